This is an optimization exercise on Yosys and OpenROAD, whose aim is small area, a short achievable clock period and few clock cycles, not a production implementation.
Where RTL was checked, it was by simulation tests only, not by an equivalence proof against the original.
Runs are listed by start time; runs that overlapped did not see each other's results, and the first one shown may already differ from the original design.
The series may have gaps, and a smaller design here may also do less where the tests do not look.
No functional check of the RTL was part of runs 1 to 7, 17 to 19, 24, 25, 30, 32, 43 and 44.
Power and IR drop assume default switching activity.

==> flow/design.v <==
`timescale 1ns / 1ps
module Data_selector(
	input clk,
	input rst,
	input data_collect_finish,
	input [7:0] data_in,
	output reg [7:0] data_out,
	output reg [13:0] read_select,
	output reg [13:0] write_out_se,
	output reg data_process_finish,
	output reg wr_enable
    );
	 parameter w1 = 1, w2 = 2, w3 = 1, w4 = 2, w5 = 4, w6 = 2, w7 = 1, w8 = 2, w9 = 1;  
	 reg [6:0] row, column;  
	 wire [13:0] scanpixel;  
	 reg [7:0] MEM [0:8];   
	 reg [3:0] mem_select;  
	 reg running;           
	 reg issue_done;        
	 wire edge_pixel;
	 reg cap_valid;
	 reg [3:0] cap_slot;    
	 reg cap_shift;         
	 reg cap_last;          
	 reg [13:0] cap_addr;   
	 reg [11:0] temp_out;
	 reg [3:0] slot;
	 reg [13:0] addr;
	 reg last_read;
	 assign scanpixel = row*100 + column;  
	 assign edge_pixel = (row == 0 || row == 99 || column == 0 || column == 99);
	 always @(*) begin
		slot = 4'd9;
		addr = scanpixel;
		last_read = 1'b1;
		if (!edge_pixel) begin
			if (column == 1) begin  
				last_read = (mem_select == 8);
				slot = mem_select;
				case (mem_select)
					0: addr = scanpixel - 101;  
					1: addr = scanpixel - 100;
					2: addr = scanpixel - 99;   
					3: addr = scanpixel - 1;
					4: addr = scanpixel;
					5: addr = scanpixel + 1;
					6: addr = scanpixel + 99;
					7: addr = scanpixel + 100;
					default: addr = scanpixel + 101;
				endcase
			end
			else begin   
				last_read = (mem_select == 2);
				case (mem_select)
					0: begin slot = 4'd2; addr = scanpixel - 99; end
					1: begin slot = 4'd5; addr = scanpixel + 1; end
					default: begin slot = 4'd8; addr = scanpixel + 101; end
				endcase
			end
		end
	 end
	 always @(*) begin
		temp_out = MEM[0] * w1 + MEM[1] * w2 + MEM[2] * w3 + MEM[3] * w4 + MEM[4] * w5
		         + MEM[5] * w6 + MEM[6] * w7 + MEM[7] * w8 + data_in * w9;
	 end
	 always @(posedge clk or posedge rst) begin
		if (rst) begin
			row <= 7'd0;
			column <= 7'd0;
			mem_select <= 0;
			read_select <= 0;
			running <= 1'b0;
			issue_done <= 1'b0;
			cap_valid <= 1'b0;
			cap_slot <= 0;
			cap_shift <= 1'b0;
			cap_last <= 1'b0;
			cap_addr <= 0;
			data_process_finish <= 1'b0;
		end
		else begin
			cap_valid <= 1'b0;
			if (running && !issue_done) begin
				read_select <= addr;
				cap_valid <= 1'b1;
				cap_slot <= slot;
				cap_shift <= (!edge_pixel && column != 1 && mem_select == 0);
				cap_last <= last_read;
				cap_addr <= scanpixel;
				if (last_read) begin
					mem_select <= 0;
					if (column == 99) begin  
						column <= 0;
						if (row == 99) issue_done <= 1'b1;
						else row <= row + 1;
					end
					else column <= column + 1;
				end
				else mem_select <= mem_select + 1;
			end
			else if (running && issue_done && !cap_valid) begin  
				running <= 1'b0;
				data_process_finish <= 1'b1;
			end
			else if (!running && data_process_finish && !data_collect_finish) begin
				data_process_finish <= 1'b0;
			end
			else if (!running && !data_process_finish && data_collect_finish) begin
				running <= 1'b1;
				issue_done <= 1'b0;
				row <= 7'd0;
				column <= 7'd0;
				mem_select <= 0;
			end
		end
	 end
	 always @(posedge clk or posedge rst) begin
		if (rst) begin
			wr_enable <= 1'b0;
			write_out_se <= 0;
		end
		else begin
			wr_enable <= 1'b0;
			if (cap_valid && cap_last) begin
				wr_enable <= 1'b1;
				write_out_se <= cap_addr;
			end
		end
	 end
	 always @(posedge clk) begin
		if (cap_valid) begin
			if (cap_slot == 9)
				data_out <= data_in;
			else begin
				if (cap_shift) begin
					MEM[0] <= MEM[1];
					MEM[1] <= MEM[2];
					MEM[3] <= MEM[4];
					MEM[4] <= MEM[5];
					MEM[6] <= MEM[7];
					MEM[7] <= MEM[8];
				end
				MEM[cap_slot] <= data_in;
				if (cap_last) data_out <= temp_out / 16;
			end
		end
	 end
endmodule
==> flow/run.sh <==
#!/bin/bash
# synth_recipe.tcl (not shown) runs the flow's synth.tcl, then flattens the netlist and writes it again
# the make line also repeats each setting of config.mk as NAME=value (left out here)
make -C /OpenROAD-flow-scripts/flow DESIGN_CONFIG=/design/flow/config.mk WORK_HOME=/design/flow/orfs CLKGATE_MAP_FILE= SYNTH_SCRIPT=/design/flow/synth_recipe.tcl finish
==> flow/config.mk <==
export PLATFORM = sky130hd
export DESIGN_NAME = Data_selector
export DESIGN_NICKNAME = Data_selector
export VERILOG_FILES = /design/flow/design.v
export SDC_FILE = /design/flow/constraint.sdc
export NUM_CORES = 4
export LEC_CHECK = 0
export CAP_MARGIN = 20
export CORE_MARGIN = 2
export CORE_UTILIZATION = 40
export SLEW_MARGIN = 20
==> flow/constraint.sdc <==
create_clock -name core_clock -period 5.5 [get_ports {clk}]
set_input_delay 1.1000 -clock core_clock [delete_from_list [all_inputs] [get_ports {clk}]]
set_output_delay 1.1000 -clock core_clock [all_outputs]
set_load 0.01 [all_outputs]
==> summary.txt, run 1 <==
Mean Syn Cell Area 10.2 sq um; RSZ-0062 raised after global routing false; CP Depth 15; Avg WL per Cell just over 20 microns; Cell Area, Synth between 10,000 and 15,000 sq um; number of setup buffers added after CTS 0; antenna-violating nets left 0; Multi-input gate area about 6900 sq um; Vias/cell about 5.8; biggest cell delay along the critical path 0.53 ns; status finished clean; Clock Sinks about 150; Synth area leader edfxtp_1; Overall Global Routing Usage between 20% and 30%; row cnt approximately 60; 1st-iter DRT viols about 780; f_max just under 0.2 GHz; clk root buf clkbuf_16; Longest Clk Path Bufs 2; final hold violations 0; die area 29,900 sq um; Num CTS Buffers 17; critical path buffer and inverter count 1; Synthesized Nets approximately 1,300; Area contributors post-synth edfxtp_1 21%, dfrtp_1 16%, fa_1 9.8%; nets@finish approximately 1,300; initial antenna violation count 0; CP arrival around 5.4 ns; most numerous cell in the Yosys netlist nand2_1; P&R area growth vs syn 14.0%; GP Congestion 0.973; Reg area between 4000 and 5000 sq um; Max Cap Viol 0; vias in the first global route around 8,800; Yosys reg bits 151; R2R depth 19; Top cell by count, worst path fa_1; Worst slew margin around 28%; Die Span Y 173 microns; Tightest Pin Transition between 1 and 1.5 ns; EDFF count, synth 80; core area between 20,000 and 30,000 sq um; DP Wirelength about 23,000 microns; share of cells above drive strength 1 a little over an eighth; Worst-Skew Late Latency around 0.45 ns; CTS tree built; Post-Route Skew slightly below 0.02 ns; Via Count slightly above 9,000; Setup WS pre-CTS -0.0414 ns; Worst Path Max Fanout 2; Die X 173 microns; Hold Path Depth 2; Post-Synthesis Cells between 1,000 and 1,500; Final Setup Violations 0; Setup Crit Path Kind in -> reg; initial core utilization between 40% and 50%; H-tree depth 4; Setup WS post-layout 0.326 ns; Worst path slowest cell fa_1; # fillers between 2,000 and 3,000; synth unique cells 85; Tmin final a little over 5 ns; Congestion Overflow GR 0; total wire length 31,800 microns; Reg clk slew, reported paths ~0.070 ns; Final Max Slew Viols 0; first-pass GRT wire length between 50,000 and 60,000 microns; Post-CTS Hold Buffers 0; HP Class reg -> reg; critical-path cell list clkdlybuf4s50_1 > fa_1 > fa_1 > fa_1 > fa_1 > ha_1 > nor2b_1 > o21ai_0 > a21oi_1 > o21ai_0 > nand2b_1 > a21o_1 > a21oi_1 > xor2_1 > o21ai_0; FFs w/ async S/R, synth between 40% and 50%; top cell type's share of synthesized area between 20% and 30%; YS warnings 1; largest net degree at the start of global routing 53; diode count 0; post_cts resized 0; Critical Path Start Type input pin; Port Buffers 48; register area share after synthesis between 30 and 40%; DRC 0; first drt pass iteration count 5; Top delay family on crit path adder cells; I/O pin total between 40 and 50; top cells by count, synth 104 x nand2_1, 81 x o21ai_0, 80 x edfxtp_1; post-route clock period utilization 94.1%; critical path required time 5.68 ns; crit path capture type register; Most used DFF post-synth edfxtp_1
[sequential cells by signal, summed over array words and instances (netlist names)]
| register | flops |
|---|---|
| mem_select | 4 |
| issue_done | 1 |
| row | 7 |
| cap_valid | 1 |
| cap_shift | 1 |
| MEM | 72 |
| data_process_finish | 1 |
| read_select | 14 |
| cap_slot | 4 |
| data_out | 8 |
| cap_addr | 14 |
| column | 7 |
| running | 1 |
| write_out_se | 14 |
| cap_last | 1 |
| wr_enable | 1 |
[placed cells by master (no fill, tap or decap), types with 17 or more instances in the layout]
| cell type | synthesis | final |
|---|---|---|
| nand2_1 | 104 | 104 |
| edfxtp_1 | 80 | 80 |
| o21ai_0 | 81 | 79 |
| nor2_1 | 78 | 77 |
| ha_1 | 77 | 77 |
| a21oi_1 | 73 | 73 |
| dfrtp_1 | 71 | 71 |
| mux2_2 | 62 | 62 |
| fa_1 | 56 | 56 |
| clkdlybuf4s50_1 | 0 | 48 |
| inv_1 | 48 | 47 |
| xnor2_1 | 39 | 39 |
| buf_4 | 1 | 36 |
| nand3_1 | 30 | 30 |
| nor3_1 | 30 | 30 |
| xor2_1 | 23 | 23 |
| clkbuf_16 | 0 | 17 |
[tightest hold or removal path: cells and delay by family (launching register included)]
kind | cells | cell delay, ns
flip-flops | 1 | 0.34
AND/OR/NAND/NOR | 2 | 0.10
[layout make-up]
cell class                 count  area share (%)
clock inverter                14           0.874
tap                          378            3.63
multi-input combinational    873            52.8
clock buffer                  18            3.29
sequential                   151            32.1
inverter                      50            1.44
timing repair buffer          85            5.85
[metal layers]
layer  vias to the layer above  GRT usage (%)  wire length (microns)
li1                       4227              -                      -
met1                      4476           31.6                  14700
met2                       357           32.7                  14100
met3                        43           4.02                   2350
met4                         0           6.46                    648
met5                         -              0                      0
[kinds of logic (layout without fill, tap and decap cells)]
kind of cell               after synthesis  count (layout)  share of synthesized area, %
AOI/OAI and AO/OA                      283             283                          16.1
xor gates and xnor gates                65              65                          5.32
adders and majority gates              133             133                          18.2
buffers and inverters                  101             167                          3.55
DFF                                    151             151                          36.6
muxes                                   63              63                          6.20
and+or+nand+nor                        329             329                          14.0
[final timing paths]
check / start / to / slack, ns
worst max-delay path: data_in[5] / data_out[7] / 0.33
worst min-delay path: cap_addr[7] / cap_addr[7] / 0.47
worst max register to register: row[2] / read_select[13] / 0.34
worst min register to register: cap_addr[7] / cap_addr[7] / 0.47
max in group asynchronous: rst / cap_shift / 3.33
min in group asynchronous: rst / write_out_se[7] / 1.18
[stage by stage]
stage,TNS [ns],util [%],cells,hold WS [ns],area [sq um]
3_5_place_dp,-0.0763,44.7,1537,0.463,12500
2_1_floorplan,0,-,1125,0.442,11400
6_report,0,46.6,1569,0.474,13000
3_3_place_gp,-0.0657,44.6,1536,0.458,12500
5_1_grt,0,46.6,1569,0.508,13000
4_1_cts,0,46.6,1569,0.479,13000
Power of run 1 is not shown: default switching activity piles up to over one toggle a cycle in this logic, so the estimate is an artifact.
==> run 2: changes to the inputs <==
==> flow/design.v (replaced) <==
`timescale 1ns / 1ps
module Data_selector(
	input clk,
	input rst,
	input data_collect_finish,
	input [7:0] data_in,
	output reg [7:0] data_out,
	output reg [13:0] read_select,
	output reg [13:0] write_out_se,
	output reg data_process_finish,
	output reg wr_enable
    );
	localparam integer H   = 7;                     
	localparam integer K   = H - 2;                 
	localparam integer NB  = (98 + K - 1) / K;      
	localparam integer R0L = 100 - H;               
	localparam integer R0P = (NB - 2) * K;          
	localparam integer DN  = 100;                               
	localparam integer DC  = 1 - 100 * (H - 1);                 
	localparam integer DB  = -199;                              
	localparam integer DBL = (R0L - R0P - H + 1) * 100 - 99;    
	localparam integer DF  = -100 * (H - 1);                    
	localparam [13:0] A1  = -201;
	localparam [13:0] A2  = 100 * (H - 1) - 102;
	localparam [13:0] A3  = 98;
	localparam [13:0] A4  = -101 - DBL;
	localparam [13:0] A5  = -101 - DF;
	localparam [13:0] A6  = -100 * K - 101;
	localparam [13:0] A7  = -100 * (R0L - R0P) - 101;
	localparam [13:0] A8  = -100 * (R0L - R0P) - 2 + 100 * (H - 1);
	localparam [13:0] A9  = -200;
	localparam [13:0] A10 = 9899;
	localparam [13:0] A11 = 100 * (H - 2) - 1;
	localparam [13:0] A12 = 100 * (H - 2);
	localparam [1:0] S_NONE = 2'd0, S_BLUR = 2'd1, S_COLC = 2'd2, S_ROWC = 2'd3;
	reg running;
	reg p1, p2;                  
	reg [2:0] j;                 
	reg [6:0] c;                 
	reg [4:0] b;                 
	reg [7:0] D [1:2*H];         
	reg [9:0] h1, h2, h3;        
	reg [1:0] src, src1;         
	reg [3:0] acode, acode1;     
	reg [13:0] delta;            
	reg zero;                    
	wire go = running | (data_collect_finish & ~data_process_finish & ~p1 & ~p2);
	wire jl = (j == H - 1);
	wire c0 = (c == 0);
	wire c1 = (c == 1);
	wire c99 = (c == 99);
	wire cf = (c == 100);
	wire bf = (b == 0);
	wire bl = (b == NB - 1);
	wire bp = (b == NB - 2);
	wire [9:0] h0 = ({2'b0, D[2*H]} + {1'b0, D[H], 1'b0}) + {2'b0, data_in};
	wire [11:0] sum = ({2'b0, h3} + {1'b0, h2, 1'b0}) + {2'b0, h1};
	always @(*) begin
		zero = 1'b0;
		if (!jl) delta = DN;
		else if (cf) begin delta = 0; zero = 1'b1; end
		else if (!c99) delta = DC;
		else if (bl) delta = DF;
		else if (bp) delta = DBL;
		else delta = DB;
		src = S_NONE;
		acode = 4'd0;
		if (j >= 2) begin
			if (c0) begin
				if (!bf) begin
					src = S_COLC;
					if (bl) acode = jl ? 4'd8 : 4'd7;
					else acode = jl ? 4'd3 : 4'd6;
				end
			end
			else if (cf) begin
				src = S_COLC;
				acode = jl ? 4'd10 : 4'd9;
			end
			else begin
				src = c1 ? S_COLC : S_BLUR;
				if (!jl) acode = 4'd1;
				else if (!c99) acode = 4'd2;
				else if (bl) acode = 4'd5;
				else if (bp) acode = 4'd4;
				else acode = 4'd3;
			end
		end
		else if (j == 1) begin
			if (bf && !cf) begin src = S_ROWC; acode = 4'd9; end
		end
		else begin
			if (cf) begin src = S_ROWC; acode = 4'd12; end
			else if (bl && !c0) begin src = S_ROWC; acode = 4'd11; end
		end
	end
	reg [13:0] aoff;
	always @(*) begin
		case (acode1)
			4'd1: aoff = A1;
			4'd2: aoff = A2;
			4'd3: aoff = A3;
			4'd4: aoff = A4;
			4'd5: aoff = A5;
			4'd6: aoff = A6;
			4'd7: aoff = A7;
			4'd8: aoff = A8;
			4'd9: aoff = A9;
			4'd10: aoff = A10;
			4'd11: aoff = A11;
			default: aoff = A12;
		endcase
	end
	always @(posedge clk or posedge rst) begin
		if (rst) begin
			running <= 1'b0;
			p1 <= 1'b0;
			p2 <= 1'b0;
			j <= 0;
			c <= 0;
			b <= 0;
			read_select <= 0;
			src1 <= S_NONE;
			acode1 <= 0;
			wr_enable <= 1'b0;
			data_process_finish <= 1'b0;
		end
		else begin
			p2 <= p1;
			p1 <= 1'b0;
			src1 <= S_NONE;
			if (go) begin
				src1 <= src;
				acode1 <= acode;
				running <= 1'b1;
				read_select <= zero ? 14'd0 : read_select + delta;
				if (!jl) j <= j + 1;
				else begin
					j <= 0;
					if (cf) begin
						c <= 0;
						b <= 0;
						running <= 1'b0;
						p1 <= 1'b1;
					end
					else if (c99) begin
						if (bl) c <= 100;
						else begin c <= 0; b <= b + 1; end
					end
					else c <= c + 1;
				end
			end
			wr_enable <= (src1 != S_NONE);
			if (p2) data_process_finish <= 1'b1;
			else if (!data_collect_finish) data_process_finish <= 1'b0;
		end
	end
	integer k;
	always @(posedge clk) begin
		D[1] <= data_in;
		for (k = 2; k <= 2 * H; k = k + 1) D[k] <= D[k-1];
		h1 <= h0;
		h2 <= h1;
		h3 <= h2;
		write_out_se <= read_select + aoff;
		case (src1)
			S_BLUR: data_out <= sum[11:4];
			S_COLC: data_out <= D[H+2];
			default: data_out <= D[2];
		endcase
	end
endmodule
==> summary.txt, run 2 <==
status finished clean; FFs w/ async S/R, synth 19.6% (-27 points); top cells by count, synth 164 x dfxtp_1, 62 x ha_1, 40 x dfrtp_1; Yosys reg bits 204 (+35%); CTS tree built; core area 19,300 sq um (-31%); commonest non-fill, non-tap cell in the layout dfxtp_1; Util after Layout 48.4% (+1.8 points); row cnt 51 (-16%); R2R depth 14 (-5); Most used DFF post-synth dfxtp_1; initial core utilization 40.5% (-0.43 points); Via Count 5,043 (-45%); Vias/cell 4.96 (-15%); Num CTS Buffers 22 (+5); register area share after synthesis 54.9% (+18 points); synth unique cells 67 (-21%); Fin Setup TNS 0 ns (unchanged); Port Buffers 48 (unchanged); Synthesized Nets 770 (-39%); most flop-heavy register D; Post-Route Skew 0.0124 ns (-0.00679 ns); Hold Path Depth 0 (-2); Post-CTS Hold Buffers 0 (unchanged); Top delay family on crit path simple AND/OR/NAND/NOR gates; die area 20,600 sq um (-31%); reg2reg end read_select[13]; critical path buffer and inverter count 3 (+2); Setup Crit Path Kind reg -> reg; number of setup buffers added after CTS 0 (unchanged); top cell type's share of synthesized area 42.1% (+21 points); Die X 144 microns (-17%); I/O pin total 49 (unchanged); clk root buf clkbuf_16; share of cells above drive strength 1 6.78% (-6.4 points); biggest cell delay along the critical path 0.43 ns (-0.10 ns); post_cts resized 0 (unchanged); Worst path slowest cell dfrtp_1; Longest Clk Path Bufs 3 (+1); Clock Sinks 204 (+35%); Overall Global Routing Usage 15.1% (-6.6 points); Critical Path Start Type register; Setup WS pre-CTS 1.85 ns (+1.89 ns); Regs by FF count D (112), read_select (14), write_out_se (14); Synth area leader dfxtp_1; placed cells 980 (-36%); YS warnings 2 (+1); Avg WL per Cell 15.1 microns (-26%); final cell count without fillers 1,017 (-35%); H-tree depth 1 (-3); vias in the first global route 5,119 (-42%); antenna-violating nets left 0 (unchanged); Setup WS post-layout 2.10 ns (+1.77 ns); EDFF count, synth 0 (-100%); Worst Path Max Fanout 12 (+10); CP arrival 3.79 ns (-1.56 ns); Die Span Y 144 microns (-17%); f_max 0.294 GHz (+52%); most frequent cells in the layout 164 x dfxtp_1, 62 x ha_1, 48 x clkdlybuf4s50_1, 40 x dfrtp_1, 39 x nand2_1; DP Wirelength 10,800 microns (-54%); first-pass GRT wire length 25,000 microns (-51%); initial antenna violation count 0 (unchanged); Worst-Skew Late Latency 0.50 ns (+0.05 ns); RSZ-0062 raised after global routing false; Worst slew margin 38.2% (+11 points); Post-Synthesis Cells 679 (-40%); GP Congestion 0.849 (-13%); nets@finish 830 (-37%); max reg flops 112 (+56%); final hold violations 0 (unchanged); post-route clock period utilization 61.9% (-32 points); Tightest Pin Transition 0.923 ns (-0.160 ns); Hold Startpoint D[11][2]; Final Setup Violations 0 (unchanged); HP Class reg -> reg; critical path required time 5.89 ns (+0.21 ns); Reg clk slew, reported paths 0.06 ns (about the same); Area contributors post-synth dfxtp_1 42%, dfrtp_1 13%, ha_1 9.9%; Congestion Overflow GR 0 (unchanged); crit path capture type register; P&R area growth vs syn 19.6%; Cell Area, Synth 7800 sq um (-32%); Mean Syn Cell Area 11.5 sq um (+13%); r2r startpoint c[0]; WHS Endpoint D[12][2]; total wire length 15,300 microns (-52%); reg2reg setup slack 2.10 ns (+1.76 ns); Tmin final 3.40 ns (-1.77 ns); DRC 0 (unchanged); 1st-iter DRT viols 244 (-69%); critical-path cell list inv_1 > ha_1 > and4_1 > nand2_1 > nand2_2 > inv_2 > nand2_1 > inv_1 > ha_1 > nand3_1 > o21ai_2 > a31oi_2 > mux2i_1 > a22o_1; most numerous cell in the Yosys netlist dfxtp_1; largest net degree at the start of global routing 41 (-23%); Final Max Slew Viols 0 (unchanged); diode count 0 (unchanged); Max Cap Viol 0 (unchanged); first drt pass iteration count 4 (-1)
## run 2: cell types whose count changed after synthesis, moves of 38 or more
cell / before / now
mux2_2: 62 / 0
dfxtp_1: 0 / 164
fa_1: 56 / 18
o21ai_0: 81 / 30
nand2_1: 104 / 39
edfxtp_1: 80 / 0
nor2_1: 78 / 35
a21oi_1: 73 / 34
## run 2: worst max-delay path by stage
stage                     slack [ns]         endpoint  depth (start not counted)                 from
after floorplan                 2.46            h1[8]                          8           data_in[2]
after global placement          1.90   read_select[5]                          6  data_collect_finish
after detailed placement        1.85            h1[8]                          9           data_in[2]
after CTS                       2.13  read_select[13]                         13                 c[0]
after global routing            1.81  read_select[11]                         13                 c[0]
final                           2.10  read_select[13]                         14                 c[0]
## run 2: metal layers
layer	wire length [microns]	global-route usage, %
met3	588	2.80
met2	7340	25.7
met1	7060	19.2
met4	321	5.26
met5	0	0
## run 2: final cells by class
| cell class | count | area [sq um] |
|---|---|---|
| Clock buffer | 33 | 686 |
| Timing Repair Buffer | 50 | 495 |
| Fill cell | 1742 | 9940 |
| Sequential cell | 204 | 4280 |
| Inverter | 38 | 143 |
| Clock inverter | 4 | 71.3 |
| Tap cell | 265 | 332 |
| Multi-Input combinational cell | 423 | 3320 |
## run 2: logic make-up after synthesis
kind of cell / after synthesis / share of synthesized area, %
buf+inv: 52 / 2.58
fa+ha+maj: 80 / 14.6
mux: 5 / 0.642
simple gates: 142 / 9.11
compound gates: 164 / 14.6
flops: 204 / 54.9
xor+xnor: 32 / 3.59
## run 2: metrics by stage
stage          instance area [sq um]  hold WS, ns
6_report                        9330        0.323
3_3_place_gp                    8570        0.310
5_1_grt                         9330        0.325
4_1_cts                         9330        0.325
2_1_floorplan                   7800        0.310
3_5_place_dp                    8570        0.312
Power of run 2 is not shown: the default activity estimate is doubtful for this run.
==> run 3: changes to the inputs <==
--- a/flow/design.v
+++ b/flow/design.v
@@ -17,2 +17,4 @@
 	localparam integer R0P = (NB - 2) * K;          
+	localparam integer JW  = $clog2(H);
+	localparam integer BW  = $clog2(NB);
 	localparam integer DN  = 100;                               
@@ -37,5 +39,8 @@
 	reg p1, p2;                  
-	reg [2:0] j;                 
+	reg [JW-1:0] j;              
 	reg [6:0] c;                 
-	reg [4:0] b;                 
+	reg [BW-1:0] b;              
+	reg jl, j2, j1;              
+	reg c0, c1, c99, cf;         
+	reg bf, bl, bp;              
 	reg [7:0] D [1:2*H];         
@@ -47,11 +52,4 @@
 	wire go = running | (data_collect_finish & ~data_process_finish & ~p1 & ~p2);
-	wire jl = (j == H - 1);
-	wire c0 = (c == 0);
-	wire c1 = (c == 1);
-	wire c99 = (c == 99);
-	wire cf = (c == 100);
-	wire bf = (b == 0);
-	wire bl = (b == NB - 1);
-	wire bp = (b == NB - 2);
-	wire [9:0] h0 = ({2'b0, D[2*H]} + {1'b0, D[H], 1'b0}) + {2'b0, data_in};
+	wire [9:0] hp = {2'b0, D[2*H]} + {1'b0, D[H], 1'b0};
+	wire [9:0] h0 = hp + {2'b0, data_in};
 	wire [11:0] sum = ({2'b0, h3} + {1'b0, h2, 1'b0}) + {2'b0, h1};
@@ -67,3 +65,3 @@
 		acode = 4'd0;
-		if (j >= 2) begin
+		if (j2) begin
 			if (c0) begin
@@ -88,3 +86,3 @@
 		end
-		else if (j == 1) begin
+		else if (j1) begin
 			if (bf && !cf) begin src = S_ROWC; acode = 4'd9; end
@@ -121,5 +119,14 @@
 			b <= 0;
+			jl <= 1'b0;
+			j2 <= 1'b0;
+			j1 <= 1'b0;
+			c0 <= 1'b1;
+			c1 <= 1'b0;
+			c99 <= 1'b0;
+			cf <= 1'b0;
+			bf <= 1'b1;
+			bl <= 1'b0;
+			bp <= (NB == 2);
 			read_select <= 0;
 			src1 <= S_NONE;
-			acode1 <= 0;
 			wr_enable <= 1'b0;
@@ -133,8 +140,15 @@
 				src1 <= src;
-				acode1 <= acode;
 				running <= 1'b1;
 				read_select <= zero ? 14'd0 : read_select + delta;
-				if (!jl) j <= j + 1;
+				if (!jl) begin
+					j <= j + 1'b1;
+					jl <= (j == H - 2);
+					j2 <= (j >= 1);
+					j1 <= (j == 0);
+				end
 				else begin
 					j <= 0;
+					jl <= 1'b0;
+					j2 <= 1'b0;
+					j1 <= 1'b0;
 					if (cf) begin
@@ -142,2 +156,7 @@
 						b <= 0;
+						c0 <= 1'b1;
+						cf <= 1'b0;
+						bf <= 1'b1;
+						bl <= 1'b0;
+						bp <= (NB == 2);
 						running <= 1'b0;
@@ -146,6 +165,22 @@
 					else if (c99) begin
-						if (bl) c <= 100;
-						else begin c <= 0; b <= b + 1; end
+						c99 <= 1'b0;
+						if (bl) begin
+							c <= 100;
+							cf <= 1'b1;
+						end
+						else begin
+							c <= 0;
+							c0 <= 1'b1;
+							b <= b + 1'b1;
+							bf <= 1'b0;
+							bl <= (b == NB - 2);
+							bp <= (b == NB - 3);
+						end
 					end
-					else c <= c + 1;
+					else begin
+						c <= c + 1'b1;
+						c0 <= 1'b0;
+						c1 <= c0;
+						c99 <= (c == 98);
+					end
 				end
@@ -159,2 +194,3 @@
 	always @(posedge clk) begin
+		acode1 <= acode;
 		D[1] <= data_in;
--- a/flow/config.mk
+++ b/flow/config.mk
@@ -10,2 +10,3 @@
 export CORE_UTILIZATION = 40
+export SETUP_SLACK_MARGIN = 3.0
 export SLEW_MARGIN = 20
==> summary.txt, run 3 <==
Longest Clk Path Bufs 3 (unchanged); Post-CTS Hold Buffers 0 (unchanged); Critical Path Start Type register; Regs by FF count D (112), read_select (14), write_out_se (14); Final Cell Area 10,800 sq um (+16%); largest net degree at the start of global routing 47 (+15%); first-pass GRT wire length 27,400 microns (+9.9%); Multi-input gate area 3810 sq um (+15%); critical-path cell list inv_2 > fa_1 > inv_1 > ha_1 > a41o_1 > or4_4 > a31o_1 > a21o_1 > a21oi_2 > o221ai_2; crit path capture type register; Die Span Y 149 microns (+3.7%); Compound-Gate Fraction of Synth Area 13.3% (-1.3 points); met2 WL 7980 microns (+8.8%); Post-Route Skew 0.0107 ns (-0.00169 ns); final hold violations 0 (unchanged); status finished clean; CP arrival 3.13 ns (-0.66 ns); Worst slew margin 55.7% (+17 points); Avg WL per Cell 14.9 microns (-1.3%); biggest cell delay along the critical path 0.52 ns (+0.09 ns); Area contributors post-synth dfxtp_1 42%, dfrtp_1 13%, ha_1 10%; vias in the first global route 5,499 (+7.4%); WL met3 633 microns (+7.7%); Yosys reg bits 221 (+8.3%); reg2reg setup slack 2.72 ns (+0.63 ns); Adder-Cell Fraction of Synth Area 14.4% (-0.15 points); critical path buffer and inverter count 2 (-1); I/O pin total 49 (unchanged); Worst Path Max Fanout 3 (-9); Top delay family on crit path compound AO/OA/AOI/OAI gates; f_max 0.360 GHz (+23%); DRC 0 (unchanged); Congestion Overflow GR 0 (unchanged); RSZ-0062 raised after global routing true; Num CTS Buffers 24 (+9.1%); Post-Synthesis Cells 741 (+9.1%); core area 20,800 sq um (+8.1%); largest family of logic cells by synthesized area adder cells; Reg area 4670 sq um (+9.1%); Worst path slowest cell fa_1; max reg flops 112 (unchanged); Synth Area in Simple Gates 9.35% (+0.24 points); synth unique cells 66 (-1.5%); Post-Synth XOR/XNOR Area 3.75% (+0.16 points); Reg clk slew, reported paths 0.06 ns (about the same); P&R area growth vs syn 28.4%; Die X 149 microns (+3.7%); Critical Path Source h1[2]; 1st-iter DRT viols 243 (-0.41%); top cell type's share of synthesized area 41.7% (-0.39 points); commonest non-fill, non-tap cell in the layout dfxtp_1; CTS tree built; register area share after synthesis 55.4% (+0.51 points); routed metal-1 wirelength 8030 microns (+14%); clk root buf clkbuf_16; Tmin final 2.78 ns (-0.629 ns); dpl cell area 9200 sq um (+7.3%); row cnt 53 (+3.9%); Fin Setup TNS 0 ns (unchanged); Setup Crit Path Kind reg -> reg; initial core utilization 40.3% (-0.13 points); Most used DFF post-synth dfxtp_1; most flop-heavy register D; hold_ws 0.323 ns (-0.0000540 ns); nets@finish 946 (+14%); Final Setup Violations 0 (unchanged); Final Max Slew Viols 0 (unchanged); most frequent cells in the layout 174 x dfxtp_1, 59 x ha_1, 49 x buf_4, 43 x inv_1, 40 x nor2_1; Synth area leader dfxtp_1; CP Depth 10 (-4); Worst-Skew Late Latency 0.50 ns (about the same); FFs w/ async S/R, synth 20.8% (+1.2 points); final cell count without fillers 1,141 (+12%); r2r startpoint h1[2]; DP Wirelength 11,000 microns (+1.8%); YS warnings 2 (unchanged); worst setup path end data_out[7]; diode count 0 (unchanged); Port Buffers 48 (unchanged); total wire length 16,900 microns (+11%); top cells by count, synth 175 x dfxtp_1, 68 x ha_1, 48 x inv_1; Overall Global Routing Usage 15.3% (+0.19 points); placed cells 1,052 (+7.3%); GP Congestion 0.828 (-2.5%); Cell Area, Synth 8400 sq um (+7.7%); die area 22,200 sq um (+7.5%); Synthesized Nets 838 (+8.8%); HP Class reg -> reg; Clock Sinks 221 (+8.3%); Max Cap Viol 0 (unchanged); EDFF count, synth 0 (unchanged); antenna-violating nets left 0 (unchanged); Via Count 5,561 (+10%); first drt pass iteration count 4 (unchanged); critical path required time 5.86 ns (-0.03 ns); initial antenna violation count 0 (unchanged); reg2reg end data_out[7]; mux cell area share after synthesis 0.745% (+0.10 points); R2R depth 10 (-4); Vias/cell 4.87 (-1.7%); H-tree depth 1 (unchanged); Mean Syn Cell Area 11.3 sq um (-1.3%); Tightest Pin Transition 0.664 ns (-0.259 ns); DR top layer met4; share of cells above drive strength 1 19.5% (+13 points); most numerous cell in the Yosys netlist dfxtp_1; # fillers 1,844 (+5.9%); post-route clock period utilization 50.5% (-11 points)
==> run 3: what timing repair did <==
| action | 4_1_cts | 5_1_grt |
|---|---|---|
| gates resized for setup | 70 | 44 |
| pin swaps | 20 | 26 |
| endpoints found under the setup margin | 62 | 35 |
| endpoints found under the hold margin | 0 | 0 |
| buffers inserted | 22 | 24 |
==> run 3: cell type report <==
type / count / share of cell area (%)
sequential: 221 / 43.3
multi-input combinational: 455 / 35.4
timing repair buffer: 98 / 7.76
clock buffer: 30 / 6.46
tap: 275 / 3.19
clock inverter: 13 / 2.15
inverter: 49 / 1.79
==> run 3: worst min path at each step <==
stage / endpoint / cells past startpoint / from
2_1_floorplan: D[11][0] / 0 / D[10][0]
3_3_place_gp: D[5][3] / 0 / D[4][3]
3_5_place_dp: D[6][1] / 0 / D[5][1]
4_1_cts: D[13][5] / 0 / D[12][5]
5_1_grt: D[13][3] / 0 / D[12][3]
6_report: D[4][1] / 0 / D[3][1]
==> run 3: metal layers <==
| metal | vias to the layer above | global-route usage [%] |
|---|---|---|
| met2 | 90 | 25.2 |
| met1 | 2651 | 20.6 |
| met4 | 0 | 4.76 |
| met3 | 28 | 2.45 |
| li1 | 2792 | - |
| met5 | - | 0 |
==> run 3: logic make-up (layout without fill, tap and decap cells) <==
| family | Yosys count | in the layout |
|---|---|---|
| multiplexers | 6 | 6 |
| buffers and inverters | 65 | 190 |
| AND/OR/NAND/NOR | 160 | 160 |
| adder cells (fa/ha/maj) | 86 | 86 |
| XOR/XNOR | 36 | 36 |
| flip-flops | 221 | 221 |
| AO/OA/AOI/OAI | 167 | 167 |
==> run 3: through the flow <==
stage                     util, %  worst slack, ns
after floorplan                 -             2.58
final                        51.8             2.72
after CTS                    50.0             2.71
after global placement       44.2             2.05
after detailed placement     44.2             2.01
after global routing         51.8             2.61
Power of run 3 is not shown: the default activity estimate is doubtful for this run.
==> run 4: changes to the inputs <==
--- a/flow/config.mk
+++ b/flow/config.mk
@@ -10,3 +10,2 @@
 export CORE_UTILIZATION = 40
-export SETUP_SLACK_MARGIN = 3.0
 export SLEW_MARGIN = 20
==> summary.txt, run 4 <==
status finished clean; Critical Path Source jl; Regs by FF count D (112), read_select (14), write_out_se (14); Post-CTS Hold Buffers 0 (unchanged); final hold violations 0 (unchanged); clk root buf clkbuf_16; largest net degree at the start of global routing 47 (unchanged); row cnt 53 (unchanged); Synthesized Nets 838 (unchanged); number of setup buffers added after CTS 0 (-100%); Yosys reg bits 221 (unchanged); EDFF count, synth 0 (unchanged); Multi-input gate area 3490 sq um (-8.5%); f_max 0.323 GHz (-10%); Worst slew margin 40.4% (-15 points); FFs w/ async S/R, synth 20.8% (unchanged); initial antenna violation count 0 (unchanged); CP arrival 3.53 ns (+0.40 ns); register area share after synthesis 55.4% (unchanged); critical-path cell list clkinv_1 > nor2_1 > inv_1 > ha_1 > o221ai_2 > o2111ai_2 > a21oi_1 > a311o_1 > o21ai_1; synth unique cells 66 (unchanged); most frequent cells in the layout 175 x dfxtp_1, 68 x ha_1, 48 x clkdlybuf4s50_1, 47 x inv_1, 45 x nor2_1; Longest Clk Path Bufs 3 (unchanged); Reg area 4660 sq um (-0.32%); top cell type's share of synthesized area 41.7% (unchanged); Fin Setup TNS 0 ns (unchanged); initial core utilization 40.3% (unchanged); H-tree depth 1 (unchanged); Critical Path Start Type register; DP Wirelength 10,800 microns (-1.5%); hold_ws 0.315 ns (-0.00776 ns); CP Depth 9 (-1); Tmin final 3.10 ns (+0.321 ns); largest family of logic cells by synthesized area adder cells; Final Max Slew Viols 0 (unchanged); 1st-iter DRT viols 208 (-14%); Max Cap Viol 0 (unchanged); vias in the first global route 5,163 (-6.1%); most numerous cell in the Yosys netlist dfxtp_1; r2r startpoint jl; Final Setup Violations 0 (unchanged); Worst path slowest cell dfrtp_1; Num CTS Buffers 23 (-4.2%); RSZ-0062 raised after global routing false; commonest non-fill, non-tap cell in the layout dfxtp_1; core area 20,800 sq um (unchanged); Setup WS post-layout 2.40 ns (-0.321 ns); YS warnings 2 (unchanged); CTS tree built; WHS Endpoint D[7][2]; die area 22,200 sq um (unchanged); Die Span Y 149 microns (unchanged); critical path buffer and inverter count 2 (unchanged); first drt pass iteration count 4 (unchanged); R2R depth 9 (-1); Clock Sinks 221 (unchanged); Avg WL per Cell 14.2 microns (-4.4%); # fillers 1,903 (+3.2%); Post-Synthesis Cells 741 (unchanged); GP Congestion 0.822 (-0.80%); nets@finish 897 (-5.2%); Synth area leader dfxtp_1; Area contributors post-synth dfxtp_1 42%, dfrtp_1 13%, ha_1 10%; post_cts resized 0 (-100%); max reg flops 112 (unchanged); Hold Startpoint D[6][2]; diode count 0 (unchanged); crit path capture type register; Cell Area, Synth 8400 sq um (unchanged); HP Class reg -> reg; Setup Crit Path Kind reg -> reg; Post-Route Skew 0.0174 ns (+0.00663 ns); Worst-Skew Late Latency 0.52 ns (+0.02 ns); reg2reg setup slack 2.40 ns (-0.32 ns); Via Count 5,354 (-3.7%); Tightest Pin Transition 0.894 ns (+0.230 ns); share of cells above drive strength 1 6.98% (-13 points); first-pass GRT wire length 25,900 microns (-5.7%); Post-Synth XOR/XNOR Area 3.75% (unchanged); final cell count without fillers 1,092 (-4.3%); Top delay family on crit path compound AO/OA/AOI/OAI gates; reg2reg end read_select[13]; top cells by count, synth 175 x dfxtp_1, 68 x ha_1, 48 x inv_1; I/O pin total 49 (unchanged); post-route clock period utilization 56.3% (+5.8 points); Mean Syn Cell Area 11.3 sq um (unchanged); Hold Path Depth 0 (unchanged); total wire length 15,500 microns (-8.5%); Setup WS pre-CTS 1.87 ns (-0.138 ns); most flop-heavy register D; Vias/cell 4.90 (+0.60%); DRC 0 (unchanged); Worst Path Max Fanout 11 (+8); placed cells 1,050 (-0.19%); Overall Global Routing Usage 14.4% (-0.89 points); Die X 149 microns (unchanged); Compound-Gate Fraction of Synth Area 13.3% (unchanged); critical path required time 5.94 ns (+0.08 ns); Adder-Cell Fraction of Synth Area 14.4% (unchanged); Reg clk slew, reported paths 0.06 ns (about the same); Most used DFF post-synth dfxtp_1; antenna-violating nets left 0 (unchanged); Synth Area in Simple Gates 9.35% (unchanged); mux cell area share after synthesis 0.745% (unchanged); Port Buffers 48 (unchanged); biggest cell delay along the critical path 0.56 ns (+0.04 ns); P&R area growth vs syn 18.7%; Congestion Overflow GR 0 (unchanged)
==> run 4: cell counts after synthesis <==
No cell type changed its count.
==> run 4: kinds of logic (layout without fill, tap and decap cells) <==
| logic type | after synthesis | count (layout) |
|---|---|---|
| AND/OR/NAND/NOR | 160 | 160 |
| multiplexers | 6 | 6 |
| AO/OA/AOI/OAI | 167 | 167 |
| adder cells (fa/ha/maj) | 86 | 86 |
| flip-flops | 221 | 221 |
| buffers and inverters | 65 | 141 |
| XOR/XNOR | 36 | 36 |
==> run 4: layout make-up <==
| class | count | share of cell area [%] |
|---|---|---|
| clock buffer | 32 | 6.82 |
| timing repair buffer | 50 | 4.97 |
| tap | 275 | 3.45 |
| clock inverter | 10 | 1.22 |
| sequential | 221 | 46.7 |
| inverter | 49 | 1.86 |
| multi-input combinational | 455 | 35.0 |
==> run 4: worst max path at each step <==
stage	to	slack [ns]
after floorplan	h1[8]	2.46
after global placement	h1[8]	1.91
after detailed placement	h1[8]	1.87
after CTS	h1[8]	2.42
after global routing	read_select[10]	2.14
final	read_select[13]	2.40
==> run 4: layer usage <==
metal,share of wire (%),global-route usage (%),up-vias
li1,-,-,2701
met1,49,20.0,2534
met2,44,22.6,86
met3,4.1,2.78,33
met4,2.8,4.57,0
met5,0,0,-
==> run 4: worst register-to-register path: stages (launching register included) <==
cell and delay, ns:
dfrtp_1 0.56, clkinv_1 0.39, nor2_1 0.45, inv_1 0.21, ha_1 0.42, o221ai_2 0.17
o2111ai_2 0.28, a21oi_1 0.10, a311o_1 0.32, o21ai_1 0.12
==> run 4: metrics by stage <==
step           area [sq um]  utilization (%)
2_1_floorplan          8400                -
3_3_place_gp           9170             44.0
3_5_place_dp           9170             44.0
4_1_cts                9970             47.9
5_1_grt                9970             47.9
6_report               9970             47.9
Power of run 4 is not shown: the default activity estimate is doubtful for this run.
==> run 5: changes to the inputs <==
--- a/flow/design.v
+++ b/flow/design.v
@@ -46,3 +46,4 @@
 	reg [7:0] D [1:2*H];         
-	reg [9:0] h1, h2, h3;        
+	reg [9:0] h1, h2;            
+	reg [11:0] q;                
 	reg [1:0] src, src1;         
@@ -54,3 +55,3 @@
 	wire [9:0] h0 = hp + {2'b0, data_in};
-	wire [11:0] sum = ({2'b0, h3} + {1'b0, h2, 1'b0}) + {2'b0, h1};
+	wire [11:0] sum = q + {2'b0, h1};
 	always @(*) begin
@@ -94,19 +95,14 @@
 	end
-	reg [13:0] aoff;
-	always @(*) begin
-		case (acode1)
-			4'd1: aoff = A1;
-			4'd2: aoff = A2;
-			4'd3: aoff = A3;
-			4'd4: aoff = A4;
-			4'd5: aoff = A5;
-			4'd6: aoff = A6;
-			4'd7: aoff = A7;
-			4'd8: aoff = A8;
-			4'd9: aoff = A9;
-			4'd10: aoff = A10;
-			4'd11: aoff = A11;
-			default: aoff = A12;
-		endcase
-	end
+	wire [13:0] aoff =
+		(acode1 == 4'd1)  ? A1  :
+		(acode1 == 4'd2)  ? A2  :
+		(acode1 == 4'd3)  ? A3  :
+		(acode1 == 4'd4)  ? A4  :
+		(acode1 == 4'd5)  ? A5  :
+		(acode1 == 4'd6)  ? A6  :
+		(acode1 == 4'd7)  ? A7  :
+		(acode1 == 4'd8)  ? A8  :
+		(acode1 == 4'd9)  ? A9  :
+		(acode1 == 4'd10) ? A10 :
+		(acode1 == 4'd11) ? A11 : A12;
 	always @(posedge clk or posedge rst) begin
@@ -199,3 +195,3 @@
 		h2 <= h1;
-		h3 <= h2;
+		q <= {2'b0, h2} + {1'b0, h1, 1'b0};
 		write_out_se <= read_select + aoff;
--- a/flow/config.mk
+++ b/flow/config.mk
@@ -10,2 +10,3 @@
 export CORE_UTILIZATION = 40
+export SETUP_SLACK_MARGIN = 3.2
 export SLEW_MARGIN = 20
==> summary.txt, run 5 <==
status finished clean; vias in the first global route 6,053 (+17%); Synthesized Nets 835 (-0.36%); first-pass GRT wire length 29,800 microns (+15%); largest net degree at the start of global routing 47 (unchanged); CP arrival 3.04 ns (-0.49 ns); Yosys reg bits 216 (-2.3%); Avg WL per Cell 15.6 microns (+10%); r2r startpoint c99; synth unique cells 54 (-18%); peak supply drop 0.359 mV; # fillers 1,694 (-11%); f_max 0.376 GHz (+16%); Final Max Slew Viols 0 (unchanged); Setup WS post-layout 2.84 ns (+0.438 ns); most numerous cell in the Yosys netlist dfxtp_1; placed cells 1,050 (unchanged); FFs w/ async S/R, synth 21.3% (+0.48 points); Post-Route Skew 0.0181 ns (+0.000746 ns); CTS tree built; initial antenna violation count 0 (unchanged); Tightest Pin Transition 0.626 ns (-0.268 ns); Num CTS Buffers 24 (+4.3%); combinational power share 48.7%; Port Buffers 48 (unchanged); nets@finish 985 (+9.8%); Hold Startpoint D[11][2]; Mean Syn Cell Area 11.0 sq um (-3.2%); Reg clk slew, reported paths 0.07 ns (about the same); share of cells above drive strength 1 28.4% (+21 points); 1st-iter DRT viols 204 (-1.9%); crit path capture type register; final cell count without fillers 1,185 (+8.5%); Worst-Skew Late Latency 0.51 ns (about the same); Synth area leader dfxtp_1; Hold Path Depth 0 (unchanged); internal power between 4 and 5 mW; initial core utilization 40.6% (+0.30 points); leakage power around 4.9 nW; Regs by FF count D (112), read_select (14), write_out_se (14); Overall Global Routing Usage 16.8% (+2.4 points); R2R depth 11 (+2); Cell Area, Synth 8200 sq um (-2.4%); Clk pwr share approximately 22%; Setup WS pre-CTS 1.92 ns (+0.0428 ns); most frequent cells in the layout 164 x dfxtp_1, 77 x buf_4, 54 x nand2_1, 48 x ha_1, 40 x o21ai_0; Most used DFF post-synth dfxtp_1; final hold violations 0 (unchanged); Final Setup Violations 0 (unchanged); top cell type's share of synthesized area 41.5% (-0.19 points); H-tree depth 1 (unchanged); Clock Sinks 216 (-2.3%); Die Span Y 147 microns (-1.2%); YS warnings 2 (unchanged); max reg flops 112 (unchanged); RSZ-0062 raised after global routing true; Setup Crit Path Kind reg -> reg; Reg area 4600 sq um (-1.2%); Die X 147 microns (-1.2%); DRC 0 (unchanged); Pwr Density about 660 nW/um^2; switching pwr 2.61 mW; Max Cap Viol 0 (unchanged); Tmin final 2.66 ns (-0.438 ns); register area share after synthesis 55.6% (+0.15 points); clk root buf clkbuf_16; WHS Endpoint D[12][2]; Fin Setup TNS 0 ns (unchanged); Final Cell Area 11,100 sq um (+11%); DP Wirelength 11,600 microns (+6.8%); antenna-violating nets left 0 (unchanged); Reg power frac between 20 and 30%; Worst Path Max Fanout 5 (-6); Vias/cell 5.04 (+2.8%); Area contributors post-synth dfxtp_1 42%, dfrtp_1 13%, ha_1 10%; Longest Clk Path Bufs 3 (unchanged); I/O pin total 49 (unchanged); most flop-heavy register D; Multi-input gate area 4010 sq um (+15%); commonest non-fill, non-tap cell in the layout dfxtp_1; P&R area growth vs syn 35.5%; Worst slew margin 58.3% (+18 points); Critical Path Start Type register; GP Congestion 0.910 (+11%); Congestion Overflow GR 0 (unchanged); first drt pass iteration count 4 (unchanged); Post-Synthesis Cells 747 (+0.81%); Net Sw Frac 35.8%; total wire length 18,500 microns (+19%); Critical Path Source c99; core area 20,200 sq um (-3.1%); row cnt 52 (-1.9%); Via Count 5,971 (+12%); diode count 0 (unchanged); dpl cell area 9150 sq um (-0.25%); HP Class reg -> reg; die area 21,700 sq um (-2.3%); reg2reg end read_select[13]; top cells by count, synth 170 x dfxtp_1, 67 x ha_1, 58 x nand2_1; EDFF count, synth 0 (unchanged); Post-CTS Hold Buffers 0 (unchanged); critical path required time 5.88 ns (-0.06 ns); reg2reg setup slack 2.84 ns (+0.44 ns); post-route clock period utilization 48.3% (-8.0 points)
[run 5: cell types whose count changed after synthesis, moves of 6 or more]
cell / previous run / this run
inv_1: 48 / 34
a21oi_1: 38 / 44
nand2_1: 37 / 58
clkbuf_1: 8 / 17
fa_1: 18 / 10
o21ai_0: 36 / 50
buf_2: 7 / 0
[run 5: final cells by class]
cell class              instances  share of cell area, %
flip-flops and latches        216                   41.4
repair buffers                140                   10.9
well taps                     270                   3.04
multi-input cells             480                   36.1
clock inverters                18                   1.52
inverters                      35                   1.36
clock buffers                  26                   5.67
[run 5: metal layers]
layer,part of all wire (%),global-route usage (%)
met2,50,29.0
met5,0,0
met4,2.6,6.25
met1,43,21.2
met3,4.8,2.70
[run 5: worst max path at each step]
stage,depth (start not counted),endpoint,slack (ns)
2_1_floorplan,10,h1[7],2.59
3_3_place_gp,10,h1[9],1.95
3_5_place_dp,12,h1[9],1.92
4_1_cts,12,h1[9],2.83
5_1_grt,13,read_select[12],2.75
6_report,11,read_select[13],2.84
[run 5: kinds of logic (layout without fill, tap and decap cells)]
kind of cell             count (synthesis)  count (layout)  synth area share (%)
adder cells (fa/ha/maj)                 77              77                  12.7
AND/OR/NAND/NOR                        172             172                  9.77
buffers and inverters                   52             219                  2.38
flip-flops                             216             216                  55.6
AO/OA/AOI/OAI                          181             182                  14.2
XOR/XNOR                                43              43                  4.59
multiplexers                             6               6                 0.794
[run 5: what timing repair did]
action	in CTS	in global routing
cloned	0	1
gates resized for setup	135	56
buffers inserted	69	21
setup endpoints to repair	88	44
pin swaps	47	63
[run 5: power groups by stage]
stage | logic (mW) | clock network [mW] | registers (mW)
after floorplan | 1.95 | 0 | 2.21
after global routing | 3.90 | 1.69 | 2.21
after detailed placement | 2.67 | 0 | 2.26
after global placement | 2.59 | 0 | 2.25
final | 3.56 | 1.58 | 2.17
after CTS | 3.20 | 1.62 | 2.16
[run 5: through the flow]
| stage | power (mW) | util, % | hold slack, ns |
|---|---|---|---|
| floorplan | 4.15 | - | 0.310 |
| detailed placement | 4.93 | 45.4 | 0.312 |
| global placement | 4.84 | 45.4 | 0.311 |
| finish | 7.31 | 55.1 | 0.323 |
| global route | 7.80 | 55.1 | 0.329 |
| CTS | 6.98 | 52.9 | 0.323 |
[run 5: critical path, stage by stage (launching register included)]
cell and delay, ns:
dfrtp_2 0.45, nor2b_4 0.15, buf_12 0.12, a21oi_2 0.24, ha_4 0.26, a21oi_2 0.21, a21oi_2 0.09, o22a_1 0.22
a211o_1 0.24, a21oi_2 0.19, mux2i_1 0.23, o221ai_2 0.11
==> run 6: changes to the inputs <==
--- a/flow/design.v
+++ b/flow/design.v
@@ -12,3 +12,3 @@
     );
-	localparam integer H   = 7;                     
+	localparam integer H   = 9;                     
 	localparam integer K   = H - 2;                 
@@ -45,3 +45,4 @@
 	reg bf, bl, bp;              
-	reg [7:0] D [1:2*H];         
+	reg [7:0] D [1:2*H-1];       
+	reg [9:0] hp;                
 	reg [9:0] h1, h2;            
@@ -49,7 +50,4 @@
 	reg [1:0] src, src1;         
-	reg [3:0] acode, acode1;     
-	reg [13:0] delta;            
-	reg zero;                    
+	reg [3:0] acode;             
 	wire go = running | (data_collect_finish & ~data_process_finish & ~p1 & ~p2);
-	wire [9:0] hp = {2'b0, D[2*H]} + {1'b0, D[H], 1'b0};
 	wire [9:0] h0 = hp + {2'b0, data_in};
@@ -57,9 +55,2 @@
 	always @(*) begin
-		zero = 1'b0;
-		if (!jl) delta = DN;
-		else if (cf) begin delta = 0; zero = 1'b1; end
-		else if (!c99) delta = DC;
-		else if (bl) delta = DF;
-		else if (bp) delta = DBL;
-		else delta = DB;
 		src = S_NONE;
@@ -96,13 +87,17 @@
 	wire [13:0] aoff =
-		(acode1 == 4'd1)  ? A1  :
-		(acode1 == 4'd2)  ? A2  :
-		(acode1 == 4'd3)  ? A3  :
-		(acode1 == 4'd4)  ? A4  :
-		(acode1 == 4'd5)  ? A5  :
-		(acode1 == 4'd6)  ? A6  :
-		(acode1 == 4'd7)  ? A7  :
-		(acode1 == 4'd8)  ? A8  :
-		(acode1 == 4'd9)  ? A9  :
-		(acode1 == 4'd10) ? A10 :
-		(acode1 == 4'd11) ? A11 : A12;
+		(acode == 4'd1)  ? A1  :
+		(acode == 4'd2)  ? A2  :
+		(acode == 4'd3)  ? A3  :
+		(acode == 4'd4)  ? A4  :
+		(acode == 4'd5)  ? A5  :
+		(acode == 4'd6)  ? A6  :
+		(acode == 4'd7)  ? A7  :
+		(acode == 4'd8)  ? A8  :
+		(acode == 4'd9)  ? A9  :
+		(acode == 4'd10) ? A10 :
+		(acode == 4'd11) ? A11 : A12;
+	reg [13:0] aoff1;
+	wire [13:0] dsw = !c99 ? DC[13:0] : bl ? DF[13:0] : bp ? DBL[13:0] : DB[13:0];
+	wire [13:0] a_row = read_select + 14'd100;
+	wire [13:0] a_sw = read_select + dsw;
 	always @(posedge clk or posedge rst) begin
@@ -137,3 +132,3 @@
 				running <= 1'b1;
-				read_select <= zero ? 14'd0 : read_select + delta;
+				read_select <= !jl ? a_row : cf ? 14'd0 : a_sw;
 				if (!jl) begin
@@ -190,5 +185,6 @@
 	always @(posedge clk) begin
-		acode1 <= acode;
+		aoff1 <= aoff;
 		D[1] <= data_in;
-		for (k = 2; k <= 2 * H; k = k + 1) D[k] <= D[k-1];
+		for (k = 2; k <= 2 * H - 1; k = k + 1) D[k] <= D[k-1];
+		hp <= {2'b0, D[2*H-1]} + {1'b0, D[H-1], 1'b0};
 		h1 <= h0;
@@ -196,3 +192,3 @@
 		q <= {2'b0, h2} + {1'b0, h1, 1'b0};
-		write_out_se <= read_select + aoff;
+		write_out_se <= read_select + aoff1;
 		case (src1)
==> summary.txt, run 6 <==
Post-CTS Hold Buffers 0 (unchanged); die area 25,200 sq um (+16%); row cnt 56 (+7.7%); register area share after synthesis 56.3% (+0.72 points); Yosys reg bits 258 (+19%); biggest cell delay along the critical path 0.41 ns (-0.04 ns); Tightest Pin Transition 0.853 ns (+0.227 ns); diode count 0 (unchanged); first-pass GRT wire length 33,500 microns (+12%); most numerous cell in the Yosys netlist dfxtp_1; Post-Synthesis Cells 888 (+19%); Post-Route Skew 0.0116 ns (-0.00653 ns); Final Max Slew Viols 0 (unchanged); Die X 159 microns (+7.9%); Congestion Overflow GR 0 (unchanged); Die Span Y 159 microns (+7.9%); Tmin final 2.31 ns (-0.354 ns); I/O pin total 49 (unchanged); core area 23,500 sq um (+16%); nets@finish 1,079 (+9.5%); initial core utilization 40.8% (+0.19 points); Via Count 6,667 (+12%); Worst path slowest cell dfrtp_2; HP Class reg -> reg; Regs by FF count D (136), read_select (14), write_out_se (14); Fin Setup TNS 0 ns (unchanged); CTS tree built; crit path capture type output port; largest net degree at the start of global routing 47 (unchanged); max reg flops 136 (+21%); share of cells above drive strength 1 20.0% (-8.4 points); YS warnings 2 (unchanged); most flop-heavy register D; initial antenna violation count 0 (unchanged); peak supply drop 0.294 mV (-18%); # fillers 2,088 (+23%); Num CTS Buffers 26 (+8.3%); GP Congestion 0.794 (-13%); Worst Path Max Fanout 2 (-3); Critical Path Start Type register; Final Setup Violations 0 (unchanged); RSZ-0062 raised after global routing true; status finished clean; Setup Crit Path Kind reg -> out; Longest Clk Path Bufs 3 (unchanged); critical-path cell list buf_4 > buf_6; leakage power 5.11 nW (+3.6%); most frequent cells in the layout 211 x dfxtp_1, 61 x nand2_1, 58 x nor2_1, 56 x ha_1, 45 x buf_4; Worst slew margin 43.2% (-15 points); critical path buffer and inverter count 2 (+1); Cell Area, Synth 9580 sq um (+17%); first drt pass iteration count 5 (+1); Clock Sinks 258 (+19%); Top delay family on crit path flip-flops; Synth area leader dfxtp_1; Port Buffers 48 (unchanged); overall power 7.67 mW (+4.9%); critical path required time 4.40 ns (-1.48 ns); CP arrival 1.20 ns (-1.84 ns); Max Cap Viol 0 (unchanged); top cell type's share of synthesized area 44.3% (+2.8 points); final hold violations 0 (unchanged); Util after Layout 51.2% (-3.9 points); Overall Global Routing Usage 16.1% (-0.67 points); f_max 0.434 GHz (+15%); 1st-iter DRT viols 252 (+24%); post-route clock period utilization 41.9% (-6.4 points); vias in the first global route 6,624 (+9.4%); top cells by count, synth 212 x dfxtp_1, 69 x ha_1, 63 x nand2_1; FFs w/ async S/R, synth 17.8% (-3.5 points); Pwr Density 638 nW/um^2 (-3.1%); P&R area growth vs syn 25.3%; antenna-violating nets left 0 (unchanged); DRC 0 (unchanged); Worst-Skew Late Latency 0.53 ns (+0.02 ns); synth unique cells 73 (+35%); Vias/cell 5.00 (-0.82%); Synthesized Nets 972 (+16%); Most used DFF post-synth dfxtp_1; commonest non-fill, non-tap cell in the layout dfxtp_1; Mean Syn Cell Area 10.8 sq um (-1.6%); DP Wirelength 13,100 microns (+13%); total wire length 20,400 microns (+10%); EDFF count, synth 0 (unchanged); H-tree depth 1 (unchanged); Avg WL per Cell 15.3 microns (-2.3%); Area contributors post-synth dfxtp_1 44%, dfrtp_1 11%, ha_1 9.0%; Reg clk slew, reported paths 0.07 ns (about the same); clk root buf clkbuf_16
run 6: metal layers:
metal / wire, microns / track usage [%] / vias to the layer above / share of wire [%]
li1: - / - / 3344 / -
met4: 566 / 4.71 / 0 / 2.8
met3: 791 / 2.61 / 48 / 3.9
met5: 0 / 0 / - / 0
met1: 9520 / 21.4 / 3156 / 47
met2: 9500 / 27.1 / 119 / 47
run 6: worst paths after layout:
check	startpoint	to	slack (ns)	cells after the start
max	read_select[1]	read_select[1]	3.20	2
min	D[1][3]	D[2][3]	0.32	0
max reg2reg	read_select[1]	write_out_se[13]	3.23	8
min reg2reg	D[1][3]	D[2][3]	0.32	0
max in group asynchronous	rst	jl	3.81	2
min in group asynchronous	rst	wr_enable	1.10	2
run 6: kinds of logic (layout without fill, tap and decap cells):
logic type,count (synthesis),in the layout,share of synthesized area (%)
flops,258,258,56.3
simple gates,234,235,12.3
compound gates,204,204,14.1
fa+ha+maj,73,73,9.84
buf+inv,68,194,2.69
xor+xnor,43,43,3.93
mux,8,8,0.849
run 6: layout make-up:
cell class / instances / area, sq um / area share, %
clock buffers: 28 / 678 / 5.65
inverters: 48 / 190 / 1.58
well taps: 319 / 399 / 3.32
clock inverters: 20 / 246 / 2.05
multi-input cells: 563 / 4270 / 35.5
flip-flops and latches: 258 / 5420 / 45.2
repair buffers: 98 / 806 / 6.71
run 6: where the power goes:
part	leakage, nW	total (mW)	internal [mW]	switching [mW]
Clock	0.441	1.86	1.10	0.763
Sequential	2.34	2.55	2.32	0.232
Combinational	2.33	3.26	1.54	1.72
Total	5.11	7.67	4.95	2.72
run 6: what timing repair did:
item / CTS / global route
pin swaps: 18 / 19
setup buffers: 40 / 8
resized for setup: 138 / 34
setup endpoints to repair: 83 / 27
gates cloned: 1 / 0
run 6: stage by stage:
stage,setup slack (ns),hold slack (ns),std cells,area (sq um)
4_1_cts,3.16,0.319,1326,11900
3_5_place_dp,2.14,0.312,1237,10500
6_report,3.20,0.316,1334,12000
3_3_place_gp,2.15,0.310,1237,10500
2_1_floorplan,2.98,0.310,888,9640
5_1_grt,3.13,0.322,1334,12000
==> run 7: changes to the inputs <==
--- a/flow/config.mk
+++ b/flow/config.mk
@@ -10,2 +10,5 @@
 export CORE_UTILIZATION = 40
+export CTS_BUF_LIST = sky130_fd_sc_hd__clkbuf_8
+export CTS_CLUSTER_DIAMETER = 60
+export CTS_CLUSTER_SIZE = 20
 export SETUP_SLACK_MARGIN = 3.2
==> summary.txt, run 7 <==
status finished clean; CTS tree built; core area 23,500 sq um (unchanged); WL met3 689 microns (-13%); Num CTS Buffers 22 (-15%); Final Max Slew Viols 0 (unchanged); Yosys reg bits 258 (unchanged); Longest Clk Path Bufs 3 (unchanged); largest net degree at the start of global routing 47 (unchanged); Regs by FF count D (136), read_select (14), write_out_se (14); total wire length 20,100 microns (-1.3%); peak supply drop 0.226 mV (-23%); I/O pin total 49 (unchanged); Post-CTS Hold Buffers 0 (unchanged); Cell Area, Synth 9580 sq um (unchanged); Clock Sinks 258 (unchanged); max reg flops 136 (unchanged); register area share after synthesis 56.3% (unchanged); Vias/cell 4.94 (-1.1%); dpl cell area 10,500 sq um (unchanged); Port Buffers 48 (unchanged); hold_ws 0.319 ns (+0.00372 ns); Worst Path Max Fanout 2 (unchanged); top cell type's share of synthesized area 44.3% (unchanged); critical path required time 4.40 ns (about the same); first drt pass iteration count 4 (-1); # fillers 2,127 (+1.9%); Setup WS pre-CTS 2.14 ns (unchanged); commonest non-fill, non-tap cell in the layout dfxtp_1; H-tree depth 1 (unchanged); Post-Synthesis Cells 888 (unchanged); initial core utilization 40.8% (unchanged); synth unique cells 73 (unchanged); Area contributors post-synth dfxtp_1 44%, dfrtp_1 11%, ha_1 9.0%; diode count 0 (unchanged); die area 25,200 sq um (unchanged); most frequent cells in the layout 211 x dfxtp_1, 61 x nand2_1, 58 x nor2_1, 55 x ha_1; leakage power 4.92 nW (-3.6%); Worst slew margin 42.4% (-0.71 points); Synthesized Nets 972 (unchanged); placed cells 1,237 (unchanged); Util after Layout 49.5% (-1.7 points); top cells by count, synth 212 x dfxtp_1, 69 x ha_1, 63 x nand2_1; final hold violations 0 (unchanged); Most used DFF post-synth dfxtp_1; Die X 159 microns (unchanged); routed metal-1 wirelength 9590 microns (+0.79%); Setup WS post-layout 3.10 ns (-0.0981 ns); Worst path slowest cell dfrtp_2; clk root buf clkbuf_8; share of cells above drive strength 1 19.4% (-0.56 points); CP arrival 1.30 ns (+0.10 ns); initial antenna violation count 0 (unchanged); Pwr Density 600 nW/um^2 (-6.0%); met2 WL 9390 microns (-1.1%); f_max 0.416 GHz (-4.1%); vias in the first global route 6,449 (-2.6%); Multi-input gate area 4290 sq um (+0.50%); Max Cap Viol 0 (unchanged); most flop-heavy register D; Avg WL per Cell 15.2 microns (-0.77%); GP Congestion 0.794 (unchanged); nets@finish 1,079 (unchanged); P&R area growth vs syn 21.1%; post-route clock period utilization 43.7% (+1.8 points); Mean Syn Cell Area 10.8 sq um (unchanged); FFs w/ async S/R, synth 17.8% (unchanged); critical path buffer and inverter count 3 (+1); HP Class reg -> reg; most numerous cell in the Yosys netlist dfxtp_1; antenna-violating nets left 0 (unchanged); Congestion Overflow GR 0 (unchanged); Fin Setup TNS 0 ns (unchanged); Final Cell Area 11,600 sq um (-3.3%); Top delay family on crit path flip-flops; row cnt 56 (unchanged); Die Span Y 159 microns (unchanged); Tmin final 2.40 ns (+0.0981 ns); Reg area 5420 sq um (unchanged); Setup Crit Path Kind reg -> out; Via Count 6,560 (-1.6%); biggest cell delay along the critical path 0.43 ns (+0.02 ns); final cell count without fillers 1,327 (-0.52%); Overall Global Routing Usage 15.9% (-0.20 points); Final Setup Violations 0 (unchanged); Tightest Pin Transition 0.863 ns (+0.0106 ns); Post-Route Skew 0.0259 ns (+0.0143 ns); YS warnings 2 (unchanged); 1st-iter DRT viols 317 (+26%); first-pass GRT wire length 32,900 microns (-1.9%); RSZ-0062 raised after global routing true; DR top layer met4; DP Wirelength 13,100 microns (unchanged); Top cell by count, worst path buf_6; Synth area leader dfxtp_1; EDFF count, synth 0 (unchanged); critical-path cell list buf_6 > buf_6 > buf_6; DRC 0 (unchanged); overall power 6.96 mW (-9.2%); crit path capture type output port; Reg clk slew, reported paths 0.11 ns (+0.04 ns); Critical Path Start Type register; Worst-Skew Late Latency 0.55 ns (+0.02 ns)
## run 7: path summary, 6_finish.rpt
| path | end | start | cells past startpoint | slack, ns |
|---|---|---|---|---|
| setup / recovery | read_select[1] | read_select[1] | 3 | 3.10 |
| hold / removal | D[16][0] | D[15][0] | 0 | 0.32 |
| setup reg to reg | write_out_se[13] | read_select[1] | 8 | 3.22 |
| hold reg to reg | D[16][0] | D[15][0] | 0 | 0.32 |
| max in group asynchronous | jl | rst | 2 | 3.83 |
| min in group asynchronous | wr_enable | rst | 2 | 1.07 |
## run 7: power by group
part / switching, mW / internal [mW] / total (mW)
clock: 0.699 / 0.440 / 1.14
combinational: 1.73 / 1.55 / 3.27
sequential: 0.238 / 2.31 / 2.55
total: 2.67 / 4.30 / 6.96
## run 7: final cells by class
type	instances	share of cell area, %
clock buffers	23	2.73
clock inverters	14	1.36
inverters	48	1.62
multi-input cells	563	36.9
flip-flops and latches	258	46.7
well taps	319	3.44
repair buffers	102	7.20
## run 7: cell families (layout without fill, tap and decap cells)
family / after synthesis / after routing / synth area share, %
flip-flops: 258 / 258 / 56.3
multiplexers: 8 / 8 / 0.849
AND/OR/NAND/NOR: 234 / 235 / 12.3
AO/OA/AOI/OAI: 204 / 204 / 14.1
XOR/XNOR: 43 / 43 / 3.93
buffers and inverters: 68 / 187 / 2.69
adder cells (fa/ha/maj): 73 / 73 / 9.84
## run 7: repair_timing
action / CTS / global route
pin swaps: 15 / 21
cloned: 1 / 0
setup buffers: 41 / 11
gates resized for setup: 147 / 48
endpoints found under the hold margin: 0 / 0
endpoints found under the setup margin: 82 / 34
## run 7: layer usage
layer / vias up / GRT usage [%]
met5: - / 0
met4: 0 / 4.09
met3: 31 / 2.40
met2: 89 / 26.9
met1: 3106 / 21.3
li1: 3334 / -
==> run 8: changes to the inputs <==
--- a/flow/design.v
+++ b/flow/design.v
@@ -17,4 +17,4 @@
 	localparam integer R0P = (NB - 2) * K;          
-	localparam integer JW  = $clog2(H);
-	localparam integer BW  = $clog2(NB);
+	localparam integer JW  = 4;                     
+	localparam integer BW  = 4;                     
 	localparam integer DN  = 100;                               
--- a/flow/config.mk
+++ b/flow/config.mk
@@ -10,5 +10,2 @@
 export CORE_UTILIZATION = 40
-export CTS_BUF_LIST = sky130_fd_sc_hd__clkbuf_8
-export CTS_CLUSTER_DIAMETER = 60
-export CTS_CLUSTER_SIZE = 20
 export SETUP_SLACK_MARGIN = 3.2
==> summary.txt, run 8 <==
status finished clean; diode count 0 (unchanged); 1st-iter DRT viols 252 (-21%); DRC 0 (unchanged); I/O pin total 49 (unchanged); final cell count without fillers 1,334 (+0.53%); crit path capture type output port; Synthesized Nets 972 (unchanged); most frequent cells in the layout 211 x dfxtp_1, 61 x nand2_1, 58 x nor2_1, 56 x ha_1, 45 x buf_4; Clock Sinks 258 (unchanged); f_max 0.434 GHz (+4.3%); EDFF count, synth 0 (unchanged); row cnt 56 (unchanged); final hold violations 0 (unchanged); vias in the first global route 6,624 (+2.7%); Congestion Overflow GR 0 (unchanged); nets@finish 1,079 (unchanged); commonest non-fill, non-tap cell in the layout dfxtp_1; Vias/cell 5.00 (+1.1%); Setup WS pre-CTS 2.14 ns (unchanged); CTS tree built; P&R area growth vs syn 25.3%; most numerous cell in the Yosys netlist dfxtp_1; reg2reg end write_out_se[13]; Tightest Pin Transition 0.853 ns (-0.0106 ns); Post-Synthesis Cells 888 (unchanged); Num CTS Buffers 26 (+18%); Overall Global Routing Usage 16.1% (+0.20 points); first drt pass iteration count 5 (+1); Tmin final 2.31 ns (-0.0981 ns); DP Wirelength 13,100 microns (unchanged); R2R depth 8 (unchanged); Synth area leader dfxtp_1; CP arrival 1.20 ns (-0.10 ns); GP Congestion 0.794 (unchanged); Yosys reg bits 258 (unchanged); Max Cap Viol 0 (unchanged); r2r startpoint read_select[1]; Most used DFF post-synth dfxtp_1; WHS Endpoint D[2][3]; Pwr Density 638 nW/um^2 (+6.4%); reg2reg setup slack 3.23 ns (about the same); synth unique cells 73 (unchanged); Via Count 6,667 (+1.6%); post-route clock period utilization 41.9% (-1.8 points); total wire length 20,400 microns (+1.3%); Hold Path Depth 0 (unchanged); Regs by FF count D (136), read_select (14), write_out_se (14); Final Setup Violations 0 (unchanged); Hold Startpoint D[1][3]; most flop-heavy register D; Die X 159 microns (unchanged); Critical Path Start Type register; top cell type's share of synthesized area 44.3% (unchanged); H-tree depth 1 (unchanged); die area 25,200 sq um (unchanged); Worst Path Max Fanout 2 (unchanged); HP Class reg -> reg; Avg WL per Cell 15.3 microns (+0.78%); peak supply drop 0.294 mV (+30%); clk root buf clkbuf_16; first-pass GRT wire length 33,500 microns (+1.9%); FFs w/ async S/R, synth 17.8% (unchanged); Worst-Skew Late Latency 0.53 ns (-0.02 ns); initial core utilization 40.8% (unchanged); share of cells above drive strength 1 20.0% (+0.56 points); antenna-violating nets left 0 (unchanged); initial antenna violation count 0 (unchanged); Post-Route Skew 0.0116 ns (-0.0143 ns); Die Span Y 159 microns (unchanged); core area 23,500 sq um (unchanged); Cell Area, Synth 9580 sq um (unchanged); Setup WS post-layout 3.20 ns (+0.0981 ns); Worst slew margin 43.2% (+0.71 points); RSZ-0062 raised after global routing true; Setup Crit Path Kind reg -> out; Longest Clk Path Bufs 3 (unchanged); top cells by count, synth 212 x dfxtp_1, 69 x ha_1, 63 x nand2_1; Port Buffers 48 (unchanged); register area share after synthesis 56.3% (unchanged); Util after Layout 51.2% (+1.7 points); critical path required time 4.40 ns (about the same); leakage power 5.11 nW (+3.7%); Mean Syn Cell Area 10.8 sq um (unchanged); max reg flops 136 (unchanged); largest net degree at the start of global routing 47 (unchanged); Area contributors post-synth dfxtp_1 44%, dfrtp_1 11%, ha_1 9.0%; Fin Setup TNS 0 ns (unchanged); Reg clk slew, reported paths 0.07 ns (-0.04 ns); Final Max Slew Viols 0 (unchanged); placed cells 1,237 (unchanged); YS warnings 2 (unchanged)
==> run 8: cell counts after synthesis <==
Identical to the previous run, type by type.
==> run 8: final cells by class <==
type | count | area, sq um
inverter | 48 | 190
timing repair buffer | 98 | 806
tap | 319 | 399
clock buffer | 28 | 678
sequential | 258 | 5420
multi-input combinational | 563 | 4270
fill | 2088 | 11500
clock inverter | 20 | 246
==> run 8: worst max path at each step <==
stage | from | to | slack, ns
finish | read_select[1] | read_select[1] | 3.20
global route | read_select[1] | write_out_se[13] | 3.13
floorplan | data_in[2] | h1[8] | 2.98
detailed placement | data_collect_finish | read_select[13] | 2.14
CTS | jl | aoff1[6] | 3.16
global placement | data_collect_finish | read_select[10] | 2.15
==> run 8: timing repair <==
item,4_1_cts,5_1_grt
setup endpoints to repair,83,27
cloned,1,0
gates resized for setup,138,34
setup buffers,40,8
endpoints found under the hold margin,0,0
pin swaps,18,19
hold buffers,0,0
==> run 8: power breakdown <==
part           switching [mW]  total, mW  leakage [nW]  internal, mW
Clock                   0.763       1.86         0.441          1.10
Sequential              0.232       2.55          2.34          2.32
Combinational            1.72       3.26          2.33          1.54
==> run 8: critical path, stage by stage (launching register included) <==
cell and delay (ns):
dfrtp_2 0.41, buf_4 0.15, buf_6 0.11
==> run 8: kinds of logic (layout without fill, tap and decap cells) <==
group | count (synthesis) | in the layout | synth area share (%)
mux | 8 | 8 | 0.849
fa+ha+maj | 73 | 73 | 9.84
compound gates | 204 | 204 | 14.1
flops | 258 | 258 | 56.3
xor+xnor | 43 | 43 | 3.93
simple gates | 234 | 235 | 12.3
buf+inv | 68 | 194 | 2.69
==> run 8: metrics by stage <==
step	cell area, sq um	power (mW)	hold slack (ns)
6_report	12000	7.67	0.316
5_1_grt	12000	8.21	0.322
4_1_cts	11900	7.56	0.319
3_5_place_dp	10500	5.42	0.312
3_3_place_gp	10500	5.40	0.310
2_1_floorplan	9640	4.60	0.310
==> run 8: per-layer routing <==
metal | wire, microns | track usage [%] | vias up
li1 | - | - | 3344
met1 | 9520 | 21.4 | 3156
met2 | 9500 | 27.1 | 119
met3 | 791 | 2.61 | 48
met4 | 566 | 4.71 | 0
met5 | 0 | 0 | -
Testbench counts for the RTL of run 8, summed over its fixed seeds: cycles 302,736.
==> run 9: changes to the inputs <==
--- a/flow/config.mk
+++ b/flow/config.mk
@@ -10,3 +10,3 @@
 export CORE_UTILIZATION = 40
-export SETUP_SLACK_MARGIN = 3.2
+export SETUP_SLACK_MARGIN = 3.5
 export SLEW_MARGIN = 20
==> summary.txt, run 9 <==
post-route clock period utilization 41.6% (-0.28 points); Final Setup Violations 0 (unchanged); top cells by count, synth 212 x dfxtp_1, 69 x ha_1, 63 x nand2_1; Worst Path Max Fanout 2 (unchanged); Yosys reg bits 258 (unchanged); I/O pin total 49 (unchanged); Overall Global Routing Usage 16.5% (+0.41 points); diode count 0 (unchanged); CTS tree built; total wire length 21,000 microns (+3.3%); Synthesized Nets 972 (unchanged); vias in the first global route 6,580 (-0.66%); Post-Route Skew 0.0105 ns (-0.00107 ns); nets@finish 1,110 (+2.9%); Port Buffers 48 (unchanged); Synth area leader dfxtp_1; Die Span Y 159 microns (unchanged); peak supply drop 0.327 mV (+12%); DRC 0 (unchanged); Area contributors post-synth dfxtp_1 44%, dfrtp_1 11%, ha_1 9.0%; max reg flops 136 (unchanged); Reg area 5450 sq um (+0.39%); GP Congestion 0.794 (about the same); Max Cap Viol 0 (unchanged); Num CTS Buffers 27 (+3.8%); HP Class reg -> reg; Hold Path Depth 0 (unchanged); Congestion Overflow GR 0 (unchanged); most numerous cell in the Yosys netlist dfxtp_1; r2r startpoint read_select[1]; first-pass GRT wire length 34,000 microns (+1.5%); Reg power frac 32.0% (-1.2 points); Tmin final 2.29 ns (-0.0154 ns); combinational power share 46.2% (+3.7 points); largest net degree at the start of global routing 47 (unchanged); met3 track demand over resource 3.03% (+0.42 points); Vias/cell 4.99 (-0.16%); Cell Area, Synth 9580 sq um (unchanged); most frequent cells in the layout 198 x dfxtp_1, 59 x nand2_1, 59 x buf_4, 56 x nor2_1, 45 x ha_1; CP arrival 1.19 ns (about the same); EDFF count, synth 0 (unchanged); initial antenna violation count 0 (unchanged); hold_ws 0.320 ns (+0.00459 ns); final hold violations 0 (unchanged); critical-path cell list buf_4 > buf_6; Mean Syn Cell Area 10.8 sq um (unchanged); internal power 5.21 mW (+5.2%); R2R depth 8 (unchanged); reg2reg end write_out_se[13]; Setup Crit Path Kind reg -> out; RSZ-0062 raised after global routing true; crit path capture type output port; core area 23,500 sq um (unchanged); Longest Clk Path Bufs 3 (unchanged); biggest cell delay along the critical path 0.41 ns (about the same); Avg WL per Cell 15.4 microns (+0.91%); Pwr Density 637 nW/um^2 (-0.27%); # fillers 1,983 (-5.0%); Worst path slowest cell dfrtp_2; share of cells above drive strength 1 32.2% (+12 points); H-tree depth 1 (unchanged); Final Max Slew Viols 0 (unchanged); critical path required time 4.40 ns (about the same); Clk pwr share 21.9% (-2.4 points); synth unique cells 73 (unchanged); Reg clk slew, reported paths 0.07 ns (about the same); Via Count 6,811 (+2.2%); Regs by FF count D (136), read_select (14), write_out_se (14); reg2reg setup slack 3.26 ns (+0.03 ns); Clock Sinks 258 (unchanged); layer with the highest usage met2; FFs w/ async S/R, synth 17.8% (unchanged); Hold Startpoint D[10][3]; initial core utilization 40.8% (unchanged); DP Wirelength 13,400 microns (+2.0%); Fin Setup TNS 0 ns (unchanged); die area 25,200 sq um (unchanged); met2 Use GR 26.3% (-0.73 points); clk root buf clkbuf_16; 1st-iter DRT viols 417 (+65%); Multi-input gate area 4690 sq um (+9.8%); Net Sw Frac 35.9% (+0.45 points); status finished clean; met1 Use GR 22.8% (+1.4 points); first drt pass iteration count 5 (unchanged); Most used DFF post-synth dfxtp_1; Die X 159 microns (unchanged); antenna-violating nets left 0 (unchanged); row cnt 56 (unchanged); switching pwr 2.91 mW (+7.3%); Tightest Pin Transition 0.581 ns (-0.272 ns); WHS Endpoint D[11][3]; most flop-heavy register D; Critical Path Start Type register; register area share after synthesis 56.3% (unchanged); YS warnings 2 (unchanged); Worst-Skew Late Latency 0.52 ns (about the same); top cell type's share of synthesized area 44.3% (unchanged); leakage power 5.35 nW (+4.8%); f_max 0.437 GHz (+0.67%); P&R area growth vs syn 33.1%; Worst slew margin 61.3% (+18 points); commonest non-fill, non-tap cell in the layout dfxtp_1; Post-Synthesis Cells 888 (unchanged)
==> run 9: cell count changes in the layout (fill, tap and decap cells not counted), sizes merged, moves of 3 or more <==
cell	before	now
bufinv	4	1
clkinvlp	6	3
clkdlybuf4s15	7	0
inv	49	52
dlygate4sd2	25	0
clkbuf	29	35
buf	61	124
==> run 9: per-stage QoR <==
stage / instances / instance area [sq um] / util [%] / power [mW] / setup slack, ns
3_3_place_gp: 1237 / 10700 / 45.7 / 5.56 / 2.32
4_1_cts: 1339 / 12300 / 52.3 / 7.79 / 3.20
5_1_grt: 1365 / 12800 / 54.3 / 8.70 / 3.14
2_1_floorplan: 888 / 9950 / - / 4.76 / 3.01
3_5_place_dp: 1237 / 10700 / 45.7 / 5.60 / 2.30
6_report: 1365 / 12800 / 54.3 / 8.12 / 3.21
==> run 9: worst max path at each step <==
stage / endpoint / slack [ns] / start
final: read_select[1] / 3.21 / read_select[1]
after global placement: read_select[9] / 2.32 / data_collect_finish
after detailed placement: read_select[9] / 2.30 / data_collect_finish
after global routing: write_out_se[13] / 3.14 / read_select[1]
after floorplan: h1[8] / 3.01 / data_in[0]
after CTS: read_select[10] / 3.20 / read_select[10]
==> run 9: layer usage <==
metal	routed length (microns)	part of all wire, %
met5	0	0
met4	505	2.4
met3	752	3.6
met2	9610	46
met1	10200	48
==> run 9: cell families (layout without fill, tap and decap cells) <==
| kind of cell | count (synthesis) | count (layout) | share of synthesized area (%) |
|---|---|---|---|
| buffers and inverters | 68 | 226 | 2.69 |
| adder cells (fa/ha/maj) | 73 | 73 | 9.84 |
| flip-flops | 258 | 258 | 56.3 |
| XOR/XNOR | 43 | 43 | 3.93 |
| AND/OR/NAND/NOR | 234 | 234 | 12.3 |
| multiplexers | 8 | 8 | 0.849 |
| AO/OA/AOI/OAI | 204 | 204 | 14.1 |
==> run 9: repair_timing <==
action / 4_1_cts / 5_1_grt
buffers inserted: 53 / 25
hold buffers: 0 / 0
endpoints found under the setup margin: 105 / 81
gates resized for setup: 278 / 76
gates cloned: 0 / 0
pin swaps: 55 / 52
==> run 9: area by class of cell <==
| type | instances | share of cell area (%) |
|---|---|---|
| Sequential cell | 258 | 42.7 |
| Clock buffer | 33 | 5.88 |
| Timing Repair Buffer | 129 | 8.98 |
| Tap cell | 319 | 3.13 |
| Inverter | 48 | 1.53 |
| Multi-Input combinational cell | 562 | 36.7 |
| Clock inverter | 16 | 1.05 |
==> run 9: power groups by stage <==
stage | Clock (mW) | Combinational (mW) | Sequential, mW
6_report | 1.78 | 3.75 | 2.59
5_1_grt | 1.91 | 4.15 | 2.64
4_1_cts | 1.83 | 3.38 | 2.59
3_5_place_dp | 0 | 2.89 | 2.70
3_3_place_gp | 0 | 2.86 | 2.70
2_1_floorplan | 0 | 2.12 | 2.64
==> run 9: critical path: cells and delay by family (launching register included) <==
family / cells / cell delay (ns)
buf+inv: 2 / 0.25
flops: 1 / 0.41
==> run 10: changes to the inputs <==
==> flow/flow/run.sh (new file) <==
#!/bin/bash
# Standard ORFS layout (standard.sh), with two changes:
#  - port buffers are the smallest buffer (buf_1) instead of clkdlybuf4s50_1;
#  - clock tree built from clkbuf_8 in clusters of up to 20 sinks, without dummy loads.
set -euo pipefail
bash standard.sh \
  "BUFFER_PORTS_ARGS=-buffer_cell sky130_fd_sc_hd__buf_1" \
  "CTS_ARGS=-sink_clustering_enable -repair_clock_nets -dont_use_dummy_load -buf_list sky130_fd_sc_hd__clkbuf_8 -sink_clustering_size 20 -sink_clustering_max_diameter 60" \
  finish > standard_flow.log 2>&1
==> flow/standard.sh (new file) <==
#!/bin/bash
# synth_recipe.tcl (not shown) runs the flow's synth.tcl, then flattens the netlist and writes it again
# the make line also repeats each setting of config.mk as NAME=value (left out here)
make -C /OpenROAD-flow-scripts/flow DESIGN_CONFIG=/design/flow/config.mk WORK_HOME=/design/flow/orfs CLKGATE_MAP_FILE= SYNTH_SCRIPT=/design/flow/synth_recipe.tcl "${@:-finish}"
--- a/flow/config.mk
+++ b/flow/config.mk
@@ -10,3 +10,3 @@
 export CORE_UTILIZATION = 40
-export SETUP_SLACK_MARGIN = 3.5
+export SETUP_SLACK_MARGIN = 3.2
 export SLEW_MARGIN = 20
removed: flow/run.sh
==> summary.txt, run 10 <==
status finished clean; Clock Sinks 258 (unchanged); WHS Endpoint D[5][2]; Cell Area, Synth 9580 sq um (unchanged); vias in the first global route 6,183 (-6.0%); antenna-violating nets left 0 (unchanged); leakage power 4.59 nW (-14%); top cells by count, synth 212 x dfxtp_1, 69 x ha_1, 63 x nand2_1; initial core utilization 40.8% (unchanged); share of cells above drive strength 1 15.2% (-17 points); initial antenna violation count 0 (unchanged); final cell count without fillers 1,301 (-4.7%); Longest Clk Path Bufs 3 (unchanged); most frequent cells in the layout 211 x dfxtp_1, 61 x nand2_1, 61 x ha_1, 58 x nor2_1, 46 x buf_1; Num CTS Buffers 23 (-15%); Die X 159 microns (unchanged); crit path capture type register; most flop-heavy register D; f_max 0.426 GHz (-2.5%); Mean Syn Cell Area 10.8 sq um (unchanged); Max Cap Viol 0 (unchanged); Area contributors post-synth dfxtp_1 44%, dfrtp_1 11%, ha_1 9.0%; Via Count 6,447 (-5.3%); Final Setup Violations 0 (unchanged); largest net degree at the start of global routing 47 (unchanged); top cell type's share of synthesized area 44.3% (unchanged); Tmin final 2.35 ns (+0.0598 ns); placed cells 1,238 (+0.081%); clk root buf clkbuf_8; most numerous cell in the Yosys netlist dfxtp_1; peak supply drop 0.206 mV (-37%); row cnt 56 (unchanged); first drt pass iteration count 4 (-1); r2r startpoint read_select[1]; Synth area leader dfxtp_1; Post-Synthesis Cells 888 (unchanged); Fin Setup TNS 0 ns (unchanged); H-tree depth 1 (unchanged); nets@finish 1,068 (-3.8%); Avg WL per Cell 14.6 microns (-5.5%); first-pass GRT wire length 30,800 microns (-9.4%); I/O pin total 49 (unchanged); critical path required time 5.86 ns (+1.46 ns); total wire length 19,000 microns (-9.9%); commonest non-fill, non-tap cell in the layout dfxtp_1; Worst-Skew Late Latency 0.55 ns (+0.03 ns); Final Max Slew Viols 0 (unchanged); diode count 0 (unchanged); Overall Global Routing Usage 14.8% (-1.7 points); Die Span Y 159 microns (unchanged); Hold Path Depth 0 (unchanged); core area 23,500 sq um (unchanged); die area 25,200 sq um (unchanged); Worst slew margin 44.9% (-16 points); Hold Startpoint D[4][2]; register area share after synthesis 56.3% (unchanged); Yosys reg bits 258 (unchanged); Critical Path Start Type register; EDFF count, synth 0 (unchanged); CTS tree built; reg2reg end write_out_se[13]; Setup Crit Path Kind reg -> reg; Post-CTS Hold Buffers 0 (unchanged); Vias/cell 4.96 (-0.69%); CP arrival 2.70 ns (+1.51 ns); Most used DFF post-synth dfxtp_1; final hold violations 0 (unchanged); Congestion Overflow GR 0 (unchanged); Pwr Density 591 nW/um^2 (-7.2%); Worst Path Max Fanout 4 (+2); RSZ-0062 raised after global routing true; max reg flops 136 (unchanged); HP Class reg -> reg; DP Wirelength 12,600 microns (-5.6%); P&R area growth vs syn 15.5%; Post-Route Skew 0.0906 ns (+0.0800 ns); 1st-iter DRT viols 365 (-12%); YS warnings 2 (unchanged); Regs by FF count D (136), read_select (14), write_out_se (14); DRC 0 (unchanged); synth unique cells 73 (unchanged); Reg clk slew, reported paths 0.10 ns (+0.03 ns); Tightest Pin Transition 0.820 ns (+0.240 ns); Port Buffers 48 (unchanged); GP Congestion 0.796 (+0.23%); reg2reg setup slack 3.15 ns (-0.11 ns); FFs w/ async S/R, synth 17.8% (unchanged); post-route clock period utilization 42.7% (+1.1 points); R2R depth 8 (unchanged); Synthesized Nets 972 (unchanged)
## run 10: changes by cell type in the layout (fill, tap and decap cells not counted), moves of 17 or more
cell       change
clkbuf_8      +20
o21ai_0       +26
clkbuf_16     -28
o21ai_1       -19
buf_2         -17
buf_4         -22
buf_1         +46
buf_6         -36
## run 10: kinds of logic (layout without fill, tap and decap cells)
| logic type | count (synthesis) | count (layout) | synth area share [%] |
|---|---|---|---|
| adder cells (fa/ha/maj) | 73 | 73 | 9.84 |
| XOR/XNOR | 43 | 43 | 3.93 |
| AND/OR/NAND/NOR | 234 | 234 | 12.3 |
| AO/OA/AOI/OAI | 204 | 204 | 14.1 |
| flip-flops | 258 | 258 | 56.3 |
| buffers and inverters | 68 | 162 | 2.69 |
| multiplexers | 8 | 8 | 0.849 |
## run 10: cell type report
| cell class | instances | area [sq um] |
|---|---|---|
| inverter | 48 | 188 |
| fill | 2201 | 12400 |
| timing repair buffer | 91 | 541 |
| tap | 319 | 399 |
| multi-input combinational | 562 | 4210 |
| sequential | 258 | 5430 |
| clock buffer | 23 | 317 |
## run 10: critical path, cell delays in order (launching register included)
cell       delay (ns)
dfrtp_2          0.45
buf_6            0.13
ha_4             0.24
a21oi_4          0.16
o211ai_1         0.12
or4_4            0.44
a31o_4           0.27
mux2i_1          0.12
a2111oi_0        0.27
## run 10: worst max-delay path by stage
stage               depth (start not counted)               end                start
floorplan                                   7             h1[8]           data_in[2]
global placement                            8          aoff1[6]                   jl
detailed placement                          8   read_select[13]  data_collect_finish
CTS                                         2    read_select[1]       read_select[1]
global route                                8  write_out_se[13]       read_select[1]
finish                                      8  write_out_se[13]       read_select[1]
## run 10: where the power goes
part           leakage, nW  switching (mW)  internal (mW)
logic                 2.09            1.62           1.39
registers             2.34           0.281           2.32
clock network        0.165           0.561          0.373
## run 10: timing repair
item,4_1_cts,5_1_grt
pin swaps,11,14
gates resized for setup,43,31
endpoints found under the setup margin,38,27
endpoints found under the hold margin,0,0
buffers inserted,23,17
## run 10: stage by stage
stage	util [%]	setup slack [ns]	cell area [sq um]	power (mW)	hold slack, ns
2_1_floorplan	-	2.98	9640	4.60	0.310
3_3_place_gp	43.3	2.66	10200	5.22	0.310
3_5_place_dp	43.3	2.60	10200	5.23	0.312
4_1_cts	46.1	3.14	10800	6.39	0.271
5_1_grt	47.2	3.07	11100	7.07	0.269
6_report	47.2	3.15	11100	6.54	0.267
## run 10: layer usage
layer	global-route usage, %	routed length [microns]	up-vias
met2	24.3	8800	91
met1	19.9	8980	3037
met5	0	0	-
met3	2.19	622	33
met4	4.92	554	0
li1	-	-	3286
==> run 11: changes to the inputs <==
--- a/flow/config.mk
+++ b/flow/config.mk
@@ -7,2 +7,3 @@
 export LEC_CHECK = 0
+export ABC_CLOCK_PERIOD_IN_PS = 1800
 export CAP_MARGIN = 20
==> summary.txt, run 11 <==
antenna-violating nets left 0 (unchanged); 1st-iter DRT viols 365 (unchanged); nets@finish 1,068 (unchanged); RSZ-0062 raised after global routing true; Tightest Pin Transition 0.820 ns (unchanged); Cell Area, Synth 9580 sq um (unchanged); Final Max Slew Viols 0 (unchanged); Tmin final 2.35 ns (unchanged); most flop-heavy register D; diode count 0 (unchanged); vias in the first global route 6,183 (unchanged); Net Sw Frac 37.6% (unchanged); Via Count 6,447 (unchanged); YS warnings 2 (unchanged); leakage power 4.59 nW (unchanged); Clk pwr share 14.3% (about the same); CP arrival 2.70 ns (about the same); Longest Clk Path Bufs 3 (unchanged); Reg power frac 39.7% (about the same); post-route clock period utilization 42.7% (unchanged); Reg clk slew, reported paths 0.10 ns (about the same); peak supply drop 0.206 mV (unchanged); Num CTS Buffers 23 (unchanged); top cells by count, synth 212 x dfxtp_1, 69 x ha_1, 63 x nand2_1; Mean Syn Cell Area 10.8 sq um (unchanged); Yosys reg bits 258 (unchanged); most numerous cell in the Yosys netlist dfxtp_1; EDFF count, synth 0 (unchanged); share of cells above drive strength 1 15.2% (unchanged); DP Wirelength 12,600 microns (unchanged); Final Setup Violations 0 (unchanged); initial core utilization 40.8% (unchanged); total wire length 19,000 microns (unchanged); switching pwr 2.46 mW (unchanged); Die X 159 microns (unchanged); Critical Path Source read_select[1]; R2R depth 8 (unchanged); final cell count without fillers 1,301 (unchanged); Clock Sinks 258 (unchanged); final hold violations 0 (unchanged); overall power 6.54 mW (unchanged); Setup Crit Path Kind reg -> reg; row cnt 56 (unchanged); largest net degree at the start of global routing 47 (unchanged); CTS tree built; worst setup path end write_out_se[13]; DRC 0 (unchanged); critical path required time 5.86 ns (about the same); P&R area growth vs syn 15.5% (unchanged); first drt pass iteration count 4 (unchanged); internal power 4.08 mW (unchanged); H-tree depth 1 (unchanged); Post-Route Skew 0.0906 ns (unchanged); f_max 0.426 GHz (unchanged); Critical Path Start Type register; Pwr Density 591 nW/um^2 (unchanged); synth unique cells 73 (unchanged); register area share after synthesis 56.3% (unchanged); Max Cap Viol 0 (unchanged); reg2reg end write_out_se[13]; top cell type's share of synthesized area 44.3% (unchanged); commonest non-fill, non-tap cell in the layout dfxtp_1; Post-CTS Hold Buffers 0 (unchanged); I/O pin total 49 (unchanged); Avg WL per Cell 14.6 microns (unchanged); Worst Path Max Fanout 4 (unchanged); Synthesized Nets 972 (unchanged); die area 25,200 sq um (unchanged); FFs w/ async S/R, synth 17.8% (unchanged); Area contributors post-synth dfxtp_1 44%, dfrtp_1 11%, ha_1 9.0%; Worst slew margin 44.9% (unchanged); core area 23,500 sq um (unchanged); Synth area leader dfxtp_1; most frequent cells in the layout 211 x dfxtp_1, 61 x nand2_1, 61 x ha_1, 58 x nor2_1, 46 x buf_1; Most used DFF post-synth dfxtp_1; r2r startpoint read_select[1]; Post-Synthesis Cells 888 (unchanged); initial antenna violation count 0 (unchanged); reg2reg setup slack 3.15 ns (about the same); Worst-Skew Late Latency 0.55 ns (about the same); crit path capture type register; HP Class reg -> reg; status finished clean; placed cells 1,238 (unchanged); Port Buffers 48 (unchanged); clk root buf clkbuf_8; Regs by FF count D (136), read_select (14), write_out_se (14); hold_ws 0.267 ns (unchanged); GP Congestion 0.796 (unchanged); first-pass GRT wire length 30,800 microns (unchanged); Fin Setup TNS 0 ns (unchanged); combinational power share 46.0% (about the same); Die Span Y 159 microns (unchanged); Vias/cell 4.96 (unchanged); max reg flops 136 (unchanged); Overall Global Routing Usage 14.8% (unchanged); Congestion Overflow GR 0 (unchanged)
-- run 11: cell counts in the layout (fill, tap and decap cells not counted) --
Identical to the previous run, type by type.
-- run 11: cell type report --
type	instances	area [sq um]
multi-input combinational	562	4210
fill	2201	12400
timing repair buffer	91	541
inverter	48	188
tap	319	399
clock buffer	23	317
sequential	258	5430
-- run 11: how the worst min path moves through the flow --
stage	endpoint	cells past startpoint	from	slack, ns
floorplan	D[10][0]	0	D[9][0]	0.31
global placement	D[15][2]	0	D[14][2]	0.31
detailed placement	D[4][0]	0	D[3][0]	0.31
CTS	D[5][2]	0	D[4][2]	0.27
global route	D[5][2]	0	D[4][2]	0.27
finish	D[5][2]	0	D[4][2]	0.27
-- run 11: metrics by stage --
stage	util [%]	setup WS [ns]	instance area, sq um
global placement	43.3	2.66	10200
detailed placement	43.3	2.60	10200
global route	47.2	3.07	11100
CTS	46.1	3.14	10800
floorplan	-	2.98	9640
finish	47.2	3.15	11100
-- run 11: repair_timing --
| action | in CTS | in global routing |
|---|---|---|
| buffers inserted | 23 | 17 |
| gates resized for setup | 43 | 31 |
| pin swaps | 11 | 14 |
| cloned | 0 | 0 |
| endpoints found under the setup margin | 38 | 27 |
| endpoints found under the hold margin | 0 | 0 |
-- run 11: power by group through the flow --
stage / clock network (mW) / logic, mW / registers (mW)
2_1_floorplan: 0 / 1.99 / 2.61
3_3_place_gp: 0 / 2.54 / 2.68
3_5_place_dp: 0 / 2.55 / 2.68
4_1_cts: 0.983 / 2.80 / 2.61
5_1_grt: 1.04 / 3.38 / 2.64
6_report: 0.934 / 3.01 / 2.60
-- run 11: layer usage --
metal	up-vias	share of wire [%]	global-route usage, %
met5	-	0	0
met4	0	2.9	4.92
met3	33	3.3	2.19
met2	91	46	24.3
met1	3037	47	19.9
li1	3286	-	-
-- run 11: critical path: stages, from the launching register on --
cell and delay, ns:
dfrtp_2 0.45, buf_6 0.13, ha_4 0.24, a21oi_4 0.16
o211ai_1 0.12, or4_4 0.44, a31o_4 0.27, mux2i_1 0.12
a2111oi_0 0.27
-- run 11: cells by family after synthesis --
kind of cell | after synthesis | share of synthesized area, %
DFF | 258 | 56.3
and+or+nand+nor | 234 | 12.3
AOI/OAI and AO/OA | 204 | 14.1
adders and majority gates | 73 | 9.84
buffers and inverters | 68 | 2.69
xor gates and xnor gates | 43 | 3.93
muxes | 8 | 0.849
==> run 12: changes to the inputs <==
--- a/flow/config.mk
+++ b/flow/config.mk
@@ -11,3 +11,3 @@
 export CORE_UTILIZATION = 40
-export SETUP_SLACK_MARGIN = 3.2
+export SETUP_SLACK_MARGIN = 3.4
 export SLEW_MARGIN = 20
==> summary.txt, run 12 <==
crit path capture type register; Synth area leader dfxtp_1; most numerous cell in the Yosys netlist dfxtp_1; Post-CTS Hold Buffers 0 (unchanged); Worst slew margin 59.6% (+15 points); Fin Setup TNS 0 ns (unchanged); Tightest Pin Transition 0.606 ns (-0.215 ns); overall power 6.94 mW (+6.0%); Avg WL per Cell 15.0 microns (+3.2%); Final Cell Area 11,700 sq um (+5.8%); 1st-iter DRT viols 340 (-6.8%); Worst Path Max Fanout 8 (+4); RSZ-0062 raised after global routing true; Pwr Density 592 nW/um^2 (+0.24%); f_max 0.446 GHz (+4.7%); peak supply drop 0.245 mV (+19%); Post-Synthesis Cells 888 (unchanged); Reg area 5430 sq um (+0.16%); Final Setup Violations 0 (unchanged); Via Count 6,624 (+2.7%); CP arrival 2.63 ns (-0.07 ns); Post-Route Skew 0.0621 ns (-0.0285 ns); critical path required time 5.88 ns (+0.02 ns); I/O pin total 49 (unchanged); clk root buf clkbuf_8; most frequent cells in the layout 205 x dfxtp_1, 60 x nand2_1, 58 x nor2_1, 50 x buf_4, 49 x ha_1; H-tree depth 1 (unchanged); register area share after synthesis 56.3% (unchanged); R2R depth 10 (+2); Synthesized Nets 972 (unchanged); Most used DFF post-synth dfxtp_1; Tmin final 2.24 ns (-0.106 ns); Reg clk slew, reported paths 0.11 ns (about the same); Final Max Slew Viols 0 (unchanged); EDFF count, synth 0 (unchanged); core area 23,500 sq um (unchanged); synth unique cells 73 (unchanged); Multi-input gate area 4520 sq um (+7.5%); Clock Sinks 258 (unchanged); initial core utilization 40.8% (unchanged); Mean Syn Cell Area 10.8 sq um (unchanged); DP Wirelength 13,100 microns (+3.6%); Setup Crit Path Kind in -> reg; Area contributors post-synth dfxtp_1 44%, dfrtp_1 11%, ha_1 9.0%; CP Depth 7 (-1); Critical Path Source data_collect_finish; commonest non-fill, non-tap cell in the layout dfxtp_1; Die Span Y 159 microns (unchanged); reg2reg setup slack 3.31 ns (+0.16 ns); Cell Area, Synth 9580 sq um (unchanged); GP Congestion 0.842 (+5.8%); hold_ws 0.254 ns (-0.0135 ns); Max Cap Viol 0 (unchanged); nets@finish 1,086 (+1.7%); top cells by count, synth 212 x dfxtp_1, 69 x ha_1, 63 x nand2_1; Critical Path Start Type input pin; P&R area growth vs syn 22.2%; top cell type's share of synthesized area 44.3% (unchanged); Util after Layout 49.9% (+2.7 points); r2r startpoint bl; Worst path slowest cell o21ai_2; YS warnings 2 (unchanged); biggest cell delay along the critical path 0.45 ns (about the same); Port Buffers 48 (unchanged); Regs by FF count D (136), read_select (14), write_out_se (14); Top delay family on crit path compound AO/OA/AOI/OAI gates; HP Class reg -> reg; status finished clean; reg2reg end read_select[10]; die area 25,200 sq um (unchanged); Worst-Skew Late Latency 0.56 ns (about the same); Overall Global Routing Usage 15.4% (+0.65 points); share of cells above drive strength 1 24.7% (+9.5 points); dpl cell area 10,400 sq um (+2.1%); DRC 0 (unchanged); Vias/cell 5.02 (+1.3%); diode count 0 (unchanged); final hold violations 0 (unchanged); largest net degree at the start of global routing 47 (unchanged); first drt pass iteration count 4 (unchanged); Yosys reg bits 258 (unchanged); leakage power 4.90 nW (+6.6%); Hold Startpoint D[13][2]; antenna-violating nets left 0 (unchanged); initial antenna violation count 0 (unchanged); # fillers 2,078 (-5.6%); max reg flops 136 (unchanged); Die X 159 microns (unchanged); row cnt 56 (unchanged); total wire length 19,800 microns (+4.7%); FFs w/ async S/R, synth 17.8% (unchanged); Num CTS Buffers 25 (+8.7%); CTS tree built; Longest Clk Path Bufs 3 (unchanged); vias in the first global route 6,355 (+2.8%); first-pass GRT wire length 32,100 microns (+4.3%); most flop-heavy register D; Congestion Overflow GR 0 (unchanged); critical path buffer and inverter count 2 (+1); critical-path cell list buf_6 > nor4b_4 > buf_4 > o21ai_2 > nor3_2 > mux2_4 > a211o_1; worst setup path end read_select[10]; post-route clock period utilization 40.8% (-1.9 points)
run 12: routing by layer:
| metal | global-route usage, % | share of wire (%) | vias to the layer above |
|---|---|---|---|
| li1 | - | - | 3330 |
| met1 | 21.9 | 50 | 3151 |
| met2 | 24.3 | 45 | 106 |
| met3 | 2.27 | 3.4 | 37 |
| met4 | 4.59 | 2.1 | 0 |
| met5 | 0 | 0 | - |
run 12: cells by family after synthesis:
| group | share of synthesized area (%) |
|---|---|
| buffers and inverters | 2.69 |
| XOR/XNOR | 3.93 |
| AO/OA/AOI/OAI | 14.1 |
| AND/OR/NAND/NOR | 12.3 |
| adder cells (fa/ha/maj) | 9.84 |
| flip-flops | 56.3 |
| multiplexers | 0.849 |
run 12: how the worst min path moves through the flow:
| stage | end | depth (start not counted) |
|---|---|---|
| after CTS | D[4][1] | 0 |
| after detailed placement | D[11][1] | 0 |
| after global placement | D[14][2] | 0 |
| after floorplan | D[10][0] | 0 |
| final | D[14][2] | 0 |
| after global routing | D[14][2] | 0 |
run 12: report_power, final:
| part | switching, mW | total [mW] | internal, mW | leakage (nW) |
|---|---|---|---|---|
| clock | 0.578 | 0.981 | 0.403 | 0.180 |
| sequential | 0.276 | 2.60 | 2.32 | 2.34 |
| combinational | 1.75 | 3.36 | 1.61 | 2.38 |
| total | 2.61 | 6.94 | 4.33 | 4.90 |
run 12: per-stage QoR:
step | cells | setup WS, ns
6_report | 1319 | 3.26
5_1_grt | 1319 | 3.21
4_1_cts | 1300 | 3.24
3_5_place_dp | 1236 | 2.63
3_3_place_gp | 1236 | 2.67
2_1_floorplan | 888 | 3.01
run 12: area by class of cell:
| type | instances | share of cell area (%) |
|---|---|---|
| clock buffer | 25 | 2.94 |
| inverter | 48 | 1.62 |
| multi-input combinational | 562 | 38.6 |
| sequential | 258 | 46.4 |
| tap | 319 | 3.41 |
| timing repair buffer | 107 | 7.02 |
run 12: timing repair:
item                                    in CTS  in global routing
endpoints found under the setup margin      71                 67
pin swaps                                   14                 33
gates resized for setup                     81                 76
gates cloned                                 1                  0
buffers inserted                            38                 18
==> run 13: changes to the inputs <==
--- a/flow/config.mk
+++ b/flow/config.mk
@@ -7,3 +7,2 @@
 export LEC_CHECK = 0
-export ABC_CLOCK_PERIOD_IN_PS = 1800
 export CAP_MARGIN = 20
@@ -11,3 +10,3 @@
 export CORE_UTILIZATION = 40
-export SETUP_SLACK_MARGIN = 3.4
+export SETUP_SLACK_MARGIN = 3.0
 export SLEW_MARGIN = 20
==> summary.txt, run 13 <==
Max Cap Viol 0 (unchanged); hold_ws 0.298 ns (+0.0444 ns); Die X 159 microns (unchanged); Synth Area in Simple Gates 12.3% (unchanged); Post-Synthesis Cells 888 (unchanged); Post-Synth XOR/XNOR Area 3.93% (unchanged); HP Class reg -> reg; largest family of logic cells by synthesized area compound AO/OA/AOI/OAI gates; CTS tree built; WL met3 751 microns (+11%); GP Congestion 0.811 (-3.7%); Clock Sinks 258 (unchanged); diode count 0 (unchanged); Pwr Density 586 nW/um^2 (-0.99%); Yosys reg bits 258 (unchanged); mux cell area share after synthesis 0.849% (unchanged); most frequent cells in the layout 212 x dfxtp_1, 68 x ha_1, 61 x nand2_1, 58 x nor2_1, 48 x buf_1; Top delay family on crit path simple AND/OR/NAND/NOR gates; leakage power 4.42 nW (-9.7%); H-tree depth 1 (unchanged); Num CTS Buffers 22 (-12%); most numerous cell in the Yosys netlist dfxtp_1; crit path capture type register; initial core utilization 40.8% (unchanged); row cnt 56 (unchanged); Worst-Skew Late Latency 0.55 ns (about the same); Worst Path Max Fanout 29 (+21); critical path buffer and inverter count 2 (unchanged); f_max 0.408 GHz (-8.5%); Post-Route Skew 0.0581 ns (-0.00405 ns); Reg clk slew, reported paths 0.10 ns (about the same); Final Setup Violations 0 (unchanged); status finished clean; most flop-heavy register D; EDFF count, synth 0 (unchanged); Congestion Overflow GR 0 (unchanged); nets@finish 1,037 (-4.5%); share of cells above drive strength 1 8.31% (-16 points); initial antenna violation count 0 (unchanged); Critical Path Start Type input pin; I/O pin total 49 (unchanged); Setup Crit Path Kind in -> reg; Avg WL per Cell 14.3 microns (-4.9%); Worst slew margin 44.3% (-15 points); critical path required time 5.93 ns (+0.05 ns); met2 WL 8330 microns (-5.7%); Compound-Gate Fraction of Synth Area 14.1% (unchanged); overall power 6.20 mW (-11%); critical-path cell list buf_1 > nor4b_4 > nor2_2 > buf_4 > or4b_4 > nor3_1 > a311oi_1 > a31oi_1; Adder-Cell Fraction of Synth Area 9.84% (unchanged); first drt pass iteration count 4 (unchanged); DP Wirelength 12,800 microns (-2.4%); clk root buf clkbuf_8; 1st-iter DRT viols 310 (-8.8%); FFs w/ async S/R, synth 17.8% (unchanged); total wire length 18,200 microns (-8.4%); YS warnings 2 (unchanged); Worst path slowest cell or4b_4; Synth area leader dfxtp_1; Via Count 6,350 (-4.1%); first-pass GRT wire length 30,200 microns (-5.9%); Tightest Pin Transition 0.835 ns (+0.229 ns); final hold violations 0 (unchanged); register area share after synthesis 56.3% (unchanged); Die Span Y 159 microns (unchanged); biggest cell delay along the critical path 0.59 ns (+0.14 ns); DRC 0 (unchanged); Cell Area, Synth 9580 sq um (unchanged); Final Max Slew Viols 0 (unchanged); Mean Syn Cell Area 10.8 sq um (unchanged); Most used DFF post-synth dfxtp_1; antenna-violating nets left 0 (unchanged); top cells by count, synth 212 x dfxtp_1, 69 x ha_1, 63 x nand2_1; die area 25,200 sq um (unchanged); Vias/cell 5.00 (-0.44%); P&R area growth vs syn 10.2%; commonest non-fill, non-tap cell in the layout dfxtp_1; post-route clock period utilization 44.6% (+3.8 points); largest net degree at the start of global routing 47 (unchanged); core area 23,500 sq um (unchanged); Overall Global Routing Usage 14.4% (-1.0 points); max reg flops 136 (unchanged); Regs by FF count D (136), read_select (14), write_out_se (14); DR top layer met4; CP arrival 2.88 ns (+0.25 ns); synth unique cells 73 (unchanged); top cell type's share of synthesized area 44.3% (unchanged); Area contributors post-synth dfxtp_1 44%, dfrtp_1 11%, ha_1 9.0%; Fin Setup TNS 0 ns (unchanged); RSZ-0062 raised after global routing false; peak supply drop 0.177 mV (-28%); Synthesized Nets 972 (unchanged); vias in the first global route 6,159 (-3.1%); Port Buffers 48 (unchanged); Tmin final 2.45 ns (+0.210 ns); Longest Clk Path Bufs 3 (unchanged); routed metal-1 wirelength 8710 microns (-12%)
## run 13: cell counts after synthesis
Identical to the previous run, type by type.
## run 13: repair_timing
action / CTS / global route
gates resized for setup: 14 / 12
buffers inserted: 8 / 3
hold buffers: 0 / 0
setup endpoints to repair: 21 / 18
gates cloned: 0 / 0
endpoints found under the hold margin: 0 / 0
pin swaps: 1 / 5
## run 13: logic make-up after synthesis
| logic type | after synthesis |
|---|---|
| fa+ha+maj | 73 |
| buf+inv | 68 |
| mux | 8 |
| compound gates | 204 |
| flops | 258 |
| xor+xnor | 43 |
| simple gates | 234 |
## run 13: where the power goes
part / internal, mW / switching, mW
sequential: 2.31 / 0.304
combinational: 1.19 / 1.48
clock: 0.358 / 0.555
## run 13: worst paths after layout
kind,startpoint,endpoint,slack (ns),depth (start not counted)
max,data_collect_finish,read_select[13],3.05,8
min,D[4][3],D[5][3],0.30,0
max reg2reg,bl,read_select[10],3.07,10
max in group asynchronous,rst,jl,4.19,2
min reg2reg,D[4][3],D[5][3],0.30,0
min in group asynchronous,rst,read_select[4],0.70,2
## run 13: layer usage
metal | track usage, % | up-vias
met1 | 19.4 | 2996
met3 | 2.51 | 27
met4 | 3.84 | 0
met2 | 23.8 | 104
met5 | 0 | -
li1 | - | 3223
## run 13: metrics by stage
step	instance area (sq um)	instances	worst slack (ns)	util, %
after global placement	10100	1237	2.50	43.0
after floorplan	9580	888	2.95	-
after global routing	10600	1270	2.98	45.0
final	10600	1270	3.05	45.0
after detailed placement	10100	1237	2.47	43.0
after CTS	10500	1267	2.96	44.7
## run 13: area by class of cell
type	count	area, sq um
flip-flops and latches	258	5410
multi-input cells	562	3990
clock buffers	22	303
well taps	319	399
repair buffers	61	278
fillers	2197	12900
inverters	48	181
==> run 14: changes to the inputs <==
==> flow/design.v (replaced) <==
`timescale 1ns / 1ps
module Data_selector(
	input clk,
	input rst,
	input data_collect_finish,
	input [7:0] data_in,
	output reg [7:0] data_out,
	output reg [13:0] read_select,
	output reg [13:0] write_out_se,
	output reg data_process_finish,
	output reg wr_enable
    );
	localparam integer H   = 9;                     
	localparam integer K   = H - 2;                 
	localparam integer R0L = 100 - H;               
	localparam [13:0] DN  = 100;                    
	localparam [13:0] DC  = 1 - 100 * (H - 1);      
	localparam [13:0] DB  = -199;                   
	localparam [13:0] DF  = -100 * (H - 1);         
	localparam [13:0] ALAST = (R0L - K + H - 1) * 100 + 99;
	localparam [13:0] A1  = -201;                   
	localparam [13:0] A2  = 100 * (H - 1) - 102;    
	localparam [13:0] A3  = 98;                     
	localparam [13:0] A5  = 100 * (H - 1) - 101;    
	localparam [13:0] A6  = -100 * K - 101;         
	localparam [13:0] A9  = -200;                   
	localparam [13:0] A10 = 9899;                   
	localparam [13:0] A11 = 100 * (H - 2) - 1;      
	localparam [13:0] A12 = 100 * (H - 2);          
	localparam [6:0] C98 = 7'd46;                   
	localparam [3:0] J7  = 4'd10;                   
	localparam [1:0] S_NONE = 2'd0, S_BLUR = 2'd1, S_COLC = 2'd2, S_ROWC = 2'd3;
	reg running;
	reg p1, p2;                  
	reg [3:0] j;                 
	reg [6:0] c;                 
	reg jl, j2, j1;              
	reg c0, c1, c99, cf;         
	reg bf, bl;                  
	reg [7:0] D [1:2*H-1];       
	reg [9:0] hp;                
	reg [9:0] h1, h2;            
	reg [11:0] q;                
	reg [1:0] src, src1;         
	reg [13:0] aoff, aoff1;      
	wire go = running | (data_collect_finish & ~data_process_finish & ~p1 & ~p2);
	wire [9:0] h0 = hp + {2'b0, data_in};
	wire [11:0] sum = q + {2'b0, h1};
	always @(*) begin
		src = S_NONE;
		aoff = A1;
		if (j2) begin
			if (c0) begin
				if (!bf) begin
					src = S_COLC;
					aoff = jl ? A3 : A6;
				end
			end
			else if (cf) begin
				src = S_COLC;
				aoff = jl ? A10 : A9;
			end
			else begin
				src = c1 ? S_COLC : S_BLUR;
				if (!jl) aoff = A1;
				else if (!c99) aoff = A2;
				else if (bl) aoff = A5;
				else aoff = A3;
			end
		end
		else if (j1) begin
			if (bf && !cf) begin src = S_ROWC; aoff = A9; end
		end
		else begin
			if (cf) begin src = S_ROWC; aoff = A12; end
			else if (bl && !c0) begin src = S_ROWC; aoff = A11; end
		end
	end
	wire [13:0] dsw = !c99 ? DC : bl ? DF : DB;
	wire [13:0] a_row = read_select + DN;
	wire [13:0] a_sw = read_select + dsw;
	always @(posedge clk or posedge rst) begin
		if (rst) begin
			running <= 1'b0;
			p1 <= 1'b0;
			p2 <= 1'b0;
			j <= 4'd1;
			c <= 7'd1;
			jl <= 1'b0;
			j2 <= 1'b0;
			j1 <= 1'b0;
			c0 <= 1'b1;
			c1 <= 1'b0;
			c99 <= 1'b0;
			cf <= 1'b0;
			bf <= 1'b1;
			bl <= 1'b0;
			read_select <= 0;
			src1 <= S_NONE;
			wr_enable <= 1'b0;
			data_process_finish <= 1'b0;
		end
		else begin
			p2 <= p1;
			p1 <= 1'b0;
			src1 <= S_NONE;
			if (go) begin
				src1 <= src;
				running <= 1'b1;
				read_select <= !jl ? a_row : cf ? 14'd0 : a_sw;
				if (!jl) begin
					j <= {j[2:0], j[3] ^ j[2]};
					jl <= (j == J7);
					j2 <= (j != 4'd1);
					j1 <= (j == 4'd1);
				end
				else begin
					j <= 4'd1;
					jl <= 1'b0;
					j2 <= 1'b0;
					j1 <= 1'b0;
					if (cf) begin
						c <= 7'd1;
						c0 <= 1'b1;
						cf <= 1'b0;
						bf <= 1'b1;
						bl <= 1'b0;
						running <= 1'b0;
						p1 <= 1'b1;
					end
					else if (c99) begin
						c99 <= 1'b0;
						if (bl) cf <= 1'b1;
						else begin
							c <= 7'd1;
							c0 <= 1'b1;
							bf <= 1'b0;
							bl <= (read_select == ALAST);
						end
					end
					else begin
						c <= {c[5:0], c[6] ^ c[5]};
						c0 <= 1'b0;
						c1 <= c0;
						c99 <= (c == C98);
					end
				end
			end
			wr_enable <= (src1 != S_NONE);
			if (p2) data_process_finish <= 1'b1;
			else if (!data_collect_finish) data_process_finish <= 1'b0;
		end
	end
	integer k;
	always @(posedge clk) begin
		aoff1 <= aoff;
		D[1] <= data_in;
		for (k = 2; k <= 2 * H - 1; k = k + 1) D[k] <= D[k-1];
		hp <= {2'b0, D[2*H-1]} + {1'b0, D[H-1], 1'b0};
		h1 <= h0;
		h2 <= h1;
		q <= {2'b0, h2} + {1'b0, h1, 1'b0};
		write_out_se <= read_select + aoff1;
		case (src1)
			S_BLUR: data_out <= sum[11:4];
			S_COLC: data_out <= D[H+2];
			default: data_out <= D[2];
		endcase
	end
endmodule
==> flow/flow/run.sh (replaced) <==
#!/bin/bash
# Standard ORFS layout (standard.sh), with two changes:
#  - port buffers are the smallest buffer (buf_1) instead of clkdlybuf4s50_1;
#  - clock tree built from clkbuf_8 in clusters of up to 16 sinks, without dummy loads.
set -euo pipefail
bash standard.sh \
  "BUFFER_PORTS_ARGS=-buffer_cell sky130_fd_sc_hd__buf_1" \
  "CTS_ARGS=-sink_clustering_enable -repair_clock_nets -dont_use_dummy_load -buf_list sky130_fd_sc_hd__clkbuf_8 -sink_clustering_size 16 -sink_clustering_max_diameter 50" \
  finish > standard_flow.log 2>&1
--- a/flow/config.mk
+++ b/flow/config.mk
@@ -7,2 +7,3 @@
 export LEC_CHECK = 0
+export ABC_AREA = 1
 export CAP_MARGIN = 20
@@ -10,3 +11,3 @@
 export CORE_UTILIZATION = 40
-export SETUP_SLACK_MARGIN = 3.0
+export SETUP_SLACK_MARGIN = 3.4
 export SLEW_MARGIN = 20
==> summary.txt, run 14 <==
Critical Path Start Type register; P&R area growth vs syn 15.6%; Tightest Pin Transition 0.906 ns (+0.0710 ns); row cnt 55 (-1.8%); Final Max Slew Viols 0 (unchanged); I/O pin total 49 (unchanged); max reg flops 136 (unchanged); FFs w/ async S/R, synth 16.2% (-1.6 points); Num CTS Buffers 28 (+27%); peak supply drop 0.239 mV (+35%); first drt pass iteration count 4 (unchanged); Die X 156 microns (-2.0%); Synth area leader dfxtp_1; internal power 4.03 mW (+4.6%); register area share after synthesis 57.4% (+1.1 points); hold_ws 0.273 ns (-0.0252 ns); Final Setup Violations 0 (unchanged); die area 24,200 sq um (-4.0%); Port Buffers 48 (unchanged); Clk pwr share 15.4% (+0.7 points); initial antenna violation count 0 (unchanged); Tmin final 2.19 ns (-0.262 ns); Fin Setup TNS 0 ns (unchanged); initial core utilization 40.7% (-0.11 points); Setup Crit Path Kind reg -> out; placed cells 1,265 (+2.3%); critical path required time 4.40 ns (-1.53 ns); Max Cap Viol 0 (unchanged); core area 22,600 sq um (-3.8%); top cells by count, synth 212 x dfxtp_1, 147 x nand2_1, 92 x inv_1; clk root buf clkbuf_8; biggest cell delay along the critical path 0.45 ns (-0.14 ns); crit path capture type output port; CP arrival 1.09 ns (-1.79 ns); Net Sw Frac 39.6% (+1.8 points); status finished clean; most numerous cell in the Yosys netlist dfxtp_1; Cell Area, Synth 9190 sq um (-4.1%); diode count 0 (unchanged); Avg WL per Cell 15.1 microns (+5.4%); largest net degree at the start of global routing 42 (-11%); critical-path cell list buf_6; f_max 0.457 GHz (+12%); Synthesized Nets 1,019 (+4.8%); most flop-heavy register D; most frequent cells in the layout 198 x dfxtp_1, 142 x nand2_1, 88 x inv_1, 82 x a21oi_1, 65 x nor2_1; Yosys reg bits 253 (-1.9%); DRC 0 (unchanged); Overall Global Routing Usage 16.5% (+2.2 points); overall power 6.68 mW (+7.8%); vias in the first global route 6,402 (+3.9%); Reg clk slew, reported paths 0.09 ns (about the same); Die Span Y 156 microns (-2.0%); Congestion Overflow GR 0 (unchanged); antenna-violating nets left 0 (unchanged); synth unique cells 51 (-30%); CTS tree built; Clock Sinks 253 (-1.9%); H-tree depth 1 (unchanged); final cell count without fillers 1,315 (+3.5%); Pwr Density 628 nW/um^2 (+7.1%); Reg power frac 39.1% (-3.1 points); Top delay family on crit path flip-flops; commonest non-fill, non-tap cell in the layout dfxtp_1; HP Class reg -> reg; Via Count 6,523 (+2.7%); leakage power 4.85 nW (+9.6%); critical path buffer and inverter count 1 (-1); Worst-Skew Late Latency 0.57 ns (+0.02 ns); Most used DFF post-synth dfxtp_1; share of cells above drive strength 1 16.6% (+8.3 points); GP Congestion 0.857 (+5.6%); RSZ-0062 raised after global routing true; Longest Clk Path Bufs 3 (unchanged); first-pass GRT wire length 32,000 microns (+5.9%); Final Cell Area 10,600 sq um (+0.58%); switching pwr 2.64 mW (+13%); final hold violations 0 (unchanged); nets@finish 1,105 (+6.6%); post-route clock period utilization 39.8% (-4.8 points); combinational power share 45.6% (+2.5 points); Worst Path Max Fanout 2 (-93%); DP Wirelength 13,800 microns (+8.1%); total wire length 19,800 microns (+9.2%); Worst path slowest cell dfrtp_2; Post-Route Skew 0.0788 ns (+0.0207 ns); 1st-iter DRT viols 352 (+14%); Area contributors post-synth dfxtp_1 46%, dfrtp_1 10%, ha_1 7.9%; Mean Syn Cell Area 9.72 sq um (-10%); YS warnings 2 (unchanged); Regs by FF count D (136), read_select (14), write_out_se (14); Post-Synthesis Cells 946 (+6.5%); dpl cell area 9730 sq um (-3.7%); Vias/cell 4.96 (-0.79%); Post-CTS Hold Buffers 0 (unchanged); top cell type's share of synthesized area 46.2% (+1.9 points); Worst slew margin 39.5% (-4.8 points); EDFF count, synth 0 (unchanged)
run 14: power groups by stage:
stage               Clock, mW  Sequential, mW  Combinational [mW]
CTS                      1.06            2.60                2.90
finish                   1.03            2.61                3.04
detailed placement          0            2.71                2.58
floorplan                   0            2.62                1.97
global placement            0            2.70                2.55
global route             1.14            2.65                3.46
run 14: what timing repair did:
item	4_1_cts	5_1_grt
setup endpoints to repair	60	57
resized for setup	70	55
pin swaps	3	5
buffers inserted	18	4
hold endpoints to repair	0	0
run 14: per-layer routing:
| metal | vias to the layer above | global-route usage, % | routed length (microns) | part of all wire [%] |
|---|---|---|---|---|
| li1 | 3289 | - | - | - |
| met1 | 3063 | 21.9 | 9170 | 46 |
| met2 | 129 | 27.5 | 9340 | 47 |
| met3 | 42 | 3.14 | 819 | 4.1 |
| met4 | 0 | 5.07 | 504 | 2.5 |
| met5 | - | 0 | 0 | 0 |
run 14: cell type report:
class                      count  area, sq um
fill                        2124        11900
clock buffer                  28          385
multi-input combinational    584         3670
inverter                      95          362
sequential                   253         5310
timing repair buffer          70          537
tap                          285          357
run 14: cells by family after synthesis:
| family | count (synthesis) | synth area share, % |
|---|---|---|
| and+or+nand+nor | 310 | 14.6 |
| DFF | 253 | 57.4 |
| AOI/OAI and AO/OA | 169 | 10.4 |
| buffers and inverters | 109 | 4.74 |
| adders and majority gates | 62 | 8.77 |
| xor gates and xnor gates | 43 | 4.10 |
run 14: through the flow:
step	util, %	setup WS, ns
2_1_floorplan	-	3.24
3_3_place_gp	43.1	2.77
3_5_place_dp	43.1	2.74
4_1_cts	46.2	3.28
5_1_grt	47.1	3.27
6_report	47.1	3.31
run 14: final timing paths:
kind,from,endpoint,slack [ns],cells past startpoint
worst min-delay path,D[1][0],D[2][0],0.27,0
max in group asynchronous,rst,read_select[4],4.10,2
worst max register to register,read_select[0],read_select[10],3.47,13
worst max-delay path,read_select[6],read_select[6],3.31,1
min in group asynchronous,rst,wr_enable,0.72,2
worst min register to register,D[1][0],D[2][0],0.27,0
Testbench counts for the RTL of run 14, summed over its fixed seeds: cycles 302,736.
==> run 15: changes to the inputs <==
--- a/flow/config.mk
+++ b/flow/config.mk
@@ -11,3 +11,3 @@
 export CORE_UTILIZATION = 40
-export SETUP_SLACK_MARGIN = 3.4
+export SETUP_SLACK_MARGIN = 3.2
 export SLEW_MARGIN = 20
==> summary.txt, run 15 <==
status finished clean; Top delay family on crit path flip-flops; switching pwr 2.53 mW (-4.4%); HP Class reg -> reg; Final Max Slew Viols 0 (unchanged); I/O pin total 49 (unchanged); YS warnings 2 (unchanged); diode count 0 (unchanged); Tightest Pin Transition 0.541 ns (-0.365 ns); Via Count 6,403 (-1.8%); Worst path slowest cell dfrtp_2; Overall Global Routing Usage 15.6% (-0.90 points); Synth area leader dfxtp_1; Area contributors post-synth dfxtp_1 46%, dfrtp_1 10%, ha_1 7.9%; Yosys reg bits 253 (unchanged); GP Congestion 0.855 (-0.22%); Die X 156 microns (unchanged); post-route clock period utilization 40.8% (+0.97 points); initial core utilization 40.7% (unchanged); DP Wirelength 13,600 microns (-1.7%); Adder-Cell Fraction of Synth Area 8.77% (unchanged); Clk pwr share 15.7% (+0.3 points); Post-Route Skew 0.0774 ns (-0.00141 ns); largest net degree at the start of global routing 42 (unchanged); RSZ-0062 raised after global routing false; Cell Area, Synth 9190 sq um (unchanged); most numerous cell in the Yosys netlist dfxtp_1; Post-Synth XOR/XNOR Area 4.10% (unchanged); Fin Setup TNS 0 ns (unchanged); Regs by FF count D (136), read_select (14), write_out_se (14); commonest non-fill, non-tap cell in the layout dfxtp_1; leakage power 4.67 nW (-3.7%); Final Setup Violations 0 (unchanged); final hold violations 0 (unchanged); register area share after synthesis 57.4% (unchanged); peak supply drop 0.255 mV (+6.5%); vias in the first global route 6,168 (-3.7%); internal power 3.81 mW (-5.6%); 1st-iter DRT viols 343 (-2.6%); Most used DFF post-synth dfxtp_1; DRC 0 (unchanged); share of cells above drive strength 1 8.28% (-8.3 points); Synthesized Nets 1,019 (unchanged); critical path required time 4.40 ns (about the same); f_max 0.446 GHz (-2.4%); Longest Clk Path Bufs 3 (unchanged); biggest cell delay along the critical path 0.46 ns (about the same); largest family of logic cells by synthesized area simple AND/OR/NAND/NOR gates; Compound-Gate Fraction of Synth Area 10.4% (unchanged); CTS tree built; combinational power share 42.9% (-2.7 points); top cells by count, synth 212 x dfxtp_1, 147 x nand2_1, 92 x inv_1; Tmin final 2.24 ns (+0.0536 ns); CP arrival 1.14 ns (+0.05 ns); antenna-violating nets left 0 (unchanged); clk root buf clkbuf_8; top cell type's share of synthesized area 46.2% (unchanged); most frequent cells in the layout 212 x dfxtp_1, 147 x nand2_1, 91 x inv_1, 87 x a21oi_1, 66 x nor2_1; most flop-heavy register D; core area 22,600 sq um (unchanged); Clock Sinks 253 (unchanged); Worst-Skew Late Latency 0.57 ns (about the same); first drt pass iteration count 5 (+1); Vias/cell 4.88 (-1.5%); # fillers 2,193 (+3.2%); crit path capture type output port; critical path buffer and inverter count 1 (unchanged); hold_ws 0.272 ns (-0.000346 ns); Congestion Overflow GR 0 (unchanged); Port Buffers 48 (unchanged); Synth Area in Simple Gates 14.6% (unchanged); Worst slew margin 64.0% (+24 points); Reg clk slew, reported paths 0.09 ns (about the same); Net Sw Frac 39.9% (+0.30 points); nets@finish 1,101 (-0.36%); Post-Synthesis Cells 946 (unchanged); Critical Path Start Type register; first-pass GRT wire length 30,600 microns (-4.3%); max reg flops 136 (unchanged); Setup Crit Path Kind reg -> out; row cnt 55 (unchanged); Pwr Density 620 nW/um^2 (-1.4%); mux cell area share after synthesis 0% (unchanged); total wire length 18,600 microns (-6.2%); P&R area growth vs syn 11.2%; Reg power frac 41.4% (+2.3 points); Die Span Y 156 microns (unchanged); Num CTS Buffers 27 (-3.6%); Max Cap Viol 0 (unchanged); Avg WL per Cell 14.2 microns (-5.9%); critical-path cell list buf_1; synth unique cells 51 (unchanged); Worst Path Max Fanout 7 (+5); H-tree depth 1 (unchanged); Post-CTS Hold Buffers 0 (unchanged); Mean Syn Cell Area 9.72 sq um (unchanged); die area 24,200 sq um (unchanged); FFs w/ async S/R, synth 16.2% (unchanged); initial antenna violation count 0 (unchanged); EDFF count, synth 0 (unchanged)
## run 15: cell count changes in the layout (fill, tap and decap cells not counted), sizes merged
cell    before  now
clkinv       1    2
inv         94   93
clkbuf      36   27
buf         62   67
## run 15: final cells by class
| type | count | area, sq um | area share, % |
|---|---|---|---|
| timing repair buffer | 67 | 335 | 3.28 |
| multi-input combinational | 584 | 3500 | 34.3 |
| inverter | 95 | 362 | 3.54 |
| sequential | 253 | 5290 | 51.8 |
| tap | 285 | 357 | 3.49 |
| clock buffer | 27 | 372 | 3.63 |
## run 15: what timing repair did
item | CTS | global route
buffers inserted | 1 | 17
resized for setup | 19 | 2
endpoints found under the setup margin | 45 | 31
pin swaps | 0 | 1
## run 15: cell families after synthesis
group	Yosys count
AO/OA/AOI/OAI	169
XOR/XNOR	43
adder cells (fa/ha/maj)	62
buffers and inverters	109
flip-flops	253
AND/OR/NAND/NOR	310
## run 15: final timing paths
| check | start | end | slack, ns | cells after the start |
|---|---|---|---|---|
| min in group asynchronous | rst | j2 | 0.67 | 3 |
| min | D[16][0] | D[17][0] | 0.27 | 0 |
| min reg2reg | D[16][0] | D[17][0] | 0.27 | 0 |
| max reg2reg | bl | read_select[10] | 3.37 | 11 |
| max in group asynchronous | rst | read_select[11] | 4.40 | 3 |
| max | read_select[6] | read_select[6] | 3.26 | 1 |
## run 15: routing by layer
metal | part of all wire [%] | global-route usage (%)
met5 | 0 | 0
met4 | 2.8 | 5.07
met3 | 4.2 | 2.94
met2 | 46 | 25.7
met1 | 47 | 20.8
## run 15: metrics by stage
| step | utilization [%] | power (mW) | worst slack (ns) | instance area, sq um | instances |
|---|---|---|---|---|---|
| floorplan | - | 4.57 | 3.22 | 9190 | 946 |
| global route | 45.3 | 6.89 | 3.20 | 10200 | 1311 |
| global placement | 42.8 | 5.23 | 2.13 | 9660 | 1266 |
| finish | 45.3 | 6.34 | 3.26 | 10200 | 1311 |
| CTS | 44.6 | 6.31 | 3.16 | 10100 | 1294 |
| detailed placement | 42.8 | 5.26 | 2.11 | 9660 | 1266 |
## run 15: power by group through the flow
stage	Combinational (mW)	Clock, mW	Sequential (mW)
floorplan	1.95	0	2.62
global placement	2.53	0	2.70
detailed placement	2.56	0	2.70
CTS	2.60	1.04	2.67
global route	3.12	1.10	2.68
finish	2.72	0.996	2.62
==> run 16: changes to the inputs <==
--- a/flow/config.mk
+++ b/flow/config.mk
@@ -10,3 +10,3 @@
 export CORE_MARGIN = 2
-export CORE_UTILIZATION = 40
+export CORE_UTILIZATION = 55
 export SETUP_SLACK_MARGIN = 3.2
==> summary.txt, run 16 <==
reg2reg end read_select[12]; diode count 0 (unchanged); initial core utilization 55.8% (+15 points); commonest non-fill, non-tap cell in the layout dfxtp_1; Synth area leader dfxtp_1; Tightest Pin Transition 0.534 ns (-0.00628 ns); Max Cap Viol 0 (unchanged); Worst slew margin 64.4% (+0.42 points); Vias/cell 5.29 (+8.4%); Top delay family on crit path flip-flops; Clock Sinks 253 (unchanged); Final Setup Violations 0 (unchanged); Critical Path Start Type register; biggest cell delay along the critical path 0.48 ns (+0.02 ns); 1st-iter DRT viols 386 (+13%); first-pass GRT wire length 32,000 microns (+4.6%); r2r startpoint bl; P&R area growth vs syn 9.15%; CP Depth 1 (unchanged); vias in the first global route 6,473 (+4.9%); f_max 0.444 GHz (-0.31%); Congestion Overflow GR 0 (unchanged); synth unique cells 51 (unchanged); I/O pin total 49 (unchanged); Regs by FF count D (136), read_select (14), write_out_se (14); most flop-heavy register D; crit path capture type output port; reg2reg setup slack 3.35 ns (-0.02 ns); Hold Path Depth 0 (unchanged); Port Buffers 48 (unchanged); Post-Route Skew 0.0625 ns (-0.0149 ns); Reg clk slew, reported paths 0.09 ns (about the same); FFs w/ async S/R, synth 16.2% (unchanged); Avg WL per Cell 15.9 microns (+12%); row cnt 47 (-15%); Worst-Skew Late Latency 0.55 ns (-0.02 ns); Die Span Y 133 microns (-14%); critical-path cell list buf_1; WHS Endpoint D[6][3]; first drt pass iteration count 5 (unchanged); Fin Setup TNS 0 ns (unchanged); post-route clock period utilization 40.9% (+0.13 points); HP Class reg -> reg; EDFF count, synth 0 (unchanged); total wire length 19,600 microns (+5.2%); Yosys reg bits 253 (unchanged); Setup Crit Path Kind reg -> out; Cell Area, Synth 9190 sq um (unchanged); top cells by count, synth 212 x dfxtp_1, 147 x nand2_1, 92 x inv_1; Via Count 6,534 (+2.0%); largest net degree at the start of global routing 42 (unchanged); DP Wirelength 14,500 microns (+6.7%); Longest Clk Path Bufs 3 (unchanged); Hold Startpoint D[5][3]; most numerous cell in the Yosys netlist dfxtp_1; core area 16,500 sq um (-27%); Most used DFF post-synth dfxtp_1; CTS tree built; Worst path slowest cell dfrtp_2; most frequent cells in the layout 212 x dfxtp_1, 147 x nand2_1, 92 x inv_1, 86 x a21oi_1, 66 x nor2_1; Post-Synthesis Cells 946 (unchanged); initial antenna violation count 0 (unchanged); Tmin final 2.25 ns (+0.00704 ns); dpl cell area 9580 sq um (-0.84%); status finished clean; register area share after synthesis 57.4% (unchanged); RSZ-0062 raised after global routing false; clk root buf clkbuf_8; nets@finish 1,089 (-1.1%); DRC 0 (unchanged); Num CTS Buffers 24 (-11%); Overall Global Routing Usage 22.4% (+6.8 points); Final Cell Area 10,000 sq um (-1.9%); die area 17,800 sq um (-27%); YS warnings 2 (unchanged); critical path required time 4.40 ns (about the same); top cell type's share of synthesized area 46.2% (unchanged); max reg flops 136 (unchanged); H-tree depth 1 (unchanged); antenna-violating nets left 0 (unchanged); CP arrival 1.15 ns (about the same); Die X 133 microns (-14%); share of cells above drive strength 1 7.50% (-0.79 points); Worst Path Max Fanout 9 (+2); Mean Syn Cell Area 9.72 sq um (unchanged); R2R depth 11 (unchanged); Final Max Slew Viols 0 (unchanged); Synthesized Nets 1,019 (unchanged); critical path buffer and inverter count 1 (unchanged); final hold violations 0 (unchanged); GP Congestion 0.903 (+5.6%); Area contributors post-synth dfxtp_1 46%, dfrtp_1 10%, ha_1 7.9%
[run 16: cell counts after synthesis]
No cell type changed its count.
[run 16: worst max path at each step]
stage,from,slack (ns),end
5_1_grt,read_select[5],3.21,read_select[5]
3_3_place_gp,data_collect_finish,2.23,read_select[2]
6_report,read_select[5],3.25,read_select[5]
2_1_floorplan,data_in[0],3.22,h1[6]
3_5_place_dp,data_collect_finish,2.11,read_select[2]
4_1_cts,data_collect_finish,3.19,read_select[2]
[run 16: cell type report]
| type | instances | area, sq um |
|---|---|---|
| Clock buffer | 24 | 330 |
| Fill cell | 1406 | 6430 |
| Inverter | 95 | 362 |
| Multi-Input combinational cell | 584 | 3520 |
| Sequential cell | 253 | 5290 |
| Tap cell | 220 | 275 |
| Timing Repair Buffer | 58 | 256 |
[run 16: metrics by stage]
stage / util [%] / std cells / hold slack (ns) / setup WS (ns)
floorplan: - / 946 / 0.310 / 3.22
global placement: 58.2 / 1201 / 0.310 / 2.23
detailed placement: 58.2 / 1201 / 0.312 / 2.11
CTS: 60.4 / 1225 / 0.270 / 3.19
global route: 60.9 / 1234 / 0.279 / 3.21
finish: 60.9 / 1234 / 0.271 / 3.25
[run 16: repair_timing]
action	CTS	global route
resized for setup	18	6
hold buffers	0	0
gates cloned	0	0
setup buffers	0	9
setup endpoints to repair	43	34
pin swaps	0	1
[run 16: metal layers]
layer | vias up | part of all wire, % | GRT usage [%]
li1 | 3251 | - | -
met1 | 3081 | 42 | 26.7
met2 | 154 | 51 | 41.1
met3 | 48 | 3.4 | 3.08
met4 | 0 | 3.8 | 8.69
met5 | - | 0 | 0
[run 16: cells by family (layout without fill, tap and decap cells)]
logic type | Yosys count | in the layout | synth area share [%]
compound gates | 169 | 169 | 10.4
xor+xnor | 43 | 43 | 4.10
fa+ha+maj | 62 | 62 | 8.77
buf+inv | 109 | 177 | 4.74
flops | 253 | 253 | 57.4
simple gates | 310 | 310 | 14.6
[run 16: worst reg2reg max path, cell delays in order (launching register included)]
cell and delay [ns]:
dfrtp_1 0.45, inv_2 0.18, nand2_4 0.11, ha_2 0.42
nand2_1 0.09, nor2_1 0.10, nand3_1 0.13, nand3_2 0.13
nand3_2 0.11, nand3_1 0.09, nand3_1 0.13, a21oi_1 0.15
Power of run 16 is not shown: the default activity estimate is doubtful for this run.
==> run 17: changes to the inputs <==
--- a/flow/design.v
+++ b/flow/design.v
@@ -148,2 +148,16 @@
 			end
+			else begin
+				read_select <= 0;
+				j <= 4'd1;
+				c <= 7'd1;
+				jl <= 1'b0;
+				j2 <= 1'b0;
+				j1 <= 1'b0;
+				c0 <= 1'b1;
+				c1 <= 1'b0;
+				c99 <= 1'b0;
+				cf <= 1'b0;
+				bf <= 1'b1;
+				bl <= 1'b0;
+			end
 			wr_enable <= (src1 != S_NONE);
==> summary.txt, run 17 <==
status finished clean; Num CTS Buffers 25 (+4.2%); reg2reg end q[9]; initial antenna violation count 0 (unchanged); overall power roughly 6.2 mW; Synthesized Nets 1,046 (+2.6%); Tmin final 2.26 ns (+0.00401 ns); Synth area leader dfxtp_1; Overall Global Routing Usage 21.2% (-1.2 points); critical path required time 4.40 ns (about the same); 1st-iter DRT viols 252 (-35%); H-tree depth 1 (unchanged); Mean Syn Cell Area 9.62 sq um (-0.96%); Congestion Overflow GR 0 (unchanged); dpl cell area 9760 sq um (+1.9%); most frequent cells in the layout 212 x dfxtp_1, 158 x nand2_1, 107 x inv_1, 74 x a21oi_1, 63 x nand3_1; Worst Path Max Fanout 8 (-1); nets@finish 1,122 (+3.0%); RSZ-0062 raised after global routing false; Pwr Density a little over 600 nW/um^2; top cell type's share of synthesized area 45.3% (-0.85 points); Regs by FF count D (136), read_select (14), write_out_se (14); FFs w/ async S/R, synth 16.2% (unchanged); most numerous cell in the Yosys netlist dfxtp_1; met1 Use GR 27.7% (+1.0 points); Fin Setup TNS 0 ns (unchanged); P&R area growth vs syn 9.03%; total wire length 18,800 microns (-4.1%); final hold violations 0 (unchanged); Port Buffers 48 (unchanged); synth unique cells 51 (unchanged); Via Count 6,385 (-2.3%); YS warnings 2 (unchanged); DRC 0 (unchanged); CTS tree built; Cell Area, Synth 9360 sq um (+1.9%); Hold Startpoint D[7][5]; met3 track demand over resource 3.04% (-0.042 points); Longest Clk Path Bufs 3 (unchanged); register area share after synthesis 56.3% (-1.1 points); I/O pin total 49 (unchanged); max reg flops 136 (unchanged); largest net degree at the start of global routing 42 (unchanged); EDFF count, synth 0 (unchanged); Vias/cell 5.04 (-4.8%); f_max 0.443 GHz (-0.18%); Reg clk slew, reported paths 0.09 ns (about the same); share of cells above drive strength 1 9.17% (+1.7 points); Setup Crit Path Kind reg -> out; Most used DFF post-synth dfxtp_1; Die X 134 microns (+0.90%); Final Setup Violations 0 (unchanged); biggest cell delay along the critical path 0.46 ns (-0.02 ns); HP Class reg -> reg; antenna-violating nets left 0 (unchanged); die area 18,100 sq um (+1.8%); leakage power 4.69 nW; critical-path cell list buf_1; Max Cap Viol 0 (unchanged); Post-CTS Hold Buffers 0 (unchanged); core area 16,600 sq um (+0.71%); reg2reg setup slack 3.39 ns (+0.04 ns); Clock Sinks 253 (unchanged); Post-Synthesis Cells 973 (+2.9%); Final Max Slew Viols 0 (unchanged); initial core utilization 56.5% (+0.64 points); crit path capture type output port; top cells by count, synth 212 x dfxtp_1, 158 x nand2_1, 108 x inv_1; critical path buffer and inverter count 1 (unchanged); Critical Path Start Type register; Avg WL per Cell 14.8 microns (-6.6%); peak supply drop around 0.26 mV; Area contributors post-synth dfxtp_1 45%, dfrtp_1 9.9%, ha_1 7.8%; WHS Endpoint D[8][5]; CP arrival 1.16 ns (about the same); Worst-Skew Late Latency 0.54 ns (about the same); Yosys reg bits 253 (unchanged); r2r startpoint h1[0]; most flop-heavy register D; commonest non-fill, non-tap cell in the layout dfxtp_1; Hold Path Depth 0 (unchanged); post-route clock period utilization 41.0% (+0.073 points); first-pass GRT wire length 30,600 microns (-4.5%); Die Span Y 134 microns (+0.90%); DP Wirelength 14,000 microns (-3.5%); GP Congestion 0.941 (+4.2%); first drt pass iteration count 5 (unchanged); Final Cell Area 10,200 sq um (+1.8%); row cnt 47 (unchanged); diode count 0 (unchanged); Post-Route Skew 0.0545 ns (-0.00801 ns); Tightest Pin Transition 0.533 ns (-0.00137 ns); clk root buf clkbuf_8; R2R depth 7 (-4); vias in the first global route 6,132 (-5.3%); layer with the highest usage met2; Top delay family on crit path flip-flops; met2 Use GR 37.0% (-4.1 points); Worst slew margin 64.5% (+0.091 points); Worst path slowest cell dfrtp_2
-- run 17: metrics by stage --
step / worst slack, ns / hold WS (ns) / instances / utilization (%)
2_1_floorplan: 3.20 / 0.310 / 973 / -
5_1_grt: 3.20 / 0.297 / 1267 / 61.6
3_5_place_dp: 2.97 / 0.312 / 1231 / 58.9
4_1_cts: 3.20 / 0.274 / 1260 / 61.2
3_3_place_gp: 3.00 / 0.310 / 1231 / 58.9
6_report: 3.24 / 0.277 / 1267 / 61.6
-- run 17: cell families after synthesis --
group	count (synthesis)	share of synthesized area, %
fa+ha+maj	62	8.61
flops	253	56.3
buf+inv	129	5.51
xor+xnor	37	3.46
compound gates	149	9.21
simple gates	343	16.9
-- run 17: layer usage --
layer,vias to the layer above,wire (microns)
met4,0,362
li1,3327,-
met2,121,9050
met3,28,769
met5,-,0
met1,2909,8590
-- run 17: power by group --
| part | switching (mW) | internal, mW | leakage, nW |
|---|---|---|---|
| combinational | 1.68 | 1.03 | 2.23 |
| sequential | 0.264 | 2.28 | 2.28 |
| clock | 0.549 | 0.404 | 0.180 |
| total | 2.49 | 3.71 | 4.69 |
-- run 17: worst max-delay path by stage --
stage               startpoint               to  slack, ns  cells past startpoint
3_5_place_dp        data_in[0]            h1[6]       2.97                      8
3_3_place_gp        data_in[0]            h1[6]       3.00                      8
5_1_grt        read_select[11]  read_select[11]       3.20                      1
6_report       read_select[12]  read_select[12]       3.24                      1
2_1_floorplan       data_in[0]            h1[6]       3.20                      7
4_1_cts         read_select[9]   read_select[9]       3.20                      1
-- run 17: final cells by class --
cell class              count  area [sq um]
clock buffers              25           344
fillers                  1495          6370
inverters                 118           450
multi-input cells         591          3580
flip-flops and latches    253          5290
well taps                 220           275
repair buffers             60           270
-- run 17: what timing repair did --
action	CTS	global route
endpoints found under the setup margin	10	12
gates cloned	0	0
pin swaps	0	0
buffers inserted	4	7
resized for setup	10	4
==> run 18: changes to the inputs <==
--- a/flow/config.mk
+++ b/flow/config.mk
@@ -7,3 +7,2 @@
 export LEC_CHECK = 0
-export ABC_AREA = 1
 export CAP_MARGIN = 20
==> summary.txt, run 18 <==
peak supply drop 0.330 mV (+27%); Setup Crit Path Kind reg -> reg; Adder-Cell Fraction of Synth Area 9.51% (+0.90 points); post-route clock period utilization 42.9% (+1.9 points); max reg flops 136 (unchanged); Tmin final 2.36 ns (+0.103 ns); Cell Area, Synth 8710 sq um (-7.0%); initial core utilization 55.6% (-0.82 points); Reg clk slew, reported paths 0.09 ns (about the same); Clk pwr share 15.0% (-0.4 points); I/O pin total 49 (unchanged); Setup WS post-layout 3.14 ns (-0.103 ns); first drt pass iteration count 4 (-1); Yosys reg bits 253 (unchanged); f_max 0.424 GHz (-4.4%); Area contributors post-synth dfxtp_1 49%, dfrtp_1 11%, ha_1 8.3%; Worst slew margin 44.0% (-20 points); Congestion Overflow GR 0 (unchanged); Final Cell Area 9830 sq um (-3.7%); YS warnings 2 (unchanged); total wire length 16,000 microns (-15%); RSZ-0062 raised after global routing true; Post-Synth XOR/XNOR Area 5.03% (+1.6 points); initial antenna violation count 0 (unchanged); met2 WL 7920 microns (-12%); Pwr Density 616 nW/um^2 (+1.3%); internal power 3.84 mW (+3.5%); DR top layer met4; critical path required time 5.85 ns (+1.45 ns); Net Sw Frac 36.6% (-3.6 points); Overall Global Routing Usage 19.7% (-1.5 points); diode count 0 (unchanged); HP Class reg -> reg; Port Buffers 48 (unchanged); Synthesized Nets 830 (-21%); Worst Path Max Fanout 5 (-3); register area share after synthesis 60.6% (+4.2 points); Avg WL per Cell 15.2 microns (+2.6%); Compound-Gate Fraction of Synth Area 13.0% (+3.8 points); combinational power share 42.3% (-1.3 points); Max Cap Viol 0 (unchanged); most flop-heavy register D; Final Setup Violations 0 (unchanged); reg2reg setup slack 3.14 ns (-0.25 ns); P&R area growth vs syn 12.9%; clk root buf clkbuf_8; Fin Setup TNS 0 ns (unchanged); Final Max Slew Viols 0 (unchanged); EDFF count, synth 0 (unchanged); CP arrival 2.71 ns (+1.55 ns); FFs w/ async S/R, synth 16.2% (unchanged); WL met3 568 microns (-26%); Die Span Y 130 microns (-3.4%); most numerous cell in the Yosys netlist dfxtp_1; Post-Synthesis Cells 757 (-22%); share of cells above drive strength 1 14.5% (+5.4 points); row cnt 46 (-2.1%); vias in the first global route 5,587 (-8.9%); Die X 130 microns (-3.4%); die area 16,900 sq um (-6.8%); crit path capture type register; commonest non-fill, non-tap cell in the layout dfxtp_1; synth unique cells 66 (+29%); dpl cell area 9180 sq um (-6.0%); # fillers 1,295 (-13%); top cell type's share of synthesized area 48.7% (+3.4 points); most frequent cells in the layout 210 x dfxtp_1, 50 x nor2_1, 50 x ha_1, 47 x buf_1, 41 x a21oi_1; H-tree depth 1 (unchanged); largest family of logic cells by synthesized area compound AO/OA/AOI/OAI gates; switching pwr 2.22 mW (-11%); 1st-iter DRT viols 204 (-19%); Via Count 5,530 (-13%); Worst-Skew Late Latency 0.53 ns (about the same); Tightest Pin Transition 0.833 ns (+0.300 ns); GP Congestion 0.796 (-15%); Regs by FF count D (136), read_select (14), write_out_se (14); final hold violations 0 (unchanged); routed metal-1 wirelength 7160 microns (-17%); Longest Clk Path Bufs 3 (unchanged); largest net degree at the start of global routing 42 (unchanged); top cells by count, synth 212 x dfxtp_1, 58 x ha_1, 51 x nor2_1; CTS tree built; DP Wirelength 11,400 microns (-19%); first-pass GRT wire length 26,600 microns (-13%); Vias/cell 5.24 (+4.0%); Most used DFF post-synth dfxtp_1; mux cell area share after synthesis 0.129% (+0.13 points); Synth area leader dfxtp_1; Synth Area in Simple Gates 9.12% (-7.8 points); Post-Route Skew 0.0575 ns (+0.00301 ns); DRC 0 (unchanged); nets@finish 914 (-19%); Setup WS pre-CTS 2.77 ns (-0.204 ns); Clock Sinks 253 (unchanged); antenna-violating nets left 0 (unchanged); Critical Path Start Type register; status finished clean; leakage power 4.16 nW (-11%); core area 15,700 sq um (-5.6%); Num CTS Buffers 23 (-8.0%); Reg power frac 42.6% (+1.6 points); Mean Syn Cell Area 11.5 sq um (+20%)
[run 18: cell count changes after synthesis, moves of 10 or more]
cell,change
a21oi_1,-26
clkbuf_1,+11
inv_1,-69
nand2_1,-118
nand2b_1,+10
nand3_1,-51
nand4_1,-17
nor2_1,-10
nor2b_1,+13
xnor2_1,+26
xor2_1,-13
[run 18: critical path, stage by stage, from the launching register on]
cell,delay (ns)
dfrtp_2,0.42
nor2b_4,0.19
inv_4,0.06
ha_4,0.22
a21o_1,0.16
a21oi_2,0.14
o31ai_2,0.08
maj3_2,0.35
a2111oi_4,0.31
xnor2_1,0.15
o22ai_1,0.08
[run 18: logic make-up after synthesis]
group | after synthesis
buffers and inverters | 58
and+or+nand+nor | 164
xor gates and xnor gates | 50
muxes | 1
adders and majority gates | 64
AOI/OAI and AO/OA | 167
DFF | 253
[run 18: stage by stage]
stage / power [mW] / std cells / hold WS (ns) / util [%]
after global placement: 4.83 / 1006 / 0.310 / 58.6
after floorplan: 4.29 / 757 / 0.310 / -
after detailed placement: 4.91 / 1006 / 0.312 / 58.6
after CTS: 5.96 / 1041 / 0.299 / 61.7
final: 6.06 / 1055 / 0.301 / 62.8
after global routing: 6.54 / 1055 / 0.300 / 62.8
[run 18: final cells by class]
class	instances	area [sq um]	area share [%]
Clock buffer	23	317	3.22
Multi-Input combinational cell	446	3400	34.6
Timing Repair Buffer	76	398	4.05
Tap cell	216	270	2.75
Inverter	41	156	1.59
Sequential cell	253	5300	53.8
[run 18: per-layer routing]
layer  vias to the layer above  track usage (%)
met5                         -                0
met4                         0             6.39
met3                        34             3.12
met2                        92             35.3
met1                      2640             24.4
li1                       2764                -
[run 18: timing repair]
action                     4_1_cts  5_1_grt
hold buffers                     0        0
setup endpoints to repair       26       21
pin swaps                        4       13
buffers inserted                12       14
resized for setup               30       22
[run 18: worst paths after layout]
kind,from,endpoint,depth (start not counted)
hold / removal,D[12][0],D[13][0],0
setup reg to reg,c99,read_select[13],10
hold reg to reg,D[12][0],D[13][0],0
setup / recovery,c99,read_select[13],10
max in group asynchronous,rst,read_select[10],3
min in group asynchronous,rst,wr_enable,3
[run 18: power by group through the flow]
stage          logic [mW]  clock network [mW]  registers [mW]
2_1_floorplan        1.73                   0            2.57
3_3_place_gp         2.19                   0            2.64
3_5_place_dp         2.26                   0            2.65
4_1_cts              2.42               0.951            2.58
5_1_grt              2.88                1.02            2.64
6_report             2.56               0.911            2.58
==> run 19: changes to the inputs <==
--- a/flow/design.v
+++ b/flow/design.v
@@ -79,4 +79,3 @@
 	wire [13:0] dsw = !c99 ? DC : bl ? DF : DB;
-	wire [13:0] a_row = read_select + DN;
-	wire [13:0] a_sw = read_select + dsw;
+	wire [13:0] a_next = read_select + (jl ? dsw : DN);
 	always @(posedge clk or posedge rst) begin
@@ -109,3 +108,3 @@
 				running <= 1'b1;
-				read_select <= !jl ? a_row : cf ? 14'd0 : a_sw;
+				read_select <= (jl && cf) ? 14'd0 : a_next;
 				if (!jl) begin
@@ -148,16 +147,2 @@
 			end
-			else begin
-				read_select <= 0;
-				j <= 4'd1;
-				c <= 7'd1;
-				jl <= 1'b0;
-				j2 <= 1'b0;
-				j1 <= 1'b0;
-				c0 <= 1'b1;
-				c1 <= 1'b0;
-				c99 <= 1'b0;
-				cf <= 1'b0;
-				bf <= 1'b1;
-				bl <= 1'b0;
-			end
 			wr_enable <= (src1 != S_NONE);
--- a/flow/config.mk
+++ b/flow/config.mk
@@ -7,2 +7,3 @@
 export LEC_CHECK = 0
+export ABC_AREA = 1
 export CAP_MARGIN = 20
==> summary.txt, run 19 <==
Final Setup Violations 0 (unchanged); Worst-Skew Late Latency 0.55 ns (+0.02 ns); I/O pin total 49 (unchanged); GP Congestion 0.888 (+12%); vias in the first global route 6,478 (+16%); first-pass GRT wire length 31,500 microns (+18%); diode count 0 (unchanged); commonest non-fill, non-tap cell in the layout dfxtp_1; clk root buf clkbuf_8; Most used DFF post-synth dfxtp_1; 1st-iter DRT viols 296 (+45%); initial core utilization 55.9% (+0.22 points); final hold violations 0 (unchanged); register area share after synthesis 57.4% (-3.2 points); CTS tree built; HP Class reg -> reg; Num CTS Buffers 25 (+8.7%); core area 16,500 sq um (+5.2%); Post-CTS Hold Buffers 0 (unchanged); row cnt 47 (+2.2%); WL met3 658 microns (+16%); RSZ-0062 raised after global routing true; Final Max Slew Viols 0 (unchanged); Max Cap Viol 0 (unchanged); DR top layer met4; Tmin final 2.24 ns (-0.119 ns); DRC 0 (unchanged); Post-Route Skew 0.0669 ns (+0.00937 ns); synth unique cells 48 (-27%); critical path required time 4.40 ns (-1.45 ns); DP Wirelength 14,200 microns (+25%); top cell type's share of synthesized area 46.1% (-2.6 points); Port Buffers 48 (unchanged); Congestion Overflow GR 0 (unchanged); Synthesized Nets 1,010 (+22%); Post-Synthesis Cells 935 (+24%); critical-path cell list buf_1; critical path buffer and inverter count 1 (unchanged); Critical Path Start Type register; Worst path slowest cell dfrtp_2; Clock Sinks 253 (unchanged); f_max 0.447 GHz (+5.3%); Setup Crit Path Kind reg -> out; Regs by FF count D (136), read_select (14), write_out_se (14); Vias/cell 5.26 (+0.27%); Die X 133 microns (+2.7%); most frequent cells in the layout 212 x dfxtp_1, 165 x nand2_1, 91 x inv_1, 67 x a21oi_1, 64 x nand3_1; EDFF count, synth 0 (unchanged); crit path capture type output port; first drt pass iteration count 5 (+1); most flop-heavy register D; share of cells above drive strength 1 9.41% (-5.1 points); initial antenna violation count 0 (unchanged); largest net degree at the start of global routing 42 (unchanged); YS warnings 2 (unchanged); Fin Setup TNS 0 ns (unchanged); P&R area growth vs syn 9.89%; Yosys reg bits 253 (unchanged); Synth area leader dfxtp_1; status finished clean; Via Count 6,465 (+17%); routed metal-1 wirelength 8210 microns (+15%); antenna-violating nets left 0 (unchanged); # fillers 1,409 (+8.8%); Reg area 5300 sq um (about the same); Cell Area, Synth 9200 sq um (+5.6%); Top delay family on crit path flip-flops; Mean Syn Cell Area 9.84 sq um (-15%); nets@finish 1,087 (+19%); Longest Clk Path Bufs 3 (unchanged); H-tree depth 1 (unchanged); most numerous cell in the Yosys netlist dfxtp_1; total wire length 19,100 microns (+19%); Worst slew margin 63.7% (+20 points); Worst Path Max Fanout 6 (+1); post-route clock period utilization 40.7% (-2.2 points); CP arrival 1.14 ns (-1.57 ns); Reg clk slew, reported paths 0.09 ns (about the same); Area contributors post-synth dfxtp_1 46%, dfrtp_1 10%, ha_1 8.2%; die area 17,800 sq um (+5.4%); Tightest Pin Transition 0.542 ns (-0.291 ns); FFs w/ async S/R, synth 16.2% (unchanged); biggest cell delay along the critical path 0.47 ns (+0.05 ns); Avg WL per Cell 15.5 microns (+2.3%); Overall Global Routing Usage 22.0% (+2.3 points); Die Span Y 133 microns (+2.7%); max reg flops 136 (unchanged); met2 WL 9520 microns (+20%); Multi-input gate area 3520 sq um (+3.7%); top cells by count, synth 212 x dfxtp_1, 165 x nand2_1, 91 x inv_1
[run 19: cell count changes after synthesis, moves of 11 or more]
cell     previous run  this run
nand3_1            12        64
xor2_1             14        25
nand2_1            40       165
xnor2_1            36         9
nor2b_1            13         0
inv_1              39        91
a21oi_1            48        67
nand4_1             2        15
[run 19: repair_timing]
item,CTS,global route
setup buffers,1,11
pin swaps,0,0
setup endpoints to repair,28,14
gates resized for setup,12,11
endpoints found under the hold margin,0,0
[run 19: path summary, 6_finish.rpt]
check	endpoint	slack, ns	from	cells after the start
min in group asynchronous	data_process_finish	0.68	rst	3
max in group asynchronous	jl	4.36	rst	3
worst min register to register	D[8][1]	0.26	D[7][1]	0
worst max-delay path	read_select[9]	3.26	read_select[9]	1
worst max register to register	read_select[12]	3.35	c99	15
worst min-delay path	D[8][1]	0.26	D[7][1]	0
[run 19: kinds of logic after synthesis]
group | count (synthesis) | share of synthesized area (%)
buffers and inverters | 107 | 4.67
adder cells (fa/ha/maj) | 64 | 9.03
XOR/XNOR | 34 | 3.24
AND/OR/NAND/NOR | 336 | 16.9
flip-flops | 253 | 57.4
AO/OA/AOI/OAI | 141 | 8.83
[run 19: layout make-up]
type | count | share of cell area, %
multi-input cells | 575 | 34.9
well taps | 220 | 2.72
inverters | 96 | 3.61
repair buffers | 61 | 3.00
clock buffers | 25 | 3.40
flip-flops and latches | 253 | 52.4
[run 19: metrics by stage]
step	std cells	util (%)	hold slack (ns)	setup WS (ns)	area, sq um
3_3_place_gp	1193	58.3	0.310	2.63	9600
6_report	1230	61.4	0.258	3.26	10100
2_1_floorplan	935	-	0.310	3.23	9200
4_1_cts	1219	60.6	0.267	3.21	9970
3_5_place_dp	1193	58.3	0.312	2.55	9600
5_1_grt	1230	61.4	0.278	3.16	10100
[run 19: metal layers]
metal  vias to the layer above  GRT usage (%)
met1                      3049           26.0
met2                       138           40.1
met4                         0           8.81
li1                       3227              -
met3                        51           3.50
met5                         -              0
Power of run 19 is not shown: the default activity estimate is doubtful for this run.
==> run 20: changes to the inputs <==
--- a/flow/design.v
+++ b/flow/design.v
@@ -147,2 +147,16 @@
 			end
+			else begin
+				read_select <= 0;
+				j <= 4'd1;
+				c <= 7'd1;
+				jl <= 1'b0;
+				j2 <= 1'b0;
+				j1 <= 1'b0;
+				c0 <= 1'b1;
+				c1 <= 1'b0;
+				c99 <= 1'b0;
+				cf <= 1'b0;
+				bf <= 1'b1;
+				bl <= 1'b0;
+			end
 			wr_enable <= (src1 != S_NONE);
==> summary.txt, run 20 <==
die area 17,500 sq um (-1.5%); Final Setup Violations 0 (unchanged); Cell Area, Synth 9050 sq um (-1.6%); GP Congestion 0.883 (-0.56%); critical path required time 4.40 ns (about the same); Worst path slowest cell dfrtp_1; max reg flops 136 (unchanged); # fillers 1,393 (-1.1%); Critical Path Start Type register; register area share after synthesis 58.3% (+0.92 points); Die Span Y 132 microns (-0.77%); DP Wirelength 13,500 microns (-5.2%); H-tree depth 1 (unchanged); EDFF count, synth 0 (unchanged); Port Buffers 48 (unchanged); diode count 0 (unchanged); Tmin final 2.25 ns (+0.00875 ns); core area 16,000 sq um (-2.8%); Area contributors post-synth dfxtp_1 47%, dfrtp_1 10%, ha_1 8.3%; f_max 0.445 GHz (-0.39%); Top delay family on crit path flip-flops; final hold violations 0 (unchanged); vias in the first global route 6,207 (-4.2%); initial antenna violation count 0 (unchanged); CTS tree built; row cnt 46 (-2.1%); Longest Clk Path Bufs 3 (unchanged); Avg WL per Cell 15.0 microns (-3.3%); Fin Setup TNS 0 ns (unchanged); largest net degree at the start of global routing 42 (unchanged); Congestion Overflow GR 0 (unchanged); synth unique cells 47 (-2.1%); first drt pass iteration count 5 (unchanged); Post-Route Skew 0.0528 ns (-0.0141 ns); P&R area growth vs syn 9.09%; Worst slew margin 64.1% (+0.38 points); Regs by FF count D (136), read_select (14), write_out_se (14); 1st-iter DRT viols 396 (+34%); Synth area leader dfxtp_1; clk root buf clkbuf_8; Die X 132 microns (-0.77%); top cells by count, synth 212 x dfxtp_1, 128 x nand2_1, 104 x inv_1; Vias/cell 5.21 (-0.80%); Synthesized Nets 988 (-2.2%); Most used DFF post-synth dfxtp_1; Num CTS Buffers 25 (unchanged); initial core utilization 56.6% (+0.72 points); DRC 0 (unchanged); commonest non-fill, non-tap cell in the layout dfxtp_1; FFs w/ async S/R, synth 16.2% (unchanged); Setup Crit Path Kind reg -> out; critical-path cell list buf_1; most flop-heavy register D; placed cells 1,171 (-1.8%); first-pass GRT wire length 29,600 microns (-6.3%); status finished clean; antenna-violating nets left 0 (unchanged); Mean Syn Cell Area 9.92 sq um (+0.79%); Tightest Pin Transition 0.538 ns (-0.00376 ns); I/O pin total 49 (unchanged); Worst-Skew Late Latency 0.54 ns (about the same); most frequent cells in the layout 212 x dfxtp_1, 127 x nand2_1, 104 x inv_1, 79 x a21oi_1, 74 x nor2_1; RSZ-0062 raised after global routing false; Util after Layout 61.7% (+0.34 points); post-route clock period utilization 40.9% (+0.16 points); nets@finish 1,061 (-2.4%); Max Cap Viol 0 (unchanged); share of cells above drive strength 1 8.13% (-1.3 points); crit path capture type output port; Yosys reg bits 253 (unchanged); biggest cell delay along the critical path 0.45 ns (-0.02 ns); critical path buffer and inverter count 1 (unchanged); Via Count 6,257 (-3.2%); top cell type's share of synthesized area 46.9% (+0.74 points); Worst Path Max Fanout 4 (-2); Clock Sinks 253 (unchanged); Post-Synthesis Cells 913 (-2.4%); Overall Global Routing Usage 20.6% (-1.5 points); Reg clk slew, reported paths 0.09 ns (about the same); total wire length 18,000 microns (-5.7%); HP Class reg -> reg; Final Max Slew Viols 0 (unchanged); YS warnings 2 (unchanged); most numerous cell in the Yosys netlist dfxtp_1; CP arrival 1.15 ns (about the same); final cell count without fillers 1,200 (-2.4%)
## run 20: cell types whose count changed in the layout (fill, tap and decap cells not counted), moves of 3 or more
cell | previous run | this run
nand2_1 | 165 | 127
dfrtp_2 | 14 | 11
inv_1 | 91 | 104
nand2_2 | 6 | 12
nor2_2 | 4 | 1
a21oi_1 | 67 | 79
buf_4 | 11 | 5
nand3_1 | 64 | 42
o21ai_0 | 37 | 29
o21ai_1 | 1 | 4
nand3_2 | 4 | 1
nor2_1 | 55 | 74
dfrtp_1 | 22 | 25
## run 20: cell families (layout without fill, tap and decap cells)
logic type	Yosys count	count (layout)	share of synthesized area (%)
AOI/OAI and AO/OA	143	143	8.72
adders and majority gates	64	64	9.18
buffers and inverters	116	187	5.02
DFF	253	253	58.3
xor gates and xnor gates	38	38	3.68
and+or+nand+nor	299	299	15.1
## run 20: area by class of cell
class	count	area [sq um]	area share, %
inverter	109	412	4.17
clock buffer	25	344	3.48
multi-input combinational	544	3340	33.8
sequential	253	5290	53.6
timing repair buffer	53	218	2.20
tap	216	270	2.74
## run 20: routing by layer
layer,GRT usage (%),vias up,share of wire (%)
li1,-,3118,-
met1,25.5,2970,44
met2,37.0,133,50
met3,3.81,36,4.2
met4,4.96,0,2.3
met5,0,-,0
## run 20: metrics by stage
stage          area [sq um]  setup WS, ns  hold slack, ns
2_1_floorplan          9060          3.24           0.310
3_3_place_gp           9470          2.82           0.311
3_5_place_dp           9470          2.72           0.312
4_1_cts                9830          3.20           0.287
5_1_grt                9880          3.20           0.293
6_report               9880          3.25           0.288
## run 20: worst paths after layout
| check | startpoint | endpoint | slack [ns] | cells after the start |
|---|---|---|---|---|
| max | read_select[6] | read_select[6] | 3.25 | 1 |
| min | D[13][5] | D[14][5] | 0.29 | 0 |
| max reg2reg | c99 | read_select[12] | 3.35 | 10 |
| min reg2reg | D[13][5] | D[14][5] | 0.29 | 0 |
| max in group asynchronous | rst | read_select[5] | 4.38 | 3 |
| min in group asynchronous | rst | c[3] | 0.66 | 3 |
## run 20: what timing repair did
action	4_1_cts	5_1_grt
endpoints found under the setup margin	17	14
hold buffers	0	0
buffers inserted	0	4
gates resized for setup	9	9
pin swaps	0	1
Testbench counts for the RTL of run 20, summed over its fixed seeds: cycles 302,736.
Power of run 20 is not shown: the default activity estimate is doubtful for this run.
==> run 21: changes to the inputs <==
--- a/flow/config.mk
+++ b/flow/config.mk
@@ -11,3 +11,3 @@
 export CORE_UTILIZATION = 55
-export SETUP_SLACK_MARGIN = 3.2
+export SETUP_SLACK_MARGIN = 3.1
 export SLEW_MARGIN = 20
==> summary.txt, run 21 <==
FFs w/ async S/R, synth 16.2% (unchanged); Setup WS post-layout 3.17 ns (-0.0823 ns); CTS tree built; DP Wirelength 13,600 microns (+0.67%); Final Max Slew Viols 0 (unchanged); H-tree depth 1 (unchanged); WHS Endpoint D[4][2]; Top delay family on crit path flip-flops; Final Setup Violations 0 (unchanged); GP Congestion 0.912 (+3.3%); top cell type's share of synthesized area 46.9% (unchanged); Yosys reg bits 253 (unchanged); total wire length 17,700 microns (-1.8%); layer with the highest usage met2; YS warnings 2 (unchanged); vias in the first global route 5,873 (-5.4%); core area 16,000 sq um (unchanged); Setup WS pre-CTS 2.74 ns (+0.0158 ns); Area contributors post-synth dfxtp_1 47%, dfrtp_1 10%, ha_1 8.3%; reg2reg end read_select[10]; Fin Setup TNS 0 ns (unchanged); CP arrival 1.23 ns (+0.08 ns); Worst slew margin 63.8% (-0.29 points); share of cells above drive strength 1 6.43% (-1.7 points); register area share after synthesis 58.3% (unchanged); top cells by count, synth 212 x dfxtp_1, 128 x nand2_1, 104 x inv_1; status finished clean; Die Span Y 132 microns (unchanged); Worst path slowest cell dfrtp_1; f_max 0.429 GHz (-3.5%); I/O pin total 49 (unchanged); Regs by FF count D (136), read_select (14), write_out_se (14); biggest cell delay along the critical path 0.53 ns (+0.08 ns); initial core utilization 56.6% (unchanged); Worst-Skew Late Latency 0.52 ns (-0.02 ns); Longest Clk Path Bufs 3 (unchanged); first-pass GRT wire length 29,100 microns (-1.6%); EDFF count, synth 0 (unchanged); RSZ-0062 raised after global routing false; Num CTS Buffers 23 (-8.0%); crit path capture type output port; met3 track demand over resource 3.23% (-0.58 points); met1 Use GR 25.9% (+0.35 points); Avg WL per Cell 14.8 microns (-1.5%); critical path buffer and inverter count 1 (unchanged); most numerous cell in the Yosys netlist dfxtp_1; Congestion Overflow GR 0 (unchanged); Clock Sinks 253 (unchanged); nets@finish 1,057 (-0.38%); Setup Crit Path Kind reg -> out; Cell Area, Synth 9050 sq um (unchanged); post-route clock period utilization 42.4% (+1.5 points); P&R area growth vs syn 8.32%; Reg clk slew, reported paths 0.09 ns (about the same); most flop-heavy register D; initial antenna violation count 0 (unchanged); HP Class reg -> reg; met2 Use GR 35.6% (-1.5 points); Hold Path Depth 0 (unchanged); Mean Syn Cell Area 9.92 sq um (unchanged); row cnt 46 (unchanged); Overall Global Routing Usage 20.4% (-0.17 points); Port Buffers 48 (unchanged); 1st-iter DRT viols 274 (-31%); Most used DFF post-synth dfxtp_1; Synth area leader dfxtp_1; diode count 0 (unchanged); Critical Path Start Type register; reg2reg setup slack 3.33 ns (-0.02 ns); Vias/cell 5.11 (-2.1%); largest net degree at the start of global routing 42 (unchanged); Post-Route Skew 0.0298 ns (-0.0230 ns); # fillers 1,425 (+2.3%); clk root buf clkbuf_8; synth unique cells 47 (unchanged); Die X 132 microns (unchanged); die area 17,500 sq um (unchanged); R2R depth 11 (+1); Via Count 6,107 (-2.4%); Tightest Pin Transition 0.542 ns (+0.00380 ns); first drt pass iteration count 5 (unchanged); critical path required time 4.40 ns (about the same); most frequent cells in the layout 212 x dfxtp_1, 128 x nand2_1, 104 x inv_1, 79 x a21oi_1, 75 x nor2_1; Synthesized Nets 988 (unchanged); Tmin final 2.33 ns (+0.0823 ns); antenna-violating nets left 0 (unchanged); Max Cap Viol 0 (unchanged); commonest non-fill, non-tap cell in the layout dfxtp_1; final hold violations 0 (unchanged); Worst Path Max Fanout 9 (+5); critical-path cell list buf_1; DRC 0 (unchanged); Post-Synthesis Cells 913 (unchanged); max reg flops 136 (unchanged); r2r startpoint bl; Hold Startpoint D[3][2]
==> run 21: cell counts after synthesis <==
Identical to the previous run, type by type.
==> run 21: layout make-up <==
cell class	count	area, sq um	area share (%)
Inverter	109	412	4.20
Timing Repair Buffer	51	203	2.07
Sequential cell	253	5280	53.9
Multi-Input combinational cell	544	3320	33.9
Clock buffer	23	317	3.23
Tap cell	216	270	2.76
==> run 21: kinds of logic after synthesis <==
kind of cell	after synthesis	share of synthesized area [%]
flops	253	58.3
compound gates	143	8.72
fa+ha+maj	64	9.18
simple gates	299	15.1
xor+xnor	38	3.68
buf+inv	116	5.02
==> run 21: routing by layer <==
| metal | up-vias | part of all wire (%) | wire length (microns) |
|---|---|---|---|
| met5 | - | 0 | 0 |
| met2 | 136 | 48 | 8570 |
| met1 | 2818 | 45 | 7910 |
| met4 | 0 | 3.0 | 528 |
| li1 | 3117 | - | - |
| met3 | 36 | 4.0 | 707 |
==> run 21: stage by stage <==
stage	instance area [sq um]	util (%)	hold slack (ns)	instances
floorplan	9050	-	0.310	913
global placement	9470	59.2	0.310	1171
detailed placement	9470	59.2	0.312	1171
CTS	9790	61.2	0.304	1194
global route	9810	61.3	0.300	1196
finish	9810	61.3	0.304	1196
==> run 21: how the worst max path moves through the flow <==
stage / end / depth (start not counted) / start
global route: read_select[5] / 1 / read_select[5]
finish: read_select[5] / 1 / read_select[5]
detailed placement: c[0] / 9 / data_collect_finish
global placement: c[0] / 9 / data_collect_finish
floorplan: h1[6] / 8 / data_in[0]
CTS: read_select[3] / 1 / read_select[3]
==> run 21: what timing repair did <==
action | in CTS | in global routing
cloned | 0 | 0
gates resized for setup | 2 | 3
endpoints found under the hold margin | 0 | 0
hold buffers | 0 | 0
endpoints found under the setup margin | 8 | 7
setup buffers | 0 | 2
Power of run 21 is not shown: the default activity estimate is doubtful for this run.
==> run 22: changes to the inputs <==
==> flow/flow/run.sh (replaced) <==
#!/bin/bash
# Standard ORFS layout (standard.sh), with two changes:
#  - port buffers are the smallest buffer (buf_1) instead of clkdlybuf4s50_1;
#  - clock tree built from clkbuf_16 in clusters of up to 30 sinks, without dummy loads.
set -euo pipefail
bash standard.sh \
  "BUFFER_PORTS_ARGS=-buffer_cell sky130_fd_sc_hd__buf_1" \
  "CTS_ARGS=-sink_clustering_enable -repair_clock_nets -dont_use_dummy_load -buf_list sky130_fd_sc_hd__clkbuf_16 -sink_clustering_size 30 -sink_clustering_max_diameter 100" \
  finish > standard_flow.log 2>&1
--- a/flow/config.mk
+++ b/flow/config.mk
@@ -11,3 +11,3 @@
 export CORE_UTILIZATION = 55
-export SETUP_SLACK_MARGIN = 3.1
+export SETUP_SLACK_MARGIN = 3.2
 export SLEW_MARGIN = 20
==> summary.txt, run 22 <==
Yosys reg bits 253 (unchanged); Die Span Y 132 microns (unchanged); f_max 0.448 GHz (+4.3%); H-tree depth 1 (unchanged); R2R depth 10 (-1); Worst Path Max Fanout 5 (-4); Fin Setup TNS 0 ns (unchanged); synth unique cells 47 (unchanged); YS warnings 2 (unchanged); top cells by count, synth 212 x dfxtp_1, 128 x nand2_1, 104 x inv_1; FFs w/ async S/R, synth 16.2% (unchanged); GP Congestion 0.883 (-3.2%); I/O pin total 49 (unchanged); top cell type's share of synthesized area 46.9% (unchanged); Longest Clk Path Bufs 3 (unchanged); Critical Path Start Type register; share of cells above drive strength 1 6.48% (+0.053 points); RSZ-0062 raised after global routing false; Num CTS Buffers 12 (-48%); diode count 0 (unchanged); Tmin final 2.23 ns (-0.0971 ns); WHS Endpoint D[14][6]; initial antenna violation count 0 (unchanged); vias in the first global route 6,089 (+3.7%); reg2reg setup slack 3.36 ns (+0.03 ns); first-pass GRT wire length 29,200 microns (+0.43%); DRC 0 (unchanged); Max Cap Viol 0 (unchanged); Tightest Pin Transition 0.537 ns (-0.00461 ns); commonest non-fill, non-tap cell in the layout dfxtp_1; Vias/cell 5.17 (+1.2%); clk root buf clkbuf_16; Final Max Slew Viols 0 (unchanged); HP Class reg -> reg; largest net degree at the start of global routing 42 (unchanged); post-route clock period utilization 40.6% (-1.8 points); 1st-iter DRT viols 338 (+23%); critical path required time 4.40 ns (about the same); Post-Synthesis Cells 913 (unchanged); Clock Sinks 253 (unchanged); r2r startpoint c99; row cnt 46 (unchanged); DP Wirelength 13,500 microns (-0.66%); register area share after synthesis 58.3% (unchanged); CTS tree built; met1 Use GR 26.0% (+0.067 points); reg2reg end read_select[12]; status finished clean; EDFF count, synth 0 (unchanged); Synth area leader dfxtp_1; Area contributors post-synth dfxtp_1 47%, dfrtp_1 10%, ha_1 8.3%; Congestion Overflow GR 0 (unchanged); core area 16,000 sq um (unchanged); initial core utilization 56.6% (unchanged); met3 track demand over resource 3.34% (+0.12 points); most frequent cells in the layout 212 x dfxtp_1, 127 x nand2_1, 104 x inv_1, 79 x a21oi_1, 74 x nor2_1; CP arrival 1.13 ns (-0.10 ns); P&R area growth vs syn 8.62%; Avg WL per Cell 14.9 microns (+0.58%); Cell Area, Synth 9050 sq um (unchanged); Worst path slowest cell dfrtp_1; Port Buffers 48 (unchanged); Reg clk slew, reported paths 0.11 ns (+0.02 ns); max reg flops 136 (unchanged); Most used DFF post-synth dfxtp_1; Via Count 6,141 (+0.56%); layer with the highest usage met2; most numerous cell in the Yosys netlist dfxtp_1; Worst-Skew Late Latency 0.47 ns (-0.05 ns); Post-Route Skew 0.0274 ns (-0.00243 ns); Setup Crit Path Kind reg -> out; critical-path cell list buf_1; met2 Use GR 36.2% (+0.67 points); critical path buffer and inverter count 1 (unchanged); first drt pass iteration count 5 (unchanged); Final Setup Violations 0 (unchanged); Die X 132 microns (unchanged); CP Depth 1 (unchanged); Regs by FF count D (136), read_select (14), write_out_se (14); antenna-violating nets left 0 (unchanged); biggest cell delay along the critical path 0.49 ns (-0.04 ns); Worst slew margin 64.2% (+0.35 points); Overall Global Routing Usage 20.5% (+0.091 points); final hold violations 0 (unchanged); Hold Startpoint D[13][6]; Hold Path Depth 0 (unchanged); total wire length 17,700 microns (about the same); most flop-heavy register D; Top delay family on crit path flip-flops; nets@finish 1,049 (-0.76%); die area 17,500 sq um (unchanged); Synthesized Nets 988 (unchanged); crit path capture type output port; Mean Syn Cell Area 9.92 sq um (unchanged)
-- run 22: cell counts after synthesis --
Identical to the previous run, type by type.
-- run 22: timing repair --
action                     in CTS  in global routing
hold buffers                    0                  0
gates resized for setup         4                  9
setup buffers                   0                  5
pin swaps                       0                  1
setup endpoints to repair      12                 18
-- run 22: worst max-delay path by stage --
| stage | startpoint | end | slack [ns] |
|---|---|---|---|
| finish | read_select[8] | read_select[8] | 3.27 |
| global placement | data_collect_finish | c[0] | 2.82 |
| global route | h1[0] | q[11] | 3.20 |
| CTS | jl | read_select[12] | 3.20 |
| detailed placement | data_collect_finish | c[0] | 2.72 |
| floorplan | data_in[0] | h1[6] | 3.24 |
-- run 22: cell families (layout without fill, tap and decap cells) --
kind of cell	Yosys count	in the layout	share of synthesized area, %
DFF	253	253	58.3
xor gates and xnor gates	38	38	3.68
buffers and inverters	116	175	5.02
AOI/OAI and AO/OA	143	143	8.72
adders and majority gates	64	64	9.18
and+or+nand+nor	299	299	15.1
-- run 22: area by class of cell --
type / count / area (sq um)
clock buffers: 12 / 300
fillers: 1396 / 6170
inverters: 109 / 412
multi-input cells: 544 / 3340
flip-flops and latches: 253 / 5290
well taps: 216 / 270
repair buffers: 54 / 225
-- run 22: per-layer routing --
| metal | routed length, microns | part of all wire [%] | up-vias |
|---|---|---|---|
| met1 | 7840 | 44 | 2897 |
| met2 | 8740 | 49 | 122 |
| met5 | 0 | 0 | - |
| met4 | 380 | 2.1 | 0 |
| li1 | - | - | 3092 |
| met3 | 736 | 4.2 | 30 |
-- run 22: stage by stage --
stage               util (%)  setup WS, ns  hold WS [ns]  cells  area [sq um]
finish                  61.5          3.27         0.328   1188          9830
global route            61.5          3.20         0.333   1188          9830
CTS                     61.1          3.20         0.329   1183          9780
detailed placement      59.2          2.72         0.312   1171          9470
global placement        59.2          2.82         0.311   1171          9470
floorplan                  -          3.24         0.310    913          9060
Power of run 22 is not shown: the default activity estimate is doubtful for this run.
==> run 23: changes to the inputs <==
==> flow/flow/run.sh (replaced) <==
#!/bin/bash
# Standard ORFS layout (standard.sh), with two changes:
#  - port buffers are the smallest buffer (buf_1) instead of clkdlybuf4s50_1;
#  - clock tree built from clkbuf_8 in clusters of up to 16 sinks, without dummy loads.
set -euo pipefail
bash standard.sh \
  "BUFFER_PORTS_ARGS=-buffer_cell sky130_fd_sc_hd__buf_1" \
  "CTS_ARGS=-sink_clustering_enable -repair_clock_nets -dont_use_dummy_load -buf_list sky130_fd_sc_hd__clkbuf_8 -sink_clustering_size 16 -sink_clustering_max_diameter 50" \
  finish > standard_flow.log 2>&1
--- a/flow/config.mk
+++ b/flow/config.mk
@@ -10,3 +10,3 @@
 export CORE_MARGIN = 2
-export CORE_UTILIZATION = 55
+export CORE_UTILIZATION = 65
 export SETUP_SLACK_MARGIN = 3.2
==> summary.txt, run 23 <==
Max Cap Viol 0 (unchanged); Most used DFF post-synth dfxtp_1; CTS tree built; Top delay family on crit path flip-flops; Area contributors post-synth dfxtp_1 47%, dfrtp_1 10%, ha_1 8.3%; diode count 0 (unchanged); crit path capture type output port; most numerous cell in the Yosys netlist dfxtp_1; Die X 122 microns (-7.8%); critical path buffer and inverter count 1 (unchanged); CP arrival 1.13 ns (about the same); synth unique cells 47 (unchanged); Reg clk slew, reported paths 0.10 ns (about the same); reg2reg setup slack 3.38 ns (+0.02 ns); Worst-Skew Late Latency 0.52 ns (+0.05 ns); Setup Crit Path Kind reg -> out; EDFF count, synth 0 (unchanged); r2r startpoint jl; top cells by count, synth 212 x dfxtp_1, 128 x nand2_1, 104 x inv_1; nets@finish 1,056 (+0.67%); 1st-iter DRT viols 426 (+26%); WHS Endpoint D[5][2]; Critical Path Start Type register; P&R area growth vs syn 7.86%; commonest non-fill, non-tap cell in the layout dfxtp_1; status finished clean; I/O pin total 49 (unchanged); Final Setup Violations 0 (unchanged); total wire length 18,400 microns (+3.8%); Cell Area, Synth 9050 sq um (unchanged); register area share after synthesis 58.3% (unchanged); GP Congestion 0.924 (+4.6%); CP Depth 1 (unchanged); Tmin final 2.23 ns (+0.00100 ns); critical-path cell list buf_1; Final Max Slew Viols 0 (unchanged); initial antenna violation count 0 (unchanged); Synthesized Nets 988 (unchanged); biggest cell delay along the critical path 0.45 ns (-0.04 ns); R2R depth 12 (+2); most flop-heavy register D; Avg WL per Cell 15.9 microns (+6.4%); top cell type's share of synthesized area 46.9% (unchanged); Num CTS Buffers 22 (+10); most frequent cells in the layout 212 x dfxtp_1, 128 x nand2_1, 104 x inv_1, 79 x a21oi_1, 75 x nor2_1; Worst Path Max Fanout 4 (-1); vias in the first global route 6,040 (-0.80%); antenna-violating nets left 0 (unchanged); Vias/cell 5.43 (+5.0%); Yosys reg bits 253 (unchanged); core area 13,700 sq um (-14%); Die Span Y 122 microns (-7.8%); RSZ-0062 raised after global routing true; YS warnings 2 (unchanged); H-tree depth 1 (unchanged); Worst path slowest cell dfrtp_1; Post-Synthesis Cells 913 (unchanged); largest net degree at the start of global routing 42 (unchanged); Regs by FF count D (136), read_select (14), write_out_se (14); Post-CTS Hold Buffers 0 (unchanged); Post-Route Skew 0.0534 ns (+0.0261 ns); Hold Path Depth 0 (unchanged); post-route clock period utilization 40.6% (about the same); Overall Global Routing Usage 24.7% (+4.2 points); die area 14,900 sq um (-15%); Port Buffers 48 (unchanged); critical path required time 4.40 ns (about the same); initial core utilization 66.0% (+9.4 points); Synth area leader dfxtp_1; Via Count 6,293 (+2.5%); FFs w/ async S/R, synth 16.2% (unchanged); first drt pass iteration count 5 (unchanged); Mean Syn Cell Area 9.92 sq um (unchanged); Tightest Pin Transition 0.537 ns (-0.000721 ns); DP Wirelength 13,600 microns (+0.79%); final hold violations 0 (unchanged); Fin Setup TNS 0 ns (unchanged); Clock Sinks 253 (unchanged); Hold Startpoint D[4][2]; reg2reg end read_select[11]; first-pass GRT wire length 28,900 microns (-0.97%); DRC 0 (unchanged); row cnt 43 (-6.5%); Longest Clk Path Bufs 3 (unchanged); share of cells above drive strength 1 7.05% (+0.57 points); f_max 0.448 GHz (about the same); Worst slew margin 64.2% (about the same); Congestion Overflow GR 0 (unchanged); clk root buf clkbuf_8; HP Class reg -> reg; max reg flops 136 (unchanged)
run 23: worst max-delay path by stage:
stage | to | startpoint
global route | read_select[12] | jl
CTS | read_select[1] | read_select[1]
detailed placement | c[0] | data_collect_finish
floorplan | h1[6] | data_in[0]
finish | read_select[2] | read_select[2]
global placement | c[0] | data_collect_finish
run 23: cell type report:
class | instances | area [sq um]
Clock buffer | 22 | 303
Tap cell | 180 | 225
Inverter | 109 | 412
Fill cell | 986 | 3960
Sequential cell | 253 | 5290
Multi-Input combinational cell | 544 | 3330
Timing Repair Buffer | 51 | 203
run 23: cell families (layout without fill, tap and decap cells):
family,after synthesis,after routing,synth area share [%]
AOI/OAI and AO/OA,143,143,8.72
xor gates and xnor gates,38,38,3.68
adders and majority gates,64,64,9.18
buffers and inverters,116,182,5.02
DFF,253,253,58.3
and+or+nand+nor,299,299,15.1
run 23: worst reg2reg max path: stages (launching register included):
cell and delay, ns:
dfrtp_4 0.48, buf_4 0.15, nand3_4 0.13, ha_1 0.35, inv_1 0.07, nor2_1 0.24
inv_1 0.10, nor2_1 0.12, nand3_1 0.11, nand3_1 0.09, nand2_1 0.05, nand2_1 0.06
nor2_1 0.03
run 23: through the flow:
step | setup WS (ns) | utilization [%] | std cells | area, sq um | hold slack (ns)
after floorplan | 3.24 | - | 913 | 9060 | 0.310
after global placement | 2.88 | 68.7 | 1135 | 9430 | 0.310
after detailed placement | 2.76 | 68.7 | 1135 | 9430 | 0.312
after CTS | 3.20 | 71.0 | 1157 | 9740 | 0.307
after global routing | 3.19 | 71.2 | 1159 | 9760 | 0.315
final | 3.27 | 71.2 | 1159 | 9760 | 0.307
run 23: timing repair:
| item | CTS | global route |
|---|---|---|
| buffers inserted | 0 | 2 |
| resized for setup | 4 | 8 |
| endpoints found under the setup margin | 12 | 16 |
| gates cloned | 0 | 0 |
run 23: routing by layer:
metal	share of wire, %	vias to the layer above	global-route usage [%]
met2	50	197	43.0
met1	43	2936	31.2
met3	4.3	42	3.70
met5	0	-	0
met4	2.9	0	9.12
li1	-	3118	-
Power of run 23 is not shown: the default activity estimate is doubtful for this run.
==> run 24: changes to the inputs <==
--- a/flow/design.v
+++ b/flow/design.v
@@ -20,11 +20,7 @@
 	localparam [13:0] ALAST = (R0L - K + H - 1) * 100 + 99;
-	localparam [13:0] A1  = -201;                   
-	localparam [13:0] A2  = 100 * (H - 1) - 102;    
-	localparam [13:0] A3  = 98;                     
-	localparam [13:0] A5  = 100 * (H - 1) - 101;    
-	localparam [13:0] A6  = -100 * K - 101;         
-	localparam [13:0] A9  = -200;                   
-	localparam [13:0] A10 = 9899;                   
-	localparam [13:0] A11 = 100 * (H - 2) - 1;      
-	localparam [13:0] A12 = 100 * (H - 2);          
+	localparam [13:0] WB  = -101;                   
+	localparam [13:0] WC  = -100 * K - 1;           
+	localparam [13:0] WU  = -100;                   
+	localparam [13:0] WL  = 100 * (H - 1) - 1;      
+	localparam [13:0] WF  = 100 * (H - 1);          
 	localparam [6:0] C98 = 7'd46;                   
@@ -44,3 +40,4 @@
 	reg [1:0] src, src1;         
-	reg [13:0] aoff, aoff1;      
+	reg [13:0] aoff;             
+	reg [13:0] wa1;              
 	wire go = running | (data_collect_finish & ~data_process_finish & ~p1 & ~p2);
@@ -50,3 +47,3 @@
 		src = S_NONE;
-		aoff = A1;
+		aoff = WB;
 		if (j2) begin
@@ -55,3 +52,3 @@
 					src = S_COLC;
-					aoff = jl ? A3 : A6;
+					aoff = WC;
 				end
@@ -60,3 +57,3 @@
 				src = S_COLC;
-				aoff = jl ? A10 : A9;
+				aoff = WU;
 			end
@@ -64,6 +61,2 @@
 				src = c1 ? S_COLC : S_BLUR;
-				if (!jl) aoff = A1;
-				else if (!c99) aoff = A2;
-				else if (bl) aoff = A5;
-				else aoff = A3;
 			end
@@ -71,7 +64,7 @@
 		else if (j1) begin
-			if (bf && !cf) begin src = S_ROWC; aoff = A9; end
+			if (bf && !cf) begin src = S_ROWC; aoff = WU; end
 		end
 		else begin
-			if (cf) begin src = S_ROWC; aoff = A12; end
-			else if (bl && !c0) begin src = S_ROWC; aoff = A11; end
+			if (cf) begin src = S_ROWC; aoff = WF; end
+			else if (bl && !c0) begin src = S_ROWC; aoff = WL; end
 		end
@@ -168,3 +161,3 @@
 	always @(posedge clk) begin
-		aoff1 <= aoff;
+		wa1 <= read_select + aoff;
 		D[1] <= data_in;
@@ -175,3 +168,3 @@
 		q <= {2'b0, h2} + {1'b0, h1, 1'b0};
-		write_out_se <= read_select + aoff1;
+		write_out_se <= wa1;
 		case (src1)
==> flow/flow/run.sh (replaced) <==
#!/bin/bash
# Standard ORFS layout (standard.sh), with two changes:
#  - port buffers are the smallest buffer (buf_1) instead of clkdlybuf4s50_1;
#  - clock tree built from clkbuf_16 in clusters of up to 30 sinks, without dummy loads.
set -euo pipefail
bash standard.sh \
  "BUFFER_PORTS_ARGS=-buffer_cell sky130_fd_sc_hd__buf_1" \
  "CTS_ARGS=-sink_clustering_enable -repair_clock_nets -dont_use_dummy_load -buf_list sky130_fd_sc_hd__clkbuf_16 -sink_clustering_size 30 -sink_clustering_max_diameter 100" \
  finish > standard_flow.log 2>&1
--- a/flow/config.mk
+++ b/flow/config.mk
@@ -11,3 +11,3 @@
 export CORE_UTILIZATION = 65
-export SETUP_SLACK_MARGIN = 3.2
+export SETUP_SLACK_MARGIN = 3.4
 export SLEW_MARGIN = 20
==> summary.txt, run 24 <==
status finished clean; Clock Sinks 255 (+0.79%); register area share after synthesis 59.3% (+1.0 points); Final Setup Violations 0 (unchanged); Longest Clk Path Bufs 3 (unchanged); Worst slew margin 62.3% (-1.9 points); Setup WS pre-CTS 2.95 ns (+0.187 ns); DR top layer met4; critical-path cell list buf_4 > nor2_4 > buf_4 > ha_2 > nand2_2 > nor2_1 > nand2_1 > nand3b_1 > nand2_2 > o21ai_2 > xor2_1; share of cells above drive strength 1 15.2% (+8.2 points); EDFF count, synth 0 (unchanged); Pwr Density between 600 and 700 nW/um^2; total wire length 20,100 microns (+9.4%); Max Cap Viol 0 (unchanged); critical path buffer and inverter count 2 (+1); initial core utilization 67.1% (+1.1 points); Mean Syn Cell Area 9.90 sq um (-0.15%); Post-CTS Hold Buffers 0 (unchanged); Most used DFF post-synth dfxtp_1; Die X 121 microns (-0.50%); vias in the first global route 6,492 (+7.5%); I/O pin total 49 (unchanged); Final Max Slew Viols 0 (unchanged); Congestion Overflow GR 0 (unchanged); Synth area leader dfxtp_1; Tightest Pin Transition 0.565 ns (+0.0287 ns); Reg clk slew, reported paths 0.11 ns (about the same); Avg WL per Cell 17.1 microns (+8.0%); Port Buffers 48 (unchanged); antenna-violating nets left 0 (unchanged); Util after Layout 77.4% (+6.2 points); largest family of logic cells by synthesized area simple AND/OR/NAND/NOR gates; DP Wirelength 13,600 microns (about the same); synth unique cells 45 (-4.3%); most flop-heavy register D; Tmin final 2.23 ns (-0.00346 ns); Yosys reg bits 255 (+0.79%); HP Class reg -> reg; clk root buf clkbuf_16; Fin Setup TNS 0 ns (unchanged); WL met3 789 microns (-0.13%); Overall Global Routing Usage 26.8% (+2.1 points); commonest non-fill, non-tap cell in the layout dfxtp_1; CP arrival 2.63 ns (+1.50 ns); Num CTS Buffers 12 (-45%); initial antenna violation count 0 (unchanged); Die Span Y 121 microns (-0.50%); first-pass GRT wire length 31,300 microns (+8.1%); routed metal-1 wirelength 8000 microns (+1.1%); critical path required time 5.90 ns (+1.50 ns); top cell type's share of synthesized area 47.8% (+0.93 points); Compound-Gate Fraction of Synth Area 8.14% (-0.58 points); final hold violations 0 (unchanged); top cells by count, synth 214 x dfxtp_1, 142 x nand2_1, 104 x inv_1; Post-Route Skew 0.0312 ns (-0.0222 ns); largest net degree at the start of global routing 42 (unchanged); 1st-iter DRT viols 442 (+3.8%); Worst-Skew Late Latency 0.47 ns (-0.05 ns); Top delay family on crit path simple AND/OR/NAND/NOR gates; P&R area growth vs syn 15.3%; leakage power around 4.8 nW; Synth Area in Simple Gates 14.5% (-0.64 points); post-route clock period utilization 40.6% (-0.063 points); crit path capture type register; f_max 0.448 GHz (+0.16%); final cell count without fillers 1,175 (+1.4%); H-tree depth 1 (unchanged); Adder-Cell Fraction of Synth Area 9.13% (-0.045 points); core area 13,300 sq um (-2.7%); GP Congestion 0.925 (+0.19%); Synthesized Nets 979 (-0.91%); Area contributors post-synth dfxtp_1 48%, dfrtp_1 10%, ha_1 8.2%; row cnt 42 (-2.3%); biggest cell delay along the critical path 0.57 ns (+0.12 ns); diode count 0 (unchanged); Setup Crit Path Kind reg -> reg; overall power around 6.5 mW; Worst path slowest cell dfstp_2; FFs w/ async S/R, synth 16.1% (-0.13 points); Vias/cell 5.54 (+1.9%); Post-Synthesis Cells 905 (-0.88%); CTS tree built; Via Count 6,504 (+3.4%); nets@finish 1,075 (+1.8%); most numerous cell in the Yosys netlist dfxtp_1; peak supply drop roughly 0.35 mV; Setup WS post-layout 3.27 ns (+0.00346 ns); met2 WL 10,600 microns (+16%); die area 14,700 sq um (-0.99%); Cell Area, Synth 8960 sq um (-1.0%); placed cells 1,123 (-1.1%); DRC 0 (unchanged); Critical Path Start Type register; max reg flops 136 (unchanged); first drt pass iteration count 5 (unchanged); Post-Synth XOR/XNOR Area 3.91% (+0.23 points); Worst Path Max Fanout 5 (+1); RSZ-0062 raised after global routing true; YS warnings 2 (unchanged); most frequent cells in the layout 213 x dfxtp_1, 132 x nand2_1, 95 x inv_1, 78 x nor2_1, 65 x a21oi_1; mux cell area share after synthesis 0% (unchanged)
==> run 24: changes by cell type in the layout (fill, tap and decap cells not counted), sizes merged, moves of 2 or more <==
cell    change
nand2       +3
dfxtp       +2
inv         -4
a21boi      -3
or2         -2
nand3       -5
nor2        +4
o21ai       -8
nand3b      +3
o221ai      +2
a21oi       -7
clkinv      +2
o21bai      +2
buf        +28
==> run 24: final cells by class <==
type	instances	area, sq um
clock buffer	12	300
multi-input combinational	536	3530
sequential	255	5330
inverter	107	409
fill	854	3020
tap	176	220
timing repair buffer	89	538
==> run 24: stage by stage <==
stage               hold WS, ns  cell area (sq um)
floorplan                 0.310               9070
global placement          0.310               9430
detailed placement        0.312               9430
CTS                       0.329              10000
global route              0.334              10300
finish                    0.319              10300
==> run 24: worst register-to-register path, delay by kind of cell (launching register included) <==
kind	cells	cell delay (ns)
AND/OR/NAND/NOR	6	0.65
flip-flops	1	0.57
adder cells (fa/ha/maj)	1	0.39
buffers and inverters	2	0.29
XOR/XNOR	1	0.15
AO/OA/AOI/OAI	1	0.13
==> run 24: routing by layer <==
layer / track usage, % / up-vias
li1: - / 3132
met1: 31.6 / 3099
met2: 50.2 / 224
met3: 3.10 / 49
met4: 9.05 / 0
met5: 0 / -
==> run 24: what timing repair did <==
action	4_1_cts	5_1_grt
gates resized for setup	29	61
buffers inserted	25	15
pin swaps	3	13
setup endpoints to repair	32	38
==> run 24: final timing paths <==
path                          from  endpoint  slack, ns  cells past startpoint
max in group asynchronous      rst        j2       4.38                      3
min in group asynchronous      rst      j[3]       0.73                      3
max                             bf   wa1[12]       3.27                     11
max reg2reg                     bf   wa1[12]       3.27                     11
min                        D[5][2]   D[6][2]       0.32                      0
min reg2reg                D[5][2]   D[6][2]       0.32                      0
==> run 24: report_power, final <==
part	internal, mW	total (mW)	switching [mW]
Combinational	1.20	3.03	1.83
Sequential	2.32	2.53	0.213
Clock	0.396	0.930	0.535
Total	3.91	6.49	2.58
==> run 24: cell families (layout without fill, tap and decap cells) <==
family                     Yosys count  count (layout)
AOI/OAI and AO/OA                  130             130
and+or+nand+nor                    303             303
buffers and inverters              114             208
xor gates and xnor gates            40              40
adders and majority gates           63              63
DFF                                255             255
==> run 25: changes to the inputs <==
--- a/flow/config.mk
+++ b/flow/config.mk
@@ -11,3 +11,3 @@
 export CORE_UTILIZATION = 65
-export SETUP_SLACK_MARGIN = 3.4
+export SETUP_SLACK_MARGIN = 3.3
 export SLEW_MARGIN = 20
==> summary.txt, run 25 <==
commonest non-fill, non-tap cell in the layout dfxtp_1; Congestion Overflow GR 0 (unchanged); antenna-violating nets left 0 (unchanged); Most used DFF post-synth dfxtp_1; most numerous cell in the Yosys netlist dfxtp_1; GP Congestion 0.910 (-1.7%); final hold violations 0 (unchanged); crit path capture type register; DP Wirelength 14,000 microns (+2.8%); EDFF count, synth 0 (unchanged); 1st-iter DRT viols 564 (+28%); Cell Area, Synth 8960 sq um (unchanged); Max Cap Viol 0 (unchanged); most frequent cells in the layout 214 x dfxtp_1, 133 x nand2_1, 97 x inv_1, 77 x nor2_1, 67 x a21oi_1; I/O pin total 49 (unchanged); Post-Route Skew 0.0464 ns (+0.0151 ns); biggest cell delay along the critical path 0.61 ns (+0.04 ns); Final Setup Violations 0 (unchanged); Worst path slowest cell dfstp_2; register area share after synthesis 59.3% (unchanged); FFs w/ async S/R, synth 16.1% (unchanged); Port Buffers 48 (unchanged); met2 WL 11,100 microns (+4.9%); Vias/cell 5.63 (+1.8%); Yosys reg bits 255 (unchanged); Tightest Pin Transition 0.532 ns (-0.0327 ns); Synth area leader dfxtp_1; routed metal-1 wirelength 8000 microns (about the same); post-route clock period utilization 41.4% (+0.87 points); die area 14,700 sq um (unchanged); f_max 0.439 GHz (-2.1%); DRC 0 (unchanged); critical path required time 5.87 ns (-0.03 ns); Top cell by count, worst path a21oi_1; first drt pass iteration count 6 (+1); Avg WL per Cell 17.8 microns (+4.0%); critical-path cell list nand2_2 > nor2_4 > buf_4 > ha_1 > a21oi_1 > o21ai_0 > a21oi_1 > nand2_1 > xnor2_1; initial antenna violation count 0 (unchanged); DR top layer met4; Worst-Skew Late Latency 0.47 ns (about the same); r2r startpoint c0; RSZ-0062 raised after global routing true; CTS tree built; Longest Clk Path Bufs 3 (unchanged); Synthesized Nets 979 (unchanged); H-tree depth 1 (unchanged); P&R area growth vs syn 13.9%; Die X 121 microns (unchanged); Setup Crit Path Kind reg -> reg; Hold Startpoint D[1][5]; Clock Sinks 255 (unchanged); most flop-heavy register D; Post-Synthesis Cells 905 (unchanged); Via Count 6,604 (+1.5%); Final Max Slew Viols 0 (unchanged); share of cells above drive strength 1 12.1% (-3.1 points); Post-CTS Hold Buffers 0 (unchanged); Top delay family on crit path compound AO/OA/AOI/OAI gates; Die Span Y 121 microns (unchanged); YS warnings 2 (unchanged); nets@finish 1,072 (-0.28%); max reg flops 136 (unchanged); Tmin final 2.28 ns (+0.0477 ns); top cells by count, synth 214 x dfxtp_1, 142 x nand2_1, 104 x inv_1; row cnt 42 (unchanged); top cell type's share of synthesized area 47.8% (unchanged); status finished clean; Critical Path Source c0; synth unique cells 45 (unchanged); Worst slew margin 64.5% (+2.2 points); Area contributors post-synth dfxtp_1 48%, dfrtp_1 10%, ha_1 8.2%; total wire length 20,900 microns (+3.7%); Mean Syn Cell Area 9.90 sq um (unchanged); Reg clk slew, reported paths 0.11 ns (about the same); Critical Path Start Type register; critical path buffer and inverter count 1 (-1); Fin Setup TNS 0 ns (unchanged); vias in the first global route 6,412 (-1.2%); Worst Path Max Fanout 5 (unchanged); CP arrival 2.64 ns (about the same); HP Class reg -> reg; diode count 0 (unchanged); Num CTS Buffers 12 (unchanged); core area 13,300 sq um (unchanged); clk root buf clkbuf_16; WL met3 937 microns (+19%); Overall Global Routing Usage 27.1% (+0.30 points); first-pass GRT wire length 31,100 microns (-0.73%); initial core utilization 67.1% (unchanged); largest net degree at the start of global routing 42 (unchanged)
## run 25: layer usage
| layer | track usage, % | vias to the layer above |
|---|---|---|
| li1 | - | 3125 |
| met1 | 30.6 | 3137 |
| met2 | 52.1 | 276 |
| met3 | 2.96 | 66 |
| met4 | 9.84 | 0 |
| met5 | 0 | - |
## run 25: cell families after synthesis
kind of cell	after synthesis	synth area share [%]
AO/OA/AOI/OAI	130	8.14
buffers and inverters	114	5.00
adder cells (fa/ha/maj)	63	9.13
XOR/XNOR	40	3.91
AND/OR/NAND/NOR	303	14.5
flip-flops	255	59.3
## run 25: final timing paths
path	to	slack, ns	cells past startpoint
worst max-delay path	wa1[13]	3.22	9
worst min-delay path	D[2][5]	0.33	0
worst max register to register	wa1[13]	3.22	9
worst min register to register	D[2][5]	0.33	0
max in group asynchronous	jl	4.31	3
min in group asynchronous	c[5]	0.74	3
## run 25: layout make-up
class / instances / area, sq um
well taps: 176 / 220
inverters: 107 / 409
flip-flops and latches: 255 / 5330
multi-input cells: 536 / 3470
repair buffers: 86 / 469
clock buffers: 12 / 300
fillers: 847 / 3150
## run 25: stage by stage
stage	cell area (sq um)	instances	util, %	hold slack [ns]	setup slack (ns)
global route	10200	1172	76.4	0.337	3.08
floorplan	9000	905	-	0.310	3.27
detailed placement	9360	1123	70.1	0.312	2.90
global placement	9360	1123	70.1	0.310	2.99
CTS	9870	1148	73.9	0.331	3.24
finish	10200	1172	76.4	0.334	3.22
## run 25: repair_timing
action	CTS	global route
buffers inserted	13	24
resized for setup	27	44
endpoints found under the hold margin	0	0
cloned	0	0
setup endpoints to repair	25	24
pin swaps	5	22
Power of run 25 is not shown: the default activity estimate is doubtful for this run.
==> run 26: changes to the inputs <==
--- a/flow/design.v
+++ b/flow/design.v
@@ -20,7 +20,11 @@
 	localparam [13:0] ALAST = (R0L - K + H - 1) * 100 + 99;
-	localparam [13:0] WB  = -101;                   
-	localparam [13:0] WC  = -100 * K - 1;           
-	localparam [13:0] WU  = -100;                   
-	localparam [13:0] WL  = 100 * (H - 1) - 1;      
-	localparam [13:0] WF  = 100 * (H - 1);          
+	localparam [13:0] A1  = -201;                   
+	localparam [13:0] A2  = 100 * (H - 1) - 102;    
+	localparam [13:0] A3  = 98;                     
+	localparam [13:0] A5  = 100 * (H - 1) - 101;    
+	localparam [13:0] A6  = -100 * K - 101;         
+	localparam [13:0] A9  = -200;                   
+	localparam [13:0] A10 = 9899;                   
+	localparam [13:0] A11 = 100 * (H - 2) - 1;      
+	localparam [13:0] A12 = 100 * (H - 2);          
 	localparam [6:0] C98 = 7'd46;                   
@@ -40,4 +44,3 @@
 	reg [1:0] src, src1;         
-	reg [13:0] aoff;             
-	reg [13:0] wa1;              
+	reg [13:0] aoff, aoff1;      
 	wire go = running | (data_collect_finish & ~data_process_finish & ~p1 & ~p2);
@@ -47,3 +50,3 @@
 		src = S_NONE;
-		aoff = WB;
+		aoff = A1;
 		if (j2) begin
@@ -52,3 +55,3 @@
 					src = S_COLC;
-					aoff = WC;
+					aoff = jl ? A3 : A6;
 				end
@@ -57,3 +60,3 @@
 				src = S_COLC;
-				aoff = WU;
+				aoff = jl ? A10 : A9;
 			end
@@ -61,2 +64,6 @@
 				src = c1 ? S_COLC : S_BLUR;
+				if (!jl) aoff = A1;
+				else if (!c99) aoff = A2;
+				else if (bl) aoff = A5;
+				else aoff = A3;
 			end
@@ -64,7 +71,7 @@
 		else if (j1) begin
-			if (bf && !cf) begin src = S_ROWC; aoff = WU; end
+			if (bf && !cf) begin src = S_ROWC; aoff = A9; end
 		end
 		else begin
-			if (cf) begin src = S_ROWC; aoff = WF; end
-			else if (bl && !c0) begin src = S_ROWC; aoff = WL; end
+			if (cf) begin src = S_ROWC; aoff = A12; end
+			else if (bl && !c0) begin src = S_ROWC; aoff = A11; end
 		end
@@ -161,3 +168,3 @@
 	always @(posedge clk) begin
-		wa1 <= read_select + aoff;
+		aoff1 <= aoff;
 		D[1] <= data_in;
@@ -168,3 +175,3 @@
 		q <= {2'b0, h2} + {1'b0, h1, 1'b0};
-		write_out_se <= wa1;
+		write_out_se <= read_select + aoff1;
 		case (src1)
==> flow/flow/run.sh (replaced) <==
#!/bin/bash
# Standard ORFS layout (standard.sh), with two changes:
#  - port buffers are the smallest buffer (buf_1) instead of clkdlybuf4s50_1;
#  - clock tree built from clkbuf_8 in clusters of up to 16 sinks, without dummy loads.
set -euo pipefail
bash standard.sh \
  "BUFFER_PORTS_ARGS=-buffer_cell sky130_fd_sc_hd__buf_1" \
  "CTS_ARGS=-sink_clustering_enable -repair_clock_nets -dont_use_dummy_load -buf_list sky130_fd_sc_hd__clkbuf_8 -sink_clustering_size 16 -sink_clustering_max_diameter 50" \
  finish > standard_flow.log 2>&1
--- a/flow/config.mk
+++ b/flow/config.mk
@@ -10,3 +10,3 @@
 export CORE_MARGIN = 2
-export CORE_UTILIZATION = 65
+export CORE_UTILIZATION = 55
 export SETUP_SLACK_MARGIN = 3.3
==> summary.txt, run 26 <==
share of cells above drive strength 1 10.4% (-1.7 points); critical path buffer and inverter count 1 (unchanged); first-pass GRT wire length 30,000 microns (-3.2%); most numerous cell in the Yosys netlist dfxtp_1; 1st-iter DRT viols 266 (-53%); Longest Clk Path Bufs 3 (unchanged); first drt pass iteration count 5 (-1); row cnt 46 (+9.5%); Worst slew margin 64.7% (+0.16 points); Reg clk slew, reported paths 0.09 ns (-0.02 ns); Via Count 6,249 (-5.4%); status finished clean; RSZ-0062 raised after global routing true; largest net degree at the start of global routing 41 (-2.4%); CTS tree built; critical path required time 4.40 ns (-1.47 ns); CP arrival 1.06 ns (-1.58 ns); Synthesized Nets 988 (+0.92%); Num CTS Buffers 24 (+12); total wire length 18,200 microns (-13%); Util after Layout 62.7% (-14 points); Die X 132 microns (+9.0%); commonest non-fill, non-tap cell in the layout dfxtp_1; Port Buffers 48 (unchanged); clk root buf clkbuf_8; Top delay family on crit path flip-flops; diode count 0 (unchanged); Congestion Overflow GR 0 (unchanged); Tmin final 2.16 ns (-0.119 ns); Area contributors post-synth dfxtp_1 47%, dfrtp_1 10%, ha_1 8.3%; top cells by count, synth 212 x dfxtp_1, 128 x nand2_1, 104 x inv_1; Reg area 5290 sq um (-0.73%); Most used DFF post-synth dfxtp_1; Final Max Slew Viols 0 (unchanged); Overall Global Routing Usage 21.0% (-6.0 points); I/O pin total 49 (unchanged); Avg WL per Cell 14.9 microns (-16%); Post-CTS Hold Buffers 0 (unchanged); Tightest Pin Transition 0.530 ns (-0.00238 ns); # fillers 1,362 (+61%); top cell type's share of synthesized area 46.9% (-0.93 points); core area 16,000 sq um (+20%); post-route clock period utilization 39.3% (-2.2 points); f_max 0.463 GHz (+5.5%); max reg flops 136 (unchanged); Post-Route Skew 0.0455 ns (-0.000873 ns); Clock Sinks 253 (-0.78%); nets@finish 1,076 (+0.37%); Fin Setup TNS 0 ns (unchanged); initial core utilization 56.6% (-11 points); Mean Syn Cell Area 9.92 sq um (+0.15%); Max Cap Viol 0 (unchanged); Worst Path Max Fanout 4 (-1); initial antenna violation count 0 (unchanged); Synth area leader dfxtp_1; Regs by FF count D (136), read_select (14), write_out_se (14); Cell Area, Synth 9050 sq um (+1.0%); critical-path cell list buf_1; HP Class reg -> reg; Worst-Skew Late Latency 0.53 ns (+0.06 ns); synth unique cells 47 (+4.4%); Vias/cell 5.14 (-8.7%); Die Span Y 132 microns (+9.0%); vias in the first global route 6,298 (-1.8%); Worst path slowest cell dfrtp_2; DRC 0 (unchanged); EDFF count, synth 0 (unchanged); GP Congestion 0.913 (+0.38%); YS warnings 2 (unchanged); Setup Crit Path Kind reg -> out; Yosys reg bits 253 (-0.78%); die area 17,500 sq um (+19%); most flop-heavy register D; FFs w/ async S/R, synth 16.2% (+0.13 points); H-tree depth 1 (unchanged); Final Setup Violations 0 (unchanged); Critical Path Start Type register; biggest cell delay along the critical path 0.43 ns (-0.18 ns); P&R area growth vs syn 10.8%; antenna-violating nets left 0 (unchanged); crit path capture type output port; Multi-input gate area 3390 sq um (-2.3%); Post-Synthesis Cells 913 (+0.88%); most frequent cells in the layout 212 x dfxtp_1, 128 x nand2_1, 103 x inv_1, 77 x a21oi_1, 74 x nor2_1; final hold violations 0 (unchanged); register area share after synthesis 58.3% (-1.0 points); DP Wirelength 13,400 microns (-4.2%)
run 26: cell count changes in the layout (fill, tap and decap cells not counted), moves of 8 or more:
cell       before  now
clkbuf_16      12    0
clkbuf_8        0   24
buf_4          37   21
o21ai_0        20   28
a21oi_1        67   77
run 26: timing repair:
| action | in CTS | in global routing |
|---|---|---|
| endpoints found under the setup margin | 27 | 11 |
| setup buffers | 18 | 2 |
| resized for setup | 16 | 10 |
| pin swaps | 0 | 2 |
run 26: per-stage QoR:
stage	cell area, sq um	setup WS (ns)	hold WS [ns]	std cells
2_1_floorplan	9080	3.28	0.310	913
3_3_place_gp	9500	2.82	0.310	1171
3_5_place_dp	9500	2.70	0.312	1171
4_1_cts	9990	3.30	0.274	1213
5_1_grt	10000	3.28	0.276	1215
6_report	10000	3.34	0.278	1215
run 26: cell type report:
cell class | count | share of cell area [%]
clock buffers | 24 | 3.29
inverters | 109 | 4.10
multi-input cells | 544 | 33.8
flip-flops and latches | 253 | 52.8
well taps | 216 | 2.69
repair buffers | 69 | 3.37
run 26: cell families (layout without fill, tap and decap cells):
logic type,count (synthesis),after routing,synth area share [%]
compound gates,143,143,8.72
fa+ha+maj,64,64,9.18
simple gates,299,299,15.1
flops,253,253,58.3
xor+xnor,38,38,3.68
buf+inv,116,202,5.02
run 26: layer usage:
metal / part of all wire, % / track usage [%] / vias up
met1: 42 / 25.0 / 2922
met3: 3.7 / 3.50 / 53
met2: 50 / 37.9 / 135
li1: - / - / 3139
met4: 3.7 / 8.42 / 0
met5: 0 / 0 / -
run 26: final timing paths:
check	slack (ns)	startpoint	depth (start not counted)	to
setup reg to reg	3.41	jl	12	read_select[12]
min in group asynchronous	0.40	rst	2	wr_enable
setup / recovery	3.34	read_select[0]	1	read_select[0]
hold reg to reg	0.28	D[1][6]	0	D[2][6]
hold / removal	0.28	D[1][6]	0	D[2][6]
max in group asynchronous	4.37	rst	3	jl
Testbench counts for the RTL of run 26, summed over its fixed seeds: cycles 302,736.
Power of run 26 is not shown: the default activity estimate is doubtful for this run.
==> run 27: changes to the inputs <==
--- a/flow/config.mk
+++ b/flow/config.mk
@@ -10,3 +10,3 @@
 export CORE_MARGIN = 2
-export CORE_UTILIZATION = 55
+export CORE_UTILIZATION = 65
 export SETUP_SLACK_MARGIN = 3.3
==> summary.txt, run 27 <==
reg2reg end read_select[10]; Port Buffers 48 (unchanged); critical-path cell list buf_1; Worst Path Max Fanout 3 (-1); share of cells above drive strength 1 10.5% (+0.13 points); r2r startpoint jl; Via Count 6,405 (+2.5%); Die Span Y 122 microns (-7.8%); Area contributors post-synth dfxtp_1 47%, dfrtp_1 10%, ha_1 8.3%; Reg clk slew, reported paths 0.10 ns (about the same); f_max 0.461 GHz (-0.52%); met1 Use GR 33.5% (+8.4 points); synth unique cells 47 (unchanged); Max Cap Viol 0 (unchanged); CTS tree built; Final Setup Violations 0 (unchanged); critical path buffer and inverter count 1 (unchanged); max reg flops 136 (unchanged); register area share after synthesis 58.3% (unchanged); Avg WL per Cell 16.1 microns (+7.9%); Post-Synthesis Cells 913 (unchanged); Vias/cell 5.40 (+5.0%); total wire length 19,100 microns (+5.3%); most frequent cells in the layout 212 x dfxtp_1, 128 x nand2_1, 103 x inv_1, 78 x a21oi_1, 74 x nor2_1; Worst slew margin 65.1% (+0.48 points); DRC 0 (unchanged); FFs w/ async S/R, synth 16.2% (unchanged); EDFF count, synth 0 (unchanged); first-pass GRT wire length 31,600 microns (+5.1%); nets@finish 1,083 (+0.65%); HP Class reg -> reg; WHS Endpoint D[2][3]; antenna-violating nets left 0 (unchanged); status finished clean; final hold violations 0 (unchanged); R2R depth 13 (+1); most flop-heavy register D; commonest non-fill, non-tap cell in the layout dfxtp_1; Longest Clk Path Bufs 3 (unchanged); GP Congestion 0.937 (+2.6%); die area 14,900 sq um (-15%); row cnt 43 (-6.5%); H-tree depth 1 (unchanged); met2 Use GR 47.1% (+9.2 points); Num CTS Buffers 22 (-8.3%); biggest cell delay along the critical path 0.44 ns (about the same); Cell Area, Synth 9050 sq um (unchanged); Synth area leader dfxtp_1; Most used DFF post-synth dfxtp_1; RSZ-0062 raised after global routing true; P&R area growth vs syn 10.5%; Die X 122 microns (-7.8%); Hold Startpoint D[1][3]; critical path required time 4.40 ns (about the same); reg2reg setup slack 3.39 ns (-0.02 ns); Tightest Pin Transition 0.523 ns (-0.00727 ns); top cells by count, synth 212 x dfxtp_1, 128 x nand2_1, 104 x inv_1; Top delay family on crit path flip-flops; largest net degree at the start of global routing 42 (+2.4%); Synthesized Nets 988 (unchanged); Hold Path Depth 0 (unchanged); initial core utilization 66.0% (+9.4 points); Yosys reg bits 253 (unchanged); I/O pin total 49 (unchanged); Worst path slowest cell dfrtp_2; crit path capture type output port; layer with the highest usage met2; met3 track demand over resource 3.79% (+0.29 points); core area 13,700 sq um (-14%); top cell type's share of synthesized area 46.9% (unchanged); Congestion Overflow GR 0 (unchanged); Post-Route Skew 0.0534 ns (+0.00787 ns); Regs by FF count D (136), read_select (14), write_out_se (14); Worst-Skew Late Latency 0.53 ns (about the same); DP Wirelength 14,000 microns (+4.5%); Fin Setup TNS 0 ns (unchanged); 1st-iter DRT viols 352 (+32%); Critical Path Start Type register; Tmin final 2.17 ns (+0.0114 ns); CP arrival 1.07 ns (about the same); initial antenna violation count 0 (unchanged); Mean Syn Cell Area 9.92 sq um (unchanged); first drt pass iteration count 5 (unchanged); vias in the first global route 6,607 (+4.9%); most numerous cell in the Yosys netlist dfxtp_1; YS warnings 2 (unchanged); Setup Crit Path Kind reg -> out; Overall Global Routing Usage 26.9% (+5.9 points); clk root buf clkbuf_8; Clock Sinks 253 (unchanged); post-route clock period utilization 39.5% (+0.21 points); diode count 0 (unchanged); Final Max Slew Viols 0 (unchanged)
## run 27: routing by layer
layer,wire (microns),up-vias,part of all wire [%]
li1,-,3160,-
met1,8160,3004,43
met2,9380,177,49
met3,868,64,4.5
met4,716,0,3.7
met5,0,-,0
## run 27: stage by stage
stage,hold WS [ns],cells,utilization [%],worst slack [ns],area [sq um]
after floorplan,0.310,913,-,3.28,9080
after global placement,0.311,1135,68.9,2.86,9450
after detailed placement,0.312,1135,68.9,2.77,9450
after CTS,0.290,1177,72.4,3.30,9930
after global routing,0.305,1186,72.9,3.29,10000
final,0.309,1186,72.9,3.33,10000
## run 27: cells by family (layout without fill, tap and decap cells)
group | after synthesis | after routing | share of synthesized area [%]
buffers and inverters | 116 | 209 | 5.02
adders and majority gates | 64 | 64 | 9.18
DFF | 253 | 253 | 58.3
and+or+nand+nor | 299 | 299 | 15.1
xor gates and xnor gates | 38 | 38 | 3.68
AOI/OAI and AO/OA | 143 | 143 | 8.72
## run 27: layout make-up
type / count / area [sq um]
inverter: 109 / 412
sequential: 253 / 5290
clock buffer: 22 / 303
fill: 972 / 3710
tap: 180 / 225
timing repair buffer: 78 / 407
multi-input combinational: 544 / 3370
## run 27: worst reg2reg max path, delay by kind of cell, from the launching register on
family / cells / cell delay, ns
simple gates: 9 / 0.76
buf+inv: 2 / 0.33
compound gates: 1 / 0.24
flops: 1 / 0.49
fa+ha+maj: 1 / 0.19
## run 27: how the worst max path moves through the flow
| stage | startpoint | endpoint | slack (ns) | cells past startpoint |
|---|---|---|---|---|
| after floorplan | data_in[0] | h1[6] | 3.28 | 8 |
| after global placement | data_collect_finish | c[0] | 2.86 | 9 |
| after detailed placement | data_collect_finish | c[0] | 2.77 | 9 |
| after CTS | read_select[6] | read_select[6] | 3.30 | 1 |
| after global routing | read_select[0] | write_out_se[10] | 3.29 | 11 |
| final | read_select[0] | read_select[0] | 3.33 | 1 |
## run 27: timing repair
item,CTS,global route
setup endpoints to repair,26,14
buffers inserted,20,9
resized for setup,14,6
pin swaps,0,2
hold buffers,0,0
Power of run 27 is not shown: the default activity estimate is doubtful for this run.
==> run 28: changes to the inputs <==
==> flow/flow/run.sh (replaced) <==
#!/bin/bash
# Standard ORFS layout (standard.sh), with two changes:
#  - port buffers are the smallest buffer (buf_1) instead of clkdlybuf4s50_1;
#  - clock tree built from clkbuf_16 in clusters of up to 30 sinks, without dummy loads.
set -euo pipefail
bash standard.sh \
  "BUFFER_PORTS_ARGS=-buffer_cell sky130_fd_sc_hd__buf_1" \
  "CTS_ARGS=-sink_clustering_enable -repair_clock_nets -dont_use_dummy_load -buf_list sky130_fd_sc_hd__clkbuf_16 -sink_clustering_size 30 -sink_clustering_max_diameter 100" \
  finish > standard_flow.log 2>&1
--- a/flow/config.mk
+++ b/flow/config.mk
@@ -10,3 +10,3 @@
 export CORE_MARGIN = 2
-export CORE_UTILIZATION = 65
+export CORE_UTILIZATION = 55
 export SETUP_SLACK_MARGIN = 3.3
==> summary.txt, run 28 <==
initial antenna violation count 0 (unchanged); Final Max Slew Viols 0 (unchanged); Multi-input gate area 3410 sq um (+1.4%); CP arrival 1.14 ns (+0.07 ns); Max Cap Viol 0 (unchanged); share of cells above drive strength 1 9.92% (-0.62 points); final hold violations 0 (unchanged); r2r startpoint jl; Area contributors post-synth dfxtp_1 47%, dfrtp_1 10%, ha_1 8.3%; first-pass GRT wire length 29,800 microns (-5.8%); critical-path cell list buf_6 > buf_6; Synth Area in Simple Gates 15.1% (unchanged); max reg flops 136 (unchanged); DP Wirelength 13,400 microns (-4.3%); antenna-violating nets left 0 (unchanged); clk root buf clkbuf_16; f_max 0.447 GHz (-3.0%); Adder-Cell Fraction of Synth Area 9.18% (unchanged); initial core utilization 56.6% (-9.4 points); YS warnings 2 (unchanged); Vias/cell 5.14 (-4.8%); register area share after synthesis 58.3% (unchanged); Setup Crit Path Kind reg -> out; diode count 0 (unchanged); Top cell by count, worst path buf_6; top cell type's share of synthesized area 46.9% (unchanged); Via Count 6,193 (-3.3%); Most used DFF post-synth dfxtp_1; Post-Synthesis Cells 913 (unchanged); Yosys reg bits 253 (unchanged); Fin Setup TNS 0 ns (unchanged); crit path capture type output port; EDFF count, synth 0 (unchanged); Cell Area, Synth 9050 sq um (unchanged); Mean Syn Cell Area 9.92 sq um (unchanged); vias in the first global route 6,151 (-6.9%); Post-Route Skew 0.0629 ns (+0.00947 ns); top cells by count, synth 212 x dfxtp_1, 128 x nand2_1, 104 x inv_1; Synth area leader dfxtp_1; most flop-heavy register D; core area 16,000 sq um (+17%); Worst Path Max Fanout 3 (unchanged); placed cells 1,171 (+3.2%); Reg area 5290 sq um (unchanged); first drt pass iteration count 5 (unchanged); Longest Clk Path Bufs 3 (unchanged); DRC 0 (unchanged); commonest non-fill, non-tap cell in the layout dfxtp_1; HP Class reg -> reg; Die Span Y 132 microns (+8.4%); most numerous cell in the Yosys netlist dfxtp_1; reg2reg setup slack 3.38 ns (about the same); Tmin final 2.24 ns (+0.0682 ns); synth unique cells 47 (unchanged); Die X 132 microns (+8.4%); biggest cell delay along the critical path 0.44 ns (about the same); H-tree depth 1 (unchanged); Congestion Overflow GR 0 (unchanged); largest family of logic cells by synthesized area simple AND/OR/NAND/NOR gates; Critical Path Source read_select[0]; 1st-iter DRT viols 305 (-13%); Avg WL per Cell 15.0 microns (-6.7%); largest net degree at the start of global routing 41 (-2.4%); Worst-Skew Late Latency 0.47 ns (-0.06 ns); FFs w/ async S/R, synth 16.2% (unchanged); Worst path slowest cell dfrtp_2; Overall Global Routing Usage 20.7% (-6.2 points); most frequent cells in the layout 212 x dfxtp_1, 128 x nand2_1, 101 x inv_1, 77 x a21oi_1, 73 x nor2_1; Port Buffers 48 (unchanged); status finished clean; nets@finish 1,065 (-1.7%); Num CTS Buffers 13 (-41%); # fillers 1,351 (+39%); Clock Sinks 253 (unchanged); CTS tree built; Hold Startpoint D[9][0]; P&R area growth vs syn 11.3%; Final Setup Violations 0 (unchanged); RSZ-0062 raised after global routing true; total wire length 18,100 microns (-5.3%); Compound-Gate Fraction of Synth Area 8.72% (unchanged); Synthesized Nets 988 (unchanged); Tightest Pin Transition 0.531 ns (+0.00808 ns); Regs by FF count D (136), read_select (14), write_out_se (14); Critical Path Start Type register; final cell count without fillers 1,204 (+1.5%); Worst slew margin 64.6% (-0.54 points); post-route clock period utilization 40.7% (+1.2 points); Reg clk slew, reported paths 0.11 ns (about the same); I/O pin total 49 (unchanged); Post-Synth XOR/XNOR Area 3.68% (unchanged); critical path required time 4.40 ns (about the same); die area 17,500 sq um (+18%); mux cell area share after synthesis 0% (unchanged); row cnt 46 (+7.0%); GP Congestion 0.913 (-2.6%)
## run 28: cell counts after synthesis
Identical to the previous run, type by type.
## run 28: final timing paths
kind | end | cells past startpoint
min in group asynchronous | wr_enable | 2
min reg2reg | D[10][0] | 0
max reg2reg | read_select[12] | 12
max | read_select[0] | 2
min | D[10][0] | 0
max in group asynchronous | j[0] | 3
## run 28: critical path: cells and delay by family (launching register included)
kind,cells,cell delay (ns)
flip-flops,1,0.44
buffers and inverters,2,0.24
## run 28: cell families (layout without fill, tap and decap cells)
kind of cell / count (synthesis) / count (layout)
adder cells (fa/ha/maj): 64 / 64
buffers and inverters: 116 / 191
AO/OA/AOI/OAI: 143 / 143
flip-flops: 253 / 253
XOR/XNOR: 38 / 38
AND/OR/NAND/NOR: 299 / 299
## run 28: what timing repair did
item                       CTS  global route
gates cloned                 0             0
hold buffers                 0             0
setup buffers                4            16
gates resized for setup     13            23
setup endpoints to repair   22            20
pin swaps                    0             2
## run 28: area by class of cell
cell class,instances,share of cell area [%]
clock buffer,13,3.23
inverter,109,4.12
multi-input combinational,544,33.9
sequential,253,52.5
tap,216,2.68
timing repair buffer,69,3.54
## run 28: routing by layer
| metal | GRT usage, % | vias to the layer above | share of wire [%] | wire length [microns] |
|---|---|---|---|---|
| met4 | 5.14 | 0 | 2.0 | 365 |
| li1 | - | 3124 | - | - |
| met2 | 38.6 | 101 | 52 | 9400 |
| met5 | 0 | - | 0 | 0 |
| met3 | 2.73 | 28 | 2.6 | 467 |
| met1 | 25.4 | 2940 | 43 | 7870 |
## run 28: metrics by stage
stage               cell area (sq um)  utilization (%)  hold WS [ns]  worst slack (ns)
floorplan                        9080                -         0.310              3.28
global placement                 9500             59.4         0.310              2.82
detailed placement               9500             59.4         0.312              2.70
CTS                              9870             61.7         0.317              3.31
global route                    10100             63.0         0.317              3.22
finish                          10100             63.0         0.316              3.26
Power of run 28 is not shown: the default activity estimate is doubtful for this run.
==> run 29: changes to the inputs <==
--- a/flow/design.v
+++ b/flow/design.v
@@ -41,4 +41,3 @@
 	reg [9:0] hp;                
-	reg [9:0] h1, h2;            
-	reg [11:0] q;                
+	reg [9:0] h1, h2, h3;        
 	reg [1:0] src, src1;         
@@ -47,3 +46,3 @@
 	wire [9:0] h0 = hp + {2'b0, data_in};
-	wire [11:0] sum = q + {2'b0, h1};
+	wire [11:0] sum = {2'b0, h3} + {1'b0, h2, 1'b0} + {2'b0, h1};
 	always @(*) begin
@@ -174,3 +173,3 @@
 		h2 <= h1;
-		q <= {2'b0, h2} + {1'b0, h1, 1'b0};
+		h3 <= h2;
 		write_out_se <= read_select + aoff1;
==> flow/flow/run.sh (replaced) <==
#!/bin/bash
# Standard ORFS layout (standard.sh), with two changes:
#  - port buffers are the smallest buffer (buf_1) instead of clkdlybuf4s50_1;
#  - clock tree built from clkbuf_8 in clusters of up to 16 sinks, without dummy loads.
set -euo pipefail
bash standard.sh \
  "BUFFER_PORTS_ARGS=-buffer_cell sky130_fd_sc_hd__buf_1" \
  "CTS_ARGS=-sink_clustering_enable -repair_clock_nets -dont_use_dummy_load -buf_list sky130_fd_sc_hd__clkbuf_8 -sink_clustering_size 16 -sink_clustering_max_diameter 50" \
  finish > standard_flow.log 2>&1
==> summary.txt, run 29 <==
FFs w/ async S/R, synth 16.3% (+0.13 points); clk root buf clkbuf_8; top cells by count, synth 210 x dfxtp_1, 113 x nand2_1, 89 x inv_1; critical path required time 4.40 ns (about the same); initial core utilization 55.6% (-0.93 points); # fillers 1,360 (+0.67%); CP Depth 1 (-1); Critical Path Start Type register; CP arrival 1.08 ns (-0.06 ns); EDFF count, synth 0 (unchanged); Fin Setup TNS 0 ns (unchanged); DP Wirelength 12,000 microns (-10%); DRC 0 (unchanged); Synthesized Nets 918 (-7.1%); Final Max Slew Viols 0 (unchanged); Reg clk slew, reported paths 0.09 ns (-0.02 ns); vias in the first global route 5,529 (-10%); first-pass GRT wire length 26,500 microns (-11%); Top delay family on crit path flip-flops; Worst path slowest cell dfrtp_2; total wire length 16,500 microns (-8.9%); Worst Path Max Fanout 3 (unchanged); Clock Sinks 251 (-0.79%); diode count 0 (unchanged); nets@finish 1,004 (-5.7%); Die Span Y 130 microns (-1.7%); Most used DFF post-synth dfxtp_1; die area 16,900 sq um (-3.3%); Mean Syn Cell Area 10.4 sq um (+4.9%); R2R depth 12 (unchanged); Yosys reg bits 251 (-0.79%); Avg WL per Cell 14.5 microns (-3.9%); H-tree depth 1 (unchanged); Setup Crit Path Kind reg -> out; critical path buffer and inverter count 1 (-1); GP Congestion 0.906 (-0.76%); core area 15,700 sq um (-1.8%); max reg flops 136 (unchanged); register area share after synthesis 59.9% (+1.6 points); Congestion Overflow GR 0 (unchanged); Synth area leader dfxtp_1; Reg area 5250 sq um (-0.85%); post-route clock period utilization 39.7% (-1.0 points); row cnt 46 (unchanged); Vias/cell 4.99 (-3.0%); critical-path cell list buf_6; Num CTS Buffers 23 (+10); largest family of logic cells by synthesized area simple AND/OR/NAND/NOR gates; Cell Area, Synth 8740 sq um (-3.4%); initial antenna violation count 0 (unchanged); HP Class reg -> reg; reg2reg setup slack 3.37 ns (about the same); reg2reg end data_out[1]; crit path capture type output port; status finished clean; Post-Route Skew 0.0631 ns (+0.000254 ns); Overall Global Routing Usage 19.8% (-0.94 points); Area contributors post-synth dfxtp_1 48%, dfrtp_1 11%, ha_1 7.7%; Longest Clk Path Bufs 3 (unchanged); RSZ-0062 raised after global routing true; YS warnings 2 (unchanged); 1st-iter DRT viols 241 (-21%); most flop-heavy register D; Worst-Skew Late Latency 0.52 ns (+0.05 ns); WHS Endpoint D[8][7]; first drt pass iteration count 6 (+1); Via Count 5,691 (-8.1%); antenna-violating nets left 0 (unchanged); Final Setup Violations 0 (unchanged); Multi-input gate area 3280 sq um (-3.9%); share of cells above drive strength 1 14.8% (+4.9 points); CTS tree built; Adder-Cell Fraction of Synth Area 10.5% (+1.3 points); Tmin final 2.18 ns (-0.0568 ns); Post-Synthesis Cells 841 (-7.9%); most numerous cell in the Yosys netlist dfxtp_1; mux cell area share after synthesis 0% (unchanged); Max Cap Viol 0 (unchanged); final hold violations 0 (unchanged); Post-Synth XOR/XNOR Area 3.41% (-0.27 points); top cell type's share of synthesized area 48.1% (+1.2 points); Regs by FF count D (136), read_select (14), write_out_se (14); Tightest Pin Transition 0.524 ns (-0.00714 ns); I/O pin total 49 (unchanged); Die X 130 microns (-1.7%); Port Buffers 48 (unchanged); Compound-Gate Fraction of Synth Area 8.33% (-0.39 points); Worst slew margin 65.1% (+0.48 points); Synth Area in Simple Gates 13.1% (-2.0 points); most frequent cells in the layout 207 x dfxtp_1, 106 x nand2_1, 84 x inv_1, 70 x nor2_1, 58 x a21oi_1; Hold Startpoint D[7][7]; biggest cell delay along the critical path 0.44 ns (about the same); Hold Path Depth 0 (unchanged); r2r startpoint h3[3]; commonest non-fill, non-tap cell in the layout dfxtp_1; P&R area growth vs syn 12.6%; largest net degree at the start of global routing 42 (+2.4%); synth unique cells 48 (+2.1%); f_max 0.458 GHz (+2.6%)
-- run 29: cell count changes after synthesis, moves of 6 or more --
cell and delta:
ha_1 -6, o21ai_1 +8, fa_1 +8, nand4_1 -7
inv_1 -15, nand3_1 -9, o21ai_0 -16, nand2_1 -15
a21oi_1 -14
-- run 29: cell families (layout without fill, tap and decap cells) --
group / after synthesis / after routing
AOI/OAI and AO/OA: 124 / 124
xor gates and xnor gates: 34 / 34
adders and majority gates: 66 / 66
buffers and inverters: 108 / 192
DFF: 251 / 251
and+or+nand+nor: 258 / 258
-- run 29: layout make-up --
| class | instances | area share, % |
|---|---|---|
| Sequential cell | 251 | 53.3 |
| Multi-Input combinational cell | 482 | 33.3 |
| Inverter | 100 | 3.86 |
| Timing Repair Buffer | 69 | 3.53 |
| Clock buffer | 23 | 3.22 |
| Tap cell | 216 | 2.75 |
-- run 29: how the worst max path moves through the flow --
stage,start,end
2_1_floorplan,data_in[0],h1[6]
3_3_place_gp,data_in[0],h1[6]
3_5_place_dp,data_in[0],h1[8]
4_1_cts,read_select[0],read_select[0]
5_1_grt,read_select[0],read_select[0]
6_report,read_select[0],read_select[0]
-- run 29: routing by layer --
metal	track usage [%]	part of all wire [%]
met4	6.89	3.1
met1	25.6	45
met2	33.8	49
met5	0	0
met3	3.16	3.3
-- run 29: what timing repair did --
action                                 4_1_cts  5_1_grt
hold buffers                                 0        0
endpoints found under the hold margin        0        0
setup endpoints to repair                   28       19
gates resized for setup                     14       41
pin swaps                                    0       19
buffers inserted                            17        3
-- run 29: metrics by stage --
step	cell area (sq um)	instances	setup WS, ns	utilization, %	hold slack (ns)
floorplan	8760	841	3.28	-	0.310
global placement	9180	1098	3.00	58.4	0.310
detailed placement	9180	1098	2.98	58.4	0.312
CTS	9650	1138	3.28	61.4	0.300
global route	9840	1141	3.26	62.6	0.294
finish	9840	1141	3.32	62.6	0.297
Testbench counts for the RTL of run 29, summed over its fixed seeds: cycles 302,736.
Power of run 29 is not shown: the default activity estimate is doubtful for this run.
==> run 30: changes to the inputs <==
==> flow/design.v (replaced) <==
`timescale 1ns / 1ps
module Data_selector(
	input clk,
	input rst,
	input data_collect_finish,
	input [7:0] data_in,
	output reg [7:0] data_out,
	output reg [13:0] read_select,
	output reg [13:0] write_out_se,
	output reg data_process_finish,
	output reg wr_enable
    );
	localparam integer H   = 9;                     
	localparam integer K   = H - 2;                 
	localparam integer R0L = 100 - H;               
	localparam [13:0] DN  = 100;                    
	localparam [13:0] DC  = 1 - 100 * (H - 1);      
	localparam [13:0] DB  = -199;                   
	localparam [13:0] DF  = -100 * (H - 1);         
	localparam [13:0] ALAST = (R0L - K + H - 1) * 100 + 99;
	localparam [13:0] W0  = -(8 * 100 + DC + 2 * 100 + DC);
	localparam [6:0] C98 = 7'd46;                   
	localparam [3:0] J1  = 4'd2;                    
	localparam [3:0] J7  = 4'd10;                   
	reg running;
	reg [3:0] j;                 
	reg [6:0] c;                 
	reg jl, j2, j1, je;          
	reg c0, c1, c99, cf, cx;     
	reg bf, bl;                  
	reg [7:0] D [1:2*H-1];       
	reg [9:0] hp;                
	reg [9:0] h1, h2, h3;        
	reg wr, blur;                
	reg wr1, blur1;              
	wire go = running | (data_collect_finish & ~data_process_finish & ~wr_enable & ~wr1);
	wire [9:0] h0 = hp + {2'b0, data_in};
	wire [11:0] sum = {2'b0, h3} + {1'b0, h2, 1'b0} + {2'b0, h1};
	always @(*) begin
		blur = 1'b0;
		if (cx)
			wr = !j1;                         
		else if (j2) begin
			if (c0) wr = !bf;                 
			else begin
				wr = 1'b1;
				blur = !c1 && !cf;            
			end
		end
		else if (j1)
			wr = bf ? !c0 : c0;               
		else
			wr = bl ? !c0 : cf;               
	end
	wire [13:0] dsw = !c99 ? DC : bl ? DF : DB;
	wire [13:0] a_next = read_select + (jl ? dsw : DN);
	wire [13:0] w_next = write_out_se + (je ? ((c1 && !bf) ? DB : DC) : DN);
	always @(posedge clk or posedge rst) begin
		if (rst) begin
			running <= 1'b0;
			j <= 4'd1;
			c <= 7'd1;
			jl <= 1'b0;
			j2 <= 1'b0;
			j1 <= 1'b0;
			je <= 1'b0;
			c0 <= 1'b1;
			c1 <= 1'b0;
			c99 <= 1'b0;
			cf <= 1'b0;
			cx <= 1'b0;
			bf <= 1'b1;
			bl <= 1'b0;
			read_select <= 0;
			write_out_se <= W0;
			wr1 <= 1'b0;
			wr_enable <= 1'b0;
			data_process_finish <= 1'b0;
		end
		else begin
			wr1 <= 1'b0;
			if (go) begin
				wr1 <= wr;
				running <= 1'b1;
				read_select <= ((jl && cf) || cx) ? 14'd0 : a_next;
				write_out_se <= w_next;
				if (cx) begin
					j <= {j[2:0], j[3] ^ j[2]};
					j1 <= 1'b1;
					if (j1) begin
						j <= 4'd1;
						j1 <= 1'b0;
						c <= 7'd1;
						c0 <= 1'b1;
						cx <= 1'b0;
						bf <= 1'b1;
						bl <= 1'b0;
						running <= 1'b0;
					end
				end
				else if (!jl) begin
					j <= {j[2:0], j[3] ^ j[2]};
					jl <= (j == J7);
					j2 <= (j != 4'd1);
					j1 <= (j == 4'd1);
					je <= (j == J1);
				end
				else begin
					j <= 4'd1;
					jl <= 1'b0;
					j2 <= 1'b0;
					j1 <= 1'b0;
					je <= 1'b0;
					if (cf) begin
						cf <= 1'b0;
						cx <= 1'b1;
					end
					else if (c99) begin
						c99 <= 1'b0;
						if (bl) cf <= 1'b1;
						else begin
							c <= 7'd1;
							c0 <= 1'b1;
							bf <= 1'b0;
							bl <= (read_select == ALAST);
						end
					end
					else begin
						c <= {c[5:0], c[6] ^ c[5]};
						c0 <= 1'b0;
						c1 <= c0;
						c99 <= (c == C98);
					end
				end
			end
			else begin
				read_select <= 0;
				write_out_se <= W0;
				j <= 4'd1;
				c <= 7'd1;
				jl <= 1'b0;
				j2 <= 1'b0;
				j1 <= 1'b0;
				je <= 1'b0;
				c0 <= 1'b1;
				c1 <= 1'b0;
				c99 <= 1'b0;
				cf <= 1'b0;
				cx <= 1'b0;
				bf <= 1'b1;
				bl <= 1'b0;
			end
			wr_enable <= wr1;
			if (!running && wr_enable && !wr1) data_process_finish <= 1'b1;
			else if (!data_collect_finish) data_process_finish <= 1'b0;
		end
	end
	integer k;
	always @(posedge clk) begin
		blur1 <= blur;
		D[1] <= data_in;
		for (k = 2; k <= 2 * H - 1; k = k + 1) D[k] <= D[k-1];
		hp <= {2'b0, D[2*H-1]} + {1'b0, D[H-1], 1'b0};
		h1 <= h0;
		h2 <= h1;
		h3 <= h2;
		data_out <= blur1 ? sum[11:4] : D[H+2];
	end
endmodule
==> summary.txt, run 30 <==
final cell count without fillers 1,127 (-1.2%); Worst-Skew Late Latency 0.54 ns (+0.02 ns); f_max 0.442 GHz (-3.5%); first-pass GRT wire length 25,800 microns (-2.7%); Reg clk slew, reported paths 0.09 ns (about the same); DP Wirelength 11,100 microns (-7.7%); final hold violations 0 (unchanged); Synthesized Nets 916 (-0.22%); Tightest Pin Transition 0.515 ns (-0.00899 ns); synth unique cells 36 (-25%); biggest cell delay along the critical path 0.55 ns (+0.11 ns); Via Count 5,726 (+0.62%); post-route clock period utilization 41.1% (+1.5 points); antenna-violating nets left 0 (unchanged); met2 WL 7600 microns (-5.3%); routed metal-1 wirelength 6950 microns (-6.2%); YS warnings 2 (unchanged); Worst path slowest cell dfstp_2; Avg WL per Cell 13.9 microns (-4.1%); # fillers 1,240 (-8.8%); Post-Route Skew 0.0656 ns (+0.00246 ns); EDFF count, synth 0 (unchanged); Mean Syn Cell Area 9.91 sq um (-4.6%); Reg area 5070 sq um (-3.3%); CTS tree built; Worst Path Max Fanout 2 (-1); Fin Setup TNS 0 ns (unchanged); clk root buf clkbuf_8; diode count 0 (unchanged); Final Max Slew Viols 0 (unchanged); Die X 128 microns (-1.8%); most numerous cell in the Yosys netlist dfxtp_1; 1st-iter DRT viols 222 (-7.9%); register area share after synthesis 60.2% (+0.32 points); Final Setup Violations 0 (unchanged); row cnt 45 (-2.2%); Cell Area, Synth 8420 sq um (-3.7%); critical path buffer and inverter count 1 (unchanged); critical-path cell list buf_6; H-tree depth 1 (unchanged); Critical Path Start Type register; WL met3 543 microns (-1.6%); Yosys reg bits 239 (-4.8%); Worst slew margin 65.7% (+0.60 points); Synth area leader dfxtp_1; Pwr Density around 610 nW/um^2; die area 16,300 sq um (-3.6%); hold_ws 0.321 ns (+0.0236 ns); Clock Sinks 239 (-4.8%); HP Class reg -> reg; critical path required time 4.40 ns (about the same); GP Congestion 0.856 (-5.5%); largest net degree at the start of global routing 41 (-2.4%); Longest Clk Path Bufs 3 (unchanged); initial core utilization 55.8% (+0.13 points); leakage power between 4 and 5 nW; Max Cap Viol 0 (unchanged); Port Buffers 48 (unchanged); Setup Crit Path Kind reg -> out; I/O pin total 49 (unchanged); share of cells above drive strength 1 12.0% (-2.8 points); crit path capture type output port; Area contributors post-synth dfxtp_1 44%, dfrtp_1 13%, ha_1 6.7%; commonest non-fill, non-tap cell in the layout dfxtp_1; most flop-heavy register D; DRC 0 (unchanged); status finished clean; Num CTS Buffers 23 (unchanged); most frequent cells in the layout 184 x dfxtp_1, 143 x nand2_1, 103 x inv_1, 74 x nor2_1, 53 x a21oi_1; P&R area growth vs syn 13.1%; placed cells 1,081 (-1.5%); reg2reg setup slack 3.35 ns (-0.02 ns); top cell type's share of synthesized area 44.0% (-4.1 points); vias in the first global route 5,659 (+2.4%); Most used DFF post-synth dfxtp_1; Util after Layout 63.1% (+0.42 points); max reg flops 136 (unchanged); top cells by count, synth 185 x dfxtp_1, 143 x nand2_1, 108 x inv_1; Vias/cell 5.08 (+1.9%); CP arrival 1.16 ns (+0.08 ns); Die Span Y 128 microns (-1.8%); Multi-input gate area 3050 sq um (-7.0%); Regs by FF count D (136), read_select (14), write_out_se (14); core area 15,100 sq um (-4.0%); total wire length 15,600 microns (-5.2%); Post-Synthesis Cells 849 (+0.95%); DR top layer met4; peak supply drop around 0.32 mV; nets@finish 1,008 (+0.40%); Tmin final 2.26 ns (+0.0799 ns); initial antenna violation count 0 (unchanged); Overall Global Routing Usage 19.6% (-0.19 points); first drt pass iteration count 5 (-1); Congestion Overflow GR 0 (unchanged); overall power between 5 and 6 mW; Top delay family on crit path flip-flops; RSZ-0062 raised after global routing true; FFs w/ async S/R, synth 22.6% (+6.3 points)
## run 30: per-layer routing
layer | global-route usage [%] | vias up
met5 | 0 | -
met4 | 7.69 | 0
met3 | 3.05 | 40
met2 | 34.0 | 124
met1 | 24.7 | 2660
li1 | - | 2902
## run 30: area by class of cell
type,count,share of cell area [%]
clock buffer,23,3.33
tap,188,2.47
multi-input combinational,496,32.1
sequential,239,53.3
timing repair buffer,72,4.44
inverter,109,4.38
## run 30: worst paths after layout
kind                            startpoint  cells after the start               to
max                        write_out_se[1]                      1  write_out_se[1]
min                               D[13][7]                      0         D[14][7]
max reg2reg                          h1[3]                      9      data_out[1]
min reg2reg                       D[13][7]                      0         D[14][7]
max in group asynchronous              rst                      3               je
min in group asynchronous              rst                      2  write_out_se[7]
## run 30: report_power, final
part | internal, mW | switching, mW | total [mW]
clock | 0.372 | 0.516 | 0.888
sequential | 2.14 | 0.232 | 2.37
combinational | 1.06 | 1.51 | 2.57
## run 30: per-stage QoR
stage / cell area, sq um / setup WS, ns
6_report: 9520 / 3.24
5_1_grt: 9520 / 3.19
4_1_cts: 9300 / 3.21
3_5_place_dp: 8850 / 2.79
3_3_place_gp: 8850 / 2.84
2_1_floorplan: 8450 / 3.28
## run 30: cell families after synthesis
logic type	synth area share [%]
AOI/OAI and AO/OA	7.31
and+or+nand+nor	15.5
adders and majority gates	9.31
xor gates and xnor gates	2.60
buffers and inverters	5.13
DFF	60.2
## run 30: repair_timing
| action | CTS | global route |
|---|---|---|
| pin swaps | 0 | 2 |
| buffers inserted | 11 | 12 |
| resized for setup | 17 | 34 |
| hold buffers | 0 | 0 |
| setup endpoints to repair | 22 | 43 |
==> run 31: changes to the inputs <==
==> flow/design.v (replaced) <==
`timescale 1ns / 1ps
module Data_selector(
	input clk,
	input rst,
	input data_collect_finish,
	input [7:0] data_in,
	output reg [7:0] data_out,
	output reg [13:0] read_select,
	output reg [13:0] write_out_se,
	output reg data_process_finish,
	output reg wr_enable
    );
	localparam integer H   = 9;                     
	localparam integer K   = H - 2;                 
	localparam integer R0L = 100 - H;               
	localparam [13:0] DN  = 100;                    
	localparam [13:0] DC  = 1 - 100 * (H - 1);      
	localparam [13:0] DB  = -199;                   
	localparam [13:0] DF  = -100 * (H - 1);         
	localparam [13:0] ALAST = (R0L - K + H - 1) * 100 + 99;
	localparam [13:0] A1  = -201;                   
	localparam [13:0] A2  = 100 * (H - 1) - 102;    
	localparam [13:0] A3  = 98;                     
	localparam [13:0] A5  = 100 * (H - 1) - 101;    
	localparam [13:0] A6  = -100 * K - 101;         
	localparam [13:0] A9  = -200;                   
	localparam [13:0] A10 = 9899;                   
	localparam [13:0] A11 = 100 * (H - 2) - 1;      
	localparam [13:0] A12 = 100 * (H - 2);          
	localparam [6:0] C98 = 7'd46;                   
	localparam [3:0] J7  = 4'd10;                   
	localparam [1:0] S_NONE = 2'd0, S_BLUR = 2'd1, S_COLC = 2'd2, S_ROWC = 2'd3;
	reg running;
	reg [3:0] j;                 
	reg [6:0] c;                 
	reg jl, j2, j1;              
	reg c0, c1, c99, cf;         
	reg bf, bl;                  
	reg [7:0] D [1:2*H-1];       
	reg [9:0] hp;                
	reg [9:0] h1, h2, h3;        
	reg [1:0] src, src1;         
	reg [13:0] aoff, aoff1;      
	wire go = running | (data_collect_finish & ~data_process_finish & ~wr_enable & (src1 == S_NONE));
	wire [9:0] h0 = hp + {2'b0, data_in};
	wire [11:0] sum = {2'b0, h3} + {1'b0, h2, 1'b0} + {2'b0, h1};
	always @(*) begin
		src = S_NONE;
		aoff = A1;
		if (j2) begin
			if (c0) begin
				if (!bf) begin
					src = S_COLC;
					aoff = jl ? A3 : A6;
				end
			end
			else if (cf) begin
				src = S_COLC;
				aoff = jl ? A10 : A9;
			end
			else begin
				src = c1 ? S_COLC : S_BLUR;
				if (!jl) aoff = A1;
				else if (!c99) aoff = A2;
				else if (bl) aoff = A5;
				else aoff = A3;
			end
		end
		else if (j1) begin
			if (bf && !cf) begin src = S_ROWC; aoff = A9; end
		end
		else begin
			if (cf) begin src = S_ROWC; aoff = A12; end
			else if (bl && !c0) begin src = S_ROWC; aoff = A11; end
		end
	end
	wire [13:0] dsw = !c99 ? DC : bl ? DF : DB;
	wire [13:0] a_next = read_select + (jl ? dsw : DN);
	always @(posedge clk or posedge rst) begin
		if (rst) begin
			running <= 1'b0;
			j <= 4'd1;
			c <= 7'd1;
			jl <= 1'b0;
			j2 <= 1'b0;
			j1 <= 1'b0;
			c0 <= 1'b1;
			c1 <= 1'b0;
			c99 <= 1'b0;
			cf <= 1'b0;
			bf <= 1'b1;
			bl <= 1'b0;
			read_select <= 0;
			src1 <= S_NONE;
			wr_enable <= 1'b0;
			data_process_finish <= 1'b0;
		end
		else begin
			src1 <= S_NONE;
			if (go) begin
				src1 <= src;
				running <= 1'b1;
				read_select <= (jl && cf) ? 14'd0 : a_next;
				if (!jl) begin
					j <= {j[2:0], j[3] ^ j[2]};
					jl <= (j == J7);
					j2 <= (j != 4'd1);
					j1 <= (j == 4'd1);
				end
				else begin
					j <= 4'd1;
					jl <= 1'b0;
					j2 <= 1'b0;
					j1 <= 1'b0;
					if (cf) begin
						c <= 7'd1;
						c0 <= 1'b1;
						cf <= 1'b0;
						bf <= 1'b1;
						bl <= 1'b0;
						running <= 1'b0;
					end
					else if (c99) begin
						c99 <= 1'b0;
						if (bl) cf <= 1'b1;
						else begin
							c <= 7'd1;
							c0 <= 1'b1;
							bf <= 1'b0;
							bl <= (read_select == ALAST);
						end
					end
					else begin
						c <= {c[5:0], c[6] ^ c[5]};
						c0 <= 1'b0;
						c1 <= c0;
						c99 <= (c == C98);
					end
				end
			end
			else begin
				read_select <= 0;
				j <= 4'd1;
				c <= 7'd1;
				jl <= 1'b0;
				j2 <= 1'b0;
				j1 <= 1'b0;
				c0 <= 1'b1;
				c1 <= 1'b0;
				c99 <= 1'b0;
				cf <= 1'b0;
				bf <= 1'b1;
				bl <= 1'b0;
			end
			wr_enable <= (src1 != S_NONE);
			if (!running && wr_enable && src1 == S_NONE) data_process_finish <= 1'b1;
			else if (!data_collect_finish) data_process_finish <= 1'b0;
		end
	end
	integer k;
	always @(posedge clk) begin
		aoff1 <= aoff;
		D[1] <= data_in;
		for (k = 2; k <= 2 * H - 1; k = k + 1) D[k] <= D[k-1];
		hp <= {2'b0, D[2*H-1]} + {1'b0, D[H-1], 1'b0};
		h1 <= h0;
		h2 <= h1;
		h3 <= h2;
		write_out_se <= read_select + aoff1;
		case (src1)
			S_BLUR: data_out <= sum[11:4];
			S_COLC: data_out <= D[H+2];
			default: data_out <= D[2];
		endcase
	end
endmodule
--- a/flow/config.mk
+++ b/flow/config.mk
@@ -11,3 +11,3 @@
 export CORE_UTILIZATION = 55
-export SETUP_SLACK_MARGIN = 3.3
+export SETUP_SLACK_MARGIN = 3.4
 export SLEW_MARGIN = 20
==> summary.txt, run 31 <==
Area contributors post-synth dfxtp_1 48%, dfrtp_1 10%, ha_1 7.8%; I/O pin total 49 (unchanged); vias in the first global route 5,645 (-0.25%); register area share after synthesis 59.6% (-0.59 points); Critical Path Start Type register; core area 15,300 sq um (+1.5%); DRC 0 (unchanged); Vias/cell 5.05 (-0.69%); commonest non-fill, non-tap cell in the layout dfxtp_1; Hold Startpoint D[13][4]; Longest Clk Path Bufs 3 (unchanged); initial antenna violation count 0 (unchanged); f_max 0.458 GHz (+3.7%); Mean Syn Cell Area 10.5 sq um (+6.0%); Post-Route Skew 0.0361 ns (-0.0295 ns); Final Setup Violations 0 (unchanged); CP arrival 1.08 ns (-0.08 ns); top cell type's share of synthesized area 48.3% (+4.3 points); critical-path cell list clkbuf_2; diode count 0 (unchanged); row cnt 45 (unchanged); initial core utilization 56.8% (+1.0 points); Cell Area, Synth 8700 sq um (+3.4%); Synth area leader dfxtp_1; Critical Path Source read_select[6]; CTS tree built; post-route clock period utilization 39.7% (-1.5 points); status finished clean; synth unique cells 51 (+42%); RSZ-0062 raised after global routing true; Most used DFF post-synth dfxtp_1; Final Max Slew Viols 0 (unchanged); Worst-Skew Late Latency 0.53 ns (about the same); EDFF count, synth 0 (unchanged); H-tree depth 1 (unchanged); Worst path slowest cell dfrtp_1; YS warnings 2 (unchanged); hold_ws 0.292 ns (-0.0293 ns); share of cells above drive strength 1 21.0% (+8.9 points); Final Cell Area 10,100 sq um (+6.1%); Top delay family on crit path flip-flops; most numerous cell in the Yosys netlist dfxtp_1; max reg flops 136 (unchanged); final hold violations 0 (unchanged); Yosys reg bits 249 (+4.2%); Die Span Y 130 microns (+1.6%); Clock Sinks 249 (+4.2%); Post-Synthesis Cells 828 (-2.5%); # fillers 1,233 (-0.56%); crit path capture type output port; most flop-heavy register D; Post-CTS Hold Buffers 0 (unchanged); Fin Setup TNS 0 ns (unchanged); biggest cell delay along the critical path 0.42 ns (-0.13 ns); Synthesized Nets 905 (-1.2%); top cells by count, synth 210 x dfxtp_1, 117 x nand2_1, 86 x inv_1; Regs by FF count D (136), read_select (14), write_out_se (14); first-pass GRT wire length 27,000 microns (+4.6%); nets@finish 1,000 (-0.79%); 1st-iter DRT viols 203 (-8.6%); antenna-violating nets left 0 (unchanged); HP Class reg -> reg; r2r startpoint h1[2]; Via Count 5,712 (-0.24%); Port Buffers 48 (unchanged); Tmin final 2.18 ns (-0.0801 ns); Worst slew margin 65.8% (+0.088 points); Congestion Overflow GR 0 (unchanged); critical path buffer and inverter count 1 (unchanged); clk root buf clkbuf_8; Setup Crit Path Kind reg -> out; Worst Path Max Fanout 2 (unchanged); die area 16,800 sq um (+3.3%); Reg clk slew, reported paths 0.09 ns (about the same); Tightest Pin Transition 0.513 ns (-0.00133 ns); Avg WL per Cell 15.4 microns (+11%); largest net degree at the start of global routing 40 (-2.4%); Max Cap Viol 0 (unchanged); critical path required time 4.40 ns (about the same); Die X 130 microns (+1.6%); Overall Global Routing Usage 20.4% (+0.78 points); total wire length 17,400 microns (+11%); most frequent cells in the layout 199 x dfxtp_1, 111 x nand2_1, 81 x inv_1, 62 x nor2_1, 56 x a21oi_1; first drt pass iteration count 4 (-1); GP Congestion 0.903 (+5.5%); FFs w/ async S/R, synth 15.7% (-6.9 points); DP Wirelength 12,400 microns (+12%); Num CTS Buffers 23 (unchanged); P&R area growth vs syn 16.0%; dpl cell area 9180 sq um (+3.6%)
[run 31: layout make-up]
cell class	instances	area (sq um)	share of cell area (%)
clock buffer	23	317	3.14
inverter	93	359	3.56
multi-input combinational	480	3470	34.4
sequential	249	5200	51.6
tap	211	264	2.62
timing repair buffer	76	474	4.70
[run 31: routing by layer]
metal  GRT usage, %  vias up  part of all wire [%]
li1               -     2863                     -
met1           24.3     2678                    42
met2           36.9      122                    51
met3           3.20       49                   3.5
met4           7.97        0                   3.9
met5              0        -                     0
[run 31: cells by family (layout without fill, tap and decap cells)]
kind of cell	count (synthesis)	after routing	share of synthesized area [%]
and+or+nand+nor	256	256	13.5
DFF	249	249	59.6
AOI/OAI and AO/OA	124	124	8.50
buffers and inverters	99	192	4.47
adders and majority gates	66	66	10.5
xor gates and xnor gates	34	34	3.42
[run 31: timing repair]
action,4_1_cts,5_1_grt
setup endpoints to repair,54,47
resized for setup,50,75
pin swaps,7,26
setup buffers,17,10
[run 31: final timing paths]
check	depth (start not counted)	to	slack [ns]
hold reg to reg	0	D[14][4]	0.29
hold / removal	0	D[14][4]	0.29
max in group asynchronous	3	read_select[12]	4.42
setup reg to reg	12	data_out[3]	3.42
setup / recovery	1	read_select[6]	3.32
min in group asynchronous	3	c1	0.65
[run 31: worst reg2reg max path: stages, from the launching register on]
cell	delay [ns]
dfxtp_2	0.34
inv_2	0.04
fa_1	0.53
inv_2	0.06
ha_4	0.27
nand2_2	0.06
o21ai_2	0.15
nand2_1	0.08
nand2_2	0.11
nand2_2	0.07
nand3_2	0.06
nand3_1	0.07
a21oi_1	0.16
[run 31: metrics by stage]
step	worst slack (ns)	std cells	utilization, %
3_5_place_dp	2.98	1082	59.9
6_report	3.32	1132	65.9
2_1_floorplan	3.28	828	-
3_3_place_gp	3.02	1082	59.9
4_1_cts	3.28	1122	63.6
5_1_grt	3.27	1132	65.9
Testbench counts for the RTL of run 31, summed over its fixed seeds: cycles 302,736.
Power of run 31 is not shown: the default activity estimate is doubtful for this run.
==> run 32: changes to the inputs <==
==> flow/design.v: back to that of run 30 <==
==> summary.txt, run 32 <==
Yosys reg bits 239 (-4.0%); Post-Route Skew 0.0468 ns (+0.0108 ns); first drt pass iteration count 4 (unchanged); HP Class reg -> reg; Die Span Y 128 microns (-1.6%); Worst-Skew Late Latency 0.53 ns (about the same); diode count 0 (unchanged); final hold violations 0 (unchanged); Max Cap Viol 0 (unchanged); Avg WL per Cell 13.9 microns (-9.8%); Post-CTS Hold Buffers 0 (unchanged); Cell Area, Synth 8420 sq um (-3.3%); critical-path cell list buf_6; first-pass GRT wire length 26,000 microns (-3.5%); P&R area growth vs syn 17.9%; EDFF count, synth 0 (unchanged); initial antenna violation count 0 (unchanged); nets@finish 1,033 (+3.3%); critical path required time 4.40 ns (about the same); synth unique cells 36 (-29%); Most used DFF post-synth dfxtp_1; I/O pin total 49 (unchanged); most frequent cells in the layout 177 x dfxtp_1, 135 x nand2_1, 100 x inv_1, 71 x nor2_1, 50 x buf_4; 1st-iter DRT viols 266 (+31%); GP Congestion 0.926 (+2.5%); status finished clean; H-tree depth 1 (unchanged); total wire length 16,000 microns (-8.2%); Area contributors post-synth dfxtp_1 44%, dfrtp_1 13%, ha_1 6.7%; Synthesized Nets 916 (+1.2%); vias in the first global route 5,767 (+2.2%); YS warnings 2 (unchanged); Reg clk slew, reported paths 0.09 ns (about the same); Worst path slowest cell dfstp_2; Top delay family on crit path flip-flops; Mean Syn Cell Area 9.91 sq um (-5.6%); Critical Path Start Type register; core area 15,100 sq um (-1.5%); Longest Clk Path Bufs 3 (unchanged); Worst Path Max Fanout 2 (unchanged); Tmin final 2.25 ns (+0.0662 ns); row cnt 45 (unchanged); CP arrival 1.15 ns (+0.07 ns); # fillers 1,206 (-2.2%); top cells by count, synth 185 x dfxtp_1, 143 x nand2_1, 108 x inv_1; register area share after synthesis 60.2% (+0.59 points); Setup Crit Path Kind reg -> out; Fin Setup TNS 0 ns (unchanged); Num CTS Buffers 22 (-4.3%); Worst slew margin 69.4% (+3.6 points); Vias/cell 5.14 (+1.8%); Overall Global Routing Usage 19.6% (-0.79 points); die area 16,300 sq um (-3.1%); top cell type's share of synthesized area 44.0% (-4.3 points); biggest cell delay along the critical path 0.54 ns (+0.12 ns); CTS tree built; initial core utilization 55.8% (-1.0 points); Final Setup Violations 0 (unchanged); f_max 0.445 GHz (-2.9%); Port Buffers 48 (unchanged); commonest non-fill, non-tap cell in the layout dfxtp_1; max reg flops 136 (unchanged); RSZ-0062 raised after global routing true; most flop-heavy register D; critical path buffer and inverter count 1 (unchanged); Via Count 5,920 (+3.6%); most numerous cell in the Yosys netlist dfxtp_1; FFs w/ async S/R, synth 22.6% (+6.9 points); DP Wirelength 10,900 microns (-13%); DRC 0 (unchanged); Congestion Overflow GR 0 (unchanged); Synth area leader dfxtp_1; crit path capture type output port; Post-Synthesis Cells 849 (+2.5%); Regs by FF count D (136), read_select (14), write_out_se (14); Clock Sinks 239 (-4.0%); antenna-violating nets left 0 (unchanged); largest net degree at the start of global routing 36 (-10%); clk root buf clkbuf_8; Final Max Slew Viols 0 (unchanged); Die X 128 microns (-1.6%); share of cells above drive strength 1 20.4% (-0.52 points); post-route clock period utilization 40.9% (+1.2 points); Tightest Pin Transition 0.460 ns (-0.0539 ns)
==> run 32: cell types whose count changed after synthesis, moves of 5 or more <==
cell     change
nand2_1     +26
dfxtp_1     -25
inv_1       +22
o21ai_0     +18
nand4_1     +14
nor2_1      +13
a21oi_1     -11
dfrtp_1     +10
ha_1         -9
nand3_1      +8
dfstp_2      +5
inv_2        -5
xnor2_1      -5
==> run 32: worst paths after layout <==
path | start | endpoint | slack, ns | cells after the start
max in group asynchronous | rst | j[0] | 4.08 | 3
min in group asynchronous | rst | write_out_se[0] | 0.59 | 2
worst min-delay path | D[9][4] | D[10][4] | 0.28 | 0
worst max register to register | h3[3] | data_out[7] | 3.43 | 12
worst max-delay path | write_out_se[1] | write_out_se[1] | 3.25 | 1
worst min register to register | D[9][4] | D[10][4] | 0.28 | 0
==> run 32: repair_timing <==
item / CTS / global route
buffers inserted: 30 / 19
endpoints found under the setup margin: 60 / 71
pin swaps: 5 / 22
resized for setup: 53 / 67
==> run 32: cell type report <==
type | count | area (sq um) | area share, %
Inverter | 109 | 419 | 4.23
Tap cell | 188 | 235 | 2.37
Clock buffer | 22 | 303 | 3.05
Timing Repair Buffer | 98 | 644 | 6.50
Sequential cell | 239 | 5080 | 51.3
Multi-Input combinational cell | 496 | 3230 | 32.6
==> run 32: through the flow <==
| step | setup slack, ns | cells | hold slack, ns | utilization, % | area, sq um |
|---|---|---|---|---|---|
| final | 3.25 | 1152 | 0.281 | 65.7 | 9920 |
| after global routing | 3.21 | 1152 | 0.291 | 65.7 | 9920 |
| after CTS | 3.22 | 1133 | 0.288 | 63.4 | 9560 |
| after detailed placement | 2.76 | 1081 | 0.312 | 58.8 | 8880 |
| after global placement | 2.85 | 1081 | 0.310 | 58.8 | 8880 |
| after floorplan | 3.29 | 849 | 0.310 | - | 8480 |
==> run 32: cells by family after synthesis <==
logic type               count (synthesis)  share of synthesized area [%]
AO/OA/AOI/OAI                          113                           7.31
XOR/XNOR                                25                           2.60
adder cells (fa/ha/maj)                 56                           9.31
buffers and inverters                  114                           5.13
flip-flops                             239                           60.2
AND/OR/NAND/NOR                        302                           15.5
==> run 32: layer usage <==
layer / up-vias / wire (microns) / track usage, %
met2: 137 / 7710 / 34.5
met5: - / 0 / 0
met3: 43 / 651 / 3.51
met4: 0 / 561 / 6.92
li1: 2961 / - / -
met1: 2779 / 7050 / 24.3
Power of run 32 is not shown: the default activity estimate is doubtful for this run.
==> run 33: changes to the inputs <==
==> flow/design.v: back to that of run 31 <==
--- a/flow/config.mk
+++ b/flow/config.mk
@@ -11,3 +11,3 @@
 export CORE_UTILIZATION = 55
-export SETUP_SLACK_MARGIN = 3.4
+export SETUP_SLACK_MARGIN = 3.3
 export SLEW_MARGIN = 20
==> summary.txt, run 33 <==
Tightest Pin Transition 0.497 ns (+0.0379 ns); top cell type's share of synthesized area 48.3% (+4.3 points); layer with the highest usage met2; Cell Area, Synth 8700 sq um (+3.4%); Longest Clk Path Bufs 3 (unchanged); met2 Use GR 36.0% (+1.5 points); GP Congestion 0.881 (-4.9%); CTS tree built; Reg clk slew, reported paths 0.09 ns (about the same); Mean Syn Cell Area 10.5 sq um (+6.0%); antenna-violating nets left 0 (unchanged); Overall Global Routing Usage 19.9% (+0.32 points); post-route clock period utilization 39.1% (-1.7 points); Post-CTS Hold Buffers 0 (unchanged); share of cells above drive strength 1 14.9% (-5.5 points); Most used DFF post-synth dfxtp_1; HP Class reg -> reg; die area 16,800 sq um (+3.3%); top cells by count, synth 210 x dfxtp_1, 117 x nand2_1, 86 x inv_1; max reg flops 136 (unchanged); final hold violations 0 (unchanged); critical path required time 4.40 ns (about the same); initial antenna violation count 0 (unchanged); Setup Crit Path Kind reg -> out; diode count 0 (unchanged); Adder-Cell Fraction of Synth Area 10.5% (+1.2 points); H-tree depth 1 (unchanged); Critical Path Start Type register; CP arrival 1.05 ns (-0.10 ns); Worst Path Max Fanout 3 (+1); Top delay family on crit path flip-flops; Max Cap Viol 0 (unchanged); # fillers 1,279 (+6.1%); met3 track demand over resource 3.53% (+0.020 points); Post-Synthesis Cells 828 (-2.5%); Port Buffers 48 (unchanged); crit path capture type output port; nets@finish 997 (-3.5%); 1st-iter DRT viols 225 (-15%); first-pass GRT wire length 26,600 microns (+2.2%); Yosys reg bits 249 (+4.2%); largest net degree at the start of global routing 40 (+11%); clk root buf clkbuf_8; Die X 130 microns (+1.6%); Num CTS Buffers 23 (+4.5%); EDFF count, synth 0 (unchanged); biggest cell delay along the critical path 0.41 ns (-0.13 ns); commonest non-fill, non-tap cell in the layout dfxtp_1; Area contributors post-synth dfxtp_1 48%, dfrtp_1 10%, ha_1 7.8%; row cnt 45 (unchanged); Congestion Overflow GR 0 (unchanged); Clock Sinks 249 (+4.2%); Vias/cell 4.98 (-3.0%); most flop-heavy register D; mux cell area share after synthesis 0% (unchanged); critical path buffer and inverter count 1 (unchanged); first drt pass iteration count 4 (unchanged); Via Count 5,628 (-4.9%); FFs w/ async S/R, synth 15.7% (-6.9 points); Final Setup Violations 0 (unchanged); Tmin final 2.15 ns (-0.0952 ns); f_max 0.464 GHz (+4.4%); most numerous cell in the Yosys netlist dfxtp_1; Post-Synth XOR/XNOR Area 3.42% (+0.82 points); Worst-Skew Late Latency 0.53 ns (about the same); DRC 0 (unchanged); Die Span Y 130 microns (+1.6%); status finished clean; vias in the first global route 5,559 (-3.6%); Avg WL per Cell 14.7 microns (+6.1%); register area share after synthesis 59.6% (-0.59 points); Synth area leader dfxtp_1; Fin Setup TNS 0 ns (unchanged); RSZ-0062 raised after global routing true; DP Wirelength 12,000 microns (+10%); Worst slew margin 66.8% (-2.5 points); largest family of logic cells by synthesized area simple AND/OR/NAND/NOR gates; Compound-Gate Fraction of Synth Area 8.50% (+1.2 points); met1 Use GR 24.5% (+0.20 points); critical-path cell list clkbuf_2; YS warnings 2 (unchanged); Post-Route Skew 0.0573 ns (+0.0105 ns); P&R area growth vs syn 13.1%; synth unique cells 51 (+42%); Worst path slowest cell dfrtp_1; total wire length 16,600 microns (+4.0%); initial core utilization 56.8% (+1.0 points); Regs by FF count D (136), read_select (14), write_out_se (14); most frequent cells in the layout 206 x dfxtp_1, 110 x nand2_1, 82 x inv_1, 63 x nor2_1, 59 x a21oi_1; I/O pin total 49 (unchanged); Synth Area in Simple Gates 13.5% (-2.0 points); core area 15,300 sq um (+1.5%); Synthesized Nets 905 (-1.2%); Final Max Slew Viols 0 (unchanged)
[run 33: logic make-up (layout without fill, tap and decap cells)]
| group | after synthesis | after routing |
|---|---|---|
| AOI/OAI and AO/OA | 124 | 124 |
| xor gates and xnor gates | 34 | 34 |
| adders and majority gates | 66 | 66 |
| buffers and inverters | 99 | 189 |
| DFF | 249 | 249 |
| and+or+nand+nor | 256 | 256 |
[run 33: stage by stage]
| stage | cell area, sq um | util (%) | instances | hold slack [ns] | setup slack, ns |
|---|---|---|---|---|---|
| 4_1_cts | 9580 | 62.5 | 1119 | 0.309 | 3.31 |
| 5_1_grt | 9840 | 64.3 | 1129 | 0.319 | 3.25 |
| 6_report | 9840 | 64.3 | 1129 | 0.304 | 3.35 |
| 3_5_place_dp | 9140 | 59.7 | 1082 | 0.312 | 2.96 |
| 3_3_place_gp | 9140 | 59.7 | 1082 | 0.310 | 3.00 |
| 2_1_floorplan | 8720 | - | 828 | 0.310 | 3.28 |
[run 33: final timing paths]
| kind | start | endpoint | slack, ns | depth (start not counted) |
|---|---|---|---|---|
| setup / recovery | read_select[0] | read_select[0] | 3.35 | 1 |
| setup reg to reg | h3[2] | data_out[3] | 3.42 | 13 |
| hold reg to reg | D[10][7] | D[11][7] | 0.30 | 0 |
| max in group asynchronous | rst | read_select[5] | 4.42 | 3 |
| hold / removal | D[10][7] | D[11][7] | 0.30 | 0 |
| min in group asynchronous | rst | j[2] | 0.67 | 3 |
[run 33: metal layers]
metal,vias to the layer above,share of wire (%)
li1,2855,-
met1,2656,44
met2,82,51
met3,35,3.3
met4,0,2.5
met5,-,0
[run 33: final cells by class]
type | count | area [sq um] | share of cell area [%]
Timing Repair Buffer | 73 | 370 | 3.76
Multi-Input combinational cell | 480 | 3330 | 33.9
Inverter | 93 | 359 | 3.65
Sequential cell | 249 | 5200 | 52.8
Tap cell | 211 | 264 | 2.68
Clock buffer | 23 | 317 | 3.22
[run 33: repair_timing]
action	CTS	global route
pin swaps	0	20
endpoints found under the setup margin	24	18
setup buffers	14	10
endpoints found under the hold margin	0	0
resized for setup	11	47
Testbench counts for the RTL of run 33, summed over its fixed seeds: cycles 302,736.
Power of run 33 is not shown: the default activity estimate is doubtful for this run.
==> run 34: changes to the inputs <==
==> flow/design.v (replaced) <==
`timescale 1ns / 1ps
module Data_selector(
	input clk,
	input rst,
	input data_collect_finish,
	input [7:0] data_in,
	output reg [7:0] data_out,
	output reg [13:0] read_select,
	output reg [13:0] write_out_se,
	output reg data_process_finish,
	output reg wr_enable
    );
	localparam integer H   = 9;                     
	localparam integer K   = H - 2;                 
	localparam integer R0L = 100 - H;               
	localparam [13:0] DN  = 100;                    
	localparam [13:0] DC  = 1 - 100 * (H - 1);      
	localparam [13:0] DB  = -199;                   
	localparam [13:0] DF  = -100 * (H - 1);         
	localparam [13:0] ALAST = (R0L - K + H - 1) * 100 + 99;
	localparam [13:0] W0  = -(8 * 100 + DC + 2 * 100 + DC);
	localparam [6:0] C98 = 7'd46;                   
	localparam [3:0] J1  = 4'd2;                    
	localparam [3:0] J7  = 4'd10;                   
	reg running;
	reg [3:0] j;                 
	reg [6:0] c;                 
	reg jl, j2, j1, je;          
	reg c0, c1, c99, cf, cx;     
	reg bf, bl;                  
	reg [7:0] D [1:2*H-1];       
	reg [9:0] hp;                
	reg [9:0] h1, h2, h3;        
	reg wr, blur;                
	reg wr1, blur1;              
	wire go = running | (data_collect_finish & ~data_process_finish & ~wr_enable & ~wr1);
	wire [9:0] h0 = hp + {2'b0, data_in};
	wire [11:0] sum = {2'b0, h3} + {1'b0, h2, 1'b0} + {2'b0, h1};
	always @(*) begin
		blur = 1'b0;
		if (cx)
			wr = !j1;                         
		else if (j2) begin
			if (c0) wr = !bf;                 
			else begin
				wr = 1'b1;
				blur = !c1 && !cf;            
			end
		end
		else if (j1)
			wr = bf ? !c0 : c0;               
		else
			wr = bl ? !c0 : cf;               
	end
	wire [13:0] dsw = !c99 ? DC : bl ? DF : DB;
	wire [13:0] a_next = read_select + (jl ? dsw : DN);
	wire [13:0] w_next = write_out_se + (je ? ((c1 && !bf) ? DB : DC) : DN);
	always @(posedge clk or posedge rst) begin
		if (rst) begin
			running <= 1'b0;
			j <= 4'd1;
			c <= 7'd1;
			jl <= 1'b0;
			j2 <= 1'b0;
			j1 <= 1'b0;
			je <= 1'b0;
			c0 <= 1'b1;
			c1 <= 1'b0;
			c99 <= 1'b0;
			cf <= 1'b0;
			cx <= 1'b0;
			bf <= 1'b1;
			bl <= 1'b0;
			read_select <= 0;
			wr1 <= 1'b0;
			wr_enable <= 1'b0;
			data_process_finish <= 1'b0;
		end
		else begin
			wr1 <= 1'b0;
			if (go) begin
				wr1 <= wr;
				running <= 1'b1;
				read_select <= ((jl && cf) || cx) ? 14'd0 : a_next;
				if (cx) begin
					j <= {j[2:0], j[3] ^ j[2]};
					j1 <= 1'b1;
					if (j1) begin
						j <= 4'd1;
						j1 <= 1'b0;
						c <= 7'd1;
						c0 <= 1'b1;
						cx <= 1'b0;
						bf <= 1'b1;
						bl <= 1'b0;
						running <= 1'b0;
					end
				end
				else if (!jl) begin
					j <= {j[2:0], j[3] ^ j[2]};
					jl <= (j == J7);
					j2 <= (j != 4'd1);
					j1 <= (j == 4'd1);
					je <= (j == J1);
				end
				else begin
					j <= 4'd1;
					jl <= 1'b0;
					j2 <= 1'b0;
					j1 <= 1'b0;
					je <= 1'b0;
					if (cf) begin
						cf <= 1'b0;
						cx <= 1'b1;
					end
					else if (c99) begin
						c99 <= 1'b0;
						if (bl) cf <= 1'b1;
						else begin
							c <= 7'd1;
							c0 <= 1'b1;
							bf <= 1'b0;
							bl <= (read_select == ALAST);
						end
					end
					else begin
						c <= {c[5:0], c[6] ^ c[5]};
						c0 <= 1'b0;
						c1 <= c0;
						c99 <= (c == C98);
					end
				end
			end
			else begin
				read_select <= 0;
				j <= 4'd1;
				c <= 7'd1;
				jl <= 1'b0;
				j2 <= 1'b0;
				j1 <= 1'b0;
				je <= 1'b0;
				c0 <= 1'b1;
				c1 <= 1'b0;
				c99 <= 1'b0;
				cf <= 1'b0;
				cx <= 1'b0;
				bf <= 1'b1;
				bl <= 1'b0;
			end
			wr_enable <= wr1;
			if (!running && wr_enable && !wr1) data_process_finish <= 1'b1;
			else if (!data_collect_finish) data_process_finish <= 1'b0;
		end
	end
	integer k;
	always @(posedge clk) begin
		blur1 <= blur;
		if (!running) write_out_se <= go ? W0 + DN : W0;
		else write_out_se <= w_next;
		D[1] <= data_in;
		for (k = 2; k <= 2 * H - 1; k = k + 1) D[k] <= D[k-1];
		hp <= {2'b0, D[2*H-1]} + {1'b0, D[H-1], 1'b0};
		h1 <= h0;
		h2 <= h1;
		h3 <= h2;
		data_out <= blur1 ? sum[11:4] : D[H+2];
	end
endmodule
==> summary.txt, run 34 <==
status finished clean; placed cells 1,065 (-1.6%); Avg WL per Cell 13.2 microns (-11%); final hold violations 0 (unchanged); mux cell area share after synthesis 0% (unchanged); clk root buf clkbuf_8; largest family of logic cells by synthesized area simple AND/OR/NAND/NOR gates; Critical Path Start Type register; most flop-heavy register D; critical path required time 4.40 ns (about the same); Reg clk slew, reported paths 0.09 ns (about the same); DP Wirelength 10,200 microns (-14%); top cells by count, synth 199 x dfxtp_1, 143 x nand2_1, 107 x inv_1; I/O pin total 49 (unchanged); Final Setup Violations 0 (unchanged); most frequent cells in the layout 196 x dfxtp_1, 139 x nand2_1, 102 x inv_1, 57 x nor2_1, 49 x a21oi_1; Worst Path Max Fanout 3 (unchanged); synth unique cells 41 (-20%); Clock Sinks 239 (-4.0%); CTS tree built; Worst slew margin 65.4% (-1.4 points); Via Count 5,510 (-2.1%); Cell Area, Synth 8350 sq um (-4.0%); worst setup path end read_select[2]; EDFF count, synth 0 (unchanged); Most used DFF post-synth dfxtp_1; Util after Layout 62.1% (-2.1 points); first-pass GRT wire length 24,400 microns (-8.2%); Worst path slowest cell dfrtp_1; Overall Global Routing Usage 18.3% (-1.6 points); r2r startpoint h1[2]; Post-Route Skew 0.0375 ns (-0.0198 ns); Synth Area in Simple Gates 14.6% (+1.1 points); Adder-Cell Fraction of Synth Area 9.83% (-0.70 points); top cell type's share of synthesized area 47.7% (-0.62 points); Congestion Overflow GR 0 (unchanged); Fin Setup TNS 0 ns (unchanged); nets@finish 989 (-0.80%); final cell count without fillers 1,105 (-2.1%); total wire length 14,500 microns (-12%); initial core utilization 55.6% (-1.3 points); first drt pass iteration count 4 (unchanged); vias in the first global route 5,400 (-2.9%); Post-CTS Hold Buffers 0 (unchanged); Hold Path Depth 0 (unchanged); Area contributors post-synth dfxtp_1 48%, dfrtp_1 11%, ha_1 7.2%; crit path capture type output port; share of cells above drive strength 1 11.8% (-3.1 points); RSZ-0062 raised after global routing true; 1st-iter DRT viols 174 (-23%); CP arrival 1.07 ns (+0.02 ns); register area share after synthesis 59.7% (+0.15 points); Max Cap Viol 0 (unchanged); YS warnings 2 (unchanged); P&R area growth vs syn 11.9%; Vias/cell 4.99 (about the same); reg2reg end data_out[1]; reg2reg setup slack 3.38 ns (-0.04 ns); Compound-Gate Fraction of Synth Area 7.91% (-0.59 points); Yosys reg bits 239 (-4.0%); HP Class reg -> reg; GP Congestion 0.862 (-2.1%); core area 15,000 sq um (-1.8%); largest net degree at the start of global routing 41 (+2.5%); Setup Crit Path Kind reg -> out; Synthesized Nets 904 (-0.11%); Critical Path Source read_select[2]; initial antenna violation count 0 (unchanged); die area 16,200 sq um (-3.9%); Synth area leader dfxtp_1; max reg flops 136 (unchanged); # fillers 1,248 (-2.4%); Port Buffers 48 (unchanged); Regs by FF count D (136), read_select (14), write_out_se (14); Post-Synth XOR/XNOR Area 2.62% (-0.80 points); critical-path cell list clkbuf_2; CP Depth 1 (unchanged); most numerous cell in the Yosys netlist dfxtp_1; Tmin final 2.17 ns (+0.0183 ns); Tightest Pin Transition 0.519 ns (+0.0216 ns); H-tree depth 1 (unchanged); Longest Clk Path Bufs 3 (unchanged); Post-Synthesis Cells 834 (+0.72%); Num CTS Buffers 24 (+4.3%); Worst-Skew Late Latency 0.54 ns (about the same); biggest cell delay along the critical path 0.41 ns (about the same); Mean Syn Cell Area 10.0 sq um (-4.7%); Die X 127 microns (-2.0%); R2R depth 11 (-2); Die Span Y 127 microns (-2.0%); antenna-violating nets left 0 (unchanged); f_max 0.461 GHz (-0.84%); critical path buffer and inverter count 1 (unchanged); diode count 0 (unchanged); row cnt 45 (unchanged); Top delay family on crit path flip-flops; post-route clock period utilization 39.5% (+0.33 points); DRC 0 (unchanged); commonest non-fill, non-tap cell in the layout dfxtp_1; Final Max Slew Viols 0 (unchanged); FFs w/ async S/R, synth 16.7% (+1.1 points)
[run 34: repair_timing]
action	in CTS	in global routing
endpoints found under the setup margin	28	30
buffers inserted	7	9
gates resized for setup	13	31
pin swaps	0	9
endpoints found under the hold margin	0	0
[run 34: cell families (layout without fill, tap and decap cells)]
family	after synthesis	in the layout
compound gates	117	117
xor+xnor	25	25
fa+ha+maj	59	59
buf+inv	114	197
flops	239	239
simple gates	280	280
[run 34: cell type report]
type / instances / area [sq um] / share of cell area (%)
Clock buffer: 24 / 330 / 3.54
Inverter: 108 / 405 / 4.34
Multi-Input combinational cell: 481 / 3050 / 32.7
Sequential cell: 239 / 5000 / 53.5
Tap cell: 188 / 235 / 2.52
Timing Repair Buffer: 65 / 320 / 3.43
[run 34: through the flow]
step                hold slack (ns)  cell area, sq um  setup WS, ns
floorplan                     0.310              8380          3.28
global placement              0.310              8770          2.92
detailed placement            0.312              8770          2.87
CTS                           0.316              9190          3.28
global route                  0.320              9340          3.21
finish                        0.314              9340          3.33
[run 34: metal layers]
layer  wire length [microns]  track usage (%)  vias to the layer above
met2                    6870             31.1                       88
li1                        -                -                     2848
met5                       0                0                        -
met1                    6850             23.8                     2543
met4                     335             6.46                        0
met3                     481             3.27                       31
[run 34: worst register-to-register path: cells and delay by family (launching register included)]
family	cells	cell delay (ns)
adder cells (fa/ha/maj)	2	0.78
AO/OA/AOI/OAI	4	0.59
flip-flops	1	0.34
AND/OR/NAND/NOR	2	0.17
buffers and inverters	3	0.13
[run 34: worst min-delay path by stage]
stage | from | end | slack (ns)
floorplan | D[9][0] | D[10][0] | 0.31
global placement | D[10][6] | D[11][6] | 0.31
detailed placement | D[10][1] | D[11][1] | 0.31
CTS | D[9][3] | D[10][3] | 0.32
global route | D[9][3] | D[10][3] | 0.32
finish | D[9][3] | D[10][3] | 0.31
Testbench counts for the RTL of run 34, summed over its fixed seeds: cycles 302,760.
Power of run 34 is not shown: the default activity estimate is doubtful for this run.
==> run 35: changes to the inputs <==
--- a/flow/config.mk
+++ b/flow/config.mk
@@ -10,3 +10,3 @@
 export CORE_MARGIN = 2
-export CORE_UTILIZATION = 55
+export CORE_UTILIZATION = 65
 export SETUP_SLACK_MARGIN = 3.3
==> summary.txt, run 35 <==
P&R area growth vs syn 12.3%; most frequent cells in the layout 195 x dfxtp_1, 139 x nand2_1, 101 x inv_1, 57 x nor2_1, 47 x a21oi_1; Die X 117 microns (-7.8%); Multi-input gate area 3120 sq um (+2.2%); top cells by count, synth 199 x dfxtp_1, 143 x nand2_1, 107 x inv_1; max reg flops 136 (unchanged); Worst-Skew Late Latency 0.50 ns (-0.04 ns); final cell count without fillers 1,089 (-1.4%); DRC 0 (unchanged); Synth area leader dfxtp_1; most numerous cell in the Yosys netlist dfxtp_1; Post-Route Skew 0.0391 ns (+0.00161 ns); Longest Clk Path Bufs 3 (unchanged); row cnt 41 (-8.9%); HP Class reg -> reg; vias in the first global route 5,537 (+2.5%); critical path buffer and inverter count 1 (unchanged); YS warnings 2 (unchanged); Avg WL per Cell 14.9 microns (+13%); Final Cell Area 9380 sq um (+0.36%); status finished clean; post-route clock period utilization 39.3% (-0.22 points); Worst Path Max Fanout 2 (-1); crit path capture type output port; Final Setup Violations 0 (unchanged); GP Congestion 0.873 (+1.3%); Hold Startpoint D[6][0]; register area share after synthesis 59.7% (unchanged); EDFF count, synth 0 (unchanged); Most used DFF post-synth dfxtp_1; die area 13,800 sq um (-15%); dpl cell area 8750 sq um (-0.23%); Congestion Overflow GR 0 (unchanged); Top delay family on crit path flip-flops; FFs w/ async S/R, synth 16.7% (unchanged); Worst path slowest cell dfrtp_1; Cell Area, Synth 8350 sq um (unchanged); Post-CTS Hold Buffers 0 (unchanged); Worst slew margin 51.4% (-14 points); diode count 0 (unchanged); I/O pin total 49 (unchanged); antenna-violating nets left 0 (unchanged); top cell type's share of synthesized area 47.7% (unchanged); f_max 0.463 GHz (+0.56%); Port Buffers 48 (unchanged); final hold violations 0 (unchanged); core area 12,600 sq um (-16%); Area contributors post-synth dfxtp_1 48%, dfrtp_1 11%, ha_1 7.2%; Tightest Pin Transition 0.729 ns (+0.210 ns); initial antenna violation count 0 (unchanged); 1st-iter DRT viols 361 (+110%); Setup Crit Path Kind reg -> out; DP Wirelength 11,100 microns (+8.6%); Critical Path Start Type register; Critical Path Source read_select[2]; initial core utilization 66.5% (+11 points); Clock Sinks 239 (unchanged); clk root buf clkbuf_8; CTS tree built; Vias/cell 5.23 (+5.0%); Tmin final 2.16 ns (-0.0121 ns); RSZ-0062 raised after global routing true; synth unique cells 41 (unchanged); Post-Synthesis Cells 834 (unchanged); Die Span Y 117 microns (-7.8%); share of cells above drive strength 1 12.1% (+0.33 points); r2r startpoint h1[2]; Yosys reg bits 239 (unchanged); first drt pass iteration count 6 (+2); critical-path cell list clkbuf_2; Max Cap Viol 0 (unchanged); first-pass GRT wire length 26,000 microns (+6.6%); Final Max Slew Viols 0 (unchanged); H-tree depth 1 (unchanged); Reg clk slew, reported paths 0.09 ns (about the same); largest net degree at the start of global routing 22 (-46%); Via Count 5,700 (+3.4%); CP arrival 1.06 ns (about the same); Fin Setup TNS 0 ns (unchanged); total wire length 16,200 microns (+11%); Reg area 5000 sq um (about the same); # fillers 873 (-30%); Mean Syn Cell Area 10.0 sq um (unchanged); biggest cell delay along the critical path 0.42 ns (about the same); Synthesized Nets 904 (unchanged); Overall Global Routing Usage 23.0% (+4.7 points); placed cells 1,049 (-1.5%); critical path required time 4.40 ns (about the same); Num CTS Buffers 21 (-13%); most flop-heavy register D; Regs by FF count D (136), read_select (14), write_out_se (14); nets@finish 989 (unchanged); commonest non-fill, non-tap cell in the layout dfxtp_1
-- run 35: changes by cell type in the layout (fill, tap and decap cells not counted), moves of 2 or more --
cell / previous run / this run
a21oi_1: 49 / 47
a21oi_2: 2 / 4
buf_1: 38 / 45
buf_2: 4 / 0
buf_4: 17 / 19
clkbuf_2: 6 / 3
clkbuf_8: 24 / 21
ha_1: 43 / 40
ha_4: 5 / 8
-- run 35: area by class of cell --
| class | instances | share of cell area (%) |
|---|---|---|
| Sequential cell | 239 | 53.3 |
| Multi-Input combinational cell | 481 | 33.3 |
| Timing Repair Buffer | 68 | 3.70 |
| Inverter | 108 | 4.32 |
| Clock buffer | 21 | 3.08 |
| Tap cell | 172 | 2.30 |
-- run 35: routing by layer --
metal | vias to the layer above | GRT usage, % | routed length (microns) | part of all wire (%)
met5 | - | 0 | 0 | 0
met4 | 0 | 6.48 | 407 | 2.5
met3 | 31 | 3.40 | 685 | 4.2
met2 | 152 | 41.7 | 8300 | 51
met1 | 2666 | 28.5 | 6800 | 42
li1 | 2851 | - | - | -
-- run 35: metrics by stage --
step / utilization [%] / hold WS (ns) / worst slack (ns)
2_1_floorplan: - / 0.310 / 3.28
3_3_place_gp: 69.6 / 0.311 / 2.95
3_5_place_dp: 69.6 / 0.312 / 2.83
4_1_cts: 72.5 / 0.305 / 3.28
5_1_grt: 74.6 / 0.315 / 3.23
6_report: 74.6 / 0.301 / 3.34
-- run 35: repair_timing --
item                       4_1_cts  5_1_grt
gates resized for setup         10       39
pin swaps                        0       13
setup endpoints to repair       25       23
setup buffers                    6       13
-- run 35: path summary, 6_finish.rpt --
kind / endpoint / slack, ns / cells past startpoint
worst max-delay path: read_select[2] / 3.34 / 1
worst min-delay path: D[7][0] / 0.30 / 0
worst max register to register: data_out[6] / 3.38 / 11
worst min register to register: D[7][0] / 0.30 / 0
max in group asynchronous: read_select[5] / 3.99 / 3
min in group asynchronous: c[4] / 0.69 / 2
-- run 35: cells by family after synthesis --
logic type / count (synthesis) / synth area share [%]
fa+ha+maj: 59 / 9.83
simple gates: 280 / 14.6
flops: 239 / 59.7
compound gates: 117 / 7.91
xor+xnor: 25 / 2.62
buf+inv: 114 / 5.27
Power of run 35 is not shown: the default activity estimate is doubtful for this run.
==> run 36: changes to the inputs <==
==> flow/flow/run.sh (replaced) <==
#!/bin/bash
# Standard ORFS layout (standard.sh), with two changes:
#  - port buffers are the smallest buffer (buf_1) instead of clkdlybuf4s50_1;
#  - clock tree built from clkbuf_16 in clusters of up to 30 sinks, without dummy loads.
set -euo pipefail
bash standard.sh \
  "BUFFER_PORTS_ARGS=-buffer_cell sky130_fd_sc_hd__buf_1" \
  "CTS_ARGS=-sink_clustering_enable -repair_clock_nets -dont_use_dummy_load -buf_list sky130_fd_sc_hd__clkbuf_16 -sink_clustering_size 30 -sink_clustering_max_diameter 100" \
  finish > standard_flow.log 2>&1
==> summary.txt, run 36 <==
status finished clean; DP Wirelength 11,100 microns (unchanged); total wire length 16,300 microns (+0.72%); Top cell by count, worst path inv_1; Post-CTS Hold Buffers 0 (unchanged); Avg WL per Cell 15.1 microns (+1.7%); Longest Clk Path Bufs 3 (unchanged); initial antenna violation count 0 (unchanged); largest net degree at the start of global routing 31 (+41%); P&R area growth vs syn 11.7%; Multi-input gate area 3110 sq um (-0.20%); Reg clk slew, reported paths 0.11 ns (+0.02 ns); CP arrival 2.52 ns (+1.46 ns); EDFF count, synth 0 (unchanged); Most used DFF post-synth dfxtp_1; first drt pass iteration count 6 (unchanged); Post-Synthesis Cells 834 (unchanged); Final Max Slew Viols 0 (unchanged); Regs by FF count D (136), read_select (14), write_out_se (14); f_max 0.460 GHz (-0.78%); most flop-heavy register D; H-tree depth 1 (unchanged); Setup Crit Path Kind reg -> reg; Die X 117 microns (unchanged); Num CTS Buffers 11 (-48%); Fin Setup TNS 0 ns (unchanged); Post-Route Skew 0.0277 ns (-0.0114 ns); nets@finish 978 (-1.1%); most frequent cells in the layout 196 x dfxtp_1, 139 x nand2_1, 101 x inv_1, 58 x nor2_1, 48 x buf_1; vias in the first global route 5,506 (-0.56%); max reg flops 136 (unchanged); Worst Path Max Fanout 2 (unchanged); first-pass GRT wire length 26,100 microns (+0.26%); row cnt 41 (unchanged); Worst-Skew Late Latency 0.47 ns (-0.03 ns); 1st-iter DRT viols 351 (-2.8%); post-route clock period utilization 39.6% (+0.31 points); most numerous cell in the Yosys netlist dfxtp_1; critical path required time 5.85 ns (+1.45 ns); I/O pin total 49 (unchanged); CTS tree built; DRC 0 (unchanged); Worst path slowest cell fa_1; Reg area 5000 sq um (unchanged); Vias/cell 5.23 (about the same); biggest cell delay along the critical path 0.52 ns (+0.10 ns); Clock Sinks 239 (unchanged); Congestion Overflow GR 0 (unchanged); Tightest Pin Transition 0.737 ns (+0.00838 ns); Worst slew margin 50.8% (-0.56 points); Die Span Y 117 microns (unchanged); GP Congestion 0.873 (unchanged); Area contributors post-synth dfxtp_1 48%, dfrtp_1 11%, ha_1 7.2%; Synth area leader dfxtp_1; Port Buffers 48 (unchanged); Via Count 5,640 (-1.1%); Critical Path Start Type register; clk root buf clkbuf_16; Synthesized Nets 904 (unchanged); Final Setup Violations 0 (unchanged); share of cells above drive strength 1 10.6% (-1.5 points); FFs w/ async S/R, synth 16.7% (unchanged); Hold Path Depth 0 (unchanged); core area 12,600 sq um (unchanged); die area 13,800 sq um (unchanged); crit path capture type register; R2R depth 11 (unchanged); HP Class reg -> reg; Tmin final 2.18 ns (+0.0170 ns); diode count 0 (unchanged); Top delay family on crit path adder cells; YS warnings 2 (unchanged); top cell type's share of synthesized area 47.7% (unchanged); register area share after synthesis 59.7% (unchanged); final hold violations 0 (unchanged); Max Cap Viol 0 (unchanged); antenna-violating nets left 0 (unchanged); Yosys reg bits 239 (unchanged); top cells by count, synth 199 x dfxtp_1, 143 x nand2_1, 107 x inv_1; initial core utilization 66.5% (unchanged); synth unique cells 41 (unchanged); RSZ-0062 raised after global routing true; Mean Syn Cell Area 10.0 sq um (unchanged); critical path buffer and inverter count 3 (+2); Cell Area, Synth 8350 sq um (unchanged); Overall Global Routing Usage 23.1% (+0.072 points); CP Depth 11 (+10); commonest non-fill, non-tap cell in the layout dfxtp_1; # fillers 870 (-0.34%); critical-path cell list inv_1 > fa_1 > inv_1 > ha_1 > inv_1 > o21bai_1 > nand2_1 > o21ai_2 > a21oi_1 > o21ai_0 > nand2_1
[run 36: cell types whose count changed in the layout (fill, tap and decap cells not counted), moves of 3 or more]
cell / previous run / this run
clkbuf_8: 21 / 0
clkbuf_2: 3 / 0
clkbuf_16: 0 / 11
buf_1: 45 / 48
[run 36: kinds of logic after synthesis]
kind of cell,count (synthesis),share of synthesized area (%)
XOR/XNOR,25,2.62
AND/OR/NAND/NOR,280,14.6
adder cells (fa/ha/maj),59,9.83
flip-flops,239,59.7
buffers and inverters,114,5.27
AO/OA/AOI/OAI,117,7.91
[run 36: layout make-up]
| type | count | area share [%] |
|---|---|---|
| Sequential cell | 239 | 53.6 |
| Tap cell | 172 | 2.31 |
| Timing Repair Buffer | 67 | 3.46 |
| Clock buffer | 11 | 2.95 |
| Inverter | 108 | 4.34 |
| Multi-Input combinational cell | 481 | 33.4 |
[run 36: per-stage QoR]
step | cell area [sq um] | setup WS (ns) | hold slack [ns] | util [%] | std cells
2_1_floorplan | 8380 | 3.28 | 0.310 | - | 834
3_3_place_gp | 8750 | 2.95 | 0.311 | 69.6 | 1049
3_5_place_dp | 8750 | 2.83 | 0.312 | 69.6 | 1049
4_1_cts | 9060 | 3.27 | 0.329 | 72.1 | 1060
5_1_grt | 9330 | 3.24 | 0.335 | 74.2 | 1078
6_report | 9330 | 3.32 | 0.326 | 74.2 | 1078
[run 36: worst paths after layout]
path,start,to,slack (ns)
max,h1[2],data_out[1],3.32
min,D[7][3],D[8][3],0.33
max reg2reg,h1[2],data_out[1],3.32
min reg2reg,D[7][3],D[8][3],0.33
max in group asynchronous,rst,c99,4.02
min in group asynchronous,rst,c[4],0.71
[run 36: per-layer routing]
layer	global-route usage, %	vias up	routed length, microns
li1	-	2834	-
met4	7.45	0	508
met2	41.8	143	8190
met5	0	-	0
met1	28.7	2621	7030
met3	2.72	42	590
[run 36: timing repair]
item | in CTS | in global routing
pin swaps | 0 | 12
buffers inserted | 0 | 18
resized for setup | 11 | 34
endpoints found under the setup margin | 19 | 25
[run 36: worst register-to-register path: cells and delay by family, from the launching register on]
family	cells	cell delay (ns)
AO/OA/AOI/OAI	4	0.57
adder cells (fa/ha/maj)	2	0.78
buffers and inverters	3	0.15
flip-flops	1	0.34
AND/OR/NAND/NOR	2	0.22
Power of run 36 is not shown: the default activity estimate is doubtful for this run.
==> run 37: changes to the inputs <==
--- a/flow/config.mk
+++ b/flow/config.mk
@@ -7,6 +7,5 @@
 export LEC_CHECK = 0
-export ABC_AREA = 1
 export CAP_MARGIN = 20
 export CORE_MARGIN = 2
-export CORE_UTILIZATION = 65
+export CORE_UTILIZATION = 55
 export SETUP_SLACK_MARGIN = 3.3
==> summary.txt, run 37 <==
Post-Synth XOR/XNOR Area 4.09% (+1.5 points); share of cells above drive strength 1 19.8% (+9.2 points); Post-CTS Hold Buffers 0 (unchanged); vias in the first global route 4,936 (-10%); Worst path slowest cell fa_1; Final Max Slew Viols 0 (unchanged); Via Count 4,972 (-12%); initial core utilization 56.2% (-10 points); Synth Area in Simple Gates 9.21% (-5.4 points); GP Congestion 0.811 (-7.1%); Critical Path Start Type register; Compound-Gate Fraction of Synth Area 11.0% (+3.1 points); R2R depth 10 (-1); Area contributors post-synth dfxtp_1 49%, dfrtp_1 11%, ha_1 7.4%; CP arrival 3.02 ns (+0.50 ns); most numerous cell in the Yosys netlist dfxtp_1; Max Cap Viol 0 (unchanged); Congestion Overflow GR 0 (unchanged); Mean Syn Cell Area 12.0 sq um (+20%); nets@finish 833 (-15%); most frequent cells in the layout 195 x dfxtp_1, 45 x buf_1, 37 x inv_1, 36 x nor2_1, 35 x ha_1; first-pass GRT wire length 23,800 microns (-9.0%); largest family of logic cells by synthesized area compound AO/OA/AOI/OAI gates; top cells by count, synth 199 x dfxtp_1, 48 x ha_1, 44 x inv_1; HP Class reg -> reg; Avg WL per Cell 15.0 microns (-0.85%); commonest non-fill, non-tap cell in the layout dfxtp_1; DRC 0 (unchanged); largest net degree at the start of global routing 41 (+32%); Regs by FF count D (136), read_select (14), write_out_se (14); register area share after synthesis 61.3% (+1.6 points); Tmin final 2.65 ns (+0.475 ns); I/O pin total 49 (unchanged); final hold violations 0 (unchanged); Worst slew margin 60.1% (+9.3 points); first drt pass iteration count 4 (-2); critical path required time 5.87 ns (+0.02 ns); YS warnings 2 (unchanged); antenna-violating nets left 0 (unchanged); top cell type's share of synthesized area 48.9% (+1.2 points); critical-path cell list inv_2 > fa_1 > inv_2 > ha_4 > nand4_1 > a2111oi_4 > nor2_2 > o211ai_1 > xor2_1 > mux2_4; Clock Sinks 239 (unchanged); reg2reg end data_out[6]; # fillers 1,128 (+30%); P&R area growth vs syn 17.2%; f_max 0.377 GHz (-18%); H-tree depth 1 (unchanged); Yosys reg bits 239 (unchanged); initial antenna violation count 0 (unchanged); die area 15,800 sq um (+15%); DP Wirelength 9350 microns (-16%); Post-Synthesis Cells 677 (-19%); total wire length 14,200 microns (-13%); Top cell by count, worst path inv_2; core area 14,500 sq um (+15%); EDFF count, synth 0 (unchanged); Post-Route Skew 0.0516 ns (+0.0239 ns); Die Span Y 126 microns (+7.1%); reg2reg setup slack 2.85 ns (-0.47 ns); Reg clk slew, reported paths 0.10 ns (about the same); Die X 126 microns (+7.1%); biggest cell delay along the critical path 0.55 ns (+0.03 ns); most flop-heavy register D; Reg area 5010 sq um (+0.18%); crit path capture type register; row cnt 44 (+7.3%); Most used DFF post-synth dfxtp_1; Util after Layout 65.9% (-8.3 points); Tightest Pin Transition 0.598 ns (-0.139 ns); status finished clean; mux cell area share after synthesis 1.20% (+1.2 points); Critical Path Source h1[2]; 1st-iter DRT viols 173 (-51%); Overall Global Routing Usage 18.2% (-4.9 points); Synthesized Nets 747 (-17%); Fin Setup TNS 0 ns (unchanged); r2r startpoint h1[2]; Longest Clk Path Bufs 3 (unchanged); Setup WS post-layout 2.85 ns (-0.475 ns); CTS tree built; RSZ-0062 raised after global routing true; clk root buf clkbuf_16; Setup Crit Path Kind reg -> reg; Adder-Cell Fraction of Synth Area 10.1% (+0.26 points); FFs w/ async S/R, synth 16.7% (unchanged); Worst Path Max Fanout 2 (unchanged); Vias/cell 5.26 (+0.56%); Multi-input gate area 3350 sq um (+7.5%); Final Setup Violations 0 (unchanged); Synth area leader dfxtp_1; Worst-Skew Late Latency 0.47 ns (about the same); Cell Area, Synth 8140 sq um (-2.5%); worst setup path end data_out[6]; max reg flops 136 (unchanged); placed cells 898 (-14%); diode count 0 (unchanged); synth unique cells 67 (+63%); Setup WS pre-CTS 2.48 ns (-0.343 ns); Port Buffers 48 (unchanged); post-route clock period utilization 48.2% (+8.6 points); final cell count without fillers 945 (-12%); Num CTS Buffers 12 (+1)
run 37: cell types whose count changed in the layout (fill, tap and decap cells not counted), moves of 12 or more:
cell | before | now
nand2_2 | 12 | 0
a21oi_1 | 47 | 27
nor2_1 | 58 | 36
nand3_1 | 30 | 3
buf_4 | 19 | 32
xnor2_1 | 8 | 28
nand2_1 | 139 | 31
inv_1 | 101 | 37
run 37: final cells by class:
type                       instances  share of cell area, %
inverter                          45                   1.88
timing repair buffer              84                   5.01
tap                              184                   2.41
clock buffer                      12                   3.15
sequential                       239                   52.5
multi-input combinational        381                   35.1
run 37: repair_timing:
item                                    in CTS  in global routing
endpoints found under the hold margin        0                  0
gates resized for setup                     50                 48
pin swaps                                   18                 29
endpoints found under the setup margin      43                 47
buffers inserted                            23                 12
gates cloned                                 0                  0
run 37: worst min path at each step:
stage	startpoint	end	slack [ns]	cells past startpoint
after floorplan	D[9][0]	D[10][0]	0.31	0
after CTS	D[2][4]	D[3][4]	0.28	0
final	D[2][4]	D[3][4]	0.28	0
after global routing	D[2][4]	D[3][4]	0.28	0
after global placement	D[14][7]	D[15][7]	0.31	0
after detailed placement	D[13][5]	D[14][5]	0.31	0
run 37: cells by family (layout without fill, tap and decap cells):
logic type      Yosys count  after routing
buf+inv                  57            141
compound gates          130            130
simple gates            145            145
fa+ha+maj                59             59
xor+xnor                 38             38
mux                       9              9
flops                   239            239
run 37: critical path, delay by kind of cell (launching register included):
kind / cells / cell delay (ns)
adders and majority gates: 2 / 0.80
AOI/OAI and AO/OA: 2 / 0.70
muxes: 1 / 0.27
xor gates and xnor gates: 1 / 0.11
buffers and inverters: 2 / 0.09
and+or+nand+nor: 2 / 0.25
DFF: 1 / 0.34
run 37: through the flow:
stage               hold WS [ns]  cell area [sq um]
floorplan                  0.310               8250
global placement           0.310               8580
detailed placement         0.312               8580
CTS                        0.278               9260
global route               0.282               9540
finish                     0.279               9540
run 37: per-layer routing:
metal  GRT usage, %  part of all wire, %  vias up
met5              0                    0        -
li1               -                    -     2481
met1           26.4                   49     2384
met3           2.97                  3.3       22
met2           28.9                   46       85
met4           4.18                  2.0        0
Power of run 37 is not shown: the default activity estimate is doubtful for this run.
==> run 38: changes to the inputs <==
--- a/flow/config.mk
+++ b/flow/config.mk
@@ -7,2 +7,3 @@
 export LEC_CHECK = 0
+export ABC_AREA = 1
 export CAP_MARGIN = 20
==> summary.txt, run 38 <==
final hold violations 0 (unchanged); first-pass GRT wire length 23,800 microns (about the same); critical path buffer and inverter count 1 (-1); Tightest Pin Transition 0.512 ns (-0.0856 ns); # fillers 1,256 (+11%); row cnt 45 (+2.3%); FFs w/ async S/R, synth 16.7% (unchanged); Regs by FF count D (136), read_select (14), write_out_se (14); critical path required time 4.40 ns (-1.47 ns); Worst slew margin 65.8% (+5.8 points); met2 WL 6790 microns (+5.3%); Die Span Y 127 microns (+1.2%); HP Class reg -> reg; most flop-heavy register D; crit path capture type output port; Hold Startpoint D[13][3]; share of cells above drive strength 1 9.14% (-11 points); status finished clean; most numerous cell in the Yosys netlist dfxtp_1; Top delay family on crit path flip-flops; register area share after synthesis 59.7% (-1.6 points); Area contributors post-synth dfxtp_1 48%, dfrtp_1 11%, ha_1 7.2%; synth unique cells 41 (-39%); H-tree depth 1 (unchanged); EDFF count, synth 0 (unchanged); reg2reg setup slack 3.38 ns (+0.53 ns); Clock Sinks 239 (unchanged); commonest non-fill, non-tap cell in the layout dfxtp_1; Synth area leader dfxtp_1; Setup Crit Path Kind reg -> out; Critical Path Start Type register; Final Setup Violations 0 (unchanged); Reg clk slew, reported paths 0.10 ns (about the same); r2r startpoint h1[2]; Yosys reg bits 239 (unchanged); DR top layer met4; Congestion Overflow GR 0 (unchanged); dpl cell area 8770 sq um (+2.2%); Most used DFF post-synth dfxtp_1; post-route clock period utilization 39.2% (-9.0 points); I/O pin total 49 (unchanged); Tmin final 2.15 ns (-0.496 ns); Final Max Slew Viols 0 (unchanged); DP Wirelength 10,200 microns (+9.5%); R2R depth 11 (+1); WHS Endpoint D[14][3]; top cell type's share of synthesized area 47.7% (-1.2 points); Via Count 5,452 (+9.7%); diode count 0 (unchanged); first drt pass iteration count 4 (unchanged); largest net degree at the start of global routing 41 (unchanged); clk root buf clkbuf_16; initial antenna violation count 0 (unchanged); nets@finish 969 (+16%); total wire length 14,400 microns (+1.6%); Cell Area, Synth 8350 sq um (+2.6%); reg2reg end data_out[1]; Die X 127 microns (+1.2%); Port Buffers 48 (unchanged); Num CTS Buffers 12 (unchanged); initial core utilization 55.6% (-0.67 points); Longest Clk Path Bufs 3 (unchanged); CTS tree built; die area 16,200 sq um (+2.5%); Worst-Skew Late Latency 0.46 ns (about the same); Post-CTS Hold Buffers 0 (unchanged); YS warnings 2 (unchanged); Worst path slowest cell dfrtp_1; vias in the first global route 5,192 (+5.2%); DRC 0 (unchanged); routed metal-1 wirelength 6740 microns (-3.4%); Final Cell Area 9290 sq um (-2.6%); 1st-iter DRT viols 217 (+25%); hold_ws 0.317 ns (+0.0378 ns); Synthesized Nets 904 (+21%); Max Cap Viol 0 (unchanged); Overall Global Routing Usage 17.7% (-0.43 points); Post-Synthesis Cells 834 (+23%); core area 15,000 sq um (+3.8%); Mean Syn Cell Area 10.0 sq um (-17%); critical-path cell list buf_1; P&R area growth vs syn 11.3%; WL met3 577 microns (+25%); CP arrival 1.05 ns (-1.97 ns); biggest cell delay along the critical path 0.44 ns (-0.11 ns); Hold Path Depth 0 (unchanged); antenna-violating nets left 0 (unchanged); max reg flops 136 (unchanged); Post-Route Skew 0.0362 ns (-0.0154 ns); GP Congestion 0.862 (+6.3%); RSZ-0062 raised after global routing true; top cells by count, synth 199 x dfxtp_1, 143 x nand2_1, 107 x inv_1; f_max 0.464 GHz (+23%); Avg WL per Cell 13.3 microns (-12%); Fin Setup TNS 0 ns (unchanged); Vias/cell 5.02 (-4.5%); Worst Path Max Fanout 4 (+2); most frequent cells in the layout 197 x dfxtp_1, 140 x nand2_1, 104 x inv_1, 57 x nor2_1
run 38: how the worst max path moves through the flow:
stage	startpoint	slack, ns	depth (start not counted)	to
3_5_place_dp	data_collect_finish	2.87	7	read_select[2]
4_1_cts	je	3.29	9	write_out_se[10]
3_3_place_gp	data_collect_finish	2.92	7	read_select[2]
2_1_floorplan	data_in[0]	3.28	8	h1[6]
6_report	read_select[1]	3.35	1	read_select[1]
5_1_grt	h1[2]	3.23	11	data_out[1]
run 38: layout make-up:
cell class / instances / area [sq um] / area share, %
Timing Repair Buffer: 57 / 248 / 2.67
Inverter: 108 / 405 / 4.36
Sequential cell: 239 / 5000 / 53.8
Tap cell: 188 / 235 / 2.53
Multi-Input combinational cell: 481 / 3100 / 33.4
Clock buffer: 12 / 300 / 3.23
run 38: per-stage QoR:
| stage | setup WS [ns] | util, % | cells |
|---|---|---|---|
| floorplan | 3.28 | - | 834 |
| global placement | 2.92 | 58.3 | 1065 |
| detailed placement | 2.87 | 58.3 | 1065 |
| CTS | 3.29 | 60.6 | 1077 |
| global route | 3.23 | 61.8 | 1085 |
| finish | 3.35 | 61.8 | 1085 |
run 38: logic make-up after synthesis:
group | Yosys count | synth area share (%)
adders and majority gates | 59 | 9.83
DFF | 239 | 59.7
buffers and inverters | 114 | 5.27
AOI/OAI and AO/OA | 117 | 7.91
and+or+nand+nor | 280 | 14.6
xor gates and xnor gates | 25 | 2.62
run 38: metal layers:
layer	GRT usage, %	vias up
met1	23.4	2526
li1	-	2806
met5	0	-
met4	4.85	0
met2	30.6	93
met3	2.72	27
run 38: timing repair:
item | in CTS | in global routing
gates cloned | 0 | 0
gates resized for setup | 10 | 29
setup buffers | 0 | 8
pin swaps | 0 | 7
endpoints found under the setup margin | 22 | 23
run 38: worst register-to-register path: stages, from the launching register on:
cell      delay, ns
dfxtp_2        0.34
inv_1          0.05
fa_1           0.52
inv_1          0.04
ha_1           0.26
inv_1          0.05
o21bai_1       0.15
nand2_1        0.10
o21ai_1        0.19
a21oi_1        0.10
o21ai_0        0.13
nand2_1        0.07
Power of run 38 is not shown: the default activity estimate is doubtful for this run.
==> run 39: changes to the inputs <==
--- a/flow/config.mk
+++ b/flow/config.mk
@@ -11,3 +11,3 @@
 export CORE_UTILIZATION = 55
-export SETUP_SLACK_MARGIN = 3.3
+export SETUP_SLACK_MARGIN = 3.35
 export SLEW_MARGIN = 20
==> summary.txt, run 39 <==
total wire length 14,900 microns (+3.3%); Fin Setup TNS 0 ns (unchanged); Post-CTS Hold Buffers 0 (unchanged); Avg WL per Cell 13.6 microns (+2.4%); Cell Area, Synth 8350 sq um (unchanged); H-tree depth 1 (unchanged); Port Buffers 48 (unchanged); vias in the first global route 5,397 (+3.9%); Longest Clk Path Bufs 3 (unchanged); Worst-Skew Late Latency 0.47 ns (about the same); CP arrival 1.04 ns (about the same); most flop-heavy register D; Final Max Slew Viols 0 (unchanged); Yosys reg bits 239 (unchanged); Mean Syn Cell Area 10.0 sq um (unchanged); Hold Path Depth 0 (unchanged); r2r startpoint h3[5]; Top delay family on crit path flip-flops; Post-Synthesis Cells 834 (unchanged); met2 WL 7140 microns (+5.0%); I/O pin total 49 (unchanged); crit path capture type output port; Most used DFF post-synth dfxtp_1; Vias/cell 5.04 (+0.27%); WHS Endpoint D[7][2]; Worst slew margin 65.6% (-0.28 points); biggest cell delay along the critical path 0.42 ns (-0.02 ns); Die Span Y 127 microns (unchanged); Congestion Overflow GR 0 (unchanged); Tightest Pin Transition 0.517 ns (+0.00419 ns); Final Setup Violations 0 (unchanged); Die X 127 microns (unchanged); Num CTS Buffers 12 (unchanged); reg2reg end data_out[7]; R2R depth 10 (-1); register area share after synthesis 59.7% (unchanged); Via Count 5,512 (+1.1%); commonest non-fill, non-tap cell in the layout dfxtp_1; HP Class reg -> reg; Overall Global Routing Usage 18.6% (+0.87 points); final hold violations 0 (unchanged); most frequent cells in the layout 193 x dfxtp_1, 137 x nand2_1, 100 x inv_1, 58 x nor2_1, 47 x a21oi_1; critical path required time 4.40 ns (about the same); Max Cap Viol 0 (unchanged); routed metal-1 wirelength 6890 microns (+2.2%); max reg flops 136 (unchanged); initial antenna violation count 0 (unchanged); row cnt 45 (unchanged); Reg clk slew, reported paths 0.10 ns (about the same); Post-Route Skew 0.0326 ns (-0.00360 ns); antenna-violating nets left 0 (unchanged); Synth area leader dfxtp_1; placed cells 1,065 (unchanged); synth unique cells 41 (unchanged); Regs by FF count D (136), read_select (14), write_out_se (14); Tmin final 2.14 ns (-0.0194 ns); P&R area growth vs syn 13.0%; Area contributors post-synth dfxtp_1 48%, dfrtp_1 11%, ha_1 7.2%; initial core utilization 55.6% (unchanged); die area 16,200 sq um (unchanged); Critical Path Start Type register; Synthesized Nets 904 (unchanged); post-route clock period utilization 38.8% (-0.35 points); Hold Startpoint D[6][2]; Setup Crit Path Kind reg -> out; final cell count without fillers 1,094 (+0.83%); status finished clean; critical-path cell list buf_1; RSZ-0062 raised after global routing true; Worst path slowest cell dfrtp_1; f_max 0.468 GHz (+0.91%); top cell type's share of synthesized area 47.7% (unchanged); core area 15,000 sq um (unchanged); YS warnings 2 (unchanged); DR top layer met4; largest net degree at the start of global routing 41 (unchanged); first-pass GRT wire length 24,800 microns (+4.1%); Worst Path Max Fanout 3 (-1); nets@finish 978 (+0.93%); DRC 0 (unchanged); EDFF count, synth 0 (unchanged); Clock Sinks 239 (unchanged); share of cells above drive strength 1 12.6% (+3.4 points); most numerous cell in the Yosys netlist dfxtp_1; CTS tree built; diode count 0 (unchanged); GP Congestion 0.876 (+1.6%); WL met3 521 microns (-9.7%); FFs w/ async S/R, synth 16.7% (unchanged); first drt pass iteration count 5 (+1); clk root buf clkbuf_16; critical path buffer and inverter count 1 (unchanged); 1st-iter DRT viols 251 (+16%); top cells by count, synth 199 x dfxtp_1, 143 x nand2_1, 107 x inv_1; reg2reg setup slack 3.41 ns (+0.03 ns); DP Wirelength 10,500 microns (+2.3%)
run 39: final cells by class:
type / count / area (sq um)
inverter: 108 / 409
multi-input combinational: 481 / 3150
sequential: 239 / 5000
fill: 1217 / 5600
timing repair buffer: 66 / 335
tap: 188 / 235
clock buffer: 12 / 300
run 39: routing by layer:
layer	global-route usage, %	vias up
li1	-	2821
met1	24.3	2566
met2	32.1	98
met3	2.93	27
met4	5.56	0
met5	0	-
run 39: worst max-delay path by stage:
stage                                    from               end  slack (ns)  depth (start not counted)
after floorplan                    data_in[0]             h1[6]        3.28                          8
after global placement    data_collect_finish    read_select[2]        2.92                          7
after detailed placement  data_collect_finish    read_select[2]        2.83                          7
after CTS                                  je  write_out_se[10]        3.35                         10
after global routing                    h3[3]       data_out[6]        3.28                         11
final                          read_select[6]    read_select[6]        3.36                          1
run 39: through the flow:
step                worst slack, ns  hold WS, ns  utilization [%]  cell area [sq um]
global placement               2.92        0.310             58.4               8780
finish                         3.36        0.297             62.8               9440
detailed placement             2.83        0.312             58.4               8780
floorplan                      3.28        0.310                -               8400
CTS                            3.35        0.298             61.2               9200
global route                   3.28        0.295             62.8               9440
run 39: timing repair:
item	CTS	global route
endpoints found under the setup margin	32	34
endpoints found under the hold margin	0	0
pin swaps	3	22
buffers inserted	9	8
gates resized for setup	15	46
run 39: cell families after synthesis:
kind of cell / after synthesis / synth area share, %
DFF: 239 / 59.7
xor gates and xnor gates: 25 / 2.62
buffers and inverters: 114 / 5.27
and+or+nand+nor: 280 / 14.6
AOI/OAI and AO/OA: 117 / 7.91
adders and majority gates: 59 / 9.83
Power of run 39 is not shown: the default activity estimate is doubtful for this run.
==> run 40: changes to the inputs <==
--- a/flow/config.mk
+++ b/flow/config.mk
@@ -11,3 +11,4 @@
 export CORE_UTILIZATION = 55
-export SETUP_SLACK_MARGIN = 3.35
+export PLACE_DENSITY = 0.8
+export SETUP_SLACK_MARGIN = 3.3
 export SLEW_MARGIN = 20
==> summary.txt, run 40 <==
crit path capture type register; max reg flops 136 (unchanged); Port Buffers 48 (unchanged); Post-Synthesis Cells 834 (unchanged); Die Span Y 127 microns (unchanged); Tightest Pin Transition 0.521 ns (+0.00444 ns); vias in the first global route 5,215 (-3.4%); CTS tree built; first drt pass iteration count 5 (unchanged); Final Setup Violations 0 (unchanged); nets@finish 966 (-1.2%); Fin Setup TNS 0 ns (unchanged); top cells by count, synth 199 x dfxtp_1, 143 x nand2_1, 107 x inv_1; critical path required time 5.87 ns (+1.47 ns); synth unique cells 41 (unchanged); P&R area growth vs syn 9.87%; Synth Area in Simple Gates 14.6% (unchanged); Setup Crit Path Kind reg -> reg; Vias/cell 5.11 (+1.4%); mux cell area share after synthesis 0% (unchanged); Via Count 5,528 (+0.29%); Longest Clk Path Bufs 3 (unchanged); Mean Syn Cell Area 10.0 sq um (unchanged); Tmin final 2.19 ns (+0.0529 ns); register area share after synthesis 59.7% (unchanged); largest family of logic cells by synthesized area simple AND/OR/NAND/NOR gates; most frequent cells in the layout 196 x dfxtp_1, 139 x nand2_1, 103 x inv_1, 58 x nor2_1; Avg WL per Cell 13.4 microns (-1.4%); Yosys reg bits 239 (unchanged); status finished clean; Worst-Skew Late Latency 0.46 ns (about the same); Congestion Overflow GR 0 (unchanged); FFs w/ async S/R, synth 16.7% (unchanged); EDFF count, synth 0 (unchanged); Adder-Cell Fraction of Synth Area 9.83% (unchanged); Regs by FF count D (136), read_select (14), write_out_se (14); commonest non-fill, non-tap cell in the layout dfxtp_1; Most used DFF post-synth dfxtp_1; Synthesized Nets 904 (unchanged); Post-Route Skew 0.0130 ns (-0.0196 ns); core area 15,000 sq um (unchanged); Synth area leader dfxtp_1; antenna-violating nets left 0 (unchanged); diode count 0 (unchanged); initial core utilization 55.6% (unchanged); post-route clock period utilization 39.8% (+0.96 points); Num CTS Buffers 11 (-1); most flop-heavy register D; I/O pin total 49 (unchanged); Area contributors post-synth dfxtp_1 48%, dfrtp_1 11%, ha_1 7.2%; H-tree depth 1 (unchanged); Reg clk slew, reported paths 0.11 ns (about the same); first-pass GRT wire length 23,800 microns (-3.8%); Die X 127 microns (unchanged); placed cells 1,065 (unchanged); f_max 0.457 GHz (-2.4%); share of cells above drive strength 1 8.17% (-4.4 points); final hold violations 0 (unchanged); largest net degree at the start of global routing 41 (unchanged); Final Max Slew Viols 0 (unchanged); DRC 0 (unchanged); Clock Sinks 239 (unchanged); # fillers 1,195 (-1.8%); top cell type's share of synthesized area 47.7% (unchanged); YS warnings 2 (unchanged); clk root buf clkbuf_16; Worst Path Max Fanout 3 (unchanged); most numerous cell in the Yosys netlist dfxtp_1; final cell count without fillers 1,082 (-1.1%); GP Congestion 0.862 (-1.5%); die area 16,200 sq um (unchanged); Critical Path Start Type register; Post-Synth XOR/XNOR Area 2.62% (unchanged); DP Wirelength 10,400 microns (-0.44%); row cnt 45 (unchanged); Max Cap Viol 0 (unchanged); RSZ-0062 raised after global routing true; total wire length 14,500 microns (-2.5%); initial antenna violation count 0 (unchanged); Overall Global Routing Usage 17.9% (-0.73 points); Compound-Gate Fraction of Synth Area 7.91% (unchanged); Worst slew margin 65.2% (-0.33 points); 1st-iter DRT viols 363 (+45%); Cell Area, Synth 8350 sq um (unchanged); CP arrival 2.56 ns (+1.52 ns); HP Class reg -> reg
run 40: cell counts after synthesis:
No cell type changed its count.
run 40: worst paths after layout:
path                       cells past startpoint  slack, ns        endpoint  startpoint
max reg2reg                                   12       3.31     data_out[2]       h1[2]
max in group asynchronous                      3       4.39             c99         rst
min                                            0       0.33         D[5][5]     D[4][5]
min reg2reg                                    0       0.33         D[5][5]     D[4][5]
min in group asynchronous                      3       0.72  read_select[8]         rst
max                                           12       3.31     data_out[2]       h1[2]
run 40: final cells by class:
type | count | area [sq um] | area share, %
Clock buffer | 11 | 275 | 3.00
Sequential cell | 239 | 5000 | 54.5
Tap cell | 188 | 235 | 2.56
Multi-Input combinational cell | 481 | 3030 | 33.0
Timing Repair Buffer | 55 | 233 | 2.54
Inverter | 108 | 405 | 4.42
run 40: worst max-delay path, cell delays in order, from the launching register on:
cell and delay [ns]:
dfxtp_2 0.35, inv_2 0.04, fa_1 0.52, inv_1 0.05, ha_1 0.27, inv_1 0.05
o21bai_1 0.22, nand2_1 0.14, nand2_2 0.12, nand2_1 0.07, nand2_1 0.06, nand2_1 0.04
a31oi_1 0.16
run 40: kinds of logic (layout without fill, tap and decap cells):
group | after synthesis | count (layout)
AND/OR/NAND/NOR | 280 | 280
adder cells (fa/ha/maj) | 59 | 59
XOR/XNOR | 25 | 25
flip-flops | 239 | 239
buffers and inverters | 114 | 174
AO/OA/AOI/OAI | 117 | 117
run 40: repair_timing:
| item | in CTS | in global routing |
|---|---|---|
| hold endpoints to repair | 0 | 0 |
| buffers inserted | 3 | 3 |
| pin swaps | 3 | 7 |
| resized for setup | 9 | 22 |
| hold buffers | 0 | 0 |
| setup endpoints to repair | 21 | 21 |
run 40: layer usage:
metal | up-vias | GRT usage (%) | wire length [microns]
li1 | 2811 | - | -
met4 | 0 | 3.49 | 167
met5 | - | 0 | 0
met3 | 15 | 2.43 | 594
met1 | 2585 | 25.1 | 6980
met2 | 117 | 30.2 | 6760
run 40: stage by stage:
step / hold slack [ns] / setup WS [ns] / utilization, % / area (sq um)
6_report: 0.325 / 3.31 / 61.0 / 9180
5_1_grt: 0.334 / 3.22 / 61.0 / 9180
4_1_cts: 0.329 / 3.27 / 60.6 / 9100
3_5_place_dp: 0.312 / 2.84 / 58.3 / 8770
3_3_place_gp: 0.310 / 2.90 / 58.3 / 8770
2_1_floorplan: 0.310 / 3.28 / - / 8380
Power of run 40 is not shown: the default activity estimate is doubtful for this run.
==> run 41: changes to the inputs <==
--- a/flow/config.mk
+++ b/flow/config.mk
@@ -11,3 +11,3 @@
 export CORE_UTILIZATION = 55
-export PLACE_DENSITY = 0.8
+export GPL_ROUTABILITY_DRIVEN = 0
 export SETUP_SLACK_MARGIN = 3.3
==> summary.txt, run 41 <==
status finished clean; EDFF count, synth 0 (unchanged); YS warnings 2 (unchanged); FFs w/ async S/R, synth 16.7% (unchanged); CP arrival 1.05 ns (-1.51 ns); die area 16,200 sq um (unchanged); Via Count 5,526 (-0.036%); final cell count without fillers 1,089 (+0.65%); DP Wirelength 10,600 microns (+2.0%); Yosys reg bits 239 (unchanged); Worst slew margin 65.8% (+0.54 points); Final Cell Area 9340 sq um (+1.8%); Most used DFF post-synth dfxtp_1; Vias/cell 5.07 (-0.68%); Mean Syn Cell Area 10.0 sq um (unchanged); Port Buffers 48 (unchanged); Synth area leader dfxtp_1; Post-Synthesis Cells 834 (unchanged); Setup Crit Path Kind reg -> out; CTS tree built; Critical Path Start Type register; HP Class reg -> reg; Worst Path Max Fanout 3 (unchanged); total wire length 14,900 microns (+3.0%); reg2reg end data_out[6]; 1st-iter DRT viols 216 (-40%); max reg flops 136 (unchanged); placed cells 1,065 (unchanged); Avg WL per Cell 13.7 microns (+2.3%); final hold violations 0 (unchanged); most flop-heavy register D; Clock Sinks 239 (unchanged); biggest cell delay along the critical path 0.42 ns (-0.10 ns); critical path required time 4.40 ns (-1.47 ns); first-pass GRT wire length 25,000 microns (+4.8%); DRC 0 (unchanged); clk root buf clkbuf_16; Reg clk slew, reported paths 0.10 ns (about the same); H-tree depth 1 (unchanged); top cell type's share of synthesized area 47.7% (unchanged); Synthesized Nets 904 (unchanged); vias in the first global route 5,463 (+4.8%); first drt pass iteration count 4 (-1); Cell Area, Synth 8350 sq um (unchanged); largest net degree at the start of global routing 41 (unchanged); Post-Synth XOR/XNOR Area 2.62% (unchanged); R2R depth 11 (-1); Final Setup Violations 0 (unchanged); Compound-Gate Fraction of Synth Area 7.91% (unchanged); Tmin final 2.15 ns (-0.0393 ns); Adder-Cell Fraction of Synth Area 9.83% (unchanged); initial core utilization 55.6% (unchanged); most numerous cell in the Yosys netlist dfxtp_1; top cells by count, synth 199 x dfxtp_1, 143 x nand2_1, 107 x inv_1; CP Depth 1 (-11); Post-CTS Hold Buffers 0 (unchanged); Worst path slowest cell dfrtp_1; Worst-Skew Late Latency 0.47 ns (about the same); Area contributors post-synth dfxtp_1 48%, dfrtp_1 11%, ha_1 7.2%; diode count 0 (unchanged); initial antenna violation count 0 (unchanged); dpl cell area 8770 sq um (unchanged); Fin Setup TNS 0 ns (unchanged); largest family of logic cells by synthesized area simple AND/OR/NAND/NOR gates; commonest non-fill, non-tap cell in the layout dfxtp_1; reg2reg setup slack 3.40 ns (+0.09 ns); P&R area growth vs syn 11.9%; I/O pin total 49 (unchanged); Longest Clk Path Bufs 3 (unchanged); post-route clock period utilization 39.1% (-0.71 points); Synth Area in Simple Gates 14.6% (unchanged); share of cells above drive strength 1 10.1% (+1.9 points); core area 15,000 sq um (unchanged); Num CTS Buffers 12 (+1); crit path capture type output port; critical-path cell list buf_1; mux cell area share after synthesis 0% (unchanged); RSZ-0062 raised after global routing true; nets@finish 973 (+0.72%); Final Max Slew Viols 0 (unchanged); Util after Layout 62.1% (+1.1 points); Regs by FF count D (136), read_select (14), write_out_se (14); most frequent cells in the layout 196 x dfxtp_1, 139 x nand2_1, 102 x inv_1, 58 x nor2_1, 48 x a21oi_1; critical path buffer and inverter count 1 (-2); synth unique cells 41 (unchanged); f_max 0.465 GHz (+1.8%); row cnt 45 (unchanged); Congestion Overflow GR 0 (unchanged); Critical Path Source read_select[6]; Die X 127 microns (unchanged); antenna-violating nets left 0 (unchanged); Die Span Y 127 microns (unchanged); Max Cap Viol 0 (unchanged); register area share after synthesis 59.7% (unchanged); Top delay family on crit path flip-flops; Hold Path Depth 0 (unchanged); r2r startpoint h1[3]; Post-Route Skew 0.0313 ns (+0.0183 ns); worst setup path end read_select[6]; Overall Global Routing Usage 18.7% (+0.85 points); Tightest Pin Transition 0.513 ns (-0.00750 ns)
## run 41: cell counts after synthesis
Identical to the previous run, type by type.
## run 41: worst min-delay path by stage
stage	startpoint	endpoint	slack (ns)
finish	D[14][3]	D[15][3]	0.29
global route	D[14][3]	D[15][3]	0.29
CTS	D[14][3]	D[15][3]	0.29
detailed placement	D[2][3]	D[3][3]	0.31
global placement	D[9][6]	D[10][6]	0.31
floorplan	D[9][0]	D[10][0]	0.31
## run 41: stage by stage
stage | worst slack (ns) | hold WS [ns]
2_1_floorplan | 3.28 | 0.310
3_3_place_gp | 2.92 | 0.310
3_5_place_dp | 2.77 | 0.312
4_1_cts | 3.26 | 0.289
5_1_grt | 3.26 | 0.292
6_report | 3.35 | 0.294
## run 41: routing by layer
layer / routed length (microns) / GRT usage [%]
met5: 0 / 0
met1: 6880 / 24.6
met2: 7120 / 32.0
met3: 548 / 2.68
met4: 391 / 6.27
## run 41: area by class of cell
cell class,count,area [sq um]
Clock buffer,12,300
Multi-Input combinational cell,481,3120
Tap cell,188,235
Timing Repair Buffer,61,279
Inverter,108,405
Fill cell,1245,5690
Sequential cell,239,5000
## run 41: cell families after synthesis
group | after synthesis
AO/OA/AOI/OAI | 117
XOR/XNOR | 25
adder cells (fa/ha/maj) | 59
buffers and inverters | 114
flip-flops | 239
AND/OR/NAND/NOR | 280
## run 41: what timing repair did
item                       CTS  global route
pin swaps                    0            13
setup buffers                3             9
setup endpoints to repair   29            27
resized for setup           12            35
Power of run 41 is not shown: the default activity estimate is doubtful for this run.
==> run 42: changes to the inputs <==
--- a/flow/config.mk
+++ b/flow/config.mk
@@ -10,4 +10,3 @@
 export CORE_MARGIN = 2
-export CORE_UTILIZATION = 55
-export GPL_ROUTABILITY_DRIVEN = 0
+export CORE_UTILIZATION = 45
 export SETUP_SLACK_MARGIN = 3.3
==> summary.txt, run 42 <==
status finished clean; Setup Crit Path Kind reg -> out; HP Class reg -> reg; die area 19,700 sq um (+21%); first drt pass iteration count 4 (unchanged); dpl cell area 8820 sq um (+0.58%); Fin Setup TNS 0 ns (unchanged); P&R area growth vs syn 12.5%; R2R depth 12 (+1); Tightest Pin Transition 0.539 ns (+0.0259 ns); most numerous cell in the Yosys netlist dfxtp_1; I/O pin total 49 (unchanged); clk root buf clkbuf_16; Post-CTS Hold Buffers 0 (unchanged); largest family of logic cells by synthesized area simple AND/OR/NAND/NOR gates; Tmin final 2.14 ns (-0.00883 ns); Critical Path Start Type register; synth unique cells 41 (unchanged); critical path required time 4.40 ns (about the same); DP Wirelength 10,200 microns (-4.4%); f_max 0.467 GHz (+0.41%); Cell Area, Synth 8350 sq um (unchanged); first-pass GRT wire length 23,700 microns (-5.1%); Post-Route Skew 0.0481 ns (+0.0168 ns); most flop-heavy register D; vias in the first global route 4,952 (-9.4%); Regs by FF count D (136), read_select (14), write_out_se (14); YS warnings 2 (unchanged); share of cells above drive strength 1 9.86% (-0.24 points); Top delay family on crit path flip-flops; RSZ-0062 raised after global routing true; EDFF count, synth 0 (unchanged); Overall Global Routing Usage 14.6% (-4.1 points); Synth Area in Simple Gates 14.6% (unchanged); GP Congestion ~0.84; final cell count without fillers 1,132 (+3.9%); top cell type's share of synthesized area 47.7% (unchanged); Clock Sinks 239 (unchanged); Final Cell Area 9400 sq um (+0.58%); Final Setup Violations 0 (unchanged); initial antenna violation count 1 (+1); max reg flops 136 (unchanged); Vias/cell 4.63 (-8.7%); Congestion Overflow GR 0 (unchanged); Worst-Skew Late Latency 0.46 ns (about the same); Die Span Y 140 microns (+10%); Synth area leader dfxtp_1; CP arrival 1.04 ns (about the same); post-route clock period utilization 38.9% (-0.16 points); total wire length 14,200 microns (-5.1%); Mean Syn Cell Area 10.0 sq um (unchanged); diode count 0 (unchanged); FFs w/ async S/R, synth 16.7% (unchanged); Post-Synthesis Cells 834 (unchanged); crit path capture type output port; most frequent cells in the layout 197 x dfxtp_1, 138 x nand2_1, 103 x inv_1, 58 x nor2_1, 48 x buf_1; r2r startpoint h1[3]; final hold violations 0 (unchanged); nets@finish 975 (+0.21%); reg2reg setup slack 3.43 ns (+0.03 ns); Die X 140 microns (+10%); Post-Synth XOR/XNOR Area 2.62% (unchanged); critical-path cell list buf_1; placed cells 1,106 (+3.8%); Max Cap Viol 0 (unchanged); Reg clk slew, reported paths 0.11 ns (about the same); core area 18,100 sq um (+20%); antenna-violating nets left 0 (unchanged); CP Depth 1 (unchanged); Final Max Slew Viols 0 (unchanged); Via Count 5,246 (-5.1%); 1st-iter DRT viols 245 (+13%); row cnt 49 (+8.9%); Longest Clk Path Bufs 3 (unchanged); Port Buffers 48 (unchanged); register area share after synthesis 59.7% (unchanged); worst setup path end read_select[8]; Area contributors post-synth dfxtp_1 48%, dfrtp_1 11%, ha_1 7.2%; initial core utilization 46.2% (-9.4 points); Adder-Cell Fraction of Synth Area 9.83% (unchanged); reg2reg end data_out[7]; Critical Path Source read_select[8]; Compound-Gate Fraction of Synth Area 7.91% (unchanged); Yosys reg bits 239 (unchanged); largest net degree at the start of global routing 41 (unchanged); mux cell area share after synthesis 0% (unchanged); Worst slew margin 64.0% (-1.8 points); Worst Path Max Fanout 3 (unchanged); Num CTS Buffers 12 (unchanged); Synthesized Nets 904 (unchanged); Worst path slowest cell dfrtp_1; top cells by count, synth 199 x dfxtp_1, 143 x nand2_1, 107 x inv_1; H-tree depth 1 (unchanged); biggest cell delay along the critical path 0.41 ns (about the same); Most used DFF post-synth dfxtp_1; Avg WL per Cell 12.5 microns (-8.7%); DRC 0 (unchanged); CTS tree built; commonest non-fill, non-tap cell in the layout dfxtp_1; critical path buffer and inverter count 1 (unchanged)
[run 42: cell counts after synthesis]
No cell type changed its count.
[run 42: worst min-delay path by stage]
stage | from | to | slack, ns | cells past startpoint
2_1_floorplan | D[9][0] | D[10][0] | 0.31 | 0
5_1_grt | D[13][1] | D[14][1] | 0.34 | 0
3_3_place_gp | D[3][6] | D[4][6] | 0.31 | 0
4_1_cts | D[13][1] | D[14][1] | 0.33 | 0
3_5_place_dp | D[10][0] | D[11][0] | 0.31 | 0
6_report | D[9][0] | D[10][0] | 0.32 | 0
[run 42: worst reg2reg max path: cells and delay by family, from the launching register on]
family,cells,cell delay (ns)
buffers and inverters,3,0.16
AOI/OAI and AO/OA,1,0.19
and+or+nand+nor,6,0.52
adders and majority gates,2,0.80
DFF,1,0.34
[run 42: area by class of cell]
class	count	area [sq um]
Clock buffer	12	300
Fill cell	1627	8690
Inverter	108	408
Multi-Input combinational cell	481	3090
Sequential cell	239	5000
Tap cell	229	287
Timing Repair Buffer	63	318
[run 42: through the flow]
step / hold slack [ns] / utilization, % / worst slack [ns]
after CTS: 0.330 / 50.6 / 3.26
after global routing: 0.335 / 52.0 / 3.28
after global placement: 0.310 / 48.8 / 2.83
after floorplan: 0.310 / - / 3.28
after detailed placement: 0.312 / 48.8 / 2.82
final: 0.325 / 52.0 / 3.36
[run 42: cells by family (layout without fill, tap and decap cells)]
family                   after synthesis  count (layout)
buffers and inverters                114             183
AND/OR/NAND/NOR                      280             280
adder cells (fa/ha/maj)               59              59
XOR/XNOR                              25              25
AO/OA/AOI/OAI                        117             117
flip-flops                           239             239
[run 42: metal layers]
metal	global-route usage (%)	vias to the layer above	share of wire [%]
met5	0	-	0
met4	3.67	0	1.7
met3	2.26	15	3.5
met2	21.3	58	40
met1	22.7	2364	55
li1	-	2809	-
[run 42: what timing repair did]
item,in CTS,in global routing
endpoints found under the setup margin,24,26
gates cloned,0,0
gates resized for setup,7,33
buffers inserted,2,12
hold endpoints to repair,0,0
pin swaps,0,8
Power of run 42 is not shown: the default activity estimate is doubtful for this run.
==> run 43: changes to the inputs <==
--- a/flow/design.v
+++ b/flow/design.v
@@ -55,4 +55,10 @@
 	wire [13:0] dsw = !c99 ? DC : bl ? DF : DB;
-	wire [13:0] a_next = read_select + (jl ? dsw : DN);
-	wire [13:0] w_next = write_out_se + (je ? ((c1 && !bf) ? DB : DC) : DN);
+	wire [13:0] astep = jl ? dsw : DN;
+	wire [7:0] a_lo = {1'b0, read_select[6:0]} + {1'b0, astep[6:0]};
+	wire [6:0] a_hi = read_select[13:7] + astep[13:7] + {6'b0, a_lo[7]};
+	wire [13:0] a_next = {a_hi, a_lo[6:0]};
+	wire [13:0] wstep = je ? ((c1 && !bf) ? DB : DC) : DN;
+	wire [7:0] w_lo = {1'b0, write_out_se[6:0]} + {1'b0, wstep[6:0]};
+	wire [6:0] w_hi = write_out_se[13:7] + wstep[13:7] + {6'b0, w_lo[7]};
+	wire [13:0] w_next = {w_hi, w_lo[6:0]};
 	always @(posedge clk or posedge rst) begin
--- a/flow/config.mk
+++ b/flow/config.mk
@@ -10,3 +10,3 @@
 export CORE_MARGIN = 2
-export CORE_UTILIZATION = 45
+export CORE_UTILIZATION = 55
 export SETUP_SLACK_MARGIN = 3.3
==> summary.txt, run 43 <==
nets@finish 948 (-2.8%); first drt pass iteration count 4 (unchanged); synth unique cells 37 (-9.8%); Avg WL per Cell 13.4 microns (+6.6%); DP Wirelength 9550 microns (-6.1%); crit path capture type register; CTS tree built; Congestion Overflow GR 0 (unchanged); Mean Syn Cell Area 10.5 sq um (+5.0%); most numerous cell in the Yosys netlist dfxtp_1; Most used DFF post-synth dfxtp_1; met2 WL 7120 microns (+25%); DR top layer met4; critical path buffer and inverter count 11 (+10); Die X 125 microns (-11%); WL met3 433 microns (-12%); P&R area growth vs syn 16.8%; reg2reg setup slack 2.66 ns (-0.77 ns); critical path required time 5.86 ns (+1.46 ns); register area share after synthesis 61.8% (+2.1 points); YS warnings 2 (unchanged); vias in the first global route 5,086 (+2.7%); Tmin final 2.84 ns (+0.697 ns); CP arrival 3.20 ns (+2.16 ns); 1st-iter DRT viols 195 (-20%); biggest cell delay along the critical path 0.39 ns (-0.02 ns); Overall Global Routing Usage 17.9% (+3.3 points); Worst Path Max Fanout 3 (unchanged); EDFF count, synth 0 (unchanged); commonest non-fill, non-tap cell in the layout dfxtp_1; CP Depth 19 (+18); clk root buf clkbuf_16; reg2reg end write_out_se[5]; r2r startpoint c1; routed metal-1 wirelength 6190 microns (-20%); Worst slew margin 63.9% (-0.10 points); FFs w/ async S/R, synth 16.7% (unchanged); initial antenna violation count 0 (-1); Regs by FF count D (136), read_select (14), write_out_se (14); HP Class reg -> reg; Fin Setup TNS 0 ns (unchanged); Reg clk slew, reported paths 0.11 ns (about the same); Num CTS Buffers 11 (-1); Critical Path Source c1; Setup Crit Path Kind reg -> reg; post-route clock period utilization 51.6% (+13 points); DRC 0 (unchanged); most flop-heavy register D; Synth area leader dfxtp_1; Final Setup Violations 0 (unchanged); max reg flops 136 (unchanged); Longest Clk Path Bufs 3 (unchanged); Post-Route Skew 0.0206 ns (-0.0275 ns); top cells by count, synth 199 x dfxtp_1, 144 x nand2_1, 85 x inv_1; die area 15,700 sq um (-20%); Die Span Y 125 microns (-11%); f_max 0.352 GHz (-25%); Top delay family on crit path buffers and inverters; largest net degree at the start of global routing 41 (unchanged); row cnt 44 (-10%); worst setup path end write_out_se[5]; diode count 0 (unchanged); Max Cap Viol 0 (unchanged); Clock Sinks 239 (unchanged); top cell type's share of synthesized area 49.4% (+1.7 points); R2R depth 19 (+7); status finished clean; critical-path cell list inv_2 > nor3_4 > ha_4 > a21oi_1 > o211ai_1 > buf_4 > buf_4 > buf_4 > buf_4 > buf_4 > buf_4 > buf_4 > buf_4 > buf_4 > buf_4 > nand2_4 > nand2_2 > nand2_1 > nand2_1; antenna-violating nets left 0 (unchanged); Area contributors post-synth dfxtp_1 49%, dfrtp_1 11%, ha_1 7.1%; Final Max Slew Viols 0 (unchanged); Worst path slowest cell dfrtp_1; Via Count 5,259 (+0.25%); final hold violations 0 (unchanged); Port Buffers 48 (unchanged); H-tree depth 1 (unchanged); RSZ-0062 raised after global routing true; Top cell by count, worst path buf_4; Vias/cell 4.97 (+7.2%); most frequent cells in the layout 198 x dfxtp_1, 136 x nand2_1, 76 x inv_1, 47 x nor2_1, 45 x buf_1; Cell Area, Synth 8070 sq um (-3.4%); initial core utilization 55.9% (+9.8 points); Synthesized Nets 838 (-7.3%); Yosys reg bits 239 (unchanged); share of cells above drive strength 1 16.3% (+6.5 points); first-pass GRT wire length 23,400 microns (-1.1%); total wire length 14,100 microns (-0.23%); Post-Synthesis Cells 767 (-8.0%); Critical Path Start Type register; Worst-Skew Late Latency 0.45 ns (about the same); GP Congestion 0.888 (+6.3%); I/O pin total 49 (unchanged); core area 14,400 sq um (-20%); Tightest Pin Transition 0.536 ns (-0.00356 ns)
[run 43: repair_timing]
item / in CTS / in global routing
hold buffers: 0 / 0
pin swaps: 16 / 14
setup buffers: 43 / 9
endpoints found under the setup margin: 15 / 22
resized for setup: 16 / 43
[run 43: layout make-up]
class,count,area (sq um)
Clock buffer,11,275
Fill cell,1138,5000
Inverter,90,343
Multi-Input combinational cell,434,2930
Sequential cell,239,5000
Tap cell,184,230
Timing Repair Buffer,101,646
[run 43: worst reg2reg max path, cell delays in order, from the launching register on]
cell      delay (ns)
dfrtp_1         0.39
inv_2           0.07
nor3_4          0.30
ha_4            0.27
a21oi_1         0.13
o211ai_1        0.13
buf_4           0.15
buf_4           0.12
buf_4           0.12
buf_4           0.12
buf_4           0.12
buf_4           0.12
buf_4           0.13
buf_4           0.12
buf_4           0.12
buf_4           0.13
nand2_4         0.06
nand2_2         0.05
nand2_1         0.05
nand2_1         0.05
[run 43: stage by stage]
step	hold slack, ns	cell area [sq um]	util, %	setup WS [ns]	instances
2_1_floorplan	0.310	8170	-	2.90	767
3_3_place_gp	0.310	8560	59.3	2.73	996
3_5_place_dp	0.312	8560	59.3	2.64	996
4_1_cts	0.332	9200	63.8	2.72	1050
5_1_grt	0.340	9420	65.3	2.47	1059
6_report	0.331	9420	65.3	2.66	1059
[run 43: logic make-up after synthesis]
| group | synth area share, % |
|---|---|
| compound gates | 6.41 |
| xor+xnor | 2.71 |
| fa+ha+maj | 10.6 |
| buf+inv | 4.51 |
| flops | 61.8 |
| simple gates | 13.9 |
[run 43: how the worst min path moves through the flow]
| stage | startpoint | end | slack, ns | cells past startpoint |
|---|---|---|---|---|
| after floorplan | D[9][0] | D[10][0] | 0.31 | 0 |
| after global placement | D[9][2] | D[10][2] | 0.31 | 0 |
| after detailed placement | D[9][3] | D[10][3] | 0.31 | 0 |
| after CTS | D[9][3] | D[10][3] | 0.33 | 0 |
| after global routing | D[10][1] | D[11][1] | 0.34 | 0 |
| final | D[9][3] | D[10][3] | 0.33 | 0 |
[run 43: routing by layer]
metal,global-route usage [%],up-vias
met1,22.6,2461
met5,0,-
met4,5.10,0
met3,2.74,33
met2,32.0,103
li1,-,2662
Power of run 43 is not shown: the default activity estimate is doubtful for this run.
==> run 44: changes to the inputs <==
--- a/flow/config.mk
+++ b/flow/config.mk
@@ -11,3 +11,3 @@
 export CORE_UTILIZATION = 55
-export SETUP_SLACK_MARGIN = 3.3
+export SETUP_SLACK_MARGIN = 3.4
 export SLEW_MARGIN = 20
==> summary.txt, run 44 <==
RSZ-0062 raised after global routing true; HP Class reg -> reg; CP arrival 3.12 ns (-0.08 ns); Via Count 5,287 (+0.53%); Post-CTS Hold Buffers 0 (unchanged); core area 14,400 sq um (unchanged); P&R area growth vs syn 20.3%; biggest cell delay along the critical path 0.41 ns (+0.02 ns); Post-Synthesis Cells 767 (unchanged); Critical Path Source je; Congestion Overflow GR 0 (unchanged); clk root buf clkbuf_16; # fillers 1,113 (-2.2%); Port Buffers 48 (unchanged); Mean Syn Cell Area 10.5 sq um (unchanged); YS warnings 2 (unchanged); Reg area 5010 sq um (+0.28%); GP Congestion 0.799 (-10%); I/O pin total 49 (unchanged); Vias/cell 4.93 (-0.78%); Regs by FF count D (136), read_select (14), write_out_se (14); Critical Path Start Type register; Reg clk slew, reported paths 0.12 ns (about the same); nets@finish 962 (+1.5%); Tmin final 2.76 ns (-0.0796 ns); Avg WL per Cell 13.4 microns (+0.52%); DRC 0 (unchanged); final hold violations 0 (unchanged); Setup WS post-layout 2.74 ns (+0.0796 ns); status finished clean; row cnt 44 (unchanged); Die X 125 microns (unchanged); share of cells above drive strength 1 23.6% (+7.3 points); Worst-Skew Late Latency 0.46 ns (about the same); Synth area leader dfxtp_1; most frequent cells in the layout 188 x dfxtp_1, 135 x nand2_1, 74 x inv_1, 47 x buf_4, 46 x nor2_1; top cells by count, synth 199 x dfxtp_1, 144 x nand2_1, 85 x inv_1; EDFF count, synth 0 (unchanged); vias in the first global route 5,086 (unchanged); Post-Route Skew 0.0172 ns (-0.00338 ns); Setup Crit Path Kind reg -> reg; H-tree depth 1 (unchanged); Synthesized Nets 838 (unchanged); diode count 0 (unchanged); Yosys reg bits 239 (unchanged); r2r startpoint je; Fin Setup TNS 0 ns (unchanged); Final Cell Area 9700 sq um (+3.0%); Num CTS Buffers 11 (unchanged); Max Cap Viol 0 (unchanged); top cell type's share of synthesized area 49.4% (unchanged); f_max 0.363 GHz (+2.9%); Overall Global Routing Usage 17.9% (about the same); commonest non-fill, non-tap cell in the layout dfxtp_1; Clock Sinks 239 (unchanged); Cell Area, Synth 8070 sq um (unchanged); Longest Clk Path Bufs 3 (unchanged); Top cell by count, worst path nand2_1; largest net degree at the start of global routing 41 (unchanged); Area contributors post-synth dfxtp_1 49%, dfrtp_1 11%, ha_1 7.1%; Setup WS pre-CTS 2.68 ns (+0.0369 ns); Hold Startpoint D[7][4]; first drt pass iteration count 6 (+2); Final Max Slew Viols 0 (unchanged); initial core utilization 55.9% (unchanged); Multi-input gate area 3050 sq um (+4.1%); post-route clock period utilization 50.1% (-1.4 points); max reg flops 136 (unchanged); synth unique cells 37 (unchanged); FFs w/ async S/R, synth 16.7% (unchanged); antenna-violating nets left 0 (unchanged); die area 15,700 sq um (unchanged); most numerous cell in the Yosys netlist dfxtp_1; Worst Path Max Fanout 4 (+1); Most used DFF post-synth dfxtp_1; total wire length 14,400 microns (+1.8%); critical-path cell list inv_4 > nor3_4 > ha_4 > a21oi_1 > o211ai_1 > or2_4 > a21oi_2 > fa_2 > fa_2 > o21ai_2 > nand2_1 > nand2_1 > a21oi_1 > nand2_1 > nand2_1 > nor2_1; first-pass GRT wire length 23,500 microns (+0.12%); Worst slew margin 64.9% (+0.96 points); crit path capture type register; Die Span Y 125 microns (unchanged); initial antenna violation count 1 (+1); critical path required time 5.86 ns (about the same); CTS tree built; Worst path slowest cell dfrtp_2; register area share after synthesis 61.8% (unchanged); 1st-iter DRT viols 225 (+15%); dpl cell area 8600 sq um (+0.48%); DP Wirelength 9520 microns (-0.37%); most flop-heavy register D; Final Setup Violations 0 (unchanged); Tightest Pin Transition 0.527 ns (-0.00876 ns)
run 44: cell count changes in the layout (fill, tap and decap cells not counted), moves of 3 or more:
cell | before | now
nand3_1 | 28 | 25
buf_1 | 45 | 21
dfxtp_2 | 1 | 10
buf_2 | 1 | 15
dfxtp_1 | 198 | 188
a21oi_1 | 42 | 36
nand3_2 | 3 | 6
a21oi_2 | 4 | 10
ha_4 | 7 | 11
clkbuf_2 | 2 | 12
buf_6 | 17 | 20
ha_1 | 38 | 35
buf_4 | 36 | 47
run 44: final cells by class:
cell class / count / area share, %
sequential: 239 / 51.6
multi-input combinational: 434 / 31.4
timing repair buffer: 115 / 8.16
inverter: 90 / 3.56
clock buffer: 11 / 2.84
tap: 184 / 2.37
run 44: worst max-delay path: cells and delay by family (launching register included):
kind / cells / cell delay (ns)
AND/OR/NAND/NOR: 7 / 0.85
buffers and inverters: 1 / 0.04
AO/OA/AOI/OAI: 5 / 0.63
adder cells (fa/ha/maj): 3 / 0.73
flip-flops: 1 / 0.41
run 44: layer usage:
layer  vias to the layer above  share of wire [%]  GRT usage [%]
met1                      2481                 48           26.3
met3                        18                4.2           2.31
met5                         -                  0              0
met4                         0                1.7           4.05
li1                       2693                  -              -
met2                        95                 46           28.6
run 44: metrics by stage:
stage	hold WS (ns)	util [%]	std cells
after floorplan	0.310	-	767
after global placement	0.310	59.6	996
after detailed placement	0.312	59.6	996
after CTS	0.328	64.8	1059
after global routing	0.335	67.3	1073
final	0.328	67.3	1073
run 44: cell families after synthesis:
family                   synth area share, %
AND/OR/NAND/NOR                         13.9
flip-flops                              61.8
buffers and inverters                   4.51
AO/OA/AOI/OAI                           6.41
adder cells (fa/ha/maj)                 10.6
XOR/XNOR                                2.71
run 44: what timing repair did:
| action | in CTS | in global routing |
|---|---|---|
| pin swaps | 13 | 20 |
| setup buffers | 52 | 14 |
| gates resized for setup | 43 | 70 |
| endpoints found under the setup margin | 42 | 59 |
| gates cloned | 0 | 0 |
run 44: path summary, 6_finish.rpt:
kind / end / slack [ns] / cells after the start
min: D[8][4] / 0.33 / 0
max reg2reg: write_out_se[13] / 2.74 / 16
max: write_out_se[13] / 2.74 / 16
min in group asynchronous: cx / 0.73 / 3
min reg2reg: D[8][4] / 0.33 / 0
max in group asynchronous: c99 / 4.39 / 3
Power of run 44 is not shown: the default activity estimate is doubtful for this run.
==> run 45: changes to the inputs <==
--- a/flow/design.v
+++ b/flow/design.v
@@ -55,10 +55,4 @@
 	wire [13:0] dsw = !c99 ? DC : bl ? DF : DB;
-	wire [13:0] astep = jl ? dsw : DN;
-	wire [7:0] a_lo = {1'b0, read_select[6:0]} + {1'b0, astep[6:0]};
-	wire [6:0] a_hi = read_select[13:7] + astep[13:7] + {6'b0, a_lo[7]};
-	wire [13:0] a_next = {a_hi, a_lo[6:0]};
-	wire [13:0] wstep = je ? ((c1 && !bf) ? DB : DC) : DN;
-	wire [7:0] w_lo = {1'b0, write_out_se[6:0]} + {1'b0, wstep[6:0]};
-	wire [6:0] w_hi = write_out_se[13:7] + wstep[13:7] + {6'b0, w_lo[7]};
-	wire [13:0] w_next = {w_hi, w_lo[6:0]};
+	wire [13:0] a_next = read_select + (jl ? dsw : DN);
+	wire [13:0] w_next = write_out_se + (je ? ((c1 && !bf) ? DB : DC) : DN);
 	always @(posedge clk or posedge rst) begin
--- a/flow/config.mk
+++ b/flow/config.mk
@@ -8,2 +8,3 @@
 export ABC_AREA = 1
+export ABC_CLOCK_PERIOD_IN_PS = 1800
 export CAP_MARGIN = 20
@@ -11,3 +12,3 @@
 export CORE_UTILIZATION = 55
-export SETUP_SLACK_MARGIN = 3.4
+export SETUP_SLACK_MARGIN = 3.3
 export SLEW_MARGIN = 20
==> summary.txt, run 45 <==
reg2reg end data_out[1]; critical-path cell list buf_1; first drt pass iteration count 4 (-2); Num CTS Buffers 12 (+1); largest net degree at the start of global routing 41 (unchanged); Most used DFF post-synth dfxtp_1; Post-Route Skew 0.0362 ns (+0.0190 ns); diode count 0 (unchanged); biggest cell delay along the critical path 0.44 ns (+0.03 ns); Synth area leader dfxtp_1; f_max 0.464 GHz (+28%); Port Buffers 48 (unchanged); Final Setup Violations 0 (unchanged); 1st-iter DRT viols 217 (-3.6%); row cnt 45 (+2.3%); Hold Path Depth 0 (unchanged); critical path buffer and inverter count 1 (unchanged); dpl cell area 8770 sq um (+2.0%); Top delay family on crit path flip-flops; RSZ-0062 raised after global routing true; top cells by count, synth 199 x dfxtp_1, 143 x nand2_1, 107 x inv_1; Hold Startpoint D[13][3]; Worst Path Max Fanout 4 (unchanged); Setup WS pre-CTS 2.87 ns (+0.194 ns); status finished clean; Die X 127 microns (+1.7%); Regs by FF count D (136), read_select (14), write_out_se (14); Die Span Y 127 microns (+1.7%); CTS tree built; final hold violations 0 (unchanged); I/O pin total 49 (unchanged); first-pass GRT wire length 23,800 microns (+1.4%); Cell Area, Synth 8350 sq um (+3.5%); nets@finish 969 (+0.73%); Tmin final 2.15 ns (-0.603 ns); # fillers 1,256 (+13%); YS warnings 2 (unchanged); total wire length 14,400 microns (unchanged); Tightest Pin Transition 0.512 ns (-0.0147 ns); top cell type's share of synthesized area 47.7% (-1.7 points); die area 16,200 sq um (+3.4%); share of cells above drive strength 1 9.14% (-14 points); initial antenna violation count 0 (-1); Fin Setup TNS 0 ns (unchanged); reg2reg setup slack 3.38 ns (+0.64 ns); antenna-violating nets left 0 (unchanged); Via Count 5,452 (+3.1%); Congestion Overflow GR 0 (unchanged); vias in the first global route 5,192 (+2.1%); FFs w/ async S/R, synth 16.7% (unchanged); WHS Endpoint D[14][3]; most numerous cell in the Yosys netlist dfxtp_1; Longest Clk Path Bufs 3 (unchanged); Worst path slowest cell dfrtp_1; Final Max Slew Viols 0 (unchanged); EDFF count, synth 0 (unchanged); DRC 0 (unchanged); Reg clk slew, reported paths 0.10 ns (-0.02 ns); Worst slew margin 65.8% (+0.98 points); crit path capture type output port; Post-Synthesis Cells 834 (+8.7%); Setup Crit Path Kind reg -> out; Area contributors post-synth dfxtp_1 48%, dfrtp_1 11%, ha_1 7.2%; most flop-heavy register D; Clock Sinks 239 (unchanged); core area 15,000 sq um (+4.2%); register area share after synthesis 59.7% (-2.1 points); Post-CTS Hold Buffers 0 (unchanged); H-tree depth 1 (unchanged); CP arrival 1.05 ns (-2.07 ns); R2R depth 11 (-5); HP Class reg -> reg; Mean Syn Cell Area 10.0 sq um (-4.8%); initial core utilization 55.6% (-0.38 points); P&R area growth vs syn 11.3%; Max Cap Viol 0 (unchanged); Vias/cell 5.02 (+2.0%); most frequent cells in the layout 197 x dfxtp_1, 140 x nand2_1, 104 x inv_1, 57 x nor2_1; Avg WL per Cell 13.3 microns (-1.1%); Critical Path Start Type register; Setup WS post-layout 3.35 ns (+0.603 ns); DP Wirelength 10,200 microns (+7.6%); critical path required time 4.40 ns (-1.46 ns); Worst-Skew Late Latency 0.46 ns (about the same); max reg flops 136 (unchanged); GP Congestion 0.862 (+8.0%); Yosys reg bits 239 (unchanged); clk root buf clkbuf_16; Util after Layout 61.8% (-5.5 points); commonest non-fill, non-tap cell in the layout dfxtp_1; post-route clock period utilization 39.2% (-11 points); Overall Global Routing Usage 17.7% (-0.19 points); Final Cell Area 9290 sq um (-4.3%); Synthesized Nets 904 (+7.9%); r2r startpoint h1[2]; synth unique cells 41 (+11%)
run 45: changes by cell type in the layout (fill, tap and decap cells not counted), moves of 11 or more:
cell / previous run / this run
buf_2: 15 / 0
buf_1: 21 / 48
nor2_1: 46 / 57
buf_6: 20 / 0
clkbuf_2: 12 / 0
buf_4: 47 / 9
a21oi_1: 36 / 48
inv_1: 74 / 104
run 45: stage by stage:
step	std cells	hold WS (ns)
2_1_floorplan	834	0.310
3_3_place_gp	1065	0.310
3_5_place_dp	1065	0.312
4_1_cts	1077	0.323
5_1_grt	1085	0.332
6_report	1085	0.317
run 45: metal layers:
layer,wire length [microns],up-vias,global-route usage [%]
met3,577,27,2.72
met1,6740,2526,23.4
met2,6790,93,30.6
met4,298,0,4.85
li1,-,2806,-
met5,0,-,0
run 45: repair_timing:
item / CTS / global route
resized for setup: 10 / 29
pin swaps: 0 / 7
hold endpoints to repair: 0 / 0
endpoints found under the setup margin: 22 / 23
buffers inserted: 0 / 8
run 45: worst max-delay path by stage:
stage / start / to / slack [ns] / cells after the start
after floorplan: data_in[0] / h1[6] / 3.28 / 8
after global placement: data_collect_finish / read_select[2] / 2.92 / 7
after detailed placement: data_collect_finish / read_select[2] / 2.87 / 7
after CTS: je / write_out_se[10] / 3.29 / 9
after global routing: h1[2] / data_out[1] / 3.23 / 11
final: read_select[1] / read_select[1] / 3.35 / 1
run 45: cell type report:
class / count / area [sq um] / share of cell area (%)
Tap cell: 188 / 235 / 2.53
Sequential cell: 239 / 5000 / 53.8
Timing Repair Buffer: 57 / 248 / 2.67
Clock buffer: 12 / 300 / 3.23
Multi-Input combinational cell: 481 / 3100 / 33.4
Inverter: 108 / 405 / 4.36
run 45: cells by family after synthesis:
group,Yosys count,synth area share [%]
buffers and inverters,114,5.27
xor gates and xnor gates,25,2.62
AOI/OAI and AO/OA,117,7.91
DFF,239,59.7
and+or+nand+nor,280,14.6
adders and majority gates,59,9.83
Testbench counts for the RTL of run 45, summed over its fixed seeds: cycles 302,760.
Power of run 45 is not shown: the default activity estimate is doubtful for this run.
==> run 46: changes to the inputs <==
--- a/flow/config.mk
+++ b/flow/config.mk
@@ -8,3 +8,3 @@
 export ABC_AREA = 1
-export ABC_CLOCK_PERIOD_IN_PS = 1800
+export ABC_CLOCK_PERIOD_IN_PS = 2500
 export CAP_MARGIN = 20
==> summary.txt, run 46 <==
Worst-Skew Late Latency 0.46 ns (about the same); final cell count without fillers 1,085 (unchanged); CTS tree built; register area share after synthesis 59.7% (unchanged); synth unique cells 41 (unchanged); CP arrival 1.05 ns (about the same); Fin Setup TNS 0 ns (unchanged); max reg flops 136 (unchanged); Avg WL per Cell 13.3 microns (unchanged); mux cell area share after synthesis 0% (unchanged); Multi-input gate area 3100 sq um (unchanged); Post-Route Skew 0.0362 ns (unchanged); Most used DFF post-synth dfxtp_1; Overall Global Routing Usage 17.7% (unchanged); Vias/cell 5.02 (unchanged); dpl cell area 8770 sq um (unchanged); share of cells above drive strength 1 9.14% (unchanged); Worst slew margin 65.8% (unchanged); critical-path cell list buf_1; Port Buffers 48 (unchanged); top cells by count, synth 199 x dfxtp_1, 143 x nand2_1, 107 x inv_1; critical path buffer and inverter count 1 (unchanged); Die Span Y 127 microns (unchanged); Worst path slowest cell dfrtp_1; RSZ-0062 raised after global routing true; largest family of logic cells by synthesized area simple AND/OR/NAND/NOR gates; Post-CTS Hold Buffers 0 (unchanged); die area 16,200 sq um (unchanged); largest net degree at the start of global routing 41 (unchanged); Setup Crit Path Kind reg -> out; most numerous cell in the Yosys netlist dfxtp_1; commonest non-fill, non-tap cell in the layout dfxtp_1; nets@finish 969 (unchanged); YS warnings 2 (unchanged); P&R area growth vs syn 11.3% (unchanged); final hold violations 0 (unchanged); Post-Synthesis Cells 834 (unchanged); EDFF count, synth 0 (unchanged); biggest cell delay along the critical path 0.44 ns (about the same); I/O pin total 49 (unchanged); most flop-heavy register D; DP Wirelength 10,200 microns (unchanged); Hold Startpoint D[13][3]; status finished clean; vias in the first global route 5,192 (unchanged); Tmin final 2.15 ns (unchanged); Clock Sinks 239 (unchanged); GP Congestion 0.862 (unchanged); first drt pass iteration count 4 (unchanged); clk root buf clkbuf_16; H-tree depth 1 (unchanged); Synthesized Nets 904 (unchanged); Post-Synth XOR/XNOR Area 2.62% (unchanged); Num CTS Buffers 12 (unchanged); Regs by FF count D (136), read_select (14), write_out_se (14); Tightest Pin Transition 0.512 ns (unchanged); FFs w/ async S/R, synth 16.7% (unchanged); total wire length 14,400 microns (unchanged); Worst Path Max Fanout 4 (unchanged); Final Setup Violations 0 (unchanged); HP Class reg -> reg; core area 15,000 sq um (unchanged); most frequent cells in the layout 197 x dfxtp_1, 140 x nand2_1, 104 x inv_1, 57 x nor2_1; crit path capture type output port; Final Max Slew Viols 0 (unchanged); Die X 127 microns (unchanged); Area contributors post-synth dfxtp_1 48%, dfrtp_1 11%, ha_1 7.2%; Longest Clk Path Bufs 3 (unchanged); 1st-iter DRT viols 217 (unchanged); Congestion Overflow GR 0 (unchanged); initial antenna violation count 0 (unchanged); Yosys reg bits 239 (unchanged); Synth Area in Simple Gates 14.6% (unchanged); top cell type's share of synthesized area 47.7% (unchanged); Top delay family on crit path flip-flops; Reg clk slew, reported paths 0.10 ns (about the same); Cell Area, Synth 8350 sq um (unchanged); Max Cap Viol 0 (unchanged); # fillers 1,256 (unchanged); antenna-violating nets left 0 (unchanged); placed cells 1,065 (unchanged); Critical Path Source read_select[1]; Reg area 5000 sq um (unchanged); Via Count 5,452 (unchanged); Mean Syn Cell Area 10.0 sq um (unchanged); post-route clock period utilization 39.2% (unchanged); r2r startpoint h1[2]; critical path required time 4.40 ns (about the same); row cnt 45 (unchanged); Final Cell Area 9290 sq um (unchanged); initial core utilization 55.6% (unchanged); diode count 0 (unchanged); DRC 0 (unchanged); Compound-Gate Fraction of Synth Area 7.91% (unchanged); Synth area leader dfxtp_1; first-pass GRT wire length 23,800 microns (unchanged); Critical Path Start Type register; Adder-Cell Fraction of Synth Area 9.83% (unchanged); f_max 0.464 GHz (unchanged)
==> run 46: cell counts after synthesis <==
Identical to the previous run, type by type.
==> run 46: layout make-up <==
| cell class | count | share of cell area, % |
|---|---|---|
| clock buffers | 12 | 3.23 |
| repair buffers | 57 | 2.67 |
| inverters | 108 | 4.36 |
| flip-flops and latches | 239 | 53.8 |
| multi-input cells | 481 | 33.4 |
| well taps | 188 | 2.53 |
==> run 46: kinds of logic after synthesis <==
logic type | after synthesis
XOR/XNOR | 25
flip-flops | 239
buffers and inverters | 114
AO/OA/AOI/OAI | 117
AND/OR/NAND/NOR | 280
adder cells (fa/ha/maj) | 59
==> run 46: stage by stage <==
| step | worst slack, ns | utilization [%] | hold WS [ns] |
|---|---|---|---|
| 3_5_place_dp | 2.87 | 58.3 | 0.312 |
| 4_1_cts | 3.29 | 60.6 | 0.323 |
| 5_1_grt | 3.23 | 61.8 | 0.332 |
| 3_3_place_gp | 2.92 | 58.3 | 0.310 |
| 6_report | 3.35 | 61.8 | 0.317 |
| 2_1_floorplan | 3.28 | - | 0.310 |
==> run 46: path summary, 6_finish.rpt <==
| kind | cells past startpoint | to | slack, ns |
|---|---|---|---|
| max | 1 | read_select[1] | 3.35 |
| min | 0 | D[14][3] | 0.32 |
| max reg2reg | 11 | data_out[1] | 3.38 |
| min reg2reg | 0 | D[14][3] | 0.32 |
| max in group asynchronous | 3 | je | 4.37 |
| min in group asynchronous | 3 | read_select[13] | 0.72 |
==> run 46: what timing repair did <==
item / in CTS / in global routing
setup endpoints to repair: 22 / 23
endpoints found under the hold margin: 0 / 0
pin swaps: 0 / 7
gates resized for setup: 10 / 29
buffers inserted: 0 / 8
==> run 46: per-layer routing <==
metal / share of wire [%] / wire (microns) / track usage [%] / up-vias
met4: 2.1 / 298 / 4.85 / 0
met5: 0 / 0 / 0 / -
met3: 4.0 / 577 / 2.72 / 27
met1: 47 / 6740 / 23.4 / 2526
met2: 47 / 6790 / 30.6 / 93
li1: - / - / - / 2806
Power of run 46 is not shown: the default activity estimate is doubtful for this run.

## what the ideal ports hide
The flow's constraints put no driver on any port. The routed layouts listed below were extracted and timed again, unchanged, in two steps.
Step 1 assumes that a clkbuf_16 drives the clock port and a buf_2 every other input.
Step 2 also shifts input and output timing later by t, the mid clock arrival at the registers, as if the neighbouring blocks saw the same clock.
Three values: no drivers, after step 1, after step 2; two values: the first two.
| run | t, ns | setup WS [ns] | worst slew at a driven data input, ns |
|---|---|---|---|
| run 1 | 0.484 | 0.326 / 0.339 / -0.136 | 0.06 |
| run 2 | 0.533 | 2.095 / 2.095 / 1.843 | 0.03 |
| run 3 | 0.540 | 2.724 / 2.724 / 2.382 | 0.04 |
| run 4 | 0.556 | 2.403 / 2.403 / 1.880 | 0.03 |
| run 5 | 0.547 | 2.841 / 2.841 / 2.354 | 0.04 |
| run 6 | 0.572 | 3.195 / 3.148 / 2.682 | 0.03 |
| run 7 | 0.580 | 3.097 / 3.055 / 2.666 | 0.04 |
| run 8 | 0.572 | 3.195 / 3.148 / 2.682 | 0.03 |
| run 9 | 0.563 | 3.210 / 3.163 / 2.759 | 0.06 |
| run 10 | 0.551 | 3.151 / 3.121 / 2.676 | 0.05 |
| run 11 | 0.551 | 3.151 / 3.121 / 2.676 | 0.05 |
| run 12 | 0.574 | 3.257 / 3.217 / 2.694 | 0.04 |
| run 13 | 0.560 | 3.047 / 3.068 / 2.507 | 0.05 |
| run 14 | 0.577 | 3.310 / 3.266 / 2.984 | 0.03 |
| run 15 | 0.575 | 3.256 / 3.212 / 2.918 | 0.04 |
| run 16 | 0.552 | 3.249 / 3.208 / 2.886 | 0.05 |
| run 17 | 0.556 | 3.245 / 3.207 / 2.934 | 0.03 |
| run 18 | 0.543 | 3.142 / 3.142 / 2.755 | 0.03 |
| run 19 | 0.555 | 3.261 / 3.220 / 2.840 | 0.05 |
| run 20 | 0.554 | 3.252 / 3.215 / 2.916 | 0.03 |
| run 21 | 0.547 | 3.170 / 3.131 / 2.755 | 0.03 |
| run 22 | 0.502 | 3.267 / 3.222 / 2.910 | 0.03 |
| run 23 | 0.529 | 3.266 / 3.230 / 2.921 | 0.03 |
| run 24 | 0.497 | 3.269 / 3.269 / 2.998 | 0.05 |
| run 25 | 0.490 | 3.221 / 3.221 / 2.959 | 0.03 |
| run 26 | 0.549 | 3.341 / 3.305 / 2.944 | 0.03 |
| run 27 | 0.541 | 3.329 / 3.290 / 2.937 | 0.04 |
| run 28 | 0.489 | 3.261 / 3.218 / 2.984 | 0.03 |
| run 29 | 0.530 | 3.318 / 3.279 / 3.000 | 0.04 |
| run 30 | 0.541 | 3.238 / 3.200 / 2.968 | 0.03 |
| run 31 | 0.547 | 3.318 / 3.281 / 2.982 | 0.05 |
| run 32 | 0.542 | 3.252 / 3.216 / 2.986 | 0.03 |
| run 33 | 0.544 | 3.347 / 3.310 / 2.954 | 0.03 |
| run 34 | 0.549 | 3.329 / 3.293 / 2.959 | 0.03 |
| run 35 | 0.522 | 3.341 / 3.305 / 2.933 | 0.03 |
| run 36 | 0.499 | 3.324 / 3.286 / 2.905 | 0.03 |
| run 37 | 0.488 | 2.849 / 2.849 / 2.849 | 0.05 |
| run 38 | 0.485 | 3.345 / 3.308 / 2.948 | 0.03 |
| run 39 | 0.489 | 3.365 / 3.327 / 2.922 | 0.03 |
| run 40 | 0.488 | 3.312 / 3.298 / 3.009 | 0.04 |
| run 41 | 0.494 | 3.351 / 3.314 / 2.920 | 0.03 |
| run 42 | 0.486 | 3.360 / 3.320 / 2.998 | 0.04 |
| run 43 | 0.488 | 2.663 / 2.663 / 2.663 | 0.03 |
| run 44 | 0.491 | 2.742 / 2.742 / 2.742 | 0.03 |
| run 45 | 0.485 | 3.345 / 3.308 / 2.948 | 0.03 |
| run 46 | 0.485 | 3.345 / 3.308 / 2.948 | 0.03 |
Met with ideal ports but missed after step 2: setup timing in run 1. For run 12, which loses most, drivers alone change the setup slack by -0.040 ns; drivers and shift together by -0.563 ns.
